This design comes from an exercise in tuning for small area, a short achievable clock period and few clock cycles per item on the open sky130 flow, not from production work. RTL that was checked went through simulation tests only; none was proved equivalent to the original. Order is by start time. A run may have started before the one above it ended, and the first run may already hold edits. The series may have gaps, and a smaller design here may also do less where the tests do not look. The RTL of runs 3 to 13, 15 to 17, 19 to 21, 24, 27 and 30 was laid out without a check of its function. Power is estimated from default activity; no workload was simulated.

### flow/config.mk
export PLATFORM = sky130hd
export DESIGN_NAME = fm_3d_ru_outline_setup
export DESIGN_NICKNAME = fm_3d_ru_outline_setup
export VERILOG_FILES = /design/flow/design.v
export SDC_FILE = /design/flow/constraint.sdc
export NUM_CORES = 4
export LEC_CHECK = 0
export CAP_MARGIN = 20
export CORE_MARGIN = 2
export CORE_UTILIZATION = 40
export PLACE_DENSITY = 0.6
export SLEW_MARGIN = 20
### flow/constraint.sdc
create_clock -name core_clock -period 10.0 [get_ports {clk_core}]
set_input_delay 2.0000 -clock core_clock [delete_from_list [all_inputs] [get_ports {clk_core}]]
set_output_delay 2.0000 -clock core_clock [all_outputs]
set_load 0.01 [all_outputs]
### flow/design.v
module fm_3d_norm (
  i_s,
  i_e,
  i_f,
  o_b
);
    input         i_s;           
    input  [4:0]  i_e;           
    input  [16:0] i_f;           
    output [21:0] o_b;           
    wire        w_carry;        
    wire [3:0]  w_penc;         
    wire        w_c_zero;       
    wire        w_ce_zero;      
    wire [15:0] w_lshifted;     
    wire [4:0]  w_lshift_val;   
    wire [15:0] w_c_fraction;
    wire [15:0] w_c_frac;
    wire [4:0]  w_c_exp;        
    wire        w_c_sign;       
    wire [5:0]  w_incdec_out;   
    assign w_carry  = i_f[16];
    assign w_c_zero = (i_f == 17'h0);
    assign w_penc = f_prenc(i_f[15:0]);
    assign w_incdec_out = f_incdec(i_e, w_penc, w_carry);
    assign  w_lshift_val = w_penc;
    assign w_lshifted = i_f[15:0] << w_lshift_val;
    assign w_c_frac = (w_carry) ? i_f[16:1] : w_lshifted;
    assign w_c_exp = (w_c_zero|w_incdec_out[5]) ? 5'h0 : w_incdec_out[4:0];
    assign w_ce_zero = (w_c_exp == 5'h0);
    assign w_c_sign = i_s & !w_ce_zero;
    assign w_c_fraction = (w_ce_zero) ? 16'h0 : w_c_frac;
    assign o_b = {w_c_sign, w_c_exp, w_c_fraction};
function [3:0] f_prenc;
  input [15:0] mat;
  begin
    if (mat[15] == 1'b1) begin
      f_prenc = 4'h0;
    end else if (mat[14] == 1'b1) begin
      f_prenc = 4'h1;
    end else if (mat[13] == 1'b1) begin
      f_prenc = 4'h2;
    end else if (mat[12] == 1'b1) begin
      f_prenc = 4'h3;
    end else if (mat[11] == 1'b1) begin
      f_prenc = 4'h4;
    end else if (mat[10] == 1'b1) begin
      f_prenc = 4'h5;
    end else if (mat[9] == 1'b1) begin
      f_prenc = 4'h6;
    end else if (mat[8] == 1'b1) begin
      f_prenc = 4'h7;
    end else if (mat[7] == 1'b1) begin
      f_prenc = 4'h8;
    end else if (mat[6] == 1'b1) begin
      f_prenc = 4'h9;
    end else if (mat[5] == 1'b1) begin
      f_prenc = 4'ha;
    end else if (mat[4] == 1'b1) begin
      f_prenc = 4'hb;
    end else if (mat[3] == 1'b1) begin
      f_prenc = 4'hc;
    end else if (mat[2] == 1'b1) begin
      f_prenc = 4'hd;
    end else if (mat[1] == 1'b1) begin
      f_prenc = 4'he;
    end else begin
      f_prenc = 4'hf;
    end
  end
endfunction
function [5:0] f_incdec;
  input [4:0] a;
  input [3:0] b;
  input       inc;
  reg   [5:0] r_inc;
  reg   [5:0] r_dec;
  reg         r_1f_flag;
  begin
    r_1f_flag = (a == 5'h1f);
    r_inc = a + !r_1f_flag;
    r_dec = a - b;
    f_incdec = (inc) ? r_inc : r_dec;
  end
endfunction
endmodule
module fm_3d_fadd (
  clk_core,
  i_en,
  i_a,
  i_b,
  i_adsb,
  o_c
);
    input         clk_core;
    input         i_en;
    input  [21:0] i_a;           
    input  [21:0] i_b;           
    input         i_adsb;        
    output [21:0] o_c;           
    reg    [21:0] r_c;          
    reg           r_sign_1z;
    reg    [4:0]  r_exp_1z;
    reg           r_sign_2z;
    reg    [4:0]  r_exp_2z;
    reg    [16:0] r_mats;
    wire         w_a_sign;
    wire [15:0]  w_a_fraction;
    wire [4:0]   w_a_exp;
    wire         w_b_sign;
    wire [15:0]  w_b_fraction;
    wire [4:0]   w_b_exp;
    wire        w_mag_frac;    
    wire        w_mag_exp;     
    wire [4:0]  w_amb;         
    wire [4:0]  w_bma;         
    wire [4:0]  w_ex0;         
    wire [4:0]  w_exp_l;      
    wire        w_mag;         
    wire [15:0] w_f0;          
    wire [15:0] w_f1_sa;       
    wire [15:0] w_f1_sb;       
    wire [15:0] w_f1t;         
    wire        w_sign;        
    wire        w_sub;         
    wire [16:0] w_mats;        
    wire [21:0] w_c;
    assign w_a_sign = i_a[21];
    assign w_a_exp  = i_a[20:16];
    assign w_a_fraction = i_a[15:0];
    assign w_b_sign = i_b[21];
    assign w_b_exp  = i_b[20:16];
    assign w_b_fraction = i_b[15:0];
    assign o_c = r_c;
    assign w_mag_frac = (w_a_fraction <= w_b_fraction );
    assign w_mag_exp = (w_a_exp <= w_b_exp );
    assign w_exp_l = (w_mag_exp) ?  w_b_exp : w_a_exp;
    assign w_amb = w_a_exp - w_b_exp;
    assign w_bma = w_b_exp - w_a_exp;
    assign w_ex0 = (w_mag_exp) ? w_bma : w_amb;
    assign w_mag = (w_ex0 == 4'b0) ? w_mag_frac : w_mag_exp;
    assign w_f0 = (!w_mag) ? w_a_fraction : w_b_fraction;
    assign w_sign = ( w_mag == 1'b0) ? w_a_sign : (i_adsb ^ w_b_sign);
    assign w_sub = ((w_a_sign ^ w_b_sign) & !i_adsb) |
                   (!(w_a_sign ^ w_b_sign) & i_adsb) ;
    assign w_f1_sa = w_a_fraction >> w_ex0;
    assign w_f1_sb = w_b_fraction >> w_ex0;
    assign w_f1t = (w_mag) ? w_f1_sa : w_f1_sb;
    reg         r_sub;
    reg  [15:0] r_f0;
    reg  [15:0] r_f1t;
    always @(posedge clk_core) begin
        if (i_en) begin
            r_sign_1z <= w_sign;
            r_exp_1z <= w_exp_l;
            r_sub <= w_sub;
            r_f0 <= w_f0;
            r_f1t <= w_f1t;
        end
    end
    assign w_mats =  (!r_sub) ? (r_f0 + r_f1t) : (r_f0 - r_f1t);
    always @(posedge clk_core) begin
        if (i_en) begin
            r_sign_2z <= r_sign_1z;
            r_exp_2z <= r_exp_1z;
            r_mats <= w_mats;
        end
    end
    fm_3d_norm norm (
        .i_s(r_sign_2z),
        .i_e(r_exp_2z),
        .i_f(r_mats),
        .o_b(w_c)
    );
    always @(posedge clk_core) begin
        if (i_en) r_c <= w_c;
    end
endmodule
module fm_3d_fmul (
  clk_core,
  i_en,
  i_a,
  i_b,
  o_c
);
    input         clk_core;
    input         i_en;
    input  [21:0] i_a;
    input  [21:0] i_b;
    output [21:0] o_c;
    reg    [21:0] r_c;
    reg           r_sign_1z;
    reg           r_sign_2z;
    reg    [17:0] r_cf_tmp;
    reg    [4:0]  r_ce_tmp_1z;
    reg    [4:0]  r_ce_tmp_2z;
    reg    [16:0] r_cf_tmp2;
    wire        w_a_sign;
    wire [15:0] w_a_fraction;
    wire [4:0]  w_a_exp;
    wire        w_b_sign;
    wire [15:0] w_b_fraction;
    wire [4:0]  w_b_exp;
    wire [5:0]  w_adder_out;    
    wire        w_sign;
    wire [31:0] w_cf_tmp;       
    wire [16:0] w_cf_tmp2;      
    wire [4:0]  w_ce_tmp;       
    wire [21:0] w_c;
    assign w_a_sign = i_a[21];
    assign w_a_exp  = i_a[20:16];
    assign w_a_fraction = i_a[15:0];
    assign w_b_sign = i_b[21];
    assign w_b_exp  = i_b[20:16];
    assign w_b_fraction = i_b[15:0];
    wire [5:0] w_exp_add;
    assign w_exp_add = w_a_exp + w_b_exp;
    assign w_adder_out = w_exp_add -  4'hf;
    assign w_ce_tmp = (w_exp_add < 5'hf) ? 5'h00 :
                      (w_adder_out[5])   ? 5'h1f :
                                           w_adder_out[4:0];
    assign w_sign = w_a_sign ^ w_b_sign;
    assign w_cf_tmp = w_a_fraction * w_b_fraction;
    always @(posedge clk_core) begin
        if (i_en) begin
            r_sign_1z <= w_sign;
            r_cf_tmp <= w_cf_tmp[31:14];
            r_ce_tmp_1z <= w_ce_tmp;
        end
    end
    wire [16:0] w_rounded;
    assign w_rounded = r_cf_tmp[17:1] + 1'b1;
    assign w_cf_tmp2 = r_cf_tmp[0] ?  w_rounded :                
                                      r_cf_tmp[17:1];
    always @(posedge clk_core) begin
        if (i_en) begin
            r_sign_2z <= r_sign_1z;
            r_ce_tmp_2z <= r_ce_tmp_1z;
            r_cf_tmp2 <= w_cf_tmp2;
        end
    end
    fm_3d_norm norm (
        .i_s(r_sign_2z),
        .i_e(r_ce_tmp_2z),
        .i_f(r_cf_tmp2),
        .o_b(w_c)
    );
    always @(posedge clk_core) begin
        if (i_en) r_c <= w_c;
    end
    assign o_c = r_c;
endmodule
module fm_3d_frcp_rom (
  clk_core,
  i_a,
  o_c
);
    input         clk_core;
    input  [6:0]  i_a;
    output [31:0] o_c;
(*rom_style="distributed" *) reg    [31:0] r_c;
    assign o_c = r_c;
    always @(posedge clk_core) begin
(* parallel_case *) case (i_a)
            7'd0:   r_c <= 32'h800001fc;
            7'd1:   r_c <= 32'h7f0101f4;
            7'd2:   r_c <= 32'h7e0701ec;
            7'd3:   r_c <= 32'h7d1101e5;
            7'd4:   r_c <= 32'h7c1f01dd;
            7'd5:   r_c <= 32'h7b3001d6;
            7'd6:   r_c <= 32'h7a4401cf;
            7'd7:   r_c <= 32'h795c01c8;
            7'd8:   r_c <= 32'h787801c2;
            7'd9:   r_c <= 32'h779701bb;
            7'd10:  r_c <= 32'h76b901b5;
            7'd11:  r_c <= 32'h75de01af;
            7'd12:  r_c <= 32'h750701a8;
            7'd13:  r_c <= 32'h743201a2;
            7'd14:  r_c <= 32'h7361019d;
            7'd15:  r_c <= 32'h72920197;
            7'd16:  r_c <= 32'h71c70191;
            7'd17:  r_c <= 32'h70fe018c;
            7'd18:  r_c <= 32'h70380186;
            7'd19:  r_c <= 32'h6f740181;
            7'd20:  r_c <= 32'h6eb3017c;
            7'd21:  r_c <= 32'h6df50177;
            7'd22:  r_c <= 32'h6d3a0172;
            7'd23:  r_c <= 32'h6c80016d;
            7'd24:  r_c <= 32'h6bca0168;
            7'd25:  r_c <= 32'h6b150164;
            7'd26:  r_c <= 32'h6a63015f;
            7'd27:  r_c <= 32'h69b4015a;
            7'd28:  r_c <= 32'h69060156;
            7'd29:  r_c <= 32'h685b0152;
            7'd30:  r_c <= 32'h67b2014d;
            7'd31:  r_c <= 32'h670b0149;
            7'd32:  r_c <= 32'h66660145;
            7'd33:  r_c <= 32'h65c30141;
            7'd34:  r_c <= 32'h6522013d;
            7'd35:  r_c <= 32'h64830139;
            7'd36:  r_c <= 32'h63e70136;
            7'd37:  r_c <= 32'h634c0132;
            7'd38:  r_c <= 32'h62b2012e;
            7'd39:  r_c <= 32'h621b012a;
            7'd40:  r_c <= 32'h61860127;
            7'd41:  r_c <= 32'h60f20123;
            7'd42:  r_c <= 32'h60600120;
            7'd43:  r_c <= 32'h5fd0011d;
            7'd44:  r_c <= 32'h5f410119;
            7'd45:  r_c <= 32'h5eb40116;
            7'd46:  r_c <= 32'h5e290113;
            7'd47:  r_c <= 32'h5d9f0110;
            7'd48:  r_c <= 32'h5d17010d;
            7'd49:  r_c <= 32'h5c90010a;
            7'd50:  r_c <= 32'h5c0b0107;
            7'd51:  r_c <= 32'h5b870104;
            7'd52:  r_c <= 32'h5b050101;
            7'd53:  r_c <= 32'h5a8400fe;
            7'd54:  r_c <= 32'h5a0500fb;
            7'd55:  r_c <= 32'h598700f9;
            7'd56:  r_c <= 32'h590b00f6;
            7'd57:  r_c <= 32'h588f00f3;
            7'd58:  r_c <= 32'h581600f1;
            7'd59:  r_c <= 32'h579d00ee;
            7'd60:  r_c <= 32'h572600ec;
            7'd61:  r_c <= 32'h56b000e9;
            7'd62:  r_c <= 32'h563b00e7;
            7'd63:  r_c <= 32'h55c700e4;
            7'd64:  r_c <= 32'h555500e2;
            7'd65:  r_c <= 32'h54e400e0;
            7'd66:  r_c <= 32'h547400dd;
            7'd67:  r_c <= 32'h540500db;
            7'd68:  r_c <= 32'h539700d9;
            7'd69:  r_c <= 32'h532a00d7;
            7'd70:  r_c <= 32'h52bf00d4;
            7'd71:  r_c <= 32'h525400d2;
            7'd72:  r_c <= 32'h51eb00d0;
            7'd73:  r_c <= 32'h518300ce;
            7'd74:  r_c <= 32'h511b00cc;
            7'd75:  r_c <= 32'h50b500ca;
            7'd76:  r_c <= 32'h505000c8;
            7'd77:  r_c <= 32'h4fec00c6;
            7'd78:  r_c <= 32'h4f8800c4;
            7'd79:  r_c <= 32'h4f2600c2;
            7'd80:  r_c <= 32'h4ec400c0;
            7'd81:  r_c <= 32'h4e6400bf;
            7'd82:  r_c <= 32'h4e0400bd;
            7'd83:  r_c <= 32'h4da600bb;
            7'd84:  r_c <= 32'h4d4800b9;
            7'd85:  r_c <= 32'h4ceb00b8;
            7'd86:  r_c <= 32'h4c8f00b6;
            7'd87:  r_c <= 32'h4c3400b4;
            7'd88:  r_c <= 32'h4bda00b2;
            7'd89:  r_c <= 32'h4b8000b1;
            7'd90:  r_c <= 32'h4b2700af;
            7'd91:  r_c <= 32'h4ad000ae;
            7'd92:  r_c <= 32'h4a7900ac;
            7'd93:  r_c <= 32'h4a2200aa;
            7'd94:  r_c <= 32'h49cd00a9;
            7'd95:  r_c <= 32'h497800a7;
            7'd96:  r_c <= 32'h492400a6;
            7'd97:  r_c <= 32'h48d100a4;
            7'd98:  r_c <= 32'h487e00a3;
            7'd99:  r_c <= 32'h482d00a2;
            7'd100: r_c <= 32'h47dc00a0;
            7'd101: r_c <= 32'h478b009f;
            7'd102: r_c <= 32'h473c009d;
            7'd103: r_c <= 32'h46ed009c;
            7'd104: r_c <= 32'h469e009b;
            7'd105: r_c <= 32'h46510099;
            7'd106: r_c <= 32'h46040098;
            7'd107: r_c <= 32'h45b80097;
            7'd108: r_c <= 32'h456c0095;
            7'd109: r_c <= 32'h45210094;
            7'd110: r_c <= 32'h44d70093;
            7'd111: r_c <= 32'h448d0092;
            7'd112: r_c <= 32'h44440091;
            7'd113: r_c <= 32'h43fb008f;
            7'd114: r_c <= 32'h43b3008e;
            7'd115: r_c <= 32'h436c008d;
            7'd116: r_c <= 32'h4325008c;
            7'd117: r_c <= 32'h42df008b;
            7'd118: r_c <= 32'h429a008a;
            7'd119: r_c <= 32'h42540088;
            7'd120: r_c <= 32'h42100087;
            7'd121: r_c <= 32'h41cc0086;
            7'd122: r_c <= 32'h41890085;
            7'd123: r_c <= 32'h41460084;
            7'd124: r_c <= 32'h41040083;
            7'd125: r_c <= 32'h40c20082;
            7'd126: r_c <= 32'h40810081;
            7'd127: r_c <= 32'h40400080;
            default: r_c <= 32'h0;
        endcase
    end
endmodule
module fm_3d_frcp (
  clk_core,
  i_en,
  i_a,
  o_c
);
    input         clk_core;
    input         i_en;
    input  [21:0] i_a;           
    output [21:0] o_c;           
    reg    [21:0] r_c;            
    reg           r_a_sign;
    reg    [4:0]  r_ce_tmp;
    reg    [7:0]  r_a_frac_l;
    reg           r_zero_flag;
    wire          w_a_sign;
    wire   [4:0]  w_a_exp;
    wire   [15:0] w_a_fraction;
    wire   [4:0]  w_2bias;
    wire   [4:0]  w_ce_tmp;
    wire   [15:0] w_cf_tmp;
    wire   [31:0] w_rom_out;
    wire   [15:0] w_rom_base;
    wire   [15:0] w_rom_diff;
    wire   [6:0]  w_rom_address;
    wire   [7:0]  w_a_frac_l;
    wire   [23:0] w_rom_correct;
    wire   [21:0] w_c;
    wire          w_zero_flag;
    assign w_a_sign = i_a[21];
    assign w_a_exp = i_a[20:16];
    assign w_a_fraction = i_a[15:0];
    assign w_2bias = 5'h1e;   
    assign w_ce_tmp = w_2bias - w_a_exp;
    assign w_rom_address = w_a_fraction[14:8];
    assign w_a_frac_l = w_a_fraction[7:0];
    assign w_rom_base = w_rom_out[31:16];    
    assign w_rom_diff = w_rom_out[15:0];     
    assign w_rom_correct = w_rom_diff * r_a_frac_l;
    assign w_cf_tmp = w_rom_base - {1'b0,w_rom_correct[23:9]};
    assign w_zero_flag = (w_a_exp == 5'h0);
    assign o_c = r_c;
    always @(posedge clk_core) begin
        if (i_en) begin
            r_a_sign <= w_a_sign;
            r_ce_tmp <= w_ce_tmp;
            r_a_frac_l <= w_a_frac_l;
            r_zero_flag <= w_zero_flag;
        end
    end
    always @(posedge clk_core) begin
        if (i_en) begin
            r_c <= (r_zero_flag) ? 22'h0 : w_c;
        end
    end
    fm_3d_frcp_rom frcp_rom (
        .clk_core(clk_core),
        .i_a(w_rom_address),
        .o_c(w_rom_out)
    );
    fm_3d_norm norm (
        .i_s(r_a_sign),
        .i_e(r_ce_tmp),
        .i_f({1'b0,w_cf_tmp[15:0]}),
        .o_b(w_c)
    );
endmodule
module fm_3d_ru_outline_setup (
    clk_core,
    rst_x,
    i_aa_en,
    i_valid,
    o_ack,
    i_vtx0_x,
    i_vtx0_y,
    i_vtx1_x,
    i_vtx1_y,
    i_vtx2_x,
    i_vtx2_y,
    o_valid,
    o_is_first,
    o_is_second,
    o_aa_mode,
    o_idle,
    o_start_x_e0,
    o_start_x_05_e0,
    o_start_y_e0,
    o_end_y_e0,
    o_delta_e0,
    o_delta_t_e0,
    o_delta_a_e0,
    o_start_x_e1,
    o_start_x_05_e1,
    o_start_y_e1,
    o_end_y_e1,
    o_delta_e1,
    o_delta_t_e1,
    o_delta_a_e1,
    o_start_x_e2,
    o_start_x_05_e2,
    o_start_y_e2,
    o_end_y_e2,
    o_delta_e2,
    o_delta_t_e2,
    o_delta_a_e2,
    i_ack
);
    parameter P_IDLE  = 3'd0;
    parameter P_EDGE0 = 3'd1;
    parameter P_EDGE1 = 3'd2;
    parameter P_EDGE2 = 3'd3;
    parameter P_PROC  = 3'd4;
    parameter P_PROC_AA  = 3'd5;
    parameter P_ACK   = 3'd6;
    parameter P_SUB0 = 4'd0;
    parameter P_SUB1 = 4'd1;
    parameter P_SUB2 = 4'd2;
    parameter P_SUB3 = 4'd3;
    parameter P_SUB4 = 4'd4;
    parameter P_SUB5 = 4'd5;
    parameter P_SUB6 = 4'd6;
    parameter P_SUB7 = 4'd7;
    parameter P_SUB8 = 4'd8;
    input         clk_core;
    input         rst_x;
    input         i_aa_en;
    input         i_valid;
    output        o_ack;
    input  [20:0] i_vtx0_x;   
    input  [20:0] i_vtx0_y;
    input  [20:0] i_vtx1_x;
    input  [20:0] i_vtx1_y;
    input  [20:0] i_vtx2_x;
    input  [20:0] i_vtx2_y;
    output        o_is_first;
    output        o_is_second;
    output        o_valid;
    output        o_aa_mode;
    output        o_idle;
    output [20:0] o_start_x_e0;
    output [20:0] o_start_x_05_e0;
    output [20:0] o_start_y_e0;
    output [20:0] o_end_y_e0;
    output [21:0] o_delta_e0;
    output [21:0] o_delta_t_e0;
    output [21:0] o_delta_a_e0;
    output [20:0] o_start_x_e1;
    output [20:0] o_start_x_05_e1;
    output [20:0] o_start_y_e1;
    output [20:0] o_end_y_e1;
    output [21:0] o_delta_e1;
    output [21:0] o_delta_t_e1;
    output [21:0] o_delta_a_e1;
    output [20:0] o_start_x_e2;
    output [20:0] o_start_x_05_e2;
    output [20:0] o_start_y_e2;
    output [20:0] o_end_y_e2;
    output [21:0] o_delta_e2;
    output [21:0] o_delta_t_e2;
    output [21:0] o_delta_a_e2;
    input         i_ack;
    reg    [2:0]  r_state;
    reg    [3:0]  r_sub_state;
    reg    [20:0] r_delta_y;
    reg    [21:0] r_delta_e0;
    reg    [21:0] r_delta_e1;
    reg    [21:0] r_delta_e2;
    reg    [21:0] r_delta_t_e0;
    reg    [21:0] r_delta_t_e1;
    reg    [21:0] r_delta_t_e2;
    reg    [20:0] r_end_y_e0;
    reg    [20:0] r_end_y_e1;
    reg    [20:0] r_end_y_e2;
    reg           r_is_delta_y_zero_e0;
    reg           r_is_delta_y_zero_e1;
    reg           r_is_delta_y_zero_e2;
    reg    [20:0] r_start_x_05_vtx1;
    reg    [20:0] r_start_x_05_vtx2;
    wire   [21:0] w_adder_in_a;
    wire   [21:0] w_adder_in_b;
    wire   [21:0] w_adder_out;
    wire   [20:0] w_adder_out_clamped;
    wire   [21:0] w_recip_out;
    wire   [21:0] w_mul_out;
    wire          w_set_delta_y;
    wire          w_set_delta_e0;
    wire          w_set_delta_e1;
    wire          w_set_delta_e2;
    wire          w_set_delta_t_e0;
    wire          w_set_delta_t_e1;
    wire          w_set_delta_t_e2;
    wire          w_set_end_y_e0;
    wire          w_set_end_y_e1;
    wire          w_set_end_y_e2;
    wire          w_sub_start;
    wire  [21:0]  w_in_a_e0;
    wire  [21:0]  w_in_b_e0;
    wire  [21:0]  w_in_a_e1;
    wire  [21:0]  w_in_b_e1;
    wire  [21:0]  w_in_a_e2;
    wire  [21:0]  w_in_b_e2;
    wire  [21:0]  w_10;
    wire  [21:0]  w_05;
    wire  [21:0]  w_00;
    wire          w_is_zero;
    wire          w_set_dy_zero_e0;
    wire          w_set_dy_zero_e1;
    wire          w_set_dy_zero_e2;
    wire          w_set_x_05_vtx1;
    wire          w_set_x_05_vtx2;
    wire          w_adsb;
    wire          w_cancel;
    wire          w_y_one_line;
    wire          w_y_two_line;
    wire          w_only_aa;
    assign w_10 = 22'hf8000;
    assign w_05 = 22'he8000;
    assign w_00 = 22'h00000;
    assign o_is_first = (i_vtx2_y != i_vtx1_y);   
    assign o_is_second = (i_vtx1_y != i_vtx0_y);   
    assign w_is_zero = (w_adder_out == w_00);   
    assign w_in_a_e0 = (r_sub_state == P_SUB0) ? {1'b0,i_vtx0_y} :
                       (r_sub_state == P_SUB2) ? {1'b0,i_vtx0_x} :
                                                 {1'b0,i_vtx0_y};
    assign w_in_b_e0 = (r_sub_state == P_SUB0) ? {1'b0,i_vtx2_y} :
                       (r_sub_state == P_SUB2) ? {1'b0,i_vtx2_x} :
                                                  w_10;
    assign w_in_a_e1 = (r_sub_state == P_SUB0) ? {1'b0,i_vtx1_y} :
                       (r_sub_state == P_SUB2) ? {1'b0,i_vtx1_x} :
                       (r_sub_state == P_SUB3) ? w_05 :
                                                 {1'b0,i_vtx1_y};
    assign w_in_b_e1 = (r_sub_state == P_SUB0) ? {1'b0,i_vtx2_y} :
                       (r_sub_state == P_SUB2) ? {1'b0,i_vtx2_x} :
                       (r_sub_state == P_SUB3) ? {1'b0,i_vtx2_x} :
                                                 w_10;
    assign w_in_a_e2 = (r_sub_state == P_SUB0) ? {1'b0,i_vtx0_y} :
                       (r_sub_state == P_SUB2) ? {1'b0,i_vtx0_x} :
                       (r_sub_state == P_SUB3) ? w_05 :
                                                 {1'b0,i_vtx0_y};
    assign w_in_b_e2 = (r_sub_state == P_SUB0) ? {1'b0,i_vtx1_y} :
                       (r_sub_state == P_SUB2) ? {1'b0,i_vtx1_x} :
                       (r_sub_state == P_SUB3) ? {1'b0,i_vtx1_x} :
                                                 w_10;
    assign w_adder_in_a = (r_state == P_EDGE0) ? w_in_a_e0 :    
                          (r_state == P_EDGE1) ? w_in_a_e1 :    
                                                 w_in_a_e2 ;    
    assign w_adder_in_b = (r_state == P_EDGE0) ? w_in_b_e0 :    
                          (r_state == P_EDGE1) ? w_in_b_e1 :    
                                                 w_in_b_e2 ;    
    assign w_set_delta_y =  (r_state == P_EDGE0) & (r_sub_state == P_SUB3);
    assign w_set_delta_t_e0 = (r_state == P_EDGE0) & (r_sub_state == P_SUB5);
    assign w_set_delta_t_e1 = (r_state == P_EDGE1) & (r_sub_state == P_SUB5);
    assign w_set_delta_t_e2 = (r_state == P_EDGE2) & (r_sub_state == P_SUB5);
    assign w_set_delta_e0 = (r_state == P_EDGE0) & (r_sub_state == P_SUB8);
    assign w_set_delta_e1 = (r_state == P_EDGE1) & (r_sub_state == P_SUB8);
    assign w_set_delta_e2 = (r_state == P_EDGE2) & (r_sub_state == P_SUB8);
    assign w_set_end_y_e0 = (r_state == P_EDGE0) & (r_sub_state == P_SUB4);
    assign w_set_end_y_e1 = (r_state == P_EDGE1) & (r_sub_state == P_SUB4);
    assign w_set_end_y_e2 = (r_state == P_EDGE2) & (r_sub_state == P_SUB4);
    assign w_set_dy_zero_e0 = (r_state == P_EDGE0) & (r_sub_state == P_SUB3);
    assign w_set_dy_zero_e1 = (r_state == P_EDGE1) & (r_sub_state == P_SUB3);
    assign w_set_dy_zero_e2 = (r_state == P_EDGE2) & (r_sub_state == P_SUB3);
    assign w_set_x_05_vtx2 =  (r_state == P_EDGE1) & (r_sub_state == P_SUB6);
    assign w_set_x_05_vtx1 =  (r_state == P_EDGE2) & (r_sub_state == P_SUB6);
    assign w_sub_start = (r_state == P_EDGE0) | 
                         (r_state == P_EDGE1) |
                         (r_state == P_EDGE2) ;
    assign w_adder_out_clamped = w_adder_out[21] ? 21'h0: w_adder_out[20:0];
    assign w_adsb = !(r_sub_state == P_SUB3);
    assign w_y_one_line = (r_delta_y == w_00[20:0]);
    assign w_y_two_line = (r_delta_y == w_10[20:0]);
    assign w_cancel = w_y_one_line | (w_y_two_line & o_is_first & !i_aa_en);
    assign w_only_aa = (w_y_two_line & o_is_first & i_aa_en);
    assign o_ack = (r_state == P_ACK) | 
                   ((r_state == P_EDGE0)&w_set_delta_e0&w_cancel);
    assign o_delta_e0 = r_delta_e0;
    assign o_delta_e1 = r_delta_e1;
    assign o_delta_e2 = r_delta_e2;
    assign o_delta_t_e0 = r_delta_t_e0;
    assign o_delta_t_e1 = r_delta_t_e1;
    assign o_delta_t_e2 = r_delta_t_e2;
    assign o_start_x_e0 = i_vtx2_x;
    assign o_start_x_05_e0 = r_start_x_05_vtx2;
    assign o_start_y_e0 = i_vtx2_y;
    assign o_end_y_e0 = r_end_y_e0;
    assign o_start_x_e1 = i_vtx2_x;
    assign o_start_x_05_e1 = r_start_x_05_vtx2;
    assign o_start_y_e1 = i_vtx2_y;
    assign o_end_y_e1 = r_end_y_e1;
    assign o_start_x_e2 = i_vtx1_x;
    assign o_start_x_05_e2 = r_start_x_05_vtx1;
    assign o_start_y_e2 = i_vtx1_y;
    assign o_end_y_e2 = r_end_y_e2;
    assign o_delta_a_e0 = (r_is_delta_y_zero_e0) ? w_00 : w_05;
    assign o_delta_a_e1 = (r_is_delta_y_zero_e1) ? w_00 : w_05;
    assign o_delta_a_e2 = (r_is_delta_y_zero_e2) ? w_00 : w_05;
    assign o_valid = (r_state == P_PROC) | (r_state == P_PROC_AA);
    assign o_aa_mode = (r_state == P_PROC_AA);
    assign o_idle = (r_state == P_IDLE);
    always @(posedge clk_core or negedge rst_x) begin
        if (~rst_x) begin
            r_state <= P_IDLE;
        end else begin
            case (r_state)
                P_IDLE: begin
                    if (i_valid) r_state <= P_EDGE0;
                end
                P_EDGE0: begin
                    if (w_set_delta_e0) begin
                        if (w_cancel) r_state <= P_IDLE;
                        else r_state <= P_EDGE1;
                    end
                end
                P_EDGE1: begin
                    if (w_set_delta_e1) r_state <= P_EDGE2;
                end
                P_EDGE2: begin
                    if (w_set_delta_e2) begin
                     if (w_only_aa) r_state <= P_PROC_AA;
                     else r_state <= P_PROC;
                    end
                end
                P_PROC: begin
                    if (i_ack) begin
                        if (i_aa_en) r_state <= P_PROC_AA;
                        else r_state <= P_ACK;
                    end
                end
                P_PROC_AA: begin
                    if (i_ack) r_state <= P_ACK;
                end
                P_ACK: begin
                    r_state <= P_IDLE;
                end
            endcase
        end
    end
    always @(posedge clk_core or negedge rst_x) begin
        if (~rst_x) begin
            r_sub_state <= P_SUB0;
        end else begin
            case (r_sub_state)
                P_SUB0: if (w_sub_start) r_sub_state <= P_SUB1;
                P_SUB1: r_sub_state <= P_SUB2;
                P_SUB2: r_sub_state <= P_SUB3;
                P_SUB3: r_sub_state <= P_SUB4;
                P_SUB4: r_sub_state <= P_SUB5;
                P_SUB5: r_sub_state <= P_SUB6;
                P_SUB6: r_sub_state <= P_SUB7;
                P_SUB7: r_sub_state <= P_SUB8;
                P_SUB8: r_sub_state <= P_SUB0;
            endcase
        end
    end
    always @(posedge clk_core) begin
        if (w_set_delta_e0) r_delta_e0 <= w_mul_out;
        if (w_set_delta_e1) r_delta_e1 <= w_mul_out;
        if (w_set_delta_e2) r_delta_e2 <= w_mul_out;
        if (w_set_delta_t_e0) r_delta_t_e0 <= w_recip_out;
        if (w_set_delta_t_e1) r_delta_t_e1 <= w_recip_out;
        if (w_set_delta_t_e2) r_delta_t_e2 <= w_recip_out;
        if (w_set_end_y_e0) r_end_y_e0 <= w_adder_out_clamped[20:0];
        if (w_set_end_y_e1) r_end_y_e1 <= w_adder_out_clamped[20:0];
        if (w_set_end_y_e2) r_end_y_e2 <= w_adder_out_clamped[20:0];
        if (w_set_dy_zero_e0) r_is_delta_y_zero_e0 <= w_is_zero;
        if (w_set_dy_zero_e1) r_is_delta_y_zero_e1 <= w_is_zero;
        if (w_set_dy_zero_e2) r_is_delta_y_zero_e2 <= w_is_zero;
        if (w_set_x_05_vtx1) r_start_x_05_vtx1 <= w_adder_out[20:0];
        if (w_set_x_05_vtx2) r_start_x_05_vtx2 <= w_adder_out[20:0];
        if (w_set_delta_y) r_delta_y <= w_adder_out[20:0];
    end
    fm_3d_fadd fadd (
        .clk_core(clk_core),
        .i_en(1'b1),
        .i_a(w_adder_in_a),
        .i_b(w_adder_in_b),
        .i_adsb(w_adsb),
        .o_c(w_adder_out)
    );
    fm_3d_frcp frcp (
        .clk_core(clk_core),
        .i_en(1'b1),
        .i_a(w_adder_out),
        .o_c(w_recip_out)
    );
    fm_3d_fmul fmul (
        .clk_core(clk_core),
        .i_en(1'b1),
        .i_a(w_adder_out),
        .i_b(w_recip_out),
        .o_c(w_mul_out)
    );
endmodule
### flow/run.sh
#!/bin/bash
# synth_recipe.tcl (not shown) runs the flow's synth.tcl, then flattens the netlist and writes it again
# the make line also repeats each setting of config.mk as NAME=value (left out here)
make -C /OpenROAD-flow-scripts/flow DESIGN_CONFIG=/design/flow/config.mk WORK_HOME=/design/flow/orfs CLKGATE_MAP_FILE= SYNTH_SCRIPT=/design/flow/synth_recipe.tcl finish
==> results of run 1 <==
-- layer usage --
metal | vias to the layer above | routed length [um] | share of wire | global-route usage
li1 | 13846 | - | - | -
met4 | 6 | 3470 | 0.028 | 0.0719
met1 | 14810 | 53300 | 0.43 | 0.355
met3 | 217 | 11600 | 0.093 | 0.0660
met5 | - | 37 | 0.00030 | 0
met2 | 1306 | 56300 | 0.45 | 0.407
-- how the worst max path moves through the flow --
stage | to | cells after the start | slack [ns]
4_1_cts | frcp.r_c[0] | 34 | 0.99
6_report | frcp.r_c[0] | 34 | 1.0
3_3_place_gp | frcp.r_c[0] | 34 | 1.04
2_1_floorplan | frcp.r_c[0] | 36 | 1.39
3_5_place_dp | frcp.r_c[0] | 34 | 0.97
5_1_grt | frcp.r_c[5] | 35 | 0.38
-- critical path: cells and delay by family (launching register included) --
family                     cells  cell delay (ns)
buffers and inverters          4             0.48
xor gates and xnor gates       1             0.13
and+or+nand+nor                9             1.68
DFF                            1             0.39
AOI/OAI and AO/OA             13             3.53
adders and majority gates      7             2.67
-- registers in the layout, indices dropped and copies added, names as in the netlist, 22 cells and up --
name,cells
fadd.r_c,22
fmul.r_c,22
frcp.frcp_rom.r_c,25
frcp.r_c,22
r_delta_e0,22
r_delta_e1,22
r_delta_e2,22
r_delta_t_e0,22
r_delta_t_e1,22
r_delta_t_e2,22
-- layout by cell type (no fill, tap or decap), types with 61 or more instances in the layout --
master,netlist,layout
clkdlybuf4s50_1,0,532
nand2_1,382,382
inv_1,370,370
edfxtp_1,261,261
nor2_1,262,250
fa_1,242,242
ha_1,232,232
dfxtp_1,215,209
a21oi_1,206,206
o21ai_0,176,176
and2_1,172,172
xnor2_1,96,96
nand3_1,78,78
mux2i_1,77,77
nor3_1,61,61
-- metrics by stage --
stage	util	setup slack (ns)	cell area, um^2
final	0.482	0.999	44000
after global routing	0.482	0.382	44000
after CTS	0.482	0.992	44000
after detailed placement	0.460	0.973	42100
after global placement	0.460	1.04	42100
after floorplan	-	1.39	36900
-- area by class of cell --
type | count | share of cell area
Sequential cell | 483 | 0.280
Antenna cell | 1 | 0.0000568
Tap cell | 1186 | 0.0337
Multi-Input combinational cell | 2721 | 0.478
Clock buffer | 70 | 0.0337
Timing Repair Buffer | 593 | 0.132
Clock inverter | 34 | 0.0109
Inverter | 375 | 0.0320
-- cell families (layout without fill, tap and decap cells) --
logic type	Yosys count	count (layout)	synth area share
flops	483	483	0.335
mux	96	96	0.0280
buf+inv	762	1072	0.0996
fa+ha+maj	474	474	0.211
compound gates	786	786	0.139
simple gates	1162	1162	0.151
xor+xnor	149	149	0.0359
other cells	1	55	0.000102
==> qor.yml, run 1 <==
sta:
  period_minus_slack_ns: 9.00
  setup_viol: 0
  hold_viol_final: 0
  worst_slew_pin_slew_ns: 1.12
  rsz0062_at_grt: "false"
  slew_viol_final: 0
  fmax_ghz: 0.111
  post-route-period-util: 0.900
  hold_ws_ns: 0.304
  fin_skew_ns: 0.0403
  max-slew-margin-rel: 0.252
  finalSetupTns_ns: 0
hold_path:
  hold_class: "flip-flop to flip-flop"
  hold_depth: 0
  min-delay-start: "fmul.r_ce_tmp_1z[4]"
  hold_end: "fmul.r_ce_tmp_2z[4]"
global_routing:
  grt_overflow: 0
  grt_pass1_wl_um: 187000
  grt_pass1_vias: 29620
  grt_max_degree: 77
  antenna_found_initial: 6
  track_usage: 0.260
cts:
  cts.root.buffer_cell: "clkbuf_16"
  cts_tree: "yes"
  holdBufCountCts: 0
  cts_resized: 0
  cts_sinks: 483
  cts_setup_buffers: 0
  cts_buffers: 55
  htreeDepth: 2
  clk_pin_slew_worst_paths_ns: 0.06
  clkLatencyLatePin_ns: 0.66
  cts_buffer_depth: 3
critical_path:
  startpoint_type: "flip-flop"
  crit_type: "flip-flop to flip-flop"
  slowest_delay_ns: 0.52
  crit_required_ns: 10.52
  critical-path-slowest-cell: "fa_1"
  crit_start: "frcp.r_a_frac_l[2]"
  worst_ep_arrival_time_ns: 9.52
  end_kind: "flip-flop"
  reg2reg_setup_slack_ns: 1.0
  crit_top_cell: "fa_1"
  worstPathMaxFanout: 10
  timing.rr.end: "frcp.r_c[0]"
  r2r_cells: 34
  r2r_start: "frcp.r_a_frac_l[2]"
synth:
  seq_area_frac_synth: 0.335
  yosysMostFrequentCell: "nand2_1"
  synth_top_area_share: 0.213
  synth_cell_types: 87
  yosys-top-cells-area: "edfxtp_1, fa_1, dfxtp_1"
  synthFlopType: "edfxtp_1"
  syn_inst: 3913
  yosys_warnings: 6
  async_flop_share: 0.0145
  synth_edf_count: 261
  ys_ff_latch: 483
  synth_top_cells_by_count: "nand2_1, inv_1, nor2_1"
  synthesis.area_um2: 36700
  syn_area_per_cell_um2: 9.39
  yosys.area.top_type: "edfxtp_1"
die:
  initial_core_util: 0.402
  core_area_um2: 91400
  io_pins: 587
  die-area_um2: 94300
  fp.dieW_um: 307
  die_h_um: 307
  rows: 111
detailed_routing:
  routedWlPerCell_um: 22.8
  viasPerCell: 5.53
  wl_um: 125000
  drtIter0Drc: 2873
  dr.pass1.iters: 6
  ant_nets: 0
  drc: 0
  num_vias: 30185
place:
  io_buffers: 532
  dpl.hpwl_um: 94100
  place_inst: 5357
  gp_congestion: 0.992
finish:
  syn_to_final_growth_pct: 19.9
  drive_gt1_frac: 0.0554
  layout.nets: 4834
  regArea_um2: 12300
  n_fill_cell: 8772
  multi_input_area_um2: 21100
  stdcell_count: 5463
run:
  cap_violations: 0
status:
  status: "no timing/DRC/antenna violations"
Testbench counts, summed over its fixed seeds: cycles 142,997, triangles 4,800.
Power of run 1 is left out: the tool's default activity adds up to more than one toggle a clock period on the data nets, which glitch-free logic cannot reach.
==> run 2, diff against run 1 <==
==> flow/design.v (replaced) <==
module fm_3d_norm (
  i_s,
  i_e,
  i_f,
  o_b
);
    input         i_s;           
    input  [4:0]  i_e;           
    input  [16:0] i_f;           
    output [21:0] o_b;           
    wire        w_carry;        
    wire [3:0]  w_penc;         
    wire        w_c_zero;       
    wire        w_ce_zero;      
    wire [15:0] w_lshifted;     
    wire [4:0]  w_lshift_val;   
    wire [15:0] w_c_fraction;
    wire [15:0] w_c_frac;
    wire [4:0]  w_c_exp;        
    wire        w_c_sign;       
    wire [5:0]  w_incdec_out;   
    assign w_carry  = i_f[16];
    assign w_c_zero = (i_f == 17'h0);
    assign w_penc = f_prenc(i_f[15:0]);
    assign w_incdec_out = f_incdec(i_e, w_penc, w_carry);
    assign  w_lshift_val = w_penc;
    assign w_lshifted = i_f[15:0] << w_lshift_val;
    assign w_c_frac = (w_carry) ? i_f[16:1] : w_lshifted;
    assign w_c_exp = (w_c_zero|w_incdec_out[5]) ? 5'h0 : w_incdec_out[4:0];
    assign w_ce_zero = (w_c_exp == 5'h0);
    assign w_c_sign = i_s & !w_ce_zero;
    assign w_c_fraction = (w_ce_zero) ? 16'h0 : w_c_frac;
    assign o_b = {w_c_sign, w_c_exp, w_c_fraction};
function [3:0] f_prenc;
  input [15:0] mat;
  begin
    if (mat[15] == 1'b1) begin
      f_prenc = 4'h0;
    end else if (mat[14] == 1'b1) begin
      f_prenc = 4'h1;
    end else if (mat[13] == 1'b1) begin
      f_prenc = 4'h2;
    end else if (mat[12] == 1'b1) begin
      f_prenc = 4'h3;
    end else if (mat[11] == 1'b1) begin
      f_prenc = 4'h4;
    end else if (mat[10] == 1'b1) begin
      f_prenc = 4'h5;
    end else if (mat[9] == 1'b1) begin
      f_prenc = 4'h6;
    end else if (mat[8] == 1'b1) begin
      f_prenc = 4'h7;
    end else if (mat[7] == 1'b1) begin
      f_prenc = 4'h8;
    end else if (mat[6] == 1'b1) begin
      f_prenc = 4'h9;
    end else if (mat[5] == 1'b1) begin
      f_prenc = 4'ha;
    end else if (mat[4] == 1'b1) begin
      f_prenc = 4'hb;
    end else if (mat[3] == 1'b1) begin
      f_prenc = 4'hc;
    end else if (mat[2] == 1'b1) begin
      f_prenc = 4'hd;
    end else if (mat[1] == 1'b1) begin
      f_prenc = 4'he;
    end else begin
      f_prenc = 4'hf;
    end
  end
endfunction
function [5:0] f_incdec;
  input [4:0] a;
  input [3:0] b;
  input       inc;
  reg   [5:0] r_inc;
  reg   [5:0] r_dec;
  reg         r_1f_flag;
  begin
    r_1f_flag = (a == 5'h1f);
    r_inc = a + !r_1f_flag;
    r_dec = a - b;
    f_incdec = (inc) ? r_inc : r_dec;
  end
endfunction
endmodule
module fm_3d_fadd_c (
  i_a,
  i_b,
  i_adsb,
  o_c
);
    input  [21:0] i_a;
    input  [21:0] i_b;
    input         i_adsb;    
    output [21:0] o_c;
    wire         w_a_sign = i_a[21];
    wire [4:0]   w_a_exp  = i_a[20:16];
    wire [15:0]  w_a_fraction = i_a[15:0];
    wire         w_b_sign = i_b[21];
    wire [4:0]   w_b_exp  = i_b[20:16];
    wire [15:0]  w_b_fraction = i_b[15:0];
    wire        w_mag_frac = (w_a_fraction <= w_b_fraction);
    wire        w_mag_exp = (w_a_exp <= w_b_exp);
    wire [4:0]  w_exp_l = (w_mag_exp) ? w_b_exp : w_a_exp;
    wire [4:0]  w_amb = w_a_exp - w_b_exp;
    wire [4:0]  w_bma = w_b_exp - w_a_exp;
    wire [4:0]  w_ex0 = (w_mag_exp) ? w_bma : w_amb;
    wire        w_mag = (w_ex0 == 5'b0) ? w_mag_frac : w_mag_exp;
    wire [15:0] w_f0 = (!w_mag) ? w_a_fraction : w_b_fraction;
    wire        w_sign = (w_mag == 1'b0) ? w_a_sign : (i_adsb ^ w_b_sign);
    wire        w_sub = ((w_a_sign ^ w_b_sign) & !i_adsb) |
                        (!(w_a_sign ^ w_b_sign) & i_adsb);
    wire [15:0] w_f1_sa = w_a_fraction >> w_ex0;
    wire [15:0] w_f1_sb = w_b_fraction >> w_ex0;
    wire [15:0] w_f1t = (w_mag) ? w_f1_sa : w_f1_sb;
    wire [16:0] w_mats = (!w_sub) ? (w_f0 + w_f1t) : (w_f0 - w_f1t);
    fm_3d_norm norm (
        .i_s(w_sign),
        .i_e(w_exp_l),
        .i_f(w_mats),
        .o_b(o_c)
    );
endmodule
module fm_3d_fsub2 (
  clk_core,
  i_en,
  i_a,
  i_b,
  o_c
);
    input         clk_core;
    input         i_en;
    input  [20:0] i_a;       
    input  [20:0] i_b;       
    output [21:0] o_c;       
    wire [4:0]   w_a_exp  = i_a[20:16];
    wire [15:0]  w_a_fraction = i_a[15:0];
    wire [4:0]   w_b_exp  = i_b[20:16];
    wire [15:0]  w_b_fraction = i_b[15:0];
    wire        w_mag_frac = (w_a_fraction <= w_b_fraction);
    wire        w_mag_exp = (w_a_exp <= w_b_exp);
    wire [4:0]  w_exp_l = (w_mag_exp) ? w_b_exp : w_a_exp;
    wire [4:0]  w_amb = w_a_exp - w_b_exp;
    wire [4:0]  w_bma = w_b_exp - w_a_exp;
    wire [4:0]  w_ex0 = (w_mag_exp) ? w_bma : w_amb;
    wire        w_mag = (w_ex0 == 5'b0) ? w_mag_frac : w_mag_exp;
    wire [15:0] w_f0 = (!w_mag) ? w_a_fraction : w_b_fraction;
    wire [15:0] w_f1_sa = w_a_fraction >> w_ex0;
    wire [15:0] w_f1_sb = w_b_fraction >> w_ex0;
    wire [15:0] w_f1t = (w_mag) ? w_f1_sa : w_f1_sb;
    reg         r_sign;
    reg  [4:0]  r_exp;
    reg  [15:0] r_f0;
    reg  [15:0] r_f1t;
    reg  [21:0] r_c;
    always @(posedge clk_core) begin
        if (i_en) begin
            r_sign <= w_mag;
            r_exp <= w_exp_l;
            r_f0 <= w_f0;
            r_f1t <= w_f1t;
        end
    end
    wire [16:0] w_mats = {1'b0, r_f0} - {1'b0, r_f1t};
    wire [21:0] w_c;
    fm_3d_norm norm (
        .i_s(r_sign),
        .i_e(r_exp),
        .i_f(w_mats),
        .o_b(w_c)
    );
    always @(posedge clk_core) begin
        if (i_en) r_c <= w_c;
    end
    assign o_c = r_c;
endmodule
module fm_3d_fmul (
  clk_core,
  i_en,
  i_a,
  i_b,
  o_c
);
    input         clk_core;
    input         i_en;
    input  [21:0] i_a;
    input  [21:0] i_b;
    output [21:0] o_c;
    reg           r_sign_1z;
    reg    [17:0] r_cf_tmp;
    reg    [4:0]  r_ce_tmp_1z;
    wire [4:0]  w_a_exp = i_a[20:16];
    wire [15:0] w_a_fraction = i_a[15:0];
    wire [4:0]  w_b_exp = i_b[20:16];
    wire [15:0] w_b_fraction = i_b[15:0];
    wire [5:0]  w_exp_add = w_a_exp + w_b_exp;
    wire [5:0]  w_adder_out = w_exp_add - 4'hf;
    wire [4:0]  w_ce_tmp = (w_exp_add < 5'hf) ? 5'h00 :
                           (w_adder_out[5])   ? 5'h1f :
                                                w_adder_out[4:0];
    wire [31:0] w_cf_tmp = w_a_fraction * w_b_fraction;
    always @(posedge clk_core) begin
        if (i_en) begin
            r_sign_1z <= i_a[21] ^ i_b[21];
            r_cf_tmp <= w_cf_tmp[31:14];
            r_ce_tmp_1z <= w_ce_tmp;
        end
    end
    wire [16:0] w_rounded = r_cf_tmp[17:1] + 1'b1;
    wire [16:0] w_cf_tmp2 = r_cf_tmp[0] ? w_rounded : r_cf_tmp[17:1];
    fm_3d_norm norm (
        .i_s(r_sign_1z),
        .i_e(r_ce_tmp_1z),
        .i_f(w_cf_tmp2),
        .o_b(o_c)
    );
endmodule
module fm_3d_frcp_rom (
  clk_core,
  i_en,
  i_a,
  o_c
);
    input         clk_core;
    input         i_en;
    input  [6:0]  i_a;
    output [31:0] o_c;
(*rom_style="distributed" *) reg    [31:0] r_c;
    assign o_c = r_c;
    always @(posedge clk_core) begin
        if (i_en)
(* parallel_case *) case (i_a)
            7'd0:   r_c <= 32'h800001fc;
            7'd1:   r_c <= 32'h7f0101f4;
            7'd2:   r_c <= 32'h7e0701ec;
            7'd3:   r_c <= 32'h7d1101e5;
            7'd4:   r_c <= 32'h7c1f01dd;
            7'd5:   r_c <= 32'h7b3001d6;
            7'd6:   r_c <= 32'h7a4401cf;
            7'd7:   r_c <= 32'h795c01c8;
            7'd8:   r_c <= 32'h787801c2;
            7'd9:   r_c <= 32'h779701bb;
            7'd10:  r_c <= 32'h76b901b5;
            7'd11:  r_c <= 32'h75de01af;
            7'd12:  r_c <= 32'h750701a8;
            7'd13:  r_c <= 32'h743201a2;
            7'd14:  r_c <= 32'h7361019d;
            7'd15:  r_c <= 32'h72920197;
            7'd16:  r_c <= 32'h71c70191;
            7'd17:  r_c <= 32'h70fe018c;
            7'd18:  r_c <= 32'h70380186;
            7'd19:  r_c <= 32'h6f740181;
            7'd20:  r_c <= 32'h6eb3017c;
            7'd21:  r_c <= 32'h6df50177;
            7'd22:  r_c <= 32'h6d3a0172;
            7'd23:  r_c <= 32'h6c80016d;
            7'd24:  r_c <= 32'h6bca0168;
            7'd25:  r_c <= 32'h6b150164;
            7'd26:  r_c <= 32'h6a63015f;
            7'd27:  r_c <= 32'h69b4015a;
            7'd28:  r_c <= 32'h69060156;
            7'd29:  r_c <= 32'h685b0152;
            7'd30:  r_c <= 32'h67b2014d;
            7'd31:  r_c <= 32'h670b0149;
            7'd32:  r_c <= 32'h66660145;
            7'd33:  r_c <= 32'h65c30141;
            7'd34:  r_c <= 32'h6522013d;
            7'd35:  r_c <= 32'h64830139;
            7'd36:  r_c <= 32'h63e70136;
            7'd37:  r_c <= 32'h634c0132;
            7'd38:  r_c <= 32'h62b2012e;
            7'd39:  r_c <= 32'h621b012a;
            7'd40:  r_c <= 32'h61860127;
            7'd41:  r_c <= 32'h60f20123;
            7'd42:  r_c <= 32'h60600120;
            7'd43:  r_c <= 32'h5fd0011d;
            7'd44:  r_c <= 32'h5f410119;
            7'd45:  r_c <= 32'h5eb40116;
            7'd46:  r_c <= 32'h5e290113;
            7'd47:  r_c <= 32'h5d9f0110;
            7'd48:  r_c <= 32'h5d17010d;
            7'd49:  r_c <= 32'h5c90010a;
            7'd50:  r_c <= 32'h5c0b0107;
            7'd51:  r_c <= 32'h5b870104;
            7'd52:  r_c <= 32'h5b050101;
            7'd53:  r_c <= 32'h5a8400fe;
            7'd54:  r_c <= 32'h5a0500fb;
            7'd55:  r_c <= 32'h598700f9;
            7'd56:  r_c <= 32'h590b00f6;
            7'd57:  r_c <= 32'h588f00f3;
            7'd58:  r_c <= 32'h581600f1;
            7'd59:  r_c <= 32'h579d00ee;
            7'd60:  r_c <= 32'h572600ec;
            7'd61:  r_c <= 32'h56b000e9;
            7'd62:  r_c <= 32'h563b00e7;
            7'd63:  r_c <= 32'h55c700e4;
            7'd64:  r_c <= 32'h555500e2;
            7'd65:  r_c <= 32'h54e400e0;
            7'd66:  r_c <= 32'h547400dd;
            7'd67:  r_c <= 32'h540500db;
            7'd68:  r_c <= 32'h539700d9;
            7'd69:  r_c <= 32'h532a00d7;
            7'd70:  r_c <= 32'h52bf00d4;
            7'd71:  r_c <= 32'h525400d2;
            7'd72:  r_c <= 32'h51eb00d0;
            7'd73:  r_c <= 32'h518300ce;
            7'd74:  r_c <= 32'h511b00cc;
            7'd75:  r_c <= 32'h50b500ca;
            7'd76:  r_c <= 32'h505000c8;
            7'd77:  r_c <= 32'h4fec00c6;
            7'd78:  r_c <= 32'h4f8800c4;
            7'd79:  r_c <= 32'h4f2600c2;
            7'd80:  r_c <= 32'h4ec400c0;
            7'd81:  r_c <= 32'h4e6400bf;
            7'd82:  r_c <= 32'h4e0400bd;
            7'd83:  r_c <= 32'h4da600bb;
            7'd84:  r_c <= 32'h4d4800b9;
            7'd85:  r_c <= 32'h4ceb00b8;
            7'd86:  r_c <= 32'h4c8f00b6;
            7'd87:  r_c <= 32'h4c3400b4;
            7'd88:  r_c <= 32'h4bda00b2;
            7'd89:  r_c <= 32'h4b8000b1;
            7'd90:  r_c <= 32'h4b2700af;
            7'd91:  r_c <= 32'h4ad000ae;
            7'd92:  r_c <= 32'h4a7900ac;
            7'd93:  r_c <= 32'h4a2200aa;
            7'd94:  r_c <= 32'h49cd00a9;
            7'd95:  r_c <= 32'h497800a7;
            7'd96:  r_c <= 32'h492400a6;
            7'd97:  r_c <= 32'h48d100a4;
            7'd98:  r_c <= 32'h487e00a3;
            7'd99:  r_c <= 32'h482d00a2;
            7'd100: r_c <= 32'h47dc00a0;
            7'd101: r_c <= 32'h478b009f;
            7'd102: r_c <= 32'h473c009d;
            7'd103: r_c <= 32'h46ed009c;
            7'd104: r_c <= 32'h469e009b;
            7'd105: r_c <= 32'h46510099;
            7'd106: r_c <= 32'h46040098;
            7'd107: r_c <= 32'h45b80097;
            7'd108: r_c <= 32'h456c0095;
            7'd109: r_c <= 32'h45210094;
            7'd110: r_c <= 32'h44d70093;
            7'd111: r_c <= 32'h448d0092;
            7'd112: r_c <= 32'h44440091;
            7'd113: r_c <= 32'h43fb008f;
            7'd114: r_c <= 32'h43b3008e;
            7'd115: r_c <= 32'h436c008d;
            7'd116: r_c <= 32'h4325008c;
            7'd117: r_c <= 32'h42df008b;
            7'd118: r_c <= 32'h429a008a;
            7'd119: r_c <= 32'h42540088;
            7'd120: r_c <= 32'h42100087;
            7'd121: r_c <= 32'h41cc0086;
            7'd122: r_c <= 32'h41890085;
            7'd123: r_c <= 32'h41460084;
            7'd124: r_c <= 32'h41040083;
            7'd125: r_c <= 32'h40c20082;
            7'd126: r_c <= 32'h40810081;
            7'd127: r_c <= 32'h40400080;
            default: r_c <= 32'h0;
        endcase
    end
endmodule
module fm_3d_frcp (
  clk_core,
  i_en,
  i_a,
  o_c,
  o_zero
);
    input         clk_core;
    input         i_en;
    input  [21:0] i_a;
    output [21:0] o_c;
    output        o_zero;
    reg    [21:0] r_c;
    reg           r_zo;
    reg           r_a_sign;
    reg    [4:0]  r_ce_tmp;
    reg    [7:0]  r_a_frac_l;
    reg           r_zero_flag;
    wire   [4:0]  w_a_exp = i_a[20:16];
    wire   [15:0] w_a_fraction = i_a[15:0];
    wire   [31:0] w_rom_out;
    wire   [15:0] w_rom_base = w_rom_out[31:16];    
    wire   [15:0] w_rom_diff = w_rom_out[15:0];     
    wire   [23:0] w_rom_correct = w_rom_diff * r_a_frac_l;
    wire   [15:0] w_cf_tmp = w_rom_base - {1'b0,w_rom_correct[23:9]};
    wire   [21:0] w_c;
    always @(posedge clk_core) begin
        if (i_en) begin
            r_a_sign <= i_a[21];
            r_ce_tmp <= 5'h1e - w_a_exp;
            r_a_frac_l <= w_a_fraction[7:0];
            r_zero_flag <= (w_a_exp == 5'h0);
        end
    end
    always @(posedge clk_core) begin
        if (i_en) begin
            r_c <= (r_zero_flag) ? 22'h0 : w_c;
            r_zo <= r_zero_flag;
        end
    end
    fm_3d_frcp_rom frcp_rom (
        .clk_core(clk_core),
        .i_en(i_en),
        .i_a(w_a_fraction[14:8]),
        .o_c(w_rom_out)
    );
    fm_3d_norm norm (
        .i_s(r_a_sign),
        .i_e(r_ce_tmp),
        .i_f({1'b0,w_cf_tmp[15:0]}),
        .o_b(w_c)
    );
    assign o_c = r_c;
    assign o_zero = r_zo;
endmodule
module fm_3d_ru_outline_setup (
    clk_core,
    rst_x,
    i_aa_en,
    i_valid,
    o_ack,
    i_vtx0_x,
    i_vtx0_y,
    i_vtx1_x,
    i_vtx1_y,
    i_vtx2_x,
    i_vtx2_y,
    o_valid,
    o_is_first,
    o_is_second,
    o_aa_mode,
    o_idle,
    o_start_x_e0,
    o_start_x_05_e0,
    o_start_y_e0,
    o_end_y_e0,
    o_delta_e0,
    o_delta_t_e0,
    o_delta_a_e0,
    o_start_x_e1,
    o_start_x_05_e1,
    o_start_y_e1,
    o_end_y_e1,
    o_delta_e1,
    o_delta_t_e1,
    o_delta_a_e1,
    o_start_x_e2,
    o_start_x_05_e2,
    o_start_y_e2,
    o_end_y_e2,
    o_delta_e2,
    o_delta_t_e2,
    o_delta_a_e2,
    i_ack
);
    input         clk_core;
    input         rst_x;
    input         i_aa_en;
    input         i_valid;
    output        o_ack;
    input  [20:0] i_vtx0_x;
    input  [20:0] i_vtx0_y;
    input  [20:0] i_vtx1_x;
    input  [20:0] i_vtx1_y;
    input  [20:0] i_vtx2_x;
    input  [20:0] i_vtx2_y;
    output        o_is_first;
    output        o_is_second;
    output        o_valid;
    output        o_aa_mode;
    output        o_idle;
    output [20:0] o_start_x_e0;
    output [20:0] o_start_x_05_e0;
    output [20:0] o_start_y_e0;
    output [20:0] o_end_y_e0;
    output [21:0] o_delta_e0;
    output [21:0] o_delta_t_e0;
    output [21:0] o_delta_a_e0;
    output [20:0] o_start_x_e1;
    output [20:0] o_start_x_05_e1;
    output [20:0] o_start_y_e1;
    output [20:0] o_end_y_e1;
    output [21:0] o_delta_e1;
    output [21:0] o_delta_t_e1;
    output [21:0] o_delta_a_e1;
    output [20:0] o_start_x_e2;
    output [20:0] o_start_x_05_e2;
    output [20:0] o_start_y_e2;
    output [20:0] o_end_y_e2;
    output [21:0] o_delta_e2;
    output [21:0] o_delta_t_e2;
    output [21:0] o_delta_a_e2;
    input         i_ack;
    localparam [21:0] W_10 = 22'h0f8000;
    localparam [21:0] W_05 = 22'h0e8000;
    reg    [2:0]  r_ph;         
    reg           r_stall;
    reg           r_fv;         
    reg           r_v1, r_rec1, r_aa1, r_oaa1;
    reg           r_rec2, r_aa2, r_oaa2;
    reg    [1:0]  r_pend;       
    reg           r_aa_mode;
    reg    [2:0]  r_cnt;        
    reg           r_idle;
    wire          w_adv = !r_stall;
    wire          w_ph0 = r_ph[0];
    wire          w_ph1 = r_ph[1];
    wire          w_ph2 = r_ph[2];
    reg    [20:0] r1_v0x, r1_v1x, r1_v2x, r1_v0y, r1_v1y, r1_v2y;
    reg           r1_isf, r1_iss;
    reg    [20:0] r2_v1x, r2_v2x, r2_v0y, r2_v1y, r2_v2y;
    reg           r2_isf, r2_iss;
    reg    [21:0] r_rca, r_rcb, r_rcc, r_rcd;
    reg           r_za, r_zb, r_zc, r_zd;
    reg    [21:0] r_dla, r_dlb;
    reg    [20:0] o_sx2, o_sy2, o_sx1, o_sy1;
    reg    [20:0] o_ey0, o_ey1, o_x052, o_x051;
    reg    [21:0] o_dl0, o_dl1, o_dl2;
    reg    [21:0] o_rc0, o_rc1, o_rc2;
    reg           o_z0, o_z1, o_z2;
    reg           o_isf, o_iss;
    wire   [20:0] w_dy_a = w_ph1 ? i_vtx1_y : i_vtx0_y;
    wire   [20:0] w_dy_b = w_ph2 ? i_vtx1_y : i_vtx2_y;
    wire   [21:0] w_dy;
    fm_3d_fsub2 u_dy (
        .clk_core(clk_core),
        .i_en(w_adv),
        .i_a(w_dy_a),
        .i_b(w_dy_b),
        .o_c(w_dy)
    );
    wire          w_isf = (i_vtx2_y != i_vtx1_y);
    wire          w_iss = (i_vtx1_y != i_vtx0_y);
    wire          w_one_line = (w_dy[20:0] == 21'h0);
    wire          w_two_line = (w_dy[20:0] == W_10[20:0]);
    wire          w_cancel = w_one_line | (w_two_line & w_isf & !i_aa_en);
    wire          w_only_aa = w_two_line & w_isf & i_aa_en;
    assign o_ack = w_ph2 & r_fv & w_adv;
    wire          w_accept = o_ack & i_valid;
    wire   [21:0] w_rc;
    wire          w_rz;
    fm_3d_frcp u_rcp (
        .clk_core(clk_core),
        .i_en(w_adv),
        .i_a(w_dy),
        .o_c(w_rc),
        .o_zero(w_rz)
    );
    wire   [20:0] w_dx_a = w_ph1 ? r1_v1x : r1_v0x;
    wire   [20:0] w_dx_b = w_ph2 ? r1_v1x : r1_v2x;
    wire   [21:0] w_dx;
    fm_3d_fsub2 u_dx (
        .clk_core(clk_core),
        .i_en(w_adv),
        .i_a(w_dx_a),
        .i_b(w_dx_b),
        .o_c(w_dx)
    );
    wire   [21:0] w_dl;
    fm_3d_fmul u_mul (
        .clk_core(clk_core),
        .i_en(w_adv),
        .i_a(w_dx),
        .i_b(r_rca),
        .o_c(w_dl)
    );
    wire   [21:0] w_ey0, w_ey1, w_x052, w_x051;
    fm_3d_fadd_c u_ey0 (.i_a({1'b0, r2_v0y}), .i_b(W_10), .i_adsb(1'b1), .o_c(w_ey0));
    fm_3d_fadd_c u_ey1 (.i_a({1'b0, r2_v1y}), .i_b(W_10), .i_adsb(1'b1), .o_c(w_ey1));
    fm_3d_fadd_c u_x2  (.i_a(W_05), .i_b({1'b0, r2_v2x}), .i_adsb(1'b0), .o_c(w_x052));
    fm_3d_fadd_c u_x1  (.i_a(W_05), .i_b({1'b0, r2_v1x}), .i_adsb(1'b0), .o_c(w_x051));
    wire          w_f1 = w_adv & w_ph2;     
    wire          w_wr = w_f1 & r_rec2;     
    always @(posedge clk_core) begin
        if (w_f1) begin
            r1_v0x <= i_vtx0_x;
            r1_v1x <= i_vtx1_x;
            r1_v2x <= i_vtx2_x;
            r1_v0y <= i_vtx0_y;
            r1_v1y <= i_vtx1_y;
            r1_v2y <= i_vtx2_y;
            r1_isf <= w_isf;
            r1_iss <= w_iss;
            r2_v1x <= r1_v1x;
            r2_v2x <= r1_v2x;
            r2_v0y <= r1_v0y;
            r2_v1y <= r1_v1y;
            r2_v2y <= r1_v2y;
            r2_isf <= r1_isf;
            r2_iss <= r1_iss;
        end
        if (w_adv) begin
            r_rca <= w_rc;
            r_rcb <= r_rca;
            r_rcc <= r_rcb;
            r_rcd <= r_rcc;
            r_za <= w_rz;
            r_zb <= r_za;
            r_zc <= r_zb;
            r_zd <= r_zc;
            r_dla <= w_dl;
            r_dlb <= r_dla;
        end
        if (w_wr) begin
            o_sx2 <= r2_v2x;
            o_sy2 <= r2_v2y;
            o_sx1 <= r2_v1x;
            o_sy1 <= r2_v1y;
            o_ey0 <= w_ey0[21] ? 21'h0 : w_ey0[20:0];
            o_ey1 <= w_ey1[21] ? 21'h0 : w_ey1[20:0];
            o_x052 <= w_x052[20:0];
            o_x051 <= w_x051[20:0];
            o_dl0 <= r_dlb;
            o_dl1 <= r_dla;
            o_dl2 <= w_dl;
            o_rc0 <= r_rcd;
            o_rc1 <= r_rcc;
            o_rc2 <= r_rcb;
            o_z0 <= r_zd;
            o_z1 <= r_zc;
            o_z2 <= r_zb;
            o_isf <= r2_isf;
            o_iss <= r2_iss;
        end
    end
    wire   [2:0]  w_ph_n = w_adv ? {r_ph[1:0], r_ph[2]} : r_ph;
    wire          w_rec2_n = w_f1 ? r_rec1 : r_rec2;
    wire          w_take = o_valid & i_ack;
    wire   [1:0]  w_pend_n = w_wr ? (r_oaa2 ? 2'd1 : r_aa2 ? 2'd2 : 2'd1) :
                             w_take ? r_pend - 2'd1 : r_pend;
    wire          w_stall_n = w_ph_n[2] & w_rec2_n & (w_pend_n != 2'd0);
    wire          w_last = w_take & (r_pend == 2'd1);
    wire   [2:0]  w_cnt_n = r_cnt + {2'b0, (w_accept & !w_cancel)} - {2'b0, w_last};
    always @(posedge clk_core or negedge rst_x) begin
        if (~rst_x) begin
            r_ph <= 3'b001;
            r_stall <= 1'b0;
            r_fv <= 1'b0;
            r_v1 <= 1'b0;
            r_rec1 <= 1'b0;
            r_aa1 <= 1'b0;
            r_oaa1 <= 1'b0;
            r_rec2 <= 1'b0;
            r_aa2 <= 1'b0;
            r_oaa2 <= 1'b0;
            r_pend <= 2'd0;
            r_aa_mode <= 1'b0;
            r_cnt <= 3'd0;
            r_idle <= 1'b1;
        end else begin
            r_ph <= w_ph_n;
            r_stall <= w_stall_n;
            if (w_adv & w_ph0) r_fv <= i_valid;
            if (w_f1) begin
                r_v1 <= r_fv;
                r_rec1 <= r_fv & !w_cancel;
                r_aa1 <= i_aa_en;
                r_oaa1 <= w_only_aa;
                r_rec2 <= r_rec1;
                r_aa2 <= r_aa1;
                r_oaa2 <= r_oaa1;
            end
            r_pend <= w_pend_n;
            if (w_wr) r_aa_mode <= r_oaa2;
            else if (w_take) r_aa_mode <= 1'b1;
            r_cnt <= w_cnt_n;
            r_idle <= !((i_valid & !w_accept) | (w_cnt_n != 3'd0));
        end
    end
    assign o_valid = (r_pend != 2'd0);
    assign o_aa_mode = r_aa_mode;
    assign o_idle = r_idle;
    assign o_is_first = o_isf;
    assign o_is_second = o_iss;
    assign o_start_x_e0 = o_sx2;
    assign o_start_x_05_e0 = o_x052;
    assign o_start_y_e0 = o_sy2;
    assign o_end_y_e0 = o_ey0;
    assign o_delta_e0 = o_dl0;
    assign o_delta_t_e0 = o_rc0;
    assign o_delta_a_e0 = o_z0 ? 22'h0 : W_05;
    assign o_start_x_e1 = o_sx2;
    assign o_start_x_05_e1 = o_x052;
    assign o_start_y_e1 = o_sy2;
    assign o_end_y_e1 = o_ey1;
    assign o_delta_e1 = o_dl1;
    assign o_delta_t_e1 = o_rc1;
    assign o_delta_a_e1 = o_z1 ? 22'h0 : W_05;
    assign o_start_x_e2 = o_sx1;
    assign o_start_x_05_e2 = o_x051;
    assign o_start_y_e2 = o_sy1;
    assign o_end_y_e2 = o_ey0;
    assign o_delta_e2 = o_dl2;
    assign o_delta_t_e2 = o_rc2;
    assign o_delta_a_e2 = o_z2 ? 22'h0 : W_05;
endmodule
==> qor.yml, run 2 <==
sta:
  finalSetupTns_ns: 0  # unchanged
  rsz0062_at_grt: "false"
  period_minus_slack_ns: 9.38  # +0.378 ns
  fmax_ghz: 0.107  # -4.0%
  setup_viol: 0  # unchanged
  setup_slack_ns: 0.620  # -0.378 ns
  hold_viol_final: 0  # unchanged
  slew_viol_final: 0  # unchanged
  max-slew-margin-rel: 0.252  # +0.000772
  worst_slew_pin_slew_ns: 1.12  # +0.000376 ns
  fin_skew_ns: 0.0332  # -0.00708 ns
  post-route-period-util: 0.938  # +0.0378
critical_path:
  critical-path-slowest-cell: "fa_1"
  r2r_start: "u_rcp.frcp_rom.r_c[3]"
  worstPathMaxFanout: 13  # +3
  startpoint_type: "flip-flop"
  reg2reg_setup_slack_ns: 0.62  # -0.38 ns
  slowest_delay_ns: 0.53  # about the same
  crit_required_ns: 10.44  # -0.08 ns
  timing.rr.end: "u_rcp.r_c[12]"
  worst_ep_arrival_time_ns: 9.82  # +0.30 ns
  end_kind: "flip-flop"
  crit_top_cell: "fa_1"
  r2r_cells: 36  # +5.9%
  crit_type: "flip-flop to flip-flop"
power_and_ir_drop:
  p_int_uw: 12000
  power_frac_seq: 0.267
  switchingPower_uw: 9210
  power_leakage_uw: 0.0305
  clockPowerShare: 0.177
  power_frac_comb: 0.557
  power.density_nw_per_um2: 273
  sw_frac_of_total: 0.434
  ir_drop_mv: 0.592
finish:
  final_cell_mix: "edfxtp_1, nand2_1, clkdlybuf4s50_1"
  fin_util: 0.464  # -0.0177
  regMostFlops: "u_rcp.frcp_rom.r_c"
  regArea_um2: 27000  # +120%
  layout_commonest_cell: "edfxtp_1"
  multi_input_area_um2: 36800  # +74%
  n_fill_cell: 15650  # +78%
  largest_reg_flops: 25  # unchanged
  stdcell_area_um2: 77700  # +76%
  stdcell_count: 9326  # +71%
  drive_gt1_frac: 0.0625  # +0.00708
  syn_to_final_growth_pct: 15.1
  layout.nets: 7817  # +62%
synth:
  yosys-top-cells-area: "edfxtp_1, fa_1, ha_1"
  async_flop_share: 0.0200  # +0.00549
  synth_edf_count: 883  # +240%
  synth_top_area_share: 0.393  # +0.179
  syn_area_per_cell_um2: 10.1  # +7.6%
  yosys_warnings: 6  # unchanged
  seq_area_frac_synth: 0.399  # +0.0640
  synthesis.area_um2: 67600  # +84%
  syn_inst: 6684  # +71%
  yosysMostFrequentCell: "edfxtp_1"
  synth_cell_types: 123  # +41%
  synthFlopType: "edfxtp_1"
  yosys.area.top_type: "edfxtp_1"
  ys_ff_latch: 901  # +87%
  synth_top_cells_by_count: "edfxtp_1, nand2_1, nor2_1"
die:
  core_area_um2: 167000  # +83%
  rows: 150  # +35%
  die-area_um2: 172000  # +83%
  initial_core_util: 0.404  # +0.00141
  die_h_um: 415  # +35%
  fp.dieW_um: 415  # +35%
  io_pins: 587  # unchanged
global_routing:
  track_usage: 0.220  # -0.0391
  antenna_found_initial: 7  # +1
  grt_pass1_wl_um: 303000  # +62%
  grt_pass1_vias: 51756  # +75%
  grt_max_degree: 155  # +100%
  grt_overflow: 0  # unchanged
place:
  post-place-ws_ns: 0.145  # -0.828 ns
  place_inst: 9148  # +71%
  io_buffers: 532  # unchanged
  post_dp_cell_area_um2: 74400  # +77%
  dpl.hpwl_um: 148000  # +57%
  gp_congestion: 0.924  # -6.9%
run:
  cap_violations: 0  # unchanged
cts:
  cts_sinks: 901  # +87%
  htreeDepth: 3  # +1
  cts_buffer_depth: 3  # unchanged
  cts.root.buffer_cell: "clkbuf_16"
  cts_tree: "yes"
  clkLatencyLatePin_ns: 0.74  # +0.08 ns
  clk_pin_slew_worst_paths_ns: 0.07  # about the same
  cts_buffers: 98  # +78%
detailed_routing:
  drtIter0Drc: 4388  # +53%
  viasPerCell: 5.62  # +1.8%
  wl_um: 194000  # +56%
  routedWlPerCell_um: 20.8  # -8.9%
  ant_nets: 0  # unchanged
  drc: 0  # unchanged
  dr.pass1.iters: 6  # unchanged
  num_vias: 52456  # +74%
hold_path:
  hold_depth: 0  # unchanged
  hold_class: "flip-flop to flip-flop"
  hold_end: "r_rca[13]"
  min-delay-start: "u_rcp.r_c[13]"
status:
  status: "no timing/DRC/antenna violations"
-- run 2: cell count changes in the layout (fill, tap and decap cells not counted), sizes merged, moves of 153 or more --
| cell | change |
|---|---|
| nand2 | +177 |
| a21oi | +218 |
| edfxtp | +622 |
| dfxtp | -215 |
| ha | +153 |
| mux2i | +210 |
| nor2 | +256 |
-- run 2: stage by stage --
step	hold slack [ns]	total power, uW
global placement	0.400	17300
global route	0.420	23200
floorplan	0.400	14400
finish	0.405	21200
detailed placement	0.405	17400
CTS	0.414	21200
-- run 2: logic make-up after synthesis --
family | count (synthesis) | synth area share
xor+xnor | 241 | 0.0316
buf+inv | 911 | 0.0607
simple gates | 2036 | 0.147
mux | 374 | 0.0593
flops | 901 | 0.399
compound gates | 1580 | 0.156
other cells | 1 | 0.0000555
fa+ha+maj | 640 | 0.147
-- run 2: worst max path at each step --
| stage | start | endpoint | slack [ns] | cells after the start |
|---|---|---|---|---|
| after floorplan | r_ph[2] | r_pend[1] | 1.17 | 8 |
| after global placement | u_rcp.frcp_rom.r_c[3] | u_rcp.r_c[0] | 0.29 | 33 |
| after detailed placement | u_rcp.frcp_rom.r_c[3] | u_rcp.r_c[0] | 0.15 | 33 |
| after CTS | u_rcp.frcp_rom.r_c[3] | u_rcp.r_c[0] | 0.11 | 33 |
| after global routing | u_rcp.frcp_rom.r_c[3] | u_rcp.r_c[12] | 0.03 | 36 |
| final | u_rcp.frcp_rom.r_c[3] | u_rcp.r_c[12] | 0.62 | 36 |
-- run 2: power groups by stage --
stage / clock network (uW) / registers (uW) / logic [uW]
floorplan: 0 / 5480 / 8880
global route: 3990 / 5730 / 13400
global placement: 0 / 5720 / 11600
detailed placement: 0 / 5740 / 11600
finish: 3750 / 5660 / 11800
CTS: 3850 / 5660 / 11700
-- run 2: routing by layer --
layer / part of all wire / GRT usage
met5: 0.00012 / 0
met4: 0.029 / 0.0729
met3: 0.049 / 0.0265
met2: 0.49 / 0.375
met1: 0.43 / 0.291
-- run 2: timing repair --
item                       CTS  global route
setup endpoints to repair    0            17
setup buffers                0             2
gates resized for setup      0             5
hold buffers                 0             0
-- run 2: worst max-delay path, delay by kind of cell, from the launching register on --
family,cells,cell delay (ns)
and+or+nand+nor,6,1.32
DFF,1,0.50
AOI/OAI and AO/OA,19,4.01
adders and majority gates,7,2.82
buffers and inverters,3,0.29
xor gates and xnor gates,1,0.14
-- run 2: area by class of cell --
class,instances,share of cell area
multi-input cells,4925,0.473
flip-flops and latches,901,0.347
repair buffers,631,0.0782
well taps,2204,0.0355
clock buffers,110,0.0324
inverters,489,0.0238
clock inverters,63,0.0101
diodes,3,0.0000966
Testbench counts for the RTL of run 2, summed over its fixed seeds: cycles 14,475, triangles 4,800.
==> run 3, diff against run 2 <==
--- a/flow/design.v
+++ b/flow/design.v
@@ -177,2 +177,49 @@
 endmodule
+module fm_3d_fsub1_c (
+  i_a,
+  o_c
+);
+    input  [20:0] i_a;
+    output [20:0] o_c;
+    wire [4:0]  w_e = i_a[20:16];
+    wire [15:0] w_f = i_a[15:0];
+    wire [15:0] w_d15 = {1'b0, w_f[14:0]};
+    wire [3:0]  w_pe = f_prenc(w_d15);
+    wire [4:0]  w_e15 = 5'd15 - {1'b0, w_pe};
+    wire [15:0] w_f15 = w_d15 << w_pe;
+    wire        w_z15 = (w_d15 == 16'h0) | (w_e15 == 5'd0);
+    wire [4:0]  w_k = w_e - 5'd15;
+    wire [15:0] w_sh = 16'h8000 >> w_k;
+    wire [15:0] w_dh = w_f - w_sh;
+    wire [20:0] w_rh = w_dh[15] ? {w_e, w_dh} : {w_e - 5'd1, w_dh[14:0], 1'b0};
+    assign o_c = (w_e < 5'd15) ? 21'h0 :
+                 (w_e == 5'd15) ? (w_z15 ? 21'h0 : {w_e15, w_f15}) :
+                                  w_rh;
+function [3:0] f_prenc;
+  input [15:0] mat;
+  integer i;
+  begin
+    f_prenc = 4'hf;
+    for (i = 1; i < 16; i = i + 1)
+      if (mat[i]) f_prenc = 4'd15 - i[3:0];
+  end
+endfunction
+endmodule
+module fm_3d_fadd05_c (
+  i_a,
+  o_c
+);
+    input  [20:0] i_a;
+    output [20:0] o_c;
+    wire [4:0]  w_e = i_a[20:16];
+    wire [15:0] w_f = i_a[15:0];
+    wire [4:0]  w_s = 5'd14 - w_e;
+    wire [15:0] w_fl = 16'h8000 | (w_f >> w_s);
+    wire [4:0]  w_k = w_e - 5'd14;
+    wire [16:0] w_sum = {1'b0, w_f} + {1'b0, 16'h8000 >> w_k};
+    wire [4:0]  w_ei = w_e + {4'd0, (w_e != 5'h1f)};
+    wire [20:0] w_rh = w_sum[16] ? {w_ei, w_sum[16:1]} : {w_e, w_sum[15:0]};
+    assign o_c = (w_e == 5'd0) ? {5'd14, 16'h8000} :
+                 (w_e < 5'd14) ? {5'd14, w_fl} : w_rh;
+endmodule
 module fm_3d_fmul (
@@ -211,8 +258,8 @@
     wire [16:0] w_cf_tmp2 = r_cf_tmp[0] ? w_rounded : r_cf_tmp[17:1];
-    fm_3d_norm norm (
-        .i_s(r_sign_1z),
-        .i_e(r_ce_tmp_1z),
-        .i_f(w_cf_tmp2),
-        .o_b(o_c)
-    );
+    wire        w_carry = w_cf_tmp2[16];
+    wire [4:0]  w_ce = (w_cf_tmp2 == 17'h0) ? 5'h0 :
+                       (w_carry & (r_ce_tmp_1z != 5'h1f)) ? r_ce_tmp_1z + 5'h1 :
+                                                           r_ce_tmp_1z;
+    wire [15:0] w_cf = w_carry ? w_cf_tmp2[16:1] : w_cf_tmp2[15:0];
+    assign o_c = (w_ce == 5'h0) ? 22'h0 : {r_sign_1z, w_ce, w_cf};
 endmodule
@@ -220,3 +267,2 @@
   clk_core,
-  i_en,
   i_a,
@@ -225,139 +271,137 @@
     input         clk_core;
-    input         i_en;
     input  [6:0]  i_a;
     output [31:0] o_c;
-(*rom_style="distributed" *) reg    [31:0] r_c;
+    reg    [31:0] r_c;
     assign o_c = r_c;
-    always @(posedge clk_core) begin
-        if (i_en)
-(* parallel_case *) case (i_a)
-            7'd0:   r_c <= 32'h800001fc;
-            7'd1:   r_c <= 32'h7f0101f4;
-            7'd2:   r_c <= 32'h7e0701ec;
-            7'd3:   r_c <= 32'h7d1101e5;
-            7'd4:   r_c <= 32'h7c1f01dd;
-            7'd5:   r_c <= 32'h7b3001d6;
-            7'd6:   r_c <= 32'h7a4401cf;
-            7'd7:   r_c <= 32'h795c01c8;
-            7'd8:   r_c <= 32'h787801c2;
-            7'd9:   r_c <= 32'h779701bb;
-            7'd10:  r_c <= 32'h76b901b5;
-            7'd11:  r_c <= 32'h75de01af;
-            7'd12:  r_c <= 32'h750701a8;
-            7'd13:  r_c <= 32'h743201a2;
-            7'd14:  r_c <= 32'h7361019d;
-            7'd15:  r_c <= 32'h72920197;
-            7'd16:  r_c <= 32'h71c70191;
-            7'd17:  r_c <= 32'h70fe018c;
-            7'd18:  r_c <= 32'h70380186;
-            7'd19:  r_c <= 32'h6f740181;
-            7'd20:  r_c <= 32'h6eb3017c;
-            7'd21:  r_c <= 32'h6df50177;
-            7'd22:  r_c <= 32'h6d3a0172;
-            7'd23:  r_c <= 32'h6c80016d;
-            7'd24:  r_c <= 32'h6bca0168;
-            7'd25:  r_c <= 32'h6b150164;
-            7'd26:  r_c <= 32'h6a63015f;
-            7'd27:  r_c <= 32'h69b4015a;
-            7'd28:  r_c <= 32'h69060156;
-            7'd29:  r_c <= 32'h685b0152;
-            7'd30:  r_c <= 32'h67b2014d;
-            7'd31:  r_c <= 32'h670b0149;
-            7'd32:  r_c <= 32'h66660145;
-            7'd33:  r_c <= 32'h65c30141;
-            7'd34:  r_c <= 32'h6522013d;
-            7'd35:  r_c <= 32'h64830139;
-            7'd36:  r_c <= 32'h63e70136;
-            7'd37:  r_c <= 32'h634c0132;
-            7'd38:  r_c <= 32'h62b2012e;
-            7'd39:  r_c <= 32'h621b012a;
-            7'd40:  r_c <= 32'h61860127;
-            7'd41:  r_c <= 32'h60f20123;
-            7'd42:  r_c <= 32'h60600120;
-            7'd43:  r_c <= 32'h5fd0011d;
-            7'd44:  r_c <= 32'h5f410119;
-            7'd45:  r_c <= 32'h5eb40116;
-            7'd46:  r_c <= 32'h5e290113;
-            7'd47:  r_c <= 32'h5d9f0110;
-            7'd48:  r_c <= 32'h5d17010d;
-            7'd49:  r_c <= 32'h5c90010a;
-            7'd50:  r_c <= 32'h5c0b0107;
-            7'd51:  r_c <= 32'h5b870104;
-            7'd52:  r_c <= 32'h5b050101;
-            7'd53:  r_c <= 32'h5a8400fe;
-            7'd54:  r_c <= 32'h5a0500fb;
-            7'd55:  r_c <= 32'h598700f9;
-            7'd56:  r_c <= 32'h590b00f6;
-            7'd57:  r_c <= 32'h588f00f3;
-            7'd58:  r_c <= 32'h581600f1;
-            7'd59:  r_c <= 32'h579d00ee;
-            7'd60:  r_c <= 32'h572600ec;
-            7'd61:  r_c <= 32'h56b000e9;
-            7'd62:  r_c <= 32'h563b00e7;
-            7'd63:  r_c <= 32'h55c700e4;
-            7'd64:  r_c <= 32'h555500e2;
-            7'd65:  r_c <= 32'h54e400e0;
-            7'd66:  r_c <= 32'h547400dd;
-            7'd67:  r_c <= 32'h540500db;
-            7'd68:  r_c <= 32'h539700d9;
-            7'd69:  r_c <= 32'h532a00d7;
-            7'd70:  r_c <= 32'h52bf00d4;
-            7'd71:  r_c <= 32'h525400d2;
-            7'd72:  r_c <= 32'h51eb00d0;
-            7'd73:  r_c <= 32'h518300ce;
-            7'd74:  r_c <= 32'h511b00cc;
-            7'd75:  r_c <= 32'h50b500ca;
-            7'd76:  r_c <= 32'h505000c8;
-            7'd77:  r_c <= 32'h4fec00c6;
-            7'd78:  r_c <= 32'h4f8800c4;
-            7'd79:  r_c <= 32'h4f2600c2;
-            7'd80:  r_c <= 32'h4ec400c0;
-            7'd81:  r_c <= 32'h4e6400bf;
-            7'd82:  r_c <= 32'h4e0400bd;
-            7'd83:  r_c <= 32'h4da600bb;
-            7'd84:  r_c <= 32'h4d4800b9;
-            7'd85:  r_c <= 32'h4ceb00b8;
-            7'd86:  r_c <= 32'h4c8f00b6;
-            7'd87:  r_c <= 32'h4c3400b4;
-            7'd88:  r_c <= 32'h4bda00b2;
-            7'd89:  r_c <= 32'h4b8000b1;
-            7'd90:  r_c <= 32'h4b2700af;
-            7'd91:  r_c <= 32'h4ad000ae;
-            7'd92:  r_c <= 32'h4a7900ac;
-            7'd93:  r_c <= 32'h4a2200aa;
-            7'd94:  r_c <= 32'h49cd00a9;
-            7'd95:  r_c <= 32'h497800a7;
-            7'd96:  r_c <= 32'h492400a6;
-            7'd97:  r_c <= 32'h48d100a4;
-            7'd98:  r_c <= 32'h487e00a3;
-            7'd99:  r_c <= 32'h482d00a2;
-            7'd100: r_c <= 32'h47dc00a0;
-            7'd101: r_c <= 32'h478b009f;
-            7'd102: r_c <= 32'h473c009d;
-            7'd103: r_c <= 32'h46ed009c;
-            7'd104: r_c <= 32'h469e009b;
-            7'd105: r_c <= 32'h46510099;
-            7'd106: r_c <= 32'h46040098;
-            7'd107: r_c <= 32'h45b80097;
-            7'd108: r_c <= 32'h456c0095;
-            7'd109: r_c <= 32'h45210094;
-            7'd110: r_c <= 32'h44d70093;
-            7'd111: r_c <= 32'h448d0092;
-            7'd112: r_c <= 32'h44440091;
-            7'd113: r_c <= 32'h43fb008f;
-            7'd114: r_c <= 32'h43b3008e;
-            7'd115: r_c <= 32'h436c008d;
-            7'd116: r_c <= 32'h4325008c;
-            7'd117: r_c <= 32'h42df008b;
-            7'd118: r_c <= 32'h429a008a;
-            7'd119: r_c <= 32'h42540088;
-            7'd120: r_c <= 32'h42100087;
-            7'd121: r_c <= 32'h41cc0086;
-            7'd122: r_c <= 32'h41890085;
-            7'd123: r_c <= 32'h41460084;
-            7'd124: r_c <= 32'h41040083;
-            7'd125: r_c <= 32'h40c20082;
-            7'd126: r_c <= 32'h40810081;
-            7'd127: r_c <= 32'h40400080;
-            default: r_c <= 32'h0;
+    always @(*) begin
+        case (i_a)
+            7'd0:   r_c = 32'h800001fc;
+            7'd1:   r_c = 32'h7f0101f4;
+            7'd2:   r_c = 32'h7e0701ec;
+            7'd3:   r_c = 32'h7d1101e5;
+            7'd4:   r_c = 32'h7c1f01dd;
+            7'd5:   r_c = 32'h7b3001d6;
+            7'd6:   r_c = 32'h7a4401cf;
+            7'd7:   r_c = 32'h795c01c8;
+            7'd8:   r_c = 32'h787801c2;
+            7'd9:   r_c = 32'h779701bb;
+            7'd10:  r_c = 32'h76b901b5;
+            7'd11:  r_c = 32'h75de01af;
+            7'd12:  r_c = 32'h750701a8;
+            7'd13:  r_c = 32'h743201a2;
+            7'd14:  r_c = 32'h7361019d;
+            7'd15:  r_c = 32'h72920197;
+            7'd16:  r_c = 32'h71c70191;
+            7'd17:  r_c = 32'h70fe018c;
+            7'd18:  r_c = 32'h70380186;
+            7'd19:  r_c = 32'h6f740181;
+            7'd20:  r_c = 32'h6eb3017c;
+            7'd21:  r_c = 32'h6df50177;
+            7'd22:  r_c = 32'h6d3a0172;
+            7'd23:  r_c = 32'h6c80016d;
+            7'd24:  r_c = 32'h6bca0168;
+            7'd25:  r_c = 32'h6b150164;
+            7'd26:  r_c = 32'h6a63015f;
+            7'd27:  r_c = 32'h69b4015a;
+            7'd28:  r_c = 32'h69060156;
+            7'd29:  r_c = 32'h685b0152;
+            7'd30:  r_c = 32'h67b2014d;
+            7'd31:  r_c = 32'h670b0149;
+            7'd32:  r_c = 32'h66660145;
+            7'd33:  r_c = 32'h65c30141;
+            7'd34:  r_c = 32'h6522013d;
+            7'd35:  r_c = 32'h64830139;
+            7'd36:  r_c = 32'h63e70136;
+            7'd37:  r_c = 32'h634c0132;
+            7'd38:  r_c = 32'h62b2012e;
+            7'd39:  r_c = 32'h621b012a;
+            7'd40:  r_c = 32'h61860127;
+            7'd41:  r_c = 32'h60f20123;
+            7'd42:  r_c = 32'h60600120;
+            7'd43:  r_c = 32'h5fd0011d;
+            7'd44:  r_c = 32'h5f410119;
+            7'd45:  r_c = 32'h5eb40116;
+            7'd46:  r_c = 32'h5e290113;
+            7'd47:  r_c = 32'h5d9f0110;
+            7'd48:  r_c = 32'h5d17010d;
+            7'd49:  r_c = 32'h5c90010a;
+            7'd50:  r_c = 32'h5c0b0107;
+            7'd51:  r_c = 32'h5b870104;
+            7'd52:  r_c = 32'h5b050101;
+            7'd53:  r_c = 32'h5a8400fe;
+            7'd54:  r_c = 32'h5a0500fb;
+            7'd55:  r_c = 32'h598700f9;
+            7'd56:  r_c = 32'h590b00f6;
+            7'd57:  r_c = 32'h588f00f3;
+            7'd58:  r_c = 32'h581600f1;
+            7'd59:  r_c = 32'h579d00ee;
+            7'd60:  r_c = 32'h572600ec;
+            7'd61:  r_c = 32'h56b000e9;
+            7'd62:  r_c = 32'h563b00e7;
+            7'd63:  r_c = 32'h55c700e4;
+            7'd64:  r_c = 32'h555500e2;
+            7'd65:  r_c = 32'h54e400e0;
+            7'd66:  r_c = 32'h547400dd;
+            7'd67:  r_c = 32'h540500db;
+            7'd68:  r_c = 32'h539700d9;
+            7'd69:  r_c = 32'h532a00d7;
+            7'd70:  r_c = 32'h52bf00d4;
+            7'd71:  r_c = 32'h525400d2;
+            7'd72:  r_c = 32'h51eb00d0;
+            7'd73:  r_c = 32'h518300ce;
+            7'd74:  r_c = 32'h511b00cc;
+            7'd75:  r_c = 32'h50b500ca;
+            7'd76:  r_c = 32'h505000c8;
+            7'd77:  r_c = 32'h4fec00c6;
+            7'd78:  r_c = 32'h4f8800c4;
+            7'd79:  r_c = 32'h4f2600c2;
+            7'd80:  r_c = 32'h4ec400c0;
+            7'd81:  r_c = 32'h4e6400bf;
+            7'd82:  r_c = 32'h4e0400bd;
+            7'd83:  r_c = 32'h4da600bb;
+            7'd84:  r_c = 32'h4d4800b9;
+            7'd85:  r_c = 32'h4ceb00b8;
+            7'd86:  r_c = 32'h4c8f00b6;
+            7'd87:  r_c = 32'h4c3400b4;
+            7'd88:  r_c = 32'h4bda00b2;
+            7'd89:  r_c = 32'h4b8000b1;
+            7'd90:  r_c = 32'h4b2700af;
+            7'd91:  r_c = 32'h4ad000ae;
+            7'd92:  r_c = 32'h4a7900ac;
+            7'd93:  r_c = 32'h4a2200aa;
+            7'd94:  r_c = 32'h49cd00a9;
+            7'd95:  r_c = 32'h497800a7;
+            7'd96:  r_c = 32'h492400a6;
+            7'd97:  r_c = 32'h48d100a4;
+            7'd98:  r_c = 32'h487e00a3;
+            7'd99:  r_c = 32'h482d00a2;
+            7'd100: r_c = 32'h47dc00a0;
+            7'd101: r_c = 32'h478b009f;
+            7'd102: r_c = 32'h473c009d;
+            7'd103: r_c = 32'h46ed009c;
+            7'd104: r_c = 32'h469e009b;
+            7'd105: r_c = 32'h46510099;
+            7'd106: r_c = 32'h46040098;
+            7'd107: r_c = 32'h45b80097;
+            7'd108: r_c = 32'h456c0095;
+            7'd109: r_c = 32'h45210094;
+            7'd110: r_c = 32'h44d70093;
+            7'd111: r_c = 32'h448d0092;
+            7'd112: r_c = 32'h44440091;
+            7'd113: r_c = 32'h43fb008f;
+            7'd114: r_c = 32'h43b3008e;
+            7'd115: r_c = 32'h436c008d;
+            7'd116: r_c = 32'h4325008c;
+            7'd117: r_c = 32'h42df008b;
+            7'd118: r_c = 32'h429a008a;
+            7'd119: r_c = 32'h42540088;
+            7'd120: r_c = 32'h42100087;
+            7'd121: r_c = 32'h41cc0086;
+            7'd122: r_c = 32'h41890085;
+            7'd123: r_c = 32'h41460084;
+            7'd124: r_c = 32'h41040083;
+            7'd125: r_c = 32'h40c20082;
+            7'd126: r_c = 32'h40810081;
+            7'd127: r_c = 32'h40400080;
+            default: r_c = 32'h0;
         endcase
@@ -381,4 +425,5 @@
     reg    [4:0]  r_ce_tmp;
-    reg    [7:0]  r_a_frac_l;
     reg           r_zero_flag;
+    reg    [15:0] r_base;
+    reg    [7:0]  r_corr;
     wire   [4:0]  w_a_exp = i_a[20:16];
@@ -387,6 +432,4 @@
     wire   [15:0] w_rom_base = w_rom_out[31:16];    
-    wire   [15:0] w_rom_diff = w_rom_out[15:0];     
-    wire   [23:0] w_rom_correct = w_rom_diff * r_a_frac_l;
-    wire   [15:0] w_cf_tmp = w_rom_base - {1'b0,w_rom_correct[23:9]};
-    wire   [21:0] w_c;
+    wire   [8:0]  w_rom_diff = w_rom_out[8:0];      
+    wire   [16:0] w_rom_correct = w_rom_diff * w_a_fraction[7:0];
     always @(posedge clk_core) begin
@@ -395,6 +438,13 @@
             r_ce_tmp <= 5'h1e - w_a_exp;
-            r_a_frac_l <= w_a_fraction[7:0];
             r_zero_flag <= (w_a_exp == 5'h0);
+            r_base <= w_rom_base;
+            r_corr <= w_rom_correct[16:9];
         end
     end
+    wire   [15:0] w_cf_tmp = r_base - {8'h0, r_corr};
+    wire          w_sh = !w_cf_tmp[15];
+    wire   [5:0]  w_ce = {1'b0, r_ce_tmp} - {5'h0, w_sh};
+    wire          w_cz = w_ce[5] | (w_ce[4:0] == 5'h0);
+    wire   [15:0] w_cf = w_sh ? {w_cf_tmp[14:0], 1'b0} : w_cf_tmp;
+    wire   [21:0] w_c = w_cz ? 22'h0 : {r_a_sign, w_ce[4:0], w_cf};
     always @(posedge clk_core) begin
@@ -407,3 +457,2 @@
         .clk_core(clk_core),
-        .i_en(i_en),
         .i_a(w_a_fraction[14:8]),
@@ -411,8 +460,2 @@
     );
-    fm_3d_norm norm (
-        .i_s(r_a_sign),
-        .i_e(r_ce_tmp),
-        .i_f({1'b0,w_cf_tmp[15:0]}),
-        .o_b(w_c)
-    );
     assign o_c = r_c;
@@ -571,7 +614,7 @@
     );
-    wire   [21:0] w_ey0, w_ey1, w_x052, w_x051;
-    fm_3d_fadd_c u_ey0 (.i_a({1'b0, r2_v0y}), .i_b(W_10), .i_adsb(1'b1), .o_c(w_ey0));
-    fm_3d_fadd_c u_ey1 (.i_a({1'b0, r2_v1y}), .i_b(W_10), .i_adsb(1'b1), .o_c(w_ey1));
-    fm_3d_fadd_c u_x2  (.i_a(W_05), .i_b({1'b0, r2_v2x}), .i_adsb(1'b0), .o_c(w_x052));
-    fm_3d_fadd_c u_x1  (.i_a(W_05), .i_b({1'b0, r2_v1x}), .i_adsb(1'b0), .o_c(w_x051));
+    wire   [20:0] w_ey0, w_ey1, w_x052, w_x051;
+    fm_3d_fsub1_c  u_ey0 (.i_a(r2_v0y), .o_c(w_ey0));
+    fm_3d_fsub1_c  u_ey1 (.i_a(r2_v1y), .o_c(w_ey1));
+    fm_3d_fadd05_c u_x2  (.i_a(r2_v2x), .o_c(w_x052));
+    fm_3d_fadd05_c u_x1  (.i_a(r2_v1x), .o_c(w_x051));
     wire          w_f1 = w_adv & w_ph2;     
@@ -613,6 +656,6 @@
             o_sy1 <= r2_v1y;
-            o_ey0 <= w_ey0[21] ? 21'h0 : w_ey0[20:0];
-            o_ey1 <= w_ey1[21] ? 21'h0 : w_ey1[20:0];
-            o_x052 <= w_x052[20:0];
-            o_x051 <= w_x051[20:0];
+            o_ey0 <= w_ey0;
+            o_ey1 <= w_ey1;
+            o_x052 <= w_x052;
+            o_x051 <= w_x051;
             o_dl0 <= r_dlb;
--- a/flow/config.mk
+++ b/flow/config.mk
@@ -7,2 +7,3 @@
 export LEC_CHECK = 0
+export ABC_CLOCK_PERIOD_IN_PS = 5000
 export CAP_MARGIN = 20
@@ -11,2 +12,3 @@
 export PLACE_DENSITY = 0.6
+export SETUP_SLACK_MARGIN = 4
 export SLEW_MARGIN = 20
==> qor.yml, run 3 <==
synth:
  async_flop_share: 0.0196  # -0.000349
  synth_top_area_share: 0.426  # +0.0336
  synth_edf_count: 874  # -1.0%
  syn_inst: 5754  # -14%
  synthesis.area_um2: 61600  # -8.8%
  ys_ff_latch: 917  # +1.8%
  synthFlopType: "edfxtp_1"
  yosys.area.top_type: "edfxtp_1"
  yosys_warnings: 7  # +1
  synth_top_cells_by_count: "edfxtp_1, inv_1, nand2_1"
  yosys-top-cells-area: "edfxtp_1, fa_1, ha_1"
  synth_cell_types: 111  # -9.8%
  seq_area_frac_synth: 0.442  # +0.0423
  yosysMostFrequentCell: "edfxtp_1"
  syn_area_per_cell_um2: 10.7  # +5.9%
critical_path:
  crit_type: "flip-flop to flip-flop"
  worst_ep_arrival_time_ns: 7.25  # -2.57 ns
  timing.rr.end: "u_rcp.w_rom_out[20]"
  r2r_cells: 34  # -5.6%
  end_kind: "flip-flop"
  worstPathMaxFanout: 7  # -6
  crit_required_ns: 10.60  # +0.16 ns
  r2r_start: "u_dy.r_f1t[0]"
  slowest_delay_ns: 0.43  # -0.10 ns
  critical-path-slowest-cell: "or3b_4"
  reg2reg_setup_slack_ns: 3.34  # +2.72 ns
  crit_start: "u_dy.r_f1t[0]"
  startpoint_type: "flip-flop"
detailed_routing:
  highest_layer: "met5"
  dr_wl_met3_um: 12600  # +31%
  met2_length_um: 86700  # -8.3%
  num_vias: 47599  # -9.3%
  drtIter0Drc: 4362  # -0.59%
  ant_nets: 0  # unchanged
  drc: 0  # unchanged
  routedWlPerCell_um: 21.5  # +3.1%
  wl_um: 184000  # -5.4%
  met1_length_um: 79100  # -6.1%
  viasPerCell: 5.56  # -1.1%
  dr.pass1.iters: 8  # +2
cts:
  cts_tree: "yes"
  cts.root.buffer_cell: "clkbuf_16"
  cts_sinks: 917  # +1.8%
  clk_pin_slew_worst_paths_ns: 0.06  # about the same
  holdBufCountCts: 0  # unchanged
  clkLatencyLatePin_ns: 0.73  # about the same
  cts_buffers: 104  # +6.1%
  htreeDepth: 3  # unchanged
  cts_buffer_depth: 3  # unchanged
finish:
  final_cell_mix: "edfxtp_1, clkdlybuf4s50_1, inv_1"
  layout_commonest_cell: "edfxtp_1"
  drive_gt1_frac: 0.154  # +0.0918
  syn_to_final_growth_pct: 24.4
  layout.nets: 7157  # -8.4%
hold_path:
  hold_class: "flip-flop to flip-flop"
  min-delay-start: "r1_v1y[20]"
  hold_depth: 0  # unchanged
  hold_end: "r2_v1y[20]"
status:
  status: "no timing/DRC/antenna violations"
die:
  die-area_um2: 157000  # -8.7%
  die_h_um: 396  # -4.5%
  initial_core_util: 0.401  # -0.00225
  core_area_um2: 154000  # -8.3%
  rows: 144  # -4.0%
  io_pins: 587  # unchanged
  fp.dieW_um: 396  # -4.5%
sta:
  post-route-period-util: 0.666  # -0.272
  worst_slew_pin_slew_ns: 1.10  # -0.0193 ns
  finalSetupTns_ns: 0  # unchanged
  period_minus_slack_ns: 6.66  # -2.72 ns
  fmax_ghz: 0.150  # +41%
  hold_viol_final: 0  # unchanged
  setup_viol: 0  # unchanged
  rsz0062_at_grt: "true"
  fin_skew_ns: 0.0349  # +0.00163 ns
  max-slew-margin-rel: 0.265  # +0.0129
  slew_viol_final: 0  # unchanged
place:
  dpl.hpwl_um: 130000  # -12%
  io_buffers: 532  # unchanged
  gp_congestion: 0.916  # -0.80%
global_routing:
  grt_max_degree: 180  # +16%
  grt_pass1_vias: 46031  # -11%
  grt_overflow: 0  # unchanged
  track_usage: 0.226  # +0.00561
  antenna_found_initial: 14  # +7
  grt_pass1_wl_um: 278000  # -8.3%
run:
  cap_violations: 0  # unchanged
==> run 3: cell types whose count changed after synthesis, moves of 36 or more <==
cell,previous run,this run
o21ai_0,288,211
nand2_1,558,505
nand3_1,138,101
nor2_1,514,392
and2_1,272,189
a21oi_1,421,293
inv_1,471,507
mux2i_1,289,186
==> run 3: worst max path at each step <==
stage	endpoint	slack, ns	cells past startpoint
2_1_floorplan	u_dx.r_f1t[2]	3.65	23
3_3_place_gp	u_dy.r_f1t[5]	1.72	19
3_5_place_dp	u_dy.r_f1t[0]	1.66	19
4_1_cts	u_mul.r_cf_tmp[17]	3.28	25
5_1_grt	u_rcp.w_rom_out[20]	3.10	37
6_report	u_rcp.w_rom_out[20]	3.34	34
==> run 3: logic make-up (layout without fill, tap and decap cells) <==
| kind of cell | after synthesis | in the layout | synth area share |
|---|---|---|---|
| adders and majority gates | 609 | 609 | 0.154 |
| AOI/OAI and AO/OA | 1211 | 1212 | 0.133 |
| other | 1 | 62 | 0.0000609 |
| and+or+nand+nor | 1612 | 1612 | 0.125 |
| muxes | 271 | 271 | 0.0496 |
| DFF | 917 | 917 | 0.442 |
| buffers and inverters | 928 | 1626 | 0.0677 |
| xor gates and xnor gates | 205 | 205 | 0.0294 |
==> run 3: layer usage <==
metal	global-route usage	up-vias
li1	-	21850
met1	0.308	23400
met2	0.368	1958
met3	0.0354	387
met4	0.0741	4
met5	0	-
==> run 3: final cells by class <==
type                            instances  area, um^2
Fill cell                           13800       76900
Clock inverter                         70         886
Timing Repair Buffer                  914        8820
Tap cell                             2044        2560
Sequential cell                       917       27200
Clock buffer                          124        2720
Multi-Input combinational cell       3963       32400
Antenna cell                            8        20.0
Timing Repair inverter                  1        5.00
Inverter                              517        2040
==> run 3: timing repair <==
item,CTS,global route
pin swaps,128,101
endpoints found under the setup margin,127,152
cloned,6,3
setup buffers,209,97
resized for setup,314,174
endpoints found under the hold margin,0,0
==> run 3: metrics by stage <==
| step | cell area (um^2) | cells | worst slack (ns) | util | hold slack, ns |
|---|---|---|---|---|---|
| floorplan | 62300 | 5807 | 3.65 | - | 0.386 |
| global placement | 68400 | 8041 | 1.72 | 0.445 | 0.389 |
| detailed placement | 68400 | 8041 | 1.66 | 0.445 | 0.393 |
| CTS | 75100 | 8450 | 3.28 | 0.489 | 0.397 |
| global route | 76600 | 8557 | 3.10 | 0.499 | 0.400 |
| finish | 76600 | 8558 | 3.34 | 0.499 | 0.394 |
==> run 3: critical path: cells and delay by family (launching register included) <==
family / cells / cell delay [ns]
AOI/OAI and AO/OA: 15 / 2.34
and+or+nand+nor: 6 / 1.54
adders and majority gates: 5 / 1.30
buffers and inverters: 8 / 0.92
DFF: 1 / 0.39
Power of run 3 is not shown: the default activity estimate is doubtful for this run.
==> run 4, diff against run 3 <==
--- a/flow/design.v
+++ b/flow/design.v
@@ -266,3 +266,2 @@
 module fm_3d_frcp_rom (
-  clk_core,
   i_a,
@@ -270,140 +269,23 @@
 );
-    input         clk_core;
     input  [6:0]  i_a;
     output [31:0] o_c;
-    reg    [31:0] r_c;
-    assign o_c = r_c;
-    always @(*) begin
-        case (i_a)
-            7'd0:   r_c = 32'h800001fc;
-            7'd1:   r_c = 32'h7f0101f4;
-            7'd2:   r_c = 32'h7e0701ec;
-            7'd3:   r_c = 32'h7d1101e5;
-            7'd4:   r_c = 32'h7c1f01dd;
-            7'd5:   r_c = 32'h7b3001d6;
-            7'd6:   r_c = 32'h7a4401cf;
-            7'd7:   r_c = 32'h795c01c8;
-            7'd8:   r_c = 32'h787801c2;
-            7'd9:   r_c = 32'h779701bb;
-            7'd10:  r_c = 32'h76b901b5;
-            7'd11:  r_c = 32'h75de01af;
-            7'd12:  r_c = 32'h750701a8;
-            7'd13:  r_c = 32'h743201a2;
-            7'd14:  r_c = 32'h7361019d;
-            7'd15:  r_c = 32'h72920197;
-            7'd16:  r_c = 32'h71c70191;
-            7'd17:  r_c = 32'h70fe018c;
-            7'd18:  r_c = 32'h70380186;
-            7'd19:  r_c = 32'h6f740181;
-            7'd20:  r_c = 32'h6eb3017c;
-            7'd21:  r_c = 32'h6df50177;
-            7'd22:  r_c = 32'h6d3a0172;
-            7'd23:  r_c = 32'h6c80016d;
-            7'd24:  r_c = 32'h6bca0168;
-            7'd25:  r_c = 32'h6b150164;
-            7'd26:  r_c = 32'h6a63015f;
-            7'd27:  r_c = 32'h69b4015a;
-            7'd28:  r_c = 32'h69060156;
-            7'd29:  r_c = 32'h685b0152;
-            7'd30:  r_c = 32'h67b2014d;
-            7'd31:  r_c = 32'h670b0149;
-            7'd32:  r_c = 32'h66660145;
-            7'd33:  r_c = 32'h65c30141;
-            7'd34:  r_c = 32'h6522013d;
-            7'd35:  r_c = 32'h64830139;
-            7'd36:  r_c = 32'h63e70136;
-            7'd37:  r_c = 32'h634c0132;
-            7'd38:  r_c = 32'h62b2012e;
-            7'd39:  r_c = 32'h621b012a;
-            7'd40:  r_c = 32'h61860127;
-            7'd41:  r_c = 32'h60f20123;
-            7'd42:  r_c = 32'h60600120;
-            7'd43:  r_c = 32'h5fd0011d;
-            7'd44:  r_c = 32'h5f410119;
-            7'd45:  r_c = 32'h5eb40116;
-            7'd46:  r_c = 32'h5e290113;
-            7'd47:  r_c = 32'h5d9f0110;
-            7'd48:  r_c = 32'h5d17010d;
-            7'd49:  r_c = 32'h5c90010a;
-            7'd50:  r_c = 32'h5c0b0107;
-            7'd51:  r_c = 32'h5b870104;
-            7'd52:  r_c = 32'h5b050101;
-            7'd53:  r_c = 32'h5a8400fe;
-            7'd54:  r_c = 32'h5a0500fb;
-            7'd55:  r_c = 32'h598700f9;
-            7'd56:  r_c = 32'h590b00f6;
-            7'd57:  r_c = 32'h588f00f3;
-            7'd58:  r_c = 32'h581600f1;
-            7'd59:  r_c = 32'h579d00ee;
-            7'd60:  r_c = 32'h572600ec;
-            7'd61:  r_c = 32'h56b000e9;
-            7'd62:  r_c = 32'h563b00e7;
-            7'd63:  r_c = 32'h55c700e4;
-            7'd64:  r_c = 32'h555500e2;
-            7'd65:  r_c = 32'h54e400e0;
-            7'd66:  r_c = 32'h547400dd;
-            7'd67:  r_c = 32'h540500db;
-            7'd68:  r_c = 32'h539700d9;
-            7'd69:  r_c = 32'h532a00d7;
-            7'd70:  r_c = 32'h52bf00d4;
-            7'd71:  r_c = 32'h525400d2;
-            7'd72:  r_c = 32'h51eb00d0;
-            7'd73:  r_c = 32'h518300ce;
-            7'd74:  r_c = 32'h511b00cc;
-            7'd75:  r_c = 32'h50b500ca;
-            7'd76:  r_c = 32'h505000c8;
-            7'd77:  r_c = 32'h4fec00c6;
-            7'd78:  r_c = 32'h4f8800c4;
-            7'd79:  r_c = 32'h4f2600c2;
-            7'd80:  r_c = 32'h4ec400c0;
-            7'd81:  r_c = 32'h4e6400bf;
-            7'd82:  r_c = 32'h4e0400bd;
-            7'd83:  r_c = 32'h4da600bb;
-            7'd84:  r_c = 32'h4d4800b9;
-            7'd85:  r_c = 32'h4ceb00b8;
-            7'd86:  r_c = 32'h4c8f00b6;
-            7'd87:  r_c = 32'h4c3400b4;
-            7'd88:  r_c = 32'h4bda00b2;
-            7'd89:  r_c = 32'h4b8000b1;
-            7'd90:  r_c = 32'h4b2700af;
-            7'd91:  r_c = 32'h4ad000ae;
-            7'd92:  r_c = 32'h4a7900ac;
-            7'd93:  r_c = 32'h4a2200aa;
-            7'd94:  r_c = 32'h49cd00a9;
-            7'd95:  r_c = 32'h497800a7;
-            7'd96:  r_c = 32'h492400a6;
-            7'd97:  r_c = 32'h48d100a4;
-            7'd98:  r_c = 32'h487e00a3;
-            7'd99:  r_c = 32'h482d00a2;
-            7'd100: r_c = 32'h47dc00a0;
-            7'd101: r_c = 32'h478b009f;
-            7'd102: r_c = 32'h473c009d;
-            7'd103: r_c = 32'h46ed009c;
-            7'd104: r_c = 32'h469e009b;
-            7'd105: r_c = 32'h46510099;
-            7'd106: r_c = 32'h46040098;
-            7'd107: r_c = 32'h45b80097;
-            7'd108: r_c = 32'h456c0095;
-            7'd109: r_c = 32'h45210094;
-            7'd110: r_c = 32'h44d70093;
-            7'd111: r_c = 32'h448d0092;
-            7'd112: r_c = 32'h44440091;
-            7'd113: r_c = 32'h43fb008f;
-            7'd114: r_c = 32'h43b3008e;
-            7'd115: r_c = 32'h436c008d;
-            7'd116: r_c = 32'h4325008c;
-            7'd117: r_c = 32'h42df008b;
-            7'd118: r_c = 32'h429a008a;
-            7'd119: r_c = 32'h42540088;
-            7'd120: r_c = 32'h42100087;
-            7'd121: r_c = 32'h41cc0086;
-            7'd122: r_c = 32'h41890085;
-            7'd123: r_c = 32'h41460084;
-            7'd124: r_c = 32'h41040083;
-            7'd125: r_c = 32'h40c20082;
-            7'd126: r_c = 32'h40810081;
-            7'd127: r_c = 32'h40400080;
-            default: r_c = 32'h0;
-        endcase
-    end
+    wire   [4095:0] w_tab = {
+        32'h40400080, 32'h40810081, 32'h40c20082, 32'h41040083, 32'h41460084, 32'h41890085, 32'h41cc0086, 32'h42100087,
+        32'h42540088, 32'h429a008a, 32'h42df008b, 32'h4325008c, 32'h436c008d, 32'h43b3008e, 32'h43fb008f, 32'h44440091,
+        32'h448d0092, 32'h44d70093, 32'h45210094, 32'h456c0095, 32'h45b80097, 32'h46040098, 32'h46510099, 32'h469e009b,
+        32'h46ed009c, 32'h473c009d, 32'h478b009f, 32'h47dc00a0, 32'h482d00a2, 32'h487e00a3, 32'h48d100a4, 32'h492400a6,
+        32'h497800a7, 32'h49cd00a9, 32'h4a2200aa, 32'h4a7900ac, 32'h4ad000ae, 32'h4b2700af, 32'h4b8000b1, 32'h4bda00b2,
+        32'h4c3400b4, 32'h4c8f00b6, 32'h4ceb00b8, 32'h4d4800b9, 32'h4da600bb, 32'h4e0400bd, 32'h4e6400bf, 32'h4ec400c0,
+        32'h4f2600c2, 32'h4f8800c4, 32'h4fec00c6, 32'h505000c8, 32'h50b500ca, 32'h511b00cc, 32'h518300ce, 32'h51eb00d0,
+        32'h525400d2, 32'h52bf00d4, 32'h532a00d7, 32'h539700d9, 32'h540500db, 32'h547400dd, 32'h54e400e0, 32'h555500e2,
+        32'h55c700e4, 32'h563b00e7, 32'h56b000e9, 32'h572600ec, 32'h579d00ee, 32'h581600f1, 32'h588f00f3, 32'h590b00f6,
+        32'h598700f9, 32'h5a0500fb, 32'h5a8400fe, 32'h5b050101, 32'h5b870104, 32'h5c0b0107, 32'h5c90010a, 32'h5d17010d,
+        32'h5d9f0110, 32'h5e290113, 32'h5eb40116, 32'h5f410119, 32'h5fd0011d, 32'h60600120, 32'h60f20123, 32'h61860127,
+        32'h621b012a, 32'h62b2012e, 32'h634c0132, 32'h63e70136, 32'h64830139, 32'h6522013d, 32'h65c30141, 32'h66660145,
+        32'h670b0149, 32'h67b2014d, 32'h685b0152, 32'h69060156, 32'h69b4015a, 32'h6a63015f, 32'h6b150164, 32'h6bca0168,
+        32'h6c80016d, 32'h6d3a0172, 32'h6df50177, 32'h6eb3017c, 32'h6f740181, 32'h70380186, 32'h70fe018c, 32'h71c70191,
+        32'h72920197, 32'h7361019d, 32'h743201a2, 32'h750701a8, 32'h75de01af, 32'h76b901b5, 32'h779701bb, 32'h787801c2,
+        32'h795c01c8, 32'h7a4401cf, 32'h7b3001d6, 32'h7c1f01dd, 32'h7d1101e5, 32'h7e0701ec, 32'h7f0101f4, 32'h800001fc
+    };
+    assign o_c = w_tab[{i_a, 5'd0} +: 32];
 endmodule
@@ -456,3 +338,2 @@
     fm_3d_frcp_rom frcp_rom (
-        .clk_core(clk_core),
         .i_a(w_a_fraction[14:8]),
@@ -614,7 +495,6 @@
     );
-    wire   [20:0] w_ey0, w_ey1, w_x052, w_x051;
-    fm_3d_fsub1_c  u_ey0 (.i_a(r2_v0y), .o_c(w_ey0));
-    fm_3d_fsub1_c  u_ey1 (.i_a(r2_v1y), .o_c(w_ey1));
-    fm_3d_fadd05_c u_x2  (.i_a(r2_v2x), .o_c(w_x052));
-    fm_3d_fadd05_c u_x1  (.i_a(r2_v1x), .o_c(w_x051));
+    wire   [20:0] w_ey, w_x05;
+    reg    [20:0] r_ey0, r_x052;
+    fm_3d_fsub1_c  u_ey  (.i_a(w_ph2 ? r2_v1y : r2_v0y), .o_c(w_ey));
+    fm_3d_fadd05_c u_x05 (.i_a(w_ph2 ? r2_v1x : r2_v2x), .o_c(w_x05));
     wire          w_f1 = w_adv & w_ph2;     
@@ -639,2 +519,6 @@
         end
+        if (w_adv & w_ph1) begin
+            r_ey0 <= w_ey;
+            r_x052 <= w_x05;
+        end
         if (w_adv) begin
@@ -656,6 +540,6 @@
             o_sy1 <= r2_v1y;
-            o_ey0 <= w_ey0;
-            o_ey1 <= w_ey1;
-            o_x052 <= w_x052;
-            o_x051 <= w_x051;
+            o_ey0 <= r_ey0;
+            o_ey1 <= w_ey;
+            o_x052 <= r_x052;
+            o_x051 <= w_x05;
             o_dl0 <= r_dlb;
--- a/flow/config.mk
+++ b/flow/config.mk
@@ -7,3 +7,3 @@
 export LEC_CHECK = 0
-export ABC_CLOCK_PERIOD_IN_PS = 5000
+export ABC_CLOCK_PERIOD_IN_PS = 4000
 export CAP_MARGIN = 20
@@ -12,3 +12,3 @@
 export PLACE_DENSITY = 0.6
-export SETUP_SLACK_MARGIN = 4
+export SETUP_SLACK_MARGIN = 5
 export SLEW_MARGIN = 20
==> qor.yml, run 4 <==
synth:
  yosys_warnings: 6  # -1
  yosys.area.top_type: "edfxtp_1"
  synth_compound_area_frac: 0.110  # -0.0226
  ys_ff_latch: 934  # +1.9%
  synth_edf_count: 916  # +4.8%
  syn_area_per_cell_um2: 11.3  # +5.6%
  async_flop_share: 0.0193  # -0.000357
  synth_cell_types: 98  # -12%
  synth_top_family_by_area: "adder cells"
  seq_area_frac_synth: 0.476  # +0.0346
  synthAdderAreaFrac: 0.154  # about the same
  muxShareOfSynthArea: 0.0557  # +0.00606
  synth-simple-area-share: 0.111  # -0.0142
  synth_top_area_share: 0.468  # +0.0424
  synth_top_cells_by_count: "edfxtp_1, inv_1, nand2_1"
  synth-xor-area-share: 0.0282  # -0.00120
  yosys-top-cells-area: "edfxtp_1, fa_1, ha_1"
  syn_inst: 5193  # -9.7%
  synthesis.area_um2: 58700  # -4.7%
  synthFlopType: "edfxtp_1"
  yosysMostFrequentCell: "edfxtp_1"
global_routing:
  antenna_found_initial: 11  # -3
  grt_max_degree: 165  # -8.3%
  grt_overflow: 0  # unchanged
  use_met3: 0.0282  # -0.00723
  grt_pass1_wl_um: 256000  # -7.7%
  use_met1: 0.292  # -0.0161
  busiest_layer: "met2"
  grt_pass1_vias: 42784  # -7.1%
  met2_usage: 0.369  # +0.00113
  track_usage: 0.218  # -0.00763
detailed_routing:
  wl_um: 170000  # -7.3%
  drc: 0  # unchanged
  drtIter0Drc: 3465  # -21%
  ant_nets: 0  # unchanged
  num_vias: 43219  # -9.2%
  viasPerCell: 5.39  # -3.1%
  routedWlPerCell_um: 21.2  # -1.0%
  dr.pass1.iters: 6  # -2
hold_path:
  hold_depth: 0  # unchanged
  hold_class: "flip-flop to flip-flop"
  min-delay-start: "r1_isf"
  hold_end: "r2_isf"
sta:
  period_minus_slack_ns: 6.54  # -0.117 ns
  post-route-period-util: 0.654  # -0.0117
  rsz0062_at_grt: "true"
  max-slew-margin-rel: 0.234  # -0.0308
  finalSetupTns_ns: 0  # unchanged
  slew_viol_final: 0  # unchanged
  setup_slack_ns: 3.46  # +0.117 ns
  worst_slew_pin_slew_ns: 1.15  # +0.0462 ns
  fin_skew_ns: 0.0802  # +0.0453 ns
  setup_viol: 0  # unchanged
  fmax_ghz: 0.153  # +1.8%
  hold_viol_final: 0  # unchanged
cts:
  cts_buffers: 103  # -0.96%
  cts_sinks: 934  # +1.9%
  htreeDepth: 3  # unchanged
  clkLatencyLatePin_ns: 0.76  # +0.03 ns
  cts_tree: "yes"
  clk_pin_slew_worst_paths_ns: 0.06  # about the same
  cts_buffer_depth: 3  # unchanged
  holdBufCountCts: 0  # unchanged
  cts.root.buffer_cell: "clkbuf_16"
critical_path:
  crit_required_ns: 10.53  # -0.07 ns
  crit_type: "flip-flop to flip-flop"
  r2r_start: "u_dx.r_c[13]"
  worstPathMaxFanout: 3  # -4
  startpoint_type: "flip-flop"
  r2r_cells: 24  # -29%
  end_kind: "flip-flop"
  reg2reg_setup_slack_ns: 3.46  # +0.12 ns
  timing.rr.end: "u_mul.r_cf_tmp[17]"
  worst_ep_arrival_time_ns: 7.07  # -0.18 ns
power_and_ir_drop:
  sw_frac_of_total: 0.394
  ir_drop_mv: 0.305
  switchingPower_uw: 8000
  p_int_uw: 12300
  power.density_nw_per_um2: 266
  power_leakage_uw: 0.0297
  clockPowerShare: 0.186
  power_frac_seq: 0.279
  power_frac_comb: 0.535
  power_uw: 20300
finish:
  syn_to_final_growth_pct: 29.8
  layout_commonest_cell: "edfxtp_1"
  layout.nets: 6715  # -6.2%
  n_fill_cell: 12689  # -8.1%
  drive_gt1_frac: 0.206  # +0.0514
  multi_input_area_um2: 30600  # -5.6%
  regArea_um2: 28000  # +2.8%
  final_cell_mix: "edfxtp_1, clkdlybuf4s50_1, inv_1"
place:
  post-place-ws_ns: 1.89  # +0.238 ns
  gp_congestion: 0.904  # -1.3%
  dpl.hpwl_um: 117000  # -9.9%
  io_buffers: 532  # unchanged
die:
  core_area_um2: 146000  # -5.1%
  initial_core_util: 0.403  # +0.00162
  rows: 140  # -2.8%
  die-area_um2: 150000  # -4.6%
  die_h_um: 387  # -2.3%
  fp.dieW_um: 387  # -2.3%
  io_pins: 587  # unchanged
status:
  status: "no timing/DRC/antenna violations"
run:
  cap_violations: 0  # unchanged
[run 4: layout make-up]
cell class,count,area share
Timing Repair inverter,6,0.000640
Timing Repair Buffer,1002,0.128
Clock buffer,120,0.0349
Antenna cell,5,0.000164
Sequential cell,934,0.367
Multi-Input combinational cell,3461,0.401
Inverter,502,0.0263
Clock inverter,72,0.00975
Tap cell,1917,0.0315
[run 4: power by group through the flow]
stage	Combinational (uW)	Clock [uW]	Sequential, uW
floorplan	6520	0	5540
global placement	8250	0	5850
detailed placement	8350	0	5870
CTS	10100	3870	5660
global route	12100	4010	5720
finish	10900	3780	5660
[run 4: how the worst max path moves through the flow]
stage / startpoint / to / slack [ns] / depth (start not counted)
floorplan: r_ph[2] / r_pend[1] / 3.62 / 10
global placement: i_vtx1_y[16] / u_dy.r_f1t[0] / 2.04 / 17
detailed placement: i_vtx1_y[16] / u_dy.r_f1t[0] / 1.89 / 17
CTS: u_dx.r_c[11] / u_mul.r_cf_tmp[17] / 3.46 / 25
global route: u_dx.r_c[6] / u_mul.r_cf_tmp[17] / 3.25 / 26
finish: u_dx.r_c[13] / u_mul.r_cf_tmp[17] / 3.46 / 24
[run 4: kinds of logic after synthesis]
group,Yosys count
AO/OA/AOI/OAI,984
XOR/XNOR,189
adder cells (fa/ha/maj),574
buffers and inverters,854
flip-flops,934
multiplexers,286
other,1
AND/OR/NAND/NOR,1371
[run 4: critical path: stages, from the launching register on]
cell and delay [ns]:
edfxtp_1 0.52, buf_6 0.18, and2_4 0.15, fa_1 0.51
inv_2 0.05, fa_1 0.57, fa_1 0.46, fa_2 0.63
fa_1 0.44, fa_1 0.51, inv_2 0.05, ha_4 0.16
a211oi_4 0.27, nand2_2 0.12, buf_4 0.15, a21oi_1 0.16
a21oi_2 0.06, nand2_1 0.15, nor3_4 0.06, o31a_1 0.27
a41o_1 0.23, o41ai_4 0.33, buf_4 0.18, nor2_1 0.04
a211oi_1 0.15
[run 4: repair_timing]
item | in CTS | in global routing
pin swaps | 162 | 164
cloned | 15 | 5
endpoints found under the setup margin | 210 | 177
resized for setup | 544 | 388
setup buffers | 320 | 89
[run 4: metrics by stage]
step                hold slack [ns]  cell area [um^2]  instances  utilization
floorplan                     0.400             59400       5246            -
global placement              0.400             65400       7393        0.449
detailed placement            0.405             65400       7393        0.449
CTS                           0.374             73700       7920        0.506
global route                  0.409             76200       8019        0.523
finish                        0.372             76200       8019        0.523
[run 4: routing by layer]
metal | wire (um) | part of all wire | vias to the layer above
met3 | 9080 | 0.053 | 293
li1 | - | - | 20030
met4 | 4780 | 0.028 | 0
met1 | 73000 | 0.43 | 21494
met2 | 83500 | 0.49 | 1402
met5 | 0 | 0 | -
==> run 5, diff against run 4 <==
--- a/flow/design.v
+++ b/flow/design.v
@@ -124,3 +124,3 @@
 endmodule
-module fm_3d_fsub2 (
+module fm_3d_fsub3 (
   clk_core,
@@ -129,2 +129,3 @@
   i_b,
+  o_n,
   o_c
@@ -133,4 +134,5 @@
     input         i_en;
-    input  [20:0] i_a;       
-    input  [20:0] i_b;       
+    input  [20:0] i_a;
+    input  [20:0] i_b;
+    output [21:0] o_n;       
     output [21:0] o_c;       
@@ -147,10 +149,10 @@
     wire        w_mag = (w_ex0 == 5'b0) ? w_mag_frac : w_mag_exp;
-    wire [15:0] w_f0 = (!w_mag) ? w_a_fraction : w_b_fraction;
-    wire [15:0] w_f1_sa = w_a_fraction >> w_ex0;
-    wire [15:0] w_f1_sb = w_b_fraction >> w_ex0;
-    wire [15:0] w_f1t = (w_mag) ? w_f1_sa : w_f1_sb;
-    reg         r_sign;
-    reg  [4:0]  r_exp;
+    reg         r_sign1;
+    reg  [4:0]  r_exp1;
+    reg  [4:0]  r_ex0;
     reg  [15:0] r_f0;
-    reg  [15:0] r_f1t;
+    reg  [15:0] r_f1;
+    reg         r_sign2;
+    reg  [4:0]  r_exp2;
+    reg  [16:0] r_mats;
     reg  [21:0] r_c;
@@ -158,18 +160,25 @@
         if (i_en) begin
-            r_sign <= w_mag;
-            r_exp <= w_exp_l;
-            r_f0 <= w_f0;
-            r_f1t <= w_f1t;
+            r_sign1 <= w_mag;
+            r_exp1 <= w_exp_l;
+            r_ex0 <= w_ex0;
+            r_f0 <= w_mag ? w_b_fraction : w_a_fraction;
+            r_f1 <= w_mag ? w_a_fraction : w_b_fraction;
+        end
+    end
+    wire [15:0] w_f1t = r_f1 >> r_ex0;
+    always @(posedge clk_core) begin
+        if (i_en) begin
+            r_sign2 <= r_sign1;
+            r_exp2 <= r_exp1;
+            r_mats <= {1'b0, r_f0} - {1'b0, w_f1t};
         end
     end
-    wire [16:0] w_mats = {1'b0, r_f0} - {1'b0, r_f1t};
-    wire [21:0] w_c;
     fm_3d_norm norm (
-        .i_s(r_sign),
-        .i_e(r_exp),
-        .i_f(w_mats),
-        .o_b(w_c)
+        .i_s(r_sign2),
+        .i_e(r_exp2),
+        .i_f(r_mats),
+        .o_b(o_n)
     );
     always @(posedge clk_core) begin
-        if (i_en) r_c <= w_c;
+        if (i_en) r_c <= o_n;
     end
@@ -237,3 +246,4 @@
     reg           r_sign_1z;
-    reg    [17:0] r_cf_tmp;
+    reg    [23:0] r_h;
+    reg    [15:0] r_l;
     reg    [4:0]  r_ce_tmp_1z;
@@ -244,3 +254,3 @@
     wire [5:0]  w_exp_add = w_a_exp + w_b_exp;
-    wire [5:0]  w_adder_out = w_exp_add - 4'hf;
+    wire [5:0]  w_adder_out = w_exp_add -  4'hf;
     wire [4:0]  w_ce_tmp = (w_exp_add < 5'hf) ? 5'h00 :
@@ -248,3 +258,4 @@
                                                 w_adder_out[4:0];
-    wire [31:0] w_cf_tmp = w_a_fraction * w_b_fraction;
+    wire [23:0] w_h = w_a_fraction * w_b_fraction[15:8];
+    wire [23:0] w_l = w_a_fraction * w_b_fraction[7:0];
     always @(posedge clk_core) begin
@@ -252,3 +263,4 @@
             r_sign_1z <= i_a[21] ^ i_b[21];
-            r_cf_tmp <= w_cf_tmp[31:14];
+            r_h <= w_h;
+            r_l <= w_l[23:8];
             r_ce_tmp_1z <= w_ce_tmp;
@@ -256,4 +268,4 @@
     end
-    wire [16:0] w_rounded = r_cf_tmp[17:1] + 1'b1;
-    wire [16:0] w_cf_tmp2 = r_cf_tmp[0] ? w_rounded : r_cf_tmp[17:1];
+    wire [24:0] w_x = {1'b0, r_h} + {9'h0, r_l} + 25'd64;
+    wire [16:0] w_cf_tmp2 = w_x[23:7];
     wire        w_carry = w_cf_tmp2[16];
@@ -441,4 +453,4 @@
     reg           r2_isf, r2_iss;
-    reg    [21:0] r_rca, r_rcb, r_rcc, r_rcd;
-    reg           r_za, r_zb, r_zc, r_zd;
+    reg    [21:0] r_rcb, r_rcc, r_rcd;
+    reg           r_zb, r_zc, r_zd;
     reg    [21:0] r_dla, r_dlb;
@@ -453,3 +465,4 @@
     wire   [21:0] w_dy;
-    fm_3d_fsub2 u_dy (
+    wire   [21:0] w_dy_n;
+    fm_3d_fsub3 u_dy (
         .clk_core(clk_core),
@@ -458,2 +471,3 @@
         .i_b(w_dy_b),
+        .o_n(w_dy_n),
         .o_c(w_dy)
@@ -462,4 +476,4 @@
     wire          w_iss = (i_vtx1_y != i_vtx0_y);
-    wire          w_one_line = (w_dy[20:0] == 21'h0);
-    wire          w_two_line = (w_dy[20:0] == W_10[20:0]);
+    wire          w_one_line = (w_dy_n[20:0] == 21'h0);
+    wire          w_two_line = (w_dy_n[20:0] == W_10[20:0]);
     wire          w_cancel = w_one_line | (w_two_line & w_isf & !i_aa_en);
@@ -477,6 +491,7 @@
     );
-    wire   [20:0] w_dx_a = w_ph1 ? r1_v1x : r1_v0x;
-    wire   [20:0] w_dx_b = w_ph2 ? r1_v1x : r1_v2x;
+    wire   [20:0] w_dx_a = w_ph2 ? i_vtx0_x : w_ph0 ? r1_v1x : r1_v0x;
+    wire   [20:0] w_dx_b = w_ph2 ? i_vtx2_x : w_ph0 ? r1_v2x : r1_v1x;
     wire   [21:0] w_dx;
-    fm_3d_fsub2 u_dx (
+    wire   [21:0] w_dx_n;
+    fm_3d_fsub3 u_dx (
         .clk_core(clk_core),
@@ -485,2 +500,3 @@
         .i_b(w_dx_b),
+        .o_n(w_dx_n),
         .o_c(w_dx)
@@ -492,3 +508,3 @@
         .i_a(w_dx),
-        .i_b(r_rca),
+        .i_b(w_rc),
         .o_c(w_dl)
@@ -524,8 +540,6 @@
         if (w_adv) begin
-            r_rca <= w_rc;
-            r_rcb <= r_rca;
+            r_rcb <= w_rc;
             r_rcc <= r_rcb;
             r_rcd <= r_rcc;
-            r_za <= w_rz;
-            r_zb <= r_za;
+            r_zb <= w_rz;
             r_zc <= r_zb;
==> qor.yml, run 5 <==
status:
  status: "no timing/DRC/antenna violations"
global_routing:
  grt_pass1_vias: 42068  # -1.7%
  grt_max_degree: 165  # unchanged
  grt_pass1_wl_um: 253000  # -1.4%
  antenna_found_initial: 11  # unchanged
  grt_overflow: 0  # unchanged
  track_usage: 0.213  # -0.00521
sta:
  period_minus_slack_ns: 5.97  # -0.575 ns
  setup_viol: 0  # unchanged
  slew_viol_final: 0  # unchanged
  hold_viol_final: 0  # unchanged
  worst_slew_pin_slew_ns: 1.01  # -0.135 ns
  max-slew-margin-rel: 0.321  # +0.0861
  fin_skew_ns: 0.0919  # +0.0117 ns
  post-route-period-util: 0.597  # -0.0575
  rsz0062_at_grt: "true"
  fmax_ghz: 0.168  # +9.6%
  hold_ws_ns: 0.385  # +0.0132 ns
place:
  dpl.hpwl_um: 119000  # +1.9%
  post_dp_cell_area_um2: 67000  # +2.5%
  io_buffers: 532  # unchanged
  gp_congestion: 0.895  # -0.96%
  place_inst: 7583  # +2.6%
synth:
  synth_cell_types: 103  # +5.1%
  yosys_warnings: 6  # unchanged
  synth_top_area_share: 0.483  # +0.0147
  synthFlopType: "edfxtp_1"
  yosysMostFrequentCell: "edfxtp_1"
  seq_area_frac_synth: 0.491  # +0.0145
  syn_area_per_cell_um2: 11.4  # +0.52%
  yosys-top-cells-area: "edfxtp_1, fa_1, ha_1"
  synthAdderAreaFrac: 0.146  # -0.00824
  synth_top_cells_by_count: "edfxtp_1, nand2_1, inv_1"
  synth-xor-area-share: 0.0274  # -0.000774
  synthesis.area_um2: 60300  # +2.7%
  muxShareOfSynthArea: 0.0555  # -0.000160
  synth-simple-area-share: 0.114  # +0.00294
  synth_edf_count: 970  # +5.9%
  yosys.area.top_type: "edfxtp_1"
  synth_compound_area_frac: 0.106  # -0.00388
  syn_inst: 5304  # +2.1%
  ys_ff_latch: 988  # +5.8%
  synth_top_family_by_area: "adder cells"
  async_flop_share: 0.0182  # -0.00105
detailed_routing:
  ant_nets: 0  # unchanged
  drtIter0Drc: 3468  # +0.087%
  num_vias: 42771  # -1.0%
  routedWlPerCell_um: 21.0  # -1.3%
  dr.pass1.iters: 6  # unchanged
  wl_um: 169000  # -0.88%
  drc: 0  # unchanged
  viasPerCell: 5.31  # -1.5%
power_and_ir_drop:
  power_uw: 20100  # -1.2%
  power_frac_seq: 0.301  # +0.022
  clockPowerShare: 0.200  # +0.014
  sw_frac_of_total: 0.389  # -0.00578
  power_leakage_uw: 0.0289  # -2.5%
  power_frac_comb: 0.499  # -0.036
  ir_drop_mv: 0.307  # +0.54%
  power.density_nw_per_um2: 268  # +0.50%
  p_int_uw: 12300  # -0.24%
  switchingPower_uw: 7790  # -2.6%
die:
  io_pins: 587  # unchanged
  initial_core_util: 0.402  # about the same
  rows: 142  # +1.4%
  core_area_um2: 150000  # +2.8%
  die-area_um2: 154000  # +2.6%
  die_h_um: 392  # +1.3%
  fp.dieW_um: 392  # +1.3%
critical_path:
  timing.rr.end: "u_rcp.r_corr[2]"
  crit_required_ns: 10.42  # -0.11 ns
  critical-path-slowest-cell: "fa_1"
  worstPathMaxFanout: 5  # +2
  startpoint_type: "flip-flop"
  path_delay_family: "adder cells"
  crit_type: "flip-flop to flip-flop"
  r2r_cells: 25  # +4.2%
  worst_ep_arrival_time_ns: 6.39  # -0.68 ns
  r2r_start: "u_dy.r_c[8]"
  cp_num_buf_inv: 6  # +1
  slowest_delay_ns: 0.54  # -0.09 ns
  end_kind: "flip-flop"
  crit_top_cell: "fa_1"
  reg2reg_setup_slack_ns: 4.03  # +0.58 ns
hold_path:
  hold_end: "o_rc0[8]"
  hold_class: "flip-flop to flip-flop"
  min-delay-start: "r_rcd[8]"
  hold_depth: 0  # unchanged
finish:
  stdcell_count: 8056  # +0.46%
  layout_commonest_cell: "edfxtp_1"
  n_fill_cell: 13255  # +4.5%
  largest_reg_flops: 24
  regMostFlops: "u_mul.r_h"
  final_cell_mix: "edfxtp_1, clkdlybuf4s50_1, nand2_1"
  regArea_um2: 29600  # +5.8%
  layout.nets: 6646  # -1.0%
  drive_gt1_frac: 0.145  # -0.0611
  syn_to_final_growth_pct: 24.3
  stdcell_area_um2: 74900  # -1.7%
  multi_input_area_um2: 29300  # -4.3%
cts:
  cts_tree: "yes"
  clk_pin_slew_worst_paths_ns: 0.06  # about the same
  cts_buffer_depth: 3  # unchanged
  cts.root.buffer_cell: "clkbuf_16"
  clkLatencyLatePin_ns: 0.78  # +0.02 ns
  cts_sinks: 988  # +5.8%
  htreeDepth: 3  # unchanged
  cts_buffers: 107  # +3.9%
run:
  cap_violations: 0  # unchanged
-- run 5: cell types whose count changed in the layout (fill, tap and decap cells not counted), sizes merged, moves of 35 or more --
cell    delta
inv       -73
mux2i     +48
nor2      +45
edfxtp    +54
a21oi     +39
a211oi    -44
nand2     +35
buf      -167
-- run 5: through the flow --
| stage | setup TNS (ns) | setup WS [ns] | util |
|---|---|---|---|
| final | 0 | 4.03 | 0.500 |
| after global placement | 0 | 2.83 | 0.447 |
| after CTS | 0 | 4.04 | 0.490 |
| after global routing | 0 | 3.86 | 0.500 |
| after detailed placement | 0 | 2.72 | 0.447 |
| after floorplan | -1082.57 | -3.54 | - |
-- run 5: worst reg2reg max path, stage by stage, from the launching register on --
cell and delay, ns:
edfxtp_1 0.50, inv_4 0.15, ha_4 0.23, buf_6 0.12
nand2_1 0.08, nand2_2 0.12, nor2_1 0.06, o21ba_2 0.25
a21oi_1 0.06, mux4_2 0.52, and2_4 0.16, fa_1 0.49
inv_2 0.04, fa_1 0.54, inv_2 0.04, fa_1 0.49
fa_1 0.42, ha_2 0.20, a211o_1 0.23, a41oi_2 0.22
o21bai_4 0.13, buf_4 0.15, buf_6 0.11, a21o_1 0.17
a21oi_2 0.13, xnor2_1 0.07
-- run 5: cells by family after synthesis --
family,Yosys count
adder cells (fa/ha/maj),568
AND/OR/NAND/NOR,1442
multiplexers,313
flip-flops,988
buffers and inverters,802
XOR/XNOR,187
other,1
AO/OA/AOI/OAI,1003
-- run 5: area by class of cell --
type	count	share of cell area
Timing Repair inverter	3	0.000351
Clock buffer	130	0.0376
Antenna cell	3	0.000100
Clock inverter	69	0.0107
Tap cell	2016	0.0337
Timing Repair Buffer	847	0.110
Inverter	427	0.0224
Sequential cell	988	0.395
Multi-Input combinational cell	3573	0.391
-- run 5: how the worst max path moves through the flow --
stage                               start              end  slack (ns)  depth (start not counted)
final                         u_dy.r_c[8]  u_rcp.r_corr[2]        4.03                         25
after global routing          u_dy.r_c[9]  u_rcp.r_corr[6]        3.86                         24
after CTS                     u_dy.r_c[9]  u_rcp.r_corr[6]        4.04                         22
after detailed placement  u_dy.r_mats[11]           r_idle        2.72                         26
after global placement        u_dy.r_c[8]  u_rcp.r_corr[6]        2.83                         23
after floorplan                   r_stall         o_dl0[0]       -3.54                          5
-- run 5: metal layers --
metal | part of all wire | global-route usage | routed length, um
met1 | 0.43 | 0.285 | 73300
met2 | 0.49 | 0.364 | 82900
met3 | 0.052 | 0.0299 | 8760
met4 | 0.023 | 0.0541 | 3880
met5 | 0.00023 | 0 | 39
-- run 5: power by group through the flow --
| stage | registers (uW) | clock network, uW | logic, uW |
|---|---|---|---|
| after floorplan | 5870 | 0 | 6270 |
| after global placement | 6240 | 0 | 7910 |
| after detailed placement | 6270 | 0 | 7990 |
| after CTS | 6030 | 4130 | 9260 |
| after global routing | 6110 | 4280 | 11100 |
| final | 6040 | 4010 | 10000 |
-- run 5: repair_timing --
action,in CTS,in global routing
gates resized for setup,252,197
setup buffers,191,62
gates cloned,11,6
endpoints found under the setup margin,221,210
pin swaps,98,113
hold buffers,0,0
==> run 6, diff against run 5 <==
--- a/flow/config.mk
+++ b/flow/config.mk
@@ -7,3 +7,3 @@
 export LEC_CHECK = 0
-export ABC_CLOCK_PERIOD_IN_PS = 4000
+export ABC_AREA = 1
 export CAP_MARGIN = 20
==> qor.yml, run 6 <==
die:
  core_area_um2: 147000  # -1.5%
  io_pins: 587  # unchanged
  fp.dieW_um: 389  # -0.75%
  rows: 141  # -0.70%
  initial_core_util: 0.403  # about the same
  die_h_um: 389  # -0.75%
  die-area_um2: 152000  # -1.5%
hold_path:
  min-delay-start: "u_dy.r_exp1[2]"
  hold_end: "u_dy.r_exp2[2]"
  hold_depth: 0  # unchanged
  hold_class: "flip-flop to flip-flop"
place:
  dpl.hpwl_um: 120000  # +0.97%
  gp_congestion: 0.919  # +2.6%
  post_dp_cell_area_um2: 65900  # -1.6%
  io_buffers: 532  # unchanged
synth:
  synth_top_cells_by_count: "nand2_1, edfxtp_1, inv_1"
  synth_cell_types: 75  # -27%
  seq_area_frac_synth: 0.498  # +0.00752
  synthesis.area_um2: 59400  # -1.5%
  yosys.area.top_type: "edfxtp_1"
  yosys-top-cells-area: "edfxtp_1, nand2_1, fa_1"
  async_flop_share: 0.0182  # unchanged
  syn_inst: 6006  # +13%
  ys_ff_latch: 988  # unchanged
  yosys_warnings: 6  # unchanged
  synthFlopType: "edfxtp_1"
  syn_area_per_cell_um2: 9.89  # -13%
  synth_top_area_share: 0.491  # +0.00740
  yosysMostFrequentCell: "nand2_1"
  synth_edf_count: 970  # unchanged
sta:
  finalSetupTns_ns: 0  # unchanged
  hold_viol_final: 0  # unchanged
  post-route-period-util: 0.557  # -0.0394
  period_minus_slack_ns: 5.57  # -0.394 ns
  max-slew-margin-rel: 0.225  # -0.0952
  setup_viol: 0  # unchanged
  worst_slew_pin_slew_ns: 1.16  # +0.148 ns
  fmax_ghz: 0.179  # +7.1%
  rsz0062_at_grt: "true"
  fin_skew_ns: 0.0811  # -0.0108 ns
  hold_ws_ns: 0.396  # +0.0115 ns
  slew_viol_final: 0  # unchanged
critical_path:
  startpoint_type: "flip-flop"
  end_kind: "flip-flop"
  r2r_start: "u_dy.r_c[9]"
  r2r_cells: 26  # +4.0%
  slowest_delay_ns: 0.55  # about the same
  crit_type: "flip-flop to flip-flop"
  worstPathMaxFanout: 6  # +1
  crit_required_ns: 10.45  # +0.03 ns
  reg2reg_setup_slack_ns: 4.43  # +0.39 ns
  crit_top_cell: "fa_1"
  critical-path-slowest-cell: "fa_1"
  worst_ep_arrival_time_ns: 6.02  # -0.37 ns
  timing.rr.end: "u_rcp.r_corr[6]"
power_and_ir_drop:
  power.density_nw_per_um2: 333  # +24%
  power_uw: 24300  # +21%
  ir_drop_mv: 0.658  # +110%
  power_leakage_uw: 0.0306  # +5.8%
global_routing:
  grt_overflow: 0  # unchanged
  grt_max_degree: 171  # +3.6%
  grt_pass1_wl_um: 253000  # about the same
  track_usage: 0.214  # +0.00115
  grt_pass1_vias: 43516  # +3.4%
  antenna_found_initial: 8  # -3
finish:
  layout_commonest_cell: "nand2_1"
  final_cell_mix: "nand2_1, edfxtp_1, inv_1"
  drive_gt1_frac: 0.125  # -0.0194
  largest_reg_flops: 24  # unchanged
  layout.nets: 7302  # +9.9%
  fin_util: 0.495  # -0.00556
  stdcell_area_um2: 73000  # -2.6%
  n_fill_cell: 13432  # +1.3%
  syn_to_final_growth_pct: 22.9
  regMostFlops: "u_mul.r_h"
detailed_routing:
  wl_um: 167000  # -1.1%
  ant_nets: 0  # unchanged
  viasPerCell: 5.13  # -3.3%
  drtIter0Drc: 3576  # +3.1%
  num_vias: 44292  # +3.6%
  routedWlPerCell_um: 19.4  # -7.7%
  drc: 0  # unchanged
  dr.pass1.iters: 6  # unchanged
cts:
  cts.root.buffer_cell: "clkbuf_16"
  holdBufCountCts: 0  # unchanged
  cts_buffers: 107  # unchanged
  cts_buffer_depth: 3  # unchanged
  cts_tree: "yes"
  htreeDepth: 3  # unchanged
  cts_sinks: 988  # unchanged
  clk_pin_slew_worst_paths_ns: 0.06  # about the same
  clkLatencyLatePin_ns: 0.76  # -0.02 ns
run:
  cap_violations: 0  # unchanged
status:
  status: "no timing/DRC/antenna violations"
run 6: kinds of logic (layout without fill, tap and decap cells):
| family | count (synthesis) | count (layout) | share of synthesized area |
|---|---|---|---|
| AOI/OAI and AO/OA | 1015 | 1015 | 0.0957 |
| muxes | 20 | 20 | 0.00339 |
| xor gates and xnor gates | 189 | 189 | 0.0279 |
| and+or+nand+nor | 2036 | 2040 | 0.142 |
| other | 1 | 58 | 0.0000632 |
| adders and majority gates | 568 | 568 | 0.148 |
| buffers and inverters | 1189 | 1820 | 0.0851 |
| DFF | 988 | 988 | 0.498 |
run 6: final cells by class:
| cell class | instances | area [um^2] | area share |
|---|---|---|---|
| inverters | 827 | 3210 | 0.0440 |
| clock inverters | 72 | 777 | 0.0106 |
| repair inverters | 6 | 40.0 | 0.000549 |
| multi-input cells | 3886 | 26500 | 0.364 |
| clock buffers | 128 | 2760 | 0.0378 |
| well taps | 1930 | 2410 | 0.0331 |
| repair buffers | 787 | 7630 | 0.105 |
| diodes | 4 | 10.0 | 0.000137 |
| flip-flops and latches | 988 | 29600 | 0.405 |
run 6: stage by stage:
| stage | cells | setup slack [ns] |
|---|---|---|
| 2_1_floorplan | 6059 | -0.836 |
| 3_3_place_gp | 8201 | 3.24 |
| 3_5_place_dp | 8201 | 3.18 |
| 4_1_cts | 8549 | 4.45 |
| 5_1_grt | 8627 | 4.18 |
| 6_report | 8628 | 4.43 |
run 6: critical path: cells and delay by family (launching register included):
kind / cells / cell delay [ns]
simple gates: 6 / 0.45
buf+inv: 6 / 0.69
fa+ha+maj: 7 / 2.61
flops: 1 / 0.48
compound gates: 6 / 0.95
xor+xnor: 1 / 0.13
run 6: how the worst max path moves through the flow:
stage,start,to,slack (ns),cells after the start
after detailed placement,u_dy.r_mats[2],r_idle,3.18,42
after floorplan,r_ph[2],r_stall,-0.84,9
final,u_dy.r_c[9],u_rcp.r_corr[6],4.43,26
after global routing,u_dy.r_c[9],u_rcp.r_corr[6],4.18,27
after CTS,u_dy.r_c[9],u_rcp.r_corr[6],4.45,25
after global placement,r_ph[2],o_x051[13],3.24,27
run 6: routing by layer:
layer | vias to the layer above | share of wire | GRT usage | routed length, um
met2 | 1432 | 0.49 | 0.364 | 81300
met3 | 279 | 0.054 | 0.0275 | 8950
li1 | 21151 | - | - | -
met1 | 21428 | 0.43 | 0.284 | 71500
met4 | 2 | 0.031 | 0.0715 | 5160
met5 | - | 0.00012 | 0 | 20
run 6: repair_timing:
item | 4_1_cts | 5_1_grt
endpoints found under the setup margin | 229 | 218
setup buffers | 139 | 70
gates cloned | 9 | 5
pin swaps | 80 | 97
resized for setup | 274 | 192
run 6: power by group:
group          leakage [uW]  switching (uW)  internal, uW
clock               0.00167            1720          2210
sequential          0.00979             417          5810
combinational        0.0191            8280          5820
==> run 7, diff against run 6 <==
--- a/flow/config.mk
+++ b/flow/config.mk
@@ -7,3 +7,2 @@
 export LEC_CHECK = 0
-export ABC_AREA = 1
 export CAP_MARGIN = 20
@@ -12,3 +11,3 @@
 export PLACE_DENSITY = 0.6
-export SETUP_SLACK_MARGIN = 5
+export SETUP_SLACK_MARGIN = 4
 export SLEW_MARGIN = 20
==> qor.yml, run 7 <==
sta:
  fin_skew_ns: 0.0637  # -0.0174 ns
  setup_slack_ns: 4.02  # -0.409 ns
  rsz0062_at_grt: "true"
  slew_viol_final: 0  # unchanged
  hold_ws_ns: 0.396  # -0.0000440 ns
  fmax_ghz: 0.167  # -6.8%
  worst_slew_pin_slew_ns: 1.17  # +0.0127 ns
  period_minus_slack_ns: 5.98  # +0.409 ns
  max-slew-margin-rel: 0.217  # -0.00849
  post-route-period-util: 0.598  # +0.0409
  setup_viol: 0  # unchanged
  hold_viol_final: 0  # unchanged
synth:
  synth-xor-area-share: 0.0274  # -0.000462
  synth_top_cells_by_count: "edfxtp_1, nand2_1, inv_1"
  yosys-top-cells-area: "edfxtp_1, fa_1, ha_1"
  ys_ff_latch: 988  # unchanged
  synthesis.area_um2: 60300  # +1.5%
  synth-simple-area-share: 0.114  # -0.0279
  muxShareOfSynthArea: 0.0555  # +0.0521
  yosys_warnings: 6  # unchanged
  synth_top_family_by_area: "adder cells"
  syn_inst: 5304  # -12%
  synth_cell_types: 103  # +37%
  syn_area_per_cell_um2: 11.4  # +15%
  synthFlopType: "edfxtp_1"
  synth_edf_count: 970  # unchanged
  yosys.area.top_type: "edfxtp_1"
  synth_compound_area_frac: 0.106  # +0.0106
  synthAdderAreaFrac: 0.146  # -0.00224
  async_flop_share: 0.0182  # unchanged
  synth_top_area_share: 0.483  # -0.00740
  yosysMostFrequentCell: "edfxtp_1"
  seq_area_frac_synth: 0.491  # -0.00752
cts:
  clk_pin_slew_worst_paths_ns: 0.07  # about the same
  cts.root.buffer_cell: "clkbuf_16"
  clkLatencyLatePin_ns: 0.77  # about the same
  cts_tree: "yes"
  cts_buffers: 108  # +0.93%
  cts_sinks: 988  # unchanged
  htreeDepth: 3  # unchanged
  cts_buffer_depth: 3  # unchanged
critical_path:
  cp_cell_sequence: "buf_8, buf_16, nor2_1, a211o_1, o21ai_0, a21oi_1, mux4_2, and2_4, fa_1, inv_1, fa_1, inv_2, fa_1, fa_1, ha_2, a211o_1, a41oi_2, o21bai_4, a311oi_4, o31ai_2, xor2_1"
  worstPathMaxFanout: 41  # +35
  startpoint_type: "flip-flop"
  critical-path-slowest-cell: "fa_1"
  worst_ep_arrival_time_ns: 6.45  # +0.43 ns
  crit_top_cell: "fa_1"
  slowest_delay_ns: 0.55  # about the same
  end_kind: "flip-flop"
  r2r_cells: 21  # -19%
  crit_required_ns: 10.47  # +0.02 ns
  crit_start: "u_dy.r_c[11]"
  crit_type: "flip-flop to flip-flop"
  r2r_start: "u_dy.r_c[11]"
die:
  io_pins: 587  # unchanged
  fp.dieW_um: 392  # +0.76%
  initial_core_util: 0.402  # about the same
  die-area_um2: 154000  # +1.5%
  die_h_um: 392  # +0.76%
  rows: 142  # +0.71%
  core_area_um2: 150000  # +1.6%
global_routing:
  grt_pass1_vias: 40810  # -6.2%
  grt_overflow: 0  # unchanged
  antenna_found_initial: 10  # +2
  grt_pass1_wl_um: 246000  # -2.9%
  grt_max_degree: 172  # +0.58%
  track_usage: 0.208  # -0.00681
place:
  post-place-ws_ns: 2.75  # -0.431 ns
  post_dp_cell_area_um2: 66900  # +1.4%
  dpl.hpwl_um: 119000  # -0.91%
  place_inst: 7577  # -7.6%
  io_buffers: 532  # unchanged
  gp_congestion: 0.892  # -2.9%
detailed_routing:
  viasPerCell: 5.27  # +2.7%
  drc: 0  # unchanged
  dr.pass1.iters: 6  # unchanged
  num_vias: 41826  # -5.6%
  ant_nets: 0  # unchanged
  routedWlPerCell_um: 20.6  # +6.3%
  wl_um: 163000  # -2.2%
  drtIter0Drc: 3174  # -11%
finish:
  syn_to_final_growth_pct: 20.2
  layout_commonest_cell: "edfxtp_1"
  layout.nets: 6522  # -11%
  largest_reg_flops: 24  # unchanged
  fin_util: 0.484  # -0.0110
  regMostFlops: "u_mul.r_h"
  final_cell_mix: "edfxtp_1, clkdlybuf4s50_1, nand2_1"
  stdcell_area_um2: 72400  # -0.71%
  n_fill_cell: 13485  # +0.39%
  drive_gt1_frac: 0.0966  # -0.0286
  stdcell_count: 7932  # -8.1%
run:
  cap_violations: 0  # unchanged
hold_path:
  min-delay-start: "r1_v1y[17]"
  hold_class: "flip-flop to flip-flop"
  hold_depth: 0  # unchanged
power_and_ir_drop:
  power.density_nw_per_um2: 266  # -20%
  power_leakage_uw: 0.0279  # -8.7%
  ir_drop_mv: 0.294  # -55%
status:
  status: "no timing/DRC/antenna violations"
==> run 7: cell count changes after synthesis, sizes merged, moves of 70 or more <==
cell	previous run	this run
mux2i	19	260
nand3	236	69
and2	2	185
o21ai	495	208
xor2	132	60
xnor2	57	127
nand2	1317	455
inv	820	425
==> run 7: path summary, 6_finish.rpt <==
kind / endpoint / slack, ns
worst max-delay path: u_rcp.r_corr[6] / 4.02
worst min-delay path: r2_v1y[17] / 0.40
worst max register to register: u_rcp.r_corr[6] / 4.02
worst min register to register: r2_v1y[17] / 0.40
max in group asynchronous: r_idle / 8.38
min in group asynchronous: r_ph[2] / 1.21
==> run 7: what timing repair did <==
| item | CTS | global route |
|---|---|---|
| cloned | 2 | 0 |
| buffers inserted | 69 | 81 |
| hold buffers | 0 | 0 |
| endpoints found under the setup margin | 61 | 104 |
| pin swaps | 13 | 38 |
| resized for setup | 69 | 88 |
==> run 7: area by class of cell <==
class	instances	area [um^2]	area share
sequential	988	29600	0.408
multi-input combinational	3567	28000	0.386
timing repair buffer	731	7010	0.0968
clock buffer	122	2770	0.0382
tap	2016	2520	0.0348
inverter	427	1680	0.0232
clock inverter	78	896	0.0124
antenna	3	7.51	0.000104
==> run 7: worst max-delay path: cells and delay by family, from the launching register on <==
family | cells | cell delay, ns
fa+ha+maj | 5 | 2.17
compound gates | 8 | 1.60
buf+inv | 4 | 0.59
mux | 1 | 0.51
flops | 1 | 0.35
simple gates | 2 | 0.29
xor+xnor | 1 | 0.16
==> run 7: power breakdown <==
part           switching, uW  total (uW)  leakage (uW)  internal [uW]
logic                   5220        9140        0.0164           3920
registers                521        6100       0.00978           5580
clock network           1730        4050       0.00176           2320
==> run 7: logic make-up (layout without fill, tap and decap cells) <==
family | count (synthesis) | after routing
and+or+nand+nor | 1442 | 1442
AOI/OAI and AO/OA | 1003 | 1003
DFF | 988 | 988
buffers and inverters | 802 | 1358
adders and majority gates | 568 | 568
muxes | 313 | 313
xor gates and xnor gates | 187 | 187
other | 1 | 57
==> run 7: stage by stage <==
stage | power, uW | TNS, ns
2_1_floorplan | 12100 | -1082.57
3_3_place_gp | 14100 | 0
3_5_place_dp | 14200 | 0
4_1_cts | 18800 | 0
5_1_grt | 20800 | 0
6_report | 19300 | 0
==> run 7: per-layer routing <==
metal  vias up  global-route usage  wire [um]
li1      19803                   -          -
met1     20458               0.281      71600
met2      1300               0.339      77300
met3       255              0.0335       9340
met4        10              0.0686       4940
met5         -                   0         74
==> run 8, diff against run 7 <==
--- a/flow/design.v
+++ b/flow/design.v
@@ -321,3 +321,4 @@
     reg    [15:0] r_base;
-    reg    [7:0]  r_corr;
+    reg    [8:0]  r_diff;
+    reg    [7:0]  r_a_frac_l;
     wire   [4:0]  w_a_exp = i_a[20:16];
@@ -325,5 +326,2 @@
     wire   [31:0] w_rom_out;
-    wire   [15:0] w_rom_base = w_rom_out[31:16];    
-    wire   [8:0]  w_rom_diff = w_rom_out[8:0];      
-    wire   [16:0] w_rom_correct = w_rom_diff * w_a_fraction[7:0];
     always @(posedge clk_core) begin
@@ -333,7 +331,9 @@
             r_zero_flag <= (w_a_exp == 5'h0);
-            r_base <= w_rom_base;
-            r_corr <= w_rom_correct[16:9];
+            r_base <= w_rom_out[31:16];      
+            r_diff <= w_rom_out[8:0];        
+            r_a_frac_l <= w_a_fraction[7:0];
         end
     end
-    wire   [15:0] w_cf_tmp = r_base - {8'h0, r_corr};
+    wire   [16:0] w_rom_correct = r_diff * r_a_frac_l;
+    wire   [15:0] w_cf_tmp = r_base - {8'h0, w_rom_correct[16:9]};
     wire          w_sh = !w_cf_tmp[15];
@@ -444,3 +444,4 @@
     reg    [2:0]  r_cnt;        
-    reg           r_idle;
+    reg           r_pres;       
+    reg           r_chk;        
     wire          w_adv = !r_stall;
@@ -476,6 +477,6 @@
     wire          w_iss = (i_vtx1_y != i_vtx0_y);
-    wire          w_one_line = (w_dy_n[20:0] == 21'h0);
-    wire          w_two_line = (w_dy_n[20:0] == W_10[20:0]);
-    wire          w_cancel = w_one_line | (w_two_line & w_isf & !i_aa_en);
-    wire          w_only_aa = w_two_line & w_isf & i_aa_en;
+    wire          w_one_line = (w_dy[20:0] == 21'h0);
+    wire          w_two_line = (w_dy[20:0] == W_10[20:0]);
+    wire          w_cancel = w_one_line | (w_two_line & r1_isf & !r_aa1);
+    wire          w_only_aa = w_two_line & r1_isf & r_aa1;
     assign o_ack = w_ph2 & r_fv & w_adv;
@@ -578,3 +579,5 @@
     wire          w_last = w_take & (r_pend == 2'd1);
-    wire   [2:0]  w_cnt_n = r_cnt + {2'b0, (w_accept & !w_cancel)} - {2'b0, w_last};
+    wire          w_drop = r_chk & w_cancel;    
+    wire   [2:0]  w_cnt_e = r_cnt - {2'b0, w_drop};
+    wire   [2:0]  w_cnt_n = w_cnt_e + {2'b0, w_accept} - {2'b0, w_last};
     always @(posedge clk_core or negedge rst_x) begin
@@ -594,3 +597,4 @@
             r_cnt <= 3'd0;
-            r_idle <= 1'b1;
+            r_pres <= 1'b0;
+            r_chk <= 1'b0;
         end else begin
@@ -601,5 +605,4 @@
                 r_v1 <= r_fv;
-                r_rec1 <= r_fv & !w_cancel;
+                r_rec1 <= r_fv;
                 r_aa1 <= i_aa_en;
-                r_oaa1 <= w_only_aa;
                 r_rec2 <= r_rec1;
@@ -611,4 +614,9 @@
             else if (w_take) r_aa_mode <= 1'b1;
+            if (r_chk) begin
+                r_rec1 <= r_rec1 & !w_cancel;
+                r_oaa1 <= w_only_aa;
+            end
             r_cnt <= w_cnt_n;
-            r_idle <= !((i_valid & !w_accept) | (w_cnt_n != 3'd0));
+            r_pres <= i_valid & !w_accept;
+            r_chk <= w_accept;
         end
@@ -617,3 +625,3 @@
     assign o_aa_mode = r_aa_mode;
-    assign o_idle = r_idle;
+    assign o_idle = !(r_pres | (w_cnt_e != 3'd0));
     assign o_is_first = o_isf;
--- a/flow/config.mk
+++ b/flow/config.mk
@@ -7,2 +7,3 @@
 export LEC_CHECK = 0
+export ABC_AREA = 1
 export CAP_MARGIN = 20
@@ -11,3 +12,3 @@
 export PLACE_DENSITY = 0.6
-export SETUP_SLACK_MARGIN = 4
+export SETUP_SLACK_MARGIN = 5
 export SLEW_MARGIN = 20
==> qor.yml, run 8 <==
global_routing:
  grt_max_degree: 184  # +7.0%
  grt_overflow: 0  # unchanged
  track_usage: 0.225  # +0.0173
  antenna_found_initial: 9  # -1
  grt_pass1_vias: 45022  # +10%
  grt_pass1_wl_um: 267000  # +8.6%
synth:
  ys_ff_latch: 999  # +1.1%
  yosys.area.top_type: "edfxtp_1"
  async_flop_share: 0.0190  # +0.000800
  synth_edf_count: 980  # +1.0%
  yosys_warnings: 6  # unchanged
  yosysMostFrequentCell: "nand2_1"
  synth_cell_types: 74  # -28%
  synthesis.area_um2: 60500  # +0.43%
  seq_area_frac_synth: 0.494  # +0.00326
  syn_area_per_cell_um2: 9.72  # -14%
  synth_top_cells_by_count: "nand2_1, edfxtp_1, inv_1"
  synthFlopType: "edfxtp_1"
  syn_inst: 6229  # +17%
  synth_top_area_share: 0.486  # +0.00290
  yosys-top-cells-area: "edfxtp_1, nand2_1, fa_1"
finish:
  layout_commonest_cell: "nand2_1"
  syn_to_final_growth_pct: 22.7
  stdcell_count: 8949  # +13%
  n_fill_cell: 13847  # +2.7%
  regMostFlops: "u_mul.r_h"
  layout.nets: 7525  # +15%
  largest_reg_flops: 24  # unchanged
  final_cell_mix: "nand2_1, edfxtp_1, inv_1"
  drive_gt1_frac: 0.115  # +0.0183
sta:
  fmax_ghz: 0.144  # -14%
  post-route-period-util: 0.695  # +0.0969
  slew_viol_final: 0  # unchanged
  max-slew-margin-rel: 0.244  # +0.0271
  period_minus_slack_ns: 6.95  # +0.969 ns
  setup_viol: 0  # unchanged
  worst_slew_pin_slew_ns: 1.13  # -0.0449 ns
  hold_viol_final: 0  # unchanged
  fin_skew_ns: 0.0938  # +0.0300 ns
  finalSetupTns_ns: 0  # unchanged
  rsz0062_at_grt: "true"
power_and_ir_drop:
  power.density_nw_per_um2: 335  # +26%
  ir_drop_mv: 0.550  # +87%
  power_leakage_uw: 0.0317  # +14%
  p_int_uw: 14200  # +20%
  clockPowerShare: 0.171  # -0.039
  power_frac_seq: 0.256  # -0.060
  sw_frac_of_total: 0.429  # +0.0423
  switchingPower_uw: 10700  # +43%
  power_frac_comb: 0.573  # +0.099
die:
  die-area_um2: 154000  # +0.42%
  rows: 142  # unchanged
  initial_core_util: 0.403  # +0.000764
  core_area_um2: 150000  # +0.24%
  die_h_um: 393  # +0.21%
  io_pins: 587  # unchanged
  fp.dieW_um: 393  # +0.21%
detailed_routing:
  wl_um: 178000  # +9.2%
  drtIter0Drc: 3900  # +23%
  routedWlPerCell_um: 19.9  # -3.2%
  drc: 0  # unchanged
  dr.pass1.iters: 6  # unchanged
  viasPerCell: 5.17  # -2.0%
  ant_nets: 0  # unchanged
  num_vias: 46255  # +11%
cts:
  cts_buffers: 108  # unchanged
  clkLatencyLatePin_ns: 0.77  # about the same
  clk_pin_slew_worst_paths_ns: 0.07  # about the same
  htreeDepth: 3  # unchanged
  cts.root.buffer_cell: "clkbuf_16"
  cts_sinks: 999  # +1.1%
  holdBufCountCts: 0  # unchanged
  cts_tree: "yes"
  cts_buffer_depth: 3  # unchanged
critical_path:
  slowest_delay_ns: 0.53  # -0.02 ns
  crit_required_ns: 10.44  # -0.03 ns
  crit_type: "flip-flop to flip-flop"
  crit_top_cell: "buf_4"
  critical-path-slowest-cell: "edfxtp_1"
  worstPathMaxFanout: 7  # -83%
  worst_ep_arrival_time_ns: 7.39  # +0.94 ns
  end_kind: "flip-flop"
  startpoint_type: "flip-flop"
  reg2reg_setup_slack_ns: 3.05  # -0.97 ns
  r2r_cells: 36  # +71%
place:
  gp_congestion: 0.942  # +5.6%
  io_buffers: 532  # unchanged
  dpl.hpwl_um: 127000  # +6.9%
  place_inst: 8490  # +12%
run:
  cap_violations: 0  # unchanged
status:
  status: "no timing/DRC/antenna violations"
hold_path:
  hold_class: "flip-flop to flip-flop"
  hold_depth: 0  # unchanged
[run 8: path summary, 6_finish.rpt]
check                               startpoint            to
max                        u_rcp.r_a_frac_l[4]  u_rcp.r_c[9]
min                                   r_rcd[7]      o_rc0[7]
max reg2reg                u_rcp.r_a_frac_l[4]  u_rcp.r_c[9]
min reg2reg                           r_rcd[7]      o_rc0[7]
max in group asynchronous                rst_x       r_stall
min in group asynchronous                rst_x       r_ph[2]
[run 8: power groups by stage]
stage	sequential [uW]	combinational (uW)	clock, uW
after global placement	6600	11500	0
final	6380	14300	4260
after global routing	6450	16000	4530
after floorplan	6130	9060	0
after detailed placement	6620	11600	0
after CTS	6380	13000	4370
[run 8: logic make-up (layout without fill, tap and decap cells)]
kind of cell / after synthesis / in the layout / synth area share
other: 1 / 55 / 0.0000619
buffers and inverters: 1296 / 1940 / 0.0913
muxes: 12 / 12 / 0.00200
adders and majority gates: 551 / 551 / 0.141
and+or+nand+nor: 2179 / 2185 / 0.150
AOI/OAI and AO/OA: 1011 / 1011 / 0.0950
xor gates and xnor gates: 180 / 180 / 0.0262
DFF: 999 / 999 / 0.494
[run 8: final cells by class]
| type | count | area [um^2] | share of cell area |
|---|---|---|---|
| timing repair inverter | 1 | 7.51 | 0.000101 |
| inverter | 919 | 3520 | 0.0474 |
| tap | 2016 | 2520 | 0.0339 |
| timing repair buffer | 821 | 7920 | 0.107 |
| clock buffer | 120 | 2750 | 0.0370 |
| sequential | 999 | 29900 | 0.402 |
| clock inverter | 79 | 1090 | 0.0147 |
| multi-input combinational | 3993 | 26600 | 0.358 |
| antenna | 1 | 2.50 | 0.0000337 |
[run 8: per-stage QoR]
step / worst slack, ns / util / area, um^2 / power, uW / hold slack (ns)
finish: 3.05 / 0.495 / 74300 / 24900 / 0.405
floorplan: -1.05 / - / 60900 / 15200 / 0.400
global route: 2.66 / 0.495 / 74300 / 27000 / 0.418
global placement: 2.56 / 0.446 / 66900 / 18100 / 0.400
CTS: 3.21 / 0.485 / 72900 / 23700 / 0.407
detailed placement: 2.36 / 0.446 / 66900 / 18200 / 0.405
[run 8: worst max-delay path, delay by kind of cell (launching register included)]
| kind | cells | cell delay [ns] |
|---|---|---|
| AOI/OAI and AO/OA | 5 | 0.84 |
| buffers and inverters | 17 | 1.83 |
| adders and majority gates | 6 | 2.58 |
| and+or+nand+nor | 6 | 0.62 |
| DFF | 1 | 0.53 |
| xor gates and xnor gates | 2 | 0.26 |
[run 8: layer usage]
metal  part of all wire  wire (um)  vias up  track usage
li1                   -          -    21856            -
met4              0.031       5600        4       0.0704
met3              0.059      10600      339       0.0342
met5            0.00015         26        -            0
met1               0.43      76000    22472        0.296
met2               0.48      86000     1584        0.381
[run 8: repair_timing]
item	in CTS	in global routing
cloned	8	6
gates resized for setup	185	166
setup buffers	165	80
setup endpoints to repair	218	213
pin swaps	66	72
==> run 9, diff against run 8 <==
==> flow/flow/run.sh (new file) <==
#!/bin/bash
# The standard layout (standard.sh: the standard flow's own synthesis and ORFS steps),
# with plain buf_1 cells as the port buffers instead of the delay buffers
# buffer_ports picks by default. Every port still gets its own buffer.
set -euo pipefail
export BUFFER_PORTS_ARGS="-buffer_cell sky130_fd_sc_hd__buf_1"
bash standard.sh > standard.log 2>&1
==> flow/standard.sh (new file) <==
#!/bin/bash
# synth_recipe.tcl (not shown) runs the flow's synth.tcl, then flattens the netlist and writes it again
# the make line also repeats each setting of config.mk as NAME=value (left out here)
make -C /OpenROAD-flow-scripts/flow DESIGN_CONFIG=/design/flow/config.mk WORK_HOME=/design/flow/orfs CLKGATE_MAP_FILE= SYNTH_SCRIPT=/design/flow/synth_recipe.tcl "${@:-finish}"
removed: flow/run.sh
==> qor.yml, run 9 <==
finish:
  regArea_um2: 29900  # unchanged
  drive_gt1_frac: 0.104  # -0.0113
  regMostFlops: "u_mul.r_h"
  n_fill_cell: 14125  # +2.0%
  multi_input_area_um2: 26300  # -0.96%
  layout_commonest_cell: "nand2_1"
  layout.nets: 7477  # -0.64%
  fin_util: 0.469  # -0.0261
  syn_to_final_growth_pct: 16.3
  stdcell_area_um2: 70400  # -5.3%
  final_cell_mix: "nand2_1, edfxtp_1, inv_1"
  largest_reg_flops: 24  # unchanged
die:
  rows: 142  # unchanged
  initial_core_util: 0.403  # unchanged
  die-area_um2: 154000  # unchanged
  fp.dieW_um: 393  # unchanged
  core_area_um2: 150000  # unchanged
  die_h_um: 393  # unchanged
  io_pins: 587  # unchanged
global_routing:
  track_usage: 0.222  # -0.00322
  grt_pass1_vias: 44605  # -0.93%
  grt_pass1_wl_um: 263000  # -1.5%
  grt_overflow: 0  # unchanged
  antenna_found_initial: 8  # -1
  grt_max_degree: 167  # -9.2%
hold_path:
  hold_class: "flip-flop to flip-flop"
  min-delay-start: "r_rcd[16]"
cts:
  htreeDepth: 3  # unchanged
  cts_buffer_depth: 3  # unchanged
  cts_tree: "yes"
  cts.root.buffer_cell: "clkbuf_16"
  clkLatencyLatePin_ns: 0.77  # about the same
  holdBufCountCts: 0  # unchanged
  clk_pin_slew_worst_paths_ns: 0.07  # about the same
  cts_buffers: 107  # -0.93%
  cts_sinks: 999  # unchanged
place:
  post_dp_cell_area_um2: 63700  # -4.9%
  post-place-ws_ns: 2.34  # -0.0262 ns
  dpl.hpwl_um: 126000  # -0.83%
  io_buffers: 532  # unchanged
  gp_congestion: 0.910  # -3.4%
sta:
  setup_slack_ns: 3.18  # +0.134 ns
  max-slew-margin-rel: 0.315  # +0.0714
  period_minus_slack_ns: 6.82  # -0.134 ns
  fin_skew_ns: 0.0922  # -0.00153 ns
  slew_viol_final: 0  # unchanged
  post-route-period-util: 0.682  # -0.0134
  finalSetupTns_ns: 0  # unchanged
  hold_viol_final: 0  # unchanged
  rsz0062_at_grt: "true"
  fmax_ghz: 0.147  # +2.0%
  worst_slew_pin_slew_ns: 1.03  # -0.103 ns
  setup_viol: 0  # unchanged
power_and_ir_drop:
  ir_drop_mv: 0.585  # +6.4%
  power_uw: 24300  # -2.6%
  power.density_nw_per_um2: 345  # +2.9%
  power_leakage_uw: 0.0301  # -5.2%
critical_path:
  crit_type: "flip-flop to flip-flop"
  crit_top_cell: "inv_1"
  reg2reg_setup_slack_ns: 3.18  # +0.13 ns
  worstPathMaxFanout: 8  # +1
  crit_required_ns: 10.59  # +0.15 ns
  timing.rr.end: "u_rcp.r_c[0]"
  critical-path-slowest-cell: "fa_1"
  crit_start: "u_rcp.r_diff[5]"
  r2r_start: "u_rcp.r_diff[5]"
  r2r_cells: 37  # +2.8%
  endpoint: "u_rcp.r_c[0]"
  worst_ep_arrival_time_ns: 7.41  # +0.02 ns
  startpoint_type: "flip-flop"
  slowest_delay_ns: 0.54  # about the same
  end_kind: "flip-flop"
run:
  cap_violations: 0  # unchanged
detailed_routing:
  drtIter0Drc: 3680  # -5.6%
  ant_nets: 0  # unchanged
  wl_um: 175000  # -1.8%
  drc: 0  # unchanged
  num_vias: 45520  # -1.6%
  routedWlPerCell_um: 19.6  # -1.3%
  viasPerCell: 5.11  # -1.1%
  dr.pass1.iters: 6  # unchanged
synth:
  synthFlopType: "edfxtp_1"
  yosys-top-cells-area: "edfxtp_1, nand2_1, fa_1"
  synth_top_area_share: 0.486  # unchanged
  synth_cell_types: 74  # unchanged
  async_flop_share: 0.0190  # unchanged
  synth_edf_count: 980  # unchanged
  ys_ff_latch: 999  # unchanged
  seq_area_frac_synth: 0.494  # unchanged
  yosys.area.top_type: "edfxtp_1"
  syn_inst: 6229  # unchanged
  yosysMostFrequentCell: "nand2_1"
  synth_top_cells_by_count: "nand2_1, edfxtp_1, inv_1"
  synthesis.area_um2: 60500  # unchanged
  syn_area_per_cell_um2: 9.72  # unchanged
  yosys_warnings: 6  # unchanged
status:
  status: "no timing/DRC/antenna violations"
[run 9: logic make-up (layout without fill, tap and decap cells)]
group	Yosys count	count (layout)	share of synthesized area
compound gates	1011	1012	0.0950
other cells	1	58	0.0000619
flops	999	999	0.494
xor+xnor	180	180	0.0262
fa+ha+maj	551	551	0.141
buf+inv	1296	1892	0.0913
mux	12	12	0.00200
simple gates	2179	2185	0.150
[run 9: worst min-delay path by stage]
stage | endpoint | cells past startpoint
after floorplan | o_dl0[0] | 0
after global placement | r2_v1y[13] | 0
after detailed placement | o_ey0[16] | 0
after CTS | o_rc0[16] | 0
after global routing | o_rc0[16] | 0
final | o_rc0[16] | 0
[run 9: final cells by class]
type                    count  area share
repair buffers            771      0.0601
well taps                2016      0.0358
inverters                 919      0.0501
clock inverters            80      0.0158
flip-flops and latches    999       0.425
clock buffers             119      0.0387
multi-input cells        3994       0.374
repair inverters            3    0.000391
diodes                      4    0.000142
[run 9: routing by layer]
layer	share of wire	global-route usage	vias to the layer above	routed length (um)
li1	-	-	21780	-
met1	0.44	0.297	22050	76600
met2	0.48	0.372	1370	83800
met3	0.053	0.0280	318	9240
met4	0.030	0.0719	2	5330
met5	0.000074	0	-	13
[run 9: power breakdown]
part           leakage (uW)  switching, uW  internal (uW)
Sequential          0.00992            499           5870
Clock               0.00182           1770           2510
Combinational        0.0183           8110           5520
Total                0.0301          10400          13900
[run 9: worst max-delay path, delay by kind of cell, from the launching register on]
family,cells,cell delay (ns)
compound gates,5,0.82
fa+ha+maj,8,2.96
flops,1,0.53
xor+xnor,2,0.19
simple gates,14,1.58
buf+inv,8,0.59
[run 9: per-stage QoR]
stage | cells | hold WS (ns)
4_1_cts | 8837 | 0.383
3_5_place_dp | 8494 | 0.405
2_1_floorplan | 6282 | 0.400
6_report | 8905 | 0.379
5_1_grt | 8903 | 0.377
3_3_place_gp | 8494 | 0.401
[run 9: timing repair]
| item | in CTS | in global routing |
|---|---|---|
| setup buffers | 134 | 58 |
| pin swaps | 51 | 64 |
| setup endpoints to repair | 218 | 209 |
| gates resized for setup | 153 | 128 |
| gates cloned | 10 | 6 |
==> run 10, diff against run 9 <==
--- a/flow/design.v
+++ b/flow/design.v
@@ -130,2 +130,4 @@
   o_n,
+  o_one,
+  o_two,
   o_c
@@ -137,2 +139,4 @@
     output [21:0] o_n;       
+    output        o_one;     
+    output        o_two;     
     output [21:0] o_c;       
@@ -184,2 +188,19 @@
     end
+    wire        w_carry = r_mats[16];
+    wire [3:0]  w_pe = f_prenc(r_mats[15:0]);
+    wire [15:0] w_m1 = r_mats[15:0] - 16'h1;
+    wire        w_pow2 = ((r_mats[15:0] & w_m1) == 16'h0);
+    assign o_one = (r_mats == 17'h0) | (!w_carry & (r_exp2 <= {1'b0, w_pe}));
+    assign o_two = w_carry ? ((r_mats[15:1] == 15'h0) & (r_exp2 == 5'd14)) :
+                             ((r_mats[15:0] != 16'h0) & w_pow2 &
+                              (r_exp2 == {1'b0, w_pe} + 5'd15));
+function [3:0] f_prenc;
+  input [15:0] mat;
+  integer i;
+  begin
+    f_prenc = 4'hf;
+    for (i = 1; i < 16; i = i + 1)
+      if (mat[i]) f_prenc = 4'd15 - i[3:0];
+  end
+endfunction
     assign o_c = r_c;
@@ -444,4 +465,3 @@
     reg    [2:0]  r_cnt;        
-    reg           r_pres;       
-    reg           r_chk;        
+    reg           r_idle;
     wire          w_adv = !r_stall;
@@ -467,2 +487,3 @@
     wire   [21:0] w_dy_n;
+    wire          w_dy_one, w_dy_two;
     fm_3d_fsub3 u_dy (
@@ -473,2 +494,4 @@
         .o_n(w_dy_n),
+        .o_one(w_dy_one),
+        .o_two(w_dy_two),
         .o_c(w_dy)
@@ -477,7 +500,9 @@
     wire          w_iss = (i_vtx1_y != i_vtx0_y);
-    wire          w_one_line = (w_dy[20:0] == 21'h0);
-    wire          w_two_line = (w_dy[20:0] == W_10[20:0]);
-    wire          w_cancel = w_one_line | (w_two_line & r1_isf & !r_aa1);
-    wire          w_only_aa = w_two_line & r1_isf & r_aa1;
-    assign o_ack = w_ph2 & r_fv & w_adv;
+    wire          w_one_line = w_dy_one;
+    wire          w_two_line = w_dy_two;
+    wire          w_cancel = w_one_line | (w_two_line & w_isf & !i_aa_en);
+    wire          w_only_aa = w_two_line & w_isf & i_aa_en;
+    reg           r_ack;        
+    reg           r_ov;         
+    assign o_ack = r_ack;
     wire          w_accept = o_ack & i_valid;
@@ -502,2 +527,4 @@
         .o_n(w_dx_n),
+        .o_one(),
+        .o_two(),
         .o_c(w_dx)
@@ -578,6 +605,5 @@
     wire          w_stall_n = w_ph_n[2] & w_rec2_n & (w_pend_n != 2'd0);
+    wire          w_fv_n = (w_adv & w_ph0) ? i_valid : r_fv;
     wire          w_last = w_take & (r_pend == 2'd1);
-    wire          w_drop = r_chk & w_cancel;    
-    wire   [2:0]  w_cnt_e = r_cnt - {2'b0, w_drop};
-    wire   [2:0]  w_cnt_n = w_cnt_e + {2'b0, w_accept} - {2'b0, w_last};
+    wire   [2:0]  w_cnt_n = r_cnt + {2'b0, (w_accept & !w_cancel)} - {2'b0, w_last};
     always @(posedge clk_core or negedge rst_x) begin
@@ -586,2 +612,4 @@
             r_stall <= 1'b0;
+            r_ack <= 1'b0;
+            r_ov <= 1'b0;
             r_fv <= 1'b0;
@@ -597,4 +625,3 @@
             r_cnt <= 3'd0;
-            r_pres <= 1'b0;
-            r_chk <= 1'b0;
+            r_idle <= 1'b1;
         end else begin
@@ -602,7 +629,10 @@
             r_stall <= w_stall_n;
-            if (w_adv & w_ph0) r_fv <= i_valid;
+            r_ack <= w_ph_n[2] & w_fv_n & !w_stall_n;
+            r_ov <= (w_pend_n != 2'd0);
+            r_fv <= w_fv_n;
             if (w_f1) begin
                 r_v1 <= r_fv;
-                r_rec1 <= r_fv;
+                r_rec1 <= r_fv & !w_cancel;
                 r_aa1 <= i_aa_en;
+                r_oaa1 <= w_only_aa;
                 r_rec2 <= r_rec1;
@@ -614,14 +644,9 @@
             else if (w_take) r_aa_mode <= 1'b1;
-            if (r_chk) begin
-                r_rec1 <= r_rec1 & !w_cancel;
-                r_oaa1 <= w_only_aa;
-            end
             r_cnt <= w_cnt_n;
-            r_pres <= i_valid & !w_accept;
-            r_chk <= w_accept;
+            r_idle <= !((i_valid & !w_accept) | (w_cnt_n != 3'd0));
         end
     end
-    assign o_valid = (r_pend != 2'd0);
+    assign o_valid = r_ov;
     assign o_aa_mode = r_aa_mode;
-    assign o_idle = !(r_pres | (w_cnt_e != 3'd0));
+    assign o_idle = r_idle;
     assign o_is_first = o_isf;
==> qor.yml, run 10 <==
detailed_routing:
  viasPerCell: 5.10  # -0.25%
  wl_um: 173000  # -1.1%
  drc: 0  # unchanged
  dr.pass1.iters: 6  # unchanged
  num_vias: 45483  # -0.081%
  routedWlPerCell_um: 19.4  # -1.3%
  drtIter0Drc: 3647  # -0.90%
  ant_nets: 0  # unchanged
finish:
  syn_to_final_growth_pct: 14.2
  stdcell_count: 8920  # +0.17%
  stdcell_area_um2: 69800  # -0.83%
  final_cell_mix: "nand2_1, edfxtp_1, inv_1"
  regMostFlops: "u_mul.r_h"
  largest_reg_flops: 24  # unchanged
  layout.nets: 7477  # unchanged
  layout_commonest_cell: "nand2_1"
  drive_gt1_frac: 0.0936  # -0.00999
synth:
  yosysMostFrequentCell: "nand2_1"
  seq_area_frac_synth: 0.489  # -0.00501
  yosys_warnings: 6  # unchanged
  synth_top_area_share: 0.481  # -0.00536
  yosys.area.top_type: "edfxtp_1"
  syn_inst: 6297  # +1.1%
  synthesis.area_um2: 61200  # +1.0%
  synthFlopType: "edfxtp_1"
  yosys-top-cells-area: "edfxtp_1, nand2_1, fa_1"
  syn_area_per_cell_um2: 9.71  # about the same
  synth_cell_types: 81  # +9.5%
  synth_edf_count: 979  # -0.10%
  synth_top_cells_by_count: "nand2_1, edfxtp_1, inv_1"
  async_flop_share: 0.0200  # +0.00100
  ys_ff_latch: 999  # unchanged
cts:
  clk_pin_slew_worst_paths_ns: 0.06  # about the same
  holdBufCountCts: 0  # unchanged
  clkLatencyLatePin_ns: 0.79  # +0.02 ns
  cts_tree: "yes"
  cts.root.buffer_cell: "clkbuf_16"
  cts_buffer_depth: 3  # unchanged
  htreeDepth: 3  # unchanged
  cts_sinks: 999  # unchanged
  cts_buffers: 106  # -0.93%
global_routing:
  grt_pass1_wl_um: 261000  # -0.66%
  track_usage: 0.215  # -0.00639
  busiest_layer: "met2"
  antenna_found_initial: 11  # +3
  use_met1: 0.288  # -0.00900
  met2_usage: 0.365  # -0.00685
  grt_overflow: 0  # unchanged
  grt_pass1_vias: 44135  # -1.1%
  use_met3: 0.0274  # -0.000650
  grt_max_degree: 173  # +3.6%
die:
  io_pins: 587  # unchanged
  core_area_um2: 152000  # +1.2%
  initial_core_util: 0.403  # -0.000671
  die_h_um: 395  # +0.50%
  fp.dieW_um: 395  # +0.50%
  die-area_um2: 156000  # +1.0%
  rows: 143  # +0.70%
critical_path:
  crit_required_ns: 10.44  # -0.15 ns
  crit_type: "flip-flop to flip-flop"
  slowest_delay_ns: 0.58  # +0.04 ns
  worstPathMaxFanout: 8  # unchanged
  crit_top_cell: "inv_2"
  r2r_start: "u_rcp.r_diff[3]"
  r2r_cells: 41  # +11%
  reg2reg_setup_slack_ns: 2.83  # -0.36 ns
  startpoint_type: "flip-flop"
  timing.rr.end: "u_rcp.r_c[0]"
  worst_ep_arrival_time_ns: 7.62  # +0.21 ns
  critical-path-slowest-cell: "fa_1"
  end_kind: "flip-flop"
place:
  post_dp_cell_area_um2: 64200  # +0.92%
  place_inst: 8581  # +1.0%
  gp_congestion: 0.922  # +1.3%
  io_buffers: 532  # unchanged
  dpl.hpwl_um: 127000  # +0.63%
sta:
  period_minus_slack_ns: 7.17  # +0.358 ns
  fin_skew_ns: 0.0942  # +0.00197 ns
  fmax_ghz: 0.139  # -5.0%
  setup_viol: 0  # unchanged
  worst_slew_pin_slew_ns: 1.10  # +0.0731 ns
  hold_viol_final: 0  # unchanged
  slew_viol_final: 0  # unchanged
  hold_ws_ns: 0.357  # -0.0219 ns
  max-slew-margin-rel: 0.264  # -0.0514
  post-route-period-util: 0.717  # +0.0358
  finalSetupTns_ns: 0  # unchanged
  rsz0062_at_grt: "true"
status:
  status: "no timing/DRC/antenna violations"
run:
  cap_violations: 0  # unchanged
hold_path:
  hold_depth: 0  # unchanged
  hold_class: "flip-flop to flip-flop"
  hold_end: "u_rcp.r_a_frac_l[0]"
  min-delay-start: "u_dy.r_c[0]"
power_and_ir_drop:
  power.density_nw_per_um2: 346  # +0.36%
  ir_drop_mv: 0.838  # +43%
  power_leakage_uw: 0.0300  # -0.33%
-- run 10: changes by cell type in the layout (fill, tap and decap cells not counted), sizes merged, moves of 15 or more --
cell and change:
nand2 +68, nor2 +32, o211ai -15, buf -64, and2 +15, inv +24, o21ai -66
-- run 10: how the worst max path moves through the flow --
| stage | from | to | slack (ns) | cells past startpoint |
|---|---|---|---|---|
| after floorplan | r_ph[2] | r_ack | -0.50 | 10 |
| after global placement | u_rcp.r_diff[3] | u_rcp.r_c[6] | 2.00 | 40 |
| after detailed placement | u_rcp.r_diff[3] | u_rcp.r_c[4] | 1.98 | 40 |
| after CTS | u_rcp.r_diff[5] | u_rcp.r_c[13] | 2.92 | 41 |
| after global routing | u_rcp.r_diff[3] | u_rcp.r_c[0] | 2.43 | 41 |
| final | u_rcp.r_diff[3] | u_rcp.r_c[0] | 2.83 | 41 |
-- run 10: cells by family (layout without fill, tap and decap cells) --
family                     after synthesis  after routing  synth area share
AOI/OAI and AO/OA                      933            934            0.0885
and+or+nand+nor                       2294           2296             0.159
adders and majority gates              554            554             0.140
DFF                                    999            999             0.489
other                                    1             61         0.0000613
muxes                                   23             23           0.00376
xor gates and xnor gates               185            185            0.0269
buffers and inverters                 1308           1838            0.0924
-- run 10: area by class of cell --
class                      instances  area, um^2
antenna                            7        17.5
clock buffer                     126        2730
clock inverter                    73         764
fill                           14450       82100
inverter                         932        3540
multi-input combinational       4046       26700
sequential                       999       29900
tap                             2030        2540
timing repair buffer             706        3650
timing repair inverter             1        5.00
-- run 10: metal layers --
layer  up-vias  wire, um  part of all wire
li1      21779         -                 -
met1     21966     74500              0.43
met2      1466     84400              0.49
met3       272      9550             0.055
met4         0      4560             0.026
met5         -         0                 0
-- run 10: repair_timing --
action,CTS,global route
setup buffers,83,41
resized for setup,93,132
pin swaps,29,52
setup endpoints to repair,218,208
gates cloned,2,7
-- run 10: critical path: cells and delay by family (launching register included) --
family	cells	cell delay (ns)
xor+xnor	2	0.29
compound gates	7	1.21
simple gates	15	1.55
buf+inv	9	0.52
fa+ha+maj	8	2.93
flops	1	0.44
-- run 10: power breakdown --
group / switching (uW) / internal [uW] / leakage (uW)
Clock: 1730 / 2190 / 0.00168
Combinational: 8290 / 5570 / 0.0184
Sequential: 483 / 5890 / 0.00987
Total: 10500 / 13700 / 0.0300
-- run 10: stage by stage --
step,worst slack (ns),util,power [uW]
after floorplan,-0.498,-,15600
after global placement,2.00,0.423,18400
after detailed placement,1.98,0.423,18500
after CTS,2.92,0.453,23400
after global routing,2.43,0.459,26400
final,2.83,0.460,24200
==> run 11, diff against run 10 <==
--- a/flow/design.v
+++ b/flow/design.v
@@ -267,4 +267,3 @@
     reg           r_sign_1z;
-    reg    [23:0] r_h;
-    reg    [15:0] r_l;
+    reg    [16:0] r_cf;
     reg    [4:0]  r_ce_tmp_1z;
@@ -279,4 +278,68 @@
                                                 w_adder_out[4:0];
-    wire [23:0] w_h = w_a_fraction * w_b_fraction[15:8];
-    wire [23:0] w_l = w_a_fraction * w_b_fraction[7:0];
+    wire [18:0] w_y = {2'b00, w_b_fraction, 1'b0};
+    wire [2:0]  w_d0 = w_y[2:0];
+    wire        w_n0 = w_d0[2] & ~(w_d0[1] & w_d0[0]);
+    wire        w_o0 = w_d0[1] ^ w_d0[0];
+    wire        w_t0 = (w_d0 == 3'b100) | (w_d0 == 3'b011);
+    wire [17:0] w_x0 = (({18{w_o0}} & {2'b00, w_a_fraction}) |
+                         ({18{w_t0}} & {1'b0, w_a_fraction, 1'b0})) ^ {18{w_n0}};
+    wire [31:0] w_r0 = {13'b0, ~w_n0, w_x0} << 0;
+    wire [2:0]  w_d1 = w_y[4:2];
+    wire        w_n1 = w_d1[2] & ~(w_d1[1] & w_d1[0]);
+    wire        w_o1 = w_d1[1] ^ w_d1[0];
+    wire        w_t1 = (w_d1 == 3'b100) | (w_d1 == 3'b011);
+    wire [17:0] w_x1 = (({18{w_o1}} & {2'b00, w_a_fraction}) |
+                         ({18{w_t1}} & {1'b0, w_a_fraction, 1'b0})) ^ {18{w_n1}};
+    wire [31:0] w_r1 = {13'b0, ~w_n1, w_x1} << 2;
+    wire [2:0]  w_d2 = w_y[6:4];
+    wire        w_n2 = w_d2[2] & ~(w_d2[1] & w_d2[0]);
+    wire        w_o2 = w_d2[1] ^ w_d2[0];
+    wire        w_t2 = (w_d2 == 3'b100) | (w_d2 == 3'b011);
+    wire [17:0] w_x2 = (({18{w_o2}} & {2'b00, w_a_fraction}) |
+                         ({18{w_t2}} & {1'b0, w_a_fraction, 1'b0})) ^ {18{w_n2}};
+    wire [31:0] w_r2 = {13'b0, ~w_n2, w_x2} << 4;
+    wire [2:0]  w_d3 = w_y[8:6];
+    wire        w_n3 = w_d3[2] & ~(w_d3[1] & w_d3[0]);
+    wire        w_o3 = w_d3[1] ^ w_d3[0];
+    wire        w_t3 = (w_d3 == 3'b100) | (w_d3 == 3'b011);
+    wire [17:0] w_x3 = (({18{w_o3}} & {2'b00, w_a_fraction}) |
+                         ({18{w_t3}} & {1'b0, w_a_fraction, 1'b0})) ^ {18{w_n3}};
+    wire [31:0] w_r3 = {13'b0, ~w_n3, w_x3} << 6;
+    wire [2:0]  w_d4 = w_y[10:8];
+    wire        w_n4 = w_d4[2] & ~(w_d4[1] & w_d4[0]);
+    wire        w_o4 = w_d4[1] ^ w_d4[0];
+    wire        w_t4 = (w_d4 == 3'b100) | (w_d4 == 3'b011);
+    wire [17:0] w_x4 = (({18{w_o4}} & {2'b00, w_a_fraction}) |
+                         ({18{w_t4}} & {1'b0, w_a_fraction, 1'b0})) ^ {18{w_n4}};
+    wire [31:0] w_r4 = {13'b0, ~w_n4, w_x4} << 8;
+    wire [2:0]  w_d5 = w_y[12:10];
+    wire        w_n5 = w_d5[2] & ~(w_d5[1] & w_d5[0]);
+    wire        w_o5 = w_d5[1] ^ w_d5[0];
+    wire        w_t5 = (w_d5 == 3'b100) | (w_d5 == 3'b011);
+    wire [17:0] w_x5 = (({18{w_o5}} & {2'b00, w_a_fraction}) |
+                         ({18{w_t5}} & {1'b0, w_a_fraction, 1'b0})) ^ {18{w_n5}};
+    wire [31:0] w_r5 = {13'b0, ~w_n5, w_x5} << 10;
+    wire [2:0]  w_d6 = w_y[14:12];
+    wire        w_n6 = w_d6[2] & ~(w_d6[1] & w_d6[0]);
+    wire        w_o6 = w_d6[1] ^ w_d6[0];
+    wire        w_t6 = (w_d6 == 3'b100) | (w_d6 == 3'b011);
+    wire [17:0] w_x6 = (({18{w_o6}} & {2'b00, w_a_fraction}) |
+                         ({18{w_t6}} & {1'b0, w_a_fraction, 1'b0})) ^ {18{w_n6}};
+    wire [31:0] w_r6 = {13'b0, ~w_n6, w_x6} << 12;
+    wire [2:0]  w_d7 = w_y[16:14];
+    wire        w_n7 = w_d7[2] & ~(w_d7[1] & w_d7[0]);
+    wire        w_o7 = w_d7[1] ^ w_d7[0];
+    wire        w_t7 = (w_d7 == 3'b100) | (w_d7 == 3'b011);
+    wire [17:0] w_x7 = (({18{w_o7}} & {2'b00, w_a_fraction}) |
+                         ({18{w_t7}} & {1'b0, w_a_fraction, 1'b0})) ^ {18{w_n7}};
+    wire [31:0] w_r7 = {13'b0, ~w_n7, w_x7} << 14;
+    wire [2:0]  w_d8 = w_y[18:16];
+    wire        w_n8 = w_d8[2] & ~(w_d8[1] & w_d8[0]);
+    wire        w_o8 = w_d8[1] ^ w_d8[0];
+    wire        w_t8 = (w_d8 == 3'b100) | (w_d8 == 3'b011);
+    wire [17:0] w_x8 = (({18{w_o8}} & {2'b00, w_a_fraction}) |
+                         ({18{w_t8}} & {1'b0, w_a_fraction, 1'b0})) ^ {18{w_n8}};
+    wire [31:0] w_r8 = {13'b0, ~w_n8, w_x8} << 16;
+    wire [31:0] w_nr = ({31'b0, w_n0} << 0) | ({31'b0, w_n1} << 2) | ({31'b0, w_n2} << 4) | ({31'b0, w_n3} << 6) | ({31'b0, w_n4} << 8) | ({31'b0, w_n5} << 10) | ({31'b0, w_n6} << 12) | ({31'b0, w_n7} << 14) | ({31'b0, w_n8} << 16);
+    wire [31:0] w_pr = w_r0 + w_r1 + w_r2 + w_r3 + w_r4 + w_r5 + w_r6 + w_r7 + w_r8 + w_nr + 32'haaac4000;
     always @(posedge clk_core) begin
@@ -284,4 +347,3 @@
             r_sign_1z <= i_a[21] ^ i_b[21];
-            r_h <= w_h;
-            r_l <= w_l[23:8];
+            r_cf <= w_pr[31:15];
             r_ce_tmp_1z <= w_ce_tmp;
@@ -289,4 +351,3 @@
     end
-    wire [24:0] w_x = {1'b0, r_h} + {9'h0, r_l} + 25'd64;
-    wire [16:0] w_cf_tmp2 = w_x[23:7];
+    wire [16:0] w_cf_tmp2 = r_cf;
     wire        w_carry = w_cf_tmp2[16];
==> qor.yml, run 11 <==
status:
  status: "no timing/DRC/antenna violations"
synth:
  synth-simple-area-share: 0.144  # -0.0154
  async_flop_share: 0.0205  # +0.000472
  synth_edf_count: 956  # -2.3%
  syn_area_per_cell_um2: 9.85  # +1.5%
  synthFlopType: "edfxtp_1"
  synth_compound_area_frac: 0.107  # +0.0185
  yosys-top-cells-area: "edfxtp_1, nand2_1, ha_1"
  synth_top_area_share: 0.490  # +0.00931
  synth_top_family_by_area: "simple AND/OR/NAND/NOR gates"
  synth_cell_types: 79  # -2.5%
  synth_top_cells_by_count: "nand2_1, edfxtp_1, inv_1"
  yosys_warnings: 6  # unchanged
  synthAdderAreaFrac: 0.122  # -0.0183
  seq_area_frac_synth: 0.499  # +0.00967
  yosys.area.top_type: "edfxtp_1"
  yosysMostFrequentCell: "nand2_1"
  muxShareOfSynthArea: 0.00361  # -0.000155
  synthesis.area_um2: 58600  # -4.2%
  syn_inst: 5946  # -5.6%
  ys_ff_latch: 976  # -2.3%
  synth-xor-area-share: 0.0418  # +0.0149
critical_path:
  worst_ep_arrival_time_ns: 7.58  # -0.04 ns
  cp_num_buf_inv: 8  # -1
  worstPathMaxFanout: 6  # -2
  crit_type: "flip-flop to flip-flop"
  path_delay_family: "adder cells"
  critical-path-slowest-cell: "fa_1"
  startpoint_type: "flip-flop"
  end_kind: "flip-flop"
  slowest_delay_ns: 0.55  # -0.03 ns
  crit_required_ns: 10.57  # +0.13 ns
sta:
  finalSetupTns_ns: 0  # unchanged
  fin_skew_ns: 0.0704  # -0.0239 ns
  period_minus_slack_ns: 7.01  # -0.165 ns
  fmax_ghz: 0.143  # +2.4%
  hold_ws_ns: 0.399  # +0.0429 ns
  post-route-period-util: 0.701  # -0.0165
  max-slew-margin-rel: 0.285  # +0.0205
  setup_viol: 0  # unchanged
  hold_viol_final: 0  # unchanged
  slew_viol_final: 0  # unchanged
  worst_slew_pin_slew_ns: 1.07  # -0.0267 ns
  rsz0062_at_grt: "true"
detailed_routing:
  viasPerCell: 5.24  # +2.8%
  drc: 0  # unchanged
  dr.pass1.iters: 6  # unchanged
  wl_um: 171000  # -1.1%
  num_vias: 44785  # -1.5%
  ant_nets: 0  # unchanged
  drtIter0Drc: 3916  # +7.4%
  routedWlPerCell_um: 20.0  # +3.3%
die:
  io_pins: 587  # unchanged
  fp.dieW_um: 387  # -2.1%
  rows: 140  # -2.1%
  die-area_um2: 150000  # -4.2%
  initial_core_util: 0.402  # about the same
  die_h_um: 387  # -2.1%
  core_area_um2: 146000  # -4.2%
finish:
  stdcell_area_um2: 68800  # -1.4%
  multi_input_area_um2: 26500  # -0.73%
  regArea_um2: 29200  # -2.3%
  final_cell_mix: "nand2_1, edfxtp_1, inv_1"
  n_fill_cell: 13513  # -6.5%
  layout.nets: 7142  # -4.5%
  drive_gt1_frac: 0.123  # +0.0293
  layout_commonest_cell: "nand2_1"
  syn_to_final_growth_pct: 17.5
cts:
  cts_buffer_depth: 3  # unchanged
  cts_tree: "yes"
  clkLatencyLatePin_ns: 0.75  # -0.04 ns
  htreeDepth: 3  # unchanged
  cts.root.buffer_cell: "clkbuf_16"
  cts_sinks: 976  # -2.3%
  holdBufCountCts: 0  # unchanged
  cts_buffers: 105  # -0.94%
  clk_pin_slew_worst_paths_ns: 0.06  # about the same
hold_path:
  hold_class: "flip-flop to flip-flop"
global_routing:
  grt_pass1_wl_um: 257000  # -1.7%
  antenna_found_initial: 8  # -3
  grt_pass1_vias: 43123  # -2.3%
  grt_max_degree: 164  # -5.2%
  track_usage: 0.219  # +0.00421
  grt_overflow: 0  # unchanged
place:
  gp_congestion: 0.951  # +3.1%
  dpl.hpwl_um: 124000  # -2.2%
  io_buffers: 532  # unchanged
  post_dp_cell_area_um2: 61800  # -3.8%
run:
  cap_violations: 0  # unchanged
-- run 11: cell types whose count changed after synthesis, moves of 17 or more --
cell	previous run	this run
inv_1	902	730
nand2_1	1352	1135
o21ai_0	357	412
ha_1	333	316
fa_1	221	160
nor2_1	374	345
edfxtp_1	979	956
xor2_1	111	215
clkbuf_1	173	135
o22ai_1	9	117
-- run 11: worst paths after layout --
check                                start            to  slack (ns)  cells past startpoint
hold / removal                  r1_v1y[17]    r2_v1y[17]        0.40                      0
max in group asynchronous            rst_x       r_ph[0]        8.47                      2
setup reg to reg           u_rcp.r_diff[4]  u_rcp.r_c[7]        2.99                     41
hold reg to reg                 r1_v1y[17]    r2_v1y[17]        0.40                      0
setup / recovery           u_rcp.r_diff[4]  u_rcp.r_c[7]        2.99                     41
min in group asynchronous            rst_x        r_rec2        1.23                      2
-- run 11: metal layers --
layer  share of wire  track usage  vias to the layer above
met5         0.00011            0                        -
met3           0.058       0.0276                      322
met2            0.48        0.366                     1577
li1                -            -                    21297
met1            0.43        0.298                    21587
met4           0.032       0.0682                        2
-- run 11: final cells by class --
| class | instances | share of cell area |
|---|---|---|
| Sequential cell | 976 | 0.425 |
| Clock inverter | 70 | 0.0127 |
| Timing Repair inverter | 1 | 0.000127 |
| Tap cell | 1917 | 0.0349 |
| Clock buffer | 121 | 0.0393 |
| Timing Repair Buffer | 776 | 0.0603 |
| Inverter | 760 | 0.0434 |
| Antenna cell | 4 | 0.000145 |
| Multi-Input combinational cell | 3915 | 0.385 |
-- run 11: cells by family (layout without fill, tap and decap cells) --
| group | Yosys count | in the layout |
|---|---|---|
| AO/OA/AOI/OAI | 1090 | 1090 |
| other | 1 | 58 |
| multiplexers | 21 | 21 |
| flip-flops | 976 | 976 |
| buffers and inverters | 1110 | 1728 |
| XOR/XNOR | 276 | 276 |
| adder cells (fa/ha/maj) | 476 | 476 |
| AND/OR/NAND/NOR | 1996 | 1998 |
-- run 11: repair_timing --
action                     in CTS  in global routing
setup buffers                 138                 62
cloned                          1                  5
setup endpoints to repair     204                197
pin swaps                      95                 79
gates resized for setup       195                166
-- run 11: worst register-to-register path, delay by kind of cell (launching register included) --
family | cells | cell delay, ns
AND/OR/NAND/NOR | 13 | 1.45
adder cells (fa/ha/maj) | 8 | 2.78
flip-flops | 1 | 0.46
XOR/XNOR | 2 | 0.26
AO/OA/AOI/OAI | 10 | 1.29
buffers and inverters | 8 | 0.62
-- run 11: per-stage QoR --
stage | instances | utilization | setup WS [ns]
after floorplan | 5999 | - | -0.689
after global placement | 8138 | 0.425 | 1.79
after detailed placement | 8138 | 0.425 | 1.61
after CTS | 8468 | 0.463 | 3.01
after global routing | 8538 | 0.473 | 2.64
final | 8540 | 0.473 | 2.99
Power of run 11 is left out: the tool's default activity adds up to more than one toggle a clock period on the data nets, which glitch-free logic cannot reach.
==> run 12, diff against run 11 <==
--- a/flow/design.v
+++ b/flow/design.v
@@ -418,4 +418,4 @@
     end
-    wire   [16:0] w_rom_correct = r_diff * r_a_frac_l;
-    wire   [15:0] w_cf_tmp = r_base - {8'h0, w_rom_correct[16:9]};
+    wire   [24:0] w_t = {r_base, 9'h0} + 25'd511 - r_diff * r_a_frac_l;
+    wire   [15:0] w_cf_tmp = w_t[24:9];
     wire          w_sh = !w_cf_tmp[15];
==> qor.yml, run 12 <==
die:
  rows: 140  # unchanged
  die-area_um2: 150000  # +0.18%
  initial_core_util: 0.403  # about the same
  core_area_um2: 146000  # +0.12%
  die_h_um: 387  # about the same
  io_pins: 587  # unchanged
  fp.dieW_um: 387  # about the same
synth:
  syn_inst: 5934  # -0.20%
  synth_edf_count: 956  # unchanged
  synth_cell_types: 79  # unchanged
  synthesis.area_um2: 58700  # +0.18%
  ys_ff_latch: 976  # unchanged
  async_flop_share: 0.0205  # unchanged
  synthFlopType: "edfxtp_1"
  yosys_warnings: 6  # unchanged
  synth_top_cells_by_count: "nand2_1, edfxtp_1, inv_1"
  yosys-top-cells-area: "edfxtp_1, ha_1, nand2_1"
  yosys.area.top_type: "edfxtp_1"
  syn_area_per_cell_um2: 9.89  # +0.38%
  synth_top_area_share: 0.489  # -0.000867
  yosysMostFrequentCell: "nand2_1"
  seq_area_frac_synth: 0.498  # -0.000882
cts:
  htreeDepth: 3  # unchanged
  cts.root.buffer_cell: "clkbuf_16"
  clk_pin_slew_worst_paths_ns: 0.06  # about the same
  cts_buffer_depth: 3  # unchanged
  clkLatencyLatePin_ns: 0.77  # +0.02 ns
  holdBufCountCts: 0  # unchanged
  cts_buffers: 105  # unchanged
  cts_tree: "yes"
  cts_sinks: 976  # unchanged
critical_path:
  crit_required_ns: 10.42  # -0.15 ns
  worstPathMaxFanout: 7  # +1
  critical-path-slowest-cell: "edfxtp_1"
  worst_ep_arrival_time_ns: 8.09  # +0.51 ns
  cp_num_buf_inv: 17  # +9
  path_delay_family: "adder cells"
  startpoint_type: "flip-flop"
  end_kind: "flip-flop"
  crit_type: "flip-flop to flip-flop"
  slowest_delay_ns: 0.54  # about the same
  crit_top_cell: "buf_4"
global_routing:
  grt_pass1_wl_um: 255000  # -0.71%
  grt_overflow: 0  # unchanged
  grt_pass1_vias: 42919  # -0.47%
  antenna_found_initial: 14  # +6
  track_usage: 0.218  # -0.00191
  grt_max_degree: 160  # -2.4%
detailed_routing:
  ant_nets: 0  # unchanged
  num_vias: 44625  # -0.36%
  drc: 0  # unchanged
  wl_um: 170000  # -0.94%
  drtIter0Drc: 3822  # -2.4%
  routedWlPerCell_um: 19.8  # -1.0%
  dr.pass1.iters: 6  # unchanged
  viasPerCell: 5.22  # -0.46%
sta:
  worst_slew_pin_slew_ns: 1.17  # +0.0921 ns
  rsz0062_at_grt: "true"
  setup_viol: 0  # unchanged
  period_minus_slack_ns: 7.67  # +0.660 ns
  hold_viol_final: 0  # unchanged
  max-slew-margin-rel: 0.223  # -0.0614
  hold_ws_ns: 0.402  # +0.00271 ns
  fin_skew_ns: 0.0696  # -0.000750 ns
  slew_viol_final: 0  # unchanged
  post-route-period-util: 0.767  # +0.0660
  fmax_ghz: 0.130  # -8.6%
  finalSetupTns_ns: 0  # unchanged
place:
  dpl.hpwl_um: 123000  # -0.82%
  io_buffers: 532  # unchanged
  gp_congestion: 0.930  # -2.2%
finish:
  drive_gt1_frac: 0.121  # -0.00134
  syn_to_final_growth_pct: 17.2
  layout_commonest_cell: "nand2_1"
  final_cell_mix: "nand2_1, edfxtp_1, inv_1"
  layout.nets: 7163  # +0.29%
hold_path:
  hold_class: "flip-flop to flip-flop"
run:
  cap_violations: 0  # unchanged
status:
  status: "no timing/DRC/antenna violations"
==> run 12: final timing paths <==
kind	slack [ns]	endpoint	depth (start not counted)	startpoint
max in group asynchronous	8.47	r_idle	2	rst_x
hold reg to reg	0.40	o_x052[3]	0	r_x052[3]
min in group asynchronous	1.24	r_ph[1]	2	rst_x
setup reg to reg	2.33	u_rcp.r_c[14]	42	u_rcp.r_a_frac_l[2]
hold / removal	0.40	o_x052[3]	0	r_x052[3]
setup / recovery	2.33	u_rcp.r_c[14]	42	u_rcp.r_a_frac_l[2]
==> run 12: cell type report <==
cell class	count	area, um^2
Timing Repair Buffer	788	4230
Fill cell	13553	77000
Sequential cell	976	29200
Clock buffer	112	2650
Antenna cell	6	15.0
Inverter	780	3060
Multi-Input combinational cell	3886	26200
Clock inverter	84	977
Tap cell	1917	2400
==> run 12: kinds of logic (layout without fill, tap and decap cells) <==
family	after synthesis	in the layout	synth area share
AND/OR/NAND/NOR	1955	1960	0.140
other	1	60	0.0000639
XOR/XNOR	292	292	0.0439
AO/OA/AOI/OAI	1066	1066	0.105
multiplexers	19	19	0.00335
flip-flops	976	976	0.498
adder cells (fa/ha/maj)	495	495	0.126
buffers and inverters	1130	1764	0.0845
==> run 12: worst register-to-register path: cells and delay by family (launching register included) <==
family | cells | cell delay, ns
flops | 1 | 0.54
xor+xnor | 2 | 0.31
simple gates | 7 | 0.54
fa+ha+maj | 7 | 2.73
compound gates | 9 | 1.36
buf+inv | 17 | 1.95
==> run 12: metrics by stage <==
| stage | setup slack (ns) | area [um^2] | util | std cells |
|---|---|---|---|---|
| floorplan | -0.839 | 59400 | - | 5987 |
| finish | 2.33 | 68800 | 0.472 | 8549 |
| global route | 2.01 | 68800 | 0.472 | 8546 |
| global placement | 1.69 | 61900 | 0.425 | 8125 |
| detailed placement | 1.61 | 61900 | 0.425 | 8125 |
| CTS | 2.60 | 67600 | 0.464 | 8486 |
==> run 12: timing repair <==
item                                    4_1_cts  5_1_grt
cloned                                        4        3
endpoints found under the setup margin      194      205
endpoints found under the hold margin         0        0
gates resized for setup                     177      158
setup buffers                               161       54
pin swaps                                    67       59
==> run 12: routing by layer <==
| layer | GRT usage | up-vias | wire (um) |
|---|---|---|---|
| met5 | 0 | - | 27 |
| met4 | 0.0611 | 4 | 4640 |
| met3 | 0.0311 | 270 | 9910 |
| met2 | 0.366 | 1508 | 82000 |
| met1 | 0.292 | 21612 | 72900 |
| li1 | - | 21231 | - |
Power of run 12 is left out for the same reason.
==> run 13, diff against run 12 <==
--- a/flow/design.v
+++ b/flow/design.v
@@ -267,3 +267,4 @@
     reg           r_sign_1z;
-    reg    [16:0] r_cf;
+    reg    [23:0] r_h;
+    reg    [15:0] r_l;
     reg    [4:0]  r_ce_tmp_1z;
@@ -278,68 +279,4 @@
                                                 w_adder_out[4:0];
-    wire [18:0] w_y = {2'b00, w_b_fraction, 1'b0};
-    wire [2:0]  w_d0 = w_y[2:0];
-    wire        w_n0 = w_d0[2] & ~(w_d0[1] & w_d0[0]);
-    wire        w_o0 = w_d0[1] ^ w_d0[0];
-    wire        w_t0 = (w_d0 == 3'b100) | (w_d0 == 3'b011);
-    wire [17:0] w_x0 = (({18{w_o0}} & {2'b00, w_a_fraction}) |
-                         ({18{w_t0}} & {1'b0, w_a_fraction, 1'b0})) ^ {18{w_n0}};
-    wire [31:0] w_r0 = {13'b0, ~w_n0, w_x0} << 0;
-    wire [2:0]  w_d1 = w_y[4:2];
-    wire        w_n1 = w_d1[2] & ~(w_d1[1] & w_d1[0]);
-    wire        w_o1 = w_d1[1] ^ w_d1[0];
-    wire        w_t1 = (w_d1 == 3'b100) | (w_d1 == 3'b011);
-    wire [17:0] w_x1 = (({18{w_o1}} & {2'b00, w_a_fraction}) |
-                         ({18{w_t1}} & {1'b0, w_a_fraction, 1'b0})) ^ {18{w_n1}};
-    wire [31:0] w_r1 = {13'b0, ~w_n1, w_x1} << 2;
-    wire [2:0]  w_d2 = w_y[6:4];
-    wire        w_n2 = w_d2[2] & ~(w_d2[1] & w_d2[0]);
-    wire        w_o2 = w_d2[1] ^ w_d2[0];
-    wire        w_t2 = (w_d2 == 3'b100) | (w_d2 == 3'b011);
-    wire [17:0] w_x2 = (({18{w_o2}} & {2'b00, w_a_fraction}) |
-                         ({18{w_t2}} & {1'b0, w_a_fraction, 1'b0})) ^ {18{w_n2}};
-    wire [31:0] w_r2 = {13'b0, ~w_n2, w_x2} << 4;
-    wire [2:0]  w_d3 = w_y[8:6];
-    wire        w_n3 = w_d3[2] & ~(w_d3[1] & w_d3[0]);
-    wire        w_o3 = w_d3[1] ^ w_d3[0];
-    wire        w_t3 = (w_d3 == 3'b100) | (w_d3 == 3'b011);
-    wire [17:0] w_x3 = (({18{w_o3}} & {2'b00, w_a_fraction}) |
-                         ({18{w_t3}} & {1'b0, w_a_fraction, 1'b0})) ^ {18{w_n3}};
-    wire [31:0] w_r3 = {13'b0, ~w_n3, w_x3} << 6;
-    wire [2:0]  w_d4 = w_y[10:8];
-    wire        w_n4 = w_d4[2] & ~(w_d4[1] & w_d4[0]);
-    wire        w_o4 = w_d4[1] ^ w_d4[0];
-    wire        w_t4 = (w_d4 == 3'b100) | (w_d4 == 3'b011);
-    wire [17:0] w_x4 = (({18{w_o4}} & {2'b00, w_a_fraction}) |
-                         ({18{w_t4}} & {1'b0, w_a_fraction, 1'b0})) ^ {18{w_n4}};
-    wire [31:0] w_r4 = {13'b0, ~w_n4, w_x4} << 8;
-    wire [2:0]  w_d5 = w_y[12:10];
-    wire        w_n5 = w_d5[2] & ~(w_d5[1] & w_d5[0]);
-    wire        w_o5 = w_d5[1] ^ w_d5[0];
-    wire        w_t5 = (w_d5 == 3'b100) | (w_d5 == 3'b011);
-    wire [17:0] w_x5 = (({18{w_o5}} & {2'b00, w_a_fraction}) |
-                         ({18{w_t5}} & {1'b0, w_a_fraction, 1'b0})) ^ {18{w_n5}};
-    wire [31:0] w_r5 = {13'b0, ~w_n5, w_x5} << 10;
-    wire [2:0]  w_d6 = w_y[14:12];
-    wire        w_n6 = w_d6[2] & ~(w_d6[1] & w_d6[0]);
-    wire        w_o6 = w_d6[1] ^ w_d6[0];
-    wire        w_t6 = (w_d6 == 3'b100) | (w_d6 == 3'b011);
-    wire [17:0] w_x6 = (({18{w_o6}} & {2'b00, w_a_fraction}) |
-                         ({18{w_t6}} & {1'b0, w_a_fraction, 1'b0})) ^ {18{w_n6}};
-    wire [31:0] w_r6 = {13'b0, ~w_n6, w_x6} << 12;
-    wire [2:0]  w_d7 = w_y[16:14];
-    wire        w_n7 = w_d7[2] & ~(w_d7[1] & w_d7[0]);
-    wire        w_o7 = w_d7[1] ^ w_d7[0];
-    wire        w_t7 = (w_d7 == 3'b100) | (w_d7 == 3'b011);
-    wire [17:0] w_x7 = (({18{w_o7}} & {2'b00, w_a_fraction}) |
-                         ({18{w_t7}} & {1'b0, w_a_fraction, 1'b0})) ^ {18{w_n7}};
-    wire [31:0] w_r7 = {13'b0, ~w_n7, w_x7} << 14;
-    wire [2:0]  w_d8 = w_y[18:16];
-    wire        w_n8 = w_d8[2] & ~(w_d8[1] & w_d8[0]);
-    wire        w_o8 = w_d8[1] ^ w_d8[0];
-    wire        w_t8 = (w_d8 == 3'b100) | (w_d8 == 3'b011);
-    wire [17:0] w_x8 = (({18{w_o8}} & {2'b00, w_a_fraction}) |
-                         ({18{w_t8}} & {1'b0, w_a_fraction, 1'b0})) ^ {18{w_n8}};
-    wire [31:0] w_r8 = {13'b0, ~w_n8, w_x8} << 16;
-    wire [31:0] w_nr = ({31'b0, w_n0} << 0) | ({31'b0, w_n1} << 2) | ({31'b0, w_n2} << 4) | ({31'b0, w_n3} << 6) | ({31'b0, w_n4} << 8) | ({31'b0, w_n5} << 10) | ({31'b0, w_n6} << 12) | ({31'b0, w_n7} << 14) | ({31'b0, w_n8} << 16);
-    wire [31:0] w_pr = w_r0 + w_r1 + w_r2 + w_r3 + w_r4 + w_r5 + w_r6 + w_r7 + w_r8 + w_nr + 32'haaac4000;
+    wire [23:0] w_h = w_a_fraction * w_b_fraction[15:8];
+    wire [23:0] w_l = w_a_fraction * w_b_fraction[7:0];
     always @(posedge clk_core) begin
@@ -347,3 +284,4 @@
             r_sign_1z <= i_a[21] ^ i_b[21];
-            r_cf <= w_pr[31:15];
+            r_h <= w_h;
+            r_l <= w_l[23:8];
             r_ce_tmp_1z <= w_ce_tmp;
@@ -351,3 +289,4 @@
     end
-    wire [16:0] w_cf_tmp2 = r_cf;
+    wire [24:0] w_x = {1'b0, r_h} + {9'h0, r_l} + 25'd64;
+    wire [16:0] w_cf_tmp2 = w_x[23:7];
     wire        w_carry = w_cf_tmp2[16];
@@ -527,2 +466,3 @@
     reg           r_idle;
+    reg           r_nph1_dy, r_nph2_dy, r_nph0_dx, r_nph2_dx, r_nph2_cu;
     wire          w_adv = !r_stall;
@@ -544,4 +484,4 @@
     reg           o_isf, o_iss;
-    wire   [20:0] w_dy_a = w_ph1 ? i_vtx1_y : i_vtx0_y;
-    wire   [20:0] w_dy_b = w_ph2 ? i_vtx1_y : i_vtx2_y;
+    wire   [20:0] w_dy_a = !r_nph1_dy ? i_vtx1_y : i_vtx0_y;
+    wire   [20:0] w_dy_b = !r_nph2_dy ? i_vtx1_y : i_vtx2_y;
     wire   [21:0] w_dy;
@@ -578,4 +518,4 @@
     );
-    wire   [20:0] w_dx_a = w_ph2 ? i_vtx0_x : w_ph0 ? r1_v1x : r1_v0x;
-    wire   [20:0] w_dx_b = w_ph2 ? i_vtx2_x : w_ph0 ? r1_v2x : r1_v1x;
+    wire   [20:0] w_dx_a = !r_nph2_dx ? i_vtx0_x : !r_nph0_dx ? r1_v1x : r1_v0x;
+    wire   [20:0] w_dx_b = !r_nph2_dx ? i_vtx2_x : !r_nph0_dx ? r1_v2x : r1_v1x;
     wire   [21:0] w_dx;
@@ -602,4 +542,4 @@
     reg    [20:0] r_ey0, r_x052;
-    fm_3d_fsub1_c  u_ey  (.i_a(w_ph2 ? r2_v1y : r2_v0y), .o_c(w_ey));
-    fm_3d_fadd05_c u_x05 (.i_a(w_ph2 ? r2_v1x : r2_v2x), .o_c(w_x05));
+    fm_3d_fsub1_c  u_ey  (.i_a(!r_nph2_cu ? r2_v1y : r2_v0y), .o_c(w_ey));
+    fm_3d_fadd05_c u_x05 (.i_a(!r_nph2_cu ? r2_v1x : r2_v2x), .o_c(w_x05));
     wire          w_f1 = w_adv & w_ph2;     
@@ -672,2 +612,7 @@
             r_ph <= 3'b001;
+            r_nph1_dy <= 1'b1;
+            r_nph2_dy <= 1'b1;
+            r_nph0_dx <= 1'b0;
+            r_nph2_dx <= 1'b1;
+            r_nph2_cu <= 1'b1;
             r_stall <= 1'b0;
@@ -689,2 +634,7 @@
             r_ph <= w_ph_n;
+            r_nph1_dy <= !w_ph_n[1];
+            r_nph2_dy <= !w_ph_n[2];
+            r_nph0_dx <= !w_ph_n[0];
+            r_nph2_dx <= w_ph_n[0] | w_ph_n[1];
+            r_nph2_cu <= w_ph_n[0] ^ w_ph_n[1];
             r_stall <= w_stall_n;
==> qor.yml, run 13 <==
global_routing:
  grt_max_degree: 179  # +12%
  track_usage: 0.211  # -0.00630
  antenna_found_initial: 12  # -2
  grt_pass1_vias: 45553  # +6.1%
  grt_pass1_wl_um: 260000  # +2.1%
  grt_overflow: 0  # unchanged
synth:
  synth_edf_count: 979  # +2.4%
  yosysMostFrequentCell: "nand2_1"
  yosys-top-cells-area: "edfxtp_1, nand2_1, fa_1"
  yosys_warnings: 6  # unchanged
  syn_inst: 6396  # +7.8%
  async_flop_share: 0.0249  # +0.00441
  seq_area_frac_synth: 0.487  # -0.0103
  ys_ff_latch: 1004  # +2.9%
  synthFlopType: "edfxtp_1"
  synthesis.area_um2: 61600  # +5.0%
  yosys.area.top_type: "edfxtp_1"
  syn_area_per_cell_um2: 9.63  # -2.6%
  synth_top_area_share: 0.477  # -0.0120
  synth_top_cells_by_count: "nand2_1, edfxtp_1, inv_1"
  synth_cell_types: 76  # -3.8%
run:
  cap_violations: 0  # unchanged
cts:
  cts_buffer_depth: 3  # unchanged
  cts.root.buffer_cell: "clkbuf_16"
  cts_buffers: 108  # +2.9%
  cts_sinks: 1004  # +2.9%
  clkLatencyLatePin_ns: 0.75  # -0.02 ns
  holdBufCountCts: 0  # unchanged
  clk_pin_slew_worst_paths_ns: 0.07  # about the same
  htreeDepth: 3  # unchanged
  cts_tree: "yes"
sta:
  setup_slack_ns: 2.70  # +0.365 ns
  post-route-period-util: 0.730  # -0.0365
  fmax_ghz: 0.137  # +5.0%
  max-slew-margin-rel: 0.209  # -0.0143
  worst_slew_pin_slew_ns: 1.19  # +0.0214 ns
  slew_viol_final: 0  # unchanged
  hold_viol_final: 0  # unchanged
  hold_ws_ns: 0.399  # -0.00285 ns
  setup_viol: 0  # unchanged
  rsz0062_at_grt: "true"
  fin_skew_ns: 0.0647  # -0.00490 ns
  period_minus_slack_ns: 7.30  # -0.365 ns
critical_path:
  worst_ep_arrival_time_ns: 7.80  # -0.29 ns
  r2r_cells: 42  # unchanged
  crit_type: "flip-flop to flip-flop"
  slowest_delay_ns: 0.55  # about the same
  timing.rr.end: "u_rcp.r_c[6]"
  r2r_start: "u_rcp.r_diff[4]"
  worstPathMaxFanout: 6  # -1
  critical-path-slowest-cell: "fa_1"
  crit_start: "u_rcp.r_diff[4]"
  reg2reg_setup_slack_ns: 2.70  # +0.36 ns
  startpoint_type: "flip-flop"
  end_kind: "flip-flop"
  crit_required_ns: 10.49  # +0.07 ns
  endpoint: "u_rcp.r_c[6]"
die:
  initial_core_util: 0.401  # -0.00137
  die-area_um2: 157000  # +4.9%
  die_h_um: 396  # +2.4%
  fp.dieW_um: 396  # +2.4%
  core_area_um2: 154000  # +5.3%
  rows: 144  # +2.9%
  io_pins: 587  # unchanged
place:
  post-place-ws_ns: 1.02  # -0.583 ns
  io_buffers: 532  # unchanged
  gp_congestion: 0.943  # +1.4%
  dpl.hpwl_um: 125000  # +1.6%
finish:
  n_fill_cell: 14580  # +7.6%
  regMostFlops: "u_mul.r_h"
  multi_input_area_um2: 27000  # +3.1%
  layout_commonest_cell: "nand2_1"
  layout.nets: 7652  # +6.8%
  largest_reg_flops: 24
  syn_to_final_growth_pct: 15.6
  regArea_um2: 30000  # +2.8%
  final_cell_mix: "nand2_1, edfxtp_1, inv_1"
  drive_gt1_frac: 0.103  # -0.0186
detailed_routing:
  wl_um: 170000  # +0.38%
  routedWlPerCell_um: 18.7  # -5.7%
  num_vias: 46273  # +3.7%
  dr.pass1.iters: 6  # unchanged
  ant_nets: 0  # unchanged
  viasPerCell: 5.09  # -2.5%
  drtIter0Drc: 3730  # -2.4%
  drc: 0  # unchanged
hold_path:
  hold_class: "flip-flop to flip-flop"
status:
  status: "no timing/DRC/antenna violations"
[run 13: changes by cell type in the layout (fill, tap and decap cells not counted), sizes merged, moves of 20 or more]
cell and change:
fa +61, o22ai -112, xor2 -103, nand2 +267, buf -25, inv +208
clkinv -20, o21ai +63, edfxtp +23, nand3 +42
[run 13: cell families after synthesis]
family                   synth area share
XOR/XNOR                           0.0273
AND/OR/NAND/NOR                     0.152
adder cells (fa/ha/maj)             0.142
buffers and inverters              0.0931
other                           0.0000609
flip-flops                          0.487
AO/OA/AOI/OAI                      0.0942
multiplexers                      0.00313
[run 13: what timing repair did]
action                     in CTS  in global routing
setup endpoints to repair     181                218
gates resized for setup       148                131
setup buffers                 126                 69
pin swaps                      35                 57
gates cloned                    6                  3
[run 13: critical path: cells and delay by family (launching register included)]
family,cells,cell delay [ns]
AO/OA/AOI/OAI,9,0.95
flip-flops,1,0.46
AND/OR/NAND/NOR,13,1.35
adder cells (fa/ha/maj),10,3.30
XOR/XNOR,2,0.27
buffers and inverters,8,0.72
[run 13: layout make-up]
| cell class | instances | area share |
|---|---|---|
| well taps | 2044 | 0.0359 |
| inverters | 967 | 0.0519 |
| repair inverters | 2 | 0.000176 |
| flip-flops and latches | 1004 | 0.422 |
| clock inverters | 77 | 0.0139 |
| clock buffers | 126 | 0.0399 |
| repair buffers | 764 | 0.0562 |
| diodes | 7 | 0.000246 |
| multi-input cells | 4105 | 0.380 |
[run 13: routing by layer]
| metal | GRT usage | wire length, um | vias to the layer above | part of all wire |
|---|---|---|---|---|
| met3 | 0.0315 | 9090 | 336 | 0.053 |
| met5 | 0 | 34 | - | 0.00020 |
| met4 | 0.0740 | 5770 | 6 | 0.034 |
| met2 | 0.356 | 82300 | 1427 | 0.48 |
| li1 | - | - | 22211 | - |
| met1 | 0.277 | 72900 | 22293 | 0.43 |
[run 13: stage by stage]
stage	setup TNS (ns)	cell area [um^2]	cells	utilization
3_3_place_gp	0	64600	8682	0.421
3_5_place_dp	0	64600	8682	0.421
6_report	0	71200	9096	0.464
5_1_grt	0	71200	9095	0.464
4_1_cts	0	70100	9017	0.457
2_1_floorplan	-12.54	61800	6449	-
[run 13: worst min path at each step]
stage	start	end	slack, ns	cells past startpoint
global route	r1_v0y[15]	r2_v0y[15]	0.41	0
CTS	r1_v1y[13]	r2_v1y[13]	0.41	0
floorplan	r_dlb[0]	o_dl0[0]	0.40	0
finish	r1_v1y[13]	r2_v1y[13]	0.40	0
global placement	r1_v0y[3]	r2_v0y[3]	0.40	0
detailed placement	r_ey0[6]	o_ey0[6]	0.40	0
Power of run 13 is left out for the same reason.
==> run 14, diff against run 13 <==
--- a/flow/design.v
+++ b/flow/design.v
@@ -342,4 +342,3 @@
     reg    [15:0] r_base;
-    reg    [8:0]  r_diff;
-    reg    [7:0]  r_a_frac_l;
+    reg    [7:0]  r_corr;
     wire   [4:0]  w_a_exp = i_a[20:16];
@@ -347,2 +346,5 @@
     wire   [31:0] w_rom_out;
+    wire   [15:0] w_rom_base = w_rom_out[31:16];    
+    wire   [8:0]  w_rom_diff = w_rom_out[8:0];      
+    wire   [16:0] w_rom_correct = w_rom_diff * w_a_fraction[7:0];
     always @(posedge clk_core) begin
@@ -352,9 +354,7 @@
             r_zero_flag <= (w_a_exp == 5'h0);
-            r_base <= w_rom_out[31:16];      
-            r_diff <= w_rom_out[8:0];        
-            r_a_frac_l <= w_a_fraction[7:0];
+            r_base <= w_rom_base;
+            r_corr <= w_rom_correct[16:9];
         end
     end
-    wire   [24:0] w_t = {r_base, 9'h0} + 25'd511 - r_diff * r_a_frac_l;
-    wire   [15:0] w_cf_tmp = w_t[24:9];
+    wire   [15:0] w_cf_tmp = r_base - {8'h0, r_corr};
     wire          w_sh = !w_cf_tmp[15];
==> qor.yml, run 14 <==
synth:
  synth_compound_area_frac: 0.0913  # -0.00285
  muxShareOfSynthArea: 0.00213  # -0.000995
  synth_cell_types: 77  # +1.3%
  synth-xor-area-share: 0.0268  # -0.000478
  yosysMostFrequentCell: "nand2_1"
  yosys_warnings: 6  # unchanged
  synth-simple-area-share: 0.158  # +0.00539
  syn_inst: 6346  # -0.78%
  yosys-top-cells-area: "edfxtp_1, nand2_1, fa_1"
  ys_ff_latch: 995  # -0.90%
  synthesis.area_um2: 61000  # -0.94%
  synth_top_family_by_area: "simple AND/OR/NAND/NOR gates"
  seq_area_frac_synth: 0.488  # about the same
  synth_edf_count: 970  # -0.92%
  synth_top_cells_by_count: "nand2_1, edfxtp_1, inv_1"
  yosys.area.top_type: "edfxtp_1"
  syn_area_per_cell_um2: 9.62  # -0.16%
  synthFlopType: "edfxtp_1"
  async_flop_share: 0.0251  # +0.000225
  synth_top_area_share: 0.477  # about the same
  synthAdderAreaFrac: 0.144  # +0.00185
global_routing:
  grt_pass1_vias: 44525  # -2.3%
  grt_pass1_wl_um: 261000  # +0.14%
  antenna_found_initial: 10  # -2
  busiest_layer: "met2"
  grt_overflow: 0  # unchanged
  track_usage: 0.213  # +0.00166
  grt_max_degree: 152  # -15%
  use_met3: 0.0325  # +0.000921
  use_met1: 0.292  # +0.0149
  met2_usage: 0.351  # -0.00505
finish:
  layout.nets: 7626  # -0.34%
  syn_to_final_growth_pct: 16.6
  regMostFlops: "u_mul.r_h"
  n_fill_cell: 14471  # -0.75%
  layout_commonest_cell: "nand2_1"
  final_cell_mix: "nand2_1, edfxtp_1, inv_1"
  fin_util: 0.469  # +0.00496
  drive_gt1_frac: 0.111  # +0.00855
  largest_reg_flops: 24  # unchanged
place:
  post-place-ws_ns: 3.09  # +2.07 ns
  dpl.hpwl_um: 125000  # about the same
  io_buffers: 532  # unchanged
  gp_congestion: 0.912  # -3.2%
detailed_routing:
  wl_um: 172000  # +0.83%
  viasPerCell: 5.12  # +0.56%
  drtIter0Drc: 3874  # +3.9%
  drc: 0  # unchanged
  ant_nets: 0  # unchanged
  num_vias: 46305  # +0.069%
  routedWlPerCell_um: 19.0  # +1.3%
  dr.pass1.iters: 6  # unchanged
critical_path:
  worstPathMaxFanout: 4  # -2
  critical-path-slowest-cell: "fa_1"
  end_kind: "flip-flop"
  startpoint_type: "flip-flop"
  worst_ep_arrival_time_ns: 5.99  # -1.81 ns
  crit_type: "flip-flop to flip-flop"
  slowest_delay_ns: 0.51  # -0.04 ns
  crit_required_ns: 10.46  # -0.03 ns
cts:
  cts_buffers: 107  # -0.93%
  cts_sinks: 995  # -0.90%
  htreeDepth: 3  # unchanged
  clk_pin_slew_worst_paths_ns: 0.07  # about the same
  cts_buffer_depth: 3  # unchanged
  cts_tree: "yes"
  cts.root.buffer_cell: "clkbuf_16"
  clkLatencyLatePin_ns: 0.77  # +0.02 ns
status:
  status: "no timing/DRC/antenna violations"
sta:
  max-slew-margin-rel: 0.241  # +0.0325
  fmax_ghz: 0.181  # +32%
  period_minus_slack_ns: 5.53  # -1.77 ns
  post-route-period-util: 0.553  # -0.177
  hold_ws_ns: 0.373  # -0.0261 ns
  finalSetupTns_ns: 0  # unchanged
  worst_slew_pin_slew_ns: 1.13  # -0.0591 ns
  slew_viol_final: 0  # unchanged
  fin_skew_ns: 0.0601  # -0.00463 ns
  setup_viol: 0  # unchanged
  hold_viol_final: 0  # unchanged
  rsz0062_at_grt: "true"
  setup_slack_ns: 4.47  # +1.77 ns
hold_path:
  hold_class: "flip-flop to flip-flop"
run:
  cap_violations: 0  # unchanged
die:
  fp.dieW_um: 395  # -0.47%
  core_area_um2: 152000  # -1.2%
  rows: 143  # -0.69%
  io_pins: 587  # unchanged
  initial_core_util: 0.402  # +0.000878
  die_h_um: 395  # -0.47%
  die-area_um2: 156000  # -0.93%
## run 14: changes by cell type in the layout (fill, tap and decap cells not counted), moves of 17 or more
| cell | change |
|---|---|
| or2_2 | +24 |
| inv_1 | -53 |
| o21ai_1 | -29 |
| nand2_1 | +37 |
| nand3_1 | +17 |
| nor2_1 | -67 |
## run 14: area by class of cell
class	count	area, um^2	share of cell area
antenna	6	15.0	0.000211
clock buffer	131	2800	0.0393
clock inverter	68	878	0.0123
inverter	916	3550	0.0499
multi-input combinational	4117	27300	0.383
sequential	995	29800	0.419
tap	2030	2540	0.0357
timing repair buffer	787	4290	0.0603
timing repair inverter	2	12.5	0.000176
## run 14: routing by layer
metal	routed length [um]	vias up
li1	-	22145
met1	74800	22391
met2	81700	1491
met3	10600	272
met4	4440	6
met5	31	-
## run 14: per-stage QoR
stage,instance area (um^2),cells
after floorplan,61200,6399
after global placement,64100,8625
after detailed placement,64100,8625
after CTS,69900,8961
after global routing,71100,9049
final,71100,9052
## run 14: final timing paths
kind	endpoint	start	cells after the start	slack, ns
worst min register to register	r2_v0y[13]	r1_v0y[13]	0	0.37
worst max register to register	u_rcp.r_corr[5]	u_dy.r_c[8]	26	4.47
min in group asynchronous	r_nph0_dx	rst_x	1	1.32
worst min-delay path	r2_v0y[13]	r1_v0y[13]	0	0.37
worst max-delay path	u_rcp.r_corr[5]	u_dy.r_c[8]	26	4.47
max in group asynchronous	r_nph0_dx	rst_x	1	8.19
## run 14: worst max-delay path: cells and delay by family, from the launching register on
family	cells	cell delay [ns]
buffers and inverters	7	0.89
adders and majority gates	6	2.61
AOI/OAI and AO/OA	6	0.76
and+or+nand+nor	6	0.41
xor gates and xnor gates	1	0.14
DFF	1	0.48
## run 14: cell families (layout without fill, tap and decap cells)
logic type / Yosys count / count (layout)
fa+ha+maj: 569 / 569
buf+inv: 1289 / 1904
simple gates: 2303 / 2304
xor+xnor: 186 / 186
flops: 995 / 995
other cells: 1 / 60
mux: 13 / 13
compound gates: 990 / 991
## run 14: timing repair
action / in CTS / in global routing
cloned: 4 / 3
pin swaps: 60 / 55
hold buffers: 0 / 0
resized for setup: 274 / 147
endpoints found under the setup margin: 177 / 201
setup buffers: 133 / 82
Testbench counts for the RTL of run 14, summed over its fixed seeds: cycles 14,475, triangles 4,800.
Power of run 14 is left out for the same reason.
==> run 15, diff against run 14 <==
--- a/flow/design.v
+++ b/flow/design.v
@@ -146,3 +146,2 @@
     wire [15:0]  w_b_fraction = i_b[15:0];
-    wire        w_mag_frac = (w_a_fraction <= w_b_fraction);
     wire        w_mag_exp = (w_a_exp <= w_b_exp);
@@ -152,4 +151,4 @@
     wire [4:0]  w_ex0 = (w_mag_exp) ? w_bma : w_amb;
-    wire        w_mag = (w_ex0 == 5'b0) ? w_mag_frac : w_mag_exp;
-    reg         r_sign1;
+    reg         r_mag_exp;
+    reg         r_eq;
     reg  [4:0]  r_exp1;
@@ -164,7 +163,8 @@
         if (i_en) begin
-            r_sign1 <= w_mag;
+            r_mag_exp <= w_mag_exp;
+            r_eq <= (w_ex0 == 5'b0);
             r_exp1 <= w_exp_l;
             r_ex0 <= w_ex0;
-            r_f0 <= w_mag ? w_b_fraction : w_a_fraction;
-            r_f1 <= w_mag ? w_a_fraction : w_b_fraction;
+            r_f0 <= w_mag_exp ? w_b_fraction : w_a_fraction;
+            r_f1 <= w_mag_exp ? w_a_fraction : w_b_fraction;
         end
@@ -172,7 +172,10 @@
     wire [15:0] w_f1t = r_f1 >> r_ex0;
+    wire [16:0] w_t1 = {1'b0, r_f0} - {1'b0, w_f1t};
+    wire [16:0] w_t2 = {1'b0, r_f1} - {1'b0, r_f0};
+    wire        w_neg = r_eq & w_t1[16];
     always @(posedge clk_core) begin
         if (i_en) begin
-            r_sign2 <= r_sign1;
+            r_sign2 <= r_eq ? !w_t1[16] : r_mag_exp;
             r_exp2 <= r_exp1;
-            r_mats <= {1'b0, r_f0} - {1'b0, w_f1t};
+            r_mats <= w_neg ? w_t2 : w_t1;
         end
--- a/flow/config.mk
+++ b/flow/config.mk
@@ -10,4 +10,4 @@
 export CORE_MARGIN = 2
-export CORE_UTILIZATION = 40
-export PLACE_DENSITY = 0.6
+export CORE_UTILIZATION = 55
+export PLACE_DENSITY = 0.65
 export SETUP_SLACK_MARGIN = 5
==> qor.yml, run 15 <==
critical_path:
  critical-path-slowest-cell: "fa_1"
  slowest_delay_ns: 0.49  # -0.02 ns
  crit_top_cell: "inv_1"
  r2r_cells: 31  # +19%
  crit_required_ns: 10.44  # -0.02 ns
  startpoint_type: "flip-flop"
  r2r_start: "u_dy.r_c[8]"
  crit_type: "flip-flop to flip-flop"
  endpoint: "u_rcp.r_corr[5]"
  timing.rr.end: "u_rcp.r_corr[5]"
  end_kind: "flip-flop"
  reg2reg_setup_slack_ns: 4.47  # about the same
  worstPathMaxFanout: 4  # unchanged
  crit_start: "u_dy.r_c[8]"
  worst_ep_arrival_time_ns: 5.97  # -0.02 ns
detailed_routing:
  drc: 0  # unchanged
  viasPerCell: 5.45  # +6.5%
  routedWlPerCell_um: 19.5  # +2.6%
  drtIter0Drc: 4141  # +6.9%
  dr.pass1.iters: 8  # +2
  wl_um: 169000  # -1.5%
  ant_nets: 0  # unchanged
  num_vias: 47310  # +2.2%
hold_path:
  hold_class: "flip-flop to flip-flop"
synth:
  synthFlopType: "edfxtp_1"
  yosysMostFrequentCell: "nand2_1"
  seq_area_frac_synth: 0.480  # -0.00724
  synthesis.area_um2: 62100  # +1.7%
  synth_cell_types: 72  # -6.5%
  synth_edf_count: 972  # +0.21%
  synth_top_area_share: 0.470  # -0.00707
  syn_area_per_cell_um2: 9.49  # -1.3%
  yosys.area.top_type: "edfxtp_1"
  async_flop_share: 0.0251  # -0.0000504
  yosys-top-cells-area: "edfxtp_1, nand2_1, fa_1"
  syn_inst: 6539  # +3.0%
  ys_ff_latch: 997  # +0.20%
  yosys_warnings: 6  # unchanged
  synth_top_cells_by_count: "nand2_1, edfxtp_1, inv_1"
sta:
  slew_viol_final: 0  # unchanged
  fmax_ghz: 0.181  # +0.11%
  post-route-period-util: 0.553  # -0.000603
  worst_slew_pin_slew_ns: 1.00  # -0.124 ns
  setup_slack_ns: 4.47  # +0.00603 ns
  rsz0062_at_grt: "true"
  max-slew-margin-rel: 0.331  # +0.0896
  period_minus_slack_ns: 5.53  # -0.00603 ns
  hold_viol_final: 0  # unchanged
  setup_viol: 0  # unchanged
  finalSetupTns_ns: 0  # unchanged
  fin_skew_ns: 0.0548  # -0.00523 ns
status:
  status: "no timing/DRC/antenna violations"
finish:
  fin_util: 0.634  # +0.165
  n_fill_cell: 9429  # -35%
  regMostFlops: "u_mul.r_h"
  layout_commonest_cell: "nand2_1"
  final_cell_mix: "nand2_1, edfxtp_1, inv_1"
  drive_gt1_frac: 0.101  # -0.0109
  syn_to_final_growth_pct: 14.5
  layout.nets: 7801  # +2.3%
  stdcell_area_um2: 71100  # about the same
  largest_reg_flops: 24  # unchanged
cts:
  cts_tree: "yes"
  cts_buffers: 104  # -2.8%
  holdBufCountCts: 0  # unchanged
  cts_buffer_depth: 3  # unchanged
  clk_pin_slew_worst_paths_ns: 0.06  # about the same
  htreeDepth: 3  # unchanged
  clkLatencyLatePin_ns: 0.74  # -0.03 ns
  cts.root.buffer_cell: "clkbuf_16"
  cts_sinks: 997  # +0.20%
die:
  die-area_um2: 116000  # -26%
  fp.dieW_um: 340  # -14%
  core_area_um2: 112000  # -26%
  initial_core_util: 0.553  # +0.151
  die_h_um: 340  # -14%
  io_pins: 587  # unchanged
  rows: 123  # -14%
place:
  gp_congestion: 0.962  # +5.4%
  post_dp_cell_area_um2: 64500  # +0.66%
  post-place-ws_ns: 3.12  # +0.0283 ns
  dpl.hpwl_um: 122000  # -2.2%
  io_buffers: 532  # unchanged
global_routing:
  grt_max_degree: 160  # +5.3%
  antenna_found_initial: 12  # +2
  grt_pass1_vias: 45129  # +1.4%
  grt_overflow: 0  # unchanged
  track_usage: 0.285  # +0.0724
  grt_pass1_wl_um: 258000  # -1.2%
run:
  cap_violations: 0  # unchanged
==> run 15: repair_timing <==
action | 4_1_cts | 5_1_grt
buffers inserted | 133 | 54
gates cloned | 5 | 2
gates resized for setup | 222 | 168
endpoints found under the setup margin | 145 | 151
pin swaps | 47 | 75
==> run 15: how the worst min path moves through the flow <==
stage                   startpoint             end  slack [ns]  cells past startpoint
global route             r_x052[0]       o_x052[0]        0.42                      0
CTS                      r1_v1y[9]       r2_v1y[9]        0.40                      0
finish                   r1_v1y[9]       r2_v1y[9]        0.40                      0
detailed placement       r_ey0[10]       o_ey0[10]        0.40                      0
global placement    u_dy.r_exp1[2]  u_dy.r_exp2[2]        0.40                      0
floorplan                 r_dlb[0]        o_dl0[0]        0.40                      0
==> run 15: logic make-up (layout without fill, tap and decap cells) <==
family,Yosys count,after routing,synth area share
xor gates and xnor gates,203,203,0.0288
and+or+nand+nor,2335,2337,0.156
muxes,17,17,0.00274
AOI/OAI and AO/OA,1080,1080,0.0976
DFF,997,997,0.480
other,1,64,0.0000604
buffers and inverters,1329,1913,0.0909
adders and majority gates,577,577,0.144
==> run 15: cell type report <==
class | count | area, um^2 | share of cell area
antenna | 10 | 25.0 | 0.000352
clock inverter | 69 | 771 | 0.0108
timing repair inverter | 1 | 7.51 | 0.000106
tap | 1500 | 1880 | 0.0264
sequential | 997 | 29800 | 0.419
clock buffer | 122 | 2670 | 0.0376
timing repair buffer | 766 | 4220 | 0.0593
inverter | 955 | 3680 | 0.0518
multi-input combinational | 4268 | 28000 | 0.394
==> run 15: worst max-delay path: cells and delay by family, from the launching register on <==
kind | cells | cell delay, ns
AOI/OAI and AO/OA | 6 | 0.97
xor gates and xnor gates | 1 | 0.14
adders and majority gates | 6 | 2.25
buffers and inverters | 11 | 0.97
DFF | 1 | 0.34
and+or+nand+nor | 7 | 0.59
==> run 15: per-layer routing <==
metal  share of wire  routed length (um)  up-vias  track usage
li1                -                   -    22734            -
met1            0.43               73000    22753        0.389
met2            0.48               81500     1558        0.478
met3           0.059               10000      263       0.0417
met4           0.026                4450        2       0.0788
met5        0.000071                  12        -            0
==> run 15: per-stage QoR <==
stage          std cells  hold WS (ns)
2_1_floorplan       6592         0.400
3_3_place_gp        8292         0.400
3_5_place_dp        8292         0.405
4_1_cts             8621         0.399
5_1_grt             8687         0.419
6_report            8688         0.401
Power of run 15 is not shown: the default activity estimate is doubtful for this run.
==> run 16, diff against run 15 <==
--- a/flow/design.v
+++ b/flow/design.v
@@ -132,2 +132,4 @@
   o_two,
+  o_ah,
+  o_al,
   o_c
@@ -142,2 +144,4 @@
     output [21:0] o_c;       
+    output [7:0]  o_ah;      
+    output [15:0] o_al;      
     wire [4:0]   w_a_exp  = i_a[20:16];
@@ -146,2 +150,3 @@
     wire [15:0]  w_b_fraction = i_b[15:0];
+    wire        w_mag_frac = (w_a_fraction <= w_b_fraction);
     wire        w_mag_exp = (w_a_exp <= w_b_exp);
@@ -151,4 +156,4 @@
     wire [4:0]  w_ex0 = (w_mag_exp) ? w_bma : w_amb;
-    reg         r_mag_exp;
-    reg         r_eq;
+    wire        w_mag = (w_ex0 == 5'b0) ? w_mag_frac : w_mag_exp;
+    reg         r_sign1;
     reg  [4:0]  r_exp1;
@@ -163,8 +168,7 @@
         if (i_en) begin
-            r_mag_exp <= w_mag_exp;
-            r_eq <= (w_ex0 == 5'b0);
+            r_sign1 <= w_mag;
             r_exp1 <= w_exp_l;
             r_ex0 <= w_ex0;
-            r_f0 <= w_mag_exp ? w_b_fraction : w_a_fraction;
-            r_f1 <= w_mag_exp ? w_a_fraction : w_b_fraction;
+            r_f0 <= w_mag ? w_b_fraction : w_a_fraction;
+            r_f1 <= w_mag ? w_a_fraction : w_b_fraction;
         end
@@ -172,10 +176,7 @@
     wire [15:0] w_f1t = r_f1 >> r_ex0;
-    wire [16:0] w_t1 = {1'b0, r_f0} - {1'b0, w_f1t};
-    wire [16:0] w_t2 = {1'b0, r_f1} - {1'b0, r_f0};
-    wire        w_neg = r_eq & w_t1[16];
     always @(posedge clk_core) begin
         if (i_en) begin
-            r_sign2 <= r_eq ? !w_t1[16] : r_mag_exp;
+            r_sign2 <= r_sign1;
             r_exp2 <= r_exp1;
-            r_mats <= w_neg ? w_t2 : w_t1;
+            r_mats <= {1'b0, r_f0} - {1'b0, w_f1t};
         end
@@ -188,5 +189,13 @@
     );
+    reg  [7:0]  r_ah;
+    reg  [15:0] r_al;
     always @(posedge clk_core) begin
-        if (i_en) r_c <= o_n;
+        if (i_en) begin
+            r_c <= o_n;
+            r_ah <= 8'h1 << o_n[14:12];
+            r_al <= 16'h1 << o_n[11:8];
+        end
     end
+    assign o_ah = r_ah;
+    assign o_al = r_al;
     wire        w_carry = r_mats[16];
@@ -302,26 +311,192 @@
 module fm_3d_frcp_rom (
-  i_a,
+  i_h,
+  i_l,
   o_c
 );
-    input  [6:0]  i_a;
+    input  [7:0]  i_h;    
+    input  [15:0] i_l;    
     output [31:0] o_c;
-    wire   [4095:0] w_tab = {
-        32'h40400080, 32'h40810081, 32'h40c20082, 32'h41040083, 32'h41460084, 32'h41890085, 32'h41cc0086, 32'h42100087,
-        32'h42540088, 32'h429a008a, 32'h42df008b, 32'h4325008c, 32'h436c008d, 32'h43b3008e, 32'h43fb008f, 32'h44440091,
-        32'h448d0092, 32'h44d70093, 32'h45210094, 32'h456c0095, 32'h45b80097, 32'h46040098, 32'h46510099, 32'h469e009b,
-        32'h46ed009c, 32'h473c009d, 32'h478b009f, 32'h47dc00a0, 32'h482d00a2, 32'h487e00a3, 32'h48d100a4, 32'h492400a6,
-        32'h497800a7, 32'h49cd00a9, 32'h4a2200aa, 32'h4a7900ac, 32'h4ad000ae, 32'h4b2700af, 32'h4b8000b1, 32'h4bda00b2,
-        32'h4c3400b4, 32'h4c8f00b6, 32'h4ceb00b8, 32'h4d4800b9, 32'h4da600bb, 32'h4e0400bd, 32'h4e6400bf, 32'h4ec400c0,
-        32'h4f2600c2, 32'h4f8800c4, 32'h4fec00c6, 32'h505000c8, 32'h50b500ca, 32'h511b00cc, 32'h518300ce, 32'h51eb00d0,
-        32'h525400d2, 32'h52bf00d4, 32'h532a00d7, 32'h539700d9, 32'h540500db, 32'h547400dd, 32'h54e400e0, 32'h555500e2,
-        32'h55c700e4, 32'h563b00e7, 32'h56b000e9, 32'h572600ec, 32'h579d00ee, 32'h581600f1, 32'h588f00f3, 32'h590b00f6,
-        32'h598700f9, 32'h5a0500fb, 32'h5a8400fe, 32'h5b050101, 32'h5b870104, 32'h5c0b0107, 32'h5c90010a, 32'h5d17010d,
-        32'h5d9f0110, 32'h5e290113, 32'h5eb40116, 32'h5f410119, 32'h5fd0011d, 32'h60600120, 32'h60f20123, 32'h61860127,
-        32'h621b012a, 32'h62b2012e, 32'h634c0132, 32'h63e70136, 32'h64830139, 32'h6522013d, 32'h65c30141, 32'h66660145,
-        32'h670b0149, 32'h67b2014d, 32'h685b0152, 32'h69060156, 32'h69b4015a, 32'h6a63015f, 32'h6b150164, 32'h6bca0168,
-        32'h6c80016d, 32'h6d3a0172, 32'h6df50177, 32'h6eb3017c, 32'h6f740181, 32'h70380186, 32'h70fe018c, 32'h71c70191,
-        32'h72920197, 32'h7361019d, 32'h743201a2, 32'h750701a8, 32'h75de01af, 32'h76b901b5, 32'h779701bb, 32'h787801c2,
-        32'h795c01c8, 32'h7a4401cf, 32'h7b3001d6, 32'h7c1f01dd, 32'h7d1101e5, 32'h7e0701ec, 32'h7f0101f4, 32'h800001fc
-    };
-    assign o_c = w_tab[{i_a, 5'd0} +: 32];
+    assign o_c[0] = (i_h[0] & (i_l[3] | i_l[4] | i_l[6] | i_l[9] | i_l[10] | i_l[11] | i_l[14] | i_l[15])) |
+                       (i_h[1] & (i_l[0] | i_l[3] | i_l[5] | i_l[7] | i_l[10] | i_l[14] | i_l[15])) |
+                       (i_h[2] & (i_l[0] | i_l[1] | i_l[2] | i_l[3] | i_l[8] | i_l[9] | i_l[11] | i_l[12] | i_l[14])) |
+                       (i_h[3] & (i_l[0] | i_l[2] | i_l[4] | i_l[6] | i_l[7] | i_l[9] | i_l[10] | i_l[13] | i_l[14])) |
+                       (i_h[4] & (i_l[2] | i_l[3] | i_l[4] | i_l[5])) |
+                       (i_h[5] & (i_l[1] | i_l[2] | i_l[3] | i_l[4] | i_l[9] | i_l[10] | i_l[14] | i_l[15])) |
+                       (i_h[6] & (i_l[2] | i_l[5] | i_l[6] | i_l[8] | i_l[9] | i_l[11] | i_l[12] | i_l[14])) |
+                       (i_h[7] & (i_l[0] | i_l[1] | i_l[3] | i_l[5] | i_l[8] | i_l[10] | i_l[12] | i_l[14]));
+    assign o_c[1] = (i_h[0] & (i_l[5] | i_l[6] | i_l[8] | i_l[9] | i_l[11] | i_l[13] | i_l[15])) |
+                       (i_h[1] & (i_l[2] | i_l[5] | i_l[6] | i_l[10] | i_l[11] | i_l[12] | i_l[13])) |
+                       (i_h[2] & (i_l[4] | i_l[5] | i_l[6] | i_l[7] | i_l[8] | i_l[9] | i_l[13] | i_l[14])) |
+                       (i_h[3] & (i_l[1] | i_l[2] | i_l[5] | i_l[6] | i_l[8] | i_l[9] | i_l[11] | i_l[14])) |
+                       (i_h[4] & (i_l[0] | i_l[3] | i_l[5] | i_l[7] | i_l[9] | i_l[11] | i_l[13] | i_l[15])) |
+                       (i_h[5] & (i_l[1] | i_l[3] | i_l[6] | i_l[8] | i_l[10] | i_l[11] | i_l[13] | i_l[15])) |
+                       (i_h[6] & (i_l[0] | i_l[2] | i_l[3] | i_l[5] | i_l[8] | i_l[11] | i_l[14] | i_l[15])) |
+                       (i_h[7] & (i_l[1] | i_l[2] | i_l[5] | i_l[6] | i_l[8] | i_l[9] | i_l[12] | i_l[13]));
+    assign o_c[2] = (i_h[0] & (i_l[0] | i_l[1] | i_l[2] | i_l[3] | i_l[4] | i_l[5] | i_l[6] | i_l[10] | i_l[11] | i_l[14] | i_l[15])) |
+                       (i_h[1] & (i_l[1] | i_l[2] | i_l[4] | i_l[5] | i_l[7] | i_l[9] | i_l[10] | i_l[12] | i_l[14])) |
+                       (i_h[2] & (i_l[0] | i_l[2] | i_l[4] | i_l[6] | i_l[8] | i_l[11] | i_l[13])) |
+                       (i_h[3] & (i_l[0] | i_l[2] | i_l[3] | i_l[5] | i_l[8] | i_l[11] | i_l[12] | i_l[14] | i_l[15])) |
+                       (i_h[4] & (i_l[2] | i_l[5] | i_l[6] | i_l[9] | i_l[10] | i_l[13] | i_l[14])) |
+                       (i_h[5] & (i_l[1] | i_l[2] | i_l[6] | i_l[7] | i_l[10] | i_l[11] | i_l[12] | i_l[15])) |
+                       (i_h[6] & (i_l[0] | i_l[1] | i_l[5] | i_l[6] | i_l[7] | i_l[11] | i_l[12] | i_l[13])) |
+                       (i_h[7] & (i_l[1] | i_l[2] | i_l[3] | i_l[4] | i_l[8] | i_l[9] | i_l[10] | i_l[11]));
+    assign o_c[3] = (i_h[0] & (i_l[0] | i_l[2] | i_l[4] | i_l[6] | i_l[7] | i_l[9] | i_l[11] | i_l[12] | i_l[14])) |
+                       (i_h[1] & (i_l[1] | i_l[4] | i_l[7] | i_l[8] | i_l[10] | i_l[11] | i_l[14] | i_l[15])) |
+                       (i_h[2] & (i_l[2] | i_l[3] | i_l[6] | i_l[7] | i_l[11] | i_l[12])) |
+                       (i_h[3] & (i_l[0] | i_l[1] | i_l[5] | i_l[6] | i_l[7] | i_l[11] | i_l[12] | i_l[13])) |
+                       (i_h[4] & (i_l[2] | i_l[3] | i_l[4] | i_l[9] | i_l[10] | i_l[11] | i_l[12])) |
+                       (i_h[5] & (i_l[1] | i_l[2] | i_l[3] | i_l[4] | i_l[5] | i_l[10] | i_l[11] | i_l[12] | i_l[13] | i_l[14])) |
+                       (i_h[6] & (i_l[5] | i_l[6] | i_l[7] | i_l[8] | i_l[9] | i_l[10])) |
+                       (i_h[7] & (i_l[1] | i_l[2] | i_l[3] | i_l[4] | i_l[5] | i_l[6] | i_l[7]));
+    assign o_c[4] = (i_h[0] & (i_l[0] | i_l[1] | i_l[4] | i_l[5] | i_l[9] | i_l[10] | i_l[14] | i_l[15])) |
+                       (i_h[1] & (i_l[0] | i_l[4] | i_l[5] | i_l[6] | i_l[10] | i_l[11] | i_l[12] | i_l[13])) |
+                       (i_h[2] & (i_l[2] | i_l[3] | i_l[4] | i_l[5] | i_l[11] | i_l[12] | i_l[13] | i_l[14] | i_l[15])) |
+                       (i_h[3] & (i_l[5] | i_l[6] | i_l[7] | i_l[8] | i_l[9] | i_l[10])) |
+                       (i_h[4] & (i_l[2] | i_l[3] | i_l[4] | i_l[5] | i_l[6] | i_l[7] | i_l[8])) |
+                       (i_h[5] & (i_l[1] | i_l[2] | i_l[3] | i_l[4] | i_l[5] | i_l[6] | i_l[7] | i_l[8] | i_l[9])) |
+                       (i_h[6] & (i_l[5] | i_l[6] | i_l[7] | i_l[8] | i_l[9] | i_l[10] | i_l[11] | i_l[12] | i_l[13] | i_l[14] | i_l[15])) |
+                       (i_h[7] & (i_l[0]));
+    assign o_c[5] = (i_h[0] & (i_l[0] | i_l[1] | i_l[2] | i_l[3] | i_l[9] | i_l[10] | i_l[11] | i_l[12] | i_l[13])) |
+                       (i_h[1] & (i_l[4] | i_l[5] | i_l[6] | i_l[7] | i_l[8] | i_l[9])) |
+                       (i_h[2] & (i_l[2] | i_l[3] | i_l[4] | i_l[5] | i_l[6] | i_l[7] | i_l[8] | i_l[9] | i_l[10])) |
+                       (i_h[3] & (i_l[5] | i_l[6] | i_l[7] | i_l[8] | i_l[9] | i_l[10] | i_l[11] | i_l[12] | i_l[13] | i_l[14] | i_l[15])) |
+                       (i_h[4] & (i_l[0] | i_l[1])) |
+                       (i_h[5] & (i_l[1] | i_l[2] | i_l[3] | i_l[4] | i_l[5] | i_l[6] | i_l[7] | i_l[8] | i_l[9] | i_l[10] | i_l[11] | i_l[12] | i_l[13] | i_l[14] | i_l[15])) |
+                       (i_h[6] & (i_l[0] | i_l[1] | i_l[2] | i_l[3] | i_l[4]));
+    assign o_c[6] = (i_h[0] & (i_l[0] | i_l[1] | i_l[2] | i_l[3] | i_l[4] | i_l[5] | i_l[6] | i_l[7] | i_l[8])) |
+                       (i_h[1] & (i_l[4] | i_l[5] | i_l[6] | i_l[7] | i_l[8] | i_l[9] | i_l[10] | i_l[11] | i_l[12] | i_l[13] | i_l[14] | i_l[15])) |
+                       (i_h[2] & (i_l[0] | i_l[1])) |
+                       (i_h[3] & (i_l[5] | i_l[6] | i_l[7] | i_l[8] | i_l[9] | i_l[10] | i_l[11] | i_l[12] | i_l[13] | i_l[14] | i_l[15])) |
+                       i_h[4] |
+                       (i_h[5] & (i_l[0]));
+    assign o_c[7] = i_h[0] |
+                       (i_h[1] & (i_l[0] | i_l[1] | i_l[2] | i_l[3])) |
+                       (i_h[3] & (i_l[5] | i_l[6] | i_l[7] | i_l[8] | i_l[9] | i_l[10] | i_l[11] | i_l[12] | i_l[13] | i_l[14] | i_l[15])) |
+                       i_h[4] |
+                       i_h[5] |
+                       i_h[6] |
+                       i_h[7];
+    assign o_c[8] = i_h[0] |
+                       i_h[1] |
+                       i_h[2] |
+                       (i_h[3] & (i_l[0] | i_l[1] | i_l[2] | i_l[3] | i_l[4]));
+    assign o_c[9] = 1'b0;
+    assign o_c[10] = 1'b0;
+    assign o_c[11] = 1'b0;
+    assign o_c[12] = 1'b0;
+    assign o_c[13] = 1'b0;
+    assign o_c[14] = 1'b0;
+    assign o_c[15] = 1'b0;
+    assign o_c[16] = (i_h[0] & (i_l[1] | i_l[2] | i_l[3] | i_l[4] | i_l[9] | i_l[10] | i_l[12] | i_l[14])) |
+                       (i_h[1] & (i_l[0] | i_l[4] | i_l[5] | i_l[9] | i_l[10] | i_l[13] | i_l[15])) |
+                       (i_h[2] & (i_l[1] | i_l[3] | i_l[4] | i_l[7] | i_l[12] | i_l[14] | i_l[15])) |
+                       (i_h[3] & (i_l[0] | i_l[2] | i_l[3] | i_l[4] | i_l[6] | i_l[7] | i_l[8] | i_l[9] | i_l[11] | i_l[14] | i_l[15])) |
+                       (i_h[4] & (i_l[0] | i_l[3] | i_l[4] | i_l[6] | i_l[8] | i_l[9] | i_l[10] | i_l[11])) |
+                       (i_h[5] & (i_l[5] | i_l[6] | i_l[10] | i_l[12] | i_l[14])) |
+                       (i_h[6] & (i_l[1] | i_l[3] | i_l[5] | i_l[7] | i_l[9] | i_l[13] | i_l[14] | i_l[15])) |
+                       (i_h[7] & (i_l[1] | i_l[2] | i_l[4] | i_l[5] | i_l[10] | i_l[14]));
+    assign o_c[17] = (i_h[0] & (i_l[2] | i_l[4] | i_l[9] | i_l[11] | i_l[12] | i_l[13] | i_l[15])) |
+                       (i_h[1] & (i_l[0] | i_l[1] | i_l[4] | i_l[6] | i_l[8] | i_l[10] | i_l[12] | i_l[13] | i_l[14] | i_l[15])) |
+                       (i_h[2] & (i_l[0] | i_l[1] | i_l[2] | i_l[3] | i_l[4] | i_l[6] | i_l[7] | i_l[8] | i_l[9] | i_l[15])) |
+                       (i_h[3] & (i_l[0] | i_l[2] | i_l[3] | i_l[7] | i_l[8] | i_l[9] | i_l[10] | i_l[12] | i_l[14] | i_l[15])) |
+                       (i_h[4] & (i_l[4] | i_l[5] | i_l[6] | i_l[8] | i_l[9] | i_l[10] | i_l[15])) |
+                       (i_h[5] & (i_l[3] | i_l[5] | i_l[6] | i_l[8] | i_l[10] | i_l[13])) |
+                       (i_h[6] & (i_l[2] | i_l[5] | i_l[8] | i_l[14])) |
+                       (i_h[7] & (i_l[1] | i_l[2] | i_l[5] | i_l[6] | i_l[11] | i_l[13]));
+    assign o_c[18] = (i_h[0] & (i_l[2] | i_l[4] | i_l[6] | i_l[7] | i_l[9] | i_l[11] | i_l[12])) |
+                       (i_h[1] & (i_l[0] | i_l[1] | i_l[3] | i_l[5] | i_l[9] | i_l[11] | i_l[12])) |
+                       (i_h[2] & (i_l[0] | i_l[4] | i_l[5] | i_l[8] | i_l[13] | i_l[15])) |
+                       (i_h[3] & (i_l[0] | i_l[3] | i_l[4] | i_l[5] | i_l[6] | i_l[7] | i_l[9] | i_l[10] | i_l[11] | i_l[12] | i_l[15])) |
+                       (i_h[4] & (i_l[0] | i_l[1] | i_l[2] | i_l[3] | i_l[4] | i_l[6] | i_l[7] | i_l[11] | i_l[13] | i_l[15])) |
+                       (i_h[5] & (i_l[0] | i_l[1] | i_l[2] | i_l[3] | i_l[6] | i_l[7] | i_l[10] | i_l[14])) |
+                       (i_h[6] & (i_l[0] | i_l[2] | i_l[3] | i_l[4] | i_l[6] | i_l[7] | i_l[8] | i_l[10] | i_l[12] | i_l[14] | i_l[15])) |
+                       (i_h[7] & (i_l[0] | i_l[3] | i_l[4] | i_l[5] | i_l[7] | i_l[9] | i_l[11] | i_l[12]));
+    assign o_c[19] = (i_h[0] & (i_l[4] | i_l[7] | i_l[8] | i_l[10] | i_l[11])) |
+                       (i_h[1] & (i_l[1] | i_l[2] | i_l[6] | i_l[8] | i_l[13] | i_l[15])) |
+                       (i_h[2] & (i_l[5] | i_l[7] | i_l[14] | i_l[15])) |
+                       (i_h[3] & (i_l[2] | i_l[8] | i_l[9] | i_l[11] | i_l[14])) |
+                       (i_h[4] & (i_l[5] | i_l[6] | i_l[8] | i_l[10] | i_l[13] | i_l[14])) |
+                       (i_h[5] & (i_l[4] | i_l[5] | i_l[6] | i_l[8] | i_l[12] | i_l[14] | i_l[15])) |
+                       (i_h[6] & (i_l[2] | i_l[3] | i_l[4] | i_l[5] | i_l[6] | i_l[7] | i_l[8] | i_l[11] | i_l[12] | i_l[15])) |
+                       (i_h[7] & (i_l[1] | i_l[3] | i_l[5] | i_l[6] | i_l[9] | i_l[10]));
+    assign o_c[20] = (i_h[0] & (i_l[3] | i_l[4] | i_l[5] | i_l[7] | i_l[8] | i_l[9] | i_l[10] | i_l[11] | i_l[13] | i_l[15])) |
+                       (i_h[1] & (i_l[1] | i_l[2] | i_l[3] | i_l[4] | i_l[5] | i_l[6] | i_l[9] | i_l[11] | i_l[13] | i_l[14])) |
+                       (i_h[2] & (i_l[6] | i_l[7] | i_l[9] | i_l[11] | i_l[13] | i_l[15])) |
+                       (i_h[3] & (i_l[0] | i_l[1] | i_l[10] | i_l[11] | i_l[13] | i_l[14])) |
+                       (i_h[4] & (i_l[0] | i_l[2] | i_l[4] | i_l[6] | i_l[7] | i_l[10] | i_l[11] | i_l[12])) |
+                       (i_h[5] & (i_l[7] | i_l[8] | i_l[11] | i_l[12] | i_l[15])) |
+                       (i_h[6] & (i_l[1] | i_l[2] | i_l[4] | i_l[6] | i_l[8] | i_l[9] | i_l[11] | i_l[14])) |
+                       (i_h[7] & (i_l[1] | i_l[2] | i_l[5] | i_l[6] | i_l[7] | i_l[8]));
+    assign o_c[21] = (i_h[0] & (i_l[5] | i_l[8] | i_l[10] | i_l[13] | i_l[14])) |
+                       (i_h[1] & (i_l[1] | i_l[2] | i_l[3] | i_l[4] | i_l[5] | i_l[6] | i_l[10] | i_l[11] | i_l[14])) |
+                       (i_h[2] & (i_l[0] | i_l[2] | i_l[4] | i_l[6] | i_l[9] | i_l[10] | i_l[13] | i_l[14])) |
+                       (i_h[3] & (i_l[12] | i_l[13] | i_l[14])) |
+                       (i_h[4] & (i_l[1] | i_l[2] | i_l[5] | i_l[6] | i_l[8] | i_l[11] | i_l[13] | i_l[15])) |
+                       (i_h[5] & (i_l[1] | i_l[3] | i_l[5] | i_l[7] | i_l[10] | i_l[12] | i_l[13] | i_l[15])) |
+                       (i_h[6] & (i_l[0] | i_l[2] | i_l[3] | i_l[6] | i_l[7] | i_l[11] | i_l[12] | i_l[13])) |
+                       (i_h[7] & (i_l[1] | i_l[2] | i_l[3] | i_l[4]));
+    assign o_c[22] = (i_h[0] & (i_l[6] | i_l[7] | i_l[8] | i_l[11] | i_l[14])) |
+                       (i_h[1] & (i_l[0] | i_l[1] | i_l[3] | i_l[5] | i_l[8] | i_l[10] | i_l[13])) |
+                       (i_h[2] & (i_l[0] | i_l[1] | i_l[4] | i_l[5] | i_l[9] | i_l[10] | i_l[11] | i_l[12])) |
+                       (i_h[3] & (i_l[15])) |
+                       (i_h[4] & (i_l[0] | i_l[1] | i_l[2] | i_l[7] | i_l[8] | i_l[12] | i_l[13])) |
+                       (i_h[5] & (i_l[0] | i_l[1] | i_l[4] | i_l[5] | i_l[8] | i_l[11] | i_l[12] | i_l[14] | i_l[15])) |
+                       (i_h[6] & (i_l[1] | i_l[2] | i_l[4] | i_l[7] | i_l[9] | i_l[12] | i_l[14])) |
+                       (i_h[7] & (i_l[0] | i_l[1] | i_l[3] | i_l[5] | i_l[7] | i_l[9] | i_l[11] | i_l[13] | i_l[15]));
+    assign o_c[23] = (i_h[0] & (i_l[9] | i_l[10] | i_l[11] | i_l[15])) |
+                       (i_h[1] & (i_l[0] | i_l[1] | i_l[4] | i_l[5] | i_l[7] | i_l[8] | i_l[11] | i_l[14])) |
+                       (i_h[2] & (i_l[1] | i_l[3] | i_l[4] | i_l[6] | i_l[8] | i_l[9] | i_l[11] | i_l[13] | i_l[15])) |
+                       (i_h[3] & (i_l[1] | i_l[3] | i_l[5] | i_l[7] | i_l[9] | i_l[11] | i_l[13] | i_l[15])) |
+                       (i_h[4] & (i_l[1] | i_l[4] | i_l[6] | i_l[8] | i_l[9] | i_l[11] | i_l[13] | i_l[14])) |
+                       (i_h[5] & (i_l[0] | i_l[3] | i_l[5] | i_l[6] | i_l[8] | i_l[9] | i_l[11] | i_l[14])) |
+                       (i_h[6] & (i_l[1] | i_l[4] | i_l[5] | i_l[7] | i_l[8] | i_l[11] | i_l[14] | i_l[15])) |
+                       (i_h[7] & (i_l[1] | i_l[2] | i_l[5] | i_l[6] | i_l[9] | i_l[10] | i_l[13] | i_l[14]));
+    assign o_c[24] = (i_h[0] & (i_l[1] | i_l[3] | i_l[5] | i_l[7] | i_l[9] | i_l[11] | i_l[12] | i_l[14])) |
+                       (i_h[1] & (i_l[0] | i_l[3] | i_l[5] | i_l[6] | i_l[8] | i_l[9] | i_l[11] | i_l[12] | i_l[14] | i_l[15])) |
+                       (i_h[2] & (i_l[1] | i_l[2] | i_l[4] | i_l[5] | i_l[8] | i_l[11] | i_l[12] | i_l[15])) |
+                       (i_h[3] & (i_l[0] | i_l[3] | i_l[4] | i_l[7] | i_l[8] | i_l[11] | i_l[12] | i_l[15])) |
+                       (i_h[4] & (i_l[0] | i_l[4] | i_l[5] | i_l[8] | i_l[9] | i_l[10] | i_l[13] | i_l[14] | i_l[15])) |
+                       (i_h[5] & (i_l[3] | i_l[4] | i_l[8] | i_l[9] | i_l[10] | i_l[14] | i_l[15])) |
+                       (i_h[6] & (i_l[0] | i_l[4] | i_l[5] | i_l[6] | i_l[11] | i_l[12] | i_l[13])) |
+                       (i_h[7] & (i_l[1] | i_l[2] | i_l[3] | i_l[4] | i_l[9] | i_l[10] | i_l[11] | i_l[12]));
+    assign o_c[25] = (i_h[0] & (i_l[1] | i_l[2] | i_l[5] | i_l[6] | i_l[9] | i_l[10] | i_l[14] | i_l[15])) |
+                       (i_h[1] & (i_l[3] | i_l[4] | i_l[8] | i_l[9] | i_l[10] | i_l[14] | i_l[15])) |
+                       (i_h[2] & (i_l[0] | i_l[4] | i_l[5] | i_l[6] | i_l[7] | i_l[11] | i_l[12] | i_l[13] | i_l[14])) |
+                       (i_h[3] & (i_l[3] | i_l[4] | i_l[5] | i_l[6] | i_l[11] | i_l[12] | i_l[13] | i_l[14])) |
+                       (i_h[4] & (i_l[4] | i_l[5] | i_l[6] | i_l[7] | i_l[13] | i_l[14] | i_l[15])) |
+                       (i_h[5] & (i_l[0] | i_l[1] | i_l[2] | i_l[8] | i_l[9] | i_l[10] | i_l[11] | i_l[12] | i_l[13])) |
+                       (i_h[6] & (i_l[4] | i_l[5] | i_l[6] | i_l[7] | i_l[8] | i_l[9] | i_l[10])) |
+                       (i_h[7] & (i_l[1] | i_l[2] | i_l[3] | i_l[4] | i_l[5] | i_l[6] | i_l[7] | i_l[8]));
+    assign o_c[26] = (i_h[0] & (i_l[1] | i_l[2] | i_l[3] | i_l[4] | i_l[9] | i_l[10] | i_l[11] | i_l[12] | i_l[13])) |
+                       (i_h[1] & (i_l[3] | i_l[4] | i_l[5] | i_l[6] | i_l[7] | i_l[14] | i_l[15])) |
+                       (i_h[2] & (i_l[0] | i_l[1] | i_l[2] | i_l[3] | i_l[11] | i_l[12] | i_l[13] | i_l[14] | i_l[15])) |
+                       (i_h[3] & (i_l[0] | i_l[1] | i_l[2] | i_l[11] | i_l[12] | i_l[13] | i_l[14] | i_l[15])) |
+                       (i_h[4] & (i_l[0] | i_l[1] | i_l[2] | i_l[3] | i_l[13] | i_l[14] | i_l[15])) |
+                       (i_h[5] & (i_l[0] | i_l[1] | i_l[2] | i_l[3] | i_l[4] | i_l[5] | i_l[6] | i_l[7])) |
+                       (i_h[6] & (i_l[4] | i_l[5] | i_l[6] | i_l[7] | i_l[8] | i_l[9] | i_l[10] | i_l[11] | i_l[12] | i_l[13] | i_l[14] | i_l[15])) |
+                       (i_h[7] & (i_l[0]));
+    assign o_c[27] = (i_h[0] & (i_l[1] | i_l[2] | i_l[3] | i_l[4] | i_l[5] | i_l[6] | i_l[7] | i_l[8])) |
+                       (i_h[1] & (i_l[3] | i_l[4] | i_l[5] | i_l[6] | i_l[7] | i_l[8] | i_l[9] | i_l[10] | i_l[11] | i_l[12] | i_l[13])) |
+                       (i_h[2] & (i_l[11] | i_l[12] | i_l[13] | i_l[14] | i_l[15])) |
+                       (i_h[3] & (i_l[0] | i_l[1] | i_l[2] | i_l[3] | i_l[4] | i_l[5] | i_l[6] | i_l[7] | i_l[8] | i_l[9] | i_l[10])) |
+                       (i_h[4] & (i_l[13] | i_l[14] | i_l[15])) |
+                       i_h[5] |
+                       (i_h[6] & (i_l[0] | i_l[1] | i_l[2] | i_l[3]));
+    assign o_c[28] = (i_h[0] & (i_l[1] | i_l[2] | i_l[3] | i_l[4] | i_l[5] | i_l[6] | i_l[7] | i_l[8] | i_l[9] | i_l[10] | i_l[11] | i_l[12] | i_l[13] | i_l[14] | i_l[15])) |
+                       (i_h[1] & (i_l[0] | i_l[1] | i_l[2])) |
+                       (i_h[2] & (i_l[11] | i_l[12] | i_l[13] | i_l[14] | i_l[15])) |
+                       i_h[3] |
+                       (i_h[4] & (i_l[0] | i_l[1] | i_l[2] | i_l[3] | i_l[4] | i_l[5] | i_l[6] | i_l[7] | i_l[8] | i_l[9] | i_l[10] | i_l[11] | i_l[12]));
+    assign o_c[29] = (i_h[0] & (i_l[1] | i_l[2] | i_l[3] | i_l[4] | i_l[5] | i_l[6] | i_l[7] | i_l[8] | i_l[9] | i_l[10] | i_l[11] | i_l[12] | i_l[13] | i_l[14] | i_l[15])) |
+                       i_h[1] |
+                       (i_h[2] & (i_l[0] | i_l[1] | i_l[2] | i_l[3] | i_l[4] | i_l[5] | i_l[6] | i_l[7] | i_l[8] | i_l[9] | i_l[10]));
+    assign o_c[30] = (i_h[0] & (i_l[1] | i_l[2] | i_l[3] | i_l[4] | i_l[5] | i_l[6] | i_l[7] | i_l[8] | i_l[9] | i_l[10] | i_l[11] | i_l[12] | i_l[13] | i_l[14] | i_l[15])) |
+                       i_h[1] |
+                       i_h[2] |
+                       i_h[3] |
+                       i_h[4] |
+                       i_h[5] |
+                       i_h[6] |
+                       i_h[7];
+    assign o_c[31] = (i_h[0] & (i_l[0]));
 endmodule
@@ -331,2 +506,4 @@
   i_a,
+  i_ah,
+  i_al,
   o_c,
@@ -337,2 +514,4 @@
     input  [21:0] i_a;
+    input  [7:0]  i_ah;      
+    input  [15:0] i_al;      
     output [21:0] o_c;
@@ -374,3 +553,4 @@
     fm_3d_frcp_rom frcp_rom (
-        .i_a(w_a_fraction[14:8]),
+        .i_h(i_ah),
+        .i_l(i_al),
         .o_c(w_rom_out)
@@ -492,2 +672,4 @@
     wire          w_dy_one, w_dy_two;
+    wire   [7:0]  w_dy_ah;
+    wire   [15:0] w_dy_al;
     fm_3d_fsub3 u_dy (
@@ -500,2 +682,4 @@
         .o_two(w_dy_two),
+        .o_ah(w_dy_ah),
+        .o_al(w_dy_al),
         .o_c(w_dy)
@@ -518,2 +702,4 @@
         .i_a(w_dy),
+        .i_ah(w_dy_ah),
+        .i_al(w_dy_al),
         .o_c(w_rc),
@@ -533,2 +719,4 @@
         .o_two(),
+        .o_ah(),
+        .o_al(),
         .o_c(w_dx)
--- a/flow/config.mk
+++ b/flow/config.mk
@@ -10,4 +10,4 @@
 export CORE_MARGIN = 2
-export CORE_UTILIZATION = 55
-export PLACE_DENSITY = 0.65
+export CORE_UTILIZATION = 40
+export PLACE_DENSITY = 0.6
 export SETUP_SLACK_MARGIN = 5
==> qor.yml, run 16 <==
die:
  die_h_um: 394  # +16%
  core_area_um2: 152000  # +35%
  fp.dieW_um: 394  # +16%
  io_pins: 587  # unchanged
  rows: 143  # +16%
  initial_core_util: 0.402  # -0.151
  die-area_um2: 155000  # +35%
place:
  post_dp_cell_area_um2: 64100  # -0.58%
  gp_congestion: 0.897  # -6.7%
  dpl.hpwl_um: 125000  # +2.2%
  io_buffers: 532  # unchanged
hold_path:
  hold_class: "flip-flop to flip-flop"
  hold_depth: 0  # unchanged
synth:
  ys_ff_latch: 1012  # +1.5%
  synth_edf_count: 987  # +1.5%
  yosysMostFrequentCell: "nand2_1"
  seq_area_frac_synth: 0.497  # +0.0164
  synthesis.area_um2: 60900  # -1.8%
  yosys.area.top_type: "edfxtp_1"
  synth_top_area_share: 0.486  # +0.0162
  syn_inst: 6294  # -3.7%
  synthFlopType: "edfxtp_1"
  yosys_warnings: 6  # unchanged
  yosys-top-cells-area: "edfxtp_1, nand2_1, fa_1"
  async_flop_share: 0.0247  # -0.000372
  syn_area_per_cell_um2: 9.68  # +2.0%
  synth_cell_types: 71  # -1.4%
  synth_top_cells_by_count: "nand2_1, edfxtp_1, inv_1"
critical_path:
  cp_cell_sequence: "clkinvlp_4, a41oi_2, a2111oi_2, nand2_1, inv_2, nor2_1, fa_1, fa_1, fa_1, inv_1, fa_1, inv_1, ha_4, nand2_1, nor2_2, nand4_1, o21ai_2, nand4_1, nand2_1, xor2_1"
  crit_type: "flip-flop to flip-flop"
  crit_required_ns: 10.46  # +0.02 ns
  r2r_cells: 20  # -35%
  startpoint_type: "flip-flop"
  slowest_delay_ns: 0.77  # +0.28 ns
  worst_ep_arrival_time_ns: 6.05  # +0.08 ns
  critical-path-slowest-cell: "edfxtp_1"
  end_kind: "flip-flop"
  worstPathMaxFanout: 12  # +8
  crit_top_cell: "fa_1"
global_routing:
  grt_overflow: 0  # unchanged
  grt_pass1_vias: 44456  # -1.5%
  grt_pass1_wl_um: 258000  # about the same
  antenna_found_initial: 6  # -6
  grt_max_degree: 156  # -2.5%
  track_usage: 0.211  # -0.0742
detailed_routing:
  viasPerCell: 5.10  # -6.3%
  drtIter0Drc: 3487  # -16%
  ant_nets: 0  # unchanged
  routedWlPerCell_um: 18.9  # -2.9%
  num_vias: 46032  # -2.7%
  dr.pass1.iters: 8  # unchanged
  drc: 0  # unchanged
  wl_um: 170000  # +0.84%
cts:
  clk_pin_slew_worst_paths_ns: 0.06  # about the same
  htreeDepth: 3  # unchanged
  cts.root.buffer_cell: "clkbuf_16"
  cts_buffer_depth: 3  # unchanged
  cts_tree: "yes"
  cts_sinks: 1012  # +1.5%
  cts_buffers: 108  # +3.8%
  holdBufCountCts: 0  # unchanged
  clkLatencyLatePin_ns: 0.75  # about the same
run:
  cap_violations: 0  # unchanged
finish:
  layout.nets: 7566  # -3.0%
  final_cell_mix: "nand2_1, edfxtp_1, inv_1"
  drive_gt1_frac: 0.109  # +0.00814
  regMostFlops: "u_mul.r_h"
  syn_to_final_growth_pct: 16.7
  stdcell_area_um2: 71100  # about the same
  layout_commonest_cell: "nand2_1"
  largest_reg_flops: 24  # unchanged
status:
  status: "no timing/DRC/antenna violations"
sta:
  rsz0062_at_grt: "true"
  max-slew-margin-rel: 0.278  # -0.0532
  period_minus_slack_ns: 5.59  # +0.0652 ns
  post-route-period-util: 0.559  # +0.00652
  hold_viol_final: 0  # unchanged
  setup_viol: 0  # unchanged
  fmax_ghz: 0.179  # -1.2%
  slew_viol_final: 0  # unchanged
  worst_slew_pin_slew_ns: 1.08  # +0.0798 ns
  fin_skew_ns: 0.0990  # +0.0441 ns
-- run 16: layout make-up --
class / count / area, um^2
well taps: 2030 / 2540
fillers: 14223 / 80400
multi-input cells: 4017 / 26600
repair inverters: 3 / 17.5
flip-flops and latches: 1012 / 30300
clock buffers: 125 / 2770
repair buffers: 788 / 4200
diodes: 3 / 7.51
inverters: 969 / 3720
clock inverters: 76 / 967
-- run 16: final timing paths --
check                              from              end  slack [ns]
max                        u_dy.r_ah[4]  u_rcp.r_corr[7]        4.41
min                            r_rcd[1]         o_rc0[1]        0.39
max reg2reg                u_dy.r_ah[4]  u_rcp.r_corr[7]        4.41
min reg2reg                    r_rcd[1]         o_rc0[1]        0.39
max in group asynchronous         rst_x          r_ph[2]        8.07
min in group asynchronous         rst_x        r_nph0_dx        1.35
-- run 16: routing by layer --
metal / global-route usage / vias up / share of wire
met2: 0.354 / 1587 / 0.48
met3: 0.0326 / 368 / 0.061
met1: 0.280 / 22073 / 0.43
met5: 0 / - / 0.00028
li1: - / 21996 / -
met4: 0.0681 / 8 / 0.031
-- run 16: cells by family after synthesis --
kind of cell	count (synthesis)	synth area share
other cells	1	0.0000616
compound gates	962	0.0905
fa+ha+maj	536	0.137
xor+xnor	176	0.0254
buf+inv	1320	0.0917
simple gates	2268	0.155
flops	1012	0.497
mux	19	0.00312
-- run 16: critical path: cells and delay by family (launching register included) --
family,cells,cell delay (ns)
compound gates,3,0.65
buf+inv,4,0.76
simple gates,7,0.94
flops,1,0.77
xor+xnor,1,0.06
fa+ha+maj,5,2.15
-- run 16: per-stage QoR --
| step | std cells | util | hold slack, ns | setup TNS (ns) | worst slack (ns) |
|---|---|---|---|---|---|
| after floorplan | 6347 | - | 0.400 | -12.54 | -0.433 |
| after global placement | 8598 | 0.423 | 0.401 | 0 | 3.29 |
| after detailed placement | 8598 | 0.423 | 0.405 | 0 | 3.14 |
| after CTS | 8940 | 0.459 | 0.387 | 0 | 4.54 |
| after global routing | 9021 | 0.469 | 0.391 | 0 | 4.25 |
| final | 9023 | 0.469 | 0.395 | 0 | 4.41 |
-- run 16: what timing repair did --
item                       4_1_cts  5_1_grt
pin swaps                       43       65
buffers inserted               137       76
setup endpoints to repair      212      181
cloned                           4        4
gates resized for setup        167      214
Power of run 16 is not shown: the default activity estimate is doubtful for this run.
==> run 17, diff against run 16 <==
--- a/flow/config.mk
+++ b/flow/config.mk
@@ -12,3 +12,3 @@
 export PLACE_DENSITY = 0.6
-export SETUP_SLACK_MARGIN = 5
+export SETUP_SLACK_MARGIN = 4.5
 export SLEW_MARGIN = 20
==> qor.yml, run 17 <==
status:
  status: "no timing/DRC/antenna violations"
synth:
  synthFlopType: "edfxtp_1"
  yosys-top-cells-area: "edfxtp_1, nand2_1, fa_1"
  yosysMostFrequentCell: "nand2_1"
  seq_area_frac_synth: 0.497  # unchanged
  synth_top_area_share: 0.486  # unchanged
  synthesis.area_um2: 60900  # unchanged
  yosys.area.top_type: "edfxtp_1"
  yosys_warnings: 6  # unchanged
  synth_cell_types: 71  # unchanged
  synth_top_cells_by_count: "nand2_1, edfxtp_1, inv_1"
  ys_ff_latch: 1012  # unchanged
  synth_edf_count: 987  # unchanged
  syn_inst: 6294  # unchanged
  async_flop_share: 0.0247  # unchanged
  syn_area_per_cell_um2: 9.68  # unchanged
sta:
  fin_skew_ns: 0.0832  # -0.0158 ns
  post-route-period-util: 0.562  # +0.00302
  hold_viol_final: 0  # unchanged
  worst_slew_pin_slew_ns: 1.08  # +0.00162 ns
  setup_viol: 0  # unchanged
  fmax_ghz: 0.178  # -0.54%
  period_minus_slack_ns: 5.62  # +0.0302 ns
  slew_viol_final: 0  # unchanged
  max-slew-margin-rel: 0.269  # -0.00872
  hold_ws_ns: 0.376  # -0.0183 ns
  rsz0062_at_grt: "true"
hold_path:
  hold_class: "flip-flop to flip-flop"
detailed_routing:
  wl_um: 169000  # -0.70%
  drtIter0Drc: 3558  # +2.0%
  viasPerCell: 5.10  # about the same
  drc: 0  # unchanged
  num_vias: 45584  # -0.97%
  ant_nets: 0  # unchanged
  routedWlPerCell_um: 18.9  # +0.22%
  dr.pass1.iters: 6  # -2
cts:
  cts_buffers: 110  # +1.9%
  holdBufCountCts: 0  # unchanged
  htreeDepth: 3  # unchanged
  cts.root.buffer_cell: "clkbuf_16"
  cts_sinks: 1012  # unchanged
  clk_pin_slew_worst_paths_ns: 0.06  # about the same
  cts_tree: "yes"
  clkLatencyLatePin_ns: 0.75  # about the same
  cts_buffer_depth: 3  # unchanged
finish:
  layout_commonest_cell: "nand2_1"
  syn_to_final_growth_pct: 14.5
  regMostFlops: "u_mul.r_h"
  drive_gt1_frac: 0.0860  # -0.0227
  largest_reg_flops: 24  # unchanged
  layout.nets: 7481  # -1.1%
  fin_util: 0.460  # -0.00878
  regArea_um2: 30300  # about the same
  final_cell_mix: "nand2_1, edfxtp_1, inv_1"
  stdcell_count: 8940  # -0.92%
  stdcell_area_um2: 69800  # -1.9%
  n_fill_cell: 14244  # +0.15%
  multi_input_area_um2: 26000  # -2.2%
place:
  post_dp_cell_area_um2: 64100  # about the same
  dpl.hpwl_um: 125000  # +0.10%
  place_inst: 8596  # -0.023%
  io_buffers: 532  # unchanged
  gp_congestion: 0.907  # +1.2%
critical_path:
  worst_ep_arrival_time_ns: 6.07  # +0.02 ns
  cp_cell_sequence: "inv_1, a21oi_1, nor4_2, nand2_2, inv_4, buf_6, nor2_2, fa_1, fa_1, fa_1, inv_1, fa_1, inv_2, ha_4, nand2_4, nor2_4, nand4_1, o21ai_2, nand4_1, nand2_1, xor2_1"
  startpoint_type: "flip-flop"
  crit_type: "flip-flop to flip-flop"
  end_kind: "flip-flop"
  critical-path-slowest-cell: "edfxtp_1"
  crit_top_cell: "fa_1"
  worstPathMaxFanout: 13  # +1
  crit_required_ns: 10.44  # -0.02 ns
  slowest_delay_ns: 0.67  # -0.10 ns
  reg2reg_setup_slack_ns: 4.38  # -0.03 ns
  path_delay_family: "adder cells"
  cp_num_buf_inv: 5  # +1
die:
  die-area_um2: 155000  # unchanged
  core_area_um2: 152000  # unchanged
  rows: 143  # unchanged
  die_h_um: 394  # unchanged
  io_pins: 587  # unchanged
  initial_core_util: 0.402  # unchanged
  fp.dieW_um: 394  # unchanged
global_routing:
  antenna_found_initial: 2  # -4
  grt_max_degree: 182  # +17%
  track_usage: 0.211  # -0.000247
  grt_overflow: 0  # unchanged
  grt_pass1_wl_um: 257000  # -0.24%
  grt_pass1_vias: 44375  # -0.18%
run:
  cap_violations: 0  # unchanged
==> run 17: kinds of logic (layout without fill, tap and decap cells) <==
| family | Yosys count | count (layout) | synth area share |
|---|---|---|---|
| other | 1 | 56 | 0.0000616 |
| muxes | 19 | 19 | 0.00312 |
| and+or+nand+nor | 2268 | 2268 | 0.155 |
| AOI/OAI and AO/OA | 962 | 962 | 0.0905 |
| buffers and inverters | 1320 | 1881 | 0.0917 |
| xor gates and xnor gates | 176 | 176 | 0.0254 |
| DFF | 1012 | 1012 | 0.497 |
| adders and majority gates | 536 | 536 | 0.137 |
==> run 17: area by class of cell <==
cell class                      count  area share
Clock inverter                     77      0.0126
Tap cell                         2030      0.0364
Antenna cell                        2   0.0000717
Sequential cell                  1012       0.434
Timing Repair Buffer              706      0.0506
Inverter                          969      0.0528
Multi-Input combinational cell   4015       0.373
Clock buffer                      129      0.0408
==> run 17: metal layers <==
metal | vias up | share of wire | GRT usage
li1 | 21841 | - | -
met1 | 21974 | 0.43 | 0.279
met2 | 1459 | 0.48 | 0.357
met3 | 310 | 0.056 | 0.0313
met4 | 0 | 0.029 | 0.0649
met5 | - | 0 | 0
==> run 17: final timing paths <==
check                              from         endpoint  depth (start not counted)
setup reg to reg           u_dy.r_ah[0]  u_rcp.r_corr[7]                         21
hold / removal                 r_dlb[3]         o_dl0[3]                          0
setup / recovery           u_dy.r_ah[0]  u_rcp.r_corr[7]                         21
max in group asynchronous         rst_x        r_aa_mode                          1
min in group asynchronous         rst_x        r_nph0_dx                          1
hold reg to reg                r_dlb[3]         o_dl0[3]                          0
==> run 17: through the flow <==
step | setup TNS, ns | setup slack, ns
floorplan | -12.91 | -0.434
global placement | 0 | 3.41
detailed placement | 0 | 3.33
CTS | 0 | 4.45
finish | 0 | 4.38
global route | 0 | 4.22
==> run 17: timing repair <==
item                                    CTS  global route
pin swaps                                15            50
endpoints found under the setup margin   93           172
buffers inserted                         70            65
gates resized for setup                  87           142
Power of run 17 is not shown: the default activity estimate is doubtful for this run.
==> run 18, diff against run 17 <==
==> flow/design.v: back to that of run 14 <==
--- a/flow/config.mk
+++ b/flow/config.mk
@@ -11,4 +11,6 @@
 export CORE_UTILIZATION = 40
+export CTS_BUF_LIST = sky130_fd_sc_hd__clkbuf_4 sky130_fd_sc_hd__clkbuf_8
 export PLACE_DENSITY = 0.6
-export SETUP_SLACK_MARGIN = 4.5
+export SETUP_SLACK_MARGIN = 5
 export SLEW_MARGIN = 20
+export TNS_END_PERCENT = 10
==> qor.yml, run 18 <==
sta:
  hold_viol_final: 0  # unchanged
  worst_slew_pin_slew_ns: 1.14  # +0.0537 ns
  fmax_ghz: 0.179  # +0.47%
  post-route-period-util: 0.560  # -0.00265
  setup_viol: 0  # unchanged
  fin_skew_ns: 0.0600  # -0.0232 ns
  period_minus_slack_ns: 5.60  # -0.0265 ns
  rsz0062_at_grt: "true"
  max-slew-margin-rel: 0.234  # -0.0351
  slew_viol_final: 0  # unchanged
detailed_routing:
  routedWlPerCell_um: 18.6  # -2.0%
  drc: 0  # unchanged
  viasPerCell: 5.09  # -0.21%
  drtIter0Drc: 3682  # +3.5%
  num_vias: 45984  # +0.88%
  ant_nets: 0  # unchanged
  dr.pass1.iters: 6  # unchanged
  wl_um: 168000  # -0.89%
hold_path:
  hold_class: "flip-flop to flip-flop"
synth:
  ys_ff_latch: 995  # -1.7%
  synth_top_cells_by_count: "nand2_1, edfxtp_1, inv_1"
  syn_inst: 6346  # +0.83%
  async_flop_share: 0.0251  # +0.000422
  synth_edf_count: 970  # -1.7%
  synthesis.area_um2: 61000  # +0.16%
  synth_top_area_share: 0.477  # -0.00916
  synth_cell_types: 77  # +8.5%
  seq_area_frac_synth: 0.488  # -0.00918
  synthFlopType: "edfxtp_1"
  yosysMostFrequentCell: "nand2_1"
  syn_area_per_cell_um2: 9.62  # -0.66%
  yosys-top-cells-area: "edfxtp_1, nand2_1, fa_1"
  yosys.area.top_type: "edfxtp_1"
  yosys_warnings: 6  # unchanged
critical_path:
  startpoint_type: "flip-flop"
  worst_ep_arrival_time_ns: 6.23  # +0.16 ns
  end_kind: "flip-flop"
  crit_required_ns: 10.63  # +0.19 ns
  crit_type: "flip-flop to flip-flop"
  worstPathMaxFanout: 5  # -8
cts:
  cts_tree: "yes"
  clk_pin_slew_worst_paths_ns: 0.06  # about the same
  htreeDepth: 4  # +1
  cts_buffer_depth: 3  # unchanged
  clkLatencyLatePin_ns: 0.90  # +0.15 ns
  cts_buffers: 168  # +53%
  holdBufCountCts: 0  # unchanged
  cts.root.buffer_cell: "clkbuf_8"
  cts_sinks: 995  # -1.7%
global_routing:
  grt_pass1_vias: 44250  # -0.28%
  grt_pass1_wl_um: 255000  # -0.75%
  grt_overflow: 0  # unchanged
  grt_max_degree: 175  # -3.8%
  track_usage: 0.209  # -0.00203
  antenna_found_initial: 7  # +5
finish:
  n_fill_cell: 14547  # +2.1%
  syn_to_final_growth_pct: 13.8
  final_cell_mix: "nand2_1, edfxtp_1, inv_1"
  stdcell_count: 9037  # +1.1%
  drive_gt1_frac: 0.0992  # +0.0132
  largest_reg_flops: 24  # unchanged
  layout_commonest_cell: "nand2_1"
  regMostFlops: "u_mul.r_h"
  layout.nets: 7593  # +1.5%
place:
  io_buffers: 532  # unchanged
  place_inst: 8627  # +0.36%
  dpl.hpwl_um: 124000  # -0.66%
  gp_congestion: 0.919  # +1.3%
die:
  die-area_um2: 156000  # +0.16%
  core_area_um2: 152000  # +0.12%
  die_h_um: 395  # about the same
  rows: 143  # unchanged
  fp.dieW_um: 395  # about the same
  io_pins: 587  # unchanged
  initial_core_util: 0.402  # about the same
status:
  status: "no timing/DRC/antenna violations"
run:
  cap_violations: 0  # unchanged
-- run 18: area by class of cell --
type	count	area (um^2)	share of cell area
Clock buffer	213	2690	0.0387
Inverter	916	3520	0.0507
Tap cell	2030	2540	0.0366
Antenna cell	3	7.51	0.000108
Sequential cell	995	29800	0.429
Clock inverter	68	628	0.00904
Multi-Input combinational cell	4116	26700	0.385
Timing Repair inverter	1	5.00	0.0000721
Timing Repair Buffer	695	3570	0.0513
-- run 18: final timing paths --
path / slack, ns / cells after the start / from / to
min in group asynchronous: 1.15 / 1 / rst_x / r_nph0_dx
setup reg to reg: 4.40 / 25 / u_dy.r_c[9] / u_rcp.r_corr[6]
max in group asynchronous: 8.35 / 1 / rst_x / r_nph0_dx
hold reg to reg: 0.39 / 0 / r_zd / o_z0
hold / removal: 0.39 / 0 / r_zd / o_z0
setup / recovery: 4.40 / 25 / u_dy.r_c[9] / u_rcp.r_corr[6]
-- run 18: kinds of logic after synthesis --
kind of cell	count (synthesis)	share of synthesized area
and+or+nand+nor	2303	0.158
AOI/OAI and AO/OA	990	0.0913
muxes	13	0.00213
other	1	0.0000615
adders and majority gates	569	0.144
xor gates and xnor gates	186	0.0268
buffers and inverters	1289	0.0900
DFF	995	0.488
-- run 18: worst max-delay path, stage by stage (launching register included) --
cell	delay, ns
edfxtp_1	0.41
buf_12	0.16
clkinvlp_4	0.11
ha_4	0.18
clkinvlp_4	0.14
nor2_4	0.20
ha_4	0.17
nor2_2	0.05
nor2_1	0.17
buf_4	0.14
buf_4	0.09
nand2_1	0.07
nand2_4	0.14
nand2_1	0.07
fa_1	0.48
fa_1	0.56
inv_1	0.06
fa_1	0.48
fa_2	0.59
ha_4	0.22
buf_4	0.14
nand2_1	0.09
o21ai_0	0.11
a211oi_1	0.26
nand2_1	0.10
xor2_1	0.14
-- run 18: metrics by stage --
stage	util	area, um^2	setup WS [ns]	setup TNS (ns)	hold WS, ns
2_1_floorplan	-	61200	-0.434	-12.91	0.400
6_report	0.458	69400	4.40	0	0.392
4_1_cts	0.451	68400	4.49	0	0.385
5_1_grt	0.458	69400	4.21	0	0.395
3_3_place_gp	0.422	64100	3.51	0	0.400
3_5_place_dp	0.422	64100	3.37	0	0.405
-- run 18: layer usage --
metal | GRT usage | vias to the layer above | share of wire
met1 | 0.281 | 22085 | 0.44
li1 | - | 22092 | -
met5 | 0 | - | 0.00020
met2 | 0.345 | 1543 | 0.47
met3 | 0.0352 | 258 | 0.062
met4 | 0.0628 | 6 | 0.023
-- run 18: timing repair --
action / in CTS / in global routing
cloned: 3 / 3
resized for setup: 174 / 104
setup endpoints to repair: 192 / 231
pin swaps: 30 / 27
endpoints found under the hold margin: 0 / 0
setup buffers: 39 / 80
Testbench counts for the RTL of run 18, summed over its fixed seeds: cycles 14,475, triangles 4,800.
Power of run 18 is not shown: the default activity estimate is doubtful for this run.
==> run 19, diff against run 18 <==
--- a/flow/design.v
+++ b/flow/design.v
@@ -348,3 +348,14 @@
     wire   [8:0]  w_rom_diff = w_rom_out[8:0];      
-    wire   [16:0] w_rom_correct = w_rom_diff * w_a_fraction[7:0];
+    wire   [7:0]  w_fl = w_a_fraction[7:0];
+    wire   [9:0]  w_fl1 = {2'b0, w_fl};
+    wire   [9:0]  w_fl2 = {1'b0, w_fl, 1'b0};
+    wire   [9:0]  w_fl3 = w_fl1 + w_fl2;
+    wire   [9:0]  w_m0 = f_sel(w_rom_diff[1:0], w_fl1, w_fl2, w_fl3);
+    wire   [9:0]  w_m1 = f_sel(w_rom_diff[3:2], w_fl1, w_fl2, w_fl3);
+    wire   [9:0]  w_m2 = f_sel(w_rom_diff[5:4], w_fl1, w_fl2, w_fl3);
+    wire   [9:0]  w_m3 = f_sel(w_rom_diff[7:6], w_fl1, w_fl2, w_fl3);
+    wire   [9:0]  w_m4 = w_rom_diff[8] ? w_fl1 : 10'h0;
+    wire   [16:0] w_rom_correct = {7'h0, w_m0} + {5'h0, w_m1, 2'h0} +
+                                  {3'h0, w_m2, 4'h0} + {1'h0, w_m3, 6'h0} +
+                                  {w_m4[8:0], 8'h0};
     always @(posedge clk_core) begin
@@ -376,2 +387,16 @@
     assign o_zero = r_zo;
+function [9:0] f_sel;
+  input [1:0] d;
+  input [9:0] x1;
+  input [9:0] x2;
+  input [9:0] x3;
+  begin
+    case (d)
+      2'd0: f_sel = 10'h0;
+      2'd1: f_sel = x1;
+      2'd2: f_sel = x2;
+      default: f_sel = x3;
+    endcase
+  end
+endfunction
 endmodule
--- a/flow/config.mk
+++ b/flow/config.mk
@@ -11,3 +11,2 @@
 export CORE_UTILIZATION = 40
-export CTS_BUF_LIST = sky130_fd_sc_hd__clkbuf_4 sky130_fd_sc_hd__clkbuf_8
 export PLACE_DENSITY = 0.6
@@ -15,2 +14 @@
 export SLEW_MARGIN = 20
-export TNS_END_PERCENT = 10
==> qor.yml, run 19 <==
critical_path:
  crit_type: "flip-flop to flip-flop"
  critical-path-slowest-cell: "fa_2"
  crit_required_ns: 10.42  # -0.21 ns
  end_kind: "flip-flop"
  worst_ep_arrival_time_ns: 6.36  # +0.13 ns
  crit_start: "u_dy.r_c[9]"
  r2r_cells: 37  # +48%
  startpoint_type: "flip-flop"
  slowest_delay_ns: 0.54  # -0.05 ns
  worstPathMaxFanout: 6  # +1
  r2r_start: "u_dy.r_c[9]"
finish:
  final_cell_mix: "nand2_1, edfxtp_1, inv_1"
  syn_to_final_growth_pct: 18.2
  stdcell_area_um2: 71500  # +2.9%
  largest_reg_flops: 24  # unchanged
  layout.nets: 7615  # +0.29%
  drive_gt1_frac: 0.125  # +0.0256
  layout_commonest_cell: "nand2_1"
  regMostFlops: "u_mul.r_h"
global_routing:
  grt_pass1_vias: 45424  # +2.7%
  grt_max_degree: 162  # -7.4%
  antenna_found_initial: 13  # +6
  track_usage: 0.224  # +0.0147
  grt_overflow: 0  # unchanged
  grt_pass1_wl_um: 266000  # +4.3%
sta:
  setup_viol: 0  # unchanged
  hold_viol_final: 0  # unchanged
  fin_skew_ns: 0.0788  # +0.0188 ns
  max-slew-margin-rel: 0.290  # +0.0563
  post-route-period-util: 0.594  # +0.0346
  period_minus_slack_ns: 5.94  # +0.346 ns
  rsz0062_at_grt: "true"
  fmax_ghz: 0.168  # -5.8%
  worst_slew_pin_slew_ns: 1.06  # -0.0740 ns
  slew_viol_final: 0  # unchanged
synth:
  synthFlopType: "edfxtp_1"
  synth_edf_count: 970  # unchanged
  seq_area_frac_synth: 0.492  # +0.00470
  synth_cell_types: 69  # -10%
  syn_inst: 6316  # -0.47%
  yosys-top-cells-area: "edfxtp_1, nand2_1, ha_1"
  yosys.area.top_type: "edfxtp_1"
  yosys_warnings: 6  # unchanged
  synth_top_area_share: 0.482  # +0.00460
  yosysMostFrequentCell: "nand2_1"
  async_flop_share: 0.0251  # unchanged
  synthesis.area_um2: 60400  # -0.96%
  ys_ff_latch: 995  # unchanged
  synth_top_cells_by_count: "nand2_1, edfxtp_1, inv_1"
  syn_area_per_cell_um2: 9.57  # -0.49%
cts:
  cts_buffer_depth: 3  # unchanged
  holdBufCountCts: 0  # unchanged
  cts.root.buffer_cell: "clkbuf_16"
  cts_sinks: 995  # unchanged
  cts_tree: "yes"
  clk_pin_slew_worst_paths_ns: 0.06  # about the same
  clkLatencyLatePin_ns: 0.74  # -0.16 ns
  cts_buffers: 108  # -36%
  htreeDepth: 3  # -1
place:
  dpl.hpwl_um: 128000  # +2.9%
  post_dp_cell_area_um2: 63500  # -0.85%
  io_buffers: 532  # unchanged
  gp_congestion: 0.925  # +0.70%
status:
  status: "no timing/DRC/antenna violations"
hold_path:
  min-delay-start: "u_dy.r_exp1[2]"
  hold_class: "flip-flop to flip-flop"
  hold_depth: 0  # unchanged
run:
  cap_violations: 0  # unchanged
die:
  die_h_um: 393  # -0.47%
  initial_core_util: 0.403  # +0.000864
  rows: 142  # -0.70%
  fp.dieW_um: 393  # -0.47%
  core_area_um2: 150000  # -1.2%
  die-area_um2: 154000  # -0.95%
  io_pins: 587  # unchanged
detailed_routing:
  num_vias: 46871  # +1.9%
  dr.pass1.iters: 7  # +1
  drc: 0  # unchanged
  wl_um: 177000  # +5.7%
  drtIter0Drc: 3761  # +2.1%
  routedWlPerCell_um: 19.6  # +5.4%
  viasPerCell: 5.17  # +1.6%
  ant_nets: 0  # unchanged
## run 19: changes by cell type after synthesis, moves of 8 or more
cell     change
a21oi_1     +27
a31oi_1     +13
fa_1        -30
ha_1        -12
inv_1       -46
nand3_1     -49
nor2_1      +32
nor3_1      -12
o21ai_0     +45
o21ai_1     +11
o22ai_1     +11
or2_2       -26
xnor2_1      +8
## run 19: timing repair
| action | in CTS | in global routing |
|---|---|---|
| setup endpoints to repair | 181 | 177 |
| buffers inserted | 179 | 73 |
| gates resized for setup | 283 | 229 |
| pin swaps | 61 | 99 |
| gates cloned | 10 | 2 |
## run 19: final timing paths
kind                                   endpoint  slack (ns)
worst max-delay path            u_rcp.r_corr[3]        4.06
worst min-delay path             u_dy.r_exp2[2]        0.40
worst max register to register  u_rcp.r_corr[3]        4.06
worst min register to register   u_dy.r_exp2[2]        0.40
max in group asynchronous             r_nph2_dy        8.38
min in group asynchronous             r_nph0_dx        1.31
## run 19: metal layers
layer / track usage / vias up / routed length [um]
li1: - / 22361 / -
met1: 0.294 / 22671 / 75200
met2: 0.377 / 1503 / 86000
met3: 0.0315 / 324 / 10200
met4: 0.0787 / 12 / 5880
met5: 0 / - / 81
## run 19: cells by family (layout without fill, tap and decap cells)
logic type,Yosys count,after routing,synth area share
adders and majority gates,527,527,0.133
AOI/OAI and AO/OA,1098,1098,0.102
and+or+nand+nor,2247,2251,0.153
other,1,58,0.0000620
buffers and inverters,1239,1914,0.0880
xor gates and xnor gates,193,193,0.0281
DFF,995,995,0.492
muxes,16,16,0.00265
## run 19: final cells by class
class / instances / area [um^2]
repair buffers: 833 / 4830
diodes: 4 / 10.0
multi-input cells: 4139 / 27200
well taps: 2016 / 2520
repair inverters: 4 / 28.8
fillers: 14100 / 78500
clock inverters: 76 / 970
clock buffers: 125 / 2770
flip-flops and latches: 995 / 29800
inverters: 876 / 3400
## run 19: through the flow
stage	utilization	worst slack [ns]	setup TNS, ns	instances	hold WS (ns)
after global routing	0.477	3.72	0	9067	0.418
final	0.477	4.06	0	9068	0.405
after floorplan	-	-0.550	-13.12	6369	0.400
after global placement	0.424	2.35	0	8599	0.401
after CTS	0.467	4.19	0	8989	0.411
after detailed placement	0.424	2.35	0	8599	0.405
## run 19: worst max-delay path: cells and delay by family (launching register included)
kind / cells / cell delay, ns
AND/OR/NAND/NOR: 18 / 1.85
buffers and inverters: 9 / 0.86
flip-flops: 1 / 0.42
adder cells (fa/ha/maj): 5 / 1.95
XOR/XNOR: 1 / 0.12
AO/OA/AOI/OAI: 4 / 0.49
Power of run 19 is not shown: default switching activity piles up to over one toggle a cycle in this logic, so the estimate is an artifact.
==> run 20, diff against run 19 <==
--- a/flow/design.v
+++ b/flow/design.v
@@ -132,2 +132,4 @@
   o_two,
+  o_ah,
+  o_al,
   o_c
@@ -142,2 +144,4 @@
     output [21:0] o_c;       
+    output [7:0]  o_ah;      
+    output [15:0] o_al;      
     wire [4:0]   w_a_exp  = i_a[20:16];
@@ -185,5 +189,13 @@
     );
+    reg  [7:0]  r_ah;
+    reg  [15:0] r_al;
     always @(posedge clk_core) begin
-        if (i_en) r_c <= o_n;
+        if (i_en) begin
+            r_c <= o_n;
+            r_ah <= 8'h1 << o_n[14:12];
+            r_al <= 16'h1 << o_n[11:8];
+        end
     end
+    assign o_ah = r_ah;
+    assign o_al = r_al;
     wire        w_carry = r_mats[16];
@@ -299,26 +311,192 @@
 module fm_3d_frcp_rom (
-  i_a,
+  i_h,
+  i_l,
   o_c
 );
-    input  [6:0]  i_a;
+    input  [7:0]  i_h;    
+    input  [15:0] i_l;    
     output [31:0] o_c;
-    wire   [4095:0] w_tab = {
-        32'h40400080, 32'h40810081, 32'h40c20082, 32'h41040083, 32'h41460084, 32'h41890085, 32'h41cc0086, 32'h42100087,
-        32'h42540088, 32'h429a008a, 32'h42df008b, 32'h4325008c, 32'h436c008d, 32'h43b3008e, 32'h43fb008f, 32'h44440091,
-        32'h448d0092, 32'h44d70093, 32'h45210094, 32'h456c0095, 32'h45b80097, 32'h46040098, 32'h46510099, 32'h469e009b,
-        32'h46ed009c, 32'h473c009d, 32'h478b009f, 32'h47dc00a0, 32'h482d00a2, 32'h487e00a3, 32'h48d100a4, 32'h492400a6,
-        32'h497800a7, 32'h49cd00a9, 32'h4a2200aa, 32'h4a7900ac, 32'h4ad000ae, 32'h4b2700af, 32'h4b8000b1, 32'h4bda00b2,
-        32'h4c3400b4, 32'h4c8f00b6, 32'h4ceb00b8, 32'h4d4800b9, 32'h4da600bb, 32'h4e0400bd, 32'h4e6400bf, 32'h4ec400c0,
-        32'h4f2600c2, 32'h4f8800c4, 32'h4fec00c6, 32'h505000c8, 32'h50b500ca, 32'h511b00cc, 32'h518300ce, 32'h51eb00d0,
-        32'h525400d2, 32'h52bf00d4, 32'h532a00d7, 32'h539700d9, 32'h540500db, 32'h547400dd, 32'h54e400e0, 32'h555500e2,
-        32'h55c700e4, 32'h563b00e7, 32'h56b000e9, 32'h572600ec, 32'h579d00ee, 32'h581600f1, 32'h588f00f3, 32'h590b00f6,
-        32'h598700f9, 32'h5a0500fb, 32'h5a8400fe, 32'h5b050101, 32'h5b870104, 32'h5c0b0107, 32'h5c90010a, 32'h5d17010d,
-        32'h5d9f0110, 32'h5e290113, 32'h5eb40116, 32'h5f410119, 32'h5fd0011d, 32'h60600120, 32'h60f20123, 32'h61860127,
-        32'h621b012a, 32'h62b2012e, 32'h634c0132, 32'h63e70136, 32'h64830139, 32'h6522013d, 32'h65c30141, 32'h66660145,
-        32'h670b0149, 32'h67b2014d, 32'h685b0152, 32'h69060156, 32'h69b4015a, 32'h6a63015f, 32'h6b150164, 32'h6bca0168,
-        32'h6c80016d, 32'h6d3a0172, 32'h6df50177, 32'h6eb3017c, 32'h6f740181, 32'h70380186, 32'h70fe018c, 32'h71c70191,
-        32'h72920197, 32'h7361019d, 32'h743201a2, 32'h750701a8, 32'h75de01af, 32'h76b901b5, 32'h779701bb, 32'h787801c2,
-        32'h795c01c8, 32'h7a4401cf, 32'h7b3001d6, 32'h7c1f01dd, 32'h7d1101e5, 32'h7e0701ec, 32'h7f0101f4, 32'h800001fc
-    };
-    assign o_c = w_tab[{i_a, 5'd0} +: 32];
+    assign o_c[0] = (i_h[0] & (i_l[3] | i_l[4] | i_l[6] | i_l[9] | i_l[10] | i_l[11] | i_l[14] | i_l[15])) |
+                       (i_h[1] & (i_l[0] | i_l[3] | i_l[5] | i_l[7] | i_l[10] | i_l[14] | i_l[15])) |
+                       (i_h[2] & (i_l[0] | i_l[1] | i_l[2] | i_l[3] | i_l[8] | i_l[9] | i_l[11] | i_l[12] | i_l[14])) |
+                       (i_h[3] & (i_l[0] | i_l[2] | i_l[4] | i_l[6] | i_l[7] | i_l[9] | i_l[10] | i_l[13] | i_l[14])) |
+                       (i_h[4] & (i_l[2] | i_l[3] | i_l[4] | i_l[5])) |
+                       (i_h[5] & (i_l[1] | i_l[2] | i_l[3] | i_l[4] | i_l[9] | i_l[10] | i_l[14] | i_l[15])) |
+                       (i_h[6] & (i_l[2] | i_l[5] | i_l[6] | i_l[8] | i_l[9] | i_l[11] | i_l[12] | i_l[14])) |
+                       (i_h[7] & (i_l[0] | i_l[1] | i_l[3] | i_l[5] | i_l[8] | i_l[10] | i_l[12] | i_l[14]));
+    assign o_c[1] = (i_h[0] & (i_l[5] | i_l[6] | i_l[8] | i_l[9] | i_l[11] | i_l[13] | i_l[15])) |
+                       (i_h[1] & (i_l[2] | i_l[5] | i_l[6] | i_l[10] | i_l[11] | i_l[12] | i_l[13])) |
+                       (i_h[2] & (i_l[4] | i_l[5] | i_l[6] | i_l[7] | i_l[8] | i_l[9] | i_l[13] | i_l[14])) |
+                       (i_h[3] & (i_l[1] | i_l[2] | i_l[5] | i_l[6] | i_l[8] | i_l[9] | i_l[11] | i_l[14])) |
+                       (i_h[4] & (i_l[0] | i_l[3] | i_l[5] | i_l[7] | i_l[9] | i_l[11] | i_l[13] | i_l[15])) |
+                       (i_h[5] & (i_l[1] | i_l[3] | i_l[6] | i_l[8] | i_l[10] | i_l[11] | i_l[13] | i_l[15])) |
+                       (i_h[6] & (i_l[0] | i_l[2] | i_l[3] | i_l[5] | i_l[8] | i_l[11] | i_l[14] | i_l[15])) |
+                       (i_h[7] & (i_l[1] | i_l[2] | i_l[5] | i_l[6] | i_l[8] | i_l[9] | i_l[12] | i_l[13]));
+    assign o_c[2] = (i_h[0] & (i_l[0] | i_l[1] | i_l[2] | i_l[3] | i_l[4] | i_l[5] | i_l[6] | i_l[10] | i_l[11] | i_l[14] | i_l[15])) |
+                       (i_h[1] & (i_l[1] | i_l[2] | i_l[4] | i_l[5] | i_l[7] | i_l[9] | i_l[10] | i_l[12] | i_l[14])) |
+                       (i_h[2] & (i_l[0] | i_l[2] | i_l[4] | i_l[6] | i_l[8] | i_l[11] | i_l[13])) |
+                       (i_h[3] & (i_l[0] | i_l[2] | i_l[3] | i_l[5] | i_l[8] | i_l[11] | i_l[12] | i_l[14] | i_l[15])) |
+                       (i_h[4] & (i_l[2] | i_l[5] | i_l[6] | i_l[9] | i_l[10] | i_l[13] | i_l[14])) |
+                       (i_h[5] & (i_l[1] | i_l[2] | i_l[6] | i_l[7] | i_l[10] | i_l[11] | i_l[12] | i_l[15])) |
+                       (i_h[6] & (i_l[0] | i_l[1] | i_l[5] | i_l[6] | i_l[7] | i_l[11] | i_l[12] | i_l[13])) |
+                       (i_h[7] & (i_l[1] | i_l[2] | i_l[3] | i_l[4] | i_l[8] | i_l[9] | i_l[10] | i_l[11]));
+    assign o_c[3] = (i_h[0] & (i_l[0] | i_l[2] | i_l[4] | i_l[6] | i_l[7] | i_l[9] | i_l[11] | i_l[12] | i_l[14])) |
+                       (i_h[1] & (i_l[1] | i_l[4] | i_l[7] | i_l[8] | i_l[10] | i_l[11] | i_l[14] | i_l[15])) |
+                       (i_h[2] & (i_l[2] | i_l[3] | i_l[6] | i_l[7] | i_l[11] | i_l[12])) |
+                       (i_h[3] & (i_l[0] | i_l[1] | i_l[5] | i_l[6] | i_l[7] | i_l[11] | i_l[12] | i_l[13])) |
+                       (i_h[4] & (i_l[2] | i_l[3] | i_l[4] | i_l[9] | i_l[10] | i_l[11] | i_l[12])) |
+                       (i_h[5] & (i_l[1] | i_l[2] | i_l[3] | i_l[4] | i_l[5] | i_l[10] | i_l[11] | i_l[12] | i_l[13] | i_l[14])) |
+                       (i_h[6] & (i_l[5] | i_l[6] | i_l[7] | i_l[8] | i_l[9] | i_l[10])) |
+                       (i_h[7] & (i_l[1] | i_l[2] | i_l[3] | i_l[4] | i_l[5] | i_l[6] | i_l[7]));
+    assign o_c[4] = (i_h[0] & (i_l[0] | i_l[1] | i_l[4] | i_l[5] | i_l[9] | i_l[10] | i_l[14] | i_l[15])) |
+                       (i_h[1] & (i_l[0] | i_l[4] | i_l[5] | i_l[6] | i_l[10] | i_l[11] | i_l[12] | i_l[13])) |
+                       (i_h[2] & (i_l[2] | i_l[3] | i_l[4] | i_l[5] | i_l[11] | i_l[12] | i_l[13] | i_l[14] | i_l[15])) |
+                       (i_h[3] & (i_l[5] | i_l[6] | i_l[7] | i_l[8] | i_l[9] | i_l[10])) |
+                       (i_h[4] & (i_l[2] | i_l[3] | i_l[4] | i_l[5] | i_l[6] | i_l[7] | i_l[8])) |
+                       (i_h[5] & (i_l[1] | i_l[2] | i_l[3] | i_l[4] | i_l[5] | i_l[6] | i_l[7] | i_l[8] | i_l[9])) |
+                       (i_h[6] & (i_l[5] | i_l[6] | i_l[7] | i_l[8] | i_l[9] | i_l[10] | i_l[11] | i_l[12] | i_l[13] | i_l[14] | i_l[15])) |
+                       (i_h[7] & (i_l[0]));
+    assign o_c[5] = (i_h[0] & (i_l[0] | i_l[1] | i_l[2] | i_l[3] | i_l[9] | i_l[10] | i_l[11] | i_l[12] | i_l[13])) |
+                       (i_h[1] & (i_l[4] | i_l[5] | i_l[6] | i_l[7] | i_l[8] | i_l[9])) |
+                       (i_h[2] & (i_l[2] | i_l[3] | i_l[4] | i_l[5] | i_l[6] | i_l[7] | i_l[8] | i_l[9] | i_l[10])) |
+                       (i_h[3] & (i_l[5] | i_l[6] | i_l[7] | i_l[8] | i_l[9] | i_l[10] | i_l[11] | i_l[12] | i_l[13] | i_l[14] | i_l[15])) |
+                       (i_h[4] & (i_l[0] | i_l[1])) |
+                       (i_h[5] & (i_l[1] | i_l[2] | i_l[3] | i_l[4] | i_l[5] | i_l[6] | i_l[7] | i_l[8] | i_l[9] | i_l[10] | i_l[11] | i_l[12] | i_l[13] | i_l[14] | i_l[15])) |
+                       (i_h[6] & (i_l[0] | i_l[1] | i_l[2] | i_l[3] | i_l[4]));
+    assign o_c[6] = (i_h[0] & (i_l[0] | i_l[1] | i_l[2] | i_l[3] | i_l[4] | i_l[5] | i_l[6] | i_l[7] | i_l[8])) |
+                       (i_h[1] & (i_l[4] | i_l[5] | i_l[6] | i_l[7] | i_l[8] | i_l[9] | i_l[10] | i_l[11] | i_l[12] | i_l[13] | i_l[14] | i_l[15])) |
+                       (i_h[2] & (i_l[0] | i_l[1])) |
+                       (i_h[3] & (i_l[5] | i_l[6] | i_l[7] | i_l[8] | i_l[9] | i_l[10] | i_l[11] | i_l[12] | i_l[13] | i_l[14] | i_l[15])) |
+                       i_h[4] |
+                       (i_h[5] & (i_l[0]));
+    assign o_c[7] = i_h[0] |
+                       (i_h[1] & (i_l[0] | i_l[1] | i_l[2] | i_l[3])) |
+                       (i_h[3] & (i_l[5] | i_l[6] | i_l[7] | i_l[8] | i_l[9] | i_l[10] | i_l[11] | i_l[12] | i_l[13] | i_l[14] | i_l[15])) |
+                       i_h[4] |
+                       i_h[5] |
+                       i_h[6] |
+                       i_h[7];
+    assign o_c[8] = i_h[0] |
+                       i_h[1] |
+                       i_h[2] |
+                       (i_h[3] & (i_l[0] | i_l[1] | i_l[2] | i_l[3] | i_l[4]));
+    assign o_c[9] = 1'b0;
+    assign o_c[10] = 1'b0;
+    assign o_c[11] = 1'b0;
+    assign o_c[12] = 1'b0;
+    assign o_c[13] = 1'b0;
+    assign o_c[14] = 1'b0;
+    assign o_c[15] = 1'b0;
+    assign o_c[16] = (i_h[0] & (i_l[1] | i_l[2] | i_l[3] | i_l[4] | i_l[9] | i_l[10] | i_l[12] | i_l[14])) |
+                       (i_h[1] & (i_l[0] | i_l[4] | i_l[5] | i_l[9] | i_l[10] | i_l[13] | i_l[15])) |
+                       (i_h[2] & (i_l[1] | i_l[3] | i_l[4] | i_l[7] | i_l[12] | i_l[14] | i_l[15])) |
+                       (i_h[3] & (i_l[0] | i_l[2] | i_l[3] | i_l[4] | i_l[6] | i_l[7] | i_l[8] | i_l[9] | i_l[11] | i_l[14] | i_l[15])) |
+                       (i_h[4] & (i_l[0] | i_l[3] | i_l[4] | i_l[6] | i_l[8] | i_l[9] | i_l[10] | i_l[11])) |
+                       (i_h[5] & (i_l[5] | i_l[6] | i_l[10] | i_l[12] | i_l[14])) |
+                       (i_h[6] & (i_l[1] | i_l[3] | i_l[5] | i_l[7] | i_l[9] | i_l[13] | i_l[14] | i_l[15])) |
+                       (i_h[7] & (i_l[1] | i_l[2] | i_l[4] | i_l[5] | i_l[10] | i_l[14]));
+    assign o_c[17] = (i_h[0] & (i_l[2] | i_l[4] | i_l[9] | i_l[11] | i_l[12] | i_l[13] | i_l[15])) |
+                       (i_h[1] & (i_l[0] | i_l[1] | i_l[4] | i_l[6] | i_l[8] | i_l[10] | i_l[12] | i_l[13] | i_l[14] | i_l[15])) |
+                       (i_h[2] & (i_l[0] | i_l[1] | i_l[2] | i_l[3] | i_l[4] | i_l[6] | i_l[7] | i_l[8] | i_l[9] | i_l[15])) |
+                       (i_h[3] & (i_l[0] | i_l[2] | i_l[3] | i_l[7] | i_l[8] | i_l[9] | i_l[10] | i_l[12] | i_l[14] | i_l[15])) |
+                       (i_h[4] & (i_l[4] | i_l[5] | i_l[6] | i_l[8] | i_l[9] | i_l[10] | i_l[15])) |
+                       (i_h[5] & (i_l[3] | i_l[5] | i_l[6] | i_l[8] | i_l[10] | i_l[13])) |
+                       (i_h[6] & (i_l[2] | i_l[5] | i_l[8] | i_l[14])) |
+                       (i_h[7] & (i_l[1] | i_l[2] | i_l[5] | i_l[6] | i_l[11] | i_l[13]));
+    assign o_c[18] = (i_h[0] & (i_l[2] | i_l[4] | i_l[6] | i_l[7] | i_l[9] | i_l[11] | i_l[12])) |
+                       (i_h[1] & (i_l[0] | i_l[1] | i_l[3] | i_l[5] | i_l[9] | i_l[11] | i_l[12])) |
+                       (i_h[2] & (i_l[0] | i_l[4] | i_l[5] | i_l[8] | i_l[13] | i_l[15])) |
+                       (i_h[3] & (i_l[0] | i_l[3] | i_l[4] | i_l[5] | i_l[6] | i_l[7] | i_l[9] | i_l[10] | i_l[11] | i_l[12] | i_l[15])) |
+                       (i_h[4] & (i_l[0] | i_l[1] | i_l[2] | i_l[3] | i_l[4] | i_l[6] | i_l[7] | i_l[11] | i_l[13] | i_l[15])) |
+                       (i_h[5] & (i_l[0] | i_l[1] | i_l[2] | i_l[3] | i_l[6] | i_l[7] | i_l[10] | i_l[14])) |
+                       (i_h[6] & (i_l[0] | i_l[2] | i_l[3] | i_l[4] | i_l[6] | i_l[7] | i_l[8] | i_l[10] | i_l[12] | i_l[14] | i_l[15])) |
+                       (i_h[7] & (i_l[0] | i_l[3] | i_l[4] | i_l[5] | i_l[7] | i_l[9] | i_l[11] | i_l[12]));
+    assign o_c[19] = (i_h[0] & (i_l[4] | i_l[7] | i_l[8] | i_l[10] | i_l[11])) |
+                       (i_h[1] & (i_l[1] | i_l[2] | i_l[6] | i_l[8] | i_l[13] | i_l[15])) |
+                       (i_h[2] & (i_l[5] | i_l[7] | i_l[14] | i_l[15])) |
+                       (i_h[3] & (i_l[2] | i_l[8] | i_l[9] | i_l[11] | i_l[14])) |
+                       (i_h[4] & (i_l[5] | i_l[6] | i_l[8] | i_l[10] | i_l[13] | i_l[14])) |
+                       (i_h[5] & (i_l[4] | i_l[5] | i_l[6] | i_l[8] | i_l[12] | i_l[14] | i_l[15])) |
+                       (i_h[6] & (i_l[2] | i_l[3] | i_l[4] | i_l[5] | i_l[6] | i_l[7] | i_l[8] | i_l[11] | i_l[12] | i_l[15])) |
+                       (i_h[7] & (i_l[1] | i_l[3] | i_l[5] | i_l[6] | i_l[9] | i_l[10]));
+    assign o_c[20] = (i_h[0] & (i_l[3] | i_l[4] | i_l[5] | i_l[7] | i_l[8] | i_l[9] | i_l[10] | i_l[11] | i_l[13] | i_l[15])) |
+                       (i_h[1] & (i_l[1] | i_l[2] | i_l[3] | i_l[4] | i_l[5] | i_l[6] | i_l[9] | i_l[11] | i_l[13] | i_l[14])) |
+                       (i_h[2] & (i_l[6] | i_l[7] | i_l[9] | i_l[11] | i_l[13] | i_l[15])) |
+                       (i_h[3] & (i_l[0] | i_l[1] | i_l[10] | i_l[11] | i_l[13] | i_l[14])) |
+                       (i_h[4] & (i_l[0] | i_l[2] | i_l[4] | i_l[6] | i_l[7] | i_l[10] | i_l[11] | i_l[12])) |
+                       (i_h[5] & (i_l[7] | i_l[8] | i_l[11] | i_l[12] | i_l[15])) |
+                       (i_h[6] & (i_l[1] | i_l[2] | i_l[4] | i_l[6] | i_l[8] | i_l[9] | i_l[11] | i_l[14])) |
+                       (i_h[7] & (i_l[1] | i_l[2] | i_l[5] | i_l[6] | i_l[7] | i_l[8]));
+    assign o_c[21] = (i_h[0] & (i_l[5] | i_l[8] | i_l[10] | i_l[13] | i_l[14])) |
+                       (i_h[1] & (i_l[1] | i_l[2] | i_l[3] | i_l[4] | i_l[5] | i_l[6] | i_l[10] | i_l[11] | i_l[14])) |
+                       (i_h[2] & (i_l[0] | i_l[2] | i_l[4] | i_l[6] | i_l[9] | i_l[10] | i_l[13] | i_l[14])) |
+                       (i_h[3] & (i_l[12] | i_l[13] | i_l[14])) |
+                       (i_h[4] & (i_l[1] | i_l[2] | i_l[5] | i_l[6] | i_l[8] | i_l[11] | i_l[13] | i_l[15])) |
+                       (i_h[5] & (i_l[1] | i_l[3] | i_l[5] | i_l[7] | i_l[10] | i_l[12] | i_l[13] | i_l[15])) |
+                       (i_h[6] & (i_l[0] | i_l[2] | i_l[3] | i_l[6] | i_l[7] | i_l[11] | i_l[12] | i_l[13])) |
+                       (i_h[7] & (i_l[1] | i_l[2] | i_l[3] | i_l[4]));
+    assign o_c[22] = (i_h[0] & (i_l[6] | i_l[7] | i_l[8] | i_l[11] | i_l[14])) |
+                       (i_h[1] & (i_l[0] | i_l[1] | i_l[3] | i_l[5] | i_l[8] | i_l[10] | i_l[13])) |
+                       (i_h[2] & (i_l[0] | i_l[1] | i_l[4] | i_l[5] | i_l[9] | i_l[10] | i_l[11] | i_l[12])) |
+                       (i_h[3] & (i_l[15])) |
+                       (i_h[4] & (i_l[0] | i_l[1] | i_l[2] | i_l[7] | i_l[8] | i_l[12] | i_l[13])) |
+                       (i_h[5] & (i_l[0] | i_l[1] | i_l[4] | i_l[5] | i_l[8] | i_l[11] | i_l[12] | i_l[14] | i_l[15])) |
+                       (i_h[6] & (i_l[1] | i_l[2] | i_l[4] | i_l[7] | i_l[9] | i_l[12] | i_l[14])) |
+                       (i_h[7] & (i_l[0] | i_l[1] | i_l[3] | i_l[5] | i_l[7] | i_l[9] | i_l[11] | i_l[13] | i_l[15]));
+    assign o_c[23] = (i_h[0] & (i_l[9] | i_l[10] | i_l[11] | i_l[15])) |
+                       (i_h[1] & (i_l[0] | i_l[1] | i_l[4] | i_l[5] | i_l[7] | i_l[8] | i_l[11] | i_l[14])) |
+                       (i_h[2] & (i_l[1] | i_l[3] | i_l[4] | i_l[6] | i_l[8] | i_l[9] | i_l[11] | i_l[13] | i_l[15])) |
+                       (i_h[3] & (i_l[1] | i_l[3] | i_l[5] | i_l[7] | i_l[9] | i_l[11] | i_l[13] | i_l[15])) |
+                       (i_h[4] & (i_l[1] | i_l[4] | i_l[6] | i_l[8] | i_l[9] | i_l[11] | i_l[13] | i_l[14])) |
+                       (i_h[5] & (i_l[0] | i_l[3] | i_l[5] | i_l[6] | i_l[8] | i_l[9] | i_l[11] | i_l[14])) |
+                       (i_h[6] & (i_l[1] | i_l[4] | i_l[5] | i_l[7] | i_l[8] | i_l[11] | i_l[14] | i_l[15])) |
+                       (i_h[7] & (i_l[1] | i_l[2] | i_l[5] | i_l[6] | i_l[9] | i_l[10] | i_l[13] | i_l[14]));
+    assign o_c[24] = (i_h[0] & (i_l[1] | i_l[3] | i_l[5] | i_l[7] | i_l[9] | i_l[11] | i_l[12] | i_l[14])) |
+                       (i_h[1] & (i_l[0] | i_l[3] | i_l[5] | i_l[6] | i_l[8] | i_l[9] | i_l[11] | i_l[12] | i_l[14] | i_l[15])) |
+                       (i_h[2] & (i_l[1] | i_l[2] | i_l[4] | i_l[5] | i_l[8] | i_l[11] | i_l[12] | i_l[15])) |
+                       (i_h[3] & (i_l[0] | i_l[3] | i_l[4] | i_l[7] | i_l[8] | i_l[11] | i_l[12] | i_l[15])) |
+                       (i_h[4] & (i_l[0] | i_l[4] | i_l[5] | i_l[8] | i_l[9] | i_l[10] | i_l[13] | i_l[14] | i_l[15])) |
+                       (i_h[5] & (i_l[3] | i_l[4] | i_l[8] | i_l[9] | i_l[10] | i_l[14] | i_l[15])) |
+                       (i_h[6] & (i_l[0] | i_l[4] | i_l[5] | i_l[6] | i_l[11] | i_l[12] | i_l[13])) |
+                       (i_h[7] & (i_l[1] | i_l[2] | i_l[3] | i_l[4] | i_l[9] | i_l[10] | i_l[11] | i_l[12]));
+    assign o_c[25] = (i_h[0] & (i_l[1] | i_l[2] | i_l[5] | i_l[6] | i_l[9] | i_l[10] | i_l[14] | i_l[15])) |
+                       (i_h[1] & (i_l[3] | i_l[4] | i_l[8] | i_l[9] | i_l[10] | i_l[14] | i_l[15])) |
+                       (i_h[2] & (i_l[0] | i_l[4] | i_l[5] | i_l[6] | i_l[7] | i_l[11] | i_l[12] | i_l[13] | i_l[14])) |
+                       (i_h[3] & (i_l[3] | i_l[4] | i_l[5] | i_l[6] | i_l[11] | i_l[12] | i_l[13] | i_l[14])) |
+                       (i_h[4] & (i_l[4] | i_l[5] | i_l[6] | i_l[7] | i_l[13] | i_l[14] | i_l[15])) |
+                       (i_h[5] & (i_l[0] | i_l[1] | i_l[2] | i_l[8] | i_l[9] | i_l[10] | i_l[11] | i_l[12] | i_l[13])) |
+                       (i_h[6] & (i_l[4] | i_l[5] | i_l[6] | i_l[7] | i_l[8] | i_l[9] | i_l[10])) |
+                       (i_h[7] & (i_l[1] | i_l[2] | i_l[3] | i_l[4] | i_l[5] | i_l[6] | i_l[7] | i_l[8]));
+    assign o_c[26] = (i_h[0] & (i_l[1] | i_l[2] | i_l[3] | i_l[4] | i_l[9] | i_l[10] | i_l[11] | i_l[12] | i_l[13])) |
+                       (i_h[1] & (i_l[3] | i_l[4] | i_l[5] | i_l[6] | i_l[7] | i_l[14] | i_l[15])) |
+                       (i_h[2] & (i_l[0] | i_l[1] | i_l[2] | i_l[3] | i_l[11] | i_l[12] | i_l[13] | i_l[14] | i_l[15])) |
+                       (i_h[3] & (i_l[0] | i_l[1] | i_l[2] | i_l[11] | i_l[12] | i_l[13] | i_l[14] | i_l[15])) |
+                       (i_h[4] & (i_l[0] | i_l[1] | i_l[2] | i_l[3] | i_l[13] | i_l[14] | i_l[15])) |
+                       (i_h[5] & (i_l[0] | i_l[1] | i_l[2] | i_l[3] | i_l[4] | i_l[5] | i_l[6] | i_l[7])) |
+                       (i_h[6] & (i_l[4] | i_l[5] | i_l[6] | i_l[7] | i_l[8] | i_l[9] | i_l[10] | i_l[11] | i_l[12] | i_l[13] | i_l[14] | i_l[15])) |
+                       (i_h[7] & (i_l[0]));
+    assign o_c[27] = (i_h[0] & (i_l[1] | i_l[2] | i_l[3] | i_l[4] | i_l[5] | i_l[6] | i_l[7] | i_l[8])) |
+                       (i_h[1] & (i_l[3] | i_l[4] | i_l[5] | i_l[6] | i_l[7] | i_l[8] | i_l[9] | i_l[10] | i_l[11] | i_l[12] | i_l[13])) |
+                       (i_h[2] & (i_l[11] | i_l[12] | i_l[13] | i_l[14] | i_l[15])) |
+                       (i_h[3] & (i_l[0] | i_l[1] | i_l[2] | i_l[3] | i_l[4] | i_l[5] | i_l[6] | i_l[7] | i_l[8] | i_l[9] | i_l[10])) |
+                       (i_h[4] & (i_l[13] | i_l[14] | i_l[15])) |
+                       i_h[5] |
+                       (i_h[6] & (i_l[0] | i_l[1] | i_l[2] | i_l[3]));
+    assign o_c[28] = (i_h[0] & (i_l[1] | i_l[2] | i_l[3] | i_l[4] | i_l[5] | i_l[6] | i_l[7] | i_l[8] | i_l[9] | i_l[10] | i_l[11] | i_l[12] | i_l[13] | i_l[14] | i_l[15])) |
+                       (i_h[1] & (i_l[0] | i_l[1] | i_l[2])) |
+                       (i_h[2] & (i_l[11] | i_l[12] | i_l[13] | i_l[14] | i_l[15])) |
+                       i_h[3] |
+                       (i_h[4] & (i_l[0] | i_l[1] | i_l[2] | i_l[3] | i_l[4] | i_l[5] | i_l[6] | i_l[7] | i_l[8] | i_l[9] | i_l[10] | i_l[11] | i_l[12]));
+    assign o_c[29] = (i_h[0] & (i_l[1] | i_l[2] | i_l[3] | i_l[4] | i_l[5] | i_l[6] | i_l[7] | i_l[8] | i_l[9] | i_l[10] | i_l[11] | i_l[12] | i_l[13] | i_l[14] | i_l[15])) |
+                       i_h[1] |
+                       (i_h[2] & (i_l[0] | i_l[1] | i_l[2] | i_l[3] | i_l[4] | i_l[5] | i_l[6] | i_l[7] | i_l[8] | i_l[9] | i_l[10]));
+    assign o_c[30] = (i_h[0] & (i_l[1] | i_l[2] | i_l[3] | i_l[4] | i_l[5] | i_l[6] | i_l[7] | i_l[8] | i_l[9] | i_l[10] | i_l[11] | i_l[12] | i_l[13] | i_l[14] | i_l[15])) |
+                       i_h[1] |
+                       i_h[2] |
+                       i_h[3] |
+                       i_h[4] |
+                       i_h[5] |
+                       i_h[6] |
+                       i_h[7];
+    assign o_c[31] = (i_h[0] & (i_l[0]));
 endmodule
@@ -328,2 +506,4 @@
   i_a,
+  i_ah,
+  i_al,
   o_c,
@@ -334,2 +514,4 @@
     input  [21:0] i_a;
+    input  [7:0]  i_ah;      
+    input  [15:0] i_al;      
     output [21:0] o_c;
@@ -382,3 +564,4 @@
     fm_3d_frcp_rom frcp_rom (
-        .i_a(w_a_fraction[14:8]),
+        .i_h(i_ah),
+        .i_l(i_al),
         .o_c(w_rom_out)
@@ -514,2 +697,4 @@
     wire          w_dy_one, w_dy_two;
+    wire   [7:0]  w_dy_ah;
+    wire   [15:0] w_dy_al;
     fm_3d_fsub3 u_dy (
@@ -522,2 +707,4 @@
         .o_two(w_dy_two),
+        .o_ah(w_dy_ah),
+        .o_al(w_dy_al),
         .o_c(w_dy)
@@ -540,2 +727,4 @@
         .i_a(w_dy),
+        .i_ah(w_dy_ah),
+        .i_al(w_dy_al),
         .o_c(w_rc),
@@ -555,2 +744,4 @@
         .o_two(),
+        .o_ah(),
+        .o_al(),
         .o_c(w_dx)
--- a/flow/config.mk
+++ b/flow/config.mk
@@ -11,2 +11,3 @@
 export CORE_UTILIZATION = 40
+export CTS_BUF_LIST = sky130_fd_sc_hd__clkbuf_4 sky130_fd_sc_hd__clkbuf_8
 export PLACE_DENSITY = 0.6
@@ -14 +15,2 @@
 export SLEW_MARGIN = 20
+export TNS_END_PERCENT = 10
==> qor.yml, run 20 <==
cts:
  clk_pin_slew_worst_paths_ns: 0.07  # about the same
  cts_sinks: 1012  # +1.7%
  cts_buffers: 171  # +58%
  htreeDepth: 4  # +1
  cts_tree: "yes"
  clkLatencyLatePin_ns: 0.94  # +0.20 ns
  cts_buffer_depth: 3  # unchanged
  cts.root.buffer_cell: "clkbuf_8"
hold_path:
  hold_depth: 0  # unchanged
  hold_class: "flip-flop to flip-flop"
finish:
  regArea_um2: 30300  # +1.7%
  regMostFlops: "u_mul.r_h"
  final_cell_mix: "nand2_1, edfxtp_1, inv_1"
  stdcell_area_um2: 70100  # -1.9%
  layout_commonest_cell: "nand2_1"
  largest_reg_flops: 24  # unchanged
  layout.nets: 7619  # +0.053%
  n_fill_cell: 14451  # +2.5%
  drive_gt1_frac: 0.115  # -0.00936
  syn_to_final_growth_pct: 15.2
  multi_input_area_um2: 26300  # -3.2%
detailed_routing:
  num_vias: 47077  # +0.44%
  routedWlPerCell_um: 19.2  # -1.7%
  viasPerCell: 5.14  # -0.51%
  drtIter0Drc: 3537  # -6.0%
  wl_um: 176000  # -0.76%
  drc: 0  # unchanged
  ant_nets: 0  # unchanged
  dr.pass1.iters: 6  # -1
global_routing:
  grt_overflow: 0  # unchanged
  grt_max_degree: 153  # -5.6%
  grt_pass1_wl_um: 266000  # about the same
  track_usage: 0.220  # -0.00315
  antenna_found_initial: 9  # -4
  grt_pass1_vias: 45824  # +0.88%
critical_path:
  critical-path-slowest-cell: "edfxtp_1"
  path_delay_family: "adder cells"
  slowest_delay_ns: 0.54  # about the same
  end_kind: "flip-flop"
  crit_type: "flip-flop to flip-flop"
  startpoint_type: "flip-flop"
  r2r_cells: 30  # -19%
  crit_cells: 30  # -19%
  worst_ep_arrival_time_ns: 6.49  # +0.13 ns
  crit_required_ns: 10.63  # +0.21 ns
  reg2reg_setup_slack_ns: 4.14  # +0.09 ns
  worstPathMaxFanout: 7  # +1
  cp_num_buf_inv: 8  # -1
synth:
  seq_area_frac_synth: 0.497  # +0.00495
  syn_area_per_cell_um2: 9.61  # +0.47%
  yosys_warnings: 6  # unchanged
  yosys.area.top_type: "edfxtp_1"
  yosysMostFrequentCell: "nand2_1"
  syn_inst: 6331  # +0.24%
  synth_edf_count: 987  # +1.8%
  synth_top_area_share: 0.487  # +0.00502
  synthesis.area_um2: 60900  # +0.70%
  synthFlopType: "edfxtp_1"
  ys_ff_latch: 1012  # +1.7%
  synth_cell_types: 70  # +1.4%
  async_flop_share: 0.0247  # -0.000422
  yosys-top-cells-area: "edfxtp_1, nand2_1, fa_1"
  synth_top_cells_by_count: "nand2_1, edfxtp_1, inv_1"
sta:
  max-slew-margin-rel: 0.267  # -0.0235
  rsz0062_at_grt: "true"
  slew_viol_final: 0  # unchanged
  post-route-period-util: 0.586  # -0.00868
  fmax_ghz: 0.171  # +1.5%
  hold_viol_final: 0  # unchanged
  fin_skew_ns: 0.0749  # -0.00387 ns
  worst_slew_pin_slew_ns: 1.09  # +0.0238 ns
  setup_viol: 0  # unchanged
  period_minus_slack_ns: 5.86  # -0.0868 ns
die:
  core_area_um2: 152000  # +1.1%
  fp.dieW_um: 394  # +0.35%
  die-area_um2: 155000  # +0.70%
  rows: 143  # +0.70%
  die_h_um: 394  # +0.35%
  io_pins: 587  # unchanged
  initial_core_util: 0.402  # -0.00143
place:
  post_dp_cell_area_um2: 63900  # +0.62%
  io_buffers: 532  # unchanged
  gp_congestion: 0.908  # -1.8%
  dpl.hpwl_um: 130000  # +1.6%
status:
  status: "no timing/DRC/antenna violations"
run:
  cap_violations: 0  # unchanged
## run 20: changes by cell type in the layout (fill, tap and decap cells not counted), moves of 21 or more
cell / before / now
buf_6: 45 / 19
nor2_1: 317 / 358
a31oi_1: 40 / 72
a21oi_1: 310 / 261
clkbuf_8: 1 / 172
xor2_1: 108 / 132
clkbuf_16: 108 / 0
inv_1: 802 / 836
nand2_2: 60 / 39
ha_4: 34 / 9
o21ai_0: 438 / 393
clkbuf_4: 1 / 47
nand2_1: 1338 / 1372
## run 20: timing repair
| action | 4_1_cts | 5_1_grt |
|---|---|---|
| pin swaps | 58 | 31 |
| gates cloned | 0 | 0 |
| setup buffers | 183 | 22 |
| hold buffers | 0 | 0 |
| resized for setup | 232 | 63 |
| setup endpoints to repair | 152 | 239 |
## run 20: cells by family (layout without fill, tap and decap cells)
| logic type | Yosys count | after routing | share of synthesized area |
|---|---|---|---|
| adder cells (fa/ha/maj) | 507 | 507 | 0.128 |
| multiplexers | 15 | 15 | 0.00259 |
| AND/OR/NAND/NOR | 2353 | 2353 | 0.162 |
| other | 1 | 62 | 0.0000616 |
| flip-flops | 1012 | 1012 | 0.497 |
| XOR/XNOR | 192 | 192 | 0.0278 |
| buffers and inverters | 1244 | 1977 | 0.0881 |
| AO/OA/AOI/OAI | 1007 | 1007 | 0.0941 |
## run 20: worst paths after layout
path                                   start         endpoint
worst max-delay path            u_dy.r_al[9]  u_rcp.r_corr[3]
worst min-delay path               r1_v2x[7]        r2_v2x[7]
worst max register to register  u_dy.r_al[9]  u_rcp.r_corr[3]
worst min register to register     r1_v2x[7]        r2_v2x[7]
max in group asynchronous              rst_x           r_oaa1
min in group asynchronous              rst_x        r_pend[1]
## run 20: layer usage
metal  track usage  routed length (um)
met1         0.285               74400
met2         0.365               84200
met3        0.0406               10700
met4        0.0875                6660
met5             0                  27
## run 20: cell type report
type / instances / area share
flip-flops and latches: 1012 / 0.432
diodes: 8 / 0.000286
clock inverters: 90 / 0.0124
well taps: 2030 / 0.0362
inverters: 897 / 0.0488
clock buffers: 219 / 0.0388
multi-input cells: 4128 / 0.375
repair buffers: 771 / 0.0562
## run 20: metrics by stage
stage | setup slack, ns | TNS, ns | utilization | hold WS, ns | std cells
after floorplan | -0.370 | -1.12 | - | 0.400 | 6384
after global placement | 3.21 | 0 | 0.422 | 0.401 | 8633
after detailed placement | 3.12 | 0 | 0.422 | 0.405 | 8633
after CTS | 4.48 | 0 | 0.460 | 0.400 | 9125
after global routing | 3.97 | 0 | 0.463 | 0.418 | 9153
final | 4.14 | 0 | 0.463 | 0.394 | 9155
## run 20: worst register-to-register path: cells and delay by family (launching register included)
kind	cells	cell delay [ns]
fa+ha+maj	4	1.46
compound gates	8	1.25
flops	1	0.54
simple gates	8	1.15
buf+inv	8	0.92
xor+xnor	2	0.28
Power of run 20 is not shown: the default activity estimate is doubtful for this run.
==> run 21, diff against run 20 <==
==> flow/design.v (replaced) <==
module fm_3d_norm (
  i_s,
  i_e,
  i_f,
  o_b
);
    input         i_s;           
    input  [4:0]  i_e;           
    input  [16:0] i_f;           
    output [21:0] o_b;           
    wire        w_carry;        
    wire [3:0]  w_penc;         
    wire        w_c_zero;       
    wire        w_ce_zero;      
    wire [15:0] w_lshifted;     
    wire [4:0]  w_lshift_val;   
    wire [15:0] w_c_fraction;
    wire [15:0] w_c_frac;
    wire [4:0]  w_c_exp;        
    wire        w_c_sign;       
    wire [5:0]  w_incdec_out;   
    assign w_carry  = i_f[16];
    assign w_c_zero = (i_f == 17'h0);
    assign w_penc = f_prenc(i_f[15:0]);
    assign w_incdec_out = f_incdec(i_e, w_penc, w_carry);
    assign  w_lshift_val = w_penc;
    assign w_lshifted = i_f[15:0] << w_lshift_val;
    assign w_c_frac = (w_carry) ? i_f[16:1] : w_lshifted;
    assign w_c_exp = (w_c_zero|w_incdec_out[5]) ? 5'h0 : w_incdec_out[4:0];
    assign w_ce_zero = (w_c_exp == 5'h0);
    assign w_c_sign = i_s & !w_ce_zero;
    assign w_c_fraction = (w_ce_zero) ? 16'h0 : w_c_frac;
    assign o_b = {w_c_sign, w_c_exp, w_c_fraction};
function [3:0] f_prenc;
  input [15:0] mat;
  begin
    if (mat[15] == 1'b1) begin
      f_prenc = 4'h0;
    end else if (mat[14] == 1'b1) begin
      f_prenc = 4'h1;
    end else if (mat[13] == 1'b1) begin
      f_prenc = 4'h2;
    end else if (mat[12] == 1'b1) begin
      f_prenc = 4'h3;
    end else if (mat[11] == 1'b1) begin
      f_prenc = 4'h4;
    end else if (mat[10] == 1'b1) begin
      f_prenc = 4'h5;
    end else if (mat[9] == 1'b1) begin
      f_prenc = 4'h6;
    end else if (mat[8] == 1'b1) begin
      f_prenc = 4'h7;
    end else if (mat[7] == 1'b1) begin
      f_prenc = 4'h8;
    end else if (mat[6] == 1'b1) begin
      f_prenc = 4'h9;
    end else if (mat[5] == 1'b1) begin
      f_prenc = 4'ha;
    end else if (mat[4] == 1'b1) begin
      f_prenc = 4'hb;
    end else if (mat[3] == 1'b1) begin
      f_prenc = 4'hc;
    end else if (mat[2] == 1'b1) begin
      f_prenc = 4'hd;
    end else if (mat[1] == 1'b1) begin
      f_prenc = 4'he;
    end else begin
      f_prenc = 4'hf;
    end
  end
endfunction
function [5:0] f_incdec;
  input [4:0] a;
  input [3:0] b;
  input       inc;
  reg   [5:0] r_inc;
  reg   [5:0] r_dec;
  reg         r_1f_flag;
  begin
    r_1f_flag = (a == 5'h1f);
    r_inc = a + !r_1f_flag;
    r_dec = a - b;
    f_incdec = (inc) ? r_inc : r_dec;
  end
endfunction
endmodule
module fm_3d_fadd_c (
  i_a,
  i_b,
  i_adsb,
  o_c
);
    input  [21:0] i_a;
    input  [21:0] i_b;
    input         i_adsb;    
    output [21:0] o_c;
    wire         w_a_sign = i_a[21];
    wire [4:0]   w_a_exp  = i_a[20:16];
    wire [15:0]  w_a_fraction = i_a[15:0];
    wire         w_b_sign = i_b[21];
    wire [4:0]   w_b_exp  = i_b[20:16];
    wire [15:0]  w_b_fraction = i_b[15:0];
    wire        w_mag_frac = (w_a_fraction <= w_b_fraction);
    wire        w_mag_exp = (w_a_exp <= w_b_exp);
    wire [4:0]  w_exp_l = (w_mag_exp) ? w_b_exp : w_a_exp;
    wire [4:0]  w_amb = w_a_exp - w_b_exp;
    wire [4:0]  w_bma = w_b_exp - w_a_exp;
    wire [4:0]  w_ex0 = (w_mag_exp) ? w_bma : w_amb;
    wire        w_mag = (w_ex0 == 5'b0) ? w_mag_frac : w_mag_exp;
    wire [15:0] w_f0 = (!w_mag) ? w_a_fraction : w_b_fraction;
    wire        w_sign = (w_mag == 1'b0) ? w_a_sign : (i_adsb ^ w_b_sign);
    wire        w_sub = ((w_a_sign ^ w_b_sign) & !i_adsb) |
                        (!(w_a_sign ^ w_b_sign) & i_adsb);
    wire [15:0] w_f1_sa = w_a_fraction >> w_ex0;
    wire [15:0] w_f1_sb = w_b_fraction >> w_ex0;
    wire [15:0] w_f1t = (w_mag) ? w_f1_sa : w_f1_sb;
    wire [16:0] w_mats = (!w_sub) ? (w_f0 + w_f1t) : (w_f0 - w_f1t);
    fm_3d_norm norm (
        .i_s(w_sign),
        .i_e(w_exp_l),
        .i_f(w_mats),
        .o_b(o_c)
    );
endmodule
module fm_3d_fsub3 (
  clk_core,
  i_en,
  i_a,
  i_b,
  o_n,
  o_one,
  o_two,
  o_c
);
    input         clk_core;
    input         i_en;
    input  [20:0] i_a;
    input  [20:0] i_b;
    output [21:0] o_n;       
    output        o_one;     
    output        o_two;     
    output [21:0] o_c;       
    wire [4:0]   w_a_exp  = i_a[20:16];
    wire [15:0]  w_a_fraction = i_a[15:0];
    wire [4:0]   w_b_exp  = i_b[20:16];
    wire [15:0]  w_b_fraction = i_b[15:0];
    wire        w_mag_frac = (w_a_fraction <= w_b_fraction);
    wire        w_mag_exp = (w_a_exp <= w_b_exp);
    wire [4:0]  w_exp_l = (w_mag_exp) ? w_b_exp : w_a_exp;
    wire [4:0]  w_amb = w_a_exp - w_b_exp;
    wire [4:0]  w_bma = w_b_exp - w_a_exp;
    wire [4:0]  w_ex0 = (w_mag_exp) ? w_bma : w_amb;
    wire        w_mag = (w_ex0 == 5'b0) ? w_mag_frac : w_mag_exp;
    reg         r_sign1;
    reg  [4:0]  r_exp1;
    reg  [4:0]  r_ex0;
    reg  [15:0] r_f0;
    reg  [15:0] r_f1;
    reg         r_sign2;
    reg  [4:0]  r_exp2;
    reg  [16:0] r_mats;
    reg  [21:0] r_c;
    always @(posedge clk_core) begin
        if (i_en) begin
            r_sign1 <= w_mag;
            r_exp1 <= w_exp_l;
            r_ex0 <= w_ex0;
            r_f0 <= w_mag ? w_b_fraction : w_a_fraction;
            r_f1 <= w_mag ? w_a_fraction : w_b_fraction;
        end
    end
    wire [15:0] w_f1t = r_f1 >> r_ex0;
    always @(posedge clk_core) begin
        if (i_en) begin
            r_sign2 <= r_sign1;
            r_exp2 <= r_exp1;
            r_mats <= {1'b0, r_f0} - {1'b0, w_f1t};
        end
    end
    fm_3d_norm norm (
        .i_s(r_sign2),
        .i_e(r_exp2),
        .i_f(r_mats),
        .o_b(o_n)
    );
    always @(posedge clk_core) begin
        if (i_en) r_c <= o_n;
    end
    wire        w_carry = r_mats[16];
    wire [3:0]  w_pe = f_prenc(r_mats[15:0]);
    wire [15:0] w_m1 = r_mats[15:0] - 16'h1;
    wire        w_pow2 = ((r_mats[15:0] & w_m1) == 16'h0);
    assign o_one = (r_mats == 17'h0) | (!w_carry & (r_exp2 <= {1'b0, w_pe}));
    assign o_two = w_carry ? ((r_mats[15:1] == 15'h0) & (r_exp2 == 5'd14)) :
                             ((r_mats[15:0] != 16'h0) & w_pow2 &
                              (r_exp2 == {1'b0, w_pe} + 5'd15));
function [3:0] f_prenc;
  input [15:0] mat;
  integer i;
  begin
    f_prenc = 4'hf;
    for (i = 1; i < 16; i = i + 1)
      if (mat[i]) f_prenc = 4'd15 - i[3:0];
  end
endfunction
    assign o_c = r_c;
endmodule
module fm_3d_fsub1_c (
  i_a,
  o_c
);
    input  [20:0] i_a;
    output [20:0] o_c;
    wire [4:0]  w_e = i_a[20:16];
    wire [15:0] w_f = i_a[15:0];
    wire [15:0] w_d15 = {1'b0, w_f[14:0]};
    wire [3:0]  w_pe = f_prenc(w_d15);
    wire [4:0]  w_e15 = 5'd15 - {1'b0, w_pe};
    wire [15:0] w_f15 = w_d15 << w_pe;
    wire        w_z15 = (w_d15 == 16'h0) | (w_e15 == 5'd0);
    wire [4:0]  w_k = w_e - 5'd15;
    wire [15:0] w_sh = 16'h8000 >> w_k;
    wire [15:0] w_dh = w_f - w_sh;
    wire [20:0] w_rh = w_dh[15] ? {w_e, w_dh} : {w_e - 5'd1, w_dh[14:0], 1'b0};
    assign o_c = (w_e < 5'd15) ? 21'h0 :
                 (w_e == 5'd15) ? (w_z15 ? 21'h0 : {w_e15, w_f15}) :
                                  w_rh;
function [3:0] f_prenc;
  input [15:0] mat;
  integer i;
  begin
    f_prenc = 4'hf;
    for (i = 1; i < 16; i = i + 1)
      if (mat[i]) f_prenc = 4'd15 - i[3:0];
  end
endfunction
endmodule
module fm_3d_fadd05_c (
  i_a,
  o_c
);
    input  [20:0] i_a;
    output [20:0] o_c;
    wire [4:0]  w_e = i_a[20:16];
    wire [15:0] w_f = i_a[15:0];
    wire [4:0]  w_s = 5'd14 - w_e;
    wire [15:0] w_fl = 16'h8000 | (w_f >> w_s);
    wire [4:0]  w_k = w_e - 5'd14;
    wire [16:0] w_sum = {1'b0, w_f} + {1'b0, 16'h8000 >> w_k};
    wire [4:0]  w_ei = w_e + {4'd0, (w_e != 5'h1f)};
    wire [20:0] w_rh = w_sum[16] ? {w_ei, w_sum[16:1]} : {w_e, w_sum[15:0]};
    assign o_c = (w_e == 5'd0) ? {5'd14, 16'h8000} :
                 (w_e < 5'd14) ? {5'd14, w_fl} : w_rh;
endmodule
module fm_3d_fmul (
  clk_core,
  i_en,
  i_a,
  i_b,
  o_c
);
    input         clk_core;
    input         i_en;
    input  [21:0] i_a;
    input  [21:0] i_b;
    output [21:0] o_c;
    reg           r_sign_1z;
    reg    [23:0] r_h;
    reg    [15:0] r_l;
    reg    [4:0]  r_ce_tmp_1z;
    wire [4:0]  w_a_exp = i_a[20:16];
    wire [15:0] w_a_fraction = i_a[15:0];
    wire [4:0]  w_b_exp = i_b[20:16];
    wire [15:0] w_b_fraction = i_b[15:0];
    wire [5:0]  w_exp_add = w_a_exp + w_b_exp;
    wire [5:0]  w_adder_out = w_exp_add -  4'hf;
    wire [4:0]  w_ce_tmp = (w_exp_add < 5'hf) ? 5'h00 :
                           (w_adder_out[5])   ? 5'h1f :
                                                w_adder_out[4:0];
    wire [10:0] w_hy = {2'b00, w_b_fraction[15:8], 1'b0};
    wire [2:0]  w_hd0 = w_hy[2:0];
    wire        w_hn0 = w_hd0[2] & ~(w_hd0[1] & w_hd0[0]);
    wire        w_ho0 = w_hd0[1] ^ w_hd0[0];
    wire        w_ht0 = (w_hd0 == 3'b100) | (w_hd0 == 3'b011);
    wire [17:0] w_hx0 = (({18{w_ho0}} & {2'b00, w_a_fraction}) |
                          ({18{w_ht0}} & {1'b0, w_a_fraction, 1'b0})) ^ {18{w_hn0}};
    wire [23:0] w_hr0 = {5'b0, ~w_hn0, w_hx0} << 0;
    wire [2:0]  w_hd1 = w_hy[4:2];
    wire        w_hn1 = w_hd1[2] & ~(w_hd1[1] & w_hd1[0]);
    wire        w_ho1 = w_hd1[1] ^ w_hd1[0];
    wire        w_ht1 = (w_hd1 == 3'b100) | (w_hd1 == 3'b011);
    wire [17:0] w_hx1 = (({18{w_ho1}} & {2'b00, w_a_fraction}) |
                          ({18{w_ht1}} & {1'b0, w_a_fraction, 1'b0})) ^ {18{w_hn1}};
    wire [23:0] w_hr1 = {5'b0, ~w_hn1, w_hx1} << 2;
    wire [2:0]  w_hd2 = w_hy[6:4];
    wire        w_hn2 = w_hd2[2] & ~(w_hd2[1] & w_hd2[0]);
    wire        w_ho2 = w_hd2[1] ^ w_hd2[0];
    wire        w_ht2 = (w_hd2 == 3'b100) | (w_hd2 == 3'b011);
    wire [17:0] w_hx2 = (({18{w_ho2}} & {2'b00, w_a_fraction}) |
                          ({18{w_ht2}} & {1'b0, w_a_fraction, 1'b0})) ^ {18{w_hn2}};
    wire [23:0] w_hr2 = {5'b0, ~w_hn2, w_hx2} << 4;
    wire [2:0]  w_hd3 = w_hy[8:6];
    wire        w_hn3 = w_hd3[2] & ~(w_hd3[1] & w_hd3[0]);
    wire        w_ho3 = w_hd3[1] ^ w_hd3[0];
    wire        w_ht3 = (w_hd3 == 3'b100) | (w_hd3 == 3'b011);
    wire [17:0] w_hx3 = (({18{w_ho3}} & {2'b00, w_a_fraction}) |
                          ({18{w_ht3}} & {1'b0, w_a_fraction, 1'b0})) ^ {18{w_hn3}};
    wire [23:0] w_hr3 = {5'b0, ~w_hn3, w_hx3} << 6;
    wire [2:0]  w_hd4 = w_hy[10:8];
    wire        w_hn4 = w_hd4[2] & ~(w_hd4[1] & w_hd4[0]);
    wire        w_ho4 = w_hd4[1] ^ w_hd4[0];
    wire        w_ht4 = (w_hd4 == 3'b100) | (w_hd4 == 3'b011);
    wire [17:0] w_hx4 = (({18{w_ho4}} & {2'b00, w_a_fraction}) |
                          ({18{w_ht4}} & {1'b0, w_a_fraction, 1'b0})) ^ {18{w_hn4}};
    wire [23:0] w_hr4 = {5'b0, ~w_hn4, w_hx4} << 8;
    wire [23:0] w_hnr = ({23'b0, w_hn0} << 0) | ({23'b0, w_hn1} << 2) | ({23'b0, w_hn2} << 4) | ({23'b0, w_hn3} << 6) | ({23'b0, w_hn4} << 8);
    wire [23:0] w_h = w_hr0 + w_hr1 + w_hr2 + w_hr3 + w_hr4 + w_hnr + 24'hac0000;
    wire [10:0] w_ly = {2'b00, w_b_fraction[7:0], 1'b0};
    wire [2:0]  w_ld0 = w_ly[2:0];
    wire        w_ln0 = w_ld0[2] & ~(w_ld0[1] & w_ld0[0]);
    wire        w_lo0 = w_ld0[1] ^ w_ld0[0];
    wire        w_lt0 = (w_ld0 == 3'b100) | (w_ld0 == 3'b011);
    wire [17:0] w_lx0 = (({18{w_lo0}} & {2'b00, w_a_fraction}) |
                          ({18{w_lt0}} & {1'b0, w_a_fraction, 1'b0})) ^ {18{w_ln0}};
    wire [23:0] w_lr0 = {5'b0, ~w_ln0, w_lx0} << 0;
    wire [2:0]  w_ld1 = w_ly[4:2];
    wire        w_ln1 = w_ld1[2] & ~(w_ld1[1] & w_ld1[0]);
    wire        w_lo1 = w_ld1[1] ^ w_ld1[0];
    wire        w_lt1 = (w_ld1 == 3'b100) | (w_ld1 == 3'b011);
    wire [17:0] w_lx1 = (({18{w_lo1}} & {2'b00, w_a_fraction}) |
                          ({18{w_lt1}} & {1'b0, w_a_fraction, 1'b0})) ^ {18{w_ln1}};
    wire [23:0] w_lr1 = {5'b0, ~w_ln1, w_lx1} << 2;
    wire [2:0]  w_ld2 = w_ly[6:4];
    wire        w_ln2 = w_ld2[2] & ~(w_ld2[1] & w_ld2[0]);
    wire        w_lo2 = w_ld2[1] ^ w_ld2[0];
    wire        w_lt2 = (w_ld2 == 3'b100) | (w_ld2 == 3'b011);
    wire [17:0] w_lx2 = (({18{w_lo2}} & {2'b00, w_a_fraction}) |
                          ({18{w_lt2}} & {1'b0, w_a_fraction, 1'b0})) ^ {18{w_ln2}};
    wire [23:0] w_lr2 = {5'b0, ~w_ln2, w_lx2} << 4;
    wire [2:0]  w_ld3 = w_ly[8:6];
    wire        w_ln3 = w_ld3[2] & ~(w_ld3[1] & w_ld3[0]);
    wire        w_lo3 = w_ld3[1] ^ w_ld3[0];
    wire        w_lt3 = (w_ld3 == 3'b100) | (w_ld3 == 3'b011);
    wire [17:0] w_lx3 = (({18{w_lo3}} & {2'b00, w_a_fraction}) |
                          ({18{w_lt3}} & {1'b0, w_a_fraction, 1'b0})) ^ {18{w_ln3}};
    wire [23:0] w_lr3 = {5'b0, ~w_ln3, w_lx3} << 6;
    wire [2:0]  w_ld4 = w_ly[10:8];
    wire        w_ln4 = w_ld4[2] & ~(w_ld4[1] & w_ld4[0]);
    wire        w_lo4 = w_ld4[1] ^ w_ld4[0];
    wire        w_lt4 = (w_ld4 == 3'b100) | (w_ld4 == 3'b011);
    wire [17:0] w_lx4 = (({18{w_lo4}} & {2'b00, w_a_fraction}) |
                          ({18{w_lt4}} & {1'b0, w_a_fraction, 1'b0})) ^ {18{w_ln4}};
    wire [23:0] w_lr4 = {5'b0, ~w_ln4, w_lx4} << 8;
    wire [23:0] w_lnr = ({23'b0, w_ln0} << 0) | ({23'b0, w_ln1} << 2) | ({23'b0, w_ln2} << 4) | ({23'b0, w_ln3} << 6) | ({23'b0, w_ln4} << 8);
    wire [23:0] w_l = w_lr0 + w_lr1 + w_lr2 + w_lr3 + w_lr4 + w_lnr + 24'hac0000;
    always @(posedge clk_core) begin
        if (i_en) begin
            r_sign_1z <= i_a[21] ^ i_b[21];
            r_h <= w_h;
            r_l <= w_l[23:8];
            r_ce_tmp_1z <= w_ce_tmp;
        end
    end
    wire [24:0] w_x = {1'b0, r_h} + {9'h0, r_l} + 25'd64;
    wire [16:0] w_cf_tmp2 = w_x[23:7];
    wire        w_carry = w_cf_tmp2[16];
    wire [4:0]  w_ce = (w_cf_tmp2 == 17'h0) ? 5'h0 :
                       (w_carry & (r_ce_tmp_1z != 5'h1f)) ? r_ce_tmp_1z + 5'h1 :
                                                           r_ce_tmp_1z;
    wire [15:0] w_cf = w_carry ? w_cf_tmp2[16:1] : w_cf_tmp2[15:0];
    assign o_c = (w_ce == 5'h0) ? 22'h0 : {r_sign_1z, w_ce, w_cf};
endmodule
module fm_3d_frcp_rom (
  i_a,
  o_c
);
    input  [6:0]  i_a;
    output [31:0] o_c;
    wire   [4095:0] w_tab = {
        32'h40400080, 32'h40810081, 32'h40c20082, 32'h41040083, 32'h41460084, 32'h41890085, 32'h41cc0086, 32'h42100087,
        32'h42540088, 32'h429a008a, 32'h42df008b, 32'h4325008c, 32'h436c008d, 32'h43b3008e, 32'h43fb008f, 32'h44440091,
        32'h448d0092, 32'h44d70093, 32'h45210094, 32'h456c0095, 32'h45b80097, 32'h46040098, 32'h46510099, 32'h469e009b,
        32'h46ed009c, 32'h473c009d, 32'h478b009f, 32'h47dc00a0, 32'h482d00a2, 32'h487e00a3, 32'h48d100a4, 32'h492400a6,
        32'h497800a7, 32'h49cd00a9, 32'h4a2200aa, 32'h4a7900ac, 32'h4ad000ae, 32'h4b2700af, 32'h4b8000b1, 32'h4bda00b2,
        32'h4c3400b4, 32'h4c8f00b6, 32'h4ceb00b8, 32'h4d4800b9, 32'h4da600bb, 32'h4e0400bd, 32'h4e6400bf, 32'h4ec400c0,
        32'h4f2600c2, 32'h4f8800c4, 32'h4fec00c6, 32'h505000c8, 32'h50b500ca, 32'h511b00cc, 32'h518300ce, 32'h51eb00d0,
        32'h525400d2, 32'h52bf00d4, 32'h532a00d7, 32'h539700d9, 32'h540500db, 32'h547400dd, 32'h54e400e0, 32'h555500e2,
        32'h55c700e4, 32'h563b00e7, 32'h56b000e9, 32'h572600ec, 32'h579d00ee, 32'h581600f1, 32'h588f00f3, 32'h590b00f6,
        32'h598700f9, 32'h5a0500fb, 32'h5a8400fe, 32'h5b050101, 32'h5b870104, 32'h5c0b0107, 32'h5c90010a, 32'h5d17010d,
        32'h5d9f0110, 32'h5e290113, 32'h5eb40116, 32'h5f410119, 32'h5fd0011d, 32'h60600120, 32'h60f20123, 32'h61860127,
        32'h621b012a, 32'h62b2012e, 32'h634c0132, 32'h63e70136, 32'h64830139, 32'h6522013d, 32'h65c30141, 32'h66660145,
        32'h670b0149, 32'h67b2014d, 32'h685b0152, 32'h69060156, 32'h69b4015a, 32'h6a63015f, 32'h6b150164, 32'h6bca0168,
        32'h6c80016d, 32'h6d3a0172, 32'h6df50177, 32'h6eb3017c, 32'h6f740181, 32'h70380186, 32'h70fe018c, 32'h71c70191,
        32'h72920197, 32'h7361019d, 32'h743201a2, 32'h750701a8, 32'h75de01af, 32'h76b901b5, 32'h779701bb, 32'h787801c2,
        32'h795c01c8, 32'h7a4401cf, 32'h7b3001d6, 32'h7c1f01dd, 32'h7d1101e5, 32'h7e0701ec, 32'h7f0101f4, 32'h800001fc
    };
    assign o_c = w_tab[{i_a, 5'd0} +: 32];
endmodule
module fm_3d_frcp (
  clk_core,
  i_en,
  i_a,
  o_c,
  o_zero
);
    input         clk_core;
    input         i_en;
    input  [21:0] i_a;
    output [21:0] o_c;
    output        o_zero;
    reg    [21:0] r_c;
    reg           r_zo;
    reg           r_a_sign;
    reg    [4:0]  r_ce_tmp;
    reg           r_zero_flag;
    reg    [15:0] r_base;
    reg    [7:0]  r_corr;
    wire   [4:0]  w_a_exp = i_a[20:16];
    wire   [15:0] w_a_fraction = i_a[15:0];
    wire   [31:0] w_rom_out;
    wire   [15:0] w_rom_base = w_rom_out[31:16];    
    wire   [8:0]  w_rom_diff = w_rom_out[8:0];      
    wire   [16:0] w_rom_correct = w_rom_diff * w_a_fraction[7:0];
    always @(posedge clk_core) begin
        if (i_en) begin
            r_a_sign <= i_a[21];
            r_ce_tmp <= 5'h1e - w_a_exp;
            r_zero_flag <= (w_a_exp == 5'h0);
            r_base <= w_rom_base;
            r_corr <= w_rom_correct[16:9];
        end
    end
    wire   [15:0] w_cf_tmp = r_base - {8'h0, r_corr};
    wire          w_sh = !w_cf_tmp[15];
    wire   [5:0]  w_ce = {1'b0, r_ce_tmp} - {5'h0, w_sh};
    wire          w_cz = w_ce[5] | (w_ce[4:0] == 5'h0);
    wire   [15:0] w_cf = w_sh ? {w_cf_tmp[14:0], 1'b0} : w_cf_tmp;
    wire   [21:0] w_c = w_cz ? 22'h0 : {r_a_sign, w_ce[4:0], w_cf};
    always @(posedge clk_core) begin
        if (i_en) begin
            r_c <= (r_zero_flag) ? 22'h0 : w_c;
            r_zo <= r_zero_flag;
        end
    end
    fm_3d_frcp_rom frcp_rom (
        .i_a(w_a_fraction[14:8]),
        .o_c(w_rom_out)
    );
    assign o_c = r_c;
    assign o_zero = r_zo;
endmodule
module fm_3d_ru_outline_setup (
    clk_core,
    rst_x,
    i_aa_en,
    i_valid,
    o_ack,
    i_vtx0_x,
    i_vtx0_y,
    i_vtx1_x,
    i_vtx1_y,
    i_vtx2_x,
    i_vtx2_y,
    o_valid,
    o_is_first,
    o_is_second,
    o_aa_mode,
    o_idle,
    o_start_x_e0,
    o_start_x_05_e0,
    o_start_y_e0,
    o_end_y_e0,
    o_delta_e0,
    o_delta_t_e0,
    o_delta_a_e0,
    o_start_x_e1,
    o_start_x_05_e1,
    o_start_y_e1,
    o_end_y_e1,
    o_delta_e1,
    o_delta_t_e1,
    o_delta_a_e1,
    o_start_x_e2,
    o_start_x_05_e2,
    o_start_y_e2,
    o_end_y_e2,
    o_delta_e2,
    o_delta_t_e2,
    o_delta_a_e2,
    i_ack
);
    input         clk_core;
    input         rst_x;
    input         i_aa_en;
    input         i_valid;
    output        o_ack;
    input  [20:0] i_vtx0_x;
    input  [20:0] i_vtx0_y;
    input  [20:0] i_vtx1_x;
    input  [20:0] i_vtx1_y;
    input  [20:0] i_vtx2_x;
    input  [20:0] i_vtx2_y;
    output        o_is_first;
    output        o_is_second;
    output        o_valid;
    output        o_aa_mode;
    output        o_idle;
    output [20:0] o_start_x_e0;
    output [20:0] o_start_x_05_e0;
    output [20:0] o_start_y_e0;
    output [20:0] o_end_y_e0;
    output [21:0] o_delta_e0;
    output [21:0] o_delta_t_e0;
    output [21:0] o_delta_a_e0;
    output [20:0] o_start_x_e1;
    output [20:0] o_start_x_05_e1;
    output [20:0] o_start_y_e1;
    output [20:0] o_end_y_e1;
    output [21:0] o_delta_e1;
    output [21:0] o_delta_t_e1;
    output [21:0] o_delta_a_e1;
    output [20:0] o_start_x_e2;
    output [20:0] o_start_x_05_e2;
    output [20:0] o_start_y_e2;
    output [20:0] o_end_y_e2;
    output [21:0] o_delta_e2;
    output [21:0] o_delta_t_e2;
    output [21:0] o_delta_a_e2;
    input         i_ack;
    localparam [21:0] W_10 = 22'h0f8000;
    localparam [21:0] W_05 = 22'h0e8000;
    reg    [2:0]  r_ph;         
    reg           r_stall;
    reg           r_fv;         
    reg           r_v1, r_rec1, r_aa1, r_oaa1;
    reg           r_rec2, r_aa2, r_oaa2;
    reg    [1:0]  r_pend;       
    reg           r_aa_mode;
    reg    [2:0]  r_cnt;        
    reg           r_idle;
    reg           r_nph1_dy, r_nph2_dy, r_nph0_dx, r_nph2_dx, r_nph2_cu;
    wire          w_adv = !r_stall;
    wire          w_ph0 = r_ph[0];
    wire          w_ph1 = r_ph[1];
    wire          w_ph2 = r_ph[2];
    reg    [20:0] r1_v0x, r1_v1x, r1_v2x, r1_v0y, r1_v1y, r1_v2y;
    reg           r1_isf, r1_iss;
    reg    [20:0] r2_v1x, r2_v2x, r2_v0y, r2_v1y, r2_v2y;
    reg           r2_isf, r2_iss;
    reg    [21:0] r_rcb, r_rcc, r_rcd;
    reg           r_zb, r_zc, r_zd;
    reg    [21:0] r_dla, r_dlb;
    reg    [20:0] o_sx2, o_sy2, o_sx1, o_sy1;
    reg    [20:0] o_ey0, o_ey1, o_x052, o_x051;
    reg    [21:0] o_dl0, o_dl1, o_dl2;
    reg    [21:0] o_rc0, o_rc1, o_rc2;
    reg           o_z0, o_z1, o_z2;
    reg           o_isf, o_iss;
    wire   [20:0] w_dy_a = !r_nph1_dy ? i_vtx1_y : i_vtx0_y;
    wire   [20:0] w_dy_b = !r_nph2_dy ? i_vtx1_y : i_vtx2_y;
    wire   [21:0] w_dy;
    wire   [21:0] w_dy_n;
    wire          w_dy_one, w_dy_two;
    fm_3d_fsub3 u_dy (
        .clk_core(clk_core),
        .i_en(w_adv),
        .i_a(w_dy_a),
        .i_b(w_dy_b),
        .o_n(w_dy_n),
        .o_one(w_dy_one),
        .o_two(w_dy_two),
        .o_c(w_dy)
    );
    wire          w_isf = (i_vtx2_y != i_vtx1_y);
    wire          w_iss = (i_vtx1_y != i_vtx0_y);
    wire          w_one_line = w_dy_one;
    wire          w_two_line = w_dy_two;
    wire          w_cancel = w_one_line | (w_two_line & w_isf & !i_aa_en);
    wire          w_only_aa = w_two_line & w_isf & i_aa_en;
    reg           r_ack;        
    reg           r_ov;         
    assign o_ack = r_ack;
    wire          w_accept = o_ack & i_valid;
    wire   [21:0] w_rc;
    wire          w_rz;
    fm_3d_frcp u_rcp (
        .clk_core(clk_core),
        .i_en(w_adv),
        .i_a(w_dy),
        .o_c(w_rc),
        .o_zero(w_rz)
    );
    wire   [20:0] w_dx_a = !r_nph2_dx ? i_vtx0_x : !r_nph0_dx ? r1_v1x : r1_v0x;
    wire   [20:0] w_dx_b = !r_nph2_dx ? i_vtx2_x : !r_nph0_dx ? r1_v2x : r1_v1x;
    wire   [21:0] w_dx;
    wire   [21:0] w_dx_n;
    fm_3d_fsub3 u_dx (
        .clk_core(clk_core),
        .i_en(w_adv),
        .i_a(w_dx_a),
        .i_b(w_dx_b),
        .o_n(w_dx_n),
        .o_one(),
        .o_two(),
        .o_c(w_dx)
    );
    wire   [21:0] w_dl;
    fm_3d_fmul u_mul (
        .clk_core(clk_core),
        .i_en(w_adv),
        .i_a(w_dx),
        .i_b(w_rc),
        .o_c(w_dl)
    );
    wire   [20:0] w_ey, w_x05;
    reg    [20:0] r_ey0, r_x052;
    fm_3d_fsub1_c  u_ey  (.i_a(!r_nph2_cu ? r2_v1y : r2_v0y), .o_c(w_ey));
    fm_3d_fadd05_c u_x05 (.i_a(!r_nph2_cu ? r2_v1x : r2_v2x), .o_c(w_x05));
    wire          w_f1 = w_adv & w_ph2;     
    wire          w_wr = w_f1 & r_rec2;     
    always @(posedge clk_core) begin
        if (w_f1) begin
            r1_v0x <= i_vtx0_x;
            r1_v1x <= i_vtx1_x;
            r1_v2x <= i_vtx2_x;
            r1_v0y <= i_vtx0_y;
            r1_v1y <= i_vtx1_y;
            r1_v2y <= i_vtx2_y;
            r1_isf <= w_isf;
            r1_iss <= w_iss;
            r2_v1x <= r1_v1x;
            r2_v2x <= r1_v2x;
            r2_v0y <= r1_v0y;
            r2_v1y <= r1_v1y;
            r2_v2y <= r1_v2y;
            r2_isf <= r1_isf;
            r2_iss <= r1_iss;
        end
        if (w_adv & w_ph1) begin
            r_ey0 <= w_ey;
            r_x052 <= w_x05;
        end
        if (w_adv) begin
            r_rcb <= w_rc;
            r_rcc <= r_rcb;
            r_rcd <= r_rcc;
            r_zb <= w_rz;
            r_zc <= r_zb;
            r_zd <= r_zc;
            r_dla <= w_dl;
            r_dlb <= r_dla;
        end
        if (w_wr) begin
            o_sx2 <= r2_v2x;
            o_sy2 <= r2_v2y;
            o_sx1 <= r2_v1x;
            o_sy1 <= r2_v1y;
            o_ey0 <= r_ey0;
            o_ey1 <= w_ey;
            o_x052 <= r_x052;
            o_x051 <= w_x05;
            o_dl0 <= r_dlb;
            o_dl1 <= r_dla;
            o_dl2 <= w_dl;
            o_rc0 <= r_rcd;
            o_rc1 <= r_rcc;
            o_rc2 <= r_rcb;
            o_z0 <= r_zd;
            o_z1 <= r_zc;
            o_z2 <= r_zb;
            o_isf <= r2_isf;
            o_iss <= r2_iss;
        end
    end
    wire   [2:0]  w_ph_n = w_adv ? {r_ph[1:0], r_ph[2]} : r_ph;
    wire          w_rec2_n = w_f1 ? r_rec1 : r_rec2;
    wire          w_take = o_valid & i_ack;
    wire   [1:0]  w_pend_n = w_wr ? (r_oaa2 ? 2'd1 : r_aa2 ? 2'd2 : 2'd1) :
                             w_take ? r_pend - 2'd1 : r_pend;
    wire          w_stall_n = w_ph_n[2] & w_rec2_n & (w_pend_n != 2'd0);
    wire          w_fv_n = (w_adv & w_ph0) ? i_valid : r_fv;
    wire          w_last = w_take & (r_pend == 2'd1);
    wire   [2:0]  w_cnt_n = r_cnt + {2'b0, (w_accept & !w_cancel)} - {2'b0, w_last};
    always @(posedge clk_core or negedge rst_x) begin
        if (~rst_x) begin
            r_ph <= 3'b001;
            r_nph1_dy <= 1'b1;
            r_nph2_dy <= 1'b1;
            r_nph0_dx <= 1'b0;
            r_nph2_dx <= 1'b1;
            r_nph2_cu <= 1'b1;
            r_stall <= 1'b0;
            r_ack <= 1'b0;
            r_ov <= 1'b0;
            r_fv <= 1'b0;
            r_v1 <= 1'b0;
            r_rec1 <= 1'b0;
            r_aa1 <= 1'b0;
            r_oaa1 <= 1'b0;
            r_rec2 <= 1'b0;
            r_aa2 <= 1'b0;
            r_oaa2 <= 1'b0;
            r_pend <= 2'd0;
            r_aa_mode <= 1'b0;
            r_cnt <= 3'd0;
            r_idle <= 1'b1;
        end else begin
            r_ph <= w_ph_n;
            r_nph1_dy <= !w_ph_n[1];
            r_nph2_dy <= !w_ph_n[2];
            r_nph0_dx <= !w_ph_n[0];
            r_nph2_dx <= w_ph_n[0] | w_ph_n[1];
            r_nph2_cu <= w_ph_n[0] ^ w_ph_n[1];
            r_stall <= w_stall_n;
            r_ack <= w_ph_n[2] & w_fv_n & !w_stall_n;
            r_ov <= (w_pend_n != 2'd0);
            r_fv <= w_fv_n;
            if (w_f1) begin
                r_v1 <= r_fv;
                r_rec1 <= r_fv & !w_cancel;
                r_aa1 <= i_aa_en;
                r_oaa1 <= w_only_aa;
                r_rec2 <= r_rec1;
                r_aa2 <= r_aa1;
                r_oaa2 <= r_oaa1;
            end
            r_pend <= w_pend_n;
            if (w_wr) r_aa_mode <= r_oaa2;
            else if (w_take) r_aa_mode <= 1'b1;
            r_cnt <= w_cnt_n;
            r_idle <= !((i_valid & !w_accept) | (w_cnt_n != 3'd0));
        end
    end
    assign o_valid = r_ov;
    assign o_aa_mode = r_aa_mode;
    assign o_idle = r_idle;
    assign o_is_first = o_isf;
    assign o_is_second = o_iss;
    assign o_start_x_e0 = o_sx2;
    assign o_start_x_05_e0 = o_x052;
    assign o_start_y_e0 = o_sy2;
    assign o_end_y_e0 = o_ey0;
    assign o_delta_e0 = o_dl0;
    assign o_delta_t_e0 = o_rc0;
    assign o_delta_a_e0 = o_z0 ? 22'h0 : W_05;
    assign o_start_x_e1 = o_sx2;
    assign o_start_x_05_e1 = o_x052;
    assign o_start_y_e1 = o_sy2;
    assign o_end_y_e1 = o_ey1;
    assign o_delta_e1 = o_dl1;
    assign o_delta_t_e1 = o_rc1;
    assign o_delta_a_e1 = o_z1 ? 22'h0 : W_05;
    assign o_start_x_e2 = o_sx1;
    assign o_start_x_05_e2 = o_x051;
    assign o_start_y_e2 = o_sy1;
    assign o_end_y_e2 = o_ey0;
    assign o_delta_e2 = o_dl2;
    assign o_delta_t_e2 = o_rc2;
    assign o_delta_a_e2 = o_z2 ? 22'h0 : W_05;
endmodule
--- a/flow/config.mk
+++ b/flow/config.mk
@@ -15,2 +15 @@
 export SLEW_MARGIN = 20
-export TNS_END_PERCENT = 10
==> qor.yml, run 21 <==
place:
  post_dp_cell_area_um2: 64400  # +0.78%
  dpl.hpwl_um: 128000  # -1.3%
  post-place-ws_ns: 2.72  # -0.402 ns
  place_inst: 8657  # +0.28%
  io_buffers: 532  # unchanged
  gp_congestion: 0.944  # +4.0%
finish:
  final_cell_mix: "nand2_1, edfxtp_1, inv_1"
  n_fill_cell: 14333  # -0.82%
  largest_reg_flops: 24  # unchanged
  stdcell_area_um2: 72300  # +3.1%
  multi_input_area_um2: 28400  # +7.9%
  layout.nets: 7688  # +0.91%
  regMostFlops: "u_mul.r_h"
  drive_gt1_frac: 0.145  # +0.0294
  layout_commonest_cell: "nand2_1"
  syn_to_final_growth_pct: 18.0
  regArea_um2: 29800  # -1.7%
  stdcell_count: 9214  # +0.64%
die:
  fp.dieW_um: 395  # +0.32%
  io_pins: 587  # unchanged
  initial_core_util: 0.403  # +0.00119
  die-area_um2: 156000  # +0.64%
  rows: 143  # unchanged
  core_area_um2: 152000  # +0.35%
  die_h_um: 395  # +0.32%
global_routing:
  grt_max_degree: 163  # +6.5%
  antenna_found_initial: 9  # unchanged
  grt_overflow: 0  # unchanged
  grt_pass1_wl_um: 269000  # +1.2%
  grt_pass1_vias: 46025  # +0.44%
  track_usage: 0.220  # about the same
hold_path:
  hold_class: "flip-flop to flip-flop"
  hold_end: "o_rc0[8]"
  hold_depth: 0  # unchanged
  min-delay-start: "r_rcd[8]"
cts:
  cts_sinks: 995  # -1.7%
  cts_tree: "yes"
  cts_buffer_depth: 3  # unchanged
  clk_pin_slew_worst_paths_ns: 0.06  # about the same
  cts.root.buffer_cell: "clkbuf_8"
  clkLatencyLatePin_ns: 0.96  # +0.02 ns
  cts_buffers: 170  # -0.58%
  htreeDepth: 4  # unchanged
  holdBufCountCts: 0  # unchanged
synth:
  ys_ff_latch: 995  # -1.7%
  syn_inst: 6352  # +0.33%
  synth_top_area_share: 0.475  # -0.0115
  yosys_warnings: 6  # unchanged
  synthesis.area_um2: 61300  # +0.65%
  async_flop_share: 0.0251  # +0.000422
  synth_edf_count: 970  # -1.7%
  syn_area_per_cell_um2: 9.64  # +0.32%
  muxShareOfSynthArea: 0.00296  # +0.000371
  synth_compound_area_frac: 0.110  # +0.0154
  synth_cell_types: 79  # +13%
  seq_area_frac_synth: 0.486  # -0.0116
  yosys.area.top_type: "edfxtp_1"
  yosysMostFrequentCell: "nand2_1"
  synthFlopType: "edfxtp_1"
  yosys-top-cells-area: "edfxtp_1, ha_1, nand2_1"
  synthAdderAreaFrac: 0.122  # -0.00602
  synth-xor-area-share: 0.0487  # +0.0210
  synth-simple-area-share: 0.145  # -0.0163
  synth_top_cells_by_count: "nand2_1, edfxtp_1, inv_1"
  synth_top_family_by_area: "simple AND/OR/NAND/NOR gates"
critical_path:
  critical-path-slowest-cell: "fa_1"
  worst_ep_arrival_time_ns: 6.69  # +0.20 ns
  slowest_delay_ns: 0.49  # -0.05 ns
  end_kind: "flip-flop"
  startpoint_type: "flip-flop"
  crit_type: "flip-flop to flip-flop"
  r2r_cells: 32  # +6.7%
  r2r_start: "u_rcp.r_c[9]"
  crit_required_ns: 10.67  # +0.04 ns
  worstPathMaxFanout: 4  # -3
  reg2reg_setup_slack_ns: 3.98  # -0.17 ns
  crit_top_cell: "ha_4"
  timing.rr.end: "u_mul.r_h[19]"
detailed_routing:
  wl_um: 177000  # +0.72%
  ant_nets: 0  # unchanged
  drtIter0Drc: 3879  # +9.7%
  routedWlPerCell_um: 19.2  # about the same
  dr.pass1.iters: 7  # +1
  viasPerCell: 5.17  # +0.63%
  num_vias: 47681  # +1.3%
  drc: 0  # unchanged
sta:
  hold_viol_final: 0  # unchanged
  fmax_ghz: 0.166  # -2.8%
  max-slew-margin-rel: 0.198  # -0.0686
  finalSetupTns_ns: 0  # unchanged
  period_minus_slack_ns: 6.02  # +0.168 ns
  fin_skew_ns: 0.0581  # -0.0168 ns
  setup_viol: 0  # unchanged
  setup_slack_ns: 3.98  # -0.168 ns
  rsz0062_at_grt: "true"
  slew_viol_final: 0  # unchanged
  worst_slew_pin_slew_ns: 1.19  # +0.102 ns
  post-route-period-util: 0.602  # +0.0168
run:
  cap_violations: 0  # unchanged
status:
  status: "no timing/DRC/antenna violations"
-- run 21: changes by cell type after synthesis, sizes merged, moves of 22 or more --
cell,delta
o211ai,+50
xor2,+126
nor2,-54
o22ai,+115
ha,+69
fa,-59
o21ai,+41
nand2,-190
inv,-42
or2,+22
a31oi,-52
-- run 21: per-stage QoR --
stage | hold slack [ns] | utilization
6_report | 0.395 | 0.475
4_1_cts | 0.387 | 0.465
3_5_place_dp | 0.405 | 0.424
3_3_place_gp | 0.400 | 0.423
2_1_floorplan | 0.400 | -
5_1_grt | 0.397 | 0.475
-- run 21: metal layers --
metal  track usage  up-vias  part of all wire
met4        0.0772        4             0.033
li1              -    22842                 -
met2         0.361     1768              0.47
met5             0        -           0.00016
met1         0.298    22724              0.43
met3        0.0323      343             0.060
-- run 21: layout make-up --
type	count	share of cell area
antenna	7	0.000242
timing repair buffer	812	0.0634
tap	2030	0.0351
sequential	995	0.412
clock buffer	199	0.0354
inverter	853	0.0470
multi-input combinational	4204	0.393
clock inverter	110	0.0138
timing repair inverter	4	0.000294
-- run 21: how the worst max path moves through the flow --
| stage | start | end | depth (start not counted) |
|---|---|---|---|
| finish | u_rcp.r_c[9] | u_mul.r_h[19] | 32 |
| global route | u_rcp.r_c[9] | u_mul.r_h[19] | 32 |
| CTS | u_rcp.r_c[9] | u_mul.r_h[23] | 32 |
| detailed placement | u_rcp.r_c[9] | u_mul.r_h[23] | 31 |
| global placement | u_rcp.r_c[9] | u_mul.r_h[23] | 28 |
| floorplan | r_stall | r_ack | 9 |
-- run 21: repair_timing --
action | 4_1_cts | 5_1_grt
endpoints found under the setup margin | 221 | 225
pin swaps | 98 | 119
setup buffers | 146 | 83
gates cloned | 9 | 3
resized for setup | 369 | 198
-- run 21: logic make-up after synthesis --
| group | count (synthesis) |
|---|---|
| AO/OA/AOI/OAI | 1165 |
| XOR/XNOR | 334 |
| adder cells (fa/ha/maj) | 517 |
| buffers and inverters | 1209 |
| flip-flops | 995 |
| multiplexers | 18 |
| other | 1 |
| AND/OR/NAND/NOR | 2113 |
-- run 21: critical path, delay by kind of cell, from the launching register on --
family / cells / cell delay [ns]
simple gates: 4 / 0.40
buf+inv: 7 / 0.75
compound gates: 11 / 1.65
fa+ha+maj: 7 / 2.20
flops: 1 / 0.43
xor+xnor: 3 / 0.35
Power of run 21 is not shown: default switching activity piles up to over one toggle a cycle in this logic, so the estimate is an artifact.
==> run 22, diff against run 21 <==
==> flow/design.v: back to that of run 14 <==
==> qor.yml, run 22 <==
critical_path:
  end_kind: "flip-flop"
  r2r_start: "u_dy.r_c[11]"
  path_delay_family: "adder cells"
  cp_cell_sequence: "buf_12, clkinv_8, buf_16, nor2_4, o21ai_0, o2111ai_1, nand3_1, nand2_2, nor2_1, fa_1, inv_2, fa_1, inv_1, fa_1, fa_1, ha_4, nand2_2, nor2_2, nand4_1, o21ai_2, buf_4, nand2_2, nand2_2, xor2_1"
  crit_type: "flip-flop to flip-flop"
  cp_num_buf_inv: 6  # -1
  critical-path-slowest-cell: "fa_1"
  worst_ep_arrival_time_ns: 6.06  # -0.63 ns
  timing.rr.end: "u_rcp.r_corr[5]"
  reg2reg_setup_slack_ns: 4.57  # +0.60 ns
  slowest_delay_ns: 0.53  # +0.04 ns
  crit_required_ns: 10.63  # -0.04 ns
  worstPathMaxFanout: 24  # +20
  startpoint_type: "flip-flop"
  r2r_cells: 24  # -25%
hold_path:
  hold_end: "r2_v1y[16]"
  min-delay-start: "r1_v1y[16]"
  hold_depth: 0  # unchanged
  hold_class: "flip-flop to flip-flop"
synth:
  syn_area_per_cell_um2: 9.62  # -0.30%
  synthAdderAreaFrac: 0.144  # +0.0221
  syn_inst: 6346  # -0.094%
  yosys.area.top_type: "edfxtp_1"
  synth_top_cells_by_count: "nand2_1, edfxtp_1, inv_1"
  yosysMostFrequentCell: "nand2_1"
  synthesis.area_um2: 61000  # -0.39%
  synth_edf_count: 970  # unchanged
  synth-xor-area-share: 0.0268  # -0.0219
  muxShareOfSynthArea: 0.00213  # -0.000829
  yosys_warnings: 6  # unchanged
  synth_top_family_by_area: "simple AND/OR/NAND/NOR gates"
  async_flop_share: 0.0251  # unchanged
  yosys-top-cells-area: "edfxtp_1, nand2_1, fa_1"
  synth_top_area_share: 0.477  # +0.00186
  seq_area_frac_synth: 0.488  # +0.00190
  synth-simple-area-share: 0.158  # +0.0122
  ys_ff_latch: 995  # unchanged
  synth_cell_types: 77  # -2.5%
  synthFlopType: "edfxtp_1"
  synth_compound_area_frac: 0.0913  # -0.0182
finish:
  layout_commonest_cell: "nand2_1"
  drive_gt1_frac: 0.121  # -0.0238
  multi_input_area_um2: 27200  # -4.2%
  largest_reg_flops: 24  # unchanged
  fin_util: 0.467  # -0.00860
  syn_to_final_growth_pct: 16.0
  layout.nets: 7665  # -0.30%
  final_cell_mix: "nand2_1, edfxtp_1, inv_1"
  regMostFlops: "u_mul.r_h"
  n_fill_cell: 14527  # +1.4%
  regArea_um2: 29800  # about the same
sta:
  worst_slew_pin_slew_ns: 1.13  # -0.0652 ns
  setup_viol: 0  # unchanged
  slew_viol_final: 0  # unchanged
  post-route-period-util: 0.543  # -0.0595
  fmax_ghz: 0.184  # +11%
  rsz0062_at_grt: "true"
  fin_skew_ns: 0.0536  # -0.00457 ns
  hold_viol_final: 0  # unchanged
  max-slew-margin-rel: 0.242  # +0.0439
  period_minus_slack_ns: 5.43  # -0.595 ns
die:
  rows: 143  # unchanged
  initial_core_util: 0.402  # -0.000625
  io_pins: 587  # unchanged
  die_h_um: 395  # -0.19%
  die-area_um2: 156000  # -0.38%
  fp.dieW_um: 395  # -0.19%
  core_area_um2: 152000  # -0.23%
place:
  io_buffers: 532  # unchanged
  gp_congestion: 0.912  # -3.4%
  dpl.hpwl_um: 125000  # -2.5%
detailed_routing:
  wl_um: 172000  # -3.1%
  drtIter0Drc: 3809  # -1.8%
  drc: 0  # unchanged
  num_vias: 46405  # -2.7%
  viasPerCell: 5.08  # -1.8%
  routedWlPerCell_um: 18.8  # -2.3%
  dr.pass1.iters: 6  # -1
  ant_nets: 0  # unchanged
cts:
  cts_tree: "yes"
  cts_sinks: 995  # unchanged
  clkLatencyLatePin_ns: 0.92  # -0.04 ns
  clk_pin_slew_worst_paths_ns: 0.07  # about the same
  cts.root.buffer_cell: "clkbuf_8"
  cts_buffer_depth: 3  # unchanged
  cts_buffers: 171  # +0.59%
  htreeDepth: 4  # unchanged
global_routing:
  grt_overflow: 0  # unchanged
  grt_pass1_wl_um: 261000  # -2.9%
  track_usage: 0.214  # -0.00641
  antenna_found_initial: 11  # +2
  grt_pass1_vias: 45191  # -1.8%
  grt_max_degree: 152  # -6.7%
run:
  cap_violations: 0  # unchanged
status:
  status: "no timing/DRC/antenna violations"
## run 22: cell types whose count changed after synthesis, moves of 20 or more
cell / change
o211ai_1: -34
xor2_1: -140
nor2_1: -42
o22ai_1: -121
o21ai_1: -20
inv_1: +77
nand2_1: +204
clkbuf_1: +25
o21ai_0: -24
fa_1: +89
ha_1: -37
## run 22: final cells by class
class / count / share of cell area
diodes: 4 / 0.000141
inverters: 916 / 0.0502
repair inverters: 2 / 0.000177
well taps: 2030 / 0.0359
repair buffers: 762 / 0.0576
multi-input cells: 4117 / 0.384
clock buffers: 218 / 0.0384
clock inverters: 91 / 0.0127
flip-flops and latches: 995 / 0.420
## run 22: worst register-to-register path, delay by kind of cell, from the launching register on
| kind | cells | cell delay, ns |
|---|---|---|
| adders and majority gates | 5 | 2.29 |
| and+or+nand+nor | 9 | 1.05 |
| buffers and inverters | 6 | 0.83 |
| AOI/OAI and AO/OA | 3 | 0.56 |
| DFF | 1 | 0.41 |
| xor gates and xnor gates | 1 | 0.06 |
## run 22: repair_timing
item,4_1_cts,5_1_grt
hold buffers,0,0
setup endpoints to repair,166,199
pin swaps,67,81
buffers inserted,125,64
gates cloned,4,4
resized for setup,259,151
## run 22: logic make-up (layout without fill, tap and decap cells)
| kind of cell | count (synthesis) | count (layout) |
|---|---|---|
| AO/OA/AOI/OAI | 990 | 991 |
| XOR/XNOR | 186 | 186 |
| adder cells (fa/ha/maj) | 569 | 569 |
| buffers and inverters | 1289 | 1989 |
| flip-flops | 995 | 995 |
| multiplexers | 13 | 13 |
| other | 1 | 58 |
| AND/OR/NAND/NOR | 2303 | 2304 |
## run 22: worst max-delay path by stage
| stage | from | end | slack (ns) | depth (start not counted) |
|---|---|---|---|---|
| after floorplan | r_stall | r_ack | -0.43 | 9 |
| after global placement | u_dy.r_c[9] | u_rcp.r_corr[7] | 3.18 | 24 |
| after detailed placement | r_nph2_cu | o_x051[0] | 3.09 | 24 |
| after CTS | u_dy.r_c[8] | u_rcp.r_corr[7] | 4.62 | 24 |
| after global routing | u_dy.r_c[8] | u_rcp.r_corr[7] | 4.37 | 23 |
| final | u_dy.r_c[11] | u_rcp.r_corr[5] | 4.57 | 24 |
## run 22: through the flow
stage	hold slack, ns	TNS, ns	setup slack (ns)	std cells	area, um^2
6_report	0.394	0	4.57	9135	70800
5_1_grt	0.389	0	4.37	9133	70800
4_1_cts	0.395	0	4.62	9063	69700
3_5_place_dp	0.405	0	3.09	8625	64100
3_3_place_gp	0.400	0	3.18	8625	64100
2_1_floorplan	0.400	-12.54	-0.433	6399	61200
## run 22: metal layers
metal,share of wire,up-vias,global-route usage
met1,0.43,22332,0.289
li1,-,22250,-
met5,0.00040,-,0
met4,0.027,12,0.0644
met2,0.48,1505,0.351
met3,0.062,306,0.0377
Testbench counts for the RTL of run 22, summed over its fixed seeds: cycles 14,475, triangles 4,800.
Power of run 22 is left out for the same reason.
==> run 23, diff against run 22 <==
--- a/flow/config.mk
+++ b/flow/config.mk
@@ -12,3 +12,3 @@
 export CTS_BUF_LIST = sky130_fd_sc_hd__clkbuf_4 sky130_fd_sc_hd__clkbuf_8
-export PLACE_DENSITY = 0.6
+export PLACE_DENSITY = 0.75
 export SETUP_SLACK_MARGIN = 5
==> qor.yml, run 23 <==
global_routing:
  antenna_found_initial: 19  # +8
  met2_usage: 0.345  # -0.00576
  grt_max_degree: 178  # +17%
  use_met1: 0.283  # -0.00540
  grt_pass1_wl_um: 262000  # about the same
  use_met3: 0.0424  # +0.00471
  grt_overflow: 0  # unchanged
  grt_pass1_vias: 46393  # +2.7%
  busiest_layer: "met2"
  track_usage: 0.214  # +0.000311
synth:
  yosys-top-cells-area: "edfxtp_1, nand2_1, fa_1"
  yosysMostFrequentCell: "nand2_1"
  syn_inst: 6346  # unchanged
  synthesis.area_um2: 61000  # unchanged
  ys_ff_latch: 995  # unchanged
  synth_cell_types: 77  # unchanged
  yosys.area.top_type: "edfxtp_1"
  synth_top_cells_by_count: "nand2_1, edfxtp_1, inv_1"
  synth_top_area_share: 0.477  # unchanged
  syn_area_per_cell_um2: 9.62  # unchanged
  async_flop_share: 0.0251  # unchanged
  synthFlopType: "edfxtp_1"
  synth_edf_count: 970  # unchanged
  seq_area_frac_synth: 0.488  # unchanged
  yosys_warnings: 6  # unchanged
cts:
  cts_buffer_depth: 3  # unchanged
  holdBufCountCts: 0  # unchanged
  cts_buffers: 165  # -3.5%
  cts.root.buffer_cell: "clkbuf_8"
  htreeDepth: 4  # unchanged
  cts_sinks: 995  # unchanged
  clkLatencyLatePin_ns: 0.96  # +0.04 ns
  cts_tree: "yes"
  clk_pin_slew_worst_paths_ns: 0.06  # about the same
finish:
  syn_to_final_growth_pct: 16.1  # about the same
  layout.nets: 7696  # +0.40%
  final_cell_mix: "nand2_1, edfxtp_1, inv_1"
  regMostFlops: "u_mul.r_h"
  drive_gt1_frac: 0.121  # -0.000599
  stdcell_count: 9169  # +0.37%
  layout_commonest_cell: "nand2_1"
  largest_reg_flops: 24  # unchanged
run:
  cap_violations: 0  # unchanged
sta:
  fin_skew_ns: 0.105  # +0.0513 ns
  post-route-period-util: 0.549  # +0.00600
  period_minus_slack_ns: 5.49  # +0.0600 ns
  worst_slew_pin_slew_ns: 1.24  # +0.114 ns
  slew_viol_final: 0  # unchanged
  rsz0062_at_grt: "true"
  setup_viol: 0  # unchanged
  hold_viol_final: 0  # unchanged
  fmax_ghz: 0.182  # -1.1%
  hold_ws_ns: 0.396  # +0.00185 ns
  max-slew-margin-rel: 0.174  # -0.0678
  finalSetupTns_ns: 0  # unchanged
detailed_routing:
  viasPerCell: 5.27  # +3.7%
  wl_um: 173000  # +0.72%
  routedWlPerCell_um: 18.9  # +0.35%
  drc: 0  # unchanged
  ant_nets: 0  # unchanged
  dr.pass1.iters: 8  # +2
  drtIter0Drc: 4680  # +23%
  num_vias: 48282  # +4.0%
critical_path:
  worst_ep_arrival_time_ns: 6.21  # +0.15 ns
  crit_required_ns: 10.72  # +0.09 ns
  startpoint_type: "flip-flop"
  slowest_delay_ns: 0.49  # -0.04 ns
  end_kind: "flip-flop"
  critical-path-slowest-cell: "edfxtp_1"
  worstPathMaxFanout: 5  # -79%
  crit_top_cell: "buf_4"
  crit_type: "flip-flop to flip-flop"
place:
  dpl.hpwl_um: 125000  # -0.24%
  place_inst: 8620  # -0.058%
  gp_congestion: 1.02  # +12%
  io_buffers: 532  # unchanged
die:
  initial_core_util: 0.402  # unchanged
  die_h_um: 395  # unchanged
  fp.dieW_um: 395  # unchanged
  die-area_um2: 156000  # unchanged
  rows: 143  # unchanged
  io_pins: 587  # unchanged
  core_area_um2: 152000  # unchanged
hold_path:
  hold_class: "flip-flop to flip-flop"
status:
  status: "no timing/DRC/antenna violations"
==> run 23: cell counts after synthesis <==
No cell type changed its count.
==> run 23: critical path: cells and delay by family, from the launching register on <==
| family | cells | cell delay, ns |
|---|---|---|
| compound gates | 3 | 0.45 |
| flops | 1 | 0.49 |
| simple gates | 1 | 0.10 |
| fa+ha+maj | 1 | 0.36 |
| buf+inv | 31 | 3.92 |
==> run 23: cells by family after synthesis <==
family | count (synthesis) | synth area share
DFF | 995 | 0.488
buffers and inverters | 1289 | 0.0900
and+or+nand+nor | 2303 | 0.158
adders and majority gates | 569 | 0.144
muxes | 13 | 0.00213
AOI/OAI and AO/OA | 990 | 0.0913
xor gates and xnor gates | 186 | 0.0268
other | 1 | 0.0000615
==> run 23: through the flow <==
step	utilization	instance area, um^2	setup slack [ns]
2_1_floorplan	-	61200	-0.433
3_3_place_gp	0.422	64000	3.36
3_5_place_dp	0.422	64000	3.26
4_1_cts	0.460	69800	4.54
5_1_grt	0.467	70900	4.31
6_report	0.467	70900	4.51
==> run 23: cell type report <==
type                            instances  area [um^2]
Clock inverter                         92          978
Inverter                              916         3550
Timing Repair Buffer                  801         4320
Multi-Input combinational cell       4116        27100
Antenna cell                           11         27.5
Fill cell                           13926        80900
Clock buffer                          207         2590
Sequential cell                       995        29800
Tap cell                             2030         2540
Timing Repair inverter                  1         5.00
==> run 23: worst paths after layout <==
| check | cells after the start | slack [ns] | start | endpoint |
|---|---|---|---|---|
| max reg2reg | 36 | 4.51 | u_dy.r_c[8] | u_rcp.r_base[4] |
| max | 36 | 4.51 | u_dy.r_c[8] | u_rcp.r_base[4] |
| min | 0 | 0.40 | r_rcd[10] | o_rc0[10] |
| max in group asynchronous | 2 | 8.64 | rst_x | r_ph[0] |
| min reg2reg | 0 | 0.40 | r_rcd[10] | o_rc0[10] |
| min in group asynchronous | 2 | 1.07 | rst_x | r_ov |
==> run 23: per-layer routing <==
metal	share of wire	routed length [um]	up-vias
met1	0.40	69400	23124
met5	0.00099	171	-
met2	0.47	80700	2369
met4	0.041	7010	10
met3	0.090	15600	450
li1	-	-	22329
==> run 23: repair_timing <==
action	in CTS	in global routing
setup buffers	163	69
gates cloned	6	0
pin swaps	48	48
resized for setup	225	139
endpoints found under the setup margin	151	217
Power of run 23 is left out for the same reason.
==> run 24, diff against run 23 <==
--- a/flow/design.v
+++ b/flow/design.v
@@ -348,3 +348,41 @@
     wire   [8:0]  w_rom_diff = w_rom_out[8:0];      
-    wire   [16:0] w_rom_correct = w_rom_diff * w_a_fraction[7:0];
+    wire   [7:0]  w_fl = w_a_fraction[7:0];
+    wire [10:0] w_by = {2'b00, w_fl, 1'b0};
+    wire [2:0]  w_bd0 = w_by[2:0];
+    wire [2:0]  w_bd1 = w_by[4:2];
+    wire [2:0]  w_bd2 = w_by[6:4];
+    wire [2:0]  w_bd3 = w_by[8:6];
+    wire [2:0]  w_bd4 = w_by[10:8];
+    wire        w_bn0 = w_bd0[2] & ~(w_bd0[1] & w_bd0[0]);
+    wire        w_bo0 = w_bd0[1] ^ w_bd0[0];
+    wire        w_bt0 = (w_bd0 == 3'b100) | (w_bd0 == 3'b011);
+    wire [10:0] w_bx0 = (({11{w_bo0}} & {2'b00, w_rom_diff}) |
+                          ({11{w_bt0}} & {1'b0, w_rom_diff, 1'b0})) ^ {11{w_bn0}};
+    wire [16:0] w_br0 = {5'b0, ~w_bn0, w_bx0} << 0;
+    wire        w_bn1 = w_bd1[2] & ~(w_bd1[1] & w_bd1[0]);
+    wire        w_bo1 = w_bd1[1] ^ w_bd1[0];
+    wire        w_bt1 = (w_bd1 == 3'b100) | (w_bd1 == 3'b011);
+    wire [10:0] w_bx1 = (({11{w_bo1}} & {2'b00, w_rom_diff}) |
+                          ({11{w_bt1}} & {1'b0, w_rom_diff, 1'b0})) ^ {11{w_bn1}};
+    wire [16:0] w_br1 = {5'b0, ~w_bn1, w_bx1} << 2;
+    wire        w_bn2 = w_bd2[2] & ~(w_bd2[1] & w_bd2[0]);
+    wire        w_bo2 = w_bd2[1] ^ w_bd2[0];
+    wire        w_bt2 = (w_bd2 == 3'b100) | (w_bd2 == 3'b011);
+    wire [10:0] w_bx2 = (({11{w_bo2}} & {2'b00, w_rom_diff}) |
+                          ({11{w_bt2}} & {1'b0, w_rom_diff, 1'b0})) ^ {11{w_bn2}};
+    wire [16:0] w_br2 = {5'b0, ~w_bn2, w_bx2} << 4;
+    wire        w_bn3 = w_bd3[2] & ~(w_bd3[1] & w_bd3[0]);
+    wire        w_bo3 = w_bd3[1] ^ w_bd3[0];
+    wire        w_bt3 = (w_bd3 == 3'b100) | (w_bd3 == 3'b011);
+    wire [10:0] w_bx3 = (({11{w_bo3}} & {2'b00, w_rom_diff}) |
+                          ({11{w_bt3}} & {1'b0, w_rom_diff, 1'b0})) ^ {11{w_bn3}};
+    wire [16:0] w_br3 = {5'b0, ~w_bn3, w_bx3} << 6;
+    wire        w_bn4 = w_bd4[2] & ~(w_bd4[1] & w_bd4[0]);
+    wire        w_bo4 = w_bd4[1] ^ w_bd4[0];
+    wire        w_bt4 = (w_bd4 == 3'b100) | (w_bd4 == 3'b011);
+    wire [10:0] w_bx4 = (({11{w_bo4}} & {2'b00, w_rom_diff}) |
+                          ({11{w_bt4}} & {1'b0, w_rom_diff, 1'b0})) ^ {11{w_bn4}};
+    wire [16:0] w_br4 = {5'b0, ~w_bn4, w_bx4} << 8;
+    wire [16:0] w_bnr = ({16'b0, w_bn0} << 0) | ({16'b0, w_bn1} << 2) | ({16'b0, w_bn2} << 4) | ({16'b0, w_bn3} << 6) | ({16'b0, w_bn4} << 8);
+    wire [16:0] w_rom_correct = w_br0 + w_br1 + w_br2 + w_br3 + w_br4 + w_bnr + 17'h15800;
     always @(posedge clk_core) begin
--- a/flow/config.mk
+++ b/flow/config.mk
@@ -12,3 +12,3 @@
 export CTS_BUF_LIST = sky130_fd_sc_hd__clkbuf_4 sky130_fd_sc_hd__clkbuf_8
-export PLACE_DENSITY = 0.75
+export PLACE_DENSITY = 0.6
 export SETUP_SLACK_MARGIN = 5
==> qor.yml, run 24 <==
detailed_routing:
  drtIter0Drc: 3482  # -26%
  viasPerCell: 5.09  # -3.4%
  wl_um: 171000  # -1.3%
  dr.pass1.iters: 7  # -1
  drc: 0  # unchanged
  num_vias: 46818  # -3.0%
  routedWlPerCell_um: 18.5  # -1.7%
  ant_nets: 0  # unchanged
die:
  io_pins: 587  # unchanged
  die_h_um: 394  # about the same
  die-area_um2: 156000  # about the same
  initial_core_util: 0.402  # about the same
  rows: 143  # unchanged
  core_area_um2: 152000  # unchanged
  fp.dieW_um: 394  # about the same
finish:
  stdcell_count: 9204  # +0.38%
  syn_to_final_growth_pct: 16.6
  fin_util: 0.469  # +0.00157
  layout.nets: 7714  # +0.23%
  layout_commonest_cell: "nand2_1"
  drive_gt1_frac: 0.126  # +0.00545
  final_cell_mix: "nand2_1, edfxtp_1, inv_1"
  largest_reg_flops: 24  # unchanged
  regMostFlops: "u_mul.r_h"
critical_path:
  r2r_start: "u_dy.r_c[9]"
  cp_num_buf_inv: 44  # +42%
  critical-path-slowest-cell: "ha_4"
  crit_required_ns: 10.60  # -0.12 ns
  crit_top_cell: "buf_4"
  end_kind: "flip-flop"
  startpoint_type: "flip-flop"
  path_delay_family: "buffers and inverters"
  crit_start: "u_dy.r_c[9]"
  worst_ep_arrival_time_ns: 7.60  # +1.39 ns
  worstPathMaxFanout: 6  # +1
  slowest_delay_ns: 0.39  # -0.10 ns
  crit_type: "flip-flop to flip-flop"
sta:
  max-slew-margin-rel: 0.264  # +0.0894
  fin_skew_ns: 0.0645  # -0.0403 ns
  setup_slack_ns: 3.00  # -1.51 ns
  setup_viol: 0  # unchanged
  fmax_ghz: 0.143  # -22%
  slew_viol_final: 0  # unchanged
  worst_slew_pin_slew_ns: 1.09  # -0.146 ns
  period_minus_slack_ns: 7.00  # +1.51 ns
  post-route-period-util: 0.700  # +0.151
  finalSetupTns_ns: 0  # unchanged
  rsz0062_at_grt: "true"
  hold_viol_final: 0  # unchanged
synth:
  yosysMostFrequentCell: "nand2_1"
  syn_inst: 6370  # +0.38%
  synth_top_cells_by_count: "nand2_1, edfxtp_1, inv_1"
  async_flop_share: 0.0251  # unchanged
  ys_ff_latch: 995  # unchanged
  yosys.area.top_type: "edfxtp_1"
  yosys_warnings: 6  # unchanged
  synthesis.area_um2: 61000  # about the same
  yosys-top-cells-area: "edfxtp_1, nand2_1, ha_1"
  seq_area_frac_synth: 0.488  # about the same
  synth_cell_types: 71  # -7.8%
  synth_edf_count: 970  # unchanged
  synth_top_area_share: 0.478  # about the same
  synthFlopType: "edfxtp_1"
  syn_area_per_cell_um2: 9.57  # -0.43%
place:
  post-place-ws_ns: 1.82  # -1.45 ns
  dpl.hpwl_um: 126000  # +0.61%
  gp_congestion: 0.927  # -9.2%
  place_inst: 8656  # +0.42%
  io_buffers: 532  # unchanged
hold_path:
  hold_class: "flip-flop to flip-flop"
  min-delay-start: "r1_v0y[10]"
run:
  cap_violations: 0  # unchanged
cts:
  cts.root.buffer_cell: "clkbuf_8"
  cts_sinks: 995  # unchanged
  cts_buffer_depth: 3  # unchanged
  cts_tree: "yes"
  cts_buffers: 169  # +2.4%
  clkLatencyLatePin_ns: 0.94  # -0.02 ns
  holdBufCountCts: 0  # unchanged
  htreeDepth: 4  # unchanged
  clk_pin_slew_worst_paths_ns: 0.06  # about the same
global_routing:
  grt_pass1_vias: 45145  # -2.7%
  grt_pass1_wl_um: 260000  # -0.77%
  grt_max_degree: 170  # -4.5%
  antenna_found_initial: 7  # -12
  grt_overflow: 0  # unchanged
  track_usage: 0.213  # -0.00133
status:
  status: "no timing/DRC/antenna violations"
## run 24: changes by cell type after synthesis, moves of 9 or more
cell	change
or2_2	-14
o21ai_0	+41
o21ai_1	+10
o22ai_1	+35
mux2_2	+9
buf_1	-9
clkinv_1	+9
fa_1	-26
nand2_1	-16
inv_1	-22
xor2_1	+25
## run 24: repair_timing
item | CTS | global route
endpoints found under the setup margin | 185 | 201
gates resized for setup | 169 | 219
gates cloned | 3 | 0
setup buffers | 162 | 79
pin swaps | 49 | 85
## run 24: cell type report
class,count,area [um^2]
well taps,2030,2540
diodes,5,12.5
flip-flops and latches,995,29800
inverters,901,3450
clock buffers,216,2700
fillers,14570,80600
repair inverters,1,5.00
clock inverters,83,768
repair buffers,815,4430
multi-input cells,4158,27400
## run 24: path summary, 6_finish.rpt
kind / to / slack (ns) / cells past startpoint
setup / recovery: u_rcp.r_base[5] / 3.00 / 49
hold reg to reg: r2_v0y[10] / 0.40 / 0
min in group asynchronous: r_nph0_dx / 1.10 / 1
max in group asynchronous: r_ph[1] / 8.39 / 1
setup reg to reg: u_rcp.r_base[5] / 3.00 / 49
hold / removal: r2_v0y[10] / 0.40 / 0
## run 24: kinds of logic after synthesis
family                   Yosys count  share of synthesized area
buffers and inverters           1271                     0.0890
other                              1                  0.0000615
AO/OA/AOI/OAI                   1083                      0.100
adder cells (fa/ha/maj)          542                      0.136
flip-flops                       995                      0.488
XOR/XNOR                         219                     0.0316
AND/OR/NAND/NOR                 2238                      0.152
multiplexers                      21                    0.00363
## run 24: metrics by stage
step / hold WS [ns] / instance area (um^2)
finish: 0.399 / 71100
detailed placement: 0.405 / 64100
global route: 0.412 / 71100
floorplan: 0.400 / 61200
CTS: 0.398 / 69500
global placement: 0.401 / 64100
## run 24: per-layer routing
metal | vias to the layer above | track usage | wire [um]
li1 | 22565 | - | -
met1 | 22403 | 0.279 | 72800
met2 | 1499 | 0.361 | 83300
met3 | 349 | 0.0309 | 9330
met4 | 2 | 0.0699 | 5200
met5 | - | 0 | 12
Power of run 24 is left out for the same reason.
==> run 25, diff against run 24 <==
==> flow/design.v: back to that of run 14 <==
--- a/flow/config.mk
+++ b/flow/config.mk
@@ -12,3 +12,3 @@
 export CTS_BUF_LIST = sky130_fd_sc_hd__clkbuf_4 sky130_fd_sc_hd__clkbuf_8
-export PLACE_DENSITY = 0.6
+export PLACE_DENSITY = 0.5
 export SETUP_SLACK_MARGIN = 5
==> qor.yml, run 25 <==
status:
  status: "no timing/DRC/antenna violations"
die:
  io_pins: 587  # unchanged
  fp.dieW_um: 395  # about the same
  rows: 143  # unchanged
  initial_core_util: 0.402  # about the same
  die_h_um: 395  # about the same
  core_area_um2: 152000  # unchanged
  die-area_um2: 156000  # about the same
finish:
  syn_to_final_growth_pct: 16.8
  final_cell_mix: "nand2_1, edfxtp_1, inv_1"
  drive_gt1_frac: 0.126  # +0.000408
  layout_commonest_cell: "nand2_1"
  regMostFlops: "u_mul.r_h"
  fin_util: 0.470  # +0.00101
  largest_reg_flops: 24  # unchanged
  n_fill_cell: 14583  # +0.089%
  layout.nets: 7693  # -0.27%
cts:
  cts_buffers: 173  # +2.4%
  holdBufCountCts: 0  # unchanged
  cts.root.buffer_cell: "clkbuf_8"
  cts_sinks: 995  # unchanged
  cts_buffer_depth: 3  # unchanged
  htreeDepth: 4  # unchanged
  clk_pin_slew_worst_paths_ns: 0.06  # about the same
  clkLatencyLatePin_ns: 0.93  # about the same
  cts_tree: "yes"
critical_path:
  startpoint_type: "flip-flop"
  end_kind: "flip-flop"
  worst_ep_arrival_time_ns: 6.20  # -1.40 ns
  crit_required_ns: 10.67  # +0.07 ns
  worstPathMaxFanout: 8  # +2
  crit_type: "flip-flop to flip-flop"
sta:
  post-route-period-util: 0.553  # -0.147
  rsz0062_at_grt: "true"
  fmax_ghz: 0.181  # +27%
  hold_viol_final: 0  # unchanged
  fin_skew_ns: 0.0504  # -0.0142 ns
  max-slew-margin-rel: 0.281  # +0.0173
  slew_viol_final: 0  # unchanged
  setup_viol: 0  # unchanged
  period_minus_slack_ns: 5.53  # -1.47 ns
  worst_slew_pin_slew_ns: 1.07  # -0.0243 ns
global_routing:
  grt_pass1_wl_um: 266000  # +2.4%
  grt_max_degree: 169  # -0.59%
  grt_overflow: 0  # unchanged
  antenna_found_initial: 23  # +16
  track_usage: 0.221  # +0.00780
  grt_pass1_vias: 44412  # -1.6%
synth:
  ys_ff_latch: 995  # unchanged
  yosysMostFrequentCell: "nand2_1"
  synth_edf_count: 970  # unchanged
  async_flop_share: 0.0251  # unchanged
  yosys_warnings: 6  # unchanged
  yosys-top-cells-area: "edfxtp_1, nand2_1, fa_1"
  syn_inst: 6346  # -0.38%
  syn_area_per_cell_um2: 9.62  # +0.43%
  seq_area_frac_synth: 0.488  # about the same
  yosys.area.top_type: "edfxtp_1"
  synthesis.area_um2: 61000  # about the same
  synth_top_cells_by_count: "nand2_1, edfxtp_1, inv_1"
  synth_top_area_share: 0.477  # about the same
  synthFlopType: "edfxtp_1"
  synth_cell_types: 77  # +8.5%
detailed_routing:
  drc: 0  # unchanged
  ant_nets: 0  # unchanged
  drtIter0Drc: 3560  # +2.2%
  dr.pass1.iters: 6  # -1
  viasPerCell: 5.04  # -0.91%
  num_vias: 46241  # -1.2%
  wl_um: 177000  # +3.9%
  routedWlPerCell_um: 19.3  # +4.2%
place:
  gp_congestion: 0.943  # +1.8%
  io_buffers: 532  # unchanged
  dpl.hpwl_um: 129000  # +2.8%
hold_path:
  hold_class: "flip-flop to flip-flop"
run:
  cap_violations: 0  # unchanged
run 25: routing by layer:
metal / up-vias / global-route usage / wire length (um)
met5: - / 0 / 34
met4: 6 / 0.0710 / 4860
met3: 298 / 0.0463 / 11600
met2: 1499 / 0.346 / 80700
met1: 22098 / 0.305 / 80100
li1: 22340 / - / -
run 25: layout make-up:
cell class / instances / area [um^2] / share of cell area
Sequential cell: 995 / 29800 / 0.418
Clock inverter: 85 / 871 / 0.0122
Timing Repair inverter: 3 / 18.8 / 0.000263
Inverter: 916 / 3560 / 0.0500
Antenna cell: 14 / 35.0 / 0.000492
Multi-Input combinational cell: 4118 / 27300 / 0.383
Timing Repair Buffer: 786 / 4330 / 0.0608
Clock buffer: 227 / 2810 / 0.0394
Tap cell: 2030 / 2540 / 0.0356
run 25: logic make-up after synthesis:
kind of cell    Yosys count  share of synthesized area
simple gates           2303                      0.158
buf+inv                1289                     0.0900
flops                   995                      0.488
compound gates          990                     0.0913
fa+ha+maj               569                      0.144
xor+xnor                186                     0.0268
mux                      13                    0.00213
other cells               1                  0.0000615
run 25: critical path, stage by stage (launching register included):
cell        delay, ns
edfxtp_1         0.47
clkinvlp_4       0.17
buf_6            0.14
ha_4             0.38
nand2_8          0.13
nand2_8          0.12
o22ai_2          0.07
nand2_1          0.08
o21ai_2          0.06
o221ai_2         0.22
nand2_2          0.14
inv_4            0.12
nand2_2          0.06
fa_1             0.52
fa_2             0.44
fa_1             0.52
inv_1            0.05
fa_1             0.49
ha_4             0.33
nand2_2          0.05
nor2_2           0.10
nand4_1          0.12
o21ai_2          0.22
nand4_1          0.11
nand2_1          0.10
xor2_1           0.06
run 25: what timing repair did:
action / in CTS / in global routing
pin swaps: 47 / 77
setup buffers: 109 / 97
endpoints found under the hold margin: 0 / 0
resized for setup: 216 / 207
cloned: 4 / 6
setup endpoints to repair: 139 / 201
run 25: stage by stage:
step                      std cells  hold WS (ns)  area (um^2)  setup WS (ns)  TNS [ns]
after floorplan                6399         0.400        61200         -0.433    -12.54
after global placement         8632         0.401        64100           3.15         0
after detailed placement       8632         0.405        64100           3.24         0
after CTS                      9057         0.386        69500           4.55         0
after global routing           9170         0.396        71200           4.30         0
final                          9174         0.389        71300           4.47         0
run 25: final timing paths:
path | startpoint | depth (start not counted) | end | slack [ns]
setup / recovery | u_dy.r_c[8] | 25 | u_rcp.r_corr[7] | 4.47
hold / removal | r_dlb[17] | 0 | o_dl0[17] | 0.39
setup reg to reg | u_dy.r_c[8] | 25 | u_rcp.r_corr[7] | 4.47
hold reg to reg | r_dlb[17] | 0 | o_dl0[17] | 0.39
max in group asynchronous | rst_x | 1 | r_nph0_dx | 8.47
min in group asynchronous | rst_x | 1 | r_nph0_dx | 1.10
Testbench counts for the RTL of run 25, summed over its fixed seeds: cycles 14,475, triangles 4,800.
Power of run 25 is left out for the same reason.
==> run 26, diff against run 25 <==
--- a/flow/config.mk
+++ b/flow/config.mk
@@ -12,4 +12,4 @@
 export CTS_BUF_LIST = sky130_fd_sc_hd__clkbuf_4 sky130_fd_sc_hd__clkbuf_8
-export PLACE_DENSITY = 0.5
-export SETUP_SLACK_MARGIN = 5
+export PLACE_DENSITY = 0.6
+export SETUP_SLACK_MARGIN = 4.4
 export SLEW_MARGIN = 20
==> qor.yml, run 26 <==
status:
  status: "no timing/DRC/antenna violations"
finish:
  largest_reg_flops: 24  # unchanged
  stdcell_count: 9038  # -1.5%
  layout_commonest_cell: "nand2_1"
  drive_gt1_frac: 0.0891  # -0.0373
  final_cell_mix: "nand2_1, edfxtp_1, inv_1"
  syn_to_final_growth_pct: 13.5
  n_fill_cell: 14497  # -0.59%
  regMostFlops: "u_mul.r_h"
  layout.nets: 7558  # -1.8%
critical_path:
  crit_start: "u_dy.r_c[8]"
  crit_required_ns: 10.65  # -0.02 ns
  end_kind: "flip-flop"
  crit_type: "flip-flop to flip-flop"
  worst_ep_arrival_time_ns: 6.18  # -0.02 ns
  r2r_start: "u_dy.r_c[8]"
  worstPathMaxFanout: 9  # +1
  r2r_cells: 24  # -4.0%
  startpoint_type: "flip-flop"
cts:
  htreeDepth: 4  # unchanged
  cts_tree: "yes"
  clkLatencyLatePin_ns: 0.93  # about the same
  clk_pin_slew_worst_paths_ns: 0.06  # about the same
  cts_sinks: 995  # unchanged
  cts_buffers: 166  # -4.0%
  cts.root.buffer_cell: "clkbuf_8"
  holdBufCountCts: 0  # unchanged
  cts_buffer_depth: 3  # unchanged
die:
  initial_core_util: 0.402  # unchanged
  die_h_um: 395  # unchanged
  core_area_um2: 152000  # unchanged
  fp.dieW_um: 395  # unchanged
  rows: 143  # unchanged
  io_pins: 587  # unchanged
  die-area_um2: 156000  # unchanged
global_routing:
  antenna_found_initial: 11  # -52%
  use_met1: 0.283  # -0.0221
  use_met3: 0.0381  # -0.00826
  grt_pass1_vias: 44913  # +1.1%
  track_usage: 0.212  # -0.00864
  grt_overflow: 0  # unchanged
  met2_usage: 0.347  # +0.000971
  grt_max_degree: 170  # +0.59%
  grt_pass1_wl_um: 258000  # -2.9%
  busiest_layer: "met2"
synth:
  yosys_warnings: 6  # unchanged
  synth_edf_count: 970  # unchanged
  seq_area_frac_synth: 0.488  # unchanged
  syn_inst: 6346  # unchanged
  synth_top_cells_by_count: "nand2_1, edfxtp_1, inv_1"
  synth_top_area_share: 0.477  # unchanged
  async_flop_share: 0.0251  # unchanged
  synth_cell_types: 77  # unchanged
  yosysMostFrequentCell: "nand2_1"
  synthFlopType: "edfxtp_1"
  synthesis.area_um2: 61000  # unchanged
  yosys.area.top_type: "edfxtp_1"
  yosys-top-cells-area: "edfxtp_1, nand2_1, fa_1"
  ys_ff_latch: 995  # unchanged
  syn_area_per_cell_um2: 9.62  # unchanged
place:
  io_buffers: 532  # unchanged
  gp_congestion: 0.927  # -1.6%
  post-place-ws_ns: 3.08  # -0.165 ns
  place_inst: 8624  # -0.093%
  dpl.hpwl_um: 126000  # -2.2%
detailed_routing:
  drtIter0Drc: 4003  # +12%
  viasPerCell: 5.09  # +0.93%
  wl_um: 170000  # -4.0%
  routedWlPerCell_um: 18.8  # -2.5%
  drc: 0  # unchanged
  dr.pass1.iters: 8  # +2
  ant_nets: 0  # unchanged
  num_vias: 45981  # -0.56%
sta:
  fmax_ghz: 0.181  # about the same
  hold_viol_final: 0  # unchanged
  worst_slew_pin_slew_ns: 1.06  # -0.00899 ns
  setup_viol: 0  # unchanged
  post-route-period-util: 0.553  # about the same
  fin_skew_ns: 0.0709  # +0.0206 ns
  max-slew-margin-rel: 0.293  # +0.0126
  period_minus_slack_ns: 5.53  # +0.00395 ns
  slew_viol_final: 0  # unchanged
  setup_slack_ns: 4.47  # -0.00395 ns
  rsz0062_at_grt: "true"
hold_path:
  min-delay-start: "r2_v2x[12]"
  hold_class: "flip-flop to flip-flop"
  hold_depth: 0  # unchanged
run:
  cap_violations: 0  # unchanged
-- run 26: cell types whose count changed in the layout (fill, tap and decap cells not counted), moves of 12 or more --
cell      previous run  this run
clkbuf_4            51        35
buf_4              207        99
ha_4                29        15
inv_1              860       872
buf_6               21         7
clkinv_1            38        55
o21ai_0            397       414
ha_1               307       325
nand2_2             45        24
nor2_1             289       301
nand2_1           1366      1394
-- run 26: area by class of cell --
class	count	area [um^2]	share of cell area
clock buffers	201	2550	0.0368
repair inverters	1	5.00	0.0000723
repair buffers	662	3300	0.0476
well taps	2030	2540	0.0367
diodes	12	30.0	0.000434
flip-flops and latches	995	29800	0.430
multi-input cells	4116	26600	0.384
inverters	916	3520	0.0508
clock inverters	105	966	0.0139
-- run 26: layer usage --
metal	vias to the layer above	routed length (um)
li1	22052	-
met1	22092	74700
met2	1516	80500
met3	315	10100
met4	6	4890
met5	-	100
-- run 26: worst paths after layout --
check	end	slack, ns
setup reg to reg	u_rcp.r_corr[7]	4.47
hold reg to reg	o_sx2[12]	0.41
setup / recovery	u_rcp.r_corr[7]	4.47
max in group asynchronous	r_nph0_dx	8.30
min in group asynchronous	r_aa1	1.16
hold / removal	o_sx2[12]	0.41
-- run 26: critical path, cell delays in order, from the launching register on --
cell        delay, ns
edfxtp_1         0.47
clkinvlp_4       0.18
ha_4             0.38
nand2_4          0.15
nand2_4          0.14
o22ai_2          0.08
nand2_1          0.07
o21ai_0          0.12
o221ai_2         0.24
nand2_2          0.14
inv_4            0.12
nand2_1          0.08
fa_2             0.56
fa_2             0.43
fa_1             0.49
inv_1            0.05
fa_1             0.50
ha_4             0.32
nand2_1          0.06
nor2_2           0.13
nand4_1          0.13
o21ai_2          0.20
nand4_1          0.11
nand2_1          0.09
xor2_1           0.06
-- run 26: per-stage QoR --
step / setup TNS (ns) / utilization / hold WS, ns / instance area, um^2
CTS: 0 / 0.448 / 0.397 / 68000
global route: 0 / 0.456 / 0.410 / 69200
detailed placement: 0 / 0.422 / 0.405 / 64000
floorplan: -12.91 / - / 0.400 / 61200
global placement: 0 / 0.422 / 0.400 / 64000
finish: 0 / 0.456 / 0.405 / 69300
-- run 26: cell families (layout without fill, tap and decap cells) --
kind of cell    count (synthesis)  in the layout  share of synthesized area
simple gates                 2303           2304                      0.158
other cells                     1             66                  0.0000615
mux                            13             13                    0.00213
fa+ha+maj                     569            569                      0.144
xor+xnor                      186            186                     0.0268
buf+inv                      1289           1885                     0.0900
compound gates                990            990                     0.0913
flops                         995            995                      0.488
-- run 26: what timing repair did --
action / 4_1_cts / 5_1_grt
gates resized for setup: 85 / 136
pin swaps: 8 / 39
buffers inserted: 10 / 78
hold endpoints to repair: 0 / 0
setup endpoints to repair: 97 / 138
gates cloned: 2 / 4
Power of run 26 is not shown: the default activity estimate is doubtful for this run.
==> run 27, diff against run 26 <==
==> flow/design.v: back to that of run 16 <==
--- a/flow/config.mk
+++ b/flow/config.mk
@@ -13,3 +13,3 @@
 export PLACE_DENSITY = 0.6
-export SETUP_SLACK_MARGIN = 4.4
+export SETUP_SLACK_MARGIN = 4.7
 export SLEW_MARGIN = 20
==> qor.yml, run 27 <==
synth:
  synthesis.area_um2: 60900  # -0.16%
  synth_cell_types: 71  # -7.8%
  seq_area_frac_synth: 0.497  # +0.00918
  yosys-top-cells-area: "edfxtp_1, nand2_1, fa_1"
  synthFlopType: "edfxtp_1"
  synth_top_area_share: 0.486  # +0.00916
  yosys_warnings: 6  # unchanged
  yosysMostFrequentCell: "nand2_1"
  syn_area_per_cell_um2: 9.68  # +0.66%
  ys_ff_latch: 1012  # +1.7%
  synth_top_cells_by_count: "nand2_1, edfxtp_1, inv_1"
  async_flop_share: 0.0247  # -0.000422
  syn_inst: 6294  # -0.82%
  synth_edf_count: 987  # +1.8%
  yosys.area.top_type: "edfxtp_1"
finish:
  drive_gt1_frac: 0.107  # +0.0184
  largest_reg_flops: 24  # unchanged
  final_cell_mix: "nand2_1, edfxtp_1, inv_1"
  fin_util: 0.464  # +0.00719
  layout_commonest_cell: "nand2_1"
  stdcell_area_um2: 70300  # +1.5%
  n_fill_cell: 14420  # -0.53%
  syn_to_final_growth_pct: 15.3
  regMostFlops: "u_mul.r_h"
  layout.nets: 7586  # +0.37%
cts:
  cts_sinks: 1012  # +1.7%
  holdBufCountCts: 0  # unchanged
  cts_tree: "yes"
  htreeDepth: 4  # unchanged
  clk_pin_slew_worst_paths_ns: 0.06  # about the same
  cts_buffers: 175  # +5.4%
  cts_buffer_depth: 3  # unchanged
  clkLatencyLatePin_ns: 0.93  # about the same
  cts.root.buffer_cell: "clkbuf_8"
run:
  cap_violations: 0  # unchanged
place:
  post-place-ws_ns: 3.18  # +0.100 ns
  io_buffers: 532  # unchanged
  dpl.hpwl_um: 127000  # +0.59%
  gp_congestion: 0.908  # -2.1%
  post_dp_cell_area_um2: 64000  # about the same
detailed_routing:
  wl_um: 173000  # +1.3%
  ant_nets: 0  # unchanged
  viasPerCell: 5.08  # -0.18%
  dr.pass1.iters: 6  # -2
  routedWlPerCell_um: 19.0  # +0.73%
  drtIter0Drc: 3565  # -11%
  num_vias: 46154  # +0.38%
  drc: 0  # unchanged
critical_path:
  slowest_delay_ns: 0.53  # -0.03 ns
  critical-path-slowest-cell: "fa_1"
  end_kind: "flip-flop"
  crit_required_ns: 10.64  # about the same
  cp_cell_sequence: "buf_4, buf_4, inv_1, a31oi_1, inv_1, o2111ai_2, nor3_1, nand2_2, nand2_1, fa_1, fa_1, inv_1, fa_1, fa_1, ha_4, a21oi_2, o21ai_1, a21oi_1, o21ai_2, buf_4, buf_6, xor2_1"
  crit_top_cell: "fa_1"
  crit_type: "flip-flop to flip-flop"
  worstPathMaxFanout: 7  # -2
  worst_ep_arrival_time_ns: 6.27  # +0.09 ns
  startpoint_type: "flip-flop"
sta:
  setup_slack_ns: 4.37  # -0.0932 ns
  worst_slew_pin_slew_ns: 1.13  # +0.0687 ns
  period_minus_slack_ns: 5.63  # +0.0932 ns
  fmax_ghz: 0.178  # -1.7%
  fin_skew_ns: 0.0822  # +0.0113 ns
  slew_viol_final: 0  # unchanged
  setup_viol: 0  # unchanged
  max-slew-margin-rel: 0.240  # -0.0538
  rsz0062_at_grt: "true"
  hold_viol_final: 0  # unchanged
  post-route-period-util: 0.563  # +0.00932
die:
  rows: 143  # unchanged
  die_h_um: 394  # about the same
  io_pins: 587  # unchanged
  core_area_um2: 152000  # -0.12%
  fp.dieW_um: 394  # about the same
  die-area_um2: 155000  # -0.16%
  initial_core_util: 0.402  # about the same
global_routing:
  antenna_found_initial: 4  # -7
  track_usage: 0.217  # +0.00468
  grt_overflow: 0  # unchanged
  grt_pass1_vias: 44784  # -0.29%
  grt_max_degree: 157  # -7.6%
  grt_pass1_wl_um: 262000  # +1.5%
hold_path:
  hold_class: "flip-flop to flip-flop"
status:
  status: "no timing/DRC/antenna violations"
run 27: cell count changes in the layout (fill, tap and decap cells not counted), moves of 19 or more:
cell | before | now
nand3_1 | 331 | 286
nor2_2 | 13 | 32
nand2_1 | 1394 | 1270
nor2_1 | 301 | 407
or2_2 | 54 | 33
a21oi_1 | 295 | 256
ha_1 | 325 | 304
buf_4 | 99 | 188
inv_1 | 872 | 912
nor2_4 | 14 | 33
run 27: timing repair:
item	CTS	global route
setup buffers	101	78
cloned	3	0
pin swaps	39	51
endpoints found under the setup margin	148	190
gates resized for setup	152	124
run 27: path summary, 6_finish.rpt:
path | start | slack [ns] | depth (start not counted) | end
min in group asynchronous | rst_x | 1.14 | 1 | r_ph[2]
max in group asynchronous | rst_x | 8.34 | 1 | r_cnt[0]
max | u_dy.r_al[14] | 4.37 | 22 | u_rcp.r_corr[3]
max reg2reg | u_dy.r_al[14] | 4.37 | 22 | u_rcp.r_corr[3]
min | r2_v2y[4] | 0.41 | 0 | o_sy2[4]
min reg2reg | r2_v2y[4] | 0.41 | 0 | o_sy2[4]
run 27: kinds of logic (layout without fill, tap and decap cells):
group,after synthesis,after routing,share of synthesized area
simple gates,2268,2269,0.155
buf+inv,1320,2028,0.0917
flops,1012,1012,0.497
compound gates,962,962,0.0905
fa+ha+maj,536,536,0.137
xor+xnor,176,176,0.0254
mux,19,19,0.00312
other cells,1,56,0.0000616
run 27: routing by layer:
metal,vias up,share of wire,GRT usage,routed length [um]
li1,22071,-,-,-
met1,22264,0.44,0.292,75500
met2,1501,0.48,0.356,82100
met3,314,0.057,0.0355,9900
met4,4,0.029,0.0703,4990
met5,-,0.00016,0,27
run 27: stage by stage:
step / hold WS, ns / std cells / TNS [ns]
after floorplan: 0.400 / 6347 / -12.91
after global placement: 0.401 / 8590 / 0
after CTS: 0.402 / 9008 / 0
after detailed placement: 0.405 / 8590 / 0
after global routing: 0.410 / 9087 / 0
final: 0.410 / 9088 / 0
run 27: area by class of cell:
cell class | count | area [um^2] | area share
antenna | 2 | 5.00 | 0.0000712
clock buffer | 228 | 2810 | 0.0400
clock inverter | 86 | 936 | 0.0133
inverter | 969 | 3720 | 0.0529
multi-input combinational | 4016 | 26200 | 0.372
sequential | 1012 | 30300 | 0.431
tap | 2030 | 2540 | 0.0361
timing repair buffer | 745 | 3810 | 0.0543
run 27: critical path: cells and delay by family, from the launching register on:
family / cells / cell delay [ns]
buffers and inverters: 7 / 1.17
adders and majority gates: 5 / 2.15
xor gates and xnor gates: 1 / 0.13
AOI/OAI and AO/OA: 6 / 0.91
DFF: 1 / 0.52
and+or+nand+nor: 3 / 0.46
Power of run 27 is not shown: the default activity estimate is doubtful for this run.
==> run 28, diff against run 27 <==
==> flow/design.v: back to that of run 14 <==
==> qor.yml, run 28 <==
status:
  status: "no timing/DRC/antenna violations"
synth:
  synthesis.area_um2: 61000  # +0.16%
  syn_area_per_cell_um2: 9.62  # -0.66%
  synth_edf_count: 970  # -1.7%
  seq_area_frac_synth: 0.488  # -0.00918
  ys_ff_latch: 995  # -1.7%
  async_flop_share: 0.0251  # +0.000422
  synthFlopType: "edfxtp_1"
  yosys-top-cells-area: "edfxtp_1, nand2_1, fa_1"
  synth-xor-area-share: 0.0268  # +0.00139
  yosys_warnings: 6  # unchanged
  synth_cell_types: 77  # +8.5%
  syn_inst: 6346  # +0.83%
  synth_top_family_by_area: "simple AND/OR/NAND/NOR gates"
  synth-simple-area-share: 0.158  # +0.00270
  yosys.area.top_type: "edfxtp_1"
  synth_top_cells_by_count: "nand2_1, edfxtp_1, inv_1"
  synth_compound_area_frac: 0.0913  # +0.000795
  synthAdderAreaFrac: 0.144  # +0.00703
  yosysMostFrequentCell: "nand2_1"
  synth_top_area_share: 0.477  # -0.00916
  muxShareOfSynthArea: 0.00213  # -0.000989
detailed_routing:
  num_vias: 46210  # +0.12%
  wl_um: 170000  # -1.2%
  viasPerCell: 5.09  # +0.14%
  drc: 0  # unchanged
  drtIter0Drc: 3620  # +1.5%
  routedWlPerCell_um: 18.8  # -1.2%
  dr.pass1.iters: 6  # unchanged
  ant_nets: 0  # unchanged
die:
  die-area_um2: 156000  # +0.16%
  rows: 143  # unchanged
  core_area_um2: 152000  # +0.12%
  die_h_um: 395  # about the same
  initial_core_util: 0.402  # about the same
  fp.dieW_um: 395  # about the same
  io_pins: 587  # unchanged
cts:
  clk_pin_slew_worst_paths_ns: 0.06  # about the same
  clkLatencyLatePin_ns: 0.95  # +0.02 ns
  cts_tree: "yes"
  cts.root.buffer_cell: "clkbuf_8"
  cts_buffer_depth: 3  # unchanged
  cts_buffers: 168  # -4.0%
  cts_sinks: 995  # -1.7%
  holdBufCountCts: 0  # unchanged
  htreeDepth: 4  # unchanged
global_routing:
  track_usage: 0.214  # -0.00292
  grt_pass1_vias: 44923  # +0.31%
  grt_max_degree: 137  # -13%
  antenna_found_initial: 10  # +6
  grt_overflow: 0  # unchanged
  grt_pass1_wl_um: 260000  # -0.92%
critical_path:
  crit_type: "flip-flop to flip-flop"
  startpoint_type: "flip-flop"
  end_kind: "flip-flop"
  crit_required_ns: 10.62  # -0.02 ns
  worstPathMaxFanout: 6  # -1
  worst_ep_arrival_time_ns: 6.08  # -0.19 ns
sta:
  fin_skew_ns: 0.0779  # -0.00436 ns
  period_minus_slack_ns: 5.46  # -0.168 ns
  setup_viol: 0  # unchanged
  post-route-period-util: 0.546  # -0.0168
  worst_slew_pin_slew_ns: 1.03  # -0.0996 ns
  hold_ws_ns: 0.379  # -0.0304 ns
  finalSetupTns_ns: 0  # unchanged
  hold_viol_final: 0  # unchanged
  rsz0062_at_grt: "true"
  max-slew-margin-rel: 0.314  # +0.0744
  fmax_ghz: 0.183  # +3.1%
  slew_viol_final: 0  # unchanged
finish:
  largest_reg_flops: 24  # unchanged
  drive_gt1_frac: 0.102  # -0.00555
  fin_util: 0.461  # -0.00305
  regMostFlops: "u_mul.r_h"
  layout_commonest_cell: "nand2_1"
  final_cell_mix: "nand2_1, edfxtp_1, inv_1"
  syn_to_final_growth_pct: 14.5
  layout.nets: 7615  # +0.38%
run:
  cap_violations: 0  # unchanged
hold_path:
  hold_class: "flip-flop to flip-flop"
place:
  dpl.hpwl_um: 126000  # -0.93%
  gp_congestion: 0.906  # -0.22%
  io_buffers: 532  # unchanged
run 28: what timing repair did:
item / CTS / global route
pin swaps: 24 / 27
gates resized for setup: 167 / 92
endpoints found under the setup margin: 117 / 172
setup buffers: 84 / 62
gates cloned: 2 / 1
run 28: final cells by class:
type | count | area (um^2)
clock inverter | 75 | 836
fill | 14660 | 81800
timing repair buffer | 718 | 3680
clock buffer | 228 | 2770
tap | 2030 | 2540
multi-input combinational | 4116 | 26700
sequential | 995 | 29800
inverter | 916 | 3530
antenna | 8 | 20.0
run 28: worst paths after layout:
path | end | cells after the start | slack, ns | startpoint
worst min register to register | r2_v0y[19] | 0 | 0.38 | r1_v0y[19]
worst max-delay path | u_rcp.r_corr[3] | 26 | 4.54 | u_dy.r_c[8]
worst max register to register | u_rcp.r_corr[3] | 26 | 4.54 | u_dy.r_c[8]
worst min-delay path | r2_v0y[19] | 0 | 0.38 | r1_v0y[19]
max in group asynchronous | r_nph0_dx | 1 | 8.32 | rst_x
min in group asynchronous | r_nph0_dx | 1 | 1.17 | rst_x
run 28: layer usage:
metal | global-route usage | up-vias | part of all wire
li1 | - | 22151 | -
met1 | 0.290 | 22307 | 0.44
met2 | 0.351 | 1464 | 0.48
met3 | 0.0346 | 286 | 0.057
met4 | 0.0660 | 2 | 0.025
met5 | 0 | - | 0.000065
run 28: cells by family after synthesis:
family          count (synthesis)
mux                            13
other cells                     1
simple gates                 2303
fa+ha+maj                     569
xor+xnor                      186
compound gates                990
buf+inv                      1289
flops                         995
run 28: metrics by stage:
step | setup WS (ns) | cell area, um^2 | cells
global route | 4.27 | 69900 | 9084
floorplan | -0.434 | 61200 | 6399
CTS | 4.56 | 69000 | 9015
global placement | 3.13 | 64100 | 8626
finish | 4.54 | 69900 | 9086
detailed placement | 3.08 | 64100 | 8626
run 28: critical path, stage by stage, from the launching register on:
cell	delay, ns
edfxtp_1	0.42
buf_6	0.15
clkinvlp_4	0.10
ha_4	0.17
clkinvlp_4	0.17
nor2_4	0.23
ha_4	0.18
nor2_4	0.05
nor2_2	0.13
o21ai_1	0.07
nand2_1	0.13
o21ai_4	0.11
inv_2	0.09
nor2_2	0.04
fa_1	0.55
inv_2	0.05
fa_2	0.56
inv_2	0.04
fa_1	0.45
fa_2	0.56
ha_4	0.21
a21oi_2	0.10
o21ai_1	0.07
a21oi_1	0.19
o21ai_2	0.10
buf_4	0.14
xor2_1	0.13
Testbench counts for the RTL of run 28, summed over its fixed seeds: cycles 14,475, triangles 4,800.
Power of run 28 is not shown: the default activity estimate is doubtful for this run.
==> run 29, diff against run 28 <==
--- a/flow/design.v
+++ b/flow/design.v
@@ -338,6 +338,8 @@
     reg           r_zo;
-    reg           r_a_sign;
-    reg    [4:0]  r_ce_tmp;
-    reg           r_zero_flag;
-    reg    [15:0] r_base;
+    reg           r_a_sign1, r_a_sign2;
+    reg    [4:0]  r_ce_tmp1, r_ce_tmp2;
+    reg           r_zero_flag1, r_zero_flag2;
+    reg    [15:0] r_base1, r_base2;
+    reg    [8:0]  r_diff;
+    reg    [7:0]  r_a_frac_l;
     reg    [7:0]  r_corr;
@@ -346,11 +348,19 @@
     wire   [31:0] w_rom_out;
-    wire   [15:0] w_rom_base = w_rom_out[31:16];    
-    wire   [8:0]  w_rom_diff = w_rom_out[8:0];      
-    wire   [16:0] w_rom_correct = w_rom_diff * w_a_fraction[7:0];
     always @(posedge clk_core) begin
         if (i_en) begin
-            r_a_sign <= i_a[21];
-            r_ce_tmp <= 5'h1e - w_a_exp;
-            r_zero_flag <= (w_a_exp == 5'h0);
-            r_base <= w_rom_base;
+            r_a_sign1 <= i_a[21];
+            r_ce_tmp1 <= 5'h1e - w_a_exp;
+            r_zero_flag1 <= (w_a_exp == 5'h0);
+            r_base1 <= w_rom_out[31:16];      
+            r_diff <= w_rom_out[8:0];         
+            r_a_frac_l <= w_a_fraction[7:0];
+        end
+    end
+    wire   [16:0] w_rom_correct = r_diff * r_a_frac_l;
+    always @(posedge clk_core) begin
+        if (i_en) begin
+            r_a_sign2 <= r_a_sign1;
+            r_ce_tmp2 <= r_ce_tmp1;
+            r_zero_flag2 <= r_zero_flag1;
+            r_base2 <= r_base1;
             r_corr <= w_rom_correct[16:9];
@@ -358,12 +368,12 @@
     end
-    wire   [15:0] w_cf_tmp = r_base - {8'h0, r_corr};
+    wire   [15:0] w_cf_tmp = r_base2 - {8'h0, r_corr};
     wire          w_sh = !w_cf_tmp[15];
-    wire   [5:0]  w_ce = {1'b0, r_ce_tmp} - {5'h0, w_sh};
+    wire   [5:0]  w_ce = {1'b0, r_ce_tmp2} - {5'h0, w_sh};
     wire          w_cz = w_ce[5] | (w_ce[4:0] == 5'h0);
     wire   [15:0] w_cf = w_sh ? {w_cf_tmp[14:0], 1'b0} : w_cf_tmp;
-    wire   [21:0] w_c = w_cz ? 22'h0 : {r_a_sign, w_ce[4:0], w_cf};
+    wire   [21:0] w_c = w_cz ? 22'h0 : {r_a_sign2, w_ce[4:0], w_cf};
     always @(posedge clk_core) begin
         if (i_en) begin
-            r_c <= (r_zero_flag) ? 22'h0 : w_c;
-            r_zo <= r_zero_flag;
+            r_c <= (r_zero_flag2) ? 22'h0 : w_c;
+            r_zo <= r_zero_flag2;
         end
@@ -462,2 +472,3 @@
     reg           r_rec2, r_aa2, r_oaa2;
+    reg           r_rec3, r_aa3, r_oaa3;
     reg    [1:0]  r_pend;       
@@ -466,3 +477,3 @@
     reg           r_idle;
-    reg           r_nph1_dy, r_nph2_dy, r_nph0_dx, r_nph2_dx, r_nph2_cu;
+    reg           r_nph1_dy, r_nph2_dy, r_nph1_dx, r_nph2_dx, r_nph2_cu;
     wire          w_adv = !r_stall;
@@ -475,2 +486,4 @@
     reg           r2_isf, r2_iss;
+    reg    [20:0] r3_v1x, r3_v2x, r3_v1y, r3_v2y;
+    reg           r3_isf, r3_iss;
     reg    [21:0] r_rcb, r_rcc, r_rcd;
@@ -518,4 +531,4 @@
     );
-    wire   [20:0] w_dx_a = !r_nph2_dx ? i_vtx0_x : !r_nph0_dx ? r1_v1x : r1_v0x;
-    wire   [20:0] w_dx_b = !r_nph2_dx ? i_vtx2_x : !r_nph0_dx ? r1_v2x : r1_v1x;
+    wire   [20:0] w_dx_a = !r_nph1_dx ? r1_v1x : r1_v0x;
+    wire   [20:0] w_dx_b = !r_nph2_dx ? r1_v1x : r1_v2x;
     wire   [21:0] w_dx;
@@ -542,6 +555,6 @@
     reg    [20:0] r_ey0, r_x052;
-    fm_3d_fsub1_c  u_ey  (.i_a(!r_nph2_cu ? r2_v1y : r2_v0y), .o_c(w_ey));
-    fm_3d_fadd05_c u_x05 (.i_a(!r_nph2_cu ? r2_v1x : r2_v2x), .o_c(w_x05));
+    fm_3d_fsub1_c  u_ey  (.i_a(!r_nph2_cu ? r2_v0y : r3_v1y), .o_c(w_ey));
+    fm_3d_fadd05_c u_x05 (.i_a(!r_nph2_cu ? r2_v2x : r3_v1x), .o_c(w_x05));
     wire          w_f1 = w_adv & w_ph2;     
-    wire          w_wr = w_f1 & r_rec2;     
+    wire          w_wr = w_adv & w_ph0 & r_rec3;     
     always @(posedge clk_core) begin
@@ -563,4 +576,10 @@
             r2_iss <= r1_iss;
+            r3_v1x <= r2_v1x;
+            r3_v2x <= r2_v2x;
+            r3_v1y <= r2_v1y;
+            r3_v2y <= r2_v2y;
+            r3_isf <= r2_isf;
+            r3_iss <= r2_iss;
         end
-        if (w_adv & w_ph1) begin
+        if (w_adv & w_ph2) begin
             r_ey0 <= w_ey;
@@ -579,6 +598,6 @@
         if (w_wr) begin
-            o_sx2 <= r2_v2x;
-            o_sy2 <= r2_v2y;
-            o_sx1 <= r2_v1x;
-            o_sy1 <= r2_v1y;
+            o_sx2 <= r3_v2x;
+            o_sy2 <= r3_v2y;
+            o_sx1 <= r3_v1x;
+            o_sy1 <= r3_v1y;
             o_ey0 <= r_ey0;
@@ -596,4 +615,4 @@
             o_z2 <= r_zb;
-            o_isf <= r2_isf;
-            o_iss <= r2_iss;
+            o_isf <= r3_isf;
+            o_iss <= r3_iss;
         end
@@ -601,7 +620,7 @@
     wire   [2:0]  w_ph_n = w_adv ? {r_ph[1:0], r_ph[2]} : r_ph;
-    wire          w_rec2_n = w_f1 ? r_rec1 : r_rec2;
+    wire          w_rec3_n = w_f1 ? r_rec2 : r_rec3;
     wire          w_take = o_valid & i_ack;
-    wire   [1:0]  w_pend_n = w_wr ? (r_oaa2 ? 2'd1 : r_aa2 ? 2'd2 : 2'd1) :
+    wire   [1:0]  w_pend_n = w_wr ? (r_oaa3 ? 2'd1 : r_aa3 ? 2'd2 : 2'd1) :
                              w_take ? r_pend - 2'd1 : r_pend;
-    wire          w_stall_n = w_ph_n[2] & w_rec2_n & (w_pend_n != 2'd0);
+    wire          w_stall_n = w_ph_n[0] & w_rec3_n & (w_pend_n != 2'd0);
     wire          w_fv_n = (w_adv & w_ph0) ? i_valid : r_fv;
@@ -614,3 +633,3 @@
             r_nph2_dy <= 1'b1;
-            r_nph0_dx <= 1'b0;
+            r_nph1_dx <= 1'b1;
             r_nph2_dx <= 1'b1;
@@ -628,2 +647,5 @@
             r_oaa2 <= 1'b0;
+            r_rec3 <= 1'b0;
+            r_aa3 <= 1'b0;
+            r_oaa3 <= 1'b0;
             r_pend <= 2'd0;
@@ -636,4 +658,4 @@
             r_nph2_dy <= !w_ph_n[2];
-            r_nph0_dx <= !w_ph_n[0];
-            r_nph2_dx <= w_ph_n[0] | w_ph_n[1];
+            r_nph1_dx <= w_ph_n[0] | w_ph_n[2];
+            r_nph2_dx <= !(w_ph_n[2] & !w_ph_n[0]);
             r_nph2_cu <= w_ph_n[0] ^ w_ph_n[1];
@@ -651,5 +673,8 @@
                 r_oaa2 <= r_oaa1;
+                r_rec3 <= r_rec2;
+                r_aa3 <= r_aa2;
+                r_oaa3 <= r_oaa2;
             end
             r_pend <= w_pend_n;
-            if (w_wr) r_aa_mode <= r_oaa2;
+            if (w_wr) r_aa_mode <= r_oaa3;
             else if (w_take) r_aa_mode <= 1'b1;
==> qor.yml, run 29 <==
status:
  status: "no timing/DRC/antenna violations"
power_and_ir_drop:
  power.density_nw_per_um2: 299
  power_leakage_uw: 0.0309
  power_frac_seq: 0.325
  switchingPower_uw: 9060
  p_int_uw: 12600
  power_frac_comb: 0.478
  clockPowerShare: 0.197
  ir_drop_mv: 0.262
  sw_frac_of_total: 0.418
hold_path:
  hold_end: "o_rc0[5]"
  min-delay-start: "r_rcd[5]"
  hold_class: "flip-flop to flip-flop"
  hold_depth: 0  # unchanged
synth:
  yosys_warnings: 6  # unchanged
  synthFlopType: "edfxtp_1"
  synthesis.area_um2: 64400  # +5.5%
  seq_area_frac_synth: 0.522  # +0.0344
  synth_cell_types: 77  # unchanged
  syn_area_per_cell_um2: 10.1  # +4.7%
  syn_inst: 6394  # +0.76%
  yosys.area.top_type: "edfxtp_1"
  async_flop_share: 0.0249  # -0.000215
  synth_top_area_share: 0.511  # +0.0338
  yosys-top-cells-area: "edfxtp_1, nand2_1, fa_1"
  synth_edf_count: 1096  # +13%
  yosysMostFrequentCell: "nand2_1"
  ys_ff_latch: 1124  # +13%
  synth_top_cells_by_count: "nand2_1, edfxtp_1, inv_1"
cts:
  cts_tree: "yes"
  clkLatencyLatePin_ns: 0.98  # +0.03 ns
  htreeDepth: 4  # unchanged
  cts_buffer_depth: 3  # unchanged
  cts.root.buffer_cell: "clkbuf_8"
  clk_pin_slew_worst_paths_ns: 0.06  # about the same
  cts_sinks: 1124  # +13%
  cts_buffers: 188  # +12%
critical_path:
  crit_type: "flip-flop to flip-flop"
  end_kind: "flip-flop"
  reg2reg_setup_slack_ns: 4.96  # +0.42 ns
  worst_ep_arrival_time_ns: 5.75  # -0.33 ns
  crit_required_ns: 10.71  # +0.09 ns
  worstPathMaxFanout: 5  # -1
  startpoint_type: "flip-flop"
  r2r_start: "u_rcp.r_c[2]"
  crit_start: "u_rcp.r_c[2]"
  timing.rr.end: "u_mul.r_l[14]"
  r2r_cells: 20  # -23%
die:
  initial_core_util: 0.402  # about the same
  die_h_um: 405  # +2.7%
  io_pins: 587  # unchanged
  rows: 147  # +2.8%
  fp.dieW_um: 405  # +2.7%
  die-area_um2: 164000  # +5.5%
  core_area_um2: 160000  # +5.6%
place:
  dpl.hpwl_um: 128000  # +1.7%
  post_dp_cell_area_um2: 67500  # +5.4%
  io_buffers: 532  # unchanged
  place_inst: 8804  # +2.1%
  gp_congestion: 0.916  # +1.1%
detailed_routing:
  drc: 0  # unchanged
  viasPerCell: 5.05  # -0.65%
  num_vias: 46737  # +1.1%
  wl_um: 176000  # +3.1%
  routedWlPerCell_um: 19.0  # +1.3%
  dr.pass1.iters: 6  # unchanged
  ant_nets: 0  # unchanged
  drtIter0Drc: 3929  # +8.5%
finish:
  stdcell_area_um2: 72500  # +3.7%
  layout_commonest_cell: "nand2_1"
  regMostFlops: "u_mul.r_h"
  final_cell_mix: "nand2_1, edfxtp_1, inv_1"
  layout.nets: 7611  # -0.053%
  syn_to_final_growth_pct: 12.6
  stdcell_count: 9250  # +1.8%
  n_fill_cell: 15067  # +2.8%
  drive_gt1_frac: 0.0827  # -0.0192
  largest_reg_flops: 24  # unchanged
sta:
  post-route-period-util: 0.504  # -0.0422
  hold_viol_final: 0  # unchanged
  fmax_ghz: 0.199  # +8.4%
  period_minus_slack_ns: 5.04  # -0.422 ns
  worst_slew_pin_slew_ns: 1.10  # +0.0673 ns
  slew_viol_final: 0  # unchanged
  finalSetupTns_ns: 0  # unchanged
  max-slew-margin-rel: 0.269  # -0.0449
  setup_viol: 0  # unchanged
  rsz0062_at_grt: "true"
  fin_skew_ns: 0.0537  # -0.0241 ns
global_routing:
  grt_overflow: 0  # unchanged
  grt_pass1_wl_um: 266000  # +2.4%
  antenna_found_initial: 12  # +2
  grt_pass1_vias: 45781  # +1.9%
  grt_max_degree: 195  # +42%
  track_usage: 0.211  # -0.00313
run:
  cap_violations: 0  # unchanged
run 29: cell types whose count changed after synthesis, sizes merged, moves of 23 or more:
cell    previous run  this run
nand3            337       301
nor2             328       356
nor3              58        81
edfxtp           970      1096
a21oi            306       275
run 29: layout make-up:
cell class	instances	area, um^2	area share
tap	2160	2700	0.0373
sequential	1124	33600	0.464
multi-input combinational	4057	25700	0.355
inverter	910	3450	0.0475
antenna	5	12.5	0.000173
clock buffer	237	2990	0.0413
clock inverter	107	946	0.0130
timing repair buffer	648	3050	0.0420
timing repair inverter	2	10.0	0.000138
run 29: what timing repair did:
item | in CTS | in global routing
pin swaps | 3 | 8
gates cloned | 2 | 4
setup buffers | 68 | 22
setup endpoints to repair | 130 | 181
resized for setup | 23 | 45
hold buffers | 0 | 0
hold endpoints to repair | 0 | 0
run 29: how the worst max path moves through the flow:
stage                         end  slack, ns  depth (start not counted)
floorplan                   r_ack       1.83                          6
global placement        o_x051[0]       3.80                         26
detailed placement      o_x051[0]       3.76                         25
CTS                     o_ey1[16]       4.72                         22
global route        u_mul.r_l[12]       4.69                         20
finish              u_mul.r_l[14]       4.96                         20
run 29: per-layer routing:
layer / part of all wire / wire, um / vias up / GRT usage
met5: 0.00024 / 42 / - / 0
met4: 0.027 / 4680 / 6 / 0.0693
met3: 0.063 / 11000 / 298 / 0.0378
met2: 0.47 / 82800 / 1541 / 0.342
met1: 0.44 / 77100 / 22586 / 0.285
li1: - / - / 22306 / -
run 29: logic make-up (layout without fill, tap and decap cells):
kind of cell             count (synthesis)  after routing  share of synthesized area
buffers and inverters                 1270           1904                     0.0850
multiplexers                            22             22                    0.00342
other                                    1             59                  0.0000582
AO/OA/AOI/OAI                          930            932                     0.0817
adder cells (fa/ha/maj)                549            549                      0.132
XOR/XNOR                               184            184                     0.0251
flip-flops                            1124           1124                      0.522
AND/OR/NAND/NOR                       2314           2316                      0.150
run 29: power by group through the flow:
stage / Sequential [uW] / Combinational (uW) / Clock [uW]
floorplan: 6750 / 7590 / 0
global placement: 7250 / 9760 / 0
detailed placement: 7270 / 9870 / 0
CTS: 7060 / 10200 / 4410
global route: 7120 / 11900 / 4600
finish: 7040 / 10400 / 4280
run 29: critical path: stages, from the launching register on:
cell and delay [ns]:
edfxtp_1 0.53, buf_12 0.20, nand2_1 0.05, inv_1 0.06, fa_1 0.52, inv_1 0.05, fa_1 0.57, fa_1 0.43
fa_1 0.49, inv_1 0.04, ha_1 0.33, nand2_1 0.08, inv_1 0.05, a221oi_1 0.28, o21ai_0 0.16, a21oi_2 0.19
o21ai_1 0.16, nand4_1 0.12, nand3_1 0.19, a21oi_2 0.19, xnor2_1 0.07
run 29: stage by stage:
stage	worst slack [ns]	util	hold slack, ns	total power [uW]
after floorplan	1.83	-	0.400	14300
after global placement	3.80	0.422	0.400	17000
after detailed placement	3.76	0.422	0.405	17100
after CTS	4.72	0.450	0.380	21700
after global routing	4.69	0.453	0.405	23600
final	4.96	0.453	0.391	21700
Testbench counts for the RTL of run 29, summed over its fixed seeds: cycles 14,483, triangles 4,800.
==> run 30, diff against run 29 <==
--- a/flow/design.v
+++ b/flow/design.v
@@ -267,4 +267,5 @@
     reg           r_sign_1z;
-    reg    [23:0] r_h;
-    reg    [15:0] r_l;
+    reg    [20:0] r_p2;
+    reg    [21:0] r_p1;
+    reg    [15:0] r_p0;
     reg    [4:0]  r_ce_tmp_1z;
@@ -279,4 +280,5 @@
                                                 w_adder_out[4:0];
-    wire [23:0] w_h = w_a_fraction * w_b_fraction[15:8];
-    wire [23:0] w_l = w_a_fraction * w_b_fraction[7:0];
+    wire [20:0] w_p2 = w_a_fraction * w_b_fraction[15:11];
+    wire [21:0] w_p1 = w_a_fraction * w_b_fraction[10:5];
+    wire [20:0] w_p0 = w_a_fraction * w_b_fraction[4:0];
     always @(posedge clk_core) begin
@@ -284,4 +286,5 @@
             r_sign_1z <= i_a[21] ^ i_b[21];
-            r_h <= w_h;
-            r_l <= w_l[23:8];
+            r_p2 <= w_p2;
+            r_p1 <= w_p1;
+            r_p0 <= w_p0[20:5];
             r_ce_tmp_1z <= w_ce_tmp;
@@ -289,4 +292,4 @@
     end
-    wire [24:0] w_x = {1'b0, r_h} + {9'h0, r_l} + 25'd64;
-    wire [16:0] w_cf_tmp2 = w_x[23:7];
+    wire [26:0] w_x = {r_p2, 6'h0} + {5'h0, r_p1} + {11'h0, r_p0} + 27'd512;
+    wire [16:0] w_cf_tmp2 = w_x[26:10];
     wire        w_carry = w_cf_tmp2[16];
--- a/flow/config.mk
+++ b/flow/config.mk
@@ -13,3 +13,3 @@
 export PLACE_DENSITY = 0.6
-export SETUP_SLACK_MARGIN = 4.7
+export SETUP_SLACK_MARGIN = 5
 export SLEW_MARGIN = 20
==> qor.yml, run 30 <==
hold_path:
  hold_end: "o_dl0[2]"
  hold_depth: 0  # unchanged
  hold_class: "flip-flop to flip-flop"
  min-delay-start: "r_dlb[2]"
detailed_routing:
  ant_nets: 0  # unchanged
  drc: 0  # unchanged
  routedWlPerCell_um: 19.0  # +0.18%
  drtIter0Drc: 4016  # +2.2%
  num_vias: 47202  # +0.99%
  viasPerCell: 5.05  # -0.12%
  wl_um: 178000  # +1.3%
  dr.pass1.iters: 6  # unchanged
cts:
  cts_buffers: 190  # +1.1%
  htreeDepth: 4  # unchanged
  clkLatencyLatePin_ns: 0.93  # -0.05 ns
  cts_tree: "yes"
  cts.root.buffer_cell: "clkbuf_8"
  cts_sinks: 1143  # +1.7%
  cts_buffer_depth: 3  # unchanged
  clk_pin_slew_worst_paths_ns: 0.06  # about the same
global_routing:
  grt_max_degree: 177  # -9.2%
  track_usage: 0.209  # -0.00120
  grt_overflow: 0  # unchanged
  grt_pass1_vias: 46181  # +0.87%
  antenna_found_initial: 9  # -3
  grt_pass1_wl_um: 270000  # +1.8%
critical_path:
  critical-path-slowest-cell: "dfstp_2"
  worst_ep_arrival_time_ns: 5.50  # -0.25 ns
  end_kind: "flip-flop"
  timing.rr.end: "o_ey1[13]"
  slowest_delay_ns: 0.55  # -0.02 ns
  worstPathMaxFanout: 29  # +24
  startpoint_type: "flip-flop"
  reg2reg_setup_slack_ns: 5.16  # +0.20 ns
  crit_type: "flip-flop to flip-flop"
  cp_num_buf_inv: 4  # -1
  crit_required_ns: 10.67  # -0.04 ns
  r2r_start: "r_nph2_cu"
  cp_cell_sequence: "buf_12, inv_2, buf_6, or2_1, o21ai_2, inv_2, ha_1, nor3b_1, ha_2, nor3_4, nand2_1, ha_1, a21oi_1, o21ai_0, nor2_1, o21ai_2, a21boi_1, o21ai_1, a21boi_1, xor2_1, nand3_1, nand3_1, a21oi_1"
  r2r_cells: 23  # +15%
  path_delay_family: "compound AO/OA/AOI/OAI gates"
finish:
  drive_gt1_frac: 0.0863  # +0.00361
  layout.nets: 7705  # +1.2%
  regArea_um2: 34200  # +1.7%
  layout_commonest_cell: "nand2_1"
  n_fill_cell: 15379  # +2.1%
  final_cell_mix: "nand2_1, edfxtp_1, inv_1"
  multi_input_area_um2: 26300  # +2.2%
  stdcell_area_um2: 73600  # +1.5%
  syn_to_final_growth_pct: 13.1
sta:
  fmax_ghz: 0.207  # +4.1%
  hold_viol_final: 0  # unchanged
  max-slew-margin-rel: 0.249  # -0.0202
  hold_ws_ns: 0.382  # -0.00879 ns
  period_minus_slack_ns: 4.84  # -0.201 ns
  finalSetupTns_ns: 0  # unchanged
  setup_viol: 0  # unchanged
  post-route-period-util: 0.484  # -0.0201
  slew_viol_final: 0  # unchanged
  rsz0062_at_grt: "true"
  worst_slew_pin_slew_ns: 1.13  # +0.0303 ns
  fin_skew_ns: 0.0545  # +0.000760 ns
place:
  post_dp_cell_area_um2: 68400  # +1.2%
  io_buffers: 532  # unchanged
  gp_congestion: 0.932  # +1.7%
  dpl.hpwl_um: 131000  # +2.1%
synth:
  synth_edf_count: 1115  # +1.7%
  seq_area_frac_synth: 0.525  # +0.00331
  synthesis.area_um2: 65100  # +1.1%
  syn_inst: 6457  # +0.99%
  yosys.area.top_type: "edfxtp_1"
  yosys_warnings: 6  # unchanged
  synthFlopType: "edfxtp_1"
  synth_cell_types: 73  # -5.2%
  ys_ff_latch: 1143  # +1.7%
  synth_top_area_share: 0.515  # +0.00342
  yosys-top-cells-area: "edfxtp_1, nand2_1, ha_1"
  syn_area_per_cell_um2: 10.1  # about the same
  yosysMostFrequentCell: "nand2_1"
  async_flop_share: 0.0245  # -0.000414
  synth_top_cells_by_count: "nand2_1, edfxtp_1, inv_1"
run:
  cap_violations: 0  # unchanged
die:
  die-area_um2: 166000  # +1.0%
  fp.dieW_um: 407  # +0.52%
  initial_core_util: 0.401  # -0.000799
  die_h_um: 407  # +0.52%
  rows: 148  # +0.68%
  core_area_um2: 162000  # +1.3%
  io_pins: 587  # unchanged
power_and_ir_drop:
  power_leakage_uw: 0.0315  # +2.1%
  ir_drop_mv: 0.221  # -16%
  power.density_nw_per_um2: 293  # -2.1%
status:
  status: "no timing/DRC/antenna violations"
-- run 30: changes by cell type after synthesis, sizes merged, moves of 10 or more --
cell    before   now
inv        899   809
nand2     1418  1482
nor2       356   396
nand3      301   326
ha         328   352
nor3        81    60
edfxtp    1096  1115
a21oi      275   292
fa         221   204
clkbuf     160   175
buf        200   189
o21ai      454   443
a22oi        4    14
xor2       123   133
-- run 30: layout make-up --
class	count	share of cell area
repair buffers	677	0.0458
well taps	2175	0.0370
diodes	7	0.000238
repair inverters	1	0.0000680
multi-input cells	4191	0.357
inverters	814	0.0420
flip-flops and latches	1143	0.465
clock inverters	87	0.0103
clock buffers	258	0.0428
-- run 30: kinds of logic after synthesis --
| kind of cell | Yosys count | synth area share |
|---|---|---|
| compound gates | 928 | 0.0799 |
| xor+xnor | 203 | 0.0274 |
| fa+ha+maj | 556 | 0.130 |
| buf+inv | 1178 | 0.0782 |
| flops | 1143 | 0.525 |
| mux | 20 | 0.00308 |
| other cells | 1 | 0.0000576 |
| simple gates | 2428 | 0.155 |
-- run 30: worst max path at each step --
stage                    from           end  slack (ns)  cells past startpoint
6_report            r_nph2_cu     o_ey1[13]        5.16                     23
5_1_grt        u_dy.r_mats[3]        r_idle        4.85                     28
4_1_cts             r_nph2_dx  u_dx.r_f1[1]        5.00                     23
3_5_place_dp        r_nph2_cu     o_x051[0]        3.64                     28
3_3_place_gp        r_nph2_cu     o_x051[0]        3.80                     28
2_1_floorplan         r_stall         r_ack        1.80                      6
-- run 30: report_power, final --
part	switching, uW	internal [uW]	leakage, uW
registers	578	6600	0.0113
logic	6510	3640	0.0182
clock network	1970	2260	0.00203
total	9060	12500	0.0315
-- run 30: stage by stage --
step / instances / total power (uW) / utilization / worst slack, ns
finish: 9353 / 21600 / 0.454 / 5.16
global route: 9352 / 23400 / 0.454 / 4.85
global placement: 8890 / 17100 / 0.421 / 3.80
detailed placement: 8891 / 17200 / 0.421 / 3.64
CTS: 9278 / 21600 / 0.449 / 5.00
floorplan: 6510 / 14400 / - / 1.80
-- run 30: layer usage --
metal	track usage	wire length [um]	vias to the layer above
li1	-	-	22680
met1	0.281	77900	22759
met2	0.346	85400	1468
met3	0.0371	10100	293
met4	0.0648	4470	2
met5	0	14	-
-- run 30: repair_timing --
action | in CTS | in global routing
pin swaps | 7 | 12
gates resized for setup | 37 | 52
setup buffers | 37 | 67
hold buffers | 0 | 0
setup endpoints to repair | 154 | 189
gates cloned | 5 | 0
==> run 31, diff against run 30 <==
--- a/flow/design.v
+++ b/flow/design.v
@@ -267,5 +267,4 @@
     reg           r_sign_1z;
-    reg    [20:0] r_p2;
-    reg    [21:0] r_p1;
-    reg    [15:0] r_p0;
+    reg    [23:0] r_h;
+    reg    [15:0] r_l;
     reg    [4:0]  r_ce_tmp_1z;
@@ -280,5 +279,4 @@
                                                 w_adder_out[4:0];
-    wire [20:0] w_p2 = w_a_fraction * w_b_fraction[15:11];
-    wire [21:0] w_p1 = w_a_fraction * w_b_fraction[10:5];
-    wire [20:0] w_p0 = w_a_fraction * w_b_fraction[4:0];
+    wire [23:0] w_h = w_a_fraction * w_b_fraction[15:8];
+    wire [23:0] w_l = w_a_fraction * w_b_fraction[7:0];
     always @(posedge clk_core) begin
@@ -286,5 +284,4 @@
             r_sign_1z <= i_a[21] ^ i_b[21];
-            r_p2 <= w_p2;
-            r_p1 <= w_p1;
-            r_p0 <= w_p0[20:5];
+            r_h <= w_h;
+            r_l <= w_l[23:8];
             r_ce_tmp_1z <= w_ce_tmp;
@@ -292,4 +289,4 @@
     end
-    wire [26:0] w_x = {r_p2, 6'h0} + {5'h0, r_p1} + {11'h0, r_p0} + 27'd512;
-    wire [16:0] w_cf_tmp2 = w_x[26:10];
+    wire [24:0] w_x = {1'b0, r_h} + {9'h0, r_l} + 25'd64;
+    wire [16:0] w_cf_tmp2 = w_x[23:7];
     wire        w_carry = w_cf_tmp2[16];
==> qor.yml, run 31 <==
die:
  core_area_um2: 160000  # -1.2%
  die_h_um: 405  # -0.52%
  die-area_um2: 164000  # -1.0%
  rows: 147  # -0.68%
  initial_core_util: 0.402  # +0.000799
  fp.dieW_um: 405  # -0.52%
  io_pins: 587  # unchanged
detailed_routing:
  drc: 0  # unchanged
  wl_um: 176000  # -0.95%
  drtIter0Drc: 3794  # -5.5%
  num_vias: 46923  # -0.59%
  routedWlPerCell_um: 18.9  # -0.48%
  dr.pass1.iters: 6  # unchanged
  viasPerCell: 5.04  # -0.12%
  ant_nets: 0  # unchanged
global_routing:
  use_met1: 0.287  # +0.00647
  track_usage: 0.211  # +0.00146
  use_met3: 0.0349  # -0.00229
  grt_pass1_wl_um: 267000  # -1.3%
  met2_usage: 0.342  # -0.00427
  busiest_layer: "met2"
  grt_pass1_vias: 45803  # -0.82%
  grt_overflow: 0  # unchanged
  antenna_found_initial: 8  # -1
  grt_max_degree: 187  # +5.6%
run:
  cap_violations: 0  # unchanged
place:
  io_buffers: 532  # unchanged
  post_dp_cell_area_um2: 67500  # -1.2%
  gp_congestion: 0.910  # -2.4%
  dpl.hpwl_um: 127000  # -2.7%
cts:
  htreeDepth: 4  # unchanged
  clkLatencyLatePin_ns: 0.98  # +0.05 ns
  cts_sinks: 1124  # -1.7%
  cts_buffer_depth: 3  # unchanged
  holdBufCountCts: 0  # unchanged
  cts_tree: "yes"
  clk_pin_slew_worst_paths_ns: 0.06  # about the same
  cts_buffers: 189  # -0.53%
  cts.root.buffer_cell: "clkbuf_8"
finish:
  n_fill_cell: 15077  # -2.0%
  regArea_um2: 33600  # -1.6%
  largest_reg_flops: 24
  layout_commonest_cell: "nand2_1"
  drive_gt1_frac: 0.0960  # +0.00970
  regMostFlops: "u_mul.r_h"
  stdcell_area_um2: 73000  # -0.77%
  multi_input_area_um2: 25900  # -1.4%
  syn_to_final_growth_pct: 13.4
  final_cell_mix: "nand2_1, edfxtp_1, inv_1"
  layout.nets: 7668  # -0.48%
status:
  status: "no timing/DRC/antenna violations"
synth:
  seq_area_frac_synth: 0.522  # -0.00331
  syn_area_per_cell_um2: 10.1  # about the same
  synth_top_area_share: 0.511  # -0.00342
  yosys-top-cells-area: "edfxtp_1, nand2_1, fa_1"
  synth-xor-area-share: 0.0251  # -0.00229
  synthFlopType: "edfxtp_1"
  synth_edf_count: 1096  # -1.7%
  synth_compound_area_frac: 0.0817  # +0.00180
  synth-simple-area-share: 0.150  # -0.00531
  ys_ff_latch: 1124  # -1.7%
  synthesis.area_um2: 64400  # -1.0%
  muxShareOfSynthArea: 0.00342  # +0.000343
  synthAdderAreaFrac: 0.132  # +0.00200
  yosys_warnings: 6  # unchanged
  async_flop_share: 0.0249  # +0.000414
  synth_top_family_by_area: "simple AND/OR/NAND/NOR gates"
  syn_inst: 6394  # -0.98%
  yosys.area.top_type: "edfxtp_1"
  synth_top_cells_by_count: "nand2_1, edfxtp_1, inv_1"
  synth_cell_types: 77  # +5.5%
  yosysMostFrequentCell: "nand2_1"
sta:
  max-slew-margin-rel: 0.183  # -0.0663
  hold_viol_final: 0  # unchanged
  fin_skew_ns: 0.0773  # +0.0228 ns
  hold_ws_ns: 0.376  # -0.00595 ns
  fmax_ghz: 0.207  # +0.13%
  slew_viol_final: 0  # unchanged
  setup_viol: 0  # unchanged
  post-route-period-util: 0.483  # -0.000616
  worst_slew_pin_slew_ns: 1.21  # +0.0866 ns
  period_minus_slack_ns: 4.83  # -0.00616 ns
  finalSetupTns_ns: 0  # unchanged
  rsz0062_at_grt: "false"
power_and_ir_drop:
  power_leakage_uw: 0.0311  # -1.3%
  ir_drop_mv: 0.269  # +22%
  power.density_nw_per_um2: 300  # +2.5%
  power_uw: 21900  # +1.7%
hold_path:
  hold_class: "flip-flop to flip-flop"
  min-delay-start: "r_rcd[5]"
critical_path:
  worstPathMaxFanout: 4  # -86%
  end_kind: "flip-flop"
  crit_type: "flip-flop to flip-flop"
  endpoint: "u_mul.r_h[19]"
  timing.rr.end: "u_mul.r_h[19]"
  startpoint_type: "flip-flop"
  crit_required_ns: 10.73  # +0.06 ns
  r2r_cells: 19  # -17%
  crit_start: "u_dx.r_c[7]"
  r2r_start: "u_dx.r_c[7]"
  reg2reg_setup_slack_ns: 5.17  # about the same
  worst_ep_arrival_time_ns: 5.56  # +0.06 ns
[run 31: changes by cell type in the layout (fill, tap and decap cells not counted), sizes merged, moves of 17 or more]
cell and change:
nor3 +21, ha -24, clkbuf -22, nor2 -40, buf +28, nand3 -25, nand2 -64, edfxtp -19
fa +17, clkinv +27, a21oi -17, inv +88
[run 31: area by class of cell]
type / instances / share of cell area
Multi-Input combinational cell: 4058 / 0.355
Tap cell: 2160 / 0.0370
Clock buffer: 237 / 0.0406
Timing Repair inverter: 3 / 0.000206
Inverter: 910 / 0.0474
Clock inverter: 110 / 0.0120
Timing Repair Buffer: 702 / 0.0471
Sequential cell: 1124 / 0.461
Antenna cell: 5 / 0.000171
[run 31: repair_timing]
action,in CTS,in global routing
buffers inserted,93,49
gates resized for setup,46,78
pin swaps,6,18
setup endpoints to repair,178,204
gates cloned,5,3
[run 31: kinds of logic (layout without fill, tap and decap cells)]
logic type / count (synthesis) / in the layout
buffers and inverters: 1270 / 1962
muxes: 22 / 22
and+or+nand+nor: 2314 / 2316
adders and majority gates: 549 / 549
AOI/OAI and AO/OA: 930 / 933
xor gates and xnor gates: 184 / 184
DFF: 1124 / 1124
other: 1 / 59
[run 31: worst min path at each step]
stage	to	slack [ns]	depth (start not counted)
detailed placement	o_dl0[0]	0.40	0
finish	o_rc0[5]	0.38	0
floorplan	o_dl0[0]	0.40	0
CTS	o_rc0[5]	0.36	0
global route	o_rc0[5]	0.37	0
global placement	r3_v1x[2]	0.40	0
[run 31: power by group]
part | switching, uW | leakage [uW] | internal (uW)
Sequential | 497 | 0.0111 | 6470
Combinational | 6770 | 0.0180 | 4000
Clock | 1990 | 0.00200 | 2190
Total | 9260 | 0.0311 | 12700
[run 31: per-stage QoR]
step / worst slack, ns / cells / util
floorplan: 1.83 / 6447 / -
global placement: 3.76 / 8806 / 0.421
detailed placement: 3.60 / 8806 / 0.421
CTS: 5.00 / 9251 / 0.451
global route: 5.00 / 9309 / 0.456
finish: 5.17 / 9309 / 0.456
[run 31: critical path: stages (launching register included)]
cell      delay, ns
edfxtp_1       0.50
buf_4          0.21
nand2_1        0.06
inv_1          0.05
fa_1           0.49
inv_1          0.05
fa_1           0.54
fa_1           0.42
fa_1           0.50
inv_1          0.05
ha_2           0.37
nand2_1        0.08
nor2_1         0.12
inv_1          0.06
o21bai_2       0.18
a31oi_2        0.15
o21ai_2        0.22
a21boi_2       0.10
buf_4          0.14
xnor2_1        0.30
[run 31: layer usage]
metal	up-vias	wire, um
met3	316	10300
met4	0	5190
li1	22444	-
met1	22608	78300
met2	1555	82500
met5	-	0
Testbench counts for the RTL of run 31, summed over its fixed seeds: cycles 14,483, triangles 4,800.

port drivers added, routing unchanged:
The results above use ideal ports. As a check the final layouts listed here were re-extracted and re-timed, cells and wires unchanged. Step 1, drivers: a clkbuf_16 drives clk_core and a buf_2 each remaining input, both assumed. Step 2 also shifts input and output timing later by t, the mid clock arrival at the registers, as if the neighbouring blocks saw the same clock. Slacks: ideal ports / drivers / drivers and shift; pairs: ideal ports / drivers.
| run | shift t [ns] | slack for setup (ns) | hold slack, ns | latest minus earliest clock arrival (ns) | cell pins on the clock port's net |
|---|---|---|---|---|---|
| run 1 | 0.707 | 0.999 / 0.999 / 0.999 | 0.304 / 0.304 / 0.304 | 0.045 / 0.045 | 1 |
| run 2 | 0.804 | 0.620 / 0.620 / 0.620 | 0.405 / 0.405 / 0.405 | 0.035 / 0.036 | 1 |
| run 3 | 0.797 | 3.341 / 3.341 / 3.341 | 0.394 / 0.394 / 0.394 | 0.050 / 0.050 | 1 |
| run 4 | 0.797 | 3.458 / 3.458 / 3.458 | 0.372 / 0.372 / 0.372 | 0.104 / 0.103 | 1 |
| run 5 | 0.799 | 4.033 / 4.033 / 3.635 | 0.385 / 0.385 / 0.385 | 0.111 / 0.111 | 1 |
| run 6 | 0.806 | 4.427 / 4.427 / 4.307 | 0.396 / 0.396 / 0.396 | 0.101 / 0.101 | 1 |
| run 7 | 0.806 | 4.018 / 4.018 / 3.543 | 0.396 / 0.396 / 0.396 | 0.095 / 0.095 | 1 |
| run 8 | 0.796 | 3.049 / 3.049 / 3.049 | 0.405 / 0.405 / 0.405 | 0.100 / 0.099 | 1 |
| run 9 | 0.799 | 3.183 / 3.183 / 3.183 | 0.379 / 0.379 / 0.379 | 0.099 / 0.099 | 1 |
| run 10 | 0.804 | 2.825 / 2.825 / 2.825 | 0.357 / 0.357 / 0.357 | 0.130 / 0.130 | 1 |
| run 11 | 0.796 | 2.990 / 2.990 / 2.990 | 0.399 / 0.399 / 0.399 | 0.096 / 0.096 | 1 |
| run 12 | 0.791 | 2.331 / 2.331 / 2.331 | 0.402 / 0.402 / 0.402 | 0.090 / 0.089 | 1 |
| run 13 | 0.797 | 2.695 / 2.695 / 2.695 | 0.399 / 0.399 / 0.399 | 0.070 / 0.070 | 1 |
| run 14 | 0.803 | 4.466 / 4.466 / 4.466 | 0.373 / 0.373 / 0.373 | 0.087 / 0.087 | 1 |
| run 15 | 0.778 | 4.472 / 4.472 / 4.472 | 0.401 / 0.401 / 0.401 | 0.067 / 0.067 | 1 |
| run 16 | 0.783 | 4.407 / 4.407 / 4.407 | 0.395 / 0.395 / 0.395 | 0.112 / 0.113 | 1 |
| run 17 | 0.798 | 4.377 / 4.377 / 4.074 | 0.376 / 0.376 / 0.376 | 0.113 / 0.112 | 1 |
| run 18 | 0.962 | 4.403 / 4.403 / 4.196 | 0.392 / 0.392 / 0.392 | 0.081 / 0.081 | 1 |
| run 19 | 0.800 | 4.057 / 4.057 / 4.057 | 0.405 / 0.405 / 0.405 | 0.120 / 0.120 | 1 |
| run 20 | 0.980 | 4.144 / 4.144 / 3.802 | 0.394 / 0.394 / 0.394 | 0.078 / 0.079 | 1 |
| run 21 | 0.991 | 3.976 / 3.976 / 3.976 | 0.395 / 0.395 / 0.395 | 0.078 / 0.078 | 1 |
| run 22 | 0.959 | 4.571 / 4.571 / 4.461 | 0.394 / 0.394 / 0.394 | 0.077 / 0.077 | 1 |
| run 23 | 0.995 | 4.511 / 4.511 / 4.358 | 0.396 / 0.396 / 0.396 | 0.122 / 0.122 | 1 |
| run 24 | 0.992 | 3.000 / 3.000 / 3.000 | 0.399 / 0.399 / 0.399 | 0.077 / 0.076 | 1 |
| run 25 | 0.984 | 4.469 / 4.469 / 4.455 | 0.389 / 0.389 / 0.389 | 0.077 / 0.077 | 1 |
| run 26 | 0.979 | 4.466 / 4.466 / 3.931 | 0.405 / 0.405 / 0.405 | 0.081 / 0.082 | 1 |
| run 27 | 0.979 | 4.372 / 4.372 / 4.080 | 0.410 / 0.410 / 0.410 | 0.118 / 0.119 | 1 |
| run 28 | 0.980 | 4.540 / 4.540 / 4.175 | 0.379 / 0.379 / 0.379 | 0.089 / 0.088 | 1 |
| run 29 | 1.027 | 4.962 / 4.962 / 4.088 | 0.391 / 0.391 / 0.391 | 0.058 / 0.059 | 1 |
| run 30 | 0.982 | 5.163 / 5.163 / 4.462 | 0.382 / 0.382 / 0.382 | 0.065 / 0.065 | 1 |
| run 31 | 1.014 | 5.169 / 5.169 / 4.312 | 0.376 / 0.376 / 0.376 | 0.087 / 0.087 | 1 |
After both steps every run listed still meets setup and hold. The setup slack of run 29, which loses most, moves by 0.000 ns with the drivers and by -0.874 ns with both steps.
